Context: an optimization exercise on an open-source flow, tuned for small area and a short achievable clock period. The choices shown serve that exercise and are no tape-out recipe.
RTL that was checked went through simulation tests only; none was proved equivalent to the original.
Order is by start time. A run may have started before the one above it ended, and the first run may already hold edits.
Some runs may be left out. An edit can pass the tests and still lose a function that they never use.
Only the layout flow was run in runs 18, 19 and 24; the RTL was not checked for function there.
The clock cells of runs 16 to 26 come from the design's own scripts or RTL, not from TritonCTS.
The flow treats the clock pin as an ideal source. Dropping or thinning the clock tree relies on that and would not hold on a real chip.

## design/flow/config.mk

```make
export PLATFORM = sky130hd
export DESIGN_NAME = c6288_top
export DESIGN_NICKNAME = c6288_top
export VERILOG_FILES = /design/flow/design.v
export SDC_FILE = /design/flow/constraint.sdc
export NUM_CORES = 4
export LEC_CHECK = 0
export CAP_MARGIN = 20
export CORE_MARGIN = 2
export CORE_UTILIZATION = 40
export SLEW_MARGIN = 20
```

## design/flow/constraint.sdc

```tcl
create_clock -name core_clock -period 15.0 [get_ports {clk}]
set_input_delay 3.0000 -clock core_clock [delete_from_list [all_inputs] [get_ports {clk}]]
set_output_delay 3.0000 -clock core_clock [all_outputs]
set_load 0.01 [all_outputs]
```

## design/flow/design.v

```verilog
module c6288(G1,G10,G11,G12,G13,G14,G15,G16,G17,G18,G19,G2,G20,G21,G22,G23,
  G24,G25,G26,G27,G28,G29,G3,G30,G31,G32,G4,G5,G6,G6257,G6258,G6259,G6260,
  G6261,G6262,G6263,G6264,G6265,G6266,G6267,G6268,G6269,G6270,G6271,G6272,
  G6273,G6274,G6275,G6276,G6277,G6278,G6279,G6280,G6281,G6282,G6283,G6284,
  G6285,G6286,G6287,G6288,G7,G8,G9);
input G1,G2,G3,G4,G5,G6,G7,G8,G9,G10,G11,G12,G13,G14,G15,G16,G17,G18,G19,G20,
  G21,G22,G23,G24,G25,G26,G27,G28,G29,G30,G31,G32;
output G6257,G6258,G6259,G6260,G6261,G6262,G6263,G6264,G6265,G6266,G6267,G6268,
  G6269,G6270,G6271,G6272,G6273,G6274,G6275,G6276,G6277,G6278,G6279,G6280,
  G6281,G6282,G6283,G6284,G6285,G6286,G6287,G6288;
  wire G545,G548,G551,G554,G557,G560,G563,G566,G569,G572,G575,G578,G581,G584,
    G587,G590,G593,G596,G599,G602,G605,G608,G611,G614,G617,G620,G623,G626,G629,
    G632,G635,G638,G641,G644,G647,G650,G653,G656,G659,G662,G665,G668,G671,G674,
    G677,G680,G683,G686,G689,G692,G695,G698,G701,G704,G707,G710,G713,G716,G719,
    G722,G725,G728,G731,G734,G737,G740,G743,G746,G749,G752,G755,G758,G761,G764,
    G767,G770,G773,G776,G779,G782,G785,G788,G791,G794,G797,G800,G803,G806,G809,
    G812,G815,G818,G821,G824,G827,G830,G833,G836,G839,G842,G845,G848,G851,G854,
    G857,G860,G863,G866,G869,G872,G875,G878,G881,G884,G887,G890,G893,G896,G899,
    G902,G905,G908,G911,G914,G917,G920,G923,G926,G929,G932,G935,G938,G941,G944,
    G947,G950,G953,G956,G959,G962,G965,G968,G971,G974,G977,G980,G983,G986,G989,
    G992,G995,G998,G1001,G1004,G1007,G1010,G1013,G1016,G1019,G1022,G1025,G1028,
    G1031,G1034,G1037,G1040,G1043,G1046,G1049,G1052,G1055,G1058,G1061,G1064,
    G1067,G1070,G1073,G1076,G1079,G1082,G1085,G1088,G1091,G1094,G1097,G1100,
    G1103,G1106,G1109,G1112,G1115,G1118,G1121,G1124,G1127,G1130,G1133,G1136,
    G1139,G1142,G1145,G1148,G1151,G1154,G1157,G1160,G1163,G1166,G1169,G1172,
    G1175,G1178,G1181,G1184,G1187,G1190,G1193,G1196,G1199,G1202,G1205,G1208,
    G1211,G1214,G1217,G1220,G1223,G1226,G1229,G1232,G1235,G1238,G1241,G1244,
    G1247,G1250,G1253,G1256,G1259,G1262,G1265,G1268,G1271,G1274,G1277,G1280,
    G1283,G1286,G1289,G1292,G1295,G1298,G1301,G1304,G1307,G1310,G1314,G1318,
    G1322,G1326,G1330,G1334,G1338,G1342,G1346,G1350,G1354,G1358,G1362,G1366,
    G1370,G1371,G1372,G1373,G1374,G1375,G1376,G1377,G1378,G1379,G1380,G1381,
    G1382,G1383,G1384,G1385,G1386,G1387,G1388,G1389,G1390,G1391,G1392,G1393,
    G1394,G1395,G1396,G1397,G1398,G1399,G1400,G1403,G1406,G1409,G1412,G1415,
    G1418,G1421,G1424,G1427,G1430,G1433,G1436,G1439,G1442,G1445,G1449,G1453,
    G1457,G1461,G1465,G1469,G1473,G1477,G1481,G1485,G1489,G1493,G1497,G1501,
    G1505,G1506,G1507,G1510,G1511,G1512,G1515,G1516,G1517,G1520,G1521,G1522,
    G1525,G1526,G1527,G1530,G1531,G1532,G1535,G1536,G1537,G1540,G1541,G1542,
    G1545,G1546,G1547,G1550,G1551,G1552,G1555,G1556,G1557,G1560,G1561,G1562,
    G1565,G1566,G1567,G1570,G1571,G1572,G1575,G1576,G1577,G1580,G1583,G1586,
    G1589,G1592,G1595,G1598,G1601,G1604,G1607,G1610,G1613,G1616,G1619,G1622,
    G1626,G1630,G1634,G1638,G1642,G1646,G1650,G1654,G1658,G1662,G1666,G1670,
    G1674,G1678,G1682,G1683,G1684,G1685,G1686,G1687,G1688,G1689,G1690,G1691,
    G1692,G1693,G1694,G1695,G1696,G1697,G1698,G1699,G1700,G1701,G1702,G1703,
    G1704,G1705,G1706,G1707,G1708,G1709,G1710,G1711,G1712,G1715,G1718,G1721,
    G1724,G1727,G1730,G1733,G1736,G1739,G1742,G1745,G1748,G1751,G1754,G1757,
    G1761,G1765,G1769,G1773,G1777,G1781,G1785,G1789,G1793,G1797,G1801,G1805,
    G1809,G1813,G1817,G1818,G1819,G1822,G1823,G1824,G1827,G1828,G1829,G1832,
    G1833,G1834,G1837,G1838,G1839,G1842,G1843,G1844,G1847,G1848,G1849,G1852,
    G1853,G1854,G1857,G1858,G1859,G1862,G1863,G1864,G1867,G1868,G1869,G1872,
    G1873,G1874,G1877,G1878,G1879,G1882,G1883,G1884,G1887,G1888,G1889,G1892,
    G1895,G1899,G1902,G1905,G1908,G1911,G1914,G1917,G1920,G1923,G1926,G1929,
    G1932,G1935,G1938,G1942,G1943,G1944,G1948,G1952,G1956,G1960,G1964,G1968,
    G1972,G1976,G1980,G1984,G1988,G1992,G1996,G1997,G1998,G2001,G2002,G2003,
    G2004,G2005,G2006,G2007,G2008,G2009,G2010,G2011,G2012,G2013,G2014,G2015,
    G2016,G2017,G2018,G2019,G2020,G2021,G2022,G2023,G2024,G2025,G2026,G2027,
    G2030,G2034,G2037,G2040,G2043,G2046,G2049,G2052,G2055,G2058,G2061,G2064,
    G2067,G2070,G2073,G2077,G2078,G2079,G2082,G2086,G2090,G2094,G2098,G2102,
    G2106,G2110,G2114,G2118,G2122,G2126,G2130,G2134,G2135,G2136,G2139,G2142,
    G2146,G2147,G2148,G2151,G2152,G2153,G2156,G2157,G2158,G2161,G2162,G2163,
    G2166,G2167,G2168,G2171,G2172,G2173,G2176,G2177,G2178,G2181,G2182,G2183,
    G2186,G2187,G2188,G2191,G2192,G2193,G2196,G2197,G2198,G2201,G2202,G2203,
    G2206,G2207,G2208,G2211,G2214,G2218,G2219,G2220,G2223,G2226,G2229,G2232,
    G2235,G2238,G2241,G2244,G2247,G2250,G2253,G2256,G2260,G2261,G2262,G2265,
    G2269,G2273,G2277,G2281,G2285,G2289,G2293,G2297,G2301,G2305,G2309,G2313,
    G2314,G2315,G2318,G2322,G2323,G2324,G2325,G2326,G2327,G2328,G2329,G2330,
    G2331,G2332,G2333,G2334,G2335,G2336,G2337,G2338,G2339,G2340,G2341,G2342,
    G2343,G2344,G2345,G2346,G2349,G2353,G2354,G2355,G2358,G2361,G2364,G2367,
    G2370,G2373,G2376,G2379,G2382,G2385,G2388,G2391,G2394,G2398,G2399,G2400,
    G2403,G2406,G2410,G2414,G2418,G2422,G2426,G2430,G2434,G2438,G2442,G2446,
    G2450,G2454,G2458,G2459,G2460,G2463,G2466,G2470,G2471,G2472,G2473,G2474,
    G2477,G2478,G2479,G2482,G2483,G2484,G2487,G2488,G2489,G2492,G2493,G2494,
    G2497,G2498,G2499,G2502,G2503,G2504,G2507,G2508,G2509,G2512,G2513,G2514,
    G2517,G2518,G2519,G2522,G2523,G2524,G2527,G2528,G2529,G2532,G2535,G2539,
    G2540,G2541,G2544,G2547,G2550,G2553,G2556,G2559,G2562,G2565,G2568,G2571,
    G2574,G2577,G2581,G2582,G2583,G2586,G2590,G2594,G2598,G2602,G2606,G2610,
    G2614,G2618,G2622,G2626,G2630,G2634,G2635,G2636,G2639,G2643,G2644,G2645,
    G2648,G2649,G2650,G2651,G2652,G2653,G2654,G2655,G2656,G2657,G2658,G2659,
    G2660,G2661,G2662,G2663,G2664,G2665,G2666,G2667,G2668,G2669,G2670,G2673,
    G2677,G2678,G2679,G2682,G2685,G2689,G2692,G2695,G2698,G2701,G2704,G2707,
    G2710,G2713,G2716,G2719,G2722,G2726,G2727,G2728,G2731,G2734,G2738,G2739,
    G2740,G2744,G2748,G2752,G2756,G2760,G2764,G2768,G2772,G2776,G2780,G2784,
    G2785,G2786,G2789,G2792,G2796,G2797,G2798,G2801,G2802,G2803,G2806,G2807,
    G2808,G2811,G2812,G2813,G2816,G2817,G2818,G2821,G2822,G2823,G2826,G2827,
    G2828,G2831,G2832,G2833,G2836,G2837,G2838,G2841,G2842,G2843,G2846,G2847,
    G2848,G2851,G2852,G2853,G2856,G2859,G2863,G2864,G2865,G2868,G2872,G2875,
    G2878,G2881,G2884,G2887,G2890,G2893,G2896,G2899,G2902,G2906,G2907,G2908,
    G2911,G2915,G2916,G2917,G2920,G2924,G2928,G2932,G2936,G2940,G2944,G2948,
    G2952,G2956,G2960,G2961,G2962,G2965,G2969,G2970,G2971,G2974,G2977,G2981,
    G2982,G2983,G2984,G2985,G2986,G2987,G2988,G2989,G2990,G2991,G2992,G2993,
    G2994,G2995,G2996,G2997,G2998,G2999,G3000,G3001,G3004,G3008,G3009,G3010,
    G3013,G3016,G3020,G3021,G3022,G3025,G3028,G3031,G3034,G3037,G3040,G3043,
    G3046,G3049,G3052,G3056,G3057,G3058,G3061,G3064,G3068,G3069,G3070,G3073,
    G3077,G3081,G3085,G3089,G3093,G3097,G3101,G3105,G3109,G3113,G3114,G3115,
    G3118,G3121,G3125,G3126,G3127,G3130,G3134,G3135,G3136,G3139,G3140,G3141,
    G3144,G3145,G3146,G3149,G3150,G3151,G3154,G3155,G3156,G3159,G3160,G3161,
    G3164,G3165,G3166,G3169,G3170,G3171,G3174,G3175,G3176,G3179,G3180,G3181,
    G3184,G3187,G3191,G3192,G3193,G3196,G3200,G3201,G3202,G3205,G3208,G3211,
    G3214,G3217,G3220,G3223,G3226,G3229,G3232,G3236,G3237,G3238,G3241,G3245,
    G3246,G3247,G3250,G3253,G3257,G3261,G3265,G3269,G3273,G3277,G3281,G3285,
    G3289,G3293,G3294,G3295,G3298,G3302,G3303,G3304,G3307,G3310,G3314,G3315,
    G3316,G3317,G3318,G3319,G3320,G3321,G3322,G3323,G3324,G3325,G3326,G3327,
    G3328,G3329,G3330,G3331,G3332,G3333,G3334,G3337,G3341,G3342,G3343,G3346,
    G3349,G3353,G3354,G3355,G3358,G3361,G3364,G3367,G3370,G3373,G3376,G3379,
    G3382,G3385,G3389,G3390,G3391,G3394,G3397,G3401,G3402,G3403,G3406,G3410,
    G3414,G3418,G3422,G3426,G3430,G3434,G3438,G3442,G3446,G3447,G3448,G3451,
    G3454,G3458,G3459,G3460,G3463,G3467,G3468,G3469,G3472,G3473,G3474,G3477,
    G3478,G3479,G3482,G3483,G3484,G3487,G3488,G3489,G3492,G3493,G3494,G3497,
    G3498,G3499,G3502,G3503,G3504,G3507,G3508,G3509,G3512,G3513,G3514,G3517,
    G3520,G3524,G3525,G3526,G3529,G3533,G3534,G3535,G3538,G3541,G3545,G3548,
    G3551,G3554,G3557,G3560,G3563,G3566,G3569,G3573,G3574,G3575,G3578,G3582,
    G3583,G3584,G3587,G3590,G3594,G3595,G3596,G3600,G3604,G3608,G3612,G3616,
    G3620,G3624,G3628,G3629,G3630,G3633,G3637,G3638,G3639,G3642,G3645,G3649,
    G3650,G3651,G3654,G3655,G3656,G3657,G3658,G3659,G3660,G3661,G3662,G3663,
    G3664,G3665,G3666,G3667,G3668,G3669,G3670,G3673,G3677,G3678,G3679,G3682,
    G3685,G3689,G3690,G3691,G3694,G3698,G3701,G3704,G3707,G3710,G3713,G3716,
    G3719,G3722,G3726,G3727,G3728,G3731,G3734,G3738,G3739,G3740,G3743,G3747,
    G3748,G3749,G3752,G3756,G3760,G3764,G3768,G3772,G3776,G3780,G3784,G3785,
    G3786,G3789,G3792,G3796,G3797,G3798,G3801,G3805,G3806,G3807,G3810,G3813,
    G3817,G3818,G3819,G3822,G3823,G3824,G3827,G3828,G3829,G3832,G3833,G3834,
    G3837,G3838,G3839,G3842,G3843,G3844,G3847,G3848,G3849,G3852,G3853,G3854,
    G3857,G3860,G3864,G3865,G3866,G3869,G3873,G3874,G3875,G3878,G3881,G3885,
    G3886,G3887,G3890,G3893,G3896,G3899,G3902,G3905,G3908,G3912,G3913,G3914,
    G3917,G3921,G3922,G3923,G3926,G3929,G3933,G3934,G3935,G3938,G3942,G3946,
    G3950,G3954,G3958,G3962,G3966,G3967,G3968,G3971,G3975,G3976,G3977,G3980,
    G3983,G3987,G3988,G3989,G3992,G3996,G3997,G3998,G3999,G4000,G4001,G4002,
    G4003,G4004,G4005,G4006,G4007,G4008,G4009,G4010,G4013,G4017,G4018,G4019,
    G4022,G4025,G4029,G4030,G4031,G4034,G4038,G4039,G4040,G4043,G4046,G4049,
    G4052,G4055,G4058,G4061,G4064,G4068,G4069,G4070,G4073,G4076,G4080,G4081,
    G4082,G4085,G4089,G4090,G4091,G4094,G4097,G4101,G4105,G4109,G4113,G4117,
    G4121,G4125,G4129,G4130,G4131,G4134,G4137,G4141,G4142,G4143,G4146,G4150,
    G4151,G4152,G4155,G4158,G4162,G4163,G4164,G4165,G4166,G4169,G4170,G4171,
    G4174,G4175,G4176,G4179,G4180,G4181,G4184,G4185,G4186,G4189,G4190,G4191,
    G4194,G4195,G4196,G4199,G4202,G4206,G4207,G4208,G4211,G4215,G4216,G4217,
    G4220,G4223,G4227,G4228,G4229,G4232,G4235,G4238,G4241,G4244,G4247,G4250,
    G4254,G4255,G4256,G4259,G4263,G4264,G4265,G4268,G4271,G4275,G4276,G4277,
    G4280,G4284,G4288,G4292,G4296,G4300,G4304,G4308,G4309,G4310,G4313,G4317,
    G4318,G4319,G4322,G4325,G4329,G4330,G4331,G4334,G4338,G4339,G4340,G4343,
    G4344,G4345,G4346,G4347,G4348,G4349,G4350,G4351,G4352,G4353,G4354,G4355,
    G4358,G4362,G4363,G4364,G4367,G4370,G4374,G4375,G4376,G4379,G4383,G4384,
    G4385,G4388,G4391,G4395,G4398,G4401,G4404,G4407,G4410,G4413,G4417,G4418,
    G4419,G4422,G4425,G4429,G4430,G4431,G4434,G4438,G4439,G4440,G4443,G4446,
    G4450,G4451,G4452,G4456,G4460,G4464,G4468,G4472,G4476,G4477,G4478,G4481,
    G4484,G4488,G4489,G4490,G4493,G4497,G4498,G4499,G4502,G4505,G4509,G4510,
    G4511,G4514,G4515,G4516,G4519,G4520,G4521,G4524,G4525,G4526,G4529,G4530,
    G4531,G4534,G4535,G4536,G4539,G4540,G4541,G4544,G4547,G4551,G4552,G4553,
    G4556,G4560,G4561,G4562,G4565,G4568,G4572,G4573,G4574,G4577,G4581,G4584,
    G4587,G4590,G4593,G4596,G4600,G4601,G4602,G4605,G4609,G4610,G4611,G4614,
    G4617,G4621,G4622,G4623,G4626,G4630,G4631,G4632,G4635,G4639,G4643,G4647,
    G4651,G4655,G4656,G4657,G4660,G4664,G4665,G4666,G4669,G4672,G4676,G4677,
    G4678,G4681,G4685,G4686,G4687,G4690,G4693,G4697,G4698,G4699,G4700,G4701,
    G4702,G4703,G4704,G4705,G4706,G4707,G4710,G4714,G4715,G4716,G4719,G4722,
    G4726,G4727,G4728,G4731,G4735,G4736,G4737,G4740,G4743,G4747,G4748,G4749,
    G4752,G4755,G4758,G4761,G4764,G4768,G4769,G4770,G4773,G4776,G4780,G4781,
    G4782,G4785,G4789,G4790,G4791,G4794,G4797,G4801,G4802,G4803,G4806,G4810,
    G4814,G4818,G4822,G4826,G4827,G4828,G4831,G4834,G4838,G4839,G4840,G4843,
    G4847,G4848,G4849,G4852,G4855,G4859,G4860,G4861,G4864,G4868,G4869,G4870,
    G4873,G4874,G4875,G4878,G4879,G4880,G4883,G4884,G4885,G4888,G4889,G4890,
    G4893,G4896,G4900,G4901,G4902,G4905,G4909,G4910,G4911,G4914,G4917,G4921,
    G4922,G4923,G4926,G4930,G4931,G4932,G4935,G4938,G4941,G4944,G4947,G4951,
    G4952,G4953,G4956,G4960,G4961,G4962,G4965,G4968,G4972,G4973,G4974,G4977,
    G4981,G4982,G4983,G4986,G4989,G4993,G4997,G5001,G5005,G5009,G5010,G5011,
    G5014,G5018,G5019,G5020,G5023,G5026,G5030,G5031,G5032,G5035,G5039,G5040,
    G5041,G5044,G5047,G5051,G5052,G5053,G5054,G5055,G5056,G5057,G5058,G5059,
    G5060,G5061,G5064,G5068,G5069,G5070,G5073,G5076,G5080,G5081,G5082,G5085,
    G5089,G5090,G5091,G5094,G5097,G5101,G5102,G5103,G5106,G5109,G5112,G5115,
    G5118,G5122,G5123,G5124,G5127,G5130,G5134,G5135,G5136,G5139,G5143,G5144,
    G5145,G5148,G5151,G5155,G5156,G5157,G5160,G5164,G5168,G5172,G5176,G5180,
    G5181,G5182,G5185,G5188,G5192,G5193,G5194,G5197,G5201,G5202,G5203,G5206,
    G5209,G5213,G5214,G5215,G5218,G5222,G5223,G5224,G5227,G5228,G5229,G5232,
    G5233,G5234,G5237,G5238,G5239,G5242,G5243,G5244,G5247,G5250,G5254,G5255,
    G5256,G5259,G5263,G5264,G5265,G5268,G5271,G5275,G5276,G5277,G5280,G5284,
    G5285,G5286,G5289,G5292,G5296,G5299,G5302,G5305,G5309,G5310,G5311,G5314,
    G5318,G5319,G5320,G5323,G5326,G5330,G5331,G5332,G5335,G5339,G5340,G5341,
    G5344,G5347,G5351,G5352,G5353,G5357,G5361,G5365,G5366,G5367,G5370,G5374,
    G5375,G5376,G5379,G5382,G5386,G5387,G5388,G5391,G5395,G5396,G5397,G5400,
    G5403,G5407,G5408,G5409,G5412,G5413,G5414,G5415,G5416,G5417,G5418,G5421,
    G5425,G5426,G5427,G5430,G5433,G5437,G5438,G5439,G5442,G5446,G5447,G5448,
    G5451,G5454,G5458,G5459,G5460,G5463,G5467,G5470,G5473,G5476,G5480,G5481,
    G5482,G5485,G5488,G5492,G5493,G5494,G5497,G5501,G5502,G5503,G5506,G5509,
    G5513,G5514,G5515,G5518,G5522,G5523,G5524,G5527,G5531,G5535,G5539,G5540,
    G5541,G5544,G5547,G5551,G5552,G5553,G5556,G5560,G5561,G5562,G5565,G5568,
    G5572,G5573,G5574,G5577,G5581,G5582,G5583,G5586,G5589,G5593,G5594,G5595,
    G5598,G5599,G5600,G5603,G5604,G5605,G5608,G5611,G5615,G5616,G5617,G5620,
    G5624,G5625,G5626,G5629,G5632,G5636,G5637,G5638,G5641,G5645,G5646,G5647,
    G5650,G5653,G5657,G5658,G5659,G5662,G5665,G5669,G5670,G5671,G5674,G5678,
    G5679,G5680,G5683,G5686,G5690,G5691,G5692,G5695,G5699,G5700,G5701,G5704,
    G5707,G5711,G5712,G5713,G5716,G5720,G5724,G5725,G5726,G5729,G5733,G5734,
    G5735,G5738,G5741,G5745,G5746,G5747,G5750,G5754,G5755,G5756,G5759,G5762,
    G5766,G5767,G5768,G5771,G5772,G5773,G5774,G5775,G5778,G5782,G5783,G5784,
    G5787,G5790,G5794,G5795,G5796,G5799,G5803,G5804,G5805,G5808,G5811,G5815,
    G5816,G5817,G5820,G5823,G5826,G5830,G5831,G5832,G5835,G5838,G5842,G5843,
    G5844,G5847,G5851,G5852,G5853,G5856,G5859,G5863,G5864,G5865,G5868,G5872,
    G5876,G5877,G5878,G5881,G5884,G5888,G5889,G5890,G5893,G5897,G5898,G5899,
    G5902,G5905,G5909,G5910,G5911,G5914,G5915,G5916,G5919,G5920,G5921,G5924,
    G5927,G5931,G5932,G5933,G5936,G5940,G5941,G5942,G5945,G5948,G5952,G5953,
    G5954,G5957,G5960,G5964,G5965,G5966,G5969,G5973,G5974,G5975,G5978,G5981,
    G5985,G5986,G5987,G5990,G5994,G5995,G5996,G5999,G6003,G6004,G6005,G6008,
    G6011,G6015,G6016,G6017,G6020,G6021,G6022,G6025,G6029,G6030,G6031,G6034,
    G6037,G6041,G6042,G6043,G6046,G6049,G6053,G6054,G6055,G6058,G6061,G6065,
    G6066,G6067,G6070,G6074,G6075,G6076,G6079,G6082,G6086,G6087,G6088,G6091,
    G6092,G6093,G6096,G6099,G6103,G6104,G6105,G6108,G6112,G6113,G6114,G6117,
    G6118,G6119,G6122,G6125,G6129,G6130,G6131,G6134,G6138,G6139,G6140,G6143,
    G6147,G6148,G6149,G6152,G6156,G6157,G6158,G6161,G6165,G6166,G6167,G6170,
    G6174,G6175,G6176,G6179,G6183,G6184,G6185,G6188,G6192,G6193,G6194,G6197,
    G6201,G6202,G6203,G6206,G6210,G6211,G6212,G6215,G6219,G6220,G6221,G6224,
    G6228,G6229,G6230,G6233,G6237,G6238,G6239,G6242,G6246,G6247,G6248,G6251,
    G6255,G6256;
  and AND2_0(G545,G1,G18);
  and AND2_1(G548,G1,G19);
  and AND2_2(G551,G1,G20);
  and AND2_3(G554,G1,G21);
  and AND2_4(G557,G1,G22);
  and AND2_5(G560,G1,G23);
  and AND2_6(G563,G1,G24);
  and AND2_7(G566,G1,G25);
  and AND2_8(G569,G1,G26);
  and AND2_9(G572,G1,G27);
  and AND2_10(G575,G1,G28);
  and AND2_11(G578,G1,G29);
  and AND2_12(G581,G1,G30);
  and AND2_13(G584,G1,G31);
  and AND2_14(G587,G1,G32);
  and AND2_15(G590,G2,G17);
  and AND2_16(G593,G2,G18);
  and AND2_17(G596,G2,G19);
  and AND2_18(G599,G2,G20);
  and AND2_19(G602,G2,G21);
  and AND2_20(G605,G2,G22);
  and AND2_21(G608,G2,G23);
  and AND2_22(G611,G2,G24);
  and AND2_23(G614,G2,G25);
  and AND2_24(G617,G2,G26);
  and AND2_25(G620,G2,G27);
  and AND2_26(G623,G2,G28);
  and AND2_27(G626,G2,G29);
  and AND2_28(G629,G2,G30);
  and AND2_29(G632,G2,G31);
  and AND2_30(G635,G2,G32);
  and AND2_31(G638,G3,G17);
  and AND2_32(G641,G3,G18);
  and AND2_33(G644,G3,G19);
  and AND2_34(G647,G3,G20);
  and AND2_35(G650,G3,G21);
  and AND2_36(G653,G3,G22);
  and AND2_37(G656,G3,G23);
  and AND2_38(G659,G3,G24);
  and AND2_39(G662,G3,G25);
  and AND2_40(G665,G3,G26);
  and AND2_41(G668,G3,G27);
  and AND2_42(G671,G3,G28);
  and AND2_43(G674,G3,G29);
  and AND2_44(G677,G3,G30);
  and AND2_45(G680,G3,G31);
  and AND2_46(G683,G3,G32);
  and AND2_47(G686,G4,G17);
  and AND2_48(G689,G4,G18);
  and AND2_49(G692,G4,G19);
  and AND2_50(G695,G4,G20);
  and AND2_51(G698,G4,G21);
  and AND2_52(G701,G4,G22);
  and AND2_53(G704,G4,G23);
  and AND2_54(G707,G4,G24);
  and AND2_55(G710,G4,G25);
  and AND2_56(G713,G4,G26);
  and AND2_57(G716,G4,G27);
  and AND2_58(G719,G4,G28);
  and AND2_59(G722,G4,G29);
  and AND2_60(G725,G4,G30);
  and AND2_61(G728,G4,G31);
  and AND2_62(G731,G4,G32);
  and AND2_63(G734,G5,G17);
  and AND2_64(G737,G5,G18);
  and AND2_65(G740,G5,G19);
  and AND2_66(G743,G5,G20);
  and AND2_67(G746,G5,G21);
  and AND2_68(G749,G5,G22);
  and AND2_69(G752,G5,G23);
  and AND2_70(G755,G5,G24);
  and AND2_71(G758,G5,G25);
  and AND2_72(G761,G5,G26);
  and AND2_73(G764,G5,G27);
  and AND2_74(G767,G5,G28);
  and AND2_75(G770,G5,G29);
  and AND2_76(G773,G5,G30);
  and AND2_77(G776,G5,G31);
  and AND2_78(G779,G5,G32);
  and AND2_79(G782,G6,G17);
  and AND2_80(G785,G6,G18);
  and AND2_81(G788,G6,G19);
  and AND2_82(G791,G6,G20);
  and AND2_83(G794,G6,G21);
  and AND2_84(G797,G6,G22);
  and AND2_85(G800,G6,G23);
  and AND2_86(G803,G6,G24);
  and AND2_87(G806,G6,G25);
  and AND2_88(G809,G6,G26);
  and AND2_89(G812,G6,G27);
  and AND2_90(G815,G6,G28);
  and AND2_91(G818,G6,G29);
  and AND2_92(G821,G6,G30);
  and AND2_93(G824,G6,G31);
  and AND2_94(G827,G6,G32);
  and AND2_95(G830,G7,G17);
  and AND2_96(G833,G7,G18);
  and AND2_97(G836,G7,G19);
  and AND2_98(G839,G7,G20);
  and AND2_99(G842,G7,G21);
  and AND2_100(G845,G7,G22);
  and AND2_101(G848,G7,G23);
  and AND2_102(G851,G7,G24);
  and AND2_103(G854,G7,G25);
  and AND2_104(G857,G7,G26);
  and AND2_105(G860,G7,G27);
  and AND2_106(G863,G7,G28);
  and AND2_107(G866,G7,G29);
  and AND2_108(G869,G7,G30);
  and AND2_109(G872,G7,G31);
  and AND2_110(G875,G7,G32);
  and AND2_111(G878,G8,G17);
  and AND2_112(G881,G8,G18);
  and AND2_113(G884,G8,G19);
  and AND2_114(G887,G8,G20);
  and AND2_115(G890,G8,G21);
  and AND2_116(G893,G8,G22);
  and AND2_117(G896,G8,G23);
  and AND2_118(G899,G8,G24);
  and AND2_119(G902,G8,G25);
  and AND2_120(G905,G8,G26);
  and AND2_121(G908,G8,G27);
  and AND2_122(G911,G8,G28);
  and AND2_123(G914,G8,G29);
  and AND2_124(G917,G8,G30);
  and AND2_125(G920,G8,G31);
  and AND2_126(G923,G8,G32);
  and AND2_127(G926,G9,G17);
  and AND2_128(G929,G9,G18);
  and AND2_129(G932,G9,G19);
  and AND2_130(G935,G9,G20);
  and AND2_131(G938,G9,G21);
  and AND2_132(G941,G9,G22);
  and AND2_133(G944,G9,G23);
  and AND2_134(G947,G9,G24);
  and AND2_135(G950,G9,G25);
  and AND2_136(G953,G9,G26);
  and AND2_137(G956,G9,G27);
  and AND2_138(G959,G9,G28);
  and AND2_139(G962,G9,G29);
  and AND2_140(G965,G9,G30);
  and AND2_141(G968,G9,G31);
  and AND2_142(G971,G9,G32);
  and AND2_143(G974,G10,G17);
  and AND2_144(G977,G10,G18);
  and AND2_145(G980,G10,G19);
  and AND2_146(G983,G10,G20);
  and AND2_147(G986,G10,G21);
  and AND2_148(G989,G10,G22);
  and AND2_149(G992,G10,G23);
  and AND2_150(G995,G10,G24);
  and AND2_151(G998,G10,G25);
  and AND2_152(G1001,G10,G26);
  and AND2_153(G1004,G10,G27);
  and AND2_154(G1007,G10,G28);
  and AND2_155(G1010,G10,G29);
  and AND2_156(G1013,G10,G30);
  and AND2_157(G1016,G10,G31);
  and AND2_158(G1019,G10,G32);
  and AND2_159(G1022,G11,G17);
  and AND2_160(G1025,G11,G18);
  and AND2_161(G1028,G11,G19);
  and AND2_162(G1031,G11,G20);
  and AND2_163(G1034,G11,G21);
  and AND2_164(G1037,G11,G22);
  and AND2_165(G1040,G11,G23);
  and AND2_166(G1043,G11,G24);
  and AND2_167(G1046,G11,G25);
  and AND2_168(G1049,G11,G26);
  and AND2_169(G1052,G11,G27);
  and AND2_170(G1055,G11,G28);
  and AND2_171(G1058,G11,G29);
  and AND2_172(G1061,G11,G30);
  and AND2_173(G1064,G11,G31);
  and AND2_174(G1067,G11,G32);
  and AND2_175(G1070,G12,G17);
  and AND2_176(G1073,G12,G18);
  and AND2_177(G1076,G12,G19);
  and AND2_178(G1079,G12,G20);
  and AND2_179(G1082,G12,G21);
  and AND2_180(G1085,G12,G22);
  and AND2_181(G1088,G12,G23);
  and AND2_182(G1091,G12,G24);
  and AND2_183(G1094,G12,G25);
  and AND2_184(G1097,G12,G26);
  and AND2_185(G1100,G12,G27);
  and AND2_186(G1103,G12,G28);
  and AND2_187(G1106,G12,G29);
  and AND2_188(G1109,G12,G30);
  and AND2_189(G1112,G12,G31);
  and AND2_190(G1115,G12,G32);
  and AND2_191(G1118,G13,G17);
  and AND2_192(G1121,G13,G18);
  and AND2_193(G1124,G13,G19);
  and AND2_194(G1127,G13,G20);
  and AND2_195(G1130,G13,G21);
  and AND2_196(G1133,G13,G22);
  and AND2_197(G1136,G13,G23);
  and AND2_198(G1139,G13,G24);
  and AND2_199(G1142,G13,G25);
  and AND2_200(G1145,G13,G26);
  and AND2_201(G1148,G13,G27);
  and AND2_202(G1151,G13,G28);
  and AND2_203(G1154,G13,G29);
  and AND2_204(G1157,G13,G30);
  and AND2_205(G1160,G13,G31);
  and AND2_206(G1163,G13,G32);
  and AND2_207(G1166,G14,G17);
  and AND2_208(G1169,G14,G18);
  and AND2_209(G1172,G14,G19);
  and AND2_210(G1175,G14,G20);
  and AND2_211(G1178,G14,G21);
  and AND2_212(G1181,G14,G22);
  and AND2_213(G1184,G14,G23);
  and AND2_214(G1187,G14,G24);
  and AND2_215(G1190,G14,G25);
  and AND2_216(G1193,G14,G26);
  and AND2_217(G1196,G14,G27);
  and AND2_218(G1199,G14,G28);
  and AND2_219(G1202,G14,G29);
  and AND2_220(G1205,G14,G30);
  and AND2_221(G1208,G14,G31);
  and AND2_222(G1211,G14,G32);
  and AND2_223(G1214,G15,G17);
  and AND2_224(G1217,G15,G18);
  and AND2_225(G1220,G15,G19);
  and AND2_226(G1223,G15,G20);
  and AND2_227(G1226,G15,G21);
  and AND2_228(G1229,G15,G22);
  and AND2_229(G1232,G15,G23);
  and AND2_230(G1235,G15,G24);
  and AND2_231(G1238,G15,G25);
  and AND2_232(G1241,G15,G26);
  and AND2_233(G1244,G15,G27);
  and AND2_234(G1247,G15,G28);
  and AND2_235(G1250,G15,G29);
  and AND2_236(G1253,G15,G30);
  and AND2_237(G1256,G15,G31);
  and AND2_238(G1259,G15,G32);
  and AND2_239(G1262,G16,G17);
  and AND2_240(G1265,G16,G18);
  and AND2_241(G1268,G16,G19);
  and AND2_242(G1271,G16,G20);
  and AND2_243(G1274,G16,G21);
  and AND2_244(G1277,G16,G22);
  and AND2_245(G1280,G16,G23);
  and AND2_246(G1283,G16,G24);
  and AND2_247(G1286,G16,G25);
  and AND2_248(G1289,G16,G26);
  and AND2_249(G1292,G16,G27);
  and AND2_250(G1295,G16,G28);
  and AND2_251(G1298,G16,G29);
  and AND2_252(G1301,G16,G30);
  and AND2_253(G1304,G16,G31);
  and AND2_254(G1307,G16,G32);
  not NOT_0(G1310,G590);
  not NOT_1(G1314,G638);
  not NOT_2(G1318,G686);
  not NOT_3(G1322,G734);
  not NOT_4(G1326,G782);
  not NOT_5(G1330,G830);
  not NOT_6(G1334,G878);
  not NOT_7(G1338,G926);
  not NOT_8(G1342,G974);
  not NOT_9(G1346,G1022);
  not NOT_10(G1350,G1070);
  not NOT_11(G1354,G1118);
  not NOT_12(G1358,G1166);
  not NOT_13(G1362,G1214);
  not NOT_14(G1366,G1262);
  nor NOR2_0(G1370,G590,G1310);
  not NOT_15(G1371,G1310);
  nor NOR2_1(G1372,G638,G1314);
  not NOT_16(G1373,G1314);
  nor NOR2_2(G1374,G686,G1318);
  not NOT_17(G1375,G1318);
  nor NOR2_3(G1376,G734,G1322);
  not NOT_18(G1377,G1322);
  nor NOR2_4(G1378,G782,G1326);
  not NOT_19(G1379,G1326);
  nor NOR2_5(G1380,G830,G1330);
  not NOT_20(G1381,G1330);
  nor NOR2_6(G1382,G878,G1334);
  not NOT_21(G1383,G1334);
  nor NOR2_7(G1384,G926,G1338);
  not NOT_22(G1385,G1338);
  nor NOR2_8(G1386,G974,G1342);
  not NOT_23(G1387,G1342);
  nor NOR2_9(G1388,G1022,G1346);
  not NOT_24(G1389,G1346);
  nor NOR2_10(G1390,G1070,G1350);
  not NOT_25(G1391,G1350);
  nor NOR2_11(G1392,G1118,G1354);
  not NOT_26(G1393,G1354);
  nor NOR2_12(G1394,G1166,G1358);
  not NOT_27(G1395,G1358);
  nor NOR2_13(G1396,G1214,G1362);
  not NOT_28(G1397,G1362);
  nor NOR2_14(G1398,G1262,G1366);
  not NOT_29(G1399,G1366);
  nor NOR2_15(G1400,G1370,G1371);
  nor NOR2_16(G1403,G1372,G1373);
  nor NOR2_17(G1406,G1374,G1375);
  nor NOR2_18(G1409,G1376,G1377);
  nor NOR2_19(G1412,G1378,G1379);
  nor NOR2_20(G1415,G1380,G1381);
  nor NOR2_21(G1418,G1382,G1383);
  nor NOR2_22(G1421,G1384,G1385);
  nor NOR2_23(G1424,G1386,G1387);
  nor NOR2_24(G1427,G1388,G1389);
  nor NOR2_25(G1430,G1390,G1391);
  nor NOR2_26(G1433,G1392,G1393);
  nor NOR2_27(G1436,G1394,G1395);
  nor NOR2_28(G1439,G1396,G1397);
  nor NOR2_29(G1442,G1398,G1399);
  nor NOR2_30(G1445,G1400,G545);
  nor NOR2_31(G1449,G1403,G593);
  nor NOR2_32(G1453,G1406,G641);
  nor NOR2_33(G1457,G1409,G689);
  nor NOR2_34(G1461,G1412,G737);
  nor NOR2_35(G1465,G1415,G785);
  nor NOR2_36(G1469,G1418,G833);
  nor NOR2_37(G1473,G1421,G881);
  nor NOR2_38(G1477,G1424,G929);
  nor NOR2_39(G1481,G1427,G977);
  nor NOR2_40(G1485,G1430,G1025);
  nor NOR2_41(G1489,G1433,G1073);
  nor NOR2_42(G1493,G1436,G1121);
  nor NOR2_43(G1497,G1439,G1169);
  nor NOR2_44(G1501,G1442,G1217);
  nor NOR2_45(G1505,G1400,G1445);
  nor NOR2_46(G1506,G1445,G545);
  nor NOR2_47(G1507,G1310,G1445);
  nor NOR2_48(G1510,G1403,G1449);
  nor NOR2_49(G1511,G1449,G593);
  nor NOR2_50(G1512,G1314,G1449);
  nor NOR2_51(G1515,G1406,G1453);
  nor NOR2_52(G1516,G1453,G641);
  nor NOR2_53(G1517,G1318,G1453);
  nor NOR2_54(G1520,G1409,G1457);
  nor NOR2_55(G1521,G1457,G689);
  nor NOR2_56(G1522,G1322,G1457);
  nor NOR2_57(G1525,G1412,G1461);
  nor NOR2_58(G1526,G1461,G737);
  nor NOR2_59(G1527,G1326,G1461);
  nor NOR2_60(G1530,G1415,G1465);
  nor NOR2_61(G1531,G1465,G785);
  nor NOR2_62(G1532,G1330,G1465);
  nor NOR2_63(G1535,G1418,G1469);
  nor NOR2_64(G1536,G1469,G833);
  nor NOR2_65(G1537,G1334,G1469);
  nor NOR2_66(G1540,G1421,G1473);
  nor NOR2_67(G1541,G1473,G881);
  nor NOR2_68(G1542,G1338,G1473);
  nor NOR2_69(G1545,G1424,G1477);
  nor NOR2_70(G1546,G1477,G929);
  nor NOR2_71(G1547,G1342,G1477);
  nor NOR2_72(G1550,G1427,G1481);
  nor NOR2_73(G1551,G1481,G977);
  nor NOR2_74(G1552,G1346,G1481);
  nor NOR2_75(G1555,G1430,G1485);
  nor NOR2_76(G1556,G1485,G1025);
  nor NOR2_77(G1557,G1350,G1485);
  nor NOR2_78(G1560,G1433,G1489);
  nor NOR2_79(G1561,G1489,G1073);
  nor NOR2_80(G1562,G1354,G1489);
  nor NOR2_81(G1565,G1436,G1493);
  nor NOR2_82(G1566,G1493,G1121);
  nor NOR2_83(G1567,G1358,G1493);
  nor NOR2_84(G1570,G1439,G1497);
  nor NOR2_85(G1571,G1497,G1169);
  nor NOR2_86(G1572,G1362,G1497);
  nor NOR2_87(G1575,G1442,G1501);
  nor NOR2_88(G1576,G1501,G1217);
  nor NOR2_89(G1577,G1366,G1501);
  nor NOR2_90(G1580,G1510,G1511);
  nor NOR2_91(G1583,G1515,G1516);
  nor NOR2_92(G1586,G1520,G1521);
  nor NOR2_93(G1589,G1525,G1526);
  nor NOR2_94(G1592,G1530,G1531);
  nor NOR2_95(G1595,G1535,G1536);
  nor NOR2_96(G1598,G1540,G1541);
  nor NOR2_97(G1601,G1545,G1546);
  nor NOR2_98(G1604,G1550,G1551);
  nor NOR2_99(G1607,G1555,G1556);
  nor NOR2_100(G1610,G1560,G1561);
  nor NOR2_101(G1613,G1565,G1566);
  nor NOR2_102(G1616,G1570,G1571);
  nor NOR2_103(G1619,G1575,G1576);
  nor NOR2_104(G1622,G1265,G1577);
  nor NOR2_105(G1626,G1580,G1507);
  nor NOR2_106(G1630,G1583,G1512);
  nor NOR2_107(G1634,G1586,G1517);
  nor NOR2_108(G1638,G1589,G1522);
  nor NOR2_109(G1642,G1592,G1527);
  nor NOR2_110(G1646,G1595,G1532);
  nor NOR2_111(G1650,G1598,G1537);
  nor NOR2_112(G1654,G1601,G1542);
  nor NOR2_113(G1658,G1604,G1547);
  nor NOR2_114(G1662,G1607,G1552);
  nor NOR2_115(G1666,G1610,G1557);
  nor NOR2_116(G1670,G1613,G1562);
  nor NOR2_117(G1674,G1616,G1567);
  nor NOR2_118(G1678,G1619,G1572);
  nor NOR2_119(G1682,G1265,G1622);
  nor NOR2_120(G1683,G1622,G1577);
  nor NOR2_121(G1684,G1580,G1626);
  nor NOR2_122(G1685,G1626,G1507);
  nor NOR2_123(G1686,G1583,G1630);
  nor NOR2_124(G1687,G1630,G1512);
  nor NOR2_125(G1688,G1586,G1634);
  nor NOR2_126(G1689,G1634,G1517);
  nor NOR2_127(G1690,G1589,G1638);
  nor NOR2_128(G1691,G1638,G1522);
  nor NOR2_129(G1692,G1592,G1642);
  nor NOR2_130(G1693,G1642,G1527);
  nor NOR2_131(G1694,G1595,G1646);
  nor NOR2_132(G1695,G1646,G1532);
  nor NOR2_133(G1696,G1598,G1650);
  nor NOR2_134(G1697,G1650,G1537);
  nor NOR2_135(G1698,G1601,G1654);
  nor NOR2_136(G1699,G1654,G1542);
  nor NOR2_137(G1700,G1604,G1658);
  nor NOR2_138(G1701,G1658,G1547);
  nor NOR2_139(G1702,G1607,G1662);
  nor NOR2_140(G1703,G1662,G1552);
  nor NOR2_141(G1704,G1610,G1666);
  nor NOR2_142(G1705,G1666,G1557);
  nor NOR2_143(G1706,G1613,G1670);
  nor NOR2_144(G1707,G1670,G1562);
  nor NOR2_145(G1708,G1616,G1674);
  nor NOR2_146(G1709,G1674,G1567);
  nor NOR2_147(G1710,G1619,G1678);
  nor NOR2_148(G1711,G1678,G1572);
  nor NOR2_149(G1712,G1682,G1683);
  nor NOR2_150(G1715,G1684,G1685);
  nor NOR2_151(G1718,G1686,G1687);
  nor NOR2_152(G1721,G1688,G1689);
  nor NOR2_153(G1724,G1690,G1691);
  nor NOR2_154(G1727,G1692,G1693);
  nor NOR2_155(G1730,G1694,G1695);
  nor NOR2_156(G1733,G1696,G1697);
  nor NOR2_157(G1736,G1698,G1699);
  nor NOR2_158(G1739,G1700,G1701);
  nor NOR2_159(G1742,G1702,G1703);
  nor NOR2_160(G1745,G1704,G1705);
  nor NOR2_161(G1748,G1706,G1707);
  nor NOR2_162(G1751,G1708,G1709);
  nor NOR2_163(G1754,G1710,G1711);
  nor NOR2_164(G1757,G1712,G1220);
  nor NOR2_165(G1761,G1715,G548);
  nor NOR2_166(G1765,G1718,G596);
  nor NOR2_167(G1769,G1721,G644);
  nor NOR2_168(G1773,G1724,G692);
  nor NOR2_169(G1777,G1727,G740);
  nor NOR2_170(G1781,G1730,G788);
  nor NOR2_171(G1785,G1733,G836);
  nor NOR2_172(G1789,G1736,G884);
  nor NOR2_173(G1793,G1739,G932);
  nor NOR2_174(G1797,G1742,G980);
  nor NOR2_175(G1801,G1745,G1028);
  nor NOR2_176(G1805,G1748,G1076);
  nor NOR2_177(G1809,G1751,G1124);
  nor NOR2_178(G1813,G1754,G1172);
  nor NOR2_179(G1817,G1712,G1757);
  nor NOR2_180(G1818,G1757,G1220);
  nor NOR2_181(G1819,G1622,G1757);
  nor NOR2_182(G1822,G1715,G1761);
  nor NOR2_183(G1823,G1761,G548);
  nor NOR2_184(G1824,G1626,G1761);
  nor NOR2_185(G1827,G1718,G1765);
  nor NOR2_186(G1828,G1765,G596);
  nor NOR2_187(G1829,G1630,G1765);
  nor NOR2_188(G1832,G1721,G1769);
  nor NOR2_189(G1833,G1769,G644);
  nor NOR2_190(G1834,G1634,G1769);
  nor NOR2_191(G1837,G1724,G1773);
  nor NOR2_192(G1838,G1773,G692);
  nor NOR2_193(G1839,G1638,G1773);
  nor NOR2_194(G1842,G1727,G1777);
  nor NOR2_195(G1843,G1777,G740);
  nor NOR2_196(G1844,G1642,G1777);
  nor NOR2_197(G1847,G1730,G1781);
  nor NOR2_198(G1848,G1781,G788);
  nor NOR2_199(G1849,G1646,G1781);
  nor NOR2_200(G1852,G1733,G1785);
  nor NOR2_201(G1853,G1785,G836);
  nor NOR2_202(G1854,G1650,G1785);
  nor NOR2_203(G1857,G1736,G1789);
  nor NOR2_204(G1858,G1789,G884);
  nor NOR2_205(G1859,G1654,G1789);
  nor NOR2_206(G1862,G1739,G1793);
  nor NOR2_207(G1863,G1793,G932);
  nor NOR2_208(G1864,G1658,G1793);
  nor NOR2_209(G1867,G1742,G1797);
  nor NOR2_210(G1868,G1797,G980);
  nor NOR2_211(G1869,G1662,G1797);
  nor NOR2_212(G1872,G1745,G1801);
  nor NOR2_213(G1873,G1801,G1028);
  nor NOR2_214(G1874,G1666,G1801);
  nor NOR2_215(G1877,G1748,G1805);
  nor NOR2_216(G1878,G1805,G1076);
  nor NOR2_217(G1879,G1670,G1805);
  nor NOR2_218(G1882,G1751,G1809);
  nor NOR2_219(G1883,G1809,G1124);
  nor NOR2_220(G1884,G1674,G1809);
  nor NOR2_221(G1887,G1754,G1813);
  nor NOR2_222(G1888,G1813,G1172);
  nor NOR2_223(G1889,G1678,G1813);
  nor NOR2_224(G1892,G1817,G1818);
  nor NOR2_225(G1895,G1268,G1819);
  nor NOR2_226(G1899,G1827,G1828);
  nor NOR2_227(G1902,G1832,G1833);
  nor NOR2_228(G1905,G1837,G1838);
  nor NOR2_229(G1908,G1842,G1843);
  nor NOR2_230(G1911,G1847,G1848);
  nor NOR2_231(G1914,G1852,G1853);
  nor NOR2_232(G1917,G1857,G1858);
  nor NOR2_233(G1920,G1862,G1863);
  nor NOR2_234(G1923,G1867,G1868);
  nor NOR2_235(G1926,G1872,G1873);
  nor NOR2_236(G1929,G1877,G1878);
  nor NOR2_237(G1932,G1882,G1883);
  nor NOR2_238(G1935,G1887,G1888);
  nor NOR2_239(G1938,G1892,G1889);
  nor NOR2_240(G1942,G1268,G1895);
  nor NOR2_241(G1943,G1895,G1819);
  nor NOR2_242(G1944,G1899,G1824);
  nor NOR2_243(G1948,G1902,G1829);
  nor NOR2_244(G1952,G1905,G1834);
  nor NOR2_245(G1956,G1908,G1839);
  nor NOR2_246(G1960,G1911,G1844);
  nor NOR2_247(G1964,G1914,G1849);
  nor NOR2_248(G1968,G1917,G1854);
  nor NOR2_249(G1972,G1920,G1859);
  nor NOR2_250(G1976,G1923,G1864);
  nor NOR2_251(G1980,G1926,G1869);
  nor NOR2_252(G1984,G1929,G1874);
  nor NOR2_253(G1988,G1932,G1879);
  nor NOR2_254(G1992,G1935,G1884);
  nor NOR2_255(G1996,G1892,G1938);
  nor NOR2_256(G1997,G1938,G1889);
  nor NOR2_257(G1998,G1942,G1943);
  nor NOR2_258(G2001,G1899,G1944);
  nor NOR2_259(G2002,G1944,G1824);
  nor NOR2_260(G2003,G1902,G1948);
  nor NOR2_261(G2004,G1948,G1829);
  nor NOR2_262(G2005,G1905,G1952);
  nor NOR2_263(G2006,G1952,G1834);
  nor NOR2_264(G2007,G1908,G1956);
  nor NOR2_265(G2008,G1956,G1839);
  nor NOR2_266(G2009,G1911,G1960);
  nor NOR2_267(G2010,G1960,G1844);
  nor NOR2_268(G2011,G1914,G1964);
  nor NOR2_269(G2012,G1964,G1849);
  nor NOR2_270(G2013,G1917,G1968);
  nor NOR2_271(G2014,G1968,G1854);
  nor NOR2_272(G2015,G1920,G1972);
  nor NOR2_273(G2016,G1972,G1859);
  nor NOR2_274(G2017,G1923,G1976);
  nor NOR2_275(G2018,G1976,G1864);
  nor NOR2_276(G2019,G1926,G1980);
  nor NOR2_277(G2020,G1980,G1869);
  nor NOR2_278(G2021,G1929,G1984);
  nor NOR2_279(G2022,G1984,G1874);
  nor NOR2_280(G2023,G1932,G1988);
  nor NOR2_281(G2024,G1988,G1879);
  nor NOR2_282(G2025,G1935,G1992);
  nor NOR2_283(G2026,G1992,G1884);
  nor NOR2_284(G2027,G1996,G1997);
  nor NOR2_285(G2030,G1998,G1223);
  nor NOR2_286(G2034,G2001,G2002);
  nor NOR2_287(G2037,G2003,G2004);
  nor NOR2_288(G2040,G2005,G2006);
  nor NOR2_289(G2043,G2007,G2008);
  nor NOR2_290(G2046,G2009,G2010);
  nor NOR2_291(G2049,G2011,G2012);
  nor NOR2_292(G2052,G2013,G2014);
  nor NOR2_293(G2055,G2015,G2016);
  nor NOR2_294(G2058,G2017,G2018);
  nor NOR2_295(G2061,G2019,G2020);
  nor NOR2_296(G2064,G2021,G2022);
  nor NOR2_297(G2067,G2023,G2024);
  nor NOR2_298(G2070,G2025,G2026);
  nor NOR2_299(G2073,G2027,G1175);
  nor NOR2_300(G2077,G1998,G2030);
  nor NOR2_301(G2078,G2030,G1223);
  nor NOR2_302(G2079,G1895,G2030);
  nor NOR2_303(G2082,G2034,G551);
  nor NOR2_304(G2086,G2037,G599);
  nor NOR2_305(G2090,G2040,G647);
  nor NOR2_306(G2094,G2043,G695);
  nor NOR2_307(G2098,G2046,G743);
  nor NOR2_308(G2102,G2049,G791);
  nor NOR2_309(G2106,G2052,G839);
  nor NOR2_310(G2110,G2055,G887);
  nor NOR2_311(G2114,G2058,G935);
  nor NOR2_312(G2118,G2061,G983);
  nor NOR2_313(G2122,G2064,G1031);
  nor NOR2_314(G2126,G2067,G1079);
  nor NOR2_315(G2130,G2070,G1127);
  nor NOR2_316(G2134,G2027,G2073);
  nor NOR2_317(G2135,G2073,G1175);
  nor NOR2_318(G2136,G1938,G2073);
  nor NOR2_319(G2139,G2077,G2078);
  nor NOR2_320(G2142,G1271,G2079);
  nor NOR2_321(G2146,G2034,G2082);
  nor NOR2_322(G2147,G2082,G551);
  nor NOR2_323(G2148,G1944,G2082);
  nor NOR2_324(G2151,G2037,G2086);
  nor NOR2_325(G2152,G2086,G599);
  nor NOR2_326(G2153,G1948,G2086);
  nor NOR2_327(G2156,G2040,G2090);
  nor NOR2_328(G2157,G2090,G647);
  nor NOR2_329(G2158,G1952,G2090);
  nor NOR2_330(G2161,G2043,G2094);
  nor NOR2_331(G2162,G2094,G695);
  nor NOR2_332(G2163,G1956,G2094);
  nor NOR2_333(G2166,G2046,G2098);
  nor NOR2_334(G2167,G2098,G743);
  nor NOR2_335(G2168,G1960,G2098);
  nor NOR2_336(G2171,G2049,G2102);
  nor NOR2_337(G2172,G2102,G791);
  nor NOR2_338(G2173,G1964,G2102);
  nor NOR2_339(G2176,G2052,G2106);
  nor NOR2_340(G2177,G2106,G839);
  nor NOR2_341(G2178,G1968,G2106);
  nor NOR2_342(G2181,G2055,G2110);
  nor NOR2_343(G2182,G2110,G887);
  nor NOR2_344(G2183,G1972,G2110);
  nor NOR2_345(G2186,G2058,G2114);
  nor NOR2_346(G2187,G2114,G935);
  nor NOR2_347(G2188,G1976,G2114);
  nor NOR2_348(G2191,G2061,G2118);
  nor NOR2_349(G2192,G2118,G983);
  nor NOR2_350(G2193,G1980,G2118);
  nor NOR2_351(G2196,G2064,G2122);
  nor NOR2_352(G2197,G2122,G1031);
  nor NOR2_353(G2198,G1984,G2122);
  nor NOR2_354(G2201,G2067,G2126);
  nor NOR2_355(G2202,G2126,G1079);
  nor NOR2_356(G2203,G1988,G2126);
  nor NOR2_357(G2206,G2070,G2130);
  nor NOR2_358(G2207,G2130,G1127);
  nor NOR2_359(G2208,G1992,G2130);
  nor NOR2_360(G2211,G2134,G2135);
  nor NOR2_361(G2214,G2139,G2136);
  nor NOR2_362(G2218,G1271,G2142);
  nor NOR2_363(G2219,G2142,G2079);
  nor NOR2_364(G2220,G2151,G2152);
  nor NOR2_365(G2223,G2156,G2157);
  nor NOR2_366(G2226,G2161,G2162);
  nor NOR2_367(G2229,G2166,G2167);
  nor NOR2_368(G2232,G2171,G2172);
  nor NOR2_369(G2235,G2176,G2177);
  nor NOR2_370(G2238,G2181,G2182);
  nor NOR2_371(G2241,G2186,G2187);
  nor NOR2_372(G2244,G2191,G2192);
  nor NOR2_373(G2247,G2196,G2197);
  nor NOR2_374(G2250,G2201,G2202);
  nor NOR2_375(G2253,G2206,G2207);
  nor NOR2_376(G2256,G2211,G2208);
  nor NOR2_377(G2260,G2139,G2214);
  nor NOR2_378(G2261,G2214,G2136);
  nor NOR2_379(G2262,G2218,G2219);
  nor NOR2_380(G2265,G2220,G2148);
  nor NOR2_381(G2269,G2223,G2153);
  nor NOR2_382(G2273,G2226,G2158);
  nor NOR2_383(G2277,G2229,G2163);
  nor NOR2_384(G2281,G2232,G2168);
  nor NOR2_385(G2285,G2235,G2173);
  nor NOR2_386(G2289,G2238,G2178);
  nor NOR2_387(G2293,G2241,G2183);
  nor NOR2_388(G2297,G2244,G2188);
  nor NOR2_389(G2301,G2247,G2193);
  nor NOR2_390(G2305,G2250,G2198);
  nor NOR2_391(G2309,G2253,G2203);
  nor NOR2_392(G2313,G2211,G2256);
  nor NOR2_393(G2314,G2256,G2208);
  nor NOR2_394(G2315,G2260,G2261);
  nor NOR2_395(G2318,G2262,G1226);
  nor NOR2_396(G2322,G2220,G2265);
  nor NOR2_397(G2323,G2265,G2148);
  nor NOR2_398(G2324,G2223,G2269);
  nor NOR2_399(G2325,G2269,G2153);
  nor NOR2_400(G2326,G2226,G2273);
  nor NOR2_401(G2327,G2273,G2158);
  nor NOR2_402(G2328,G2229,G2277);
  nor NOR2_403(G2329,G2277,G2163);
  nor NOR2_404(G2330,G2232,G2281);
  nor NOR2_405(G2331,G2281,G2168);
  nor NOR2_406(G2332,G2235,G2285);
  nor NOR2_407(G2333,G2285,G2173);
  nor NOR2_408(G2334,G2238,G2289);
  nor NOR2_409(G2335,G2289,G2178);
  nor NOR2_410(G2336,G2241,G2293);
  nor NOR2_411(G2337,G2293,G2183);
  nor NOR2_412(G2338,G2244,G2297);
  nor NOR2_413(G2339,G2297,G2188);
  nor NOR2_414(G2340,G2247,G2301);
  nor NOR2_415(G2341,G2301,G2193);
  nor NOR2_416(G2342,G2250,G2305);
  nor NOR2_417(G2343,G2305,G2198);
  nor NOR2_418(G2344,G2253,G2309);
  nor NOR2_419(G2345,G2309,G2203);
  nor NOR2_420(G2346,G2313,G2314);
  nor NOR2_421(G2349,G2315,G1178);
  nor NOR2_422(G2353,G2262,G2318);
  nor NOR2_423(G2354,G2318,G1226);
  nor NOR2_424(G2355,G2142,G2318);
  nor NOR2_425(G2358,G2322,G2323);
  nor NOR2_426(G2361,G2324,G2325);
  nor NOR2_427(G2364,G2326,G2327);
  nor NOR2_428(G2367,G2328,G2329);
  nor NOR2_429(G2370,G2330,G2331);
  nor NOR2_430(G2373,G2332,G2333);
  nor NOR2_431(G2376,G2334,G2335);
  nor NOR2_432(G2379,G2336,G2337);
  nor NOR2_433(G2382,G2338,G2339);
  nor NOR2_434(G2385,G2340,G2341);
  nor NOR2_435(G2388,G2342,G2343);
  nor NOR2_436(G2391,G2344,G2345);
  nor NOR2_437(G2394,G2346,G1130);
  nor NOR2_438(G2398,G2315,G2349);
  nor NOR2_439(G2399,G2349,G1178);
  nor NOR2_440(G2400,G2214,G2349);
  nor NOR2_441(G2403,G2353,G2354);
  nor NOR2_442(G2406,G1274,G2355);
  nor NOR2_443(G2410,G2358,G554);
  nor NOR2_444(G2414,G2361,G602);
  nor NOR2_445(G2418,G2364,G650);
  nor NOR2_446(G2422,G2367,G698);
  nor NOR2_447(G2426,G2370,G746);
  nor NOR2_448(G2430,G2373,G794);
  nor NOR2_449(G2434,G2376,G842);
  nor NOR2_450(G2438,G2379,G890);
  nor NOR2_451(G2442,G2382,G938);
  nor NOR2_452(G2446,G2385,G986);
  nor NOR2_453(G2450,G2388,G1034);
  nor NOR2_454(G2454,G2391,G1082);
  nor NOR2_455(G2458,G2346,G2394);
  nor NOR2_456(G2459,G2394,G1130);
  nor NOR2_457(G2460,G2256,G2394);
  nor NOR2_458(G2463,G2398,G2399);
  nor NOR2_459(G2466,G2403,G2400);
  nor NOR2_460(G2470,G1274,G2406);
  nor NOR2_461(G2471,G2406,G2355);
  nor NOR2_462(G2472,G2358,G2410);
  nor NOR2_463(G2473,G2410,G554);
  nor NOR2_464(G2474,G2265,G2410);
  nor NOR2_465(G2477,G2361,G2414);
  nor NOR2_466(G2478,G2414,G602);
  nor NOR2_467(G2479,G2269,G2414);
  nor NOR2_468(G2482,G2364,G2418);
  nor NOR2_469(G2483,G2418,G650);
  nor NOR2_470(G2484,G2273,G2418);
  nor NOR2_471(G2487,G2367,G2422);
  nor NOR2_472(G2488,G2422,G698);
  nor NOR2_473(G2489,G2277,G2422);
  nor NOR2_474(G2492,G2370,G2426);
  nor NOR2_475(G2493,G2426,G746);
  nor NOR2_476(G2494,G2281,G2426);
  nor NOR2_477(G2497,G2373,G2430);
  nor NOR2_478(G2498,G2430,G794);
  nor NOR2_479(G2499,G2285,G2430);
  nor NOR2_480(G2502,G2376,G2434);
  nor NOR2_481(G2503,G2434,G842);
  nor NOR2_482(G2504,G2289,G2434);
  nor NOR2_483(G2507,G2379,G2438);
  nor NOR2_484(G2508,G2438,G890);
  nor NOR2_485(G2509,G2293,G2438);
  nor NOR2_486(G2512,G2382,G2442);
  nor NOR2_487(G2513,G2442,G938);
  nor NOR2_488(G2514,G2297,G2442);
  nor NOR2_489(G2517,G2385,G2446);
  nor NOR2_490(G2518,G2446,G986);
  nor NOR2_491(G2519,G2301,G2446);
  nor NOR2_492(G2522,G2388,G2450);
  nor NOR2_493(G2523,G2450,G1034);
  nor NOR2_494(G2524,G2305,G2450);
  nor NOR2_495(G2527,G2391,G2454);
  nor NOR2_496(G2528,G2454,G1082);
  nor NOR2_497(G2529,G2309,G2454);
  nor NOR2_498(G2532,G2458,G2459);
  nor NOR2_499(G2535,G2463,G2460);
  nor NOR2_500(G2539,G2403,G2466);
  nor NOR2_501(G2540,G2466,G2400);
  nor NOR2_502(G2541,G2470,G2471);
  nor NOR2_503(G2544,G2477,G2478);
  nor NOR2_504(G2547,G2482,G2483);
  nor NOR2_505(G2550,G2487,G2488);
  nor NOR2_506(G2553,G2492,G2493);
  nor NOR2_507(G2556,G2497,G2498);
  nor NOR2_508(G2559,G2502,G2503);
  nor NOR2_509(G2562,G2507,G2508);
  nor NOR2_510(G2565,G2512,G2513);
  nor NOR2_511(G2568,G2517,G2518);
  nor NOR2_512(G2571,G2522,G2523);
  nor NOR2_513(G2574,G2527,G2528);
  nor NOR2_514(G2577,G2532,G2529);
  nor NOR2_515(G2581,G2463,G2535);
  nor NOR2_516(G2582,G2535,G2460);
  nor NOR2_517(G2583,G2539,G2540);
  nor NOR2_518(G2586,G2541,G1229);
  nor NOR2_519(G2590,G2544,G2474);
  nor NOR2_520(G2594,G2547,G2479);
  nor NOR2_521(G2598,G2550,G2484);
  nor NOR2_522(G2602,G2553,G2489);
  nor NOR2_523(G2606,G2556,G2494);
  nor NOR2_524(G2610,G2559,G2499);
  nor NOR2_525(G2614,G2562,G2504);
  nor NOR2_526(G2618,G2565,G2509);
  nor NOR2_527(G2622,G2568,G2514);
  nor NOR2_528(G2626,G2571,G2519);
  nor NOR2_529(G2630,G2574,G2524);
  nor NOR2_530(G2634,G2532,G2577);
  nor NOR2_531(G2635,G2577,G2529);
  nor NOR2_532(G2636,G2581,G2582);
  nor NOR2_533(G2639,G2583,G1181);
  nor NOR2_534(G2643,G2541,G2586);
  nor NOR2_535(G2644,G2586,G1229);
  nor NOR2_536(G2645,G2406,G2586);
  nor NOR2_537(G2648,G2544,G2590);
  nor NOR2_538(G2649,G2590,G2474);
  nor NOR2_539(G2650,G2547,G2594);
  nor NOR2_540(G2651,G2594,G2479);
  nor NOR2_541(G2652,G2550,G2598);
  nor NOR2_542(G2653,G2598,G2484);
  nor NOR2_543(G2654,G2553,G2602);
  nor NOR2_544(G2655,G2602,G2489);
  nor NOR2_545(G2656,G2556,G2606);
  nor NOR2_546(G2657,G2606,G2494);
  nor NOR2_547(G2658,G2559,G2610);
  nor NOR2_548(G2659,G2610,G2499);
  nor NOR2_549(G2660,G2562,G2614);
  nor NOR2_550(G2661,G2614,G2504);
  nor NOR2_551(G2662,G2565,G2618);
  nor NOR2_552(G2663,G2618,G2509);
  nor NOR2_553(G2664,G2568,G2622);
  nor NOR2_554(G2665,G2622,G2514);
  nor NOR2_555(G2666,G2571,G2626);
  nor NOR2_556(G2667,G2626,G2519);
  nor NOR2_557(G2668,G2574,G2630);
  nor NOR2_558(G2669,G2630,G2524);
  nor NOR2_559(G2670,G2634,G2635);
  nor NOR2_560(G2673,G2636,G1133);
  nor NOR2_561(G2677,G2583,G2639);
  nor NOR2_562(G2678,G2639,G1181);
  nor NOR2_563(G2679,G2466,G2639);
  nor NOR2_564(G2682,G2643,G2644);
  nor NOR2_565(G2685,G1277,G2645);
  nor NOR2_566(G2689,G2648,G2649);
  nor NOR2_567(G2692,G2650,G2651);
  nor NOR2_568(G2695,G2652,G2653);
  nor NOR2_569(G2698,G2654,G2655);
  nor NOR2_570(G2701,G2656,G2657);
  nor NOR2_571(G2704,G2658,G2659);
  nor NOR2_572(G2707,G2660,G2661);
  nor NOR2_573(G2710,G2662,G2663);
  nor NOR2_574(G2713,G2664,G2665);
  nor NOR2_575(G2716,G2666,G2667);
  nor NOR2_576(G2719,G2668,G2669);
  nor NOR2_577(G2722,G2670,G1085);
  nor NOR2_578(G2726,G2636,G2673);
  nor NOR2_579(G2727,G2673,G1133);
  nor NOR2_580(G2728,G2535,G2673);
  nor NOR2_581(G2731,G2677,G2678);
  nor NOR2_582(G2734,G2682,G2679);
  nor NOR2_583(G2738,G1277,G2685);
  nor NOR2_584(G2739,G2685,G2645);
  nor NOR2_585(G2740,G2689,G557);
  nor NOR2_586(G2744,G2692,G605);
  nor NOR2_587(G2748,G2695,G653);
  nor NOR2_588(G2752,G2698,G701);
  nor NOR2_589(G2756,G2701,G749);
  nor NOR2_590(G2760,G2704,G797);
  nor NOR2_591(G2764,G2707,G845);
  nor NOR2_592(G2768,G2710,G893);
  nor NOR2_593(G2772,G2713,G941);
  nor NOR2_594(G2776,G2716,G989);
  nor NOR2_595(G2780,G2719,G1037);
  nor NOR2_596(G2784,G2670,G2722);
  nor NOR2_597(G2785,G2722,G1085);
  nor NOR2_598(G2786,G2577,G2722);
  nor NOR2_599(G2789,G2726,G2727);
  nor NOR2_600(G2792,G2731,G2728);
  nor NOR2_601(G2796,G2682,G2734);
  nor NOR2_602(G2797,G2734,G2679);
  nor NOR2_603(G2798,G2738,G2739);
  nor NOR2_604(G2801,G2689,G2740);
  nor NOR2_605(G2802,G2740,G557);
  nor NOR2_606(G2803,G2590,G2740);
  nor NOR2_607(G2806,G2692,G2744);
  nor NOR2_608(G2807,G2744,G605);
  nor NOR2_609(G2808,G2594,G2744);
  nor NOR2_610(G2811,G2695,G2748);
  nor NOR2_611(G2812,G2748,G653);
  nor NOR2_612(G2813,G2598,G2748);
  nor NOR2_613(G2816,G2698,G2752);
  nor NOR2_614(G2817,G2752,G701);
  nor NOR2_615(G2818,G2602,G2752);
  nor NOR2_616(G2821,G2701,G2756);
  nor NOR2_617(G2822,G2756,G749);
  nor NOR2_618(G2823,G2606,G2756);
  nor NOR2_619(G2826,G2704,G2760);
  nor NOR2_620(G2827,G2760,G797);
  nor NOR2_621(G2828,G2610,G2760);
  nor NOR2_622(G2831,G2707,G2764);
  nor NOR2_623(G2832,G2764,G845);
  nor NOR2_624(G2833,G2614,G2764);
  nor NOR2_625(G2836,G2710,G2768);
  nor NOR2_626(G2837,G2768,G893);
  nor NOR2_627(G2838,G2618,G2768);
  nor NOR2_628(G2841,G2713,G2772);
  nor NOR2_629(G2842,G2772,G941);
  nor NOR2_630(G2843,G2622,G2772);
  nor NOR2_631(G2846,G2716,G2776);
  nor NOR2_632(G2847,G2776,G989);
  nor NOR2_633(G2848,G2626,G2776);
  nor NOR2_634(G2851,G2719,G2780);
  nor NOR2_635(G2852,G2780,G1037);
  nor NOR2_636(G2853,G2630,G2780);
  nor NOR2_637(G2856,G2784,G2785);
  nor NOR2_638(G2859,G2789,G2786);
  nor NOR2_639(G2863,G2731,G2792);
  nor NOR2_640(G2864,G2792,G2728);
  nor NOR2_641(G2865,G2796,G2797);
  nor NOR2_642(G2868,G2798,G1232);
  nor NOR2_643(G2872,G2806,G2807);
  nor NOR2_644(G2875,G2811,G2812);
  nor NOR2_645(G2878,G2816,G2817);
  nor NOR2_646(G2881,G2821,G2822);
  nor NOR2_647(G2884,G2826,G2827);
  nor NOR2_648(G2887,G2831,G2832);
  nor NOR2_649(G2890,G2836,G2837);
  nor NOR2_650(G2893,G2841,G2842);
  nor NOR2_651(G2896,G2846,G2847);
  nor NOR2_652(G2899,G2851,G2852);
  nor NOR2_653(G2902,G2856,G2853);
  nor NOR2_654(G2906,G2789,G2859);
  nor NOR2_655(G2907,G2859,G2786);
  nor NOR2_656(G2908,G2863,G2864);
  nor NOR2_657(G2911,G2865,G1184);
  nor NOR2_658(G2915,G2798,G2868);
  nor NOR2_659(G2916,G2868,G1232);
  nor NOR2_660(G2917,G2685,G2868);
  nor NOR2_661(G2920,G2872,G2803);
  nor NOR2_662(G2924,G2875,G2808);
  nor NOR2_663(G2928,G2878,G2813);
  nor NOR2_664(G2932,G2881,G2818);
  nor NOR2_665(G2936,G2884,G2823);
  nor NOR2_666(G2940,G2887,G2828);
  nor NOR2_667(G2944,G2890,G2833);
  nor NOR2_668(G2948,G2893,G2838);
  nor NOR2_669(G2952,G2896,G2843);
  nor NOR2_670(G2956,G2899,G2848);
  nor NOR2_671(G2960,G2856,G2902);
  nor NOR2_672(G2961,G2902,G2853);
  nor NOR2_673(G2962,G2906,G2907);
  nor NOR2_674(G2965,G2908,G1136);
  nor NOR2_675(G2969,G2865,G2911);
  nor NOR2_676(G2970,G2911,G1184);
  nor NOR2_677(G2971,G2734,G2911);
  nor NOR2_678(G2974,G2915,G2916);
  nor NOR2_679(G2977,G1280,G2917);
  nor NOR2_680(G2981,G2872,G2920);
  nor NOR2_681(G2982,G2920,G2803);
  nor NOR2_682(G2983,G2875,G2924);
  nor NOR2_683(G2984,G2924,G2808);
  nor NOR2_684(G2985,G2878,G2928);
  nor NOR2_685(G2986,G2928,G2813);
  nor NOR2_686(G2987,G2881,G2932);
  nor NOR2_687(G2988,G2932,G2818);
  nor NOR2_688(G2989,G2884,G2936);
  nor NOR2_689(G2990,G2936,G2823);
  nor NOR2_690(G2991,G2887,G2940);
  nor NOR2_691(G2992,G2940,G2828);
  nor NOR2_692(G2993,G2890,G2944);
  nor NOR2_693(G2994,G2944,G2833);
  nor NOR2_694(G2995,G2893,G2948);
  nor NOR2_695(G2996,G2948,G2838);
  nor NOR2_696(G2997,G2896,G2952);
  nor NOR2_697(G2998,G2952,G2843);
  nor NOR2_698(G2999,G2899,G2956);
  nor NOR2_699(G3000,G2956,G2848);
  nor NOR2_700(G3001,G2960,G2961);
  nor NOR2_701(G3004,G2962,G1088);
  nor NOR2_702(G3008,G2908,G2965);
  nor NOR2_703(G3009,G2965,G1136);
  nor NOR2_704(G3010,G2792,G2965);
  nor NOR2_705(G3013,G2969,G2970);
  nor NOR2_706(G3016,G2974,G2971);
  nor NOR2_707(G3020,G1280,G2977);
  nor NOR2_708(G3021,G2977,G2917);
  nor NOR2_709(G3022,G2981,G2982);
  nor NOR2_710(G3025,G2983,G2984);
  nor NOR2_711(G3028,G2985,G2986);
  nor NOR2_712(G3031,G2987,G2988);
  nor NOR2_713(G3034,G2989,G2990);
  nor NOR2_714(G3037,G2991,G2992);
  nor NOR2_715(G3040,G2993,G2994);
  nor NOR2_716(G3043,G2995,G2996);
  nor NOR2_717(G3046,G2997,G2998);
  nor NOR2_718(G3049,G2999,G3000);
  nor NOR2_719(G3052,G3001,G1040);
  nor NOR2_720(G3056,G2962,G3004);
  nor NOR2_721(G3057,G3004,G1088);
  nor NOR2_722(G3058,G2859,G3004);
  nor NOR2_723(G3061,G3008,G3009);
  nor NOR2_724(G3064,G3013,G3010);
  nor NOR2_725(G3068,G2974,G3016);
  nor NOR2_726(G3069,G3016,G2971);
  nor NOR2_727(G3070,G3020,G3021);
  nor NOR2_728(G3073,G3022,G560);
  nor NOR2_729(G3077,G3025,G608);
  nor NOR2_730(G3081,G3028,G656);
  nor NOR2_731(G3085,G3031,G704);
  nor NOR2_732(G3089,G3034,G752);
  nor NOR2_733(G3093,G3037,G800);
  nor NOR2_734(G3097,G3040,G848);
  nor NOR2_735(G3101,G3043,G896);
  nor NOR2_736(G3105,G3046,G944);
  nor NOR2_737(G3109,G3049,G992);
  nor NOR2_738(G3113,G3001,G3052);
  nor NOR2_739(G3114,G3052,G1040);
  nor NOR2_740(G3115,G2902,G3052);
  nor NOR2_741(G3118,G3056,G3057);
  nor NOR2_742(G3121,G3061,G3058);
  nor NOR2_743(G3125,G3013,G3064);
  nor NOR2_744(G3126,G3064,G3010);
  nor NOR2_745(G3127,G3068,G3069);
  nor NOR2_746(G3130,G3070,G1235);
  nor NOR2_747(G3134,G3022,G3073);
  nor NOR2_748(G3135,G3073,G560);
  nor NOR2_749(G3136,G2920,G3073);
  nor NOR2_750(G3139,G3025,G3077);
  nor NOR2_751(G3140,G3077,G608);
  nor NOR2_752(G3141,G2924,G3077);
  nor NOR2_753(G3144,G3028,G3081);
  nor NOR2_754(G3145,G3081,G656);
  nor NOR2_755(G3146,G2928,G3081);
  nor NOR2_756(G3149,G3031,G3085);
  nor NOR2_757(G3150,G3085,G704);
  nor NOR2_758(G3151,G2932,G3085);
  nor NOR2_759(G3154,G3034,G3089);
  nor NOR2_760(G3155,G3089,G752);
  nor NOR2_761(G3156,G2936,G3089);
  nor NOR2_762(G3159,G3037,G3093);
  nor NOR2_763(G3160,G3093,G800);
  nor NOR2_764(G3161,G2940,G3093);
  nor NOR2_765(G3164,G3040,G3097);
  nor NOR2_766(G3165,G3097,G848);
  nor NOR2_767(G3166,G2944,G3097);
  nor NOR2_768(G3169,G3043,G3101);
  nor NOR2_769(G3170,G3101,G896);
  nor NOR2_770(G3171,G2948,G3101);
  nor NOR2_771(G3174,G3046,G3105);
  nor NOR2_772(G3175,G3105,G944);
  nor NOR2_773(G3176,G2952,G3105);
  nor NOR2_774(G3179,G3049,G3109);
  nor NOR2_775(G3180,G3109,G992);
  nor NOR2_776(G3181,G2956,G3109);
  nor NOR2_777(G3184,G3113,G3114);
  nor NOR2_778(G3187,G3118,G3115);
  nor NOR2_779(G3191,G3061,G3121);
  nor NOR2_780(G3192,G3121,G3058);
  nor NOR2_781(G3193,G3125,G3126);
  nor NOR2_782(G3196,G3127,G1187);
  nor NOR2_783(G3200,G3070,G3130);
  nor NOR2_784(G3201,G3130,G1235);
  nor NOR2_785(G3202,G2977,G3130);
  nor NOR2_786(G3205,G3139,G3140);
  nor NOR2_787(G3208,G3144,G3145);
  nor NOR2_788(G3211,G3149,G3150);
  nor NOR2_789(G3214,G3154,G3155);
  nor NOR2_790(G3217,G3159,G3160);
  nor NOR2_791(G3220,G3164,G3165);
  nor NOR2_792(G3223,G3169,G3170);
  nor NOR2_793(G3226,G3174,G3175);
  nor NOR2_794(G3229,G3179,G3180);
  nor NOR2_795(G3232,G3184,G3181);
  nor NOR2_796(G3236,G3118,G3187);
  nor NOR2_797(G3237,G3187,G3115);
  nor NOR2_798(G3238,G3191,G3192);
  nor NOR2_799(G3241,G3193,G1139);
  nor NOR2_800(G3245,G3127,G3196);
  nor NOR2_801(G3246,G3196,G1187);
  nor NOR2_802(G3247,G3016,G3196);
  nor NOR2_803(G3250,G3200,G3201);
  nor NOR2_804(G3253,G1283,G3202);
  nor NOR2_805(G3257,G3205,G3136);
  nor NOR2_806(G3261,G3208,G3141);
  nor NOR2_807(G3265,G3211,G3146);
  nor NOR2_808(G3269,G3214,G3151);
  nor NOR2_809(G3273,G3217,G3156);
  nor NOR2_810(G3277,G3220,G3161);
  nor NOR2_811(G3281,G3223,G3166);
  nor NOR2_812(G3285,G3226,G3171);
  nor NOR2_813(G3289,G3229,G3176);
  nor NOR2_814(G3293,G3184,G3232);
  nor NOR2_815(G3294,G3232,G3181);
  nor NOR2_816(G3295,G3236,G3237);
  nor NOR2_817(G3298,G3238,G1091);
  nor NOR2_818(G3302,G3193,G3241);
  nor NOR2_819(G3303,G3241,G1139);
  nor NOR2_820(G3304,G3064,G3241);
  nor NOR2_821(G3307,G3245,G3246);
  nor NOR2_822(G3310,G3250,G3247);
  nor NOR2_823(G3314,G1283,G3253);
  nor NOR2_824(G3315,G3253,G3202);
  nor NOR2_825(G3316,G3205,G3257);
  nor NOR2_826(G3317,G3257,G3136);
  nor NOR2_827(G3318,G3208,G3261);
  nor NOR2_828(G3319,G3261,G3141);
  nor NOR2_829(G3320,G3211,G3265);
  nor NOR2_830(G3321,G3265,G3146);
  nor NOR2_831(G3322,G3214,G3269);
  nor NOR2_832(G3323,G3269,G3151);
  nor NOR2_833(G3324,G3217,G3273);
  nor NOR2_834(G3325,G3273,G3156);
  nor NOR2_835(G3326,G3220,G3277);
  nor NOR2_836(G3327,G3277,G3161);
  nor NOR2_837(G3328,G3223,G3281);
  nor NOR2_838(G3329,G3281,G3166);
  nor NOR2_839(G3330,G3226,G3285);
  nor NOR2_840(G3331,G3285,G3171);
  nor NOR2_841(G3332,G3229,G3289);
  nor NOR2_842(G3333,G3289,G3176);
  nor NOR2_843(G3334,G3293,G3294);
  nor NOR2_844(G3337,G3295,G1043);
  nor NOR2_845(G3341,G3238,G3298);
  nor NOR2_846(G3342,G3298,G1091);
  nor NOR2_847(G3343,G3121,G3298);
  nor NOR2_848(G3346,G3302,G3303);
  nor NOR2_849(G3349,G3307,G3304);
  nor NOR2_850(G3353,G3250,G3310);
  nor NOR2_851(G3354,G3310,G3247);
  nor NOR2_852(G3355,G3314,G3315);
  nor NOR2_853(G3358,G3316,G3317);
  nor NOR2_854(G3361,G3318,G3319);
  nor NOR2_855(G3364,G3320,G3321);
  nor NOR2_856(G3367,G3322,G3323);
  nor NOR2_857(G3370,G3324,G3325);
  nor NOR2_858(G3373,G3326,G3327);
  nor NOR2_859(G3376,G3328,G3329);
  nor NOR2_860(G3379,G3330,G3331);
  nor NOR2_861(G3382,G3332,G3333);
  nor NOR2_862(G3385,G3334,G995);
  nor NOR2_863(G3389,G3295,G3337);
  nor NOR2_864(G3390,G3337,G1043);
  nor NOR2_865(G3391,G3187,G3337);
  nor NOR2_866(G3394,G3341,G3342);
  nor NOR2_867(G3397,G3346,G3343);
  nor NOR2_868(G3401,G3307,G3349);
  nor NOR2_869(G3402,G3349,G3304);
  nor NOR2_870(G3403,G3353,G3354);
  nor NOR2_871(G3406,G3355,G1238);
  nor NOR2_872(G3410,G3358,G563);
  nor NOR2_873(G3414,G3361,G611);
  nor NOR2_874(G3418,G3364,G659);
  nor NOR2_875(G3422,G3367,G707);
  nor NOR2_876(G3426,G3370,G755);
  nor NOR2_877(G3430,G3373,G803);
  nor NOR2_878(G3434,G3376,G851);
  nor NOR2_879(G3438,G3379,G899);
  nor NOR2_880(G3442,G3382,G947);
  nor NOR2_881(G3446,G3334,G3385);
  nor NOR2_882(G3447,G3385,G995);
  nor NOR2_883(G3448,G3232,G3385);
  nor NOR2_884(G3451,G3389,G3390);
  nor NOR2_885(G3454,G3394,G3391);
  nor NOR2_886(G3458,G3346,G3397);
  nor NOR2_887(G3459,G3397,G3343);
  nor NOR2_888(G3460,G3401,G3402);
  nor NOR2_889(G3463,G3403,G1190);
  nor NOR2_890(G3467,G3355,G3406);
  nor NOR2_891(G3468,G3406,G1238);
  nor NOR2_892(G3469,G3253,G3406);
  nor NOR2_893(G3472,G3358,G3410);
  nor NOR2_894(G3473,G3410,G563);
  nor NOR2_895(G3474,G3257,G3410);
  nor NOR2_896(G3477,G3361,G3414);
  nor NOR2_897(G3478,G3414,G611);
  nor NOR2_898(G3479,G3261,G3414);
  nor NOR2_899(G3482,G3364,G3418);
  nor NOR2_900(G3483,G3418,G659);
  nor NOR2_901(G3484,G3265,G3418);
  nor NOR2_902(G3487,G3367,G3422);
  nor NOR2_903(G3488,G3422,G707);
  nor NOR2_904(G3489,G3269,G3422);
  nor NOR2_905(G3492,G3370,G3426);
  nor NOR2_906(G3493,G3426,G755);
  nor NOR2_907(G3494,G3273,G3426);
  nor NOR2_908(G3497,G3373,G3430);
  nor NOR2_909(G3498,G3430,G803);
  nor NOR2_910(G3499,G3277,G3430);
  nor NOR2_911(G3502,G3376,G3434);
  nor NOR2_912(G3503,G3434,G851);
  nor NOR2_913(G3504,G3281,G3434);
  nor NOR2_914(G3507,G3379,G3438);
  nor NOR2_915(G3508,G3438,G899);
  nor NOR2_916(G3509,G3285,G3438);
  nor NOR2_917(G3512,G3382,G3442);
  nor NOR2_918(G3513,G3442,G947);
  nor NOR2_919(G3514,G3289,G3442);
  nor NOR2_920(G3517,G3446,G3447);
  nor NOR2_921(G3520,G3451,G3448);
  nor NOR2_922(G3524,G3394,G3454);
  nor NOR2_923(G3525,G3454,G3391);
  nor NOR2_924(G3526,G3458,G3459);
  nor NOR2_925(G3529,G3460,G1142);
  nor NOR2_926(G3533,G3403,G3463);
  nor NOR2_927(G3534,G3463,G1190);
  nor NOR2_928(G3535,G3310,G3463);
  nor NOR2_929(G3538,G3467,G3468);
  nor NOR2_930(G3541,G1286,G3469);
  nor NOR2_931(G3545,G3477,G3478);
  nor NOR2_932(G3548,G3482,G3483);
  nor NOR2_933(G3551,G3487,G3488);
  nor NOR2_934(G3554,G3492,G3493);
  nor NOR2_935(G3557,G3497,G3498);
  nor NOR2_936(G3560,G3502,G3503);
  nor NOR2_937(G3563,G3507,G3508);
  nor NOR2_938(G3566,G3512,G3513);
  nor NOR2_939(G3569,G3517,G3514);
  nor NOR2_940(G3573,G3451,G3520);
  nor NOR2_941(G3574,G3520,G3448);
  nor NOR2_942(G3575,G3524,G3525);
  nor NOR2_943(G3578,G3526,G1094);
  nor NOR2_944(G3582,G3460,G3529);
  nor NOR2_945(G3583,G3529,G1142);
  nor NOR2_946(G3584,G3349,G3529);
  nor NOR2_947(G3587,G3533,G3534);
  nor NOR2_948(G3590,G3538,G3535);
  nor NOR2_949(G3594,G1286,G3541);
  nor NOR2_950(G3595,G3541,G3469);
  nor NOR2_951(G3596,G3545,G3474);
  nor NOR2_952(G3600,G3548,G3479);
  nor NOR2_953(G3604,G3551,G3484);
  nor NOR2_954(G3608,G3554,G3489);
  nor NOR2_955(G3612,G3557,G3494);
  nor NOR2_956(G3616,G3560,G3499);
  nor NOR2_957(G3620,G3563,G3504);
  nor NOR2_958(G3624,G3566,G3509);
  nor NOR2_959(G3628,G3517,G3569);
  nor NOR2_960(G3629,G3569,G3514);
  nor NOR2_961(G3630,G3573,G3574);
  nor NOR2_962(G3633,G3575,G1046);
  nor NOR2_963(G3637,G3526,G3578);
  nor NOR2_964(G3638,G3578,G1094);
  nor NOR2_965(G3639,G3397,G3578);
  nor NOR2_966(G3642,G3582,G3583);
  nor NOR2_967(G3645,G3587,G3584);
  nor NOR2_968(G3649,G3538,G3590);
  nor NOR2_969(G3650,G3590,G3535);
  nor NOR2_970(G3651,G3594,G3595);
  nor NOR2_971(G3654,G3545,G3596);
  nor NOR2_972(G3655,G3596,G3474);
  nor NOR2_973(G3656,G3548,G3600);
  nor NOR2_974(G3657,G3600,G3479);
  nor NOR2_975(G3658,G3551,G3604);
  nor NOR2_976(G3659,G3604,G3484);
  nor NOR2_977(G3660,G3554,G3608);
  nor NOR2_978(G3661,G3608,G3489);
  nor NOR2_979(G3662,G3557,G3612);
  nor NOR2_980(G3663,G3612,G3494);
  nor NOR2_981(G3664,G3560,G3616);
  nor NOR2_982(G3665,G3616,G3499);
  nor NOR2_983(G3666,G3563,G3620);
  nor NOR2_984(G3667,G3620,G3504);
  nor NOR2_985(G3668,G3566,G3624);
  nor NOR2_986(G3669,G3624,G3509);
  nor NOR2_987(G3670,G3628,G3629);
  nor NOR2_988(G3673,G3630,G998);
  nor NOR2_989(G3677,G3575,G3633);
  nor NOR2_990(G3678,G3633,G1046);
  nor NOR2_991(G3679,G3454,G3633);
  nor NOR2_992(G3682,G3637,G3638);
  nor NOR2_993(G3685,G3642,G3639);
  nor NOR2_994(G3689,G3587,G3645);
  nor NOR2_995(G3690,G3645,G3584);
  nor NOR2_996(G3691,G3649,G3650);
  nor NOR2_997(G3694,G3651,G1241);
  nor NOR2_998(G3698,G3654,G3655);
  nor NOR2_999(G3701,G3656,G3657);
  nor NOR2_1000(G3704,G3658,G3659);
  nor NOR2_1001(G3707,G3660,G3661);
  nor NOR2_1002(G3710,G3662,G3663);
  nor NOR2_1003(G3713,G3664,G3665);
  nor NOR2_1004(G3716,G3666,G3667);
  nor NOR2_1005(G3719,G3668,G3669);
  nor NOR2_1006(G3722,G3670,G950);
  nor NOR2_1007(G3726,G3630,G3673);
  nor NOR2_1008(G3727,G3673,G998);
  nor NOR2_1009(G3728,G3520,G3673);
  nor NOR2_1010(G3731,G3677,G3678);
  nor NOR2_1011(G3734,G3682,G3679);
  nor NOR2_1012(G3738,G3642,G3685);
  nor NOR2_1013(G3739,G3685,G3639);
  nor NOR2_1014(G3740,G3689,G3690);
  nor NOR2_1015(G3743,G3691,G1193);
  nor NOR2_1016(G3747,G3651,G3694);
  nor NOR2_1017(G3748,G3694,G1241);
  nor NOR2_1018(G3749,G3541,G3694);
  nor NOR2_1019(G3752,G3698,G566);
  nor NOR2_1020(G3756,G3701,G614);
  nor NOR2_1021(G3760,G3704,G662);
  nor NOR2_1022(G3764,G3707,G710);
  nor NOR2_1023(G3768,G3710,G758);
  nor NOR2_1024(G3772,G3713,G806);
  nor NOR2_1025(G3776,G3716,G854);
  nor NOR2_1026(G3780,G3719,G902);
  nor NOR2_1027(G3784,G3670,G3722);
  nor NOR2_1028(G3785,G3722,G950);
  nor NOR2_1029(G3786,G3569,G3722);
  nor NOR2_1030(G3789,G3726,G3727);
  nor NOR2_1031(G3792,G3731,G3728);
  nor NOR2_1032(G3796,G3682,G3734);
  nor NOR2_1033(G3797,G3734,G3679);
  nor NOR2_1034(G3798,G3738,G3739);
  nor NOR2_1035(G3801,G3740,G1145);
  nor NOR2_1036(G3805,G3691,G3743);
  nor NOR2_1037(G3806,G3743,G1193);
  nor NOR2_1038(G3807,G3590,G3743);
  nor NOR2_1039(G3810,G3747,G3748);
  nor NOR2_1040(G3813,G1289,G3749);
  nor NOR2_1041(G3817,G3698,G3752);
  nor NOR2_1042(G3818,G3752,G566);
  nor NOR2_1043(G3819,G3596,G3752);
  nor NOR2_1044(G3822,G3701,G3756);
  nor NOR2_1045(G3823,G3756,G614);
  nor NOR2_1046(G3824,G3600,G3756);
  nor NOR2_1047(G3827,G3704,G3760);
  nor NOR2_1048(G3828,G3760,G662);
  nor NOR2_1049(G3829,G3604,G3760);
  nor NOR2_1050(G3832,G3707,G3764);
  nor NOR2_1051(G3833,G3764,G710);
  nor NOR2_1052(G3834,G3608,G3764);
  nor NOR2_1053(G3837,G3710,G3768);
  nor NOR2_1054(G3838,G3768,G758);
  nor NOR2_1055(G3839,G3612,G3768);
  nor NOR2_1056(G3842,G3713,G3772);
  nor NOR2_1057(G3843,G3772,G806);
  nor NOR2_1058(G3844,G3616,G3772);
  nor NOR2_1059(G3847,G3716,G3776);
  nor NOR2_1060(G3848,G3776,G854);
  nor NOR2_1061(G3849,G3620,G3776);
  nor NOR2_1062(G3852,G3719,G3780);
  nor NOR2_1063(G3853,G3780,G902);
  nor NOR2_1064(G3854,G3624,G3780);
  nor NOR2_1065(G3857,G3784,G3785);
  nor NOR2_1066(G3860,G3789,G3786);
  nor NOR2_1067(G3864,G3731,G3792);
  nor NOR2_1068(G3865,G3792,G3728);
  nor NOR2_1069(G3866,G3796,G3797);
  nor NOR2_1070(G3869,G3798,G1097);
  nor NOR2_1071(G3873,G3740,G3801);
  nor NOR2_1072(G3874,G3801,G1145);
  nor NOR2_1073(G3875,G3645,G3801);
  nor NOR2_1074(G3878,G3805,G3806);
  nor NOR2_1075(G3881,G3810,G3807);
  nor NOR2_1076(G3885,G1289,G3813);
  nor NOR2_1077(G3886,G3813,G3749);
  nor NOR2_1078(G3887,G3822,G3823);
  nor NOR2_1079(G3890,G3827,G3828);
  nor NOR2_1080(G3893,G3832,G3833);
  nor NOR2_1081(G3896,G3837,G3838);
  nor NOR2_1082(G3899,G3842,G3843);
  nor NOR2_1083(G3902,G3847,G3848);
  nor NOR2_1084(G3905,G3852,G3853);
  nor NOR2_1085(G3908,G3857,G3854);
  nor NOR2_1086(G3912,G3789,G3860);
  nor NOR2_1087(G3913,G3860,G3786);
  nor NOR2_1088(G3914,G3864,G3865);
  nor NOR2_1089(G3917,G3866,G1049);
  nor NOR2_1090(G3921,G3798,G3869);
  nor NOR2_1091(G3922,G3869,G1097);
  nor NOR2_1092(G3923,G3685,G3869);
  nor NOR2_1093(G3926,G3873,G3874);
  nor NOR2_1094(G3929,G3878,G3875);
  nor NOR2_1095(G3933,G3810,G3881);
  nor NOR2_1096(G3934,G3881,G3807);
  nor NOR2_1097(G3935,G3885,G3886);
  nor NOR2_1098(G3938,G3887,G3819);
  nor NOR2_1099(G3942,G3890,G3824);
  nor NOR2_1100(G3946,G3893,G3829);
  nor NOR2_1101(G3950,G3896,G3834);
  nor NOR2_1102(G3954,G3899,G3839);
  nor NOR2_1103(G3958,G3902,G3844);
  nor NOR2_1104(G3962,G3905,G3849);
  nor NOR2_1105(G3966,G3857,G3908);
  nor NOR2_1106(G3967,G3908,G3854);
  nor NOR2_1107(G3968,G3912,G3913);
  nor NOR2_1108(G3971,G3914,G1001);
  nor NOR2_1109(G3975,G3866,G3917);
  nor NOR2_1110(G3976,G3917,G1049);
  nor NOR2_1111(G3977,G3734,G3917);
  nor NOR2_1112(G3980,G3921,G3922);
  nor NOR2_1113(G3983,G3926,G3923);
  nor NOR2_1114(G3987,G3878,G3929);
  nor NOR2_1115(G3988,G3929,G3875);
  nor NOR2_1116(G3989,G3933,G3934);
  nor NOR2_1117(G3992,G3935,G1244);
  nor NOR2_1118(G3996,G3887,G3938);
  nor NOR2_1119(G3997,G3938,G3819);
  nor NOR2_1120(G3998,G3890,G3942);
  nor NOR2_1121(G3999,G3942,G3824);
  nor NOR2_1122(G4000,G3893,G3946);
  nor NOR2_1123(G4001,G3946,G3829);
  nor NOR2_1124(G4002,G3896,G3950);
  nor NOR2_1125(G4003,G3950,G3834);
  nor NOR2_1126(G4004,G3899,G3954);
  nor NOR2_1127(G4005,G3954,G3839);
  nor NOR2_1128(G4006,G3902,G3958);
  nor NOR2_1129(G4007,G3958,G3844);
  nor NOR2_1130(G4008,G3905,G3962);
  nor NOR2_1131(G4009,G3962,G3849);
  nor NOR2_1132(G4010,G3966,G3967);
  nor NOR2_1133(G4013,G3968,G953);
  nor NOR2_1134(G4017,G3914,G3971);
  nor NOR2_1135(G4018,G3971,G1001);
  nor NOR2_1136(G4019,G3792,G3971);
  nor NOR2_1137(G4022,G3975,G3976);
  nor NOR2_1138(G4025,G3980,G3977);
  nor NOR2_1139(G4029,G3926,G3983);
  nor NOR2_1140(G4030,G3983,G3923);
  nor NOR2_1141(G4031,G3987,G3988);
  nor NOR2_1142(G4034,G3989,G1196);
  nor NOR2_1143(G4038,G3935,G3992);
  nor NOR2_1144(G4039,G3992,G1244);
  nor NOR2_1145(G4040,G3813,G3992);
  nor NOR2_1146(G4043,G3996,G3997);
  nor NOR2_1147(G4046,G3998,G3999);
  nor NOR2_1148(G4049,G4000,G4001);
  nor NOR2_1149(G4052,G4002,G4003);
  nor NOR2_1150(G4055,G4004,G4005);
  nor NOR2_1151(G4058,G4006,G4007);
  nor NOR2_1152(G4061,G4008,G4009);
  nor NOR2_1153(G4064,G4010,G905);
  nor NOR2_1154(G4068,G3968,G4013);
  nor NOR2_1155(G4069,G4013,G953);
  nor NOR2_1156(G4070,G3860,G4013);
  nor NOR2_1157(G4073,G4017,G4018);
  nor NOR2_1158(G4076,G4022,G4019);
  nor NOR2_1159(G4080,G3980,G4025);
  nor NOR2_1160(G4081,G4025,G3977);
  nor NOR2_1161(G4082,G4029,G4030);
  nor NOR2_1162(G4085,G4031,G1148);
  nor NOR2_1163(G4089,G3989,G4034);
  nor NOR2_1164(G4090,G4034,G1196);
  nor NOR2_1165(G4091,G3881,G4034);
  nor NOR2_1166(G4094,G4038,G4039);
  nor NOR2_1167(G4097,G1292,G4040);
  nor NOR2_1168(G4101,G4043,G569);
  nor NOR2_1169(G4105,G4046,G617);
  nor NOR2_1170(G4109,G4049,G665);
  nor NOR2_1171(G4113,G4052,G713);
  nor NOR2_1172(G4117,G4055,G761);
  nor NOR2_1173(G4121,G4058,G809);
  nor NOR2_1174(G4125,G4061,G857);
  nor NOR2_1175(G4129,G4010,G4064);
  nor NOR2_1176(G4130,G4064,G905);
  nor NOR2_1177(G4131,G3908,G4064);
  nor NOR2_1178(G4134,G4068,G4069);
  nor NOR2_1179(G4137,G4073,G4070);
  nor NOR2_1180(G4141,G4022,G4076);
  nor NOR2_1181(G4142,G4076,G4019);
  nor NOR2_1182(G4143,G4080,G4081);
  nor NOR2_1183(G4146,G4082,G1100);
  nor NOR2_1184(G4150,G4031,G4085);
  nor NOR2_1185(G4151,G4085,G1148);
  nor NOR2_1186(G4152,G3929,G4085);
  nor NOR2_1187(G4155,G4089,G4090);
  nor NOR2_1188(G4158,G4094,G4091);
  nor NOR2_1189(G4162,G1292,G4097);
  nor NOR2_1190(G4163,G4097,G4040);
  nor NOR2_1191(G4164,G4043,G4101);
  nor NOR2_1192(G4165,G4101,G569);
  nor NOR2_1193(G4166,G3938,G4101);
  nor NOR2_1194(G4169,G4046,G4105);
  nor NOR2_1195(G4170,G4105,G617);
  nor NOR2_1196(G4171,G3942,G4105);
  nor NOR2_1197(G4174,G4049,G4109);
  nor NOR2_1198(G4175,G4109,G665);
  nor NOR2_1199(G4176,G3946,G4109);
  nor NOR2_1200(G4179,G4052,G4113);
  nor NOR2_1201(G4180,G4113,G713);
  nor NOR2_1202(G4181,G3950,G4113);
  nor NOR2_1203(G4184,G4055,G4117);
  nor NOR2_1204(G4185,G4117,G761);
  nor NOR2_1205(G4186,G3954,G4117);
  nor NOR2_1206(G4189,G4058,G4121);
  nor NOR2_1207(G4190,G4121,G809);
  nor NOR2_1208(G4191,G3958,G4121);
  nor NOR2_1209(G4194,G4061,G4125);
  nor NOR2_1210(G4195,G4125,G857);
  nor NOR2_1211(G4196,G3962,G4125);
  nor NOR2_1212(G4199,G4129,G4130);
  nor NOR2_1213(G4202,G4134,G4131);
  nor NOR2_1214(G4206,G4073,G4137);
  nor NOR2_1215(G4207,G4137,G4070);
  nor NOR2_1216(G4208,G4141,G4142);
  nor NOR2_1217(G4211,G4143,G1052);
  nor NOR2_1218(G4215,G4082,G4146);
  nor NOR2_1219(G4216,G4146,G1100);
  nor NOR2_1220(G4217,G3983,G4146);
  nor NOR2_1221(G4220,G4150,G4151);
  nor NOR2_1222(G4223,G4155,G4152);
  nor NOR2_1223(G4227,G4094,G4158);
  nor NOR2_1224(G4228,G4158,G4091);
  nor NOR2_1225(G4229,G4162,G4163);
  nor NOR2_1226(G4232,G4169,G4170);
  nor NOR2_1227(G4235,G4174,G4175);
  nor NOR2_1228(G4238,G4179,G4180);
  nor NOR2_1229(G4241,G4184,G4185);
  nor NOR2_1230(G4244,G4189,G4190);
  nor NOR2_1231(G4247,G4194,G4195);
  nor NOR2_1232(G4250,G4199,G4196);
  nor NOR2_1233(G4254,G4134,G4202);
  nor NOR2_1234(G4255,G4202,G4131);
  nor NOR2_1235(G4256,G4206,G4207);
  nor NOR2_1236(G4259,G4208,G1004);
  nor NOR2_1237(G4263,G4143,G4211);
  nor NOR2_1238(G4264,G4211,G1052);
  nor NOR2_1239(G4265,G4025,G4211);
  nor NOR2_1240(G4268,G4215,G4216);
  nor NOR2_1241(G4271,G4220,G4217);
  nor NOR2_1242(G4275,G4155,G4223);
  nor NOR2_1243(G4276,G4223,G4152);
  nor NOR2_1244(G4277,G4227,G4228);
  nor NOR2_1245(G4280,G4229,G1247);
  nor NOR2_1246(G4284,G4232,G4166);
  nor NOR2_1247(G4288,G4235,G4171);
  nor NOR2_1248(G4292,G4238,G4176);
  nor NOR2_1249(G4296,G4241,G4181);
  nor NOR2_1250(G4300,G4244,G4186);
  nor NOR2_1251(G4304,G4247,G4191);
  nor NOR2_1252(G4308,G4199,G4250);
  nor NOR2_1253(G4309,G4250,G4196);
  nor NOR2_1254(G4310,G4254,G4255);
  nor NOR2_1255(G4313,G4256,G956);
  nor NOR2_1256(G4317,G4208,G4259);
  nor NOR2_1257(G4318,G4259,G1004);
  nor NOR2_1258(G4319,G4076,G4259);
  nor NOR2_1259(G4322,G4263,G4264);
  nor NOR2_1260(G4325,G4268,G4265);
  nor NOR2_1261(G4329,G4220,G4271);
  nor NOR2_1262(G4330,G4271,G4217);
  nor NOR2_1263(G4331,G4275,G4276);
  nor NOR2_1264(G4334,G4277,G1199);
  nor NOR2_1265(G4338,G4229,G4280);
  nor NOR2_1266(G4339,G4280,G1247);
  nor NOR2_1267(G4340,G4097,G4280);
  nor NOR2_1268(G4343,G4232,G4284);
  nor NOR2_1269(G4344,G4284,G4166);
  nor NOR2_1270(G4345,G4235,G4288);
  nor NOR2_1271(G4346,G4288,G4171);
  nor NOR2_1272(G4347,G4238,G4292);
  nor NOR2_1273(G4348,G4292,G4176);
  nor NOR2_1274(G4349,G4241,G4296);
  nor NOR2_1275(G4350,G4296,G4181);
  nor NOR2_1276(G4351,G4244,G4300);
  nor NOR2_1277(G4352,G4300,G4186);
  nor NOR2_1278(G4353,G4247,G4304);
  nor NOR2_1279(G4354,G4304,G4191);
  nor NOR2_1280(G4355,G4308,G4309);
  nor NOR2_1281(G4358,G4310,G908);
  nor NOR2_1282(G4362,G4256,G4313);
  nor NOR2_1283(G4363,G4313,G956);
  nor NOR2_1284(G4364,G4137,G4313);
  nor NOR2_1285(G4367,G4317,G4318);
  nor NOR2_1286(G4370,G4322,G4319);
  nor NOR2_1287(G4374,G4268,G4325);
  nor NOR2_1288(G4375,G4325,G4265);
  nor NOR2_1289(G4376,G4329,G4330);
  nor NOR2_1290(G4379,G4331,G1151);
  nor NOR2_1291(G4383,G4277,G4334);
  nor NOR2_1292(G4384,G4334,G1199);
  nor NOR2_1293(G4385,G4158,G4334);
  nor NOR2_1294(G4388,G4338,G4339);
  nor NOR2_1295(G4391,G1295,G4340);
  nor NOR2_1296(G4395,G4343,G4344);
  nor NOR2_1297(G4398,G4345,G4346);
  nor NOR2_1298(G4401,G4347,G4348);
  nor NOR2_1299(G4404,G4349,G4350);
  nor NOR2_1300(G4407,G4351,G4352);
  nor NOR2_1301(G4410,G4353,G4354);
  nor NOR2_1302(G4413,G4355,G860);
  nor NOR2_1303(G4417,G4310,G4358);
  nor NOR2_1304(G4418,G4358,G908);
  nor NOR2_1305(G4419,G4202,G4358);
  nor NOR2_1306(G4422,G4362,G4363);
  nor NOR2_1307(G4425,G4367,G4364);
  nor NOR2_1308(G4429,G4322,G4370);
  nor NOR2_1309(G4430,G4370,G4319);
  nor NOR2_1310(G4431,G4374,G4375);
  nor NOR2_1311(G4434,G4376,G1103);
  nor NOR2_1312(G4438,G4331,G4379);
  nor NOR2_1313(G4439,G4379,G1151);
  nor NOR2_1314(G4440,G4223,G4379);
  nor NOR2_1315(G4443,G4383,G4384);
  nor NOR2_1316(G4446,G4388,G4385);
  nor NOR2_1317(G4450,G1295,G4391);
  nor NOR2_1318(G4451,G4391,G4340);
  nor NOR2_1319(G4452,G4395,G572);
  nor NOR2_1320(G4456,G4398,G620);
  nor NOR2_1321(G4460,G4401,G668);
  nor NOR2_1322(G4464,G4404,G716);
  nor NOR2_1323(G4468,G4407,G764);
  nor NOR2_1324(G4472,G4410,G812);
  nor NOR2_1325(G4476,G4355,G4413);
  nor NOR2_1326(G4477,G4413,G860);
  nor NOR2_1327(G4478,G4250,G4413);
  nor NOR2_1328(G4481,G4417,G4418);
  nor NOR2_1329(G4484,G4422,G4419);
  nor NOR2_1330(G4488,G4367,G4425);
  nor NOR2_1331(G4489,G4425,G4364);
  nor NOR2_1332(G4490,G4429,G4430);
  nor NOR2_1333(G4493,G4431,G1055);
  nor NOR2_1334(G4497,G4376,G4434);
  nor NOR2_1335(G4498,G4434,G1103);
  nor NOR2_1336(G4499,G4271,G4434);
  nor NOR2_1337(G4502,G4438,G4439);
  nor NOR2_1338(G4505,G4443,G4440);
  nor NOR2_1339(G4509,G4388,G4446);
  nor NOR2_1340(G4510,G4446,G4385);
  nor NOR2_1341(G4511,G4450,G4451);
  nor NOR2_1342(G4514,G4395,G4452);
  nor NOR2_1343(G4515,G4452,G572);
  nor NOR2_1344(G4516,G4284,G4452);
  nor NOR2_1345(G4519,G4398,G4456);
  nor NOR2_1346(G4520,G4456,G620);
  nor NOR2_1347(G4521,G4288,G4456);
  nor NOR2_1348(G4524,G4401,G4460);
  nor NOR2_1349(G4525,G4460,G668);
  nor NOR2_1350(G4526,G4292,G4460);
  nor NOR2_1351(G4529,G4404,G4464);
  nor NOR2_1352(G4530,G4464,G716);
  nor NOR2_1353(G4531,G4296,G4464);
  nor NOR2_1354(G4534,G4407,G4468);
  nor NOR2_1355(G4535,G4468,G764);
  nor NOR2_1356(G4536,G4300,G4468);
  nor NOR2_1357(G4539,G4410,G4472);
  nor NOR2_1358(G4540,G4472,G812);
  nor NOR2_1359(G4541,G4304,G4472);
  nor NOR2_1360(G4544,G4476,G4477);
  nor NOR2_1361(G4547,G4481,G4478);
  nor NOR2_1362(G4551,G4422,G4484);
  nor NOR2_1363(G4552,G4484,G4419);
  nor NOR2_1364(G4553,G4488,G4489);
  nor NOR2_1365(G4556,G4490,G1007);
  nor NOR2_1366(G4560,G4431,G4493);
  nor NOR2_1367(G4561,G4493,G1055);
  nor NOR2_1368(G4562,G4325,G4493);
  nor NOR2_1369(G4565,G4497,G4498);
  nor NOR2_1370(G4568,G4502,G4499);
  nor NOR2_1371(G4572,G4443,G4505);
  nor NOR2_1372(G4573,G4505,G4440);
  nor NOR2_1373(G4574,G4509,G4510);
  nor NOR2_1374(G4577,G4511,G1250);
  nor NOR2_1375(G4581,G4519,G4520);
  nor NOR2_1376(G4584,G4524,G4525);
  nor NOR2_1377(G4587,G4529,G4530);
  nor NOR2_1378(G4590,G4534,G4535);
  nor NOR2_1379(G4593,G4539,G4540);
  nor NOR2_1380(G4596,G4544,G4541);
  nor NOR2_1381(G4600,G4481,G4547);
  nor NOR2_1382(G4601,G4547,G4478);
  nor NOR2_1383(G4602,G4551,G4552);
  nor NOR2_1384(G4605,G4553,G959);
  nor NOR2_1385(G4609,G4490,G4556);
  nor NOR2_1386(G4610,G4556,G1007);
  nor NOR2_1387(G4611,G4370,G4556);
  nor NOR2_1388(G4614,G4560,G4561);
  nor NOR2_1389(G4617,G4565,G4562);
  nor NOR2_1390(G4621,G4502,G4568);
  nor NOR2_1391(G4622,G4568,G4499);
  nor NOR2_1392(G4623,G4572,G4573);
  nor NOR2_1393(G4626,G4574,G1202);
  nor NOR2_1394(G4630,G4511,G4577);
  nor NOR2_1395(G4631,G4577,G1250);
  nor NOR2_1396(G4632,G4391,G4577);
  nor NOR2_1397(G4635,G4581,G4516);
  nor NOR2_1398(G4639,G4584,G4521);
  nor NOR2_1399(G4643,G4587,G4526);
  nor NOR2_1400(G4647,G4590,G4531);
  nor NOR2_1401(G4651,G4593,G4536);
  nor NOR2_1402(G4655,G4544,G4596);
  nor NOR2_1403(G4656,G4596,G4541);
  nor NOR2_1404(G4657,G4600,G4601);
  nor NOR2_1405(G4660,G4602,G911);
  nor NOR2_1406(G4664,G4553,G4605);
  nor NOR2_1407(G4665,G4605,G959);
  nor NOR2_1408(G4666,G4425,G4605);
  nor NOR2_1409(G4669,G4609,G4610);
  nor NOR2_1410(G4672,G4614,G4611);
  nor NOR2_1411(G4676,G4565,G4617);
  nor NOR2_1412(G4677,G4617,G4562);
  nor NOR2_1413(G4678,G4621,G4622);
  nor NOR2_1414(G4681,G4623,G1154);
  nor NOR2_1415(G4685,G4574,G4626);
  nor NOR2_1416(G4686,G4626,G1202);
  nor NOR2_1417(G4687,G4446,G4626);
  nor NOR2_1418(G4690,G4630,G4631);
  nor NOR2_1419(G4693,G1298,G4632);
  nor NOR2_1420(G4697,G4581,G4635);
  nor NOR2_1421(G4698,G4635,G4516);
  nor NOR2_1422(G4699,G4584,G4639);
  nor NOR2_1423(G4700,G4639,G4521);
  nor NOR2_1424(G4701,G4587,G4643);
  nor NOR2_1425(G4702,G4643,G4526);
  nor NOR2_1426(G4703,G4590,G4647);
  nor NOR2_1427(G4704,G4647,G4531);
  nor NOR2_1428(G4705,G4593,G4651);
  nor NOR2_1429(G4706,G4651,G4536);
  nor NOR2_1430(G4707,G4655,G4656);
  nor NOR2_1431(G4710,G4657,G863);
  nor NOR2_1432(G4714,G4602,G4660);
  nor NOR2_1433(G4715,G4660,G911);
  nor NOR2_1434(G4716,G4484,G4660);
  nor NOR2_1435(G4719,G4664,G4665);
  nor NOR2_1436(G4722,G4669,G4666);
  nor NOR2_1437(G4726,G4614,G4672);
  nor NOR2_1438(G4727,G4672,G4611);
  nor NOR2_1439(G4728,G4676,G4677);
  nor NOR2_1440(G4731,G4678,G1106);
  nor NOR2_1441(G4735,G4623,G4681);
  nor NOR2_1442(G4736,G4681,G1154);
  nor NOR2_1443(G4737,G4505,G4681);
  nor NOR2_1444(G4740,G4685,G4686);
  nor NOR2_1445(G4743,G4690,G4687);
  nor NOR2_1446(G4747,G1298,G4693);
  nor NOR2_1447(G4748,G4693,G4632);
  nor NOR2_1448(G4749,G4697,G4698);
  nor NOR2_1449(G4752,G4699,G4700);
  nor NOR2_1450(G4755,G4701,G4702);
  nor NOR2_1451(G4758,G4703,G4704);
  nor NOR2_1452(G4761,G4705,G4706);
  nor NOR2_1453(G4764,G4707,G815);
  nor NOR2_1454(G4768,G4657,G4710);
  nor NOR2_1455(G4769,G4710,G863);
  nor NOR2_1456(G4770,G4547,G4710);
  nor NOR2_1457(G4773,G4714,G4715);
  nor NOR2_1458(G4776,G4719,G4716);
  nor NOR2_1459(G4780,G4669,G4722);
  nor NOR2_1460(G4781,G4722,G4666);
  nor NOR2_1461(G4782,G4726,G4727);
  nor NOR2_1462(G4785,G4728,G1058);
  nor NOR2_1463(G4789,G4678,G4731);
  nor NOR2_1464(G4790,G4731,G1106);
  nor NOR2_1465(G4791,G4568,G4731);
  nor NOR2_1466(G4794,G4735,G4736);
  nor NOR2_1467(G4797,G4740,G4737);
  nor NOR2_1468(G4801,G4690,G4743);
  nor NOR2_1469(G4802,G4743,G4687);
  nor NOR2_1470(G4803,G4747,G4748);
  nor NOR2_1471(G4806,G4749,G575);
  nor NOR2_1472(G4810,G4752,G623);
  nor NOR2_1473(G4814,G4755,G671);
  nor NOR2_1474(G4818,G4758,G719);
  nor NOR2_1475(G4822,G4761,G767);
  nor NOR2_1476(G4826,G4707,G4764);
  nor NOR2_1477(G4827,G4764,G815);
  nor NOR2_1478(G4828,G4596,G4764);
  nor NOR2_1479(G4831,G4768,G4769);
  nor NOR2_1480(G4834,G4773,G4770);
  nor NOR2_1481(G4838,G4719,G4776);
  nor NOR2_1482(G4839,G4776,G4716);
  nor NOR2_1483(G4840,G4780,G4781);
  nor NOR2_1484(G4843,G4782,G1010);
  nor NOR2_1485(G4847,G4728,G4785);
  nor NOR2_1486(G4848,G4785,G1058);
  nor NOR2_1487(G4849,G4617,G4785);
  nor NOR2_1488(G4852,G4789,G4790);
  nor NOR2_1489(G4855,G4794,G4791);
  nor NOR2_1490(G4859,G4740,G4797);
  nor NOR2_1491(G4860,G4797,G4737);
  nor NOR2_1492(G4861,G4801,G4802);
  nor NOR2_1493(G4864,G4803,G1253);
  nor NOR2_1494(G4868,G4749,G4806);
  nor NOR2_1495(G4869,G4806,G575);
  nor NOR2_1496(G4870,G4635,G4806);
  nor NOR2_1497(G4873,G4752,G4810);
  nor NOR2_1498(G4874,G4810,G623);
  nor NOR2_1499(G4875,G4639,G4810);
  nor NOR2_1500(G4878,G4755,G4814);
  nor NOR2_1501(G4879,G4814,G671);
  nor NOR2_1502(G4880,G4643,G4814);
  nor NOR2_1503(G4883,G4758,G4818);
  nor NOR2_1504(G4884,G4818,G719);
  nor NOR2_1505(G4885,G4647,G4818);
  nor NOR2_1506(G4888,G4761,G4822);
  nor NOR2_1507(G4889,G4822,G767);
  nor NOR2_1508(G4890,G4651,G4822);
  nor NOR2_1509(G4893,G4826,G4827);
  nor NOR2_1510(G4896,G4831,G4828);
  nor NOR2_1511(G4900,G4773,G4834);
  nor NOR2_1512(G4901,G4834,G4770);
  nor NOR2_1513(G4902,G4838,G4839);
  nor NOR2_1514(G4905,G4840,G962);
  nor NOR2_1515(G4909,G4782,G4843);
  nor NOR2_1516(G4910,G4843,G1010);
  nor NOR2_1517(G4911,G4672,G4843);
  nor NOR2_1518(G4914,G4847,G4848);
  nor NOR2_1519(G4917,G4852,G4849);
  nor NOR2_1520(G4921,G4794,G4855);
  nor NOR2_1521(G4922,G4855,G4791);
  nor NOR2_1522(G4923,G4859,G4860);
  nor NOR2_1523(G4926,G4861,G1205);
  nor NOR2_1524(G4930,G4803,G4864);
  nor NOR2_1525(G4931,G4864,G1253);
  nor NOR2_1526(G4932,G4693,G4864);
  nor NOR2_1527(G4935,G4873,G4874);
  nor NOR2_1528(G4938,G4878,G4879);
  nor NOR2_1529(G4941,G4883,G4884);
  nor NOR2_1530(G4944,G4888,G4889);
  nor NOR2_1531(G4947,G4893,G4890);
  nor NOR2_1532(G4951,G4831,G4896);
  nor NOR2_1533(G4952,G4896,G4828);
  nor NOR2_1534(G4953,G4900,G4901);
  nor NOR2_1535(G4956,G4902,G914);
  nor NOR2_1536(G4960,G4840,G4905);
  nor NOR2_1537(G4961,G4905,G962);
  nor NOR2_1538(G4962,G4722,G4905);
  nor NOR2_1539(G4965,G4909,G4910);
  nor NOR2_1540(G4968,G4914,G4911);
  nor NOR2_1541(G4972,G4852,G4917);
  nor NOR2_1542(G4973,G4917,G4849);
  nor NOR2_1543(G4974,G4921,G4922);
  nor NOR2_1544(G4977,G4923,G1157);
  nor NOR2_1545(G4981,G4861,G4926);
  nor NOR2_1546(G4982,G4926,G1205);
  nor NOR2_1547(G4983,G4743,G4926);
  nor NOR2_1548(G4986,G4930,G4931);
  nor NOR2_1549(G4989,G1301,G4932);
  nor NOR2_1550(G4993,G4935,G4870);
  nor NOR2_1551(G4997,G4938,G4875);
  nor NOR2_1552(G5001,G4941,G4880);
  nor NOR2_1553(G5005,G4944,G4885);
  nor NOR2_1554(G5009,G4893,G4947);
  nor NOR2_1555(G5010,G4947,G4890);
  nor NOR2_1556(G5011,G4951,G4952);
  nor NOR2_1557(G5014,G4953,G866);
  nor NOR2_1558(G5018,G4902,G4956);
  nor NOR2_1559(G5019,G4956,G914);
  nor NOR2_1560(G5020,G4776,G4956);
  nor NOR2_1561(G5023,G4960,G4961);
  nor NOR2_1562(G5026,G4965,G4962);
  nor NOR2_1563(G5030,G4914,G4968);
  nor NOR2_1564(G5031,G4968,G4911);
  nor NOR2_1565(G5032,G4972,G4973);
  nor NOR2_1566(G5035,G4974,G1109);
  nor NOR2_1567(G5039,G4923,G4977);
  nor NOR2_1568(G5040,G4977,G1157);
  nor NOR2_1569(G5041,G4797,G4977);
  nor NOR2_1570(G5044,G4981,G4982);
  nor NOR2_1571(G5047,G4986,G4983);
  nor NOR2_1572(G5051,G1301,G4989);
  nor NOR2_1573(G5052,G4989,G4932);
  nor NOR2_1574(G5053,G4935,G4993);
  nor NOR2_1575(G5054,G4993,G4870);
  nor NOR2_1576(G5055,G4938,G4997);
  nor NOR2_1577(G5056,G4997,G4875);
  nor NOR2_1578(G5057,G4941,G5001);
  nor NOR2_1579(G5058,G5001,G4880);
  nor NOR2_1580(G5059,G4944,G5005);
  nor NOR2_1581(G5060,G5005,G4885);
  nor NOR2_1582(G5061,G5009,G5010);
  nor NOR2_1583(G5064,G5011,G818);
  nor NOR2_1584(G5068,G4953,G5014);
  nor NOR2_1585(G5069,G5014,G866);
  nor NOR2_1586(G5070,G4834,G5014);
  nor NOR2_1587(G5073,G5018,G5019);
  nor NOR2_1588(G5076,G5023,G5020);
  nor NOR2_1589(G5080,G4965,G5026);
  nor NOR2_1590(G5081,G5026,G4962);
  nor NOR2_1591(G5082,G5030,G5031);
  nor NOR2_1592(G5085,G5032,G1061);
  nor NOR2_1593(G5089,G4974,G5035);
  nor NOR2_1594(G5090,G5035,G1109);
  nor NOR2_1595(G5091,G4855,G5035);
  nor NOR2_1596(G5094,G5039,G5040);
  nor NOR2_1597(G5097,G5044,G5041);
  nor NOR2_1598(G5101,G4986,G5047);
  nor NOR2_1599(G5102,G5047,G4983);
  nor NOR2_1600(G5103,G5051,G5052);
  nor NOR2_1601(G5106,G5053,G5054);
  nor NOR2_1602(G5109,G5055,G5056);
  nor NOR2_1603(G5112,G5057,G5058);
  nor NOR2_1604(G5115,G5059,G5060);
  nor NOR2_1605(G5118,G5061,G770);
  nor NOR2_1606(G5122,G5011,G5064);
  nor NOR2_1607(G5123,G5064,G818);
  nor NOR2_1608(G5124,G4896,G5064);
  nor NOR2_1609(G5127,G5068,G5069);
  nor NOR2_1610(G5130,G5073,G5070);
  nor NOR2_1611(G5134,G5023,G5076);
  nor NOR2_1612(G5135,G5076,G5020);
  nor NOR2_1613(G5136,G5080,G5081);
  nor NOR2_1614(G5139,G5082,G1013);
  nor NOR2_1615(G5143,G5032,G5085);
  nor NOR2_1616(G5144,G5085,G1061);
  nor NOR2_1617(G5145,G4917,G5085);
  nor NOR2_1618(G5148,G5089,G5090);
  nor NOR2_1619(G5151,G5094,G5091);
  nor NOR2_1620(G5155,G5044,G5097);
  nor NOR2_1621(G5156,G5097,G5041);
  nor NOR2_1622(G5157,G5101,G5102);
  nor NOR2_1623(G5160,G5103,G1256);
  nor NOR2_1624(G5164,G5106,G578);
  nor NOR2_1625(G5168,G5109,G626);
  nor NOR2_1626(G5172,G5112,G674);
  nor NOR2_1627(G5176,G5115,G722);
  nor NOR2_1628(G5180,G5061,G5118);
  nor NOR2_1629(G5181,G5118,G770);
  nor NOR2_1630(G5182,G4947,G5118);
  nor NOR2_1631(G5185,G5122,G5123);
  nor NOR2_1632(G5188,G5127,G5124);
  nor NOR2_1633(G5192,G5073,G5130);
  nor NOR2_1634(G5193,G5130,G5070);
  nor NOR2_1635(G5194,G5134,G5135);
  nor NOR2_1636(G5197,G5136,G965);
  nor NOR2_1637(G5201,G5082,G5139);
  nor NOR2_1638(G5202,G5139,G1013);
  nor NOR2_1639(G5203,G4968,G5139);
  nor NOR2_1640(G5206,G5143,G5144);
  nor NOR2_1641(G5209,G5148,G5145);
  nor NOR2_1642(G5213,G5094,G5151);
  nor NOR2_1643(G5214,G5151,G5091);
  nor NOR2_1644(G5215,G5155,G5156);
  nor NOR2_1645(G5218,G5157,G1208);
  nor NOR2_1646(G5222,G5103,G5160);
  nor NOR2_1647(G5223,G5160,G1256);
  nor NOR2_1648(G5224,G4989,G5160);
  nor NOR2_1649(G5227,G5106,G5164);
  nor NOR2_1650(G5228,G5164,G578);
  nor NOR2_1651(G5229,G4993,G5164);
  nor NOR2_1652(G5232,G5109,G5168);
  nor NOR2_1653(G5233,G5168,G626);
  nor NOR2_1654(G5234,G4997,G5168);
  nor NOR2_1655(G5237,G5112,G5172);
  nor NOR2_1656(G5238,G5172,G674);
  nor NOR2_1657(G5239,G5001,G5172);
  nor NOR2_1658(G5242,G5115,G5176);
  nor NOR2_1659(G5243,G5176,G722);
  nor NOR2_1660(G5244,G5005,G5176);
  nor NOR2_1661(G5247,G5180,G5181);
  nor NOR2_1662(G5250,G5185,G5182);
  nor NOR2_1663(G5254,G5127,G5188);
  nor NOR2_1664(G5255,G5188,G5124);
  nor NOR2_1665(G5256,G5192,G5193);
  nor NOR2_1666(G5259,G5194,G917);
  nor NOR2_1667(G5263,G5136,G5197);
  nor NOR2_1668(G5264,G5197,G965);
  nor NOR2_1669(G5265,G5026,G5197);
  nor NOR2_1670(G5268,G5201,G5202);
  nor NOR2_1671(G5271,G5206,G5203);
  nor NOR2_1672(G5275,G5148,G5209);
  nor NOR2_1673(G5276,G5209,G5145);
  nor NOR2_1674(G5277,G5213,G5214);
  nor NOR2_1675(G5280,G5215,G1160);
  nor NOR2_1676(G5284,G5157,G5218);
  nor NOR2_1677(G5285,G5218,G1208);
  nor NOR2_1678(G5286,G5047,G5218);
  nor NOR2_1679(G5289,G5222,G5223);
  nor NOR2_1680(G5292,G1304,G5224);
  nor NOR2_1681(G5296,G5232,G5233);
  nor NOR2_1682(G5299,G5237,G5238);
  nor NOR2_1683(G5302,G5242,G5243);
  nor NOR2_1684(G5305,G5247,G5244);
  nor NOR2_1685(G5309,G5185,G5250);
  nor NOR2_1686(G5310,G5250,G5182);
  nor NOR2_1687(G5311,G5254,G5255);
  nor NOR2_1688(G5314,G5256,G869);
  nor NOR2_1689(G5318,G5194,G5259);
  nor NOR2_1690(G5319,G5259,G917);
  nor NOR2_1691(G5320,G5076,G5259);
  nor NOR2_1692(G5323,G5263,G5264);
  nor NOR2_1693(G5326,G5268,G5265);
  nor NOR2_1694(G5330,G5206,G5271);
  nor NOR2_1695(G5331,G5271,G5203);
  nor NOR2_1696(G5332,G5275,G5276);
  nor NOR2_1697(G5335,G5277,G1112);
  nor NOR2_1698(G5339,G5215,G5280);
  nor NOR2_1699(G5340,G5280,G1160);
  nor NOR2_1700(G5341,G5097,G5280);
  nor NOR2_1701(G5344,G5284,G5285);
  nor NOR2_1702(G5347,G5289,G5286);
  nor NOR2_1703(G5351,G1304,G5292);
  nor NOR2_1704(G5352,G5292,G5224);
  nor NOR2_1705(G5353,G5296,G5229);
  nor NOR2_1706(G5357,G5299,G5234);
  nor NOR2_1707(G5361,G5302,G5239);
  nor NOR2_1708(G5365,G5247,G5305);
  nor NOR2_1709(G5366,G5305,G5244);
  nor NOR2_1710(G5367,G5309,G5310);
  nor NOR2_1711(G5370,G5311,G821);
  nor NOR2_1712(G5374,G5256,G5314);
  nor NOR2_1713(G5375,G5314,G869);
  nor NOR2_1714(G5376,G5130,G5314);
  nor NOR2_1715(G5379,G5318,G5319);
  nor NOR2_1716(G5382,G5323,G5320);
  nor NOR2_1717(G5386,G5268,G5326);
  nor NOR2_1718(G5387,G5326,G5265);
  nor NOR2_1719(G5388,G5330,G5331);
  nor NOR2_1720(G5391,G5332,G1064);
  nor NOR2_1721(G5395,G5277,G5335);
  nor NOR2_1722(G5396,G5335,G1112);
  nor NOR2_1723(G5397,G5151,G5335);
  nor NOR2_1724(G5400,G5339,G5340);
  nor NOR2_1725(G5403,G5344,G5341);
  nor NOR2_1726(G5407,G5289,G5347);
  nor NOR2_1727(G5408,G5347,G5286);
  nor NOR2_1728(G5409,G5351,G5352);
  nor NOR2_1729(G5412,G5296,G5353);
  nor NOR2_1730(G5413,G5353,G5229);
  nor NOR2_1731(G5414,G5299,G5357);
  nor NOR2_1732(G5415,G5357,G5234);
  nor NOR2_1733(G5416,G5302,G5361);
  nor NOR2_1734(G5417,G5361,G5239);
  nor NOR2_1735(G5418,G5365,G5366);
  nor NOR2_1736(G5421,G5367,G773);
  nor NOR2_1737(G5425,G5311,G5370);
  nor NOR2_1738(G5426,G5370,G821);
  nor NOR2_1739(G5427,G5188,G5370);
  nor NOR2_1740(G5430,G5374,G5375);
  nor NOR2_1741(G5433,G5379,G5376);
  nor NOR2_1742(G5437,G5323,G5382);
  nor NOR2_1743(G5438,G5382,G5320);
  nor NOR2_1744(G5439,G5386,G5387);
  nor NOR2_1745(G5442,G5388,G1016);
  nor NOR2_1746(G5446,G5332,G5391);
  nor NOR2_1747(G5447,G5391,G1064);
  nor NOR2_1748(G5448,G5209,G5391);
  nor NOR2_1749(G5451,G5395,G5396);
  nor NOR2_1750(G5454,G5400,G5397);
  nor NOR2_1751(G5458,G5344,G5403);
  nor NOR2_1752(G5459,G5403,G5341);
  nor NOR2_1753(G5460,G5407,G5408);
  nor NOR2_1754(G5463,G5409,G1259);
  nor NOR2_1755(G5467,G5412,G5413);
  nor NOR2_1756(G5470,G5414,G5415);
  nor NOR2_1757(G5473,G5416,G5417);
  nor NOR2_1758(G5476,G5418,G725);
  nor NOR2_1759(G5480,G5367,G5421);
  nor NOR2_1760(G5481,G5421,G773);
  nor NOR2_1761(G5482,G5250,G5421);
  nor NOR2_1762(G5485,G5425,G5426);
  nor NOR2_1763(G5488,G5430,G5427);
  nor NOR2_1764(G5492,G5379,G5433);
  nor NOR2_1765(G5493,G5433,G5376);
  nor NOR2_1766(G5494,G5437,G5438);
  nor NOR2_1767(G5497,G5439,G968);
  nor NOR2_1768(G5501,G5388,G5442);
  nor NOR2_1769(G5502,G5442,G1016);
  nor NOR2_1770(G5503,G5271,G5442);
  nor NOR2_1771(G5506,G5446,G5447);
  nor NOR2_1772(G5509,G5451,G5448);
  nor NOR2_1773(G5513,G5400,G5454);
  nor NOR2_1774(G5514,G5454,G5397);
  nor NOR2_1775(G5515,G5458,G5459);
  nor NOR2_1776(G5518,G5460,G1211);
  nor NOR2_1777(G5522,G5409,G5463);
  nor NOR2_1778(G5523,G5463,G1259);
  nor NOR2_1779(G5524,G5292,G5463);
  nor NOR2_1780(G5527,G5467,G581);
  nor NOR2_1781(G5531,G5470,G629);
  nor NOR2_1782(G5535,G5473,G677);
  nor NOR2_1783(G5539,G5418,G5476);
  nor NOR2_1784(G5540,G5476,G725);
  nor NOR2_1785(G5541,G5305,G5476);
  nor NOR2_1786(G5544,G5480,G5481);
  nor NOR2_1787(G5547,G5485,G5482);
  nor NOR2_1788(G5551,G5430,G5488);
  nor NOR2_1789(G5552,G5488,G5427);
  nor NOR2_1790(G5553,G5492,G5493);
  nor NOR2_1791(G5556,G5494,G920);
  nor NOR2_1792(G5560,G5439,G5497);
  nor NOR2_1793(G5561,G5497,G968);
  nor NOR2_1794(G5562,G5326,G5497);
  nor NOR2_1795(G5565,G5501,G5502);
  nor NOR2_1796(G5568,G5506,G5503);
  nor NOR2_1797(G5572,G5451,G5509);
  nor NOR2_1798(G5573,G5509,G5448);
  nor NOR2_1799(G5574,G5513,G5514);
  nor NOR2_1800(G5577,G5515,G1163);
  nor NOR2_1801(G5581,G5460,G5518);
  nor NOR2_1802(G5582,G5518,G1211);
  nor NOR2_1803(G5583,G5347,G5518);
  nor NOR2_1804(G5586,G5522,G5523);
  nor NOR2_1805(G5589,G1307,G5524);
  nor NOR2_1806(G5593,G5467,G5527);
  nor NOR2_1807(G5594,G5527,G581);
  nor NOR2_1808(G5595,G5353,G5527);
  nor NOR2_1809(G5598,G5470,G5531);
  nor NOR2_1810(G5599,G5531,G629);
  nor NOR2_1811(G5600,G5357,G5531);
  nor NOR2_1812(G5603,G5473,G5535);
  nor NOR2_1813(G5604,G5535,G677);
  nor NOR2_1814(G5605,G5361,G5535);
  nor NOR2_1815(G5608,G5539,G5540);
  nor NOR2_1816(G5611,G5544,G5541);
  nor NOR2_1817(G5615,G5485,G5547);
  nor NOR2_1818(G5616,G5547,G5482);
  nor NOR2_1819(G5617,G5551,G5552);
  nor NOR2_1820(G5620,G5553,G872);
  nor NOR2_1821(G5624,G5494,G5556);
  nor NOR2_1822(G5625,G5556,G920);
  nor NOR2_1823(G5626,G5382,G5556);
  nor NOR2_1824(G5629,G5560,G5561);
  nor NOR2_1825(G5632,G5565,G5562);
  nor NOR2_1826(G5636,G5506,G5568);
  nor NOR2_1827(G5637,G5568,G5503);
  nor NOR2_1828(G5638,G5572,G5573);
  nor NOR2_1829(G5641,G5574,G1115);
  nor NOR2_1830(G5645,G5515,G5577);
  nor NOR2_1831(G5646,G5577,G1163);
  nor NOR2_1832(G5647,G5403,G5577);
  nor NOR2_1833(G5650,G5581,G5582);
  nor NOR2_1834(G5653,G5586,G5583);
  nor NOR2_1835(G5657,G1307,G5589);
  nor NOR2_1836(G5658,G5589,G5524);
  nor NOR2_1837(G5659,G5598,G5599);
  nor NOR2_1838(G5662,G5603,G5604);
  nor NOR2_1839(G5665,G5608,G5605);
  nor NOR2_1840(G5669,G5544,G5611);
  nor NOR2_1841(G5670,G5611,G5541);
  nor NOR2_1842(G5671,G5615,G5616);
  nor NOR2_1843(G5674,G5617,G824);
  nor NOR2_1844(G5678,G5553,G5620);
  nor NOR2_1845(G5679,G5620,G872);
  nor NOR2_1846(G5680,G5433,G5620);
  nor NOR2_1847(G5683,G5624,G5625);
  nor NOR2_1848(G5686,G5629,G5626);
  nor NOR2_1849(G5690,G5565,G5632);
  nor NOR2_1850(G5691,G5632,G5562);
  nor NOR2_1851(G5692,G5636,G5637);
  nor NOR2_1852(G5695,G5638,G1067);
  nor NOR2_1853(G5699,G5574,G5641);
  nor NOR2_1854(G5700,G5641,G1115);
  nor NOR2_1855(G5701,G5454,G5641);
  nor NOR2_1856(G5704,G5645,G5646);
  nor NOR2_1857(G5707,G5650,G5647);
  nor NOR2_1858(G5711,G5586,G5653);
  nor NOR2_1859(G5712,G5653,G5583);
  nor NOR2_1860(G5713,G5657,G5658);
  nor NOR2_1861(G5716,G5659,G5595);
  nor NOR2_1862(G5720,G5662,G5600);
  nor NOR2_1863(G5724,G5608,G5665);
  nor NOR2_1864(G5725,G5665,G5605);
  nor NOR2_1865(G5726,G5669,G5670);
  nor NOR2_1866(G5729,G5671,G776);
  nor NOR2_1867(G5733,G5617,G5674);
  nor NOR2_1868(G5734,G5674,G824);
  nor NOR2_1869(G5735,G5488,G5674);
  nor NOR2_1870(G5738,G5678,G5679);
  nor NOR2_1871(G5741,G5683,G5680);
  nor NOR2_1872(G5745,G5629,G5686);
  nor NOR2_1873(G5746,G5686,G5626);
  nor NOR2_1874(G5747,G5690,G5691);
  nor NOR2_1875(G5750,G5692,G1019);
  nor NOR2_1876(G5754,G5638,G5695);
  nor NOR2_1877(G5755,G5695,G1067);
  nor NOR2_1878(G5756,G5509,G5695);
  nor NOR2_1879(G5759,G5699,G5700);
  nor NOR2_1880(G5762,G5704,G5701);
  nor NOR2_1881(G5766,G5650,G5707);
  nor NOR2_1882(G5767,G5707,G5647);
  nor NOR2_1883(G5768,G5711,G5712);
  nor NOR2_1884(G5771,G5659,G5716);
  nor NOR2_1885(G5772,G5716,G5595);
  nor NOR2_1886(G5773,G5662,G5720);
  nor NOR2_1887(G5774,G5720,G5600);
  nor NOR2_1888(G5775,G5724,G5725);
  nor NOR2_1889(G5778,G5726,G728);
  nor NOR2_1890(G5782,G5671,G5729);
  nor NOR2_1891(G5783,G5729,G776);
  nor NOR2_1892(G5784,G5547,G5729);
  nor NOR2_1893(G5787,G5733,G5734);
  nor NOR2_1894(G5790,G5738,G5735);
  nor NOR2_1895(G5794,G5683,G5741);
  nor NOR2_1896(G5795,G5741,G5680);
  nor NOR2_1897(G5796,G5745,G5746);
  nor NOR2_1898(G5799,G5747,G971);
  nor NOR2_1899(G5803,G5692,G5750);
  nor NOR2_1900(G5804,G5750,G1019);
  nor NOR2_1901(G5805,G5568,G5750);
  nor NOR2_1902(G5808,G5754,G5755);
  nor NOR2_1903(G5811,G5759,G5756);
  nor NOR2_1904(G5815,G5704,G5762);
  nor NOR2_1905(G5816,G5762,G5701);
  nor NOR2_1906(G5817,G5766,G5767);
  nor NOR2_1907(G5820,G5771,G5772);
  nor NOR2_1908(G5823,G5773,G5774);
  nor NOR2_1909(G5826,G5775,G680);
  nor NOR2_1910(G5830,G5726,G5778);
  nor NOR2_1911(G5831,G5778,G728);
  nor NOR2_1912(G5832,G5611,G5778);
  nor NOR2_1913(G5835,G5782,G5783);
  nor NOR2_1914(G5838,G5787,G5784);
  nor NOR2_1915(G5842,G5738,G5790);
  nor NOR2_1916(G5843,G5790,G5735);
  nor NOR2_1917(G5844,G5794,G5795);
  nor NOR2_1918(G5847,G5796,G923);
  nor NOR2_1919(G5851,G5747,G5799);
  nor NOR2_1920(G5852,G5799,G971);
  nor NOR2_1921(G5853,G5632,G5799);
  nor NOR2_1922(G5856,G5803,G5804);
  nor NOR2_1923(G5859,G5808,G5805);
  nor NOR2_1924(G5863,G5759,G5811);
  nor NOR2_1925(G5864,G5811,G5756);
  nor NOR2_1926(G5865,G5815,G5816);
  nor NOR2_1927(G5868,G5820,G584);
  nor NOR2_1928(G5872,G5823,G632);
  nor NOR2_1929(G5876,G5775,G5826);
  nor NOR2_1930(G5877,G5826,G680);
  nor NOR2_1931(G5878,G5665,G5826);
  nor NOR2_1932(G5881,G5830,G5831);
  nor NOR2_1933(G5884,G5835,G5832);
  nor NOR2_1934(G5888,G5787,G5838);
  nor NOR2_1935(G5889,G5838,G5784);
  nor NOR2_1936(G5890,G5842,G5843);
  nor NOR2_1937(G5893,G5844,G875);
  nor NOR2_1938(G5897,G5796,G5847);
  nor NOR2_1939(G5898,G5847,G923);
  nor NOR2_1940(G5899,G5686,G5847);
  nor NOR2_1941(G5902,G5851,G5852);
  nor NOR2_1942(G5905,G5856,G5853);
  nor NOR2_1943(G5909,G5808,G5859);
  nor NOR2_1944(G5910,G5859,G5805);
  nor NOR2_1945(G5911,G5863,G5864);
  nor NOR2_1946(G5914,G5820,G5868);
  nor NOR2_1947(G5915,G5868,G584);
  nor NOR2_1948(G5916,G5716,G5868);
  nor NOR2_1949(G5919,G5823,G5872);
  nor NOR2_1950(G5920,G5872,G632);
  nor NOR2_1951(G5921,G5720,G5872);
  nor NOR2_1952(G5924,G5876,G5877);
  nor NOR2_1953(G5927,G5881,G5878);
  nor NOR2_1954(G5931,G5835,G5884);
  nor NOR2_1955(G5932,G5884,G5832);
  nor NOR2_1956(G5933,G5888,G5889);
  nor NOR2_1957(G5936,G5890,G827);
  nor NOR2_1958(G5940,G5844,G5893);
  nor NOR2_1959(G5941,G5893,G875);
  nor NOR2_1960(G5942,G5741,G5893);
  nor NOR2_1961(G5945,G5897,G5898);
  nor NOR2_1962(G5948,G5902,G5899);
  nor NOR2_1963(G5952,G5856,G5905);
  nor NOR2_1964(G5953,G5905,G5853);
  nor NOR2_1965(G5954,G5909,G5910);
  nor NOR2_1966(G5957,G5919,G5920);
  nor NOR2_1967(G5960,G5924,G5921);
  nor NOR2_1968(G5964,G5881,G5927);
  nor NOR2_1969(G5965,G5927,G5878);
  nor NOR2_1970(G5966,G5931,G5932);
  nor NOR2_1971(G5969,G5933,G779);
  nor NOR2_1972(G5973,G5890,G5936);
  nor NOR2_1973(G5974,G5936,G827);
  nor NOR2_1974(G5975,G5790,G5936);
  nor NOR2_1975(G5978,G5940,G5941);
  nor NOR2_1976(G5981,G5945,G5942);
  nor NOR2_1977(G5985,G5902,G5948);
  nor NOR2_1978(G5986,G5948,G5899);
  nor NOR2_1979(G5987,G5952,G5953);
  nor NOR2_1980(G5990,G5957,G5916);
  nor NOR2_1981(G5994,G5924,G5960);
  nor NOR2_1982(G5995,G5960,G5921);
  nor NOR2_1983(G5996,G5964,G5965);
  nor NOR2_1984(G5999,G5966,G731);
  nor NOR2_1985(G6003,G5933,G5969);
  nor NOR2_1986(G6004,G5969,G779);
  nor NOR2_1987(G6005,G5838,G5969);
  nor NOR2_1988(G6008,G5973,G5974);
  nor NOR2_1989(G6011,G5978,G5975);
  nor NOR2_1990(G6015,G5945,G5981);
  nor NOR2_1991(G6016,G5981,G5942);
  nor NOR2_1992(G6017,G5985,G5986);
  nor NOR2_1993(G6020,G5957,G5990);
  nor NOR2_1994(G6021,G5990,G5916);
  nor NOR2_1995(G6022,G5994,G5995);
  nor NOR2_1996(G6025,G5996,G683);
  nor NOR2_1997(G6029,G5966,G5999);
  nor NOR2_1998(G6030,G5999,G731);
  nor NOR2_1999(G6031,G5884,G5999);
  nor NOR2_2000(G6034,G6003,G6004);
  nor NOR2_2001(G6037,G6008,G6005);
  nor NOR2_2002(G6041,G5978,G6011);
  nor NOR2_2003(G6042,G6011,G5975);
  nor NOR2_2004(G6043,G6015,G6016);
  nor NOR2_2005(G6046,G6020,G6021);
  nor NOR2_2006(G6049,G6022,G635);
  nor NOR2_2007(G6053,G5996,G6025);
  nor NOR2_2008(G6054,G6025,G683);
  nor NOR2_2009(G6055,G5927,G6025);
  nor NOR2_2010(G6058,G6029,G6030);
  nor NOR2_2011(G6061,G6034,G6031);
  nor NOR2_2012(G6065,G6008,G6037);
  nor NOR2_2013(G6066,G6037,G6005);
  nor NOR2_2014(G6067,G6041,G6042);
  nor NOR2_2015(G6070,G6046,G587);
  nor NOR2_2016(G6074,G6022,G6049);
  nor NOR2_2017(G6075,G6049,G635);
  nor NOR2_2018(G6076,G5960,G6049);
  nor NOR2_2019(G6079,G6053,G6054);
  nor NOR2_2020(G6082,G6058,G6055);
  nor NOR2_2021(G6086,G6034,G6061);
  nor NOR2_2022(G6087,G6061,G6031);
  nor NOR2_2023(G6088,G6065,G6066);
  nor NOR2_2024(G6091,G6046,G6070);
  nor NOR2_2025(G6092,G6070,G587);
  nor NOR2_2026(G6093,G5990,G6070);
  nor NOR2_2027(G6096,G6074,G6075);
  nor NOR2_2028(G6099,G6079,G6076);
  nor NOR2_2029(G6103,G6058,G6082);
  nor NOR2_2030(G6104,G6082,G6055);
  nor NOR2_2031(G6105,G6086,G6087);
  nor NOR2_2032(G6108,G6096,G6093);
  nor NOR2_2033(G6112,G6079,G6099);
  nor NOR2_2034(G6113,G6099,G6076);
  nor NOR2_2035(G6114,G6103,G6104);
  nor NOR2_2036(G6117,G6096,G6108);
  nor NOR2_2037(G6118,G6108,G6093);
  nor NOR2_2038(G6119,G6112,G6113);
  nor NOR2_2039(G6122,G6117,G6118);
  not NOT_30(G6125,G6122);
  nor NOR2_2040(G6129,G6122,G6125);
  not NOT_31(G6130,G6125);
  nor NOR2_2041(G6131,G6108,G6125);
  nor NOR2_2042(G6134,G6119,G6131);
  nor NOR2_2043(G6138,G6119,G6134);
  nor NOR2_2044(G6139,G6134,G6131);
  nor NOR2_2045(G6140,G6099,G6134);
  nor NOR2_2046(G6143,G6114,G6140);
  nor NOR2_2047(G6147,G6114,G6143);
  nor NOR2_2048(G6148,G6143,G6140);
  nor NOR2_2049(G6149,G6082,G6143);
  nor NOR2_2050(G6152,G6105,G6149);
  nor NOR2_2051(G6156,G6105,G6152);
  nor NOR2_2052(G6157,G6152,G6149);
  nor NOR2_2053(G6158,G6061,G6152);
  nor NOR2_2054(G6161,G6088,G6158);
  nor NOR2_2055(G6165,G6088,G6161);
  nor NOR2_2056(G6166,G6161,G6158);
  nor NOR2_2057(G6167,G6037,G6161);
  nor NOR2_2058(G6170,G6067,G6167);
  nor NOR2_2059(G6174,G6067,G6170);
  nor NOR2_2060(G6175,G6170,G6167);
  nor NOR2_2061(G6176,G6011,G6170);
  nor NOR2_2062(G6179,G6043,G6176);
  nor NOR2_2063(G6183,G6043,G6179);
  nor NOR2_2064(G6184,G6179,G6176);
  nor NOR2_2065(G6185,G5981,G6179);
  nor NOR2_2066(G6188,G6017,G6185);
  nor NOR2_2067(G6192,G6017,G6188);
  nor NOR2_2068(G6193,G6188,G6185);
  nor NOR2_2069(G6194,G5948,G6188);
  nor NOR2_2070(G6197,G5987,G6194);
  nor NOR2_2071(G6201,G5987,G6197);
  nor NOR2_2072(G6202,G6197,G6194);
  nor NOR2_2073(G6203,G5905,G6197);
  nor NOR2_2074(G6206,G5954,G6203);
  nor NOR2_2075(G6210,G5954,G6206);
  nor NOR2_2076(G6211,G6206,G6203);
  nor NOR2_2077(G6212,G5859,G6206);
  nor NOR2_2078(G6215,G5911,G6212);
  nor NOR2_2079(G6219,G5911,G6215);
  nor NOR2_2080(G6220,G6215,G6212);
  nor NOR2_2081(G6221,G5811,G6215);
  nor NOR2_2082(G6224,G5865,G6221);
  nor NOR2_2083(G6228,G5865,G6224);
  nor NOR2_2084(G6229,G6224,G6221);
  nor NOR2_2085(G6230,G5762,G6224);
  nor NOR2_2086(G6233,G5817,G6230);
  nor NOR2_2087(G6237,G5817,G6233);
  nor NOR2_2088(G6238,G6233,G6230);
  nor NOR2_2089(G6239,G5707,G6233);
  nor NOR2_2090(G6242,G5768,G6239);
  nor NOR2_2091(G6246,G5768,G6242);
  nor NOR2_2092(G6247,G6242,G6239);
  nor NOR2_2093(G6248,G5653,G6242);
  nor NOR2_2094(G6251,G5713,G6248);
  nor NOR2_2095(G6255,G5713,G6251);
  nor NOR2_2096(G6256,G6251,G6248);
  and AND2_255(G6257,G1,G17);
  nor NOR2_2097(G6258,G1505,G1506);
  nor NOR2_2098(G6259,G1822,G1823);
  nor NOR2_2099(G6260,G2146,G2147);
  nor NOR2_2100(G6261,G2472,G2473);
  nor NOR2_2101(G6262,G2801,G2802);
  nor NOR2_2102(G6263,G3134,G3135);
  nor NOR2_2103(G6264,G3472,G3473);
  nor NOR2_2104(G6265,G3817,G3818);
  nor NOR2_2105(G6266,G4164,G4165);
  nor NOR2_2106(G6267,G4514,G4515);
  nor NOR2_2107(G6268,G4868,G4869);
  nor NOR2_2108(G6269,G5227,G5228);
  nor NOR2_2109(G6270,G5593,G5594);
  nor NOR2_2110(G6271,G5914,G5915);
  nor NOR2_2111(G6272,G6091,G6092);
  nor NOR2_2112(G6273,G6129,G6130);
  nor NOR2_2113(G6274,G6138,G6139);
  nor NOR2_2114(G6275,G6147,G6148);
  nor NOR2_2115(G6276,G6156,G6157);
  nor NOR2_2116(G6277,G6165,G6166);
  nor NOR2_2117(G6278,G6174,G6175);
  nor NOR2_2118(G6279,G6183,G6184);
  nor NOR2_2119(G6280,G6192,G6193);
  nor NOR2_2120(G6281,G6201,G6202);
  nor NOR2_2121(G6282,G6210,G6211);
  nor NOR2_2122(G6283,G6219,G6220);
  nor NOR2_2123(G6284,G6228,G6229);
  nor NOR2_2124(G6285,G6237,G6238);
  nor NOR2_2125(G6286,G6246,G6247);
  nor NOR2_2126(G6287,G5589,G6251);
  nor NOR2_2127(G6288,G6255,G6256);
endmodule
module c6288_top (
  input         clk,
  input  [15:0] a,
  input  [15:0] b,
  output [31:0] p
);
  reg  [15:0] a_q;
  reg  [15:0] b_q;
  reg  [31:0] p_q;
  wire [31:0] prod;
  always @(posedge clk) begin
    a_q <= a;
    b_q <= b;
    p_q <= prod;
  end
  assign p = p_q;
  c6288 u_mul (
    .G1 (a_q[0]),  .G2 (a_q[1]),  .G3 (a_q[2]),  .G4 (a_q[3]),
    .G5 (a_q[4]),  .G6 (a_q[5]),  .G7 (a_q[6]),  .G8 (a_q[7]),
    .G9 (a_q[8]),  .G10(a_q[9]),  .G11(a_q[10]), .G12(a_q[11]),
    .G13(a_q[12]), .G14(a_q[13]), .G15(a_q[14]), .G16(a_q[15]),
    .G17(b_q[0]),  .G18(b_q[1]),  .G19(b_q[2]),  .G20(b_q[3]),
    .G21(b_q[4]),  .G22(b_q[5]),  .G23(b_q[6]),  .G24(b_q[7]),
    .G25(b_q[8]),  .G26(b_q[9]),  .G27(b_q[10]), .G28(b_q[11]),
    .G29(b_q[12]), .G30(b_q[13]), .G31(b_q[14]), .G32(b_q[15]),
    .G6257(prod[0]),  .G6258(prod[1]),  .G6259(prod[2]),  .G6260(prod[3]),
    .G6261(prod[4]),  .G6262(prod[5]),  .G6263(prod[6]),  .G6264(prod[7]),
    .G6265(prod[8]),  .G6266(prod[9]),  .G6267(prod[10]), .G6268(prod[11]),
    .G6269(prod[12]), .G6270(prod[13]), .G6271(prod[14]), .G6272(prod[15]),
    .G6273(prod[16]), .G6274(prod[17]), .G6275(prod[18]), .G6276(prod[19]),
    .G6277(prod[20]), .G6278(prod[21]), .G6279(prod[22]), .G6280(prod[23]),
    .G6281(prod[24]), .G6282(prod[25]), .G6283(prod[26]), .G6284(prod[27]),
    .G6285(prod[28]), .G6286(prod[29]), .G6287(prod[31]), .G6288(prod[30])
  );
endmodule
```

## design/flow/run.sh

```bash
#!/bin/bash
# synth_recipe.tcl (not shown) runs the flow's synth.tcl, then flattens the netlist and writes it again
# the make line also repeats each setting of config.mk as NAME=value (left out here)
make -C /OpenROAD-flow-scripts/flow DESIGN_CONFIG=/design/flow/config.mk WORK_HOME=/design/flow/orfs CLKGATE_MAP_FILE= SYNTH_SCRIPT=/design/flow/synth_recipe.tcl finish
```

==> flow_metrics.py, run 1 <==
metrics = {
    "grt": {
        "grt_remaining_overflow": 0,
        "antenna_found_initial": 0,
        "grt_max_degree": 17,
        "grt_pass1_vias": 4940,
        "grt.total_usage_pct": 12.42,
        "grt_pass1_wl_mm": 21.34,
    },
    "route": {
        "met1Wirelength_mm": 4.548,
        "dr.pass1.iters": 4,
        "via_per_inst": 4.627,
        "wl_met3_um": 366,
        "top_layer_used": "met4",
        "drc_errors": 0,
        "route.antenna.remaining_nets": 0,
        "met2_length_mm": 6.623,
        "via_count": 4201,
        "wl_per_cell_um": 12.91,
        "drt_iter0_drc": 55,
        "wl_mm": 11.72,
    },
    "setup_path": {
        "path_max_fanout": 16,
        "worst-path-buf-inv": 0,
        "crit_path_max_incr_delay_ns": 0.59,
        "cp.arrival_ns": 14.27,
        "cp.required_ns": 15.22,
        "cp_top_family": "adder cells",
        "end_kind": "register",
        "crit_path_start_kind": "register",
        "critPathKind": "reg -> reg",
        "cpMaxStageDelayCell": "dfxtp_1",
        "cpMostUsedCell": "fa_1",
    },
    "place": {
        "place_congestion": 0.7531,
        "io_buffers": 64,
        "dp_hpwl_mm": 10.42,
    },
    "timing": {
        "report.final.slew_viol_count": 0,
        "finalSetupViolCount": 0,
        "skew_ns": 0.009526,
        "timing.slew.headroom_pct": 65.40,
        "rsz0062_at_grt": "false",
        "tns_ns": 0,
        "period_needed_ns": 14.05,
        "worstMarginPinSlew_ns": 0.5184,
        "finalHoldViolCount": 0,
        "period_share_pct": 93.68,
        "max_freq_ghz": 0.07116,
    },
    "cts": {
        "cts_resized": 0,
        "cts_made_buffers": 9,
        "cts_max_path_buffers": 2,
        "cts_tree": "yes",
        "clk_latency_ns": 0.35,
        "clock-sinks": 64,
        "ctsHtreeMaxLevel": 3,
        "clock-root-buffer": "clkbuf_16",
        "path_clk_slew_ns": 0.06,
        "post_cts_buffers": 0,
        "cts_hold_buf": 0,
    },
    "yosys": {
        "synth_area_um2": 7946,
        "ys_seq_area_share_pct": 16.12,
        "syn_area_per_cell_um2": 13.33,
        "ys_ff_latch": 64,
        "ys_warn_count": 1,
        "synth.distinct_cells": 9,
        "synthCells": 596,
    },
    "floorplan": {
        "ios": 65,
        "initial_core_util_pct": 40.83,
        "core_area_um2": 19460,
        "design.die.area_um2": 21010,
        "die_y_um": 144.9,
        "rows": 51,
        "die_x_um": 144.9,
    },
    "run": {
        "maxCapViolations": 0,
    },
    "cells_and_area": {
        "n_antenna_cell": 0,
        "post-route-util_pct": 45.74,
        "drive_gt1_share_pct": 3.577,
        "final_common_cell": "and2_1",
        "synthToLayoutAreaGrowth_pct": 12.03,
        "nets": 912,
        "final_cell_mix": "and2_1 (247), fa_1 (224), dfxtp_1 (64), clkdlybuf4s50_1 (64), ha_1 (16)",
    },
    "status": {
        "outcome": "timing/DRC/antenna clean",
    },
    "worst_hold_path": {
        "hold_path.class": "reg -> reg",
    },
}
## flip-flops by register name, indices dropped and copies added (netlist names)
signal	count
p_q	32
a_q	16
b_q	16
## per-layer routing
metal	vias to the layer above	track usage, %
li1	1861	-
met5	-	0
met1	2277	13.26
met2	50	23.95
met3	13	2.610
met4	0	4.455
## worst paths after layout
path                           to      startpoint  cells past startpoint  slack [ns]
setup / recovery  p_q[30]$_DFF_P_  b_q[0]$_DFF_P_                     31        0.95
hold / removal     p_q[0]$_DFF_P_  a_q[0]$_DFF_P_                      1        0.70
setup reg to reg  p_q[30]$_DFF_P_  b_q[0]$_DFF_P_                     31        0.95
hold reg to reg    p_q[0]$_DFF_P_  a_q[0]$_DFF_P_                      1        0.70
## Yosys cell counts, drive strengths merged
master | instances | area (um^2)
and2 | 255 | 1605
buf | 32 | 356.6
dfxtp | 64 | 1281
fa | 224 | 4484
ha | 16 | 200.2
inv | 4 | 15.01
nand2 | 1 | 3.750
## layout make-up
class / instances / area [um^2]
inverter: 4 / 15.01
clock buffer: 13 / 280.3
timing repair buffer: 64 / 640.6
clock inverter: 2 / 60.06
fill: 1799 / 10560
tap: 265 / 331.6
multi-input combinational: 496 / 6294
sequential: 64 / 1281
## kinds of logic (layout without fill, tap and decap cells)
logic type                 after synthesis  after routing  synth area share, %
and+or+nand+nor                        256            256                20.25
buffers and inverters                   36             83                4.676
adders and majority gates              240            240                58.95
DFF                                     64             64                16.12
## worst register-to-register path: cells and delay by family, from the launching register on
| kind | cells | cell delay, ns |
|---|---|---|
| flip-flops | 1 | 0.59 |
| adder cells (fa/ha/maj) | 30 | 13.16 |
| AND/OR/NAND/NOR | 1 | 0.20 |
## per-stage QoR
| step | hold slack (ns) | std cells | worst slack [ns] | area (um^2) |
|---|---|---|---|---|
| final | 0.6969 | 908 | 0.9481 | 8902 |
| after global routing | 0.7468 | 908 | 0.3939 | 8902 |
| after CTS | 0.7077 | 908 | 0.8112 | 8902 |
| after detailed placement | 0.6937 | 893 | 0.8166 | 8562 |
| after global placement | 0.6986 | 893 | 1.070 | 8562 |
| after floorplan | 0.5261 | 596 | 1.389 | 7946 |
Power of run 1 is not shown: default switching activity piles up to over one toggle a cycle in this logic, so the estimate is an artifact.
==> inputs of run 2 (changes only) <==
==> design/flow/design.v (replaced) <==
module c6288 (
  input  [15:0] a,
  input  [15:0] b,
  output [31:0] p
);
  wire pp1;
  wire pp2;
  wire pp3;
  wire pp4;
  wire pp5;
  wire pp6;
  wire pp7;
  wire pp8;
  wire pp9;
  wire pp10;
  wire pp11;
  wire pp12;
  wire pp13;
  wire pp14;
  wire pp15;
  wire pp16;
  wire pp17;
  wire pp18;
  wire pp19;
  wire pp20;
  wire pp21;
  wire pp22;
  wire pp23;
  wire pp24;
  wire pp25;
  wire pp26;
  wire pp27;
  wire pp28;
  wire pp29;
  wire pp30;
  wire pp31;
  wire pp32;
  wire pp33;
  wire pp34;
  wire pp35;
  wire pp36;
  wire pp37;
  wire pp38;
  wire pp39;
  wire pp40;
  wire pp41;
  wire pp42;
  wire pp43;
  wire pp44;
  wire pp45;
  wire pp46;
  wire pp47;
  wire pp48;
  wire pp49;
  wire pp50;
  wire pp51;
  wire pp52;
  wire pp53;
  wire pp54;
  wire pp55;
  wire pp56;
  wire pp57;
  wire pp58;
  wire pp59;
  wire pp60;
  wire pp61;
  wire pp62;
  wire pp63;
  wire pp64;
  wire pp65;
  wire pp66;
  wire pp67;
  wire pp68;
  wire pp69;
  wire pp70;
  wire pp71;
  wire pp72;
  wire pp73;
  wire pp74;
  wire pp75;
  wire pp76;
  wire pp77;
  wire pp78;
  wire pp79;
  wire pp80;
  wire pp81;
  wire pp82;
  wire pp83;
  wire pp84;
  wire pp85;
  wire pp86;
  wire pp87;
  wire pp88;
  wire pp89;
  wire pp90;
  wire pp91;
  wire pp92;
  wire pp93;
  wire pp94;
  wire pp95;
  wire pp96;
  wire pp97;
  wire pp98;
  wire pp99;
  wire pp100;
  wire pp101;
  wire pp102;
  wire pp103;
  wire pp104;
  wire pp105;
  wire pp106;
  wire pp107;
  wire pp108;
  wire pp109;
  wire pp110;
  wire pp111;
  wire pp112;
  wire pp113;
  wire pp114;
  wire pp115;
  wire pp116;
  wire pp117;
  wire pp118;
  wire pp119;
  wire pp120;
  wire pp121;
  wire pp122;
  wire pp123;
  wire pp124;
  wire pp125;
  wire pp126;
  wire pp127;
  wire pp128;
  wire pp129;
  wire pp130;
  wire pp131;
  wire pp132;
  wire pp133;
  wire pp134;
  wire pp135;
  wire pp136;
  wire pp137;
  wire pp138;
  wire pp139;
  wire pp140;
  wire pp141;
  wire pp142;
  wire pp143;
  wire pp144;
  wire pp145;
  wire pp146;
  wire pp147;
  wire pp148;
  wire pp149;
  wire pp150;
  wire pp151;
  wire pp152;
  wire pp153;
  wire pp154;
  wire pp155;
  wire pp156;
  wire pp157;
  wire pp158;
  wire pp159;
  wire pp160;
  wire pp161;
  wire pp162;
  wire pp163;
  wire pp164;
  wire pp165;
  wire pp166;
  wire pp167;
  wire pp168;
  wire pp169;
  wire pp170;
  wire pp171;
  wire pp172;
  wire pp173;
  wire pp174;
  wire pp175;
  wire pp176;
  wire pp177;
  wire pp178;
  wire pp179;
  wire pp180;
  wire pp181;
  wire pp182;
  wire pp183;
  wire pp184;
  wire pp185;
  wire pp186;
  wire pp187;
  wire pp188;
  wire pp189;
  wire pp190;
  wire pp191;
  wire pp192;
  wire pp193;
  wire pp194;
  wire pp195;
  wire pp196;
  wire pp197;
  wire pp198;
  wire pp199;
  wire pp200;
  wire pp201;
  wire pp202;
  wire pp203;
  wire pp204;
  wire pp205;
  wire pp206;
  wire pp207;
  wire pp208;
  wire pp209;
  wire pp210;
  wire pp211;
  wire pp212;
  wire pp213;
  wire pp214;
  wire pp215;
  wire pp216;
  wire pp217;
  wire pp218;
  wire pp219;
  wire pp220;
  wire pp221;
  wire pp222;
  wire pp223;
  wire pp224;
  wire pp225;
  wire pp226;
  wire pp227;
  wire pp228;
  wire pp229;
  wire pp230;
  wire pp231;
  wire pp232;
  wire pp233;
  wire pp234;
  wire pp235;
  wire pp236;
  wire pp237;
  wire pp238;
  wire pp239;
  wire pp240;
  wire pp241;
  wire pp242;
  wire pp243;
  wire pp244;
  wire pp245;
  wire pp246;
  wire pp247;
  wire pp248;
  wire pp249;
  wire pp250;
  wire pp251;
  wire pp252;
  wire pp253;
  wire pp254;
  wire pp255;
  wire pp256;
  wire s257;
  wire c258;
  wire s259;
  wire c260;
  wire s261;
  wire c262;
  wire s263;
  wire c264;
  wire s265;
  wire c266;
  wire s267;
  wire c268;
  wire s269;
  wire c270;
  wire s271;
  wire c272;
  wire s273;
  wire c274;
  wire s275;
  wire c276;
  wire s277;
  wire c278;
  wire s279;
  wire c280;
  wire s281;
  wire c282;
  wire s283;
  wire c284;
  wire s285;
  wire c286;
  wire s287;
  wire c288;
  wire s289;
  wire c290;
  wire s291;
  wire c292;
  wire s293;
  wire c294;
  wire s295;
  wire c296;
  wire s297;
  wire c298;
  wire s299;
  wire c300;
  wire s301;
  wire c302;
  wire s303;
  wire c304;
  wire s305;
  wire c306;
  wire s307;
  wire c308;
  wire s309;
  wire c310;
  wire s311;
  wire c312;
  wire s313;
  wire c314;
  wire s315;
  wire c316;
  wire s317;
  wire c318;
  wire s319;
  wire c320;
  wire s321;
  wire c322;
  wire s323;
  wire c324;
  wire s325;
  wire c326;
  wire s327;
  wire c328;
  wire s329;
  wire c330;
  wire s331;
  wire c332;
  wire s333;
  wire c334;
  wire s335;
  wire c336;
  wire s337;
  wire c338;
  wire s339;
  wire c340;
  wire s341;
  wire c342;
  wire s343;
  wire c344;
  wire s345;
  wire c346;
  wire s347;
  wire c348;
  wire s349;
  wire c350;
  wire s351;
  wire c352;
  wire s353;
  wire c354;
  wire s355;
  wire c356;
  wire s357;
  wire c358;
  wire s359;
  wire c360;
  wire s361;
  wire c362;
  wire s363;
  wire c364;
  wire s365;
  wire c366;
  wire s367;
  wire c368;
  wire s369;
  wire c370;
  wire s371;
  wire c372;
  wire s373;
  wire c374;
  wire s375;
  wire c376;
  wire s377;
  wire c378;
  wire s379;
  wire c380;
  wire s381;
  wire c382;
  wire s383;
  wire c384;
  wire s385;
  wire c386;
  wire s387;
  wire c388;
  wire s389;
  wire c390;
  wire s391;
  wire c392;
  wire s393;
  wire c394;
  wire s395;
  wire c396;
  wire s397;
  wire c398;
  wire s399;
  wire c400;
  wire s401;
  wire c402;
  wire s403;
  wire c404;
  wire s405;
  wire c406;
  wire s407;
  wire c408;
  wire s409;
  wire c410;
  wire s411;
  wire c412;
  wire s413;
  wire c414;
  wire s415;
  wire c416;
  wire s417;
  wire c418;
  wire s419;
  wire c420;
  wire s421;
  wire c422;
  wire s423;
  wire c424;
  wire s425;
  wire c426;
  wire s427;
  wire c428;
  wire s429;
  wire c430;
  wire s431;
  wire c432;
  wire s433;
  wire c434;
  wire s435;
  wire c436;
  wire s437;
  wire c438;
  wire s439;
  wire c440;
  wire s441;
  wire c442;
  wire s443;
  wire c444;
  wire s445;
  wire c446;
  wire s447;
  wire c448;
  wire s449;
  wire c450;
  wire s451;
  wire c452;
  wire s453;
  wire c454;
  wire s455;
  wire c456;
  wire s457;
  wire c458;
  wire s459;
  wire c460;
  wire s461;
  wire c462;
  wire s463;
  wire c464;
  wire s465;
  wire c466;
  wire s467;
  wire c468;
  wire s469;
  wire c470;
  wire s471;
  wire c472;
  wire s473;
  wire c474;
  wire s475;
  wire c476;
  wire s477;
  wire c478;
  wire s479;
  wire c480;
  wire s481;
  wire c482;
  wire s483;
  wire c484;
  wire s485;
  wire c486;
  wire s487;
  wire c488;
  wire s489;
  wire c490;
  wire s491;
  wire c492;
  wire s493;
  wire c494;
  wire s495;
  wire c496;
  wire s497;
  wire c498;
  wire s499;
  wire c500;
  wire s501;
  wire c502;
  wire s503;
  wire c504;
  wire s505;
  wire c506;
  wire s507;
  wire c508;
  wire s509;
  wire c510;
  wire s511;
  wire c512;
  wire s513;
  wire c514;
  wire s515;
  wire c516;
  wire s517;
  wire c518;
  wire s519;
  wire c520;
  wire s521;
  wire c522;
  wire s523;
  wire c524;
  wire s525;
  wire c526;
  wire s527;
  wire c528;
  wire s529;
  wire c530;
  wire s531;
  wire c532;
  wire s533;
  wire c534;
  wire s535;
  wire c536;
  wire s537;
  wire c538;
  wire s539;
  wire c540;
  wire s541;
  wire c542;
  wire s543;
  wire c544;
  wire s545;
  wire c546;
  wire s547;
  wire c548;
  wire s549;
  wire c550;
  wire s551;
  wire c552;
  wire s553;
  wire c554;
  wire s555;
  wire c556;
  wire s557;
  wire c558;
  wire s559;
  wire c560;
  wire s561;
  wire c562;
  wire s563;
  wire c564;
  wire s565;
  wire c566;
  wire s567;
  wire c568;
  wire s569;
  wire c570;
  wire s571;
  wire c572;
  wire s573;
  wire c574;
  wire s575;
  wire c576;
  wire s577;
  wire c578;
  wire s579;
  wire c580;
  wire s581;
  wire c582;
  wire s583;
  wire c584;
  wire s585;
  wire c586;
  wire s587;
  wire c588;
  wire s589;
  wire c590;
  wire s591;
  wire c592;
  wire s593;
  wire c594;
  wire s595;
  wire c596;
  wire s597;
  wire c598;
  wire s599;
  wire c600;
  wire s601;
  wire c602;
  wire s603;
  wire c604;
  wire s605;
  wire c606;
  wire s607;
  wire c608;
  wire s609;
  wire c610;
  wire s611;
  wire c612;
  wire s613;
  wire c614;
  wire s615;
  wire c616;
  wire s617;
  wire c618;
  wire s619;
  wire c620;
  wire s621;
  wire c622;
  wire s623;
  wire c624;
  wire s625;
  wire c626;
  wire s627;
  wire c628;
  wire s629;
  wire c630;
  wire s631;
  wire c632;
  wire s633;
  wire c634;
  wire s635;
  wire c636;
  wire s637;
  wire c638;
  wire s639;
  wire c640;
  wire s641;
  wire c642;
  wire s643;
  wire c644;
  wire s645;
  wire c646;
  wire s647;
  wire c648;
  wire s649;
  wire c650;
  wire s651;
  wire c652;
  wire s653;
  wire c654;
  wire s655;
  wire c656;
  wire s657;
  wire c658;
  wire s659;
  wire c660;
  wire s661;
  wire c662;
  wire s663;
  wire c664;
  wire s665;
  wire c666;
  wire s667;
  wire c668;
  wire s669;
  wire c670;
  wire s671;
  wire c672;
  wire s673;
  wire c674;
  wire s675;
  wire c676;
  assign pp1 = ~(a[0] & b[0]);
  assign pp2 = ~(a[1] & b[0]);
  assign pp3 = ~(a[2] & b[0]);
  assign pp4 = ~(a[3] & b[0]);
  assign pp5 = ~(a[4] & b[0]);
  assign pp6 = ~(a[5] & b[0]);
  assign pp7 = ~(a[6] & b[0]);
  assign pp8 = ~(a[7] & b[0]);
  assign pp9 = ~(a[8] & b[0]);
  assign pp10 = ~(a[9] & b[0]);
  assign pp11 = ~(a[10] & b[0]);
  assign pp12 = ~(a[11] & b[0]);
  assign pp13 = ~(a[12] & b[0]);
  assign pp14 = ~(a[13] & b[0]);
  assign pp15 = ~(a[14] & b[0]);
  assign pp16 = ~(a[15] & b[0]);
  assign pp17 = ~(a[0] & b[1]);
  assign pp18 = ~(a[1] & b[1]);
  assign pp19 = ~(a[2] & b[1]);
  assign pp20 = ~(a[3] & b[1]);
  assign pp21 = ~(a[4] & b[1]);
  assign pp22 = ~(a[5] & b[1]);
  assign pp23 = ~(a[6] & b[1]);
  assign pp24 = ~(a[7] & b[1]);
  assign pp25 = ~(a[8] & b[1]);
  assign pp26 = ~(a[9] & b[1]);
  assign pp27 = ~(a[10] & b[1]);
  assign pp28 = ~(a[11] & b[1]);
  assign pp29 = ~(a[12] & b[1]);
  assign pp30 = ~(a[13] & b[1]);
  assign pp31 = ~(a[14] & b[1]);
  assign pp32 = ~(a[15] & b[1]);
  assign pp33 = ~(a[0] & b[2]);
  assign pp34 = ~(a[1] & b[2]);
  assign pp35 = ~(a[2] & b[2]);
  assign pp36 = ~(a[3] & b[2]);
  assign pp37 = ~(a[4] & b[2]);
  assign pp38 = ~(a[5] & b[2]);
  assign pp39 = ~(a[6] & b[2]);
  assign pp40 = ~(a[7] & b[2]);
  assign pp41 = ~(a[8] & b[2]);
  assign pp42 = ~(a[9] & b[2]);
  assign pp43 = ~(a[10] & b[2]);
  assign pp44 = ~(a[11] & b[2]);
  assign pp45 = ~(a[12] & b[2]);
  assign pp46 = ~(a[13] & b[2]);
  assign pp47 = ~(a[14] & b[2]);
  assign pp48 = ~(a[15] & b[2]);
  assign pp49 = ~(a[0] & b[3]);
  assign pp50 = ~(a[1] & b[3]);
  assign pp51 = ~(a[2] & b[3]);
  assign pp52 = ~(a[3] & b[3]);
  assign pp53 = ~(a[4] & b[3]);
  assign pp54 = ~(a[5] & b[3]);
  assign pp55 = ~(a[6] & b[3]);
  assign pp56 = ~(a[7] & b[3]);
  assign pp57 = ~(a[8] & b[3]);
  assign pp58 = ~(a[9] & b[3]);
  assign pp59 = ~(a[10] & b[3]);
  assign pp60 = ~(a[11] & b[3]);
  assign pp61 = ~(a[12] & b[3]);
  assign pp62 = ~(a[13] & b[3]);
  assign pp63 = ~(a[14] & b[3]);
  assign pp64 = ~(a[15] & b[3]);
  assign pp65 = ~(a[0] & b[4]);
  assign pp66 = ~(a[1] & b[4]);
  assign pp67 = ~(a[2] & b[4]);
  assign pp68 = ~(a[3] & b[4]);
  assign pp69 = ~(a[4] & b[4]);
  assign pp70 = ~(a[5] & b[4]);
  assign pp71 = ~(a[6] & b[4]);
  assign pp72 = ~(a[7] & b[4]);
  assign pp73 = ~(a[8] & b[4]);
  assign pp74 = ~(a[9] & b[4]);
  assign pp75 = ~(a[10] & b[4]);
  assign pp76 = ~(a[11] & b[4]);
  assign pp77 = ~(a[12] & b[4]);
  assign pp78 = ~(a[13] & b[4]);
  assign pp79 = ~(a[14] & b[4]);
  assign pp80 = ~(a[15] & b[4]);
  assign pp81 = ~(a[0] & b[5]);
  assign pp82 = ~(a[1] & b[5]);
  assign pp83 = ~(a[2] & b[5]);
  assign pp84 = ~(a[3] & b[5]);
  assign pp85 = ~(a[4] & b[5]);
  assign pp86 = ~(a[5] & b[5]);
  assign pp87 = ~(a[6] & b[5]);
  assign pp88 = ~(a[7] & b[5]);
  assign pp89 = ~(a[8] & b[5]);
  assign pp90 = ~(a[9] & b[5]);
  assign pp91 = ~(a[10] & b[5]);
  assign pp92 = ~(a[11] & b[5]);
  assign pp93 = ~(a[12] & b[5]);
  assign pp94 = ~(a[13] & b[5]);
  assign pp95 = ~(a[14] & b[5]);
  assign pp96 = ~(a[15] & b[5]);
  assign pp97 = ~(a[0] & b[6]);
  assign pp98 = ~(a[1] & b[6]);
  assign pp99 = ~(a[2] & b[6]);
  assign pp100 = ~(a[3] & b[6]);
  assign pp101 = ~(a[4] & b[6]);
  assign pp102 = ~(a[5] & b[6]);
  assign pp103 = ~(a[6] & b[6]);
  assign pp104 = ~(a[7] & b[6]);
  assign pp105 = ~(a[8] & b[6]);
  assign pp106 = ~(a[9] & b[6]);
  assign pp107 = ~(a[10] & b[6]);
  assign pp108 = ~(a[11] & b[6]);
  assign pp109 = ~(a[12] & b[6]);
  assign pp110 = ~(a[13] & b[6]);
  assign pp111 = ~(a[14] & b[6]);
  assign pp112 = ~(a[15] & b[6]);
  assign pp113 = ~(a[0] & b[7]);
  assign pp114 = ~(a[1] & b[7]);
  assign pp115 = ~(a[2] & b[7]);
  assign pp116 = ~(a[3] & b[7]);
  assign pp117 = ~(a[4] & b[7]);
  assign pp118 = ~(a[5] & b[7]);
  assign pp119 = ~(a[6] & b[7]);
  assign pp120 = ~(a[7] & b[7]);
  assign pp121 = ~(a[8] & b[7]);
  assign pp122 = ~(a[9] & b[7]);
  assign pp123 = ~(a[10] & b[7]);
  assign pp124 = ~(a[11] & b[7]);
  assign pp125 = ~(a[12] & b[7]);
  assign pp126 = ~(a[13] & b[7]);
  assign pp127 = ~(a[14] & b[7]);
  assign pp128 = ~(a[15] & b[7]);
  assign pp129 = ~(a[0] & b[8]);
  assign pp130 = ~(a[1] & b[8]);
  assign pp131 = ~(a[2] & b[8]);
  assign pp132 = ~(a[3] & b[8]);
  assign pp133 = ~(a[4] & b[8]);
  assign pp134 = ~(a[5] & b[8]);
  assign pp135 = ~(a[6] & b[8]);
  assign pp136 = ~(a[7] & b[8]);
  assign pp137 = ~(a[8] & b[8]);
  assign pp138 = ~(a[9] & b[8]);
  assign pp139 = ~(a[10] & b[8]);
  assign pp140 = ~(a[11] & b[8]);
  assign pp141 = ~(a[12] & b[8]);
  assign pp142 = ~(a[13] & b[8]);
  assign pp143 = ~(a[14] & b[8]);
  assign pp144 = ~(a[15] & b[8]);
  assign pp145 = ~(a[0] & b[9]);
  assign pp146 = ~(a[1] & b[9]);
  assign pp147 = ~(a[2] & b[9]);
  assign pp148 = ~(a[3] & b[9]);
  assign pp149 = ~(a[4] & b[9]);
  assign pp150 = ~(a[5] & b[9]);
  assign pp151 = ~(a[6] & b[9]);
  assign pp152 = ~(a[7] & b[9]);
  assign pp153 = ~(a[8] & b[9]);
  assign pp154 = ~(a[9] & b[9]);
  assign pp155 = ~(a[10] & b[9]);
  assign pp156 = ~(a[11] & b[9]);
  assign pp157 = ~(a[12] & b[9]);
  assign pp158 = ~(a[13] & b[9]);
  assign pp159 = ~(a[14] & b[9]);
  assign pp160 = ~(a[15] & b[9]);
  assign pp161 = ~(a[0] & b[10]);
  assign pp162 = ~(a[1] & b[10]);
  assign pp163 = ~(a[2] & b[10]);
  assign pp164 = ~(a[3] & b[10]);
  assign pp165 = ~(a[4] & b[10]);
  assign pp166 = ~(a[5] & b[10]);
  assign pp167 = ~(a[6] & b[10]);
  assign pp168 = ~(a[7] & b[10]);
  assign pp169 = ~(a[8] & b[10]);
  assign pp170 = ~(a[9] & b[10]);
  assign pp171 = ~(a[10] & b[10]);
  assign pp172 = ~(a[11] & b[10]);
  assign pp173 = ~(a[12] & b[10]);
  assign pp174 = ~(a[13] & b[10]);
  assign pp175 = ~(a[14] & b[10]);
  assign pp176 = ~(a[15] & b[10]);
  assign pp177 = ~(a[0] & b[11]);
  assign pp178 = ~(a[1] & b[11]);
  assign pp179 = ~(a[2] & b[11]);
  assign pp180 = ~(a[3] & b[11]);
  assign pp181 = ~(a[4] & b[11]);
  assign pp182 = ~(a[5] & b[11]);
  assign pp183 = ~(a[6] & b[11]);
  assign pp184 = ~(a[7] & b[11]);
  assign pp185 = ~(a[8] & b[11]);
  assign pp186 = ~(a[9] & b[11]);
  assign pp187 = ~(a[10] & b[11]);
  assign pp188 = ~(a[11] & b[11]);
  assign pp189 = ~(a[12] & b[11]);
  assign pp190 = ~(a[13] & b[11]);
  assign pp191 = ~(a[14] & b[11]);
  assign pp192 = ~(a[15] & b[11]);
  assign pp193 = ~(a[0] & b[12]);
  assign pp194 = ~(a[1] & b[12]);
  assign pp195 = ~(a[2] & b[12]);
  assign pp196 = ~(a[3] & b[12]);
  assign pp197 = ~(a[4] & b[12]);
  assign pp198 = ~(a[5] & b[12]);
  assign pp199 = ~(a[6] & b[12]);
  assign pp200 = ~(a[7] & b[12]);
  assign pp201 = ~(a[8] & b[12]);
  assign pp202 = ~(a[9] & b[12]);
  assign pp203 = ~(a[10] & b[12]);
  assign pp204 = ~(a[11] & b[12]);
  assign pp205 = ~(a[12] & b[12]);
  assign pp206 = ~(a[13] & b[12]);
  assign pp207 = ~(a[14] & b[12]);
  assign pp208 = ~(a[15] & b[12]);
  assign pp209 = ~(a[0] & b[13]);
  assign pp210 = ~(a[1] & b[13]);
  assign pp211 = ~(a[2] & b[13]);
  assign pp212 = ~(a[3] & b[13]);
  assign pp213 = ~(a[4] & b[13]);
  assign pp214 = ~(a[5] & b[13]);
  assign pp215 = ~(a[6] & b[13]);
  assign pp216 = ~(a[7] & b[13]);
  assign pp217 = ~(a[8] & b[13]);
  assign pp218 = ~(a[9] & b[13]);
  assign pp219 = ~(a[10] & b[13]);
  assign pp220 = ~(a[11] & b[13]);
  assign pp221 = ~(a[12] & b[13]);
  assign pp222 = ~(a[13] & b[13]);
  assign pp223 = ~(a[14] & b[13]);
  assign pp224 = ~(a[15] & b[13]);
  assign pp225 = ~(a[0] & b[14]);
  assign pp226 = ~(a[1] & b[14]);
  assign pp227 = ~(a[2] & b[14]);
  assign pp228 = ~(a[3] & b[14]);
  assign pp229 = ~(a[4] & b[14]);
  assign pp230 = ~(a[5] & b[14]);
  assign pp231 = ~(a[6] & b[14]);
  assign pp232 = ~(a[7] & b[14]);
  assign pp233 = ~(a[8] & b[14]);
  assign pp234 = ~(a[9] & b[14]);
  assign pp235 = ~(a[10] & b[14]);
  assign pp236 = ~(a[11] & b[14]);
  assign pp237 = ~(a[12] & b[14]);
  assign pp238 = ~(a[13] & b[14]);
  assign pp239 = ~(a[14] & b[14]);
  assign pp240 = ~(a[15] & b[14]);
  assign pp241 = ~(a[0] & b[15]);
  assign pp242 = ~(a[1] & b[15]);
  assign pp243 = ~(a[2] & b[15]);
  assign pp244 = ~(a[3] & b[15]);
  assign pp245 = ~(a[4] & b[15]);
  assign pp246 = ~(a[5] & b[15]);
  assign pp247 = ~(a[6] & b[15]);
  assign pp248 = ~(a[7] & b[15]);
  assign pp249 = ~(a[8] & b[15]);
  assign pp250 = ~(a[9] & b[15]);
  assign pp251 = ~(a[10] & b[15]);
  assign pp252 = ~(a[11] & b[15]);
  assign pp253 = ~(a[12] & b[15]);
  assign pp254 = ~(a[13] & b[15]);
  assign pp255 = ~(a[14] & b[15]);
  assign pp256 = ~(a[15] & b[15]);
  assign s257 = ~(pp104 ^ pp119);
  assign c258 = pp104 | pp119;
  mul_fa us259 (.a(pp105), .b(pp120), .c(pp135), .s(s259), .co(c260));
  assign s261 = ~(pp15 ^ pp150);
  assign c262 = pp15 | pp150;
  mul_fa us263 (.a(pp106), .b(pp121), .c(pp136), .s(s263), .co(c264));
  mul_fa us265 (.a(pp151), .b(pp16), .c(pp166), .s(s265), .co(c266));
  assign s267 = ~(pp181 ^ pp196);
  assign c268 = pp181 | pp196;
  mul_fa us269 (.a(pp107), .b(pp122), .c(pp137), .s(s269), .co(c270));
  mul_fa us271 (.a(pp152), .b(pp167), .c(pp182), .s(s271), .co(c272));
  assign s273 = ~(pp197 ^ pp212);
  assign c274 = pp197 | pp212;
  mul_fa us275 (.a(pp108), .b(pp123), .c(pp138), .s(s275), .co(c276));
  mul_fa us277 (.a(pp153), .b(pp168), .c(pp183), .s(s277), .co(c278));
  mul_fa us279 (.a(pp109), .b(pp124), .c(pp139), .s(s279), .co(c280));
  assign s281 = ~(pp10 ^ pp100);
  assign c282 = pp10 | pp100;
  mul_fa us283 (.a(pp101), .b(pp11), .c(pp116), .s(s283), .co(c284));
  assign s285 = ~(pp131 ^ pp146);
  assign c286 = pp131 | pp146;
  mul_fa us287 (.a(pp102), .b(pp117), .c(pp12), .s(s287), .co(c288));
  mul_fa us289 (.a(pp132), .b(pp147), .c(pp162), .s(s289), .co(c290));
  assign s291 = ~(pp177 ^ pp27);
  assign c292 = pp177 | pp27;
  mul_fa us293 (.a(pp103), .b(pp118), .c(pp13), .s(s293), .co(c294));
  mul_fa us295 (.a(pp133), .b(pp148), .c(pp163), .s(s295), .co(c296));
  mul_fa us297 (.a(pp178), .b(pp193), .c(pp28), .s(s297), .co(c298));
  assign s299 = ~(pp43 ^ pp58);
  assign c300 = pp43 | pp58;
  mul_fa us301 (.a(pp134), .b(pp14), .c(pp149), .s(s301), .co(c302));
  mul_fa us303 (.a(pp164), .b(pp179), .c(pp194), .s(s303), .co(c304));
  mul_fa us305 (.a(pp209), .b(pp29), .c(pp44), .s(s305), .co(c306));
  mul_fa us307 (.a(pp59), .b(pp74), .c(pp89), .s(s307), .co(c308));
  mul_fa us309 (.a(pp165), .b(pp180), .c(pp195), .s(s309), .co(c310));
  mul_fa us311 (.a(pp210), .b(pp225), .c(pp30), .s(s311), .co(c312));
  mul_fa us313 (.a(pp45), .b(pp60), .c(pp75), .s(s313), .co(c314));
  mul_fa us315 (.a(pp90), .b(c258), .c(s261), .s(s315), .co(c316));
  mul_fa us317 (.a(pp211), .b(pp226), .c(pp241), .s(s317), .co(c318));
  mul_fa us319 (.a(pp31), .b(pp46), .c(pp61), .s(s319), .co(c320));
  mul_fa us321 (.a(pp76), .b(pp91), .c(c262), .s(s321), .co(c322));
  mul_fa us323 (.a(s267), .b(c260), .c(s263), .s(s323), .co(c324));
  mul_fa us325 (.a(pp227), .b(pp242), .c(pp32), .s(s325), .co(c326));
  mul_fa us327 (.a(pp47), .b(pp62), .c(pp77), .s(s327), .co(c328));
  mul_fa us329 (.a(pp92), .b(c268), .c(s273), .s(s329), .co(c330));
  mul_fa us331 (.a(c264), .b(c266), .c(s269), .s(s331), .co(c332));
  mul_fa us333 (.a(pp198), .b(pp213), .c(pp228), .s(s333), .co(c334));
  mul_fa us335 (.a(pp243), .b(pp48), .c(pp63), .s(s335), .co(c336));
  mul_fa us337 (.a(pp78), .b(pp93), .c(c274), .s(s337), .co(c338));
  mul_fa us339 (.a(c270), .b(c272), .c(s275), .s(s339), .co(c340));
  mul_fa us341 (.a(pp154), .b(pp169), .c(pp184), .s(s341), .co(c342));
  mul_fa us343 (.a(pp199), .b(pp214), .c(pp229), .s(s343), .co(c344));
  mul_fa us345 (.a(pp244), .b(pp64), .c(pp79), .s(s345), .co(c346));
  mul_fa us347 (.a(pp94), .b(c276), .c(c278), .s(s347), .co(c348));
  mul_fa us349 (.a(pp110), .b(pp125), .c(pp140), .s(s349), .co(c350));
  mul_fa us351 (.a(pp155), .b(pp170), .c(pp185), .s(s351), .co(c352));
  mul_fa us353 (.a(pp200), .b(pp215), .c(pp230), .s(s353), .co(c354));
  mul_fa us355 (.a(pp245), .b(pp80), .c(pp95), .s(s355), .co(c356));
  mul_fa us357 (.a(pp111), .b(pp126), .c(pp141), .s(s357), .co(c358));
  mul_fa us359 (.a(pp156), .b(pp171), .c(pp186), .s(s359), .co(c360));
  mul_fa us361 (.a(pp201), .b(pp216), .c(pp231), .s(s361), .co(c362));
  mul_fa us363 (.a(pp112), .b(pp127), .c(pp142), .s(s363), .co(c364));
  mul_fa us365 (.a(pp157), .b(pp172), .c(pp187), .s(s365), .co(c366));
  mul_fa us367 (.a(pp128), .b(pp143), .c(pp158), .s(s367), .co(c368));
  assign s369 = ~(pp22 ^ pp37);
  assign c370 = pp22 | pp37;
  mul_fa us371 (.a(pp113), .b(pp23), .c(pp38), .s(s371), .co(c372));
  assign s373 = ~(pp53 ^ pp68);
  assign c374 = pp53 | pp68;
  mul_fa us375 (.a(pp114), .b(pp129), .c(pp24), .s(s375), .co(c376));
  mul_fa us377 (.a(pp39), .b(pp54), .c(pp69), .s(s377), .co(c378));
  assign s379 = ~(pp84 ^ pp9);
  assign c380 = pp84 | pp9;
  mul_fa us381 (.a(pp115), .b(pp130), .c(pp145), .s(s381), .co(c382));
  mul_fa us383 (.a(pp25), .b(pp40), .c(pp55), .s(s383), .co(c384));
  mul_fa us385 (.a(pp70), .b(pp85), .c(s281), .s(s385), .co(c386));
  mul_fa us387 (.a(pp161), .b(pp26), .c(pp41), .s(s387), .co(c388));
  mul_fa us389 (.a(pp56), .b(pp71), .c(pp86), .s(s389), .co(c390));
  mul_fa us391 (.a(c282), .b(s285), .c(s283), .s(s391), .co(c392));
  mul_fa us393 (.a(pp42), .b(pp57), .c(pp72), .s(s393), .co(c394));
  mul_fa us395 (.a(pp87), .b(c286), .c(s291), .s(s395), .co(c396));
  mul_fa us397 (.a(c284), .b(s287), .c(s289), .s(s397), .co(c398));
  mul_fa us399 (.a(pp73), .b(pp88), .c(c292), .s(s399), .co(c400));
  mul_fa us401 (.a(s299), .b(c288), .c(c290), .s(s401), .co(c402));
  mul_fa us403 (.a(s293), .b(s295), .c(s297), .s(s403), .co(c404));
  mul_fa us405 (.a(c300), .b(s257), .c(c294), .s(s405), .co(c406));
  mul_fa us407 (.a(c296), .b(c298), .c(s301), .s(s407), .co(c408));
  mul_fa us409 (.a(s303), .b(s305), .c(s307), .s(s409), .co(c410));
  mul_fa us411 (.a(c302), .b(c304), .c(c306), .s(s411), .co(c412));
  mul_fa us413 (.a(c308), .b(s259), .c(s309), .s(s413), .co(c414));
  mul_fa us415 (.a(s311), .b(s313), .c(s315), .s(s415), .co(c416));
  mul_fa us417 (.a(c310), .b(c312), .c(c314), .s(s417), .co(c418));
  mul_fa us419 (.a(s265), .b(s317), .c(s319), .s(s419), .co(c420));
  mul_fa us421 (.a(c316), .b(s321), .c(s323), .s(s421), .co(c422));
  mul_fa us423 (.a(c318), .b(c320), .c(s271), .s(s423), .co(c424));
  mul_fa us425 (.a(s325), .b(s327), .c(c322), .s(s425), .co(c426));
  mul_fa us427 (.a(s329), .b(c324), .c(s331), .s(s427), .co(c428));
  mul_fa us429 (.a(c326), .b(c328), .c(s277), .s(s429), .co(c430));
  mul_fa us431 (.a(s333), .b(s335), .c(c330), .s(s431), .co(c432));
  mul_fa us433 (.a(s337), .b(c332), .c(s339), .s(s433), .co(c434));
  mul_fa us435 (.a(c334), .b(c336), .c(s279), .s(s435), .co(c436));
  mul_fa us437 (.a(s341), .b(s343), .c(s345), .s(s437), .co(c438));
  mul_fa us439 (.a(c338), .b(c340), .c(s347), .s(s439), .co(c440));
  mul_fa us441 (.a(c280), .b(c342), .c(c344), .s(s441), .co(c442));
  mul_fa us443 (.a(c346), .b(s349), .c(s351), .s(s443), .co(c444));
  mul_fa us445 (.a(s353), .b(s355), .c(c348), .s(s445), .co(c446));
  mul_fa us447 (.a(pp246), .b(pp96), .c(c350), .s(s447), .co(c448));
  mul_fa us449 (.a(c352), .b(c354), .c(c356), .s(s449), .co(c450));
  mul_fa us451 (.a(s357), .b(s359), .c(s361), .s(s451), .co(c452));
  mul_fa us453 (.a(pp202), .b(pp217), .c(pp232), .s(s453), .co(c454));
  mul_fa us455 (.a(pp247), .b(c358), .c(c360), .s(s455), .co(c456));
  mul_fa us457 (.a(c362), .b(s363), .c(s365), .s(s457), .co(c458));
  mul_fa us459 (.a(pp173), .b(pp188), .c(pp203), .s(s459), .co(c460));
  mul_fa us461 (.a(pp218), .b(pp233), .c(pp248), .s(s461), .co(c462));
  mul_fa us463 (.a(c364), .b(c366), .c(s367), .s(s463), .co(c464));
  mul_fa us465 (.a(pp144), .b(pp159), .c(pp174), .s(s465), .co(c466));
  mul_fa us467 (.a(pp189), .b(pp204), .c(pp219), .s(s467), .co(c468));
  mul_fa us469 (.a(pp234), .b(pp249), .c(c368), .s(s469), .co(c470));
  mul_fa us471 (.a(pp160), .b(pp175), .c(pp190), .s(s471), .co(c472));
  mul_fa us473 (.a(pp205), .b(pp220), .c(pp235), .s(s473), .co(c474));
  mul_fa us475 (.a(pp176), .b(pp191), .c(pp206), .s(s475), .co(c476));
  assign s477 = ~(pp20 ^ pp35);
  assign c478 = pp20 | pp35;
  mul_fa us479 (.a(pp21), .b(pp36), .c(pp51), .s(s479), .co(c480));
  assign s481 = ~(pp6 ^ pp66);
  assign c482 = pp6 | pp66;
  mul_fa us483 (.a(pp52), .b(pp67), .c(pp7), .s(s483), .co(c484));
  mul_fa us485 (.a(pp82), .b(pp97), .c(s369), .s(s485), .co(c486));
  mul_fa us487 (.a(pp8), .b(pp83), .c(pp98), .s(s487), .co(c488));
  mul_fa us489 (.a(c370), .b(s373), .c(s371), .s(s489), .co(c490));
  mul_fa us491 (.a(pp99), .b(c374), .c(s379), .s(s491), .co(c492));
  mul_fa us493 (.a(c372), .b(s375), .c(s377), .s(s493), .co(c494));
  mul_fa us495 (.a(c380), .b(c376), .c(c378), .s(s495), .co(c496));
  mul_fa us497 (.a(s381), .b(s383), .c(s385), .s(s497), .co(c498));
  mul_fa us499 (.a(c382), .b(c384), .c(s387), .s(s499), .co(c500));
  mul_fa us501 (.a(s389), .b(c386), .c(s391), .s(s501), .co(c502));
  mul_fa us503 (.a(c388), .b(c390), .c(s393), .s(s503), .co(c504));
  mul_fa us505 (.a(s395), .b(c392), .c(s397), .s(s505), .co(c506));
  mul_fa us507 (.a(c394), .b(c396), .c(s399), .s(s507), .co(c508));
  mul_fa us509 (.a(c398), .b(s401), .c(s403), .s(s509), .co(c510));
  mul_fa us511 (.a(c400), .b(c402), .c(c404), .s(s511), .co(c512));
  mul_fa us513 (.a(s405), .b(s407), .c(s409), .s(s513), .co(c514));
  mul_fa us515 (.a(c406), .b(c408), .c(c410), .s(s515), .co(c516));
  mul_fa us517 (.a(s411), .b(s413), .c(s415), .s(s517), .co(c518));
  mul_fa us519 (.a(c412), .b(c414), .c(s417), .s(s519), .co(c520));
  mul_fa us521 (.a(s419), .b(c416), .c(s421), .s(s521), .co(c522));
  mul_fa us523 (.a(c418), .b(c420), .c(s423), .s(s523), .co(c524));
  mul_fa us525 (.a(s425), .b(c422), .c(s427), .s(s525), .co(c526));
  mul_fa us527 (.a(c424), .b(s429), .c(c426), .s(s527), .co(c528));
  mul_fa us529 (.a(s431), .b(c428), .c(s433), .s(s529), .co(c530));
  mul_fa us531 (.a(c430), .b(s435), .c(s437), .s(s531), .co(c532));
  mul_fa us533 (.a(c432), .b(c434), .c(s439), .s(s533), .co(c534));
  mul_fa us535 (.a(c436), .b(c438), .c(s441), .s(s535), .co(c536));
  mul_fa us537 (.a(s443), .b(c440), .c(s445), .s(s537), .co(c538));
  mul_fa us539 (.a(c442), .b(c444), .c(s447), .s(s539), .co(c540));
  mul_fa us541 (.a(s449), .b(s451), .c(c446), .s(s541), .co(c542));
  mul_fa us543 (.a(s453), .b(c448), .c(c450), .s(s543), .co(c544));
  mul_fa us545 (.a(c452), .b(s455), .c(s457), .s(s545), .co(c546));
  mul_fa us547 (.a(c454), .b(s459), .c(s461), .s(s547), .co(c548));
  mul_fa us549 (.a(c456), .b(c458), .c(s463), .s(s549), .co(c550));
  mul_fa us551 (.a(c460), .b(c462), .c(s465), .s(s551), .co(c552));
  mul_fa us553 (.a(s467), .b(c464), .c(s469), .s(s553), .co(c554));
  mul_fa us555 (.a(pp250), .b(c466), .c(c468), .s(s555), .co(c556));
  mul_fa us557 (.a(s471), .b(s473), .c(c470), .s(s557), .co(c558));
  mul_fa us559 (.a(pp221), .b(pp236), .c(pp251), .s(s559), .co(c560));
  mul_fa us561 (.a(c472), .b(c474), .c(s475), .s(s561), .co(c562));
  mul_fa us563 (.a(pp192), .b(pp207), .c(pp222), .s(s563), .co(c564));
  mul_fa us565 (.a(pp237), .b(pp252), .c(c476), .s(s565), .co(c566));
  mul_fa us567 (.a(pp208), .b(pp223), .c(pp238), .s(s567), .co(c568));
  assign s569 = ~(pp19 ^ pp34);
  assign c570 = pp19 | pp34;
  mul_fa us571 (.a(pp5), .b(pp50), .c(pp65), .s(s571), .co(c572));
  mul_fa us573 (.a(pp81), .b(c478), .c(s481), .s(s573), .co(c574));
  mul_fa us575 (.a(c482), .b(c480), .c(s483), .s(s575), .co(c576));
  mul_fa us577 (.a(c484), .b(s487), .c(c486), .s(s577), .co(c578));
  mul_fa us579 (.a(c488), .b(s491), .c(c490), .s(s579), .co(c580));
  mul_fa us581 (.a(c492), .b(c494), .c(s495), .s(s581), .co(c582));
  mul_fa us583 (.a(c496), .b(s499), .c(c498), .s(s583), .co(c584));
  mul_fa us585 (.a(c500), .b(s503), .c(c502), .s(s585), .co(c586));
  mul_fa us587 (.a(c504), .b(s507), .c(c506), .s(s587), .co(c588));
  mul_fa us589 (.a(c508), .b(c510), .c(s511), .s(s589), .co(c590));
  mul_fa us591 (.a(c512), .b(c514), .c(s515), .s(s591), .co(c592));
  mul_fa us593 (.a(c516), .b(s519), .c(c518), .s(s593), .co(c594));
  mul_fa us595 (.a(c520), .b(s523), .c(c522), .s(s595), .co(c596));
  mul_fa us597 (.a(c524), .b(s527), .c(c526), .s(s597), .co(c598));
  mul_fa us599 (.a(c528), .b(s531), .c(c530), .s(s599), .co(c600));
  mul_fa us601 (.a(c532), .b(s535), .c(c534), .s(s601), .co(c602));
  mul_fa us603 (.a(c536), .b(s539), .c(c538), .s(s603), .co(c604));
  mul_fa us605 (.a(c540), .b(s543), .c(s545), .s(s605), .co(c606));
  mul_fa us607 (.a(s547), .b(c544), .c(c546), .s(s607), .co(c608));
  mul_fa us609 (.a(c548), .b(s551), .c(c550), .s(s609), .co(c610));
  mul_fa us611 (.a(c552), .b(s555), .c(c554), .s(s611), .co(c612));
  mul_fa us613 (.a(s559), .b(c556), .c(s561), .s(s613), .co(c614));
  mul_fa us615 (.a(c560), .b(s563), .c(c562), .s(s615), .co(c616));
  mul_fa us617 (.a(pp253), .b(c564), .c(s567), .s(s617), .co(c618));
  mul_fa us619 (.a(pp224), .b(pp239), .c(pp254), .s(s619), .co(c620));
  assign s621 = ~(pp18 ^ pp3);
  assign c622 = pp18 | pp3;
  mul_fa us623 (.a(pp4), .b(pp49), .c(s569), .s(s623), .co(c624));
  mul_fa us625 (.a(c570), .b(s477), .c(s571), .s(s625), .co(c626));
  mul_fa us627 (.a(c572), .b(s479), .c(s573), .s(s627), .co(c628));
  mul_fa us629 (.a(c574), .b(s485), .c(s575), .s(s629), .co(c630));
  mul_fa us631 (.a(c576), .b(s489), .c(s577), .s(s631), .co(c632));
  mul_fa us633 (.a(s493), .b(c578), .c(s579), .s(s633), .co(c634));
  mul_fa us635 (.a(s497), .b(c580), .c(s581), .s(s635), .co(c636));
  mul_fa us637 (.a(c582), .b(s501), .c(s583), .s(s637), .co(c638));
  mul_fa us639 (.a(s505), .b(c584), .c(s585), .s(s639), .co(c640));
  mul_fa us641 (.a(s509), .b(c586), .c(s587), .s(s641), .co(c642));
  mul_fa us643 (.a(s513), .b(c588), .c(s589), .s(s643), .co(c644));
  mul_fa us645 (.a(s517), .b(c590), .c(s591), .s(s645), .co(c646));
  mul_fa us647 (.a(c592), .b(s521), .c(s593), .s(s647), .co(c648));
  mul_fa us649 (.a(s525), .b(c594), .c(s595), .s(s649), .co(c650));
  mul_fa us651 (.a(s529), .b(c596), .c(s597), .s(s651), .co(c652));
  mul_fa us653 (.a(s533), .b(c598), .c(s599), .s(s653), .co(c654));
  mul_fa us655 (.a(s537), .b(c600), .c(s601), .s(s655), .co(c656));
  mul_fa us657 (.a(s541), .b(c602), .c(s603), .s(s657), .co(c658));
  mul_fa us659 (.a(c542), .b(s605), .c(c604), .s(s659), .co(c660));
  mul_fa us661 (.a(s549), .b(c606), .c(s607), .s(s661), .co(c662));
  mul_fa us663 (.a(s553), .b(c608), .c(s609), .s(s663), .co(c664));
  mul_fa us665 (.a(s557), .b(c610), .c(s611), .s(s665), .co(c666));
  mul_fa us667 (.a(c558), .b(s613), .c(c612), .s(s667), .co(c668));
  mul_fa us669 (.a(s565), .b(c614), .c(s615), .s(s669), .co(c670));
  mul_fa us671 (.a(c566), .b(s617), .c(c616), .s(s671), .co(c672));
  mul_fa us673 (.a(c568), .b(s619), .c(c618), .s(s673), .co(c674));
  mul_fa us675 (.a(pp240), .b(pp255), .c(c620), .s(s675), .co(c676));
  wire [31:0] x = {1'b1, pp256, s675, s673, c670, s669, c666, c664, c662, s661, c658, c656, c654, c652, c650, c648, c646, c644, c642, c640, c638, c636, c634, c632, c630, c628, c626, c624, c622, pp33, pp17, pp1};
  wire [31:0] y = {1'b1, c676, c674, c672, s671, c668, s667, s665, s663, c660, s659, s657, s655, s653, s651, s649, s647, s645, s643, s641, s639, s637, s635, s633, s631, s629, s627, s625, s623, s621, pp2, 1'b1};
  wire [31:0] g0 = x & y;
  wire [31:0] p0 = x ^ y;
  wire nc0 = g0[0] | p0[0];
  wire G0_1 = g0[1] | (p0[1] & nc0);
  wire P0_1 = p0[1] & p0[0];
  wire G0_3 = g0[3] | (p0[3] & g0[2]);
  wire P0_3 = p0[3] & p0[2];
  wire G0_5 = g0[5] | (p0[5] & g0[4]);
  wire P0_5 = p0[5] & p0[4];
  wire G0_7 = g0[7] | (p0[7] & g0[6]);
  wire P0_7 = p0[7] & p0[6];
  wire G0_9 = g0[9] | (p0[9] & g0[8]);
  wire P0_9 = p0[9] & p0[8];
  wire G0_11 = g0[11] | (p0[11] & g0[10]);
  wire P0_11 = p0[11] & p0[10];
  wire G0_13 = g0[13] | (p0[13] & g0[12]);
  wire P0_13 = p0[13] & p0[12];
  wire G0_15 = g0[15] | (p0[15] & g0[14]);
  wire P0_15 = p0[15] & p0[14];
  wire G0_17 = g0[17] | (p0[17] & g0[16]);
  wire P0_17 = p0[17] & p0[16];
  wire G0_19 = g0[19] | (p0[19] & g0[18]);
  wire P0_19 = p0[19] & p0[18];
  wire G0_21 = g0[21] | (p0[21] & g0[20]);
  wire P0_21 = p0[21] & p0[20];
  wire G0_23 = g0[23] | (p0[23] & g0[22]);
  wire P0_23 = p0[23] & p0[22];
  wire G0_25 = g0[25] | (p0[25] & g0[24]);
  wire P0_25 = p0[25] & p0[24];
  wire G0_27 = g0[27] | (p0[27] & g0[26]);
  wire P0_27 = p0[27] & p0[26];
  wire G0_29 = g0[29] | (p0[29] & g0[28]);
  wire P0_29 = p0[29] & p0[28];
  wire G0_31 = g0[31] | (p0[31] & g0[30]);
  wire P0_31 = p0[31] & p0[30];
  wire G1_2 = g0[2] | (p0[2] & G0_1);
  wire P1_2 = p0[2] & P0_1;
  wire G1_3 = G0_3 | (P0_3 & G0_1);
  wire P1_3 = P0_3 & P0_1;
  wire G1_6 = g0[6] | (p0[6] & G0_5);
  wire P1_6 = p0[6] & P0_5;
  wire G1_7 = G0_7 | (P0_7 & G0_5);
  wire P1_7 = P0_7 & P0_5;
  wire G1_10 = g0[10] | (p0[10] & G0_9);
  wire P1_10 = p0[10] & P0_9;
  wire G1_11 = G0_11 | (P0_11 & G0_9);
  wire P1_11 = P0_11 & P0_9;
  wire G1_14 = g0[14] | (p0[14] & G0_13);
  wire P1_14 = p0[14] & P0_13;
  wire G1_15 = G0_15 | (P0_15 & G0_13);
  wire P1_15 = P0_15 & P0_13;
  wire G1_18 = g0[18] | (p0[18] & G0_17);
  wire P1_18 = p0[18] & P0_17;
  wire G1_19 = G0_19 | (P0_19 & G0_17);
  wire P1_19 = P0_19 & P0_17;
  wire G1_22 = g0[22] | (p0[22] & G0_21);
  wire P1_22 = p0[22] & P0_21;
  wire G1_23 = G0_23 | (P0_23 & G0_21);
  wire P1_23 = P0_23 & P0_21;
  wire G1_26 = g0[26] | (p0[26] & G0_25);
  wire P1_26 = p0[26] & P0_25;
  wire G1_27 = G0_27 | (P0_27 & G0_25);
  wire P1_27 = P0_27 & P0_25;
  wire G1_30 = g0[30] | (p0[30] & G0_29);
  wire P1_30 = p0[30] & P0_29;
  wire G1_31 = G0_31 | (P0_31 & G0_29);
  wire P1_31 = P0_31 & P0_29;
  wire G2_4 = g0[4] | (p0[4] & G1_3);
  wire P2_4 = p0[4] & P1_3;
  wire G2_5 = G0_5 | (P0_5 & G1_3);
  wire P2_5 = P0_5 & P1_3;
  wire G2_6 = G1_6 | (P1_6 & G1_3);
  wire P2_6 = P1_6 & P1_3;
  wire G2_7 = G1_7 | (P1_7 & G1_3);
  wire P2_7 = P1_7 & P1_3;
  wire G2_12 = g0[12] | (p0[12] & G1_11);
  wire P2_12 = p0[12] & P1_11;
  wire G2_13 = G0_13 | (P0_13 & G1_11);
  wire P2_13 = P0_13 & P1_11;
  wire G2_14 = G1_14 | (P1_14 & G1_11);
  wire P2_14 = P1_14 & P1_11;
  wire G2_15 = G1_15 | (P1_15 & G1_11);
  wire P2_15 = P1_15 & P1_11;
  wire G2_20 = g0[20] | (p0[20] & G1_19);
  wire P2_20 = p0[20] & P1_19;
  wire G2_21 = G0_21 | (P0_21 & G1_19);
  wire P2_21 = P0_21 & P1_19;
  wire G2_22 = G1_22 | (P1_22 & G1_19);
  wire P2_22 = P1_22 & P1_19;
  wire G2_23 = G1_23 | (P1_23 & G1_19);
  wire P2_23 = P1_23 & P1_19;
  wire G2_28 = g0[28] | (p0[28] & G1_27);
  wire P2_28 = p0[28] & P1_27;
  wire G2_29 = G0_29 | (P0_29 & G1_27);
  wire P2_29 = P0_29 & P1_27;
  wire G2_30 = G1_30 | (P1_30 & G1_27);
  wire P2_30 = P1_30 & P1_27;
  wire G2_31 = G1_31 | (P1_31 & G1_27);
  wire P2_31 = P1_31 & P1_27;
  wire G3_8 = g0[8] | (p0[8] & G2_7);
  wire P3_8 = p0[8] & P2_7;
  wire G3_9 = G0_9 | (P0_9 & G2_7);
  wire P3_9 = P0_9 & P2_7;
  wire G3_10 = G1_10 | (P1_10 & G2_7);
  wire P3_10 = P1_10 & P2_7;
  wire G3_11 = G1_11 | (P1_11 & G2_7);
  wire P3_11 = P1_11 & P2_7;
  wire G3_12 = G2_12 | (P2_12 & G2_7);
  wire P3_12 = P2_12 & P2_7;
  wire G3_13 = G2_13 | (P2_13 & G2_7);
  wire P3_13 = P2_13 & P2_7;
  wire G3_14 = G2_14 | (P2_14 & G2_7);
  wire P3_14 = P2_14 & P2_7;
  wire G3_15 = G2_15 | (P2_15 & G2_7);
  wire P3_15 = P2_15 & P2_7;
  wire G3_24 = g0[24] | (p0[24] & G2_23);
  wire P3_24 = p0[24] & P2_23;
  wire G3_25 = G0_25 | (P0_25 & G2_23);
  wire P3_25 = P0_25 & P2_23;
  wire G3_26 = G1_26 | (P1_26 & G2_23);
  wire P3_26 = P1_26 & P2_23;
  wire G3_27 = G1_27 | (P1_27 & G2_23);
  wire P3_27 = P1_27 & P2_23;
  wire G3_28 = G2_28 | (P2_28 & G2_23);
  wire P3_28 = P2_28 & P2_23;
  wire G3_29 = G2_29 | (P2_29 & G2_23);
  wire P3_29 = P2_29 & P2_23;
  wire G3_30 = G2_30 | (P2_30 & G2_23);
  wire P3_30 = P2_30 & P2_23;
  wire G3_31 = G2_31 | (P2_31 & G2_23);
  wire P3_31 = P2_31 & P2_23;
  wire G4_16 = g0[16] | (p0[16] & G3_15);
  wire P4_16 = p0[16] & P3_15;
  wire G4_17 = G0_17 | (P0_17 & G3_15);
  wire P4_17 = P0_17 & P3_15;
  wire G4_18 = G1_18 | (P1_18 & G3_15);
  wire P4_18 = P1_18 & P3_15;
  wire G4_19 = G1_19 | (P1_19 & G3_15);
  wire P4_19 = P1_19 & P3_15;
  wire G4_20 = G2_20 | (P2_20 & G3_15);
  wire P4_20 = P2_20 & P3_15;
  wire G4_21 = G2_21 | (P2_21 & G3_15);
  wire P4_21 = P2_21 & P3_15;
  wire G4_22 = G2_22 | (P2_22 & G3_15);
  wire P4_22 = P2_22 & P3_15;
  wire G4_23 = G2_23 | (P2_23 & G3_15);
  wire P4_23 = P2_23 & P3_15;
  wire G4_24 = G3_24 | (P3_24 & G3_15);
  wire P4_24 = P3_24 & P3_15;
  wire G4_25 = G3_25 | (P3_25 & G3_15);
  wire P4_25 = P3_25 & P3_15;
  wire G4_26 = G3_26 | (P3_26 & G3_15);
  wire P4_26 = P3_26 & P3_15;
  wire G4_27 = G3_27 | (P3_27 & G3_15);
  wire P4_27 = P3_27 & P3_15;
  wire G4_28 = G3_28 | (P3_28 & G3_15);
  wire P4_28 = P3_28 & P3_15;
  wire G4_29 = G3_29 | (P3_29 & G3_15);
  wire P4_29 = P3_29 & P3_15;
  wire G4_30 = G3_30 | (P3_30 & G3_15);
  wire P4_30 = P3_30 & P3_15;
  wire G4_31 = G3_31 | (P3_31 & G3_15);
  wire P4_31 = P3_31 & P3_15;
  assign p[0] = p0[0];
  assign p[1] = ~(p0[1] ^ nc0);
  assign p[2] = ~(p0[2] ^ G0_1);
  assign p[3] = ~(p0[3] ^ G1_2);
  assign p[4] = ~(p0[4] ^ G1_3);
  assign p[5] = ~(p0[5] ^ G2_4);
  assign p[6] = ~(p0[6] ^ G2_5);
  assign p[7] = ~(p0[7] ^ G2_6);
  assign p[8] = ~(p0[8] ^ G2_7);
  assign p[9] = ~(p0[9] ^ G3_8);
  assign p[10] = ~(p0[10] ^ G3_9);
  assign p[11] = ~(p0[11] ^ G3_10);
  assign p[12] = ~(p0[12] ^ G3_11);
  assign p[13] = ~(p0[13] ^ G3_12);
  assign p[14] = ~(p0[14] ^ G3_13);
  assign p[15] = ~(p0[15] ^ G3_14);
  assign p[16] = ~(p0[16] ^ G3_15);
  assign p[17] = ~(p0[17] ^ G4_16);
  assign p[18] = ~(p0[18] ^ G4_17);
  assign p[19] = ~(p0[19] ^ G4_18);
  assign p[20] = ~(p0[20] ^ G4_19);
  assign p[21] = ~(p0[21] ^ G4_20);
  assign p[22] = ~(p0[22] ^ G4_21);
  assign p[23] = ~(p0[23] ^ G4_22);
  assign p[24] = ~(p0[24] ^ G4_23);
  assign p[25] = ~(p0[25] ^ G4_24);
  assign p[26] = ~(p0[26] ^ G4_25);
  assign p[27] = ~(p0[27] ^ G4_26);
  assign p[28] = ~(p0[28] ^ G4_27);
  assign p[29] = ~(p0[29] ^ G4_28);
  assign p[30] = ~(p0[30] ^ G4_29);
  assign p[31] = ~(p0[31] ^ G4_30);
endmodule
module mul_fa (input a, input b, input c, output s, output co);
  assign s  = a ^ b ^ c;
  assign co = (a & b) | (a & c) | (b & c);
endmodule
module mul_ha (input a, input b, output s, output co);
  assign s  = a ^ b;
  assign co = a & b;
endmodule
module c6288_top (
  input         clk,
  input  [15:0] a,
  input  [15:0] b,
  output [31:0] p
);
  reg  [15:0] a_q;
  reg  [15:0] b_q;
  reg  [31:0] p_q;
  wire [31:0] prod;
  always @(posedge clk) begin
    a_q <= a;
    b_q <= b;
    p_q <= prod;
  end
  assign p = p_q;
  c6288 u_mul (.a(a_q), .b(b_q), .p(prod));
endmodule
--- a/design/flow/config.mk
+++ b/design/flow/config.mk
@@ -9,3 +9,5 @@
 export CORE_MARGIN = 2
 export CORE_UTILIZATION = 40
 export SLEW_MARGIN = 20
+export SYNTH_HIERARCHICAL = 1
+export SYNTH_MINIMUM_KEEP_SIZE = 0
==> run 2 against run 1 <==
  * Global-route usage grew 6.7 points
  * Sequential share of layout area decreased by 0.48 points
  * Synthesized cell count up 31%
  * Non-clock buffer count grew 1
  * Die area rose by 1.7%
  * Clock skew about the same
  * Worst hold slack improved by 0.11 ns
==> flow_metrics.py, run 2 <==
metrics = {
    "setup_path": {
        "cp.arrival_ns": 5.89,
        "end_kind": "register",
        "cp.required_ns": 15.24,
        "crit_path_start_kind": "register",
        "path_max_fanout": 16,
        "critPathKind": "reg -> reg",
    },
    "grt": {
        "grt_pass1_wl_mm": 31.63,
        "grt_max_degree": 17,
        "grt.total_usage_pct": 19.12,
        "antenna_found_initial": 0,
        "grt_pass1_vias": 5904,
        "grt_remaining_overflow": 0,
    },
    "cells_and_area": {
        "nets": 1092,
        "regMostFlops": "p_q",
        "drive_gt1_share_pct": 4.390,
        "multi_input_area_um2": 6485,
        "n_antenna_cell": 0,
        "largest_reg_flops": 32,
        "synthToLayoutAreaGrowth_pct": 13.96,
        "final_common_cell": "nand2_1",
        "seq_area_um2": 1281,
        "nFillCells": 1891,
        "final_cell_mix": "nand2_1 (234), fa_1 (199), dfxtp_1 (64), clkdlybuf4s50_1 (64), ha_1 (45)",
        "reg_top3": "p_q (32), a_q (16), b_q (16)",
    },
    "timing": {
        "worstMarginPinSlew_ns": 0.8230,
        "period_share_pct": 37.69,
        "finalSetupViolCount": 0,
        "max_freq_ghz": 0.1769,
        "report.final.slew_viol_count": 0,
        "timing.slew.headroom_pct": 45.06,
        "tns_ns": 0,
        "finalHoldViolCount": 0,
        "skew_ns": 0.009596,
        "rsz0062_at_grt": "false",
        "period_needed_ns": 5.653,
    },
    "cts": {
        "cts_resized": 0,
        "cts_tree": "yes",
        "post_cts_buffers": 0,
        "cts_made_buffers": 9,
        "clock-root-buffer": "clkbuf_16",
        "ctsHtreeMaxLevel": 3,
        "path_clk_slew_ns": 0.06,
        "clk_latency_ns": 0.35,
        "cts_hold_buf": 0,
        "clock-sinks": 64,
        "cts_max_path_buffers": 2,
    },
    "yosys": {
        "dominantRegCellSynth": "dfxtp_1",
        "synth_top_area_cell": "fa_1",
        "synth.area.top_cells": "fa_1 (49%), dfxtp_1 (16%), nand2_1 (11%)",
        "synthCells": 779,
        "synth_top_area_share_pct": 49.30,
        "synth_area_um2": 8082,
        "async_flop_share_pct": 0,
        "ys_warn_count": 7,
        "synthTopCellsByCount": "nand2_1 (234), fa_1 (199), dfxtp_1 (64)",
        "syn_area_per_cell_um2": 10.37,
        "ys_seq_area_share_pct": 15.85,
        "ys_ff_latch": 64,
        "synth_most_common_cell": "nand2_1",
        "synth.distinct_cells": 45,
        "synth_edf_count": 0,
    },
    "status": {
        "outcome": "timing/DRC/antenna clean",
    },
    "route": {
        "drc_errors": 0,
        "wl_per_cell_um": 18.18,
        "dr.pass1.iters": 5,
        "via_count": 5587,
        "via_per_inst": 5.149,
        "wl_mm": 19.72,
        "route.antenna.remaining_nets": 0,
        "drt_iter0_drc": 274,
    },
    "worst_hold_path": {
        "hold_path.class": "reg -> reg",
    },
    "floorplan": {
        "design.die.area_um2": 21360,
        "ios": 65,
        "die_x_um": 146.1,
        "die_y_um": 146.1,
        "rows": 51,
        "initial_core_util_pct": 41.12,
        "core_area_um2": 19650,
    },
    "place": {
        "io_buffers": 64,
        "dp_hpwl_mm": 14.96,
        "place_congestion": 0.8230,
    },
    "run": {
        "maxCapViolations": 0,
    },
}
-- run 2: changes by cell type after synthesis, sizes merged, moves of 29 or more --
cell / before / now
clkbuf: 0 / 39
ha: 16 / 45
buf: 32 / 1
and2: 255 / 33
inv: 4 / 42
nand2: 1 / 234
-- run 2: worst max-delay path, cell delays in order, from the launching register on --
cell and delay [ns]:
dfxtp_1 0.78, nand2_1 0.17, fa_1 0.48, fa_1 0.55, fa_1 0.44, fa_1 0.43, fa_1 0.51, fa_1 0.41
ha_1 0.40, nand3_1 0.11, nor2_1 0.27, nand4_1 0.15, a21oi_2 0.29, o21ai_2 0.16, o21a_1 0.20, o21ba_1 0.18
-- run 2: modules after synthesis, one instance, submodules excluded --
module	flip-flops and latches	times used
c6288	0	1
c6288_top	64	1
mul_fa	0	195
-- run 2: metal layers --
layer  GRT usage (%)  vias to the layer above  share of wire [%]
met4           6.505                        0                2.1
met2           31.01                      181                 49
met5               0                        -                  0
met3           3.344                       22                5.3
li1                -                     2496                  -
met1           26.15                     2888                 43
-- run 2: cell type report --
class                           count  share of cell area [%]
Sequential cell                    64                   13.91
Inverter                           42                   1.712
Clock inverter                      6                  0.7336
Tap cell                          265                   3.600
Timing Repair Buffer               65                   7.037
Multi-Input combinational cell    633                   70.41
Clock buffer                       10                   2.595
-- run 2: metrics by stage --
stage               setup WS (ns)  cell area (um^2)  cells  hold WS, ns  utilization [%]
global route                9.119              9210   1085       0.8224            46.86
finish                      9.347              9210   1085       0.8036            46.86
floorplan                   9.840              8082    779       0.5007                -
CTS                         9.380              9210   1085       0.8020            46.86
detailed placement          9.414              8904   1069       0.7988            45.30
global placement            9.505              8904   1069       0.7767            45.30
-- run 2: path summary, 6_finish.rpt --
path,start,endpoint,slack (ns),cells after the start
max,a_q[11]$_DFF_P_,p_q[31]$_DFF_P_,9.35,15
min,b_q[0]$_DFF_P_,p_q[0]$_DFF_P_,0.80,1
max reg2reg,a_q[11]$_DFF_P_,p_q[31]$_DFF_P_,9.35,15
min reg2reg,b_q[0]$_DFF_P_,p_q[0]$_DFF_P_,0.80,1
-- run 2: cells by family (layout without fill, tap and decap cells) --
| group | count (synthesis) | after routing | synth area share (%) |
|---|---|---|---|
| compound gates | 59 | 59 | 5.280 |
| xor+xnor | 19 | 19 | 2.059 |
| fa+ha+maj | 244 | 244 | 56.26 |
| buf+inv | 82 | 123 | 3.902 |
| flops | 64 | 64 | 15.85 |
| mux | 2 | 2 | 0.2477 |
| simple gates | 309 | 309 | 16.40 |
Power of run 2 is not shown: the default activity estimate is doubtful for this run.
==> inputs of run 3 (changes only) <==
==> design/flow/flow/run.sh (new file) <==
#!/bin/bash
# Layout flow: the standard flow (standard synthesis unchanged), with
# small port buffers and timing repair aimed at a tighter setup target than
# the clock period needs. The clock period and constraints are unchanged.
set -uo pipefail
source flow/params.sh
bash standard.sh \
  SETUP_SLACK_MARGIN=$SETUP_MARGIN \
  MATCH_CELL_FOOTPRINT=0 \
  "BUFFER_PORTS_ARGS=-buffer_cell $PORT_BUF" \
  $EXTRA finish > standard.log 2>&1
st=$?
cp orfs/logs/sky130hd/c6288_top/base/*.log . 2>/dev/null
exit $st
==> design/flow/flow/params.sh (new file) <==
SETUP_MARGIN=0
PORT_BUF=sky130_fd_sc_hd__buf_1
EXTRA=""
==> design/flow/standard.sh (new file) <==
#!/bin/bash
# synth_recipe.tcl (not shown) runs the flow's synth.tcl, then flattens the netlist and writes it again
# the make line also repeats each setting of config.mk as NAME=value (left out here)
make -C /OpenROAD-flow-scripts/flow DESIGN_CONFIG=/design/flow/config.mk WORK_HOME=/design/flow/orfs CLKGATE_MAP_FILE= SYNTH_SCRIPT=/design/flow/synth_recipe.tcl "${@:-finish}"
removed: design/flow/run.sh
==> run 3 against run 2 <==
  * Routed wire length rose by 0.75%
  * Die area did not move
  * Core utilization fell by 1.9 points
  * Still clean on timing, DRC and antenna
  * Sequential share of layout area rose by 0.60 points
  * Clock skew fell by 0.0029 ns
==> flow_metrics.py, run 3 <==
metrics = {
    "cells_and_area": {
        "multi_input_area_um2": 6485,
        "stdcell_area_um2": 8831,
        "final_cell_mix": "nand2_1 (234), fa_1 (199), dfxtp_1 (64), buf_1 (64), ha_1 (45)",
        "seq_area_um2": 1281,
        "regMostFlops": "p_q",
        "reg_top3": "p_q (32), a_q (16), b_q (16)",
        "final_common_cell": "nand2_1",
        "nets": 1093,
        "synthToLayoutAreaGrowth_pct": 9.274,
        "n_antenna_cell": 0,
        "drive_gt1_share_pct": 4.390,
        "nFillCells": 1900,
        "largest_reg_flops": 32,
    },
    "yosys": {
        "syn_area_per_cell_um2": 10.37,
        "synth_area_um2": 8082,
        "synth_edf_count": 0,
        "dominantRegCellSynth": "dfxtp_1",
        "ys_warn_count": 7,
        "async_flop_share_pct": 0,
        "synthTopCellsByCount": "nand2_1 (234), fa_1 (199), dfxtp_1 (64)",
        "synthCells": 779,
        "ys_ff_latch": 64,
        "yosys.area_share.adder_pct": 56.26,
        "synth-simple-area-share_pct": 16.40,
        "synth_xor_area_share_pct": 2.059,
        "synth_most_common_cell": "nand2_1",
        "synth.area.mux_share_pct": 0.2477,
        "synth_top_family_by_area": "adder cells",
        "synth-compound-area-share_pct": 5.279,
        "synth_top_area_cell": "fa_1",
        "synth.area.top_cells": "fa_1 (49%), dfxtp_1 (16%), nand2_1 (11%)",
        "synth.distinct_cells": 45,
        "ys_seq_area_share_pct": 15.85,
        "synth_top_area_share_pct": 49.30,
    },
    "worst_hold_path": {
        "hold_path.class": "reg -> reg",
        "hold_depth": 2,
        "hold_end": "p_q[0]$_DFF_P_",
        "worstHoldStart": "a_q[0]$_DFF_P_",
    },
    "grt": {
        "antenna_found_initial": 0,
        "grt_remaining_overflow": 0,
        "met2_usage_pct": 32.50,
        "met3_usage_pct": 3.313,
        "grt.total_usage_pct": 19.68,
        "top_usage_layer": "met2",
        "grt_max_degree": 17,
        "grt_pass1_vias": 6076,
        "grt_pass1_wl_mm": 32.59,
        "grtUsageMet1_pct": 26.93,
    },
    "floorplan": {
        "core_area_um2": 19650,
        "die_x_um": 146.1,
        "die_y_um": 146.1,
        "initial_core_util_pct": 41.12,
        "rows": 51,
        "design.die.area_um2": 21360,
        "ios": 65,
    },
    "route": {
        "wl_mm": 19.87,
        "drc_errors": 0,
        "via_count": 5613,
        "wl_per_cell_um": 18.32,
        "via_per_inst": 5.173,
        "route.antenna.remaining_nets": 0,
        "dr.pass1.iters": 6,
        "drt_iter0_drc": 316,
    },
    "cts": {
        "cts_hold_buf": 0,
        "clock-sinks": 64,
        "cts_resized": 0,
        "ctsHtreeMaxLevel": 3,
        "cts_max_path_buffers": 2,
        "clk_latency_ns": 0.34,
        "cts_made_buffers": 9,
        "post_cts_buffers": 0,
        "cts_tree": "yes",
        "clock-root-buffer": "clkbuf_16",
        "path_clk_slew_ns": 0.06,
    },
    "setup_path": {
        "critPathKind": "reg -> reg",
        "cpMaxStageDelayCell": "dfxtp_1",
        "cp_top_family": "adder cells",
        "crit_chain": "nand2_1 -> fa_1 -> fa_1 -> fa_1 -> fa_1 -> fa_1 -> fa_1 -> ha_1 -> a211oi_2 -> nor2_2 -> nor4_4 -> o311ai_4 -> o21ai_2 -> o21a_1 -> o21ba_1",
        "cp.required_ns": 15.23,
        "end_kind": "register",
        "worst-path-stages": 15,
        "cp.arrival_ns": 5.87,
        "ff2ff_path_depth": 15,
        "r2r_start": "b_q[6]$_DFF_P_",
        "cpMostUsedCell": "fa_1",
        "r2r_slack_ns": 9.36,
        "r2r-end": "p_q[31]$_DFF_P_",
        "path_max_fanout": 16,
        "crit_path_start_kind": "register",
        "crit_path_max_incr_delay_ns": 0.76,
        "worst-path-buf-inv": 0,
    },
    "timing": {
        "finalSetupViolCount": 0,
        "report.final.slew_viol_count": 0,
        "rsz0062_at_grt": "false",
        "worstMarginPinSlew_ns": 0.8347,
        "finalHoldViolCount": 0,
        "timing.slew.headroom_pct": 44.27,
        "whs_ns": 0.7134,
        "period_needed_ns": 5.643,
        "tns_ns": 0,
        "period_share_pct": 37.62,
        "skew_ns": 0.006697,
        "max_freq_ghz": 0.1772,
    },
    "run": {
        "maxCapViolations": 0,
    },
    "place": {
        "dp_hpwl_mm": 15.24,
        "place_congestion": 0.8509,
        "placed_area_um2": 8511,
        "io_buffers": 64,
    },
    "status": {
        "outcome": "timing/DRC/antenna clean",
    },
}
run 3: cell count changes in the layout (fill, tap and decap cells not counted), sizes merged:
| cell | before | now |
|---|---|---|
| clkdlybuf4s50 | 64 | 0 |
| bufinv | 1 | 2 |
| buf | 1 | 66 |
| clkinvlp | 2 | 1 |
| inv | 43 | 42 |
run 3: metal layers:
metal / share of wire, % / wire length, um
met5: 0 / 0
met4: 2.0 / 391
met3: 4.9 / 981
met2: 49 / 9761
met1: 44 / 8737
run 3: through the flow:
step                setup slack, ns  utilization, %  instances
floorplan                     9.840               -        779
global placement              9.504           43.30       1070
detailed placement            9.404           43.30       1070
CTS                           9.378           44.93       1085
global route                  9.098           44.93       1085
finish                        9.357           44.93       1085
run 3: cells by family (layout without fill, tap and decap cells):
logic type      Yosys count  in the layout
simple gates            309            309
fa+ha+maj               244            244
buf+inv                  82            123
flops                    64             64
compound gates           59             59
xor+xnor                 19             19
mux                       2              2
run 3: worst max-delay path by stage:
| stage | start | slack [ns] | to |
|---|---|---|---|
| global route | a_q[10]$_DFF_P_ | 9.10 | p_q[28]$_DFF_P_ |
| CTS | b_q[6]$_DFF_P_ | 9.38 | p_q[31]$_DFF_P_ |
| finish | b_q[6]$_DFF_P_ | 9.36 | p_q[31]$_DFF_P_ |
| detailed placement | b_q[6]$_DFF_P_ | 9.40 | p_q[31]$_DFF_P_ |
| floorplan | a_q[15]$_DFF_P_ | 9.84 | p_q[27]$_DFF_P_ |
| global placement | b_q[6]$_DFF_P_ | 9.50 | p_q[31]$_DFF_P_ |
run 3: cell type report:
cell class / instances / area share (%)
Clock inverter: 5 / 0.9209
Clock buffer: 10 / 2.706
Timing Repair Buffer: 66 / 2.890
Inverter: 42 / 1.785
Tap cell: 265 / 3.755
Multi-Input combinational cell: 633 / 73.43
Sequential cell: 64 / 14.51
run 3: worst register-to-register path, cell delays in order, from the launching register on:
cell      delay [ns]
dfxtp_1         0.76
nand2_1         0.19
fa_1            0.59
fa_1            0.45
fa_1            0.47
fa_1            0.41
fa_1            0.51
fa_1            0.41
ha_1            0.43
a211oi_2        0.11
nor2_2          0.24
nor4_4          0.08
o311ai_4        0.34
o21ai_2         0.15
o21a_1          0.21
o21ba_1         0.19
run 3: per-module statistics from Yosys (local to each module, per instance):
module     flops+latches  cell area [um^2]  cells  times used
c6288                  0              2897    520           1
mul_fa                 0             20.02      1         195
c6288_top             64              1281     64           1
Power of run 3 is not shown: the default activity estimate is doubtful for this run.
==> inputs of run 4 (changes only) <==
==> design/flow/flow/params.sh (replaced) <==
SETUP_MARGIN=10.5
PORT_BUF=sky130_fd_sc_hd__buf_1
EXTRA=""
==> run 4 against run 3 <==
  * Still clean
  * Core utilization is 3.9 points higher
  * Count of clock-buffer cells in the layout did not move
  * Non-clock buffer count rose by 43
  * Clock skew grew 0.0087 ns
  * Maximum frequency increased by 13%
  * Sequential cell count is the same
  * Register-to-register slack improved by 0.66 ns
  * Synthesized area did not move
  * Critical path type unchanged
  * Critical endpoint is now p_q[28]$_DFF_P_
==> flow_metrics.py, run 4 <==
metrics = {
    "yosys": {
        "synth_edf_count": 0,
        "synth-simple-area-share_pct": 16.40,
        "syn_area_per_cell_um2": 10.37,
        "synth.area.top_cells": "fa_1 (49%), dfxtp_1 (16%), nand2_1 (11%)",
        "yosys.area_share.adder_pct": 56.26,
        "synth_most_common_cell": "nand2_1",
        "async_flop_share_pct": 0,
        "ys_warn_count": 7,
        "synth.distinct_cells": 45,
        "synth.area.mux_share_pct": 0.2477,
        "ys_ff_latch": 64,
        "dominantRegCellSynth": "dfxtp_1",
        "synth_top_area_share_pct": 49.30,
        "synthTopCellsByCount": "nand2_1 (234), fa_1 (199), dfxtp_1 (64)",
        "synth_top_area_cell": "fa_1",
        "synthCells": 779,
        "synth-compound-area-share_pct": 5.279,
        "ys_seq_area_share_pct": 15.85,
        "synth_xor_area_share_pct": 2.059,
        "synth_area_um2": 8082,
        "synth_top_family_by_area": "adder cells",
    },
    "timing": {
        "finalHoldViolCount": 0,
        "period_needed_ns": 4.982,
        "tns_ns": 0,
        "report.final.slew_viol_count": 0,
        "timing.slew.headroom_pct": 72.03,
        "max_freq_ghz": 0.2007,
        "rsz0062_at_grt": "true",
        "finalSetupViolCount": 0,
        "period_share_pct": 33.22,
        "worstMarginPinSlew_ns": 0.4195,
        "skew_ns": 0.01544,
    },
    "route": {
        "wl_mm": 21.48,
        "via_per_inst": 5.215,
        "wl_per_cell_um": 19.04,
        "drt_iter0_drc": 386,
        "dr.pass1.iters": 5,
        "via_count": 5883,
        "drc_errors": 0,
        "route.antenna.remaining_nets": 0,
    },
    "status": {
        "outcome": "timing/DRC/antenna clean",
    },
    "worst_hold_path": {
        "worstHoldStart": "b_q[0]$_DFF_P_",
        "hold_path.class": "reg -> reg",
        "hold_depth": 1,
        "hold_end": "p_q[0]$_DFF_P_",
    },
    "floorplan": {
        "die_y_um": 146.1,
        "ios": 65,
        "design.die.area_um2": 21360,
        "rows": 51,
        "die_x_um": 146.1,
        "core_area_um2": 19650,
        "initial_core_util_pct": 41.12,
    },
    "cells_and_area": {
        "regMostFlops": "p_q",
        "nets": 1136,
        "final_common_cell": "nand2_1",
        "instances_no_fill": 1128,
        "synthToLayoutAreaGrowth_pct": 18.81,
        "largest_reg_flops": 32,
        "n_antenna_cell": 0,
        "final_cell_mix": "nand2_1 (231), fa_1 (183), buf_1 (64)",
        "reg_top3": "p_q (32), a_q (16), b_q (16)",
        "drive_gt1_share_pct": 17.73,
        "stdcell_area_um2": 9602,
    },
    "cts": {
        "cts_tree": "yes",
        "cts_max_path_buffers": 2,
        "clock-root-buffer": "clkbuf_16",
        "path_clk_slew_ns": 0.05,
        "clk_latency_ns": 0.35,
        "clock-sinks": 64,
        "ctsHtreeMaxLevel": 3,
        "cts_made_buffers": 9,
    },
    "place": {
        "io_buffers": 64,
        "dp.cells": 1069,
        "placed_area_um2": 8559,
        "place_congestion": 0.8322,
        "dp_hpwl_mm": 15.29,
    },
    "setup_path": {
        "critPathKind": "reg -> reg",
        "crit_path_start_kind": "register",
        "ff2ff_path_depth": 16,
        "path_max_fanout": 6,
        "crit_start": "b_q[6]$_DFF_P_",
        "cp.required_ns": 15.23,
        "cp.arrival_ns": 5.21,
        "r2r_slack_ns": 10.02,
        "r2r_start": "b_q[6]$_DFF_P_",
        "end_kind": "register",
        "r2r-end": "p_q[28]$_DFF_P_",
    },
    "grt": {
        "grt_max_degree": 17,
        "grt_pass1_wl_mm": 34.20,
        "grt_pass1_vias": 6360,
        "grt.total_usage_pct": 20.77,
        "grt_remaining_overflow": 0,
        "antenna_found_initial": 0,
    },
    "run": {
        "maxCapViolations": 0,
    },
}
-- run 4: repair_timing --
action                                  4_1_cts  5_1_grt
hold buffers                                  0        0
buffers inserted                             36        8
pin swaps                                    16        4
resized for setup                            71       25
endpoints found under the setup margin       19       19
-- run 4: logic make-up after synthesis --
logic type                 Yosys count
and+or+nand+nor                    309
adders and majority gates          244
DFF                                 64
muxes                                2
AOI/OAI and AO/OA                   59
buffers and inverters               82
xor gates and xnor gates            19
-- run 4: worst max-delay path by stage --
| stage | end | slack [ns] | cells after the start |
|---|---|---|---|
| after global placement | p_q[31]$_DFF_P_ | 9.55 | 15 |
| after detailed placement | p_q[31]$_DFF_P_ | 9.50 | 15 |
| after floorplan | p_q[27]$_DFF_P_ | 10.14 | 17 |
| after global routing | p_q[28]$_DFF_P_ | 9.89 | 16 |
| after CTS | p_q[31]$_DFF_P_ | 10.08 | 16 |
| final | p_q[28]$_DFF_P_ | 10.02 | 16 |
-- run 4: layout make-up --
| class | count | area, um^2 |
|---|---|---|
| Fill cell | 1902 | 10050 |
| Multi-Input combinational cell | 633 | 6782 |
| Sequential cell | 64 | 1370 |
| Timing Repair Buffer | 109 | 618.1 |
| Tap cell | 265 | 331.6 |
| Clock buffer | 10 | 239.0 |
| Inverter | 42 | 157.7 |
| Clock inverter | 5 | 103.9 |
-- run 4: modules after synthesis (local to each module, per instance) --
module     copies in the design  cells inside  flops+latches
c6288                         1           520              0
c6288_top                     1            64             64
mul_fa                      195             1              0
-- run 4: through the flow --
step	setup WS (ns)	utilization [%]	hold slack, ns
CTS	10.08	48.06	0.6228
floorplan	10.14	-	0.5037
global placement	9.550	43.55	0.7988
detailed placement	9.499	43.55	0.8013
global route	9.888	48.85	0.6516
finish	10.02	48.85	0.6211
-- run 4: routing by layer --
layer	part of all wire (%)	vias up	global-route usage (%)	routed length, um
li1	-	2585	-	-
met1	41	3014	27.53	8768
met2	49	224	33.37	10460
met3	6.7	60	4.469	1429
met4	3.8	0	8.495	818
met5	0	-	0	0
-- run 4: critical path: stages (launching register included) --
cell and delay, ns:
dfxtp_4 0.43, nand2_2 0.08, fa_2 0.48, fa_1 0.57, fa_2 0.45, fa_2 0.35
fa_2 0.55, fa_2 0.46, ha_4 0.20, a211oi_4 0.27, nor2_4 0.07, nor4_4 0.22
o311ai_4 0.16, o21ai_4 0.24, buf_4 0.14, a21bo_2 0.12, o31ai_2 0.05
Power of run 4 is not shown: the default activity estimate is doubtful for this run.
--- run 5: outline of the changes from run 4 ---
design/flow/design.v: 1386 -> 1393 lines; modules unchanged: 3
  c6288: edited, 1360 -> 1345 lines, shown in part
  mul_fx: new, 6 lines
  mul_x2: new, 3 lines
  mul_maj: new, 3 lines
  mul_han: new, 4 lines
  mul_xn2: new, 3 lines
  mul_or2: new, 3 lines
==> module c6288 as of run 5, first 125 of 1345 lines <==
module c6288 (
  input  [15:0] a,
  input  [15:0] b,
  output [31:0] p
);
  wire pp0_0;
  wire pp0_1;
  wire pp0_2;
  wire pp0_3;
  wire pp0_4;
  wire pp0_5;
  wire pp0_6;
  wire pp0_7;
  wire pp0_8;
  wire pp0_9;
  wire pp0_10;
  wire pp0_11;
  wire pp0_12;
  wire pp0_13;
  wire pp0_14;
  wire pp0_15;
  wire pp1_0;
  wire pp1_1;
  wire pp1_2;
  wire pp1_3;
  wire pp1_4;
  wire pp1_5;
  wire pp1_6;
  wire pp1_7;
  wire pp1_8;
  wire pp1_9;
  wire pp1_10;
  wire pp1_11;
  wire pp1_12;
  wire pp1_13;
  wire pp1_14;
  wire pp1_15;
  wire pp2_0;
  wire pp2_1;
  wire pp2_2;
  wire pp2_3;
  wire pp2_4;
  wire pp2_5;
  wire pp2_6;
  wire pp2_7;
  wire pp2_8;
  wire pp2_9;
  wire pp2_10;
  wire pp2_11;
  wire pp2_12;
  wire pp2_13;
  wire pp2_14;
  wire pp2_15;
  wire pp3_0;
  wire pp3_1;
  wire pp3_2;
  wire pp3_3;
  wire pp3_4;
  wire pp3_5;
  wire pp3_6;
  wire pp3_7;
  wire pp3_8;
  wire pp3_9;
  wire pp3_10;
  wire pp3_11;
  wire pp3_12;
  wire pp3_13;
  wire pp3_14;
  wire pp3_15;
  wire pp4_0;
  wire pp4_1;
  wire pp4_2;
  wire pp4_3;
  wire pp4_4;
  wire pp4_5;
  wire pp4_6;
  wire pp4_7;
  wire pp4_8;
  wire pp4_9;
  wire pp4_10;
  wire pp4_11;
  wire pp4_12;
  wire pp4_13;
  wire pp4_14;
  wire pp4_15;
  wire pp5_0;
  wire pp5_1;
  wire pp5_2;
  wire pp5_3;
  wire pp5_4;
  wire pp5_5;
  wire pp5_6;
  wire pp5_7;
  wire pp5_8;
  wire pp5_9;
  wire pp5_10;
  wire pp5_11;
  wire pp5_12;
  wire pp5_13;
  wire pp5_14;
  wire pp5_15;
  wire pp6_0;
  wire pp6_1;
  wire pp6_2;
  wire pp6_3;
  wire pp6_4;
  wire pp6_5;
  wire pp6_6;
  wire pp6_7;
  wire pp6_8;
  wire pp6_9;
  wire pp6_10;
  wire pp6_11;
  wire pp6_12;
  wire pp6_13;
  wire pp6_14;
  wire pp6_15;
  wire pp7_0;
  wire pp7_1;
  wire pp7_2;
  wire pp7_3;
  wire pp7_4;
  wire pp7_5;
  wire pp7_6;
  wire pp7_7;
==> module mul_fx as of run 5 <==
module mul_fx (input a, input b, input c, output s, output co);
  wire t;
  mul_x2  u_x1 (.a(a), .b(b), .y(t));
  mul_x2  u_x2 (.a(t), .b(c), .y(s));
  mul_maj u_mj (.a(a), .b(b), .c(c), .y(co));
endmodule
==> module mul_x2 as of run 5 <==
module mul_x2 (input a, input b, output y);
  assign y = a ^ b;
endmodule
==> module mul_maj as of run 5 <==
module mul_maj (input a, input b, input c, output y);
  assign y = (a & b) | (a & c) | (b & c);
endmodule
==> module mul_han as of run 5 <==
module mul_han (input a, input b, output s, output co);
  mul_xn2 u_x (.a(a), .b(b), .y(s));
  mul_or2 u_o (.a(a), .b(b), .y(co));
endmodule
==> module mul_xn2 as of run 5 <==
module mul_xn2 (input a, input b, output y);
  assign y = ~(a ^ b);
endmodule
==> module mul_or2 as of run 5 <==
module mul_or2 (input a, input b, output y);
  assign y = a | b;
endmodule
==> design/flow/flow/params.sh (replaced) <==
SETUP_MARGIN=10.6
PORT_BUF=sky130_fd_sc_hd__buf_1
EXTRA=""
==> run 5 against run 4 <==
  * Still clean on timing, DRC and antenna
  * Synthesized area down 0.51%
  * Global-route usage up 0.27 points
  * Count of clock-buffer cells in the layout down 1
  * Clock skew down 0.0071 ns
  * Critical endpoint is now p_q[29]$_DFF_P_
  * Largest cell class unchanged
  * Highest routed layer unchanged
==> flow_metrics.py, run 5 <==
metrics = {
    "status": {
        "outcome": "timing/DRC/antenna clean",
    },
    "yosys": {
        "synth_top_area_cell": "fa_1",
        "synth_xor_area_share_pct": 3.813,
        "synth_area_um2": 8040,
        "ys_ff_latch": 64,
        "synth-simple-area-share_pct": 17.20,
        "synth.area.mux_share_pct": 0.2490,
        "async_flop_share_pct": 0,
        "synth_most_common_cell": "nand2_1",
        "synthTopCellsByCount": "nand2_1 (266), fa_1 (195), dfxtp_1 (64)",
        "ys_warn_count": 7,
        "yosys.area_share.adder_pct": 54.00,
        "ys_seq_area_share_pct": 15.94,
        "synth_edf_count": 0,
        "dominantRegCellSynth": "dfxtp_1",
        "syn_area_per_cell_um2": 10.16,
        "synth.area.top_cells": "fa_1 (49%), dfxtp_1 (16%), nand2_1 (12%)",
        "synth-compound-area-share_pct": 5.213,
        "synth_top_area_share_pct": 48.55,
        "synthCells": 791,
        "synth_top_family_by_area": "adder cells",
        "synth.distinct_cells": 57,
    },
    "timing": {
        "worstMarginPinSlew_ns": 0.5112,
        "period_share_pct": 32.20,
        "finalSetupViolCount": 0,
        "period_needed_ns": 4.830,
        "timing.slew.headroom_pct": 65.92,
        "rsz0062_at_grt": "true",
        "report.final.slew_viol_count": 0,
        "tns_ns": 0,
        "finalHoldViolCount": 0,
        "skew_ns": 0.008297,
        "max_freq_ghz": 0.2071,
    },
    "floorplan": {
        "die_y_um": 145.8,
        "design.die.area_um2": 21250,
        "ios": 65,
        "core_area_um2": 19590,
        "initial_core_util_pct": 41.04,
        "rows": 51,
        "die_x_um": 145.8,
    },
    "cts": {
        "clock-root-buffer": "clkbuf_16",
        "cts_max_path_buffers": 2,
        "clk_latency_ns": 0.35,
        "path_clk_slew_ns": 0.06,
        "ctsHtreeMaxLevel": 3,
        "cts_made_buffers": 9,
        "cts_tree": "yes",
        "cts_hold_buf": 0,
        "clock-sinks": 64,
    },
    "grt": {
        "antenna_found_initial": 0,
        "grt_pass1_vias": 6373,
        "grt_remaining_overflow": 0,
        "grt_max_degree": 17,
        "grt_pass1_wl_mm": 34.28,
        "grt.total_usage_pct": 21.04,
    },
    "setup_path": {
        "critPathKind": "reg -> reg",
        "crit_path_start_kind": "register",
        "ff2ff_path_depth": 14,
        "path_max_fanout": 6,
        "end_kind": "register",
        "cp.required_ns": 15.24,
        "cp.arrival_ns": 5.07,
    },
    "cells_and_area": {
        "largest_reg_flops": 32,
        "n_antenna_cell": 0,
        "synthToLayoutAreaGrowth_pct": 19.93,
        "final_common_cell": "nand2_1",
        "drive_gt1_share_pct": 22.13,
        "nets": 1130,
        "regMostFlops": "p_q",
        "reg_top3": "p_q (32), a_q (16), b_q (16)",
        "nFillCells": 1846,
        "final_cell_mix": "nand2_1 (260), fa_1 (181), buf_1 (64)",
    },
    "place": {
        "dp_hpwl_mm": 15.42,
        "place_congestion": 0.8408,
        "io_buffers": 64,
    },
    "route": {
        "wl_per_cell_um": 19.31,
        "via_count": 5983,
        "via_per_inst": 5.262,
        "dr.pass1.iters": 5,
        "drc_errors": 0,
        "wl_mm": 21.95,
        "drt_iter0_drc": 427,
        "route.antenna.remaining_nets": 0,
    },
    "worst_hold_path": {
        "hold_depth": 1,
        "hold_path.class": "reg -> reg",
    },
    "run": {
        "maxCapViolations": 0,
    },
}
## run 5: cell count changes in the layout (fill, tap and decap cells not counted), moves of 5 or more
| cell | delta |
|---|---|
| nand3_1 | -5 |
| dfxtp_4 | +12 |
| or2_1 | +15 |
| buf_4 | +17 |
| dfxtp_2 | -11 |
| xnor2_1 | +11 |
| nand2_1 | +29 |
| and2_1 | -32 |
| ha_1 | -11 |
| inv_1 | -33 |
| xor2_1 | +5 |
## run 5: final timing paths
kind	start	to	slack (ns)
setup / recovery	b_q[10]$_DFF_P_	p_q[29]$_DFF_P_	10.17
hold / removal	a_q[0]$_DFF_P_	p_q[0]$_DFF_P_	0.62
setup reg to reg	b_q[10]$_DFF_P_	p_q[29]$_DFF_P_	10.17
hold reg to reg	a_q[0]$_DFF_P_	p_q[0]$_DFF_P_	0.62
## run 5: logic make-up (layout without fill, tap and decap cells)
kind of cell               count (synthesis)  count (layout)
AOI/OAI and AO/OA                         57              57
and+or+nand+nor                          330             330
xor gates and xnor gates                  35              35
muxes                                      2               2
buffers and inverters                     73             154
DFF                                       64              64
adders and majority gates                230             230
## run 5: modules after synthesis (local to each module, per instance), excerpt
module	flops+latches	area [um^2]
c6288	0	2255
c6288_top	64	1281
mul_fa	0	20.02
mul_ha	0	12.51
mul_or2	0	6.256
mul_xn2	0	8.758
## run 5: metrics by stage
stage,std cells,utilization [%],hold WS [ns],setup WS [ns],area (um^2)
2_1_floorplan,791,-,0.5928,10.13,8323
3_3_place_gp,1055,43.11,0.6401,9.622,8446
3_5_place_dp,1055,43.11,0.6381,9.532,8446
4_1_cts,1122,48.23,0.6213,10.16,9448
5_1_grt,1137,49.22,0.6366,9.995,9643
6_report,1137,49.22,0.6234,10.17,9643
## run 5: area by class of cell
type                       count  area, um^2  area share [%]
timing repair buffer         130       793.3           8.226
multi-input combinational    654        6789           70.40
clock inverter                 7       72.57          0.7526
tap                          265       331.6           3.438
inverter                       8       30.03          0.3114
clock buffer                   9       225.2           2.336
sequential                    64        1401           14.53
## run 5: metal layers
layer  GRT usage, %  share of wire, %  vias to the layer above
li1               -                 -                     2617
met1          26.93                40                     3120
met2          36.18                51                      216
met3          3.386               5.9                       30
met4          7.598               2.5                        0
met5              0                 0                        -
## run 5: repair_timing
action | CTS | global route
resized for setup | 99 | 15
pin swaps | 27 | 15
buffers inserted | 51 | 15
endpoints found under the setup margin | 22 | 20
## run 5: critical path: stages, from the launching register on
cell and delay [ns]:
dfxtp_4 0.41, nand2_2 0.07, fa_1 0.45, fa_2 0.40
fa_1 0.54, fa_1 0.46, fa_1 0.51, fa_1 0.45
ha_4 0.32, o21ai_2 0.05, o211a_1 0.23, or3b_4 0.39
o211ai_4 0.15, mux2i_1 0.21, nand2_1 0.06
Power of run 5 is not shown: the default activity estimate is doubtful for this run.
==> inputs of run 6 (changes only) <==
==> design/flow/flow/params.sh (replaced) <==
SETUP_MARGIN=0
PORT_BUF=sky130_fd_sc_hd__buf_1
EXTRA=""
==> run 6 against run 5 <==
  * Still clean on timing, DRC and antenna
  * Sequential cell count unchanged
  * Die area unchanged
  * Critical path depth unchanged
  * Maximum frequency is 15% lower
  * Worst setup slack worse by 0.87 ns
  * First-iteration DRC count decreased by 28%
  * Sequential share of layout area grew 0.26 points
  * Synthesized area is the same
  * Worst hold slack better by 0.17 ns
  * Routed wire length decreased by 9.9%
  * Clock skew down 0.0030 ns
  * Highest routed layer unchanged
==> flow_metrics.py, run 6 <==
metrics = {
    "setup_path": {
        "r2r_slack_ns": 9.30,
        "crit_path_start_kind": "register",
        "r2r-end": "p_q[28]$_DFF_P_",
        "cp.required_ns": 15.26,
        "ff2ff_path_depth": 14,
        "critPathKind": "reg -> reg",
        "end_kind": "register",
        "path_max_fanout": 16,
        "cp.arrival_ns": 5.96,
        "r2r_start": "b_q[13]$_DFF_P_",
    },
    "timing": {
        "rsz0062_at_grt": "false",
        "period_needed_ns": 5.704,
        "report.final.slew_viol_count": 0,
        "finalSetupViolCount": 0,
        "period_share_pct": 38.03,
        "tns_ns": 0,
        "worstMarginPinSlew_ns": 0.8752,
        "finalHoldViolCount": 0,
        "setup_ws_ns": 9.296,
        "timing.slew.headroom_pct": 41.57,
        "skew_ns": 0.005255,
        "max_freq_ghz": 0.1753,
    },
    "yosys": {
        "synth_edf_count": 0,
        "synth.area.top_cells": "fa_1 (49%), dfxtp_1 (16%), nand2_1 (12%)",
        "ys_ff_latch": 64,
        "synth.distinct_cells": 57,
        "dominantRegCellSynth": "dfxtp_1",
        "synth_most_common_cell": "nand2_1",
        "synth_top_area_share_pct": 48.55,
        "synth_area_um2": 8040,
        "synth_top_area_cell": "fa_1",
        "synthCells": 791,
        "synthTopCellsByCount": "nand2_1 (266), fa_1 (195), dfxtp_1 (64)",
        "ys_seq_area_share_pct": 15.94,
        "async_flop_share_pct": 0,
        "ys_warn_count": 7,
        "syn_area_per_cell_um2": 10.16,
    },
    "floorplan": {
        "die_y_um": 145.8,
        "initial_core_util_pct": 41.04,
        "core_area_um2": 19590,
        "rows": 51,
        "ios": 65,
        "design.die.area_um2": 21250,
        "die_x_um": 145.8,
    },
    "cts": {
        "clock-root-buffer": "clkbuf_16",
        "post_cts_buffers": 0,
        "cts_made_buffers": 9,
        "cts_resized": 0,
        "ctsHtreeMaxLevel": 3,
        "cts_max_path_buffers": 2,
        "clk_latency_ns": 0.34,
        "cts_tree": "yes",
        "path_clk_slew_ns": 0.06,
        "cts_hold_buf": 0,
        "clock-sinks": 64,
    },
    "route": {
        "drt_iter0_drc": 307,
        "route.antenna.remaining_nets": 0,
        "drc_errors": 0,
        "dr.pass1.iters": 4,
        "wl_per_cell_um": 18.47,
        "via_count": 5612,
        "via_per_inst": 5.240,
        "wl_mm": 19.78,
    },
    "place": {
        "pre_cts_ws_ns": 9.346,
        "place_congestion": 0.8486,
        "dp_hpwl_mm": 15.20,
        "io_buffers": 64,
        "dp.cells": 1055,
    },
    "grt": {
        "grtUsageMet1_pct": 25.10,
        "met3_usage_pct": 3.542,
        "grt_remaining_overflow": 0,
        "grt_pass1_vias": 6070,
        "grt_max_degree": 17,
        "top_usage_layer": "met2",
        "met2_usage_pct": 32.33,
        "grt_pass1_wl_mm": 31.97,
        "grt.total_usage_pct": 19.43,
        "antenna_found_initial": 0,
    },
    "run": {
        "maxCapViolations": 0,
    },
    "worst_hold_path": {
        "hold_end": "p_q[0]$_DFF_P_",
        "hold_path.class": "reg -> reg",
        "hold_depth": 1,
        "worstHoldStart": "b_q[0]$_DFF_P_",
    },
    "cells_and_area": {
        "final_cell_mix": "nand2_1 (266), fa_1 (195), dfxtp_1 (64), buf_1 (64), ha_1 (35)",
        "final_common_cell": "nand2_1",
        "largest_reg_flops": 32,
        "post-route-util_pct": 44.20,
        "reg_top3": "p_q (32), a_q (16), b_q (16)",
        "nFillCells": 1901,
        "regMostFlops": "p_q",
        "instances_no_fill": 1071,
        "synthToLayoutAreaGrowth_pct": 7.703,
        "n_antenna_cell": 0,
        "drive_gt1_share_pct": 4.963,
        "nets": 1064,
    },
    "status": {
        "outcome": "timing/DRC/antenna clean",
    },
}
## run 6: modules after synthesis (local to each module, per instance), a selection
module     cells inside  copies in the design
c6288               472                     1
c6288_top            64                     1
mul_fa                1                   195
mul_ha                1                    30
mul_or2               1                    15
mul_xn2               1                    15
## run 6: how the worst max path moves through the flow
stage | start | end | slack (ns) | cells past startpoint
2_1_floorplan | b_q[10]$_DFF_P_ | p_q[28]$_DFF_P_ | 9.81 | 16
3_3_place_gp | b_q[13]$_DFF_P_ | p_q[29]$_DFF_P_ | 9.42 | 14
3_5_place_dp | b_q[10]$_DFF_P_ | p_q[28]$_DFF_P_ | 9.35 | 14
4_1_cts | a_q[6]$_DFF_P_ | p_q[28]$_DFF_P_ | 9.32 | 14
5_1_grt | b_q[10]$_DFF_P_ | p_q[29]$_DFF_P_ | 9.02 | 14
6_report | b_q[13]$_DFF_P_ | p_q[28]$_DFF_P_ | 9.30 | 14
## run 6: metal layers
layer / wire [um] / up-vias
met5: 0 / -
met3: 1150 / 43
met2: 9848 / 209
li1: - / 2486
met1: 8097 / 2874
met4: 683 / 0
## run 6: kinds of logic (layout without fill, tap and decap cells)
| logic type | count (synthesis) | in the layout | synth area share (%) |
|---|---|---|---|
| AOI/OAI and AO/OA | 57 | 57 | 5.213 |
| xor gates and xnor gates | 35 | 35 | 3.813 |
| adders and majority gates | 230 | 230 | 54.00 |
| buffers and inverters | 73 | 88 | 3.595 |
| DFF | 64 | 64 | 15.94 |
| muxes | 2 | 2 | 0.2490 |
| and+or+nand+nor | 330 | 330 | 17.20 |
## run 6: per-stage QoR
stage                     hold slack, ns  area [um^2]
after floorplan                   0.6290         8040
after global placement            0.7831         8353
after detailed placement          0.7891         8353
after CTS                         0.8048         8660
after global routing              0.8450         8660
final                             0.7969         8660
## run 6: layout make-up
type / count / area, um^2 / area share (%)
Sequential cell: 64 / 1281 / 14.80
Tap cell: 265 / 331.6 / 3.829
Multi-Input combinational cell: 654 / 6470 / 74.71
Inverter: 8 / 30.03 / 0.3468
Timing Repair Buffer: 64 / 240.2 / 2.774
Clock inverter: 6 / 67.56 / 0.7802
Clock buffer: 10 / 239.0 / 2.760
## run 6: worst max-delay path: stages, from the launching register on
cell       delay, ns
dfxtp_1         0.77
nand2_1         0.18
fa_1            0.49
fa_1            0.49
fa_1            0.41
fa_1            0.57
fa_1            0.45
fa_1            0.47
ha_1            0.37
and3_2          0.23
and4_2          0.27
o2111ai_1       0.32
o211ai_4        0.27
nor3_2          0.09
a311oi_2        0.22
Power of run 6 is not shown: the default activity estimate is doubtful for this run.
==> inputs of run 7 (changes only) <==
==> design/flow/flow/run.sh (replaced) <==
#!/bin/bash
set -uo pipefail
source flow/params.sh
export RES=orfs/results/sky130hd/c6288_top/base
ARGS=(MATCH_CELL_FOOTPRINT=0 "BUFFER_PORTS_ARGS=-buffer_cell $PORT_BUF" SETUP_SLACK_MARGIN=$SETUP_MARGIN $EXTRA)
bash standard.sh "${ARGS[@]}" floorplan > std_floorplan.log 2>&1 || exit 1
if [ -n "$IN_FF" ]; then
  IN_FF=$IN_FF openroad -no_init -exit flow/upsize.tcl > upsize.log 2>&1 || exit 1
fi
bash standard.sh "${ARGS[@]}" cts > std_cts.log 2>&1 || exit 1
if [ -n "$SKEW_CELLS" ]; then
  SKEW_CELLS="$SKEW_CELLS" openroad -no_init -exit flow/skew.tcl > skew.log 2>&1 || exit 1
fi
bash standard.sh "${ARGS[@]}" finish > std_finish.log 2>&1
st=$?
cp orfs/logs/sky130hd/c6288_top/base/*.log . 2>/dev/null
exit $st
==> design/flow/flow/params.sh (replaced) <==
SETUP_MARGIN=0
PORT_BUF=sky130_fd_sc_hd__buf_1
IN_FF=sky130_fd_sc_hd__dfxtp_4
SKEW_CELLS="sky130_fd_sc_hd__clkdlybuf4s50_1 sky130_fd_sc_hd__clkbuf_4"
EXTRA=""
==> design/flow/flow/skew.tcl (new file) <==
read_db $::env(RES)/4_cts.odb
set block [ord::get_db_block]
set db [ord::get_db]
array set groups {}
foreach inst [$block getInsts] {
  if {[string match {p_q*} [$inst getName]]} {
    set it [$inst findITerm CLK]
    lappend groups([[$it getNet] getName]) $it
  }
}
set k 0
foreach netname [lsort [array names groups]] {
  set src [$block findNet $netname]
  set sx 0; set sy 0; set c 0
  foreach it $groups($netname) {
    set bb [[$it getInst] getBBox]
    incr sx [$bb xMin]; incr sy [$bb yMin]; incr c
  }
  set x [expr {$sx / $c}]; set y [expr {$sy / $c}]
  foreach cell $::env(SKEW_CELLS) {
    set buf [odb::dbInst_create $block [$db findMaster $cell] "skew_buf_$k"]
    set dst [odb::dbNet_create $block "skew_clk_$k"]
    $dst setSigType CLOCK
    [$buf findITerm A] connect $src
    [$buf findITerm X] connect $dst
    $buf setLocation $x $y
    $buf setPlacementStatus PLACED
    set src $dst
    incr k
  }
  foreach it $groups($netname) {
    $it disconnect
    $it connect $src
  }
  puts "leaf $netname: $c product registers behind $::env(SKEW_CELLS)"
}
global_connect
detailed_placement
check_placement
write_db $::env(RES)/4_cts.odb
==> design/flow/flow/upsize.tcl (new file) <==
# Give the operand registers a stronger flip-flop of the same type.
read_db $::env(RES)/2_floorplan.odb
set block [ord::get_db_block]
set m [[ord::get_db] findMaster $::env(IN_FF)]
set n 0
foreach inst [$block getInsts] {
  set name [$inst getName]
  if {[string match {a_q*} $name] || [string match {b_q*} $name]} {
    $inst swapMaster $m
    incr n
  }
}
puts "upsized $n registers to $::env(IN_FF)"
write_db $::env(RES)/2_floorplan.odb
==> run 7 against run 6 <==
  * Synthesized area unchanged
  * Synthesized cell count unchanged
  * Routed wire length up 1.9%
  * Sequential cell count unchanged
  * Worst setup slack better by 1.1 ns
  * Critical endpoint is now p_q[26]$_DFF_P_
  * Largest cell class unchanged
  * Highest routed layer unchanged
==> flow_metrics.py, run 7 <==
metrics = {
    "cts": {
        "ctsHtreeMaxLevel": 3,
        "cts_hold_buf": 0,
        "cts_tree": "yes",
        "path_clk_slew_ns": 0.06,
        "cts_resized": 0,
        "post_cts_buffers": 0,
        "clk_latency_ns": 0.97,
        "clock-sinks": 64,
        "cts_max_path_buffers": 2,
        "cts_made_buffers": 9,
        "clock-root-buffer": "clkbuf_16",
    },
    "route": {
        "drc_errors": 0,
        "wl_mm": 20.15,
        "via_per_inst": 5.263,
        "route.antenna.remaining_nets": 0,
        "via_count": 5700,
        "drt_iter0_drc": 295,
        "dr.pass1.iters": 5,
        "wl_per_cell_um": 18.61,
    },
    "setup_path": {
        "cpMaxStageDelayCell": "fa_1",
        "crit_path_max_incr_delay_ns": 0.57,
        "cpMostUsedCell": "fa_1",
        "ff2ff_path_depth": 14,
        "critPathKind": "reg -> reg",
        "path_max_fanout": 16,
        "end_kind": "register",
        "cp.arrival_ns": 5.50,
        "crit_chain": "nand2_1 -> fa_1 -> fa_1 -> fa_1 -> fa_1 -> fa_1 -> fa_1 -> ha_1 -> and3_2 -> and4_2 -> o2111ai_1 -> o2111a_1 -> o21bai_2 -> xnor2_1",
        "cp.required_ns": 15.87,
        "crit_path_start_kind": "register",
    },
    "grt": {
        "grt_remaining_overflow": 0,
        "antenna_found_initial": 0,
        "grt_pass1_vias": 6121,
        "grt_pass1_wl_mm": 32.72,
        "grt_max_degree": 17,
        "grt.total_usage_pct": 20.07,
    },
    "cells_and_area": {
        "final_cell_mix": "nand2_1 (266), fa_1 (195), buf_1 (64)",
        "nFillCells": 1879,
        "instances_no_fill": 1083,
        "largest_reg_flops": 32,
        "regMostFlops": "p_q",
        "final_common_cell": "nand2_1",
        "nets": 1076,
        "reg_top3": "p_q (32), a_q (16), b_q (16)",
        "synthToLayoutAreaGrowth_pct": 10.40,
        "multi_input_area_um2": 6470,
        "seq_area_um2": 1401,
        "drive_gt1_share_pct": 9.535,
        "n_antenna_cell": 0,
    },
    "floorplan": {
        "rows": 51,
        "ios": 65,
        "die_y_um": 145.8,
        "design.die.area_um2": 21250,
        "core_area_um2": 19590,
        "initial_core_util_pct": 41.04,
        "die_x_um": 145.8,
    },
    "run": {
        "maxCapViolations": 0,
    },
    "yosys": {
        "synth_edf_count": 0,
        "synthCells": 791,
        "synth_most_common_cell": "nand2_1",
        "dominantRegCellSynth": "dfxtp_1",
        "synth_area_um2": 8040,
        "synth.area.top_cells": "fa_1 (49%), dfxtp_1 (16%), nand2_1 (12%)",
        "ys_warn_count": 7,
        "ys_ff_latch": 64,
        "ys_seq_area_share_pct": 15.94,
        "syn_area_per_cell_um2": 10.16,
        "synth.distinct_cells": 57,
        "synthTopCellsByCount": "nand2_1 (266), fa_1 (195), dfxtp_1 (64)",
        "synth_top_area_cell": "fa_1",
        "async_flop_share_pct": 0,
        "synth_top_area_share_pct": 48.55,
    },
    "timing": {
        "finalHoldViolCount": 0,
        "timing.slew.headroom_pct": 59.52,
        "period_share_pct": 30.85,
        "rsz0062_at_grt": "false",
        "tns_ns": 0,
        "worstMarginPinSlew_ns": 0.6066,
        "finalSetupViolCount": 0,
        "max_freq_ghz": 0.2161,
        "period_needed_ns": 4.628,
        "whs_ns": 0.005859,
        "skew_ns": 0.6409,
        "report.final.slew_viol_count": 0,
    },
    "worst_hold_path": {
        "hold_path.class": "reg -> reg",
        "hold_depth": 1,
    },
    "place": {
        "place_congestion": 0.8383,
        "dp.cells": 1055,
        "io_buffers": 64,
        "dp_hpwl_mm": 15.39,
    },
    "status": {
        "outcome": "timing/DRC/antenna clean",
    },
}
## run 7: cell families after synthesis
group	Yosys count	synth area share [%]
adder cells (fa/ha/maj)	230	54.00
multiplexers	2	0.2490
AND/OR/NAND/NOR	330	17.20
AO/OA/AOI/OAI	57	5.213
buffers and inverters	73	3.595
XOR/XNOR	35	3.813
flip-flops	64	15.94
## run 7: through the flow
step | area (um^2) | utilization [%] | setup WS (ns)
after CTS | 8771 | 44.77 | 9.754
after floorplan | 8040 | - | 9.811
final | 8876 | 45.31 | 10.37
after global placement | 8473 | 43.25 | 9.799
after global routing | 8876 | 45.31 | 10.14
after detailed placement | 8473 | 43.25 | 9.765
## run 7: layer usage
layer	vias to the layer above	share of wire [%]	wire (um)	track usage, %
li1	2512	-	-	-
met1	2974	41	8272	25.76
met2	176	50	10160	33.33
met3	38	4.9	983	3.730
met4	0	3.7	738	8.725
met5	-	0	0	0
## run 7: layout make-up
cell class	instances	share of cell area, %
sequential	64	15.79
tap	265	3.736
clock buffer	9	2.537
inverter	8	0.3383
clock inverter	7	0.8176
buffer	12	1.184
timing repair buffer	64	2.707
multi-input combinational	654	72.89
## run 7: path summary, 6_finish.rpt
path / end / startpoint / slack (ns)
max: p_q[26]$_DFF_P_ / b_q[10]$_DFF_P_ / 10.37
min: p_q[0]$_DFF_P_ / b_q[0]$_DFF_P_ / 0.006
max reg2reg: p_q[26]$_DFF_P_ / b_q[10]$_DFF_P_ / 10.37
min reg2reg: p_q[0]$_DFF_P_ / b_q[0]$_DFF_P_ / 0.006
## run 7: worst max-delay path, delay by kind of cell, from the launching register on
kind | cells | cell delay, ns
compound gates | 3 | 0.75
xor+xnor | 1 | 0.13
fa+ha+maj | 7 | 3.19
simple gates | 3 | 0.61
flops | 1 | 0.46
## run 7: per-module statistics from Yosys, one instance, submodules excluded, a selection
| module | times used | cells | flip-flops and latches |
|---|---|---|---|
| mul_ha | 30 | 1 | 0 |
| mul_fa | 195 | 1 | 0 |
| mul_or2 | 15 | 1 | 0 |
| c6288 | 1 | 472 | 0 |
| c6288_top | 1 | 64 | 64 |
| mul_xn2 | 15 | 1 | 0 |
Power of run 7 is not shown: the default activity estimate is doubtful for this run.
==> inputs of run 8 (changes only) <==
--- a/design/flow/config.mk
+++ b/design/flow/config.mk
@@ -8,6 +8,7 @@
 export CAP_MARGIN = 20
 export CORE_MARGIN = 2
 export CORE_UTILIZATION = 40
+export CTS_BUF_LIST = sky130_fd_sc_hd__clkbuf_4 sky130_fd_sc_hd__clkbuf_8
 export SLEW_MARGIN = 20
 export SYNTH_HIERARCHICAL = 1
 export SYNTH_MINIMUM_KEEP_SIZE = 0
==> run 8 against run 7 <==
  * Still clean on timing, DRC and antenna
  * Sequential share of layout area increased by 0.15 points
  * Critical endpoint is now p_q[28]$_DFF_P_
  * Worst setup slack gained 0.015 ns
  * Critical path depth stayed put
  * Worst hold slack improved by 0.036 ns
  * Cell count grew 0.18%
==> flow_metrics.py, run 8 <==
metrics = {
    "cells_and_area": {
        "seq_area_um2": 1401,
        "reg_top3": "p_q (32), a_q (16), b_q (16)",
        "final_common_cell": "nand2_1",
        "synthToLayoutAreaGrowth_pct": 9.384,
        "final_cell_mix": "nand2_1 (266), fa_1 (195), buf_1 (64)",
        "multi_input_area_um2": 6470,
        "n_antenna_cell": 0,
        "regMostFlops": "p_q",
        "nFillCells": 1886,
        "largest_reg_flops": 32,
        "drive_gt1_share_pct": 9.512,
        "stdcell_area_um2": 8795,
        "nets": 1078,
    },
    "yosys": {
        "ys_warn_count": 7,
        "synth_edf_count": 0,
        "ys_ff_latch": 64,
        "async_flop_share_pct": 0,
        "synth.distinct_cells": 57,
        "synth.area.top_cells": "fa_1 (49%), dfxtp_1 (16%), nand2_1 (12%)",
        "synthTopCellsByCount": "nand2_1 (266), fa_1 (195), dfxtp_1 (64)",
        "synth_most_common_cell": "nand2_1",
        "dominantRegCellSynth": "dfxtp_1",
        "synth_top_area_cell": "fa_1",
        "synth_area_um2": 8040,
        "syn_area_per_cell_um2": 10.16,
        "synthCells": 791,
        "synth_top_area_share_pct": 48.55,
        "ys_seq_area_share_pct": 15.94,
    },
    "timing": {
        "report.final.slew_viol_count": 0,
        "finalSetupViolCount": 0,
        "worstMarginPinSlew_ns": 0.6067,
        "skew_ns": 0.6489,
        "tns_ns": 0,
        "max_freq_ghz": 0.2168,
        "period_share_pct": 30.75,
        "rsz0062_at_grt": "false",
        "finalHoldViolCount": 0,
        "timing.slew.headroom_pct": 59.51,
        "period_needed_ns": 4.613,
    },
    "route": {
        "wl_per_cell_um": 18.45,
        "wl_mm": 20.02,
        "via_count": 5649,
        "route.antenna.remaining_nets": 0,
        "dr.pass1.iters": 5,
        "drc_errors": 0,
        "via_per_inst": 5.206,
        "drt_iter0_drc": 296,
    },
    "setup_path": {
        "critPathKind": "reg -> reg",
        "r2r_slack_ns": 10.39,
        "r2r-end": "p_q[28]$_DFF_P_",
        "worst-path-buf-inv": 0,
        "ff2ff_path_depth": 14,
        "end_kind": "register",
        "crit_chain": "nand2_1 -> fa_1 -> fa_1 -> fa_1 -> fa_1 -> fa_1 -> fa_1 -> ha_1 -> and3_2 -> and4_2 -> o2111ai_1 -> o211ai_4 -> nor3_2 -> a311oi_2",
        "crit_path_start_kind": "register",
        "path_max_fanout": 16,
        "cp.required_ns": 15.91,
        "cpMaxStageDelayCell": "fa_1",
        "cpMostUsedCell": "fa_1",
        "r2r_start": "a_q[4]$_DFF_P_",
        "crit_path_max_incr_delay_ns": 0.56,
        "cp_top_family": "adder cells",
        "cp.arrival_ns": 5.52,
    },
    "worst_hold_path": {
        "worstHoldStart": "a_q[0]$_DFF_P_",
        "hold_path.class": "reg -> reg",
        "hold_depth": 2,
        "hold_end": "p_q[1]$_DFF_P_",
    },
    "cts": {
        "clock-root-buffer": "clkbuf_8",
        "post_cts_buffers": 0,
        "clock-sinks": 64,
        "cts_made_buffers": 9,
        "cts_max_path_buffers": 2,
        "clk_latency_ns": 0.99,
        "cts_tree": "yes",
        "cts_resized": 0,
        "ctsHtreeMaxLevel": 3,
        "path_clk_slew_ns": 0.09,
        "cts_hold_buf": 0,
    },
    "place": {
        "io_buffers": 64,
        "dp_hpwl_mm": 15.39,
        "placed_area_um2": 8473,
        "place_congestion": 0.8383,
    },
    "run": {
        "maxCapViolations": 0,
    },
    "grt": {
        "antenna_found_initial": 0,
        "grt_remaining_overflow": 0,
        "grt_max_degree": 17,
        "grt_pass1_wl_mm": 32.71,
        "grt.total_usage_pct": 20.02,
        "grt_pass1_vias": 6106,
    },
    "floorplan": {
        "core_area_um2": 19590,
        "initial_core_util_pct": 41.04,
        "design.die.area_um2": 21250,
        "ios": 65,
        "rows": 51,
        "die_x_um": 145.8,
        "die_y_um": 145.8,
    },
    "status": {
        "outcome": "timing/DRC/antenna clean",
    },
}
-- run 8: cell types whose count changed in the layout (fill, tap and decap cells not counted), sizes merged --
cell / delta
dlygate4sd3: +2
-- run 8: how the worst max path moves through the flow --
stage,startpoint,end,slack [ns],cells after the start
2_1_floorplan,b_q[10]$_DFF_P_,p_q[28]$_DFF_P_,9.81,16
5_1_grt,a_q[4]$_DFF_P_,p_q[26]$_DFF_P_,10.14,14
3_5_place_dp,a_q[4]$_DFF_P_,p_q[29]$_DFF_P_,9.77,14
4_1_cts,a_q[4]$_DFF_P_,p_q[28]$_DFF_P_,9.75,14
6_report,a_q[4]$_DFF_P_,p_q[28]$_DFF_P_,10.39,14
3_3_place_gp,a_q[4]$_DFF_P_,p_q[29]$_DFF_P_,9.80,14
-- run 8: cell families (layout without fill, tap and decap cells) --
| kind of cell | after synthesis | after routing | synth area share (%) |
|---|---|---|---|
| AOI/OAI and AO/OA | 57 | 57 | 5.213 |
| buffers and inverters | 73 | 102 | 3.595 |
| DFF | 64 | 64 | 15.94 |
| xor gates and xnor gates | 35 | 35 | 3.813 |
| muxes | 2 | 2 | 0.2490 |
| adders and majority gates | 230 | 230 | 54.00 |
| and+or+nand+nor | 330 | 330 | 17.20 |
-- run 8: stage by stage --
stage               worst slack [ns]  hold slack, ns  std cells  utilization, %
floorplan                      9.811          0.6290        791               -
global placement               9.799          0.6000       1055           43.25
detailed placement             9.765          0.6116       1055           43.25
CTS                            9.754          0.6202       1071           44.26
global route                   10.14         0.02963       1085           44.89
finish                         10.39         0.04229       1085           44.89
-- run 8: cell type report --
class,instances,share of cell area (%)
Multi-Input combinational cell,654,73.57
Buffer,12,1.195
Inverter,8,0.3414
Clock inverter,7,0.8252
Timing Repair Buffer,66,2.959
Tap cell,265,3.770
Sequential cell,64,15.93
Clock buffer,9,1.408
-- run 8: worst reg2reg max path, stage by stage, from the launching register on --
cell and delay (ns):
dfxtp_4 0.46, nand2_1 0.12, fa_1 0.46, fa_1 0.48, fa_1 0.40, fa_1 0.56
fa_1 0.44, fa_1 0.47, ha_1 0.37, and3_2 0.23, and4_2 0.27, o2111ai_1 0.31
o211ai_4 0.26, nor3_2 0.09, a311oi_2 0.23
-- run 8: Yosys stat by module, one instance, submodules excluded, excerpt --
module	flip-flops and latches	cells	times used	area (um^2)
mul_xn2	0	1	15	8.758
mul_or2	0	1	15	6.256
mul_fa	0	1	195	20.02
c6288	0	472	1	2255
mul_ha	0	1	30	12.51
c6288_top	64	64	1	1281
-- run 8: layer usage --
| layer | GRT usage (%) | up-vias | routed length, um |
|---|---|---|---|
| met3 | 3.417 | 40 | 1123 |
| met1 | 25.96 | 2902 | 8030 |
| met4 | 8.676 | 0 | 687 |
| li1 | - | 2515 | - |
| met5 | 0 | - | 0 |
| met2 | 33.18 | 192 | 10180 |
Power of run 8 is not shown: the default activity estimate is doubtful for this run.
==> inputs of run 9 (changes only) <==
--- a/design/flow/design.v
+++ b/design/flow/design.v
@@ -1311,37 +1311,37 @@
   wire G4_30 = G3_30 | (P3_30 & G3_15);
   wire G4_31 = G3_31 | (P3_31 & G3_15);
   assign p[0] = pg[0];
-  assign p[1] = ~(pg[1] ^ nc0);
-  assign p[2] = ~(pg[2] ^ rg1);
-  assign p[3] = ~(pg[3] ^ rg2);
-  assign p[4] = ~(pg[4] ^ rg3);
-  assign p[5] = ~(pg[5] ^ G2_4);
-  assign p[6] = ~(pg[6] ^ G2_5);
-  assign p[7] = ~(pg[7] ^ G2_6);
-  assign p[8] = ~(pg[8] ^ G2_7);
-  assign p[9] = ~(pg[9] ^ G3_8);
-  assign p[10] = ~(pg[10] ^ G3_9);
-  assign p[11] = ~(pg[11] ^ G3_10);
-  assign p[12] = ~(pg[12] ^ G3_11);
-  assign p[13] = ~(pg[13] ^ G3_12);
-  assign p[14] = ~(pg[14] ^ G3_13);
-  assign p[15] = ~(pg[15] ^ G3_14);
-  assign p[16] = ~(pg[16] ^ G3_15);
-  assign p[17] = ~(pg[17] ^ G4_16);
-  assign p[18] = ~(pg[18] ^ G4_17);
-  assign p[19] = ~(pg[19] ^ G4_18);
-  assign p[20] = ~(pg[20] ^ G4_19);
-  assign p[21] = ~(pg[21] ^ G4_20);
-  assign p[22] = ~(pg[22] ^ G4_21);
-  assign p[23] = ~(pg[23] ^ G4_22);
-  assign p[24] = ~(pg[24] ^ G4_23);
-  assign p[25] = ~(pg[25] ^ G4_24);
-  assign p[26] = ~(pg[26] ^ G4_25);
-  assign p[27] = ~(pg[27] ^ G4_26);
-  assign p[28] = ~(pg[28] ^ G4_27);
-  assign p[29] = ~(pg[29] ^ G4_28);
-  assign p[30] = ~(pg[30] ^ G4_29);
-  assign p[31] = ~(pg[31] ^ G4_30);
+  mul_xn2 u_sum1 (.a(pg[1]), .b(nc0), .y(p[1]));
+  mul_xn2 u_sum2 (.a(pg[2]), .b(rg1), .y(p[2]));
+  mul_xn2 u_sum3 (.a(pg[3]), .b(rg2), .y(p[3]));
+  mul_xn2 u_sum4 (.a(pg[4]), .b(rg3), .y(p[4]));
+  mul_xn2 u_sum5 (.a(pg[5]), .b(G2_4), .y(p[5]));
+  mul_xn2 u_sum6 (.a(pg[6]), .b(G2_5), .y(p[6]));
+  mul_xn2 u_sum7 (.a(pg[7]), .b(G2_6), .y(p[7]));
+  mul_xn2 u_sum8 (.a(pg[8]), .b(G2_7), .y(p[8]));
+  mul_xn2 u_sum9 (.a(pg[9]), .b(G3_8), .y(p[9]));
+  mul_xn2 u_sum10 (.a(pg[10]), .b(G3_9), .y(p[10]));
+  mul_xn2 u_sum11 (.a(pg[11]), .b(G3_10), .y(p[11]));
+  mul_xn2 u_sum12 (.a(pg[12]), .b(G3_11), .y(p[12]));
+  mul_xn2 u_sum13 (.a(pg[13]), .b(G3_12), .y(p[13]));
+  mul_xn2 u_sum14 (.a(pg[14]), .b(G3_13), .y(p[14]));
+  mul_xn2 u_sum15 (.a(pg[15]), .b(G3_14), .y(p[15]));
+  mul_xn2 u_sum16 (.a(pg[16]), .b(G3_15), .y(p[16]));
+  mul_xn2 u_sum17 (.a(pg[17]), .b(G4_16), .y(p[17]));
+  mul_xn2 u_sum18 (.a(pg[18]), .b(G4_17), .y(p[18]));
+  mul_xn2 u_sum19 (.a(pg[19]), .b(G4_18), .y(p[19]));
+  mul_xn2 u_sum20 (.a(pg[20]), .b(G4_19), .y(p[20]));
+  mul_xn2 u_sum21 (.a(pg[21]), .b(G4_20), .y(p[21]));
+  mul_xn2 u_sum22 (.a(pg[22]), .b(G4_21), .y(p[22]));
+  mul_xn2 u_sum23 (.a(pg[23]), .b(G4_22), .y(p[23]));
+  mul_xn2 u_sum24 (.a(pg[24]), .b(G4_23), .y(p[24]));
+  mul_xn2 u_sum25 (.a(pg[25]), .b(G4_24), .y(p[25]));
+  mul_xn2 u_sum26 (.a(pg[26]), .b(G4_25), .y(p[26]));
+  mul_xn2 u_sum27 (.a(pg[27]), .b(G4_26), .y(p[27]));
+  mul_xn2 u_sum28 (.a(pg[28]), .b(G4_27), .y(p[28]));
+  mul_xn2 u_sum29 (.a(pg[29]), .b(G4_28), .y(p[29]));
+  mul_xn2 u_sum30 (.a(pg[30]), .b(G4_29), .y(p[30]));
+  mul_xn2 u_sum31 (.a(pg[31]), .b(G4_30), .y(p[31]));
 endmodule
 module mul_fa (input a, input b, input c, output s, output co);
   assign s  = a ^ b ^ c;
==> run 9 against run 8 <==
  * First-iteration DRC count decreased by 3.4%
  * Synthesized area is 2.0% lower
  * Largest cell class unchanged
  * Clock skew is 0.0037 ns lower
  * Critical endpoint is now p_q[31]$_DFF_P_
==> flow_metrics.py, run 9 <==
metrics = {
    "cts": {
        "clock-sinks": 64,
        "ctsHtreeMaxLevel": 3,
        "post_cts_buffers": 0,
        "cts_hold_buf": 0,
        "cts_resized": 0,
        "cts_tree": "yes",
        "cts_max_path_buffers": 2,
        "cts_made_buffers": 9,
        "clock-root-buffer": "clkbuf_8",
        "clk_latency_ns": 0.99,
        "path_clk_slew_ns": 0.08,
    },
    "floorplan": {
        "initial_core_util_pct": 40.63,
        "design.die.area_um2": 20840,
        "rows": 51,
        "die_y_um": 144.4,
        "core_area_um2": 19400,
        "die_x_um": 144.4,
        "ios": 65,
    },
    "cells_and_area": {
        "final_common_cell": "nand2_1",
        "reg_top3": "p_q (32), a_q (16), b_q (16)",
        "final_cell_mix": "nand2_1 (267), fa_1 (195), buf_1 (64)",
        "drive_gt1_share_pct": 7.950,
        "n_antenna_cell": 0,
        "multi_input_area_um2": 6345,
        "nets": 1058,
        "post-route-util_pct": 44.70,
        "nFillCells": 1907,
        "stdcell_area_um2": 8672,
        "regMostFlops": "p_q",
        "seq_area_um2": 1401,
        "synthToLayoutAreaGrowth_pct": 10.03,
        "largest_reg_flops": 32,
    },
    "timing": {
        "finalHoldViolCount": 0,
        "finalSetupViolCount": 0,
        "period_share_pct": 30.28,
        "worstMarginPinSlew_ns": 0.9309,
        "period_needed_ns": 4.543,
        "max_freq_ghz": 0.2201,
        "rsz0062_at_grt": "false",
        "tns_ns": 0,
        "skew_ns": 0.6453,
        "timing.slew.headroom_pct": 37.29,
        "report.final.slew_viol_count": 0,
        "setup_ws_ns": 10.46,
    },
    "worst_hold_path": {
        "hold_path.class": "reg -> reg",
        "worstHoldStart": "b_q[0]$_DFF_P_",
        "hold_depth": 1,
        "hold_end": "p_q[0]$_DFF_P_",
    },
    "setup_path": {
        "r2r-end": "p_q[31]$_DFF_P_",
        "crit_path_start_kind": "register",
        "critPathKind": "reg -> reg",
        "r2r_start": "b_q[10]$_DFF_P_",
        "cp.required_ns": 15.85,
        "r2r_slack_ns": 10.46,
        "cpMostUsedCell": "fa_1",
        "end_kind": "register",
        "crit_path_max_incr_delay_ns": 0.57,
        "cpMaxStageDelayCell": "fa_1",
        "ff2ff_path_depth": 14,
        "path_max_fanout": 16,
        "crit_chain": "nand2_1 -> fa_1 -> fa_1 -> fa_1 -> fa_1 -> fa_1 -> fa_1 -> ha_1 -> a21oi_1 -> o21ai_1 -> o211a_1 -> o31ai_1 -> a311oi_1 -> xnor2_1",
        "cp.arrival_ns": 5.39,
    },
    "grt": {
        "grt_remaining_overflow": 0,
        "antenna_found_initial": 0,
        "grt.total_usage_pct": 20.04,
        "grt_pass1_wl_mm": 31.16,
        "grt_max_degree": 17,
        "grt_pass1_vias": 5906,
    },
    "place": {
        "dp_hpwl_mm": 14.67,
        "io_buffers": 64,
        "place_congestion": 0.8406,
        "pre_cts_ws_ns": 9.922,
        "placed_area_um2": 8333,
    },
    "route": {
        "via_per_inst": 5.101,
        "wl_per_cell_um": 18.15,
        "dr.pass1.iters": 5,
        "route.antenna.remaining_nets": 0,
        "drc_errors": 0,
        "via_count": 5458,
        "drt_iter0_drc": 286,
        "wl_mm": 19.43,
    },
    "yosys": {
        "ys_warn_count": 7,
        "synthTopCellsByCount": "nand2_1 (267), fa_1 (195), dfxtp_1 (64)",
        "async_flop_share_pct": 0,
        "synth.area.top_cells": "fa_1 (50%), dfxtp_1 (16%), nand2_1 (13%)",
        "synth.distinct_cells": 38,
        "syn_area_per_cell_um2": 10.18,
        "ys_seq_area_share_pct": 16.26,
        "ys_ff_latch": 64,
        "synth_top_area_share_pct": 49.53,
        "synth_most_common_cell": "nand2_1",
        "synth_top_area_cell": "fa_1",
        "synthCells": 774,
        "synth_edf_count": 0,
        "dominantRegCellSynth": "dfxtp_1",
        "synth_area_um2": 7881,
    },
    "status": {
        "outcome": "timing/DRC/antenna clean",
    },
    "run": {
        "maxCapViolations": 0,
    },
}
run 9: cell types whose count changed after synthesis, moves of 4 or more:
cell,change
clkbuf_1,+9
xor2_1,-10
ha_1,-5
and3_1,+4
inv_1,-4
buf_1,-9
a21o_1,+9
xnor2_1,+21
a211oi_1,-4
run 9: worst max-delay path by stage:
stage / end / slack, ns / from
6_report: p_q[31]$_DFF_P_ / 10.46 / b_q[10]$_DFF_P_
5_1_grt: p_q[31]$_DFF_P_ / 10.21 / a_q[6]$_DFF_P_
4_1_cts: p_q[31]$_DFF_P_ / 9.89 / b_q[10]$_DFF_P_
3_5_place_dp: p_q[31]$_DFF_P_ / 9.92 / a_q[15]$_DFF_P_
3_3_place_gp: p_q[31]$_DFF_P_ / 9.99 / a_q[15]$_DFF_P_
2_1_floorplan: p_q[31]$_DFF_P_ / 9.92 / b_q[10]$_DFF_P_
run 9: worst max-delay path: cells and delay by family (launching register included):
family,cells,cell delay (ns)
adders and majority gates,7,3.14
xor gates and xnor gates,1,0.11
AOI/OAI and AO/OA,5,1.18
and+or+nand+nor,1,0.12
DFF,1,0.47
run 9: routing by layer:
metal	vias to the layer above	part of all wire [%]	track usage, %
li1	2440	-	-
met1	2809	41	26.02
met2	179	49	32.63
met3	30	6.8	5.232
met4	0	2.3	7.052
met5	-	0	0
run 9: through the flow:
step	std cells	hold WS (ns)
2_1_floorplan	774	0.6290
3_3_place_gp	1040	0.6094
3_5_place_dp	1040	0.6179
4_1_cts	1056	0.6288
5_1_grt	1070	0.01970
6_report	1070	0.01672
run 9: cell type report:
| type | count | share of cell area [%] |
|---|---|---|
| Timing Repair Buffer | 64 | 2.770 |
| Inverter | 4 | 0.1731 |
| Tap cell | 265 | 3.823 |
| Sequential cell | 64 | 16.16 |
| Buffer | 14 | 1.414 |
| Clock inverter | 6 | 0.9811 |
| Clock buffer | 10 | 1.515 |
| Multi-Input combinational cell | 643 | 73.16 |
run 9: cell families (layout without fill, tap and decap cells):
kind of cell	after synthesis	after routing	share of synthesized area, %
compound gates	55	55	4.921
xor+xnor	46	46	5.112
fa+ha+maj	225	225	54.29
buf+inv	67	98	3.239
flops	64	64	16.26
other cells	2	2	0.09529
simple gates	315	315	16.08
run 9: Yosys stat by module, one instance, submodules excluded, excerpt:
module,cell area (um^2),flops+latches,copies in the design
c6288,1824,0,1
c6288_top,1281,64,1
mul_fa,20.02,0,195
mul_ha,12.51,0,30
mul_xn2,8.758,0,46
mul_or2,6.256,0,15
Power of run 9 is not shown: the default activity estimate is doubtful for this run.
==> inputs of run 10 (changes only) <==
==> design/flow/flow/params.sh (replaced) <==
SETUP_MARGIN=0
PORT_BUF=sky130_fd_sc_hd__buf_1
IN_FF=sky130_fd_sc_hd__dfxtp_4
SKEW_CELLS="sky130_fd_sc_hd__clkdlybuf4s50_1 sky130_fd_sc_hd__clkdlybuf4s15_1 sky130_fd_sc_hd__clkbuf_4"
EXTRA=""
--- a/design/flow/config.mk
+++ b/design/flow/config.mk
@@ -8,7 +8,7 @@
 export CAP_MARGIN = 20
 export CORE_MARGIN = 2
 export CORE_UTILIZATION = 40
-export CTS_BUF_LIST = sky130_fd_sc_hd__clkbuf_4 sky130_fd_sc_hd__clkbuf_8
+export CTS_BUF_LIST = sky130_fd_sc_hd__clkbuf_4
 export SLEW_MARGIN = 20
 export SYNTH_HIERARCHICAL = 1
 export SYNTH_MINIMUM_KEEP_SIZE = 0
==> run 10 against run 9 <==
  * Core utilization is 0.29 points higher
  * Die area is the same
  * Sequential cell count stayed put
  * Synthesized cell count unchanged
  * Non-clock buffer count grew 11
  * Clock skew grew 0.20 ns
  * Synthesized area unchanged
  * Worst setup slack got worse by 0.20 ns
  * Routed wire length is 0.80% higher
  * First-iteration DRC count rose by 13%
  * Highest routed layer unchanged
==> flow_metrics.py, run 10 <==
metrics = {
    "setup_path": {
        "cp.required_ns": 12.00,
        "crit_chain": "buf_1",
        "r2r-end": "p_q[31]$_DFF_P_",
        "critPathKind": "reg -> out",
        "r2r_start": "a_q[15]$_DFF_P_",
        "crit_path_max_incr_delay_ns": 0.33,
        "crit_path_start_kind": "register",
        "ff2ff_path_depth": 14,
        "cpMaxStageDelayCell": "dfxtp_1",
        "cp_top_family": "flip-flops",
        "path_max_fanout": 1,
        "worst-path-buf-inv": 1,
        "cp.arrival_ns": 1.74,
        "r2r_slack_ns": 10.61,
        "end_kind": "output pin",
    },
    "yosys": {
        "async_flop_share_pct": 0,
        "ys_warn_count": 7,
        "ys_ff_latch": 64,
        "synth.area.top_cells": "fa_1 (50%), dfxtp_1 (16%), nand2_1 (13%)",
        "synth-compound-area-share_pct": 4.921,
        "yosys.area_share.adder_pct": 54.29,
        "synth_most_common_cell": "nand2_1",
        "synth.distinct_cells": 38,
        "dominantRegCellSynth": "dfxtp_1",
        "syn_area_per_cell_um2": 10.18,
        "synth_area_um2": 7881,
        "ys_seq_area_share_pct": 16.26,
        "synthTopCellsByCount": "nand2_1 (267), fa_1 (195), dfxtp_1 (64)",
        "synth_xor_area_share_pct": 5.112,
        "synth_top_family_by_area": "adder cells",
        "synth_edf_count": 0,
        "synthCells": 774,
        "synth-simple-area-share_pct": 16.08,
        "synth_top_area_cell": "fa_1",
        "synth.area.mux_share_pct": 0,
        "synth_top_area_share_pct": 49.53,
    },
    "cells_and_area": {
        "largest_reg_flops": 32,
        "nets": 1069,
        "drive_gt1_share_pct": 7.843,
        "nFillCells": 1903,
        "multi_input_area_um2": 6345,
        "synthToLayoutAreaGrowth_pct": 10.75,
        "seq_area_um2": 1401,
        "reg_top3": "p_q (32), a_q (16), b_q (16)",
        "final_common_cell": "nand2_1",
        "final_cell_mix": "nand2_1 (267), fa_1 (195), buf_1 (64)",
        "regMostFlops": "p_q",
        "instances_no_fill": 1082,
        "stdcell_area_um2": 8728,
    },
    "worst_hold_path": {
        "worstHoldStart": "b_q[2]$_DFF_P_",
        "hold_path.class": "reg -> reg",
        "hold_depth": 3,
        "hold_end": "p_q[2]$_DFF_P_",
    },
    "cts": {
        "path_clk_slew_ns": 0.08,
        "post_cts_buffers": 0,
        "clock-sinks": 64,
        "clock-root-buffer": "clkbuf_4",
        "ctsHtreeMaxLevel": 3,
        "cts_made_buffers": 9,
        "clk_latency_ns": 1.25,
        "cts_tree": "yes",
        "cts_resized": 0,
        "cts_max_path_buffers": 2,
    },
    "grt": {
        "grt.total_usage_pct": 20.09,
        "grt_pass1_wl_mm": 31.31,
        "grt_max_degree": 17,
        "grt_remaining_overflow": 0,
        "antenna_found_initial": 1,
        "grt_pass1_vias": 5980,
    },
    "place": {
        "io_buffers": 64,
        "dp_hpwl_mm": 14.67,
        "placed_area_um2": 8333,
        "place_congestion": 0.8406,
        "dp.cells": 1040,
    },
    "timing": {
        "period_needed_ns": 4.739,
        "timing.slew.headroom_pct": 37.11,
        "report.final.slew_viol_count": 0,
        "period_share_pct": 31.60,
        "rsz0062_at_grt": "false",
        "whs_ns": 0.03124,
        "max_freq_ghz": 0.2110,
        "skew_ns": 0.8411,
        "finalSetupViolCount": 0,
        "worstMarginPinSlew_ns": 0.9335,
        "tns_ns": 0,
        "finalHoldViolCount": 0,
    },
    "route": {
        "drt_iter0_drc": 324,
        "via_count": 5514,
        "drc_errors": 0,
        "dr.pass1.iters": 5,
        "via_per_inst": 5.096,
        "wl_mm": 19.58,
        "route.antenna.remaining_nets": 0,
        "wl_per_cell_um": 18.10,
    },
    "floorplan": {
        "core_area_um2": 19400,
        "ios": 65,
        "design.die.area_um2": 20840,
        "die_x_um": 144.4,
        "initial_core_util_pct": 40.63,
        "die_y_um": 144.4,
        "rows": 51,
    },
    "status": {
        "outcome": "timing/DRC/antenna clean",
    },
    "run": {
        "maxCapViolations": 0,
    },
}
## run 10: cells by family (layout without fill, tap and decap cells)
| family | after synthesis | count (layout) |
|---|---|---|
| AO/OA/AOI/OAI | 55 | 55 |
| XOR/XNOR | 46 | 46 |
| adder cells (fa/ha/maj) | 225 | 225 |
| buffers and inverters | 67 | 109 |
| flip-flops | 64 | 64 |
| other | 2 | 3 |
| AND/OR/NAND/NOR | 315 | 315 |
## run 10: worst max path at each step
stage / from / endpoint / slack (ns) / cells past startpoint
6_report: p_q[29]$_DFF_P_ / p[29] / 10.26 / 1
5_1_grt: p_q[31]$_DFF_P_ / p[31] / 10.16 / 1
4_1_cts: a_q[15]$_DFF_P_ / p_q[31]$_DFF_P_ / 9.90 / 14
3_5_place_dp: a_q[15]$_DFF_P_ / p_q[31]$_DFF_P_ / 9.92 / 14
3_3_place_gp: a_q[15]$_DFF_P_ / p_q[31]$_DFF_P_ / 9.99 / 14
2_1_floorplan: b_q[10]$_DFF_P_ / p_q[31]$_DFF_P_ / 9.92 / 16
## run 10: timing repair
item | 4_1_cts | 5_1_grt
hold buffers | 0 | 4
endpoints found under the hold margin | 0 | 2
setup endpoints to repair | 0 | 0
## run 10: metal layers
layer / share of wire (%) / routed length, um / global-route usage [%]
met2: 50 / 9724 / 32.50
met5: 0 / 0 / 0
met1: 41 / 8016 / 26.34
met3: 7.1 / 1385 / 5.066
met4: 2.3 / 455 / 7.205
## run 10: layout make-up
cell class / count / area share (%)
multi-input combinational: 643 / 72.69
buffer: 21 / 2.208
clock buffer: 10 / 0.8601
tap: 265 / 3.799
antenna: 1 / 0.02867
sequential: 64 / 16.06
clock inverter: 6 / 0.9748
timing repair buffer: 68 / 3.211
inverter: 4 / 0.1720
## run 10: metrics by stage
stage | util (%) | worst slack (ns)
floorplan | - | 9.920
global placement | 42.96 | 9.993
detailed placement | 42.96 | 9.922
CTS | 43.78 | 9.901
global route | 44.99 | 10.16
finish | 44.99 | 10.26
## run 10: modules after synthesis (local to each module, per instance), a selection
| module | cell area (um^2) | flip-flops and latches |
|---|---|---|
| c6288_top | 1281 | 64 |
| mul_xn2 | 8.758 | 0 |
| c6288 | 1824 | 0 |
| mul_ha | 12.51 | 0 |
| mul_fa | 20.02 | 0 |
| mul_or2 | 6.256 | 0 |
Power of run 10 is not shown: the default activity estimate is doubtful for this run.
==> inputs of run 11 (changes only) <==
--- a/design/flow/flow/run.sh
+++ b/design/flow/flow/run.sh
@@ -3,6 +3,7 @@
 source flow/params.sh
 export RES=orfs/results/sky130hd/c6288_top/base
 ARGS=(MATCH_CELL_FOOTPRINT=0 "BUFFER_PORTS_ARGS=-buffer_cell $PORT_BUF" SETUP_SLACK_MARGIN=$SETUP_MARGIN $EXTRA)
+if [ -n "${CTS_OPTS:-}" ]; then ARGS+=("CTS_ARGS=$CTS_OPTS"); fi
 bash standard.sh "${ARGS[@]}" floorplan > std_floorplan.log 2>&1 || exit 1
 if [ -n "$IN_FF" ]; then
   IN_FF=$IN_FF openroad -no_init -exit flow/upsize.tcl > upsize.log 2>&1 || exit 1
==> design/flow/flow/params.sh (replaced) <==
SETUP_MARGIN=0
PORT_BUF=sky130_fd_sc_hd__buf_1
IN_FF=sky130_fd_sc_hd__dfxtp_4
SKEW_CELLS="sky130_fd_sc_hd__clkdlybuf4s50_1 sky130_fd_sc_hd__clkbuf_4"
EXTRA=""
CTS_OPTS="-sink_clustering_enable -repair_clock_nets -dont_use_dummy_load -buf_list {sky130_fd_sc_hd__clkbuf_4 sky130_fd_sc_hd__clkbuf_8}"
--- a/design/flow/config.mk
+++ b/design/flow/config.mk
@@ -8,7 +8,7 @@
 export CAP_MARGIN = 20
 export CORE_MARGIN = 2
 export CORE_UTILIZATION = 40
-export CTS_BUF_LIST = sky130_fd_sc_hd__clkbuf_4
+export CTS_BUF_LIST = sky130_fd_sc_hd__clkbuf_4 sky130_fd_sc_hd__clkbuf_8
 export SLEW_MARGIN = 20
 export SYNTH_HIERARCHICAL = 1
 export SYNTH_MINIMUM_KEEP_SIZE = 0
==> run 11 against run 10 <==
  * Synthesized area unchanged
  * Count of clock-buffer cells in the layout decreased by 1
  * Clock skew decreased by 0.19 ns
  * Largest cell class unchanged
  * Highest routed layer unchanged
==> flow_metrics.py, run 11 <==
metrics = {
    "yosys": {
        "synth_top_area_cell": "fa_1",
        "ys_seq_area_share_pct": 16.26,
        "synth_most_common_cell": "nand2_1",
        "synth_top_family_by_area": "adder cells",
        "synth-compound-area-share_pct": 4.921,
        "synth.area.top_cells": "fa_1 (50%), dfxtp_1 (16%), nand2_1 (13%)",
        "synthCells": 774,
        "synth_area_um2": 7881,
        "synth-simple-area-share_pct": 16.08,
        "synth_top_area_share_pct": 49.53,
        "ys_warn_count": 7,
        "async_flop_share_pct": 0,
        "synthTopCellsByCount": "nand2_1 (267), fa_1 (195), dfxtp_1 (64)",
        "synth_xor_area_share_pct": 5.112,
        "dominantRegCellSynth": "dfxtp_1",
        "syn_area_per_cell_um2": 10.18,
        "yosys.area_share.adder_pct": 54.29,
        "ys_ff_latch": 64,
        "synth.distinct_cells": 38,
        "synth.area.mux_share_pct": 0,
        "synth_edf_count": 0,
    },
    "grt": {
        "grt_max_degree": 17,
        "grt_remaining_overflow": 0,
        "grt.total_usage_pct": 20.02,
        "grt_pass1_vias": 5834,
        "grt_pass1_wl_mm": 31.02,
        "antenna_found_initial": 0,
    },
    "setup_path": {
        "cp.required_ns": 15.84,
        "cp.arrival_ns": 5.43,
        "critPathKind": "reg -> reg",
        "crit_path_start_kind": "register",
        "path_max_fanout": 16,
        "end_kind": "register",
    },
    "worst_hold_path": {
        "hold_path.class": "reg -> reg",
    },
    "timing": {
        "timing.slew.headroom_pct": 33.89,
        "finalHoldViolCount": 0,
        "finalSetupViolCount": 0,
        "period_share_pct": 30.64,
        "report.final.slew_viol_count": 0,
        "period_needed_ns": 4.597,
        "skew_ns": 0.6535,
        "rsz0062_at_grt": "false",
        "max_freq_ghz": 0.2175,
        "tns_ns": 0,
        "worstMarginPinSlew_ns": 0.9812,
    },
    "status": {
        "outcome": "timing/DRC/antenna clean",
    },
    "cts": {
        "post_cts_buffers": 0,
        "cts_made_buffers": 9,
        "ctsHtreeMaxLevel": 3,
        "clk_latency_ns": 0.98,
        "cts_tree": "yes",
        "clock-root-buffer": "clkbuf_8",
        "path_clk_slew_ns": 0.08,
        "clock-sinks": 64,
        "cts_resized": 0,
        "cts_max_path_buffers": 2,
        "cts_hold_buf": 0,
    },
    "floorplan": {
        "design.die.area_um2": 20840,
        "die_x_um": 144.4,
        "die_y_um": 144.4,
        "rows": 51,
        "initial_core_util_pct": 40.63,
        "core_area_um2": 19400,
        "ios": 65,
    },
    "cells_and_area": {
        "reg_top3": "p_q (32), a_q (16), b_q (16)",
        "nFillCells": 1915,
        "final_cell_mix": "nand2_1 (267), fa_1 (195), buf_1 (64)",
        "regMostFlops": "p_q",
        "synthToLayoutAreaGrowth_pct": 8.859,
        "drive_gt1_share_pct": 7.268,
        "nets": 1058,
        "final_common_cell": "nand2_1",
        "largest_reg_flops": 32,
        "n_antenna_cell": 0,
        "post-route-util_pct": 44.23,
    },
    "route": {
        "drt_iter0_drc": 336,
        "via_count": 5448,
        "via_per_inst": 5.125,
        "drc_errors": 0,
        "wl_mm": 19.45,
        "dr.pass1.iters": 5,
        "route.antenna.remaining_nets": 0,
        "wl_per_cell_um": 18.29,
    },
    "place": {
        "place_congestion": 0.8406,
        "dp_hpwl_mm": 14.67,
        "io_buffers": 64,
    },
    "run": {
        "maxCapViolations": 0,
    },
}
[run 11: cell count changes in the layout (fill, tap and decap cells not counted), sizes merged, moves of 2 or more]
cell,before,now
clkinv,3,0
clkdlybuf4s15,7,0
bufinv,2,0
dlygate4sd3,4,0
[run 11: stage by stage]
stage | hold WS [ns] | instance area [um^2] | instances | worst slack, ns
2_1_floorplan | 0.6290 | 7881 | 774 | 9.920
3_3_place_gp | 0.6094 | 8333 | 1040 | 9.993
3_5_place_dp | 0.6179 | 8333 | 1040 | 9.922
4_1_cts | 0.6339 | 8457 | 1049 | 9.886
5_1_grt | 0.02832 | 8579 | 1063 | 10.19
6_report | 0.02336 | 8579 | 1063 | 10.40
[run 11: path summary, 6_finish.rpt]
check / start / endpoint / slack [ns] / depth (start not counted)
setup / recovery: b_q[10]$_DFF_P_ / p_q[31]$_DFF_P_ / 10.40 / 14
hold / removal: b_q[0]$_DFF_P_ / p_q[0]$_DFF_P_ / 0.02 / 1
setup reg to reg: b_q[10]$_DFF_P_ / p_q[31]$_DFF_P_ / 10.40 / 14
hold reg to reg: b_q[0]$_DFF_P_ / p_q[0]$_DFF_P_ / 0.02 / 1
[run 11: worst max-delay path, stage by stage, from the launching register on]
cell and delay [ns]:
dfxtp_4 0.47, nand2_1 0.12, fa_1 0.58, fa_1 0.44
fa_1 0.46, fa_1 0.41, fa_1 0.51, fa_1 0.41
ha_1 0.34, a21oi_1 0.13, o21ai_1 0.40, o211a_1 0.22
o31ai_1 0.11, a311oi_1 0.36, xnor2_1 0.11
[run 11: final cells by class]
cell class	count	area (um^2)	area share (%)
Timing Repair Buffer	64	240.2	2.800
Clock buffer	9	123.9	1.444
Tap cell	265	331.6	3.865
Multi-Input combinational cell	643	6345	73.95
Inverter	4	15.01	0.1750
Buffer	14	122.6	1.429
Sequential cell	64	1401	16.33
[run 11: cell families after synthesis]
group | Yosys count
and+or+nand+nor | 315
AOI/OAI and AO/OA | 55
adders and majority gates | 225
xor gates and xnor gates | 46
DFF | 64
other | 2
buffers and inverters | 67
[run 11: metal layers]
metal	up-vias	routed length, um	GRT usage [%]
met5	-	0	0
met4	0	439	7.001
met3	25	1378	5.199
met2	187	9658	32.53
met1	2801	7969	26.09
li1	2435	-	-
[run 11: Yosys stat by module (local to each module, per instance), excerpt]
module     cell area, um^2  flops+latches
mul_fa               20.02              0
c6288_top             1281             64
mul_or2              6.256              0
mul_ha               12.51              0
mul_xn2              8.758              0
c6288                 1824              0
Power of run 11 is not shown: the default activity estimate is doubtful for this run.
==> inputs of run 12 (changes only) <==
==> design/flow/flow/params.sh (replaced) <==
SETUP_MARGIN=0
PORT_BUF=sky130_fd_sc_hd__buf_1
IN_FF=sky130_fd_sc_hd__dfxtp_2
SKEW_CELLS="sky130_fd_sc_hd__clkdlybuf4s50_1 sky130_fd_sc_hd__clkbuf_4"
EXTRA=""
CTS_OPTS="-sink_clustering_enable -repair_clock_nets -dont_use_dummy_load -buf_list {sky130_fd_sc_hd__clkbuf_4 sky130_fd_sc_hd__clkbuf_8}"
==> run 12 against run 11 <==
  * Still clean
  * Synthesized cell count stayed put
  * Sequential cell count is the same
  * Non-clock buffer count stayed put
  * Maximum frequency decreased by 0.61%
  * Core utilization down 0.41 points
  * Via count is 1.0% higher
  * Critical path type unchanged
==> flow_metrics.py, run 12 <==
metrics = {
    "yosys": {
        "synth_top_area_cell": "fa_1",
        "ys_ff_latch": 64,
        "async_flop_share_pct": 0,
        "synth_area_um2": 7881,
        "synth_edf_count": 0,
        "synth_most_common_cell": "nand2_1",
        "dominantRegCellSynth": "dfxtp_1",
        "synth.distinct_cells": 38,
        "ys_warn_count": 7,
        "synthTopCellsByCount": "nand2_1 (267), fa_1 (195), dfxtp_1 (64)",
        "ys_seq_area_share_pct": 16.26,
        "syn_area_per_cell_um2": 10.18,
        "synth.area.top_cells": "fa_1 (50%), dfxtp_1 (16%), nand2_1 (13%)",
        "synthCells": 774,
        "synth_top_area_share_pct": 49.53,
    },
    "cells_and_area": {
        "instances_no_fill": 1063,
        "stdcell_area_um2": 8499,
        "synthToLayoutAreaGrowth_pct": 7.842,
        "regMostFlops": "p_q",
        "drive_gt1_share_pct": 7.268,
        "final_common_cell": "nand2_1",
        "n_antenna_cell": 0,
        "final_cell_mix": "nand2_1 (267), fa_1 (195), buf_1 (64)",
        "largest_reg_flops": 32,
        "post-route-util_pct": 43.81,
        "reg_top3": "p_q (32), a_q (16), b_q (16)",
        "nets": 1058,
    },
    "grt": {
        "grt_max_degree": 17,
        "grt_pass1_vias": 5777,
        "grtUsageMet1_pct": 27.52,
        "grt.total_usage_pct": 19.95,
        "grt_pass1_wl_mm": 30.97,
        "met2_usage_pct": 32.20,
        "antenna_found_initial": 0,
        "met3_usage_pct": 4.338,
        "top_usage_layer": "met2",
        "grt_remaining_overflow": 0,
    },
    "setup_path": {
        "ff2ff_path_depth": 14,
        "worst-path-stages": 14,
        "critPathKind": "reg -> reg",
        "cp.arrival_ns": 5.50,
        "crit_path_start_kind": "register",
        "cpMostUsedCell": "fa_1",
        "path_max_fanout": 16,
        "end_kind": "register",
        "cp_top_family": "adder cells",
        "r2r_start": "b_q[10]$_DFF_P_",
        "worst-path-buf-inv": 0,
        "cp.required_ns": 15.88,
        "r2r-end": "p_q[31]$_DFF_P_",
        "cpMaxStageDelayCell": "fa_1",
        "r2r_slack_ns": 10.38,
        "crit_path_max_incr_delay_ns": 0.57,
        "crit_chain": "nand2_1 -> fa_1 -> fa_1 -> fa_1 -> fa_1 -> fa_1 -> fa_1 -> ha_1 -> a21oi_1 -> o21ai_1 -> o211a_1 -> o31ai_1 -> a311oi_1 -> xnor2_1",
    },
    "timing": {
        "worstMarginPinSlew_ns": 0.5879,
        "period_needed_ns": 4.625,
        "period_share_pct": 30.83,
        "report.final.slew_viol_count": 0,
        "max_freq_ghz": 0.2162,
        "skew_ns": 0.6578,
        "timing.slew.headroom_pct": 60.40,
        "finalSetupViolCount": 0,
        "finalHoldViolCount": 0,
        "tns_ns": 0,
        "rsz0062_at_grt": "false",
    },
    "route": {
        "dr.pass1.iters": 5,
        "via_count": 5503,
        "wl_mm": 19.48,
        "drt_iter0_drc": 274,
        "drc_errors": 0,
        "route.antenna.remaining_nets": 0,
        "wl_per_cell_um": 18.33,
        "via_per_inst": 5.177,
    },
    "cts": {
        "cts_hold_buf": 0,
        "ctsHtreeMaxLevel": 3,
        "cts_max_path_buffers": 2,
        "cts_tree": "yes",
        "clock-root-buffer": "clkbuf_8",
        "clk_latency_ns": 0.98,
        "path_clk_slew_ns": 0.09,
        "clock-sinks": 64,
        "post_cts_buffers": 0,
        "cts_made_buffers": 9,
        "cts_resized": 0,
    },
    "place": {
        "place_congestion": 0.8283,
        "dp.cells": 1040,
        "dp_hpwl_mm": 14.69,
        "placed_area_um2": 8253,
        "io_buffers": 64,
    },
    "worst_hold_path": {
        "worstHoldStart": "b_q[0]$_DFF_P_",
        "hold_end": "p_q[0]$_DFF_P_",
        "hold_depth": 1,
        "hold_path.class": "reg -> reg",
    },
    "floorplan": {
        "die_x_um": 144.4,
        "design.die.area_um2": 20840,
        "initial_core_util_pct": 40.63,
        "die_y_um": 144.4,
        "rows": 51,
        "ios": 65,
        "core_area_um2": 19400,
    },
    "run": {
        "maxCapViolations": 0,
    },
    "status": {
        "outcome": "timing/DRC/antenna clean",
    },
}
-- run 12: cell counts after synthesis --
Identical to the previous run, type by type.
-- run 12: worst reg2reg max path, cell delays in order (launching register included) --
cell and delay, ns:
dfxtp_2 0.54, nand2_1 0.14, fa_1 0.57, fa_1 0.44
fa_1 0.46, fa_1 0.41, fa_1 0.51, fa_1 0.41
ha_1 0.34, a21oi_1 0.13, o21ai_1 0.39, o211a_1 0.22
o31ai_1 0.11, a311oi_1 0.36, xnor2_1 0.11
-- run 12: final cells by class --
type                            instances  area, um^2
Buffer                                 14       122.6
Fill cell                            1944       10900
Inverter                                4       15.01
Sequential cell                        64        1321
Clock buffer                            9       123.9
Timing Repair Buffer                   64       240.2
Multi-Input combinational cell        643        6345
Tap cell                              265       331.6
-- run 12: cells by family after synthesis --
family | share of synthesized area (%)
other cells | 0.09529
fa+ha+maj | 54.29
buf+inv | 3.239
compound gates | 4.921
simple gates | 16.08
flops | 16.26
xor+xnor | 5.112
-- run 12: how the worst max path moves through the flow --
stage                     from               to  slack, ns
6_report       b_q[10]$_DFF_P_  p_q[31]$_DFF_P_      10.38
5_1_grt        b_q[10]$_DFF_P_  p_q[31]$_DFF_P_      10.22
4_1_cts        b_q[10]$_DFF_P_  p_q[31]$_DFF_P_       9.77
3_5_place_dp    b_q[0]$_DFF_P_  p_q[31]$_DFF_P_       9.77
3_3_place_gp   a_q[15]$_DFF_P_  p_q[31]$_DFF_P_       9.88
2_1_floorplan  b_q[10]$_DFF_P_  p_q[31]$_DFF_P_       9.92
-- run 12: modules after synthesis (local to each module, per instance), excerpt --
| module | times used | area, um^2 |
|---|---|---|
| mul_ha | 30 | 12.51 |
| c6288_top | 1 | 1281 |
| mul_or2 | 15 | 6.256 |
| mul_fa | 195 | 20.02 |
| mul_xn2 | 46 | 8.758 |
| c6288 | 1 | 1824 |
-- run 12: layer usage --
metal,vias to the layer above,routed length (um),share of wire [%]
met2,181,9529,49
li1,2433,-,-
met3,26,1212,6.2
met4,0,366,1.9
met5,-,0,0
met1,2863,8376,43
-- run 12: per-stage QoR --
step	hold WS [ns]	worst slack (ns)
global placement	0.6394	9.877
detailed placement	0.6490	9.774
CTS	0.6551	9.768
finish	0.05820	10.38
global route	0.06116	10.22
floorplan	0.6290	9.920
Power of run 12 is not shown: the default activity estimate is doubtful for this run.
==> inputs of run 13 (changes only) <==
==> design/flow/flow/params.sh (replaced) <==
SETUP_MARGIN=11.0
PORT_BUF=sky130_fd_sc_hd__buf_1
IN_FF=sky130_fd_sc_hd__dfxtp_2
SKEW_CELLS="sky130_fd_sc_hd__clkdlybuf4s50_1 sky130_fd_sc_hd__clkbuf_4"
EXTRA="SKIP_CTS_REPAIR_TIMING=1 REMOVE_ABC_BUFFERS=1 SETUP_MOVE_SEQUENCE=sizeup,swap"
CTS_OPTS="-sink_clustering_enable -repair_clock_nets -dont_use_dummy_load -buf_list {sky130_fd_sc_hd__clkbuf_4 sky130_fd_sc_hd__clkbuf_8}"
==> run 13 against run 12 <==
  * Clock skew is 0.0011 ns higher
  * Highest routed layer unchanged
  * Via count is 0.31% higher
  * First-iteration DRC count is 11% higher
  * Count of clock-buffer cells in the layout is the same
  * Largest cell class unchanged
  * Non-clock buffer count shrank 1
  * Cell count barely moved
  * Sequential share of layout area increased by 0.26 points
==> flow_metrics.py, run 13 <==
metrics = {
    "status": {
        "outcome": "timing/DRC/antenna clean",
    },
    "floorplan": {
        "design.die.area_um2": 20840,
        "die_y_um": 144.4,
        "core_area_um2": 19400,
        "rows": 51,
        "die_x_um": 144.4,
        "ios": 65,
        "initial_core_util_pct": 40.63,
    },
    "cts": {
        "ctsHtreeMaxLevel": 3,
        "clock-root-buffer": "clkbuf_8",
        "clock-sinks": 64,
        "cts_made_buffers": 9,
        "clk_latency_ns": 0.99,
        "cts_tree": "yes",
        "cts_max_path_buffers": 2,
        "path_clk_slew_ns": 0.11,
    },
    "timing": {
        "skew_ns": 0.6588,
        "finalSetupViolCount": 0,
        "finalHoldViolCount": 0,
        "worstMarginPinSlew_ns": 0.5725,
        "period_needed_ns": 4.444,
        "tns_ns": 0,
        "timing.slew.headroom_pct": 61.43,
        "period_share_pct": 29.63,
        "max_freq_ghz": 0.2250,
        "whs_ns": 0.008973,
        "report.final.slew_viol_count": 0,
        "rsz0062_at_grt": "true",
    },
    "yosys": {
        "synth.distinct_cells": 38,
        "synth_top_area_share_pct": 49.53,
        "dominantRegCellSynth": "dfxtp_1",
        "synth_top_area_cell": "fa_1",
        "synth.area.top_cells": "fa_1 (50%), dfxtp_1 (16%), nand2_1 (13%)",
        "synthCells": 774,
        "synth_edf_count": 0,
        "synthTopCellsByCount": "nand2_1 (267), fa_1 (195), dfxtp_1 (64)",
        "async_flop_share_pct": 0,
        "synth_area_um2": 7881,
        "ys_seq_area_share_pct": 16.26,
        "synth_most_common_cell": "nand2_1",
        "syn_area_per_cell_um2": 10.18,
        "ys_ff_latch": 64,
        "ys_warn_count": 7,
    },
    "route": {
        "drc_errors": 0,
        "dr.pass1.iters": 5,
        "wl_per_cell_um": 18.34,
        "drt_iter0_drc": 304,
        "via_count": 5520,
        "via_per_inst": 5.198,
        "route.antenna.remaining_nets": 0,
        "wl_mm": 19.48,
    },
    "grt": {
        "met2_usage_pct": 31.40,
        "top_usage_layer": "met2",
        "met3_usage_pct": 4.040,
        "antenna_found_initial": 0,
        "grt_max_degree": 17,
        "grt_pass1_vias": 5821,
        "grtUsageMet1_pct": 27.11,
        "grt_remaining_overflow": 0,
        "grt_pass1_wl_mm": 30.85,
        "grt.total_usage_pct": 19.81,
    },
    "cells_and_area": {
        "nets": 1057,
        "nFillCells": 1869,
        "final_common_cell": "nand2_1",
        "multi_input_area_um2": 6601,
        "seq_area_um2": 1415,
        "n_antenna_cell": 0,
        "final_cell_mix": "nand2_1 (253), fa_1 (184), xnor2_1 (44)",
        "drive_gt1_share_pct": 18.07,
        "stdcell_area_um2": 8951,
        "regMostFlops": "p_q",
        "largest_reg_flops": 32,
        "synthToLayoutAreaGrowth_pct": 13.57,
        "reg_top3": "p_q (32), a_q (16), b_q (16)",
    },
    "setup_path": {
        "critPathKind": "reg -> out",
        "crit_path_max_incr_delay_ns": 0.33,
        "cpMaxStageDelayCell": "dfxtp_1",
        "cp_top_family": "flip-flops",
        "cp.arrival_ns": 1.44,
        "end_kind": "output pin",
        "cp.required_ns": 12.00,
        "crit_chain": "buf_2",
        "worst-path-buf-inv": 1,
        "crit_path_start_kind": "register",
        "path_max_fanout": 1,
    },
    "place": {
        "io_buffers": 64,
        "placed_area_um2": 8253,
        "place_congestion": 0.8640,
        "dp_hpwl_mm": 14.40,
    },
    "worst_hold_path": {
        "hold_path.class": "reg -> reg",
    },
    "run": {
        "maxCapViolations": 0,
    },
}
-- run 13: cell counts after synthesis --
Identical to the previous run, type by type.
-- run 13: final cells by class --
type | count | share of cell area (%)
inverter | 4 | 0.1677
multi-input combinational | 643 | 73.75
tap | 265 | 3.704
clock buffer | 9 | 1.384
sequential | 64 | 15.81
buffer | 12 | 1.174
timing repair buffer | 65 | 4.012
-- run 13: cells by family (layout without fill, tap and decap cells) --
family / count (synthesis) / after routing / share of synthesized area [%]
AOI/OAI and AO/OA: 55 / 55 / 4.921
xor gates and xnor gates: 46 / 46 / 5.112
adders and majority gates: 225 / 225 / 54.29
buffers and inverters: 67 / 90 / 3.239
DFF: 64 / 64 / 16.26
other: 2 / 2 / 0.09529
and+or+nand+nor: 315 / 315 / 16.08
-- run 13: stage by stage --
stage	instances	setup WS [ns]	utilization (%)
2_1_floorplan	711	10.14	-
3_5_place_dp	1040	9.836	42.54
3_3_place_gp	1040	9.911	42.54
6_report	1062	10.56	46.14
5_1_grt	1062	10.49	46.14
4_1_cts	1049	9.824	43.18
-- run 13: final timing paths --
kind | start | end | slack (ns) | cells past startpoint
worst max-delay path | p_q[25]$_DFF_P_ | p[25] | 10.56 | 1
worst min register to register | a_q[0]$_DFF_P_ | p_q[0]$_DFF_P_ | 0.009 | 1
worst max register to register | b_q[13]$_DFF_P_ | p_q[31]$_DFF_P_ | 10.73 | 14
worst min-delay path | a_q[0]$_DFF_P_ | p_q[0]$_DFF_P_ | 0.009 | 1
-- run 13: modules after synthesis (local to each module, per instance), excerpt --
module / flip-flops and latches / cell area (um^2) / cells / times used
c6288: 0 / 1824 / 424 / 1
c6288_top: 64 / 1281 / 64 / 1
mul_fa: 0 / 20.02 / 1 / 195
mul_ha: 0 / 12.51 / 1 / 30
mul_or2: 0 / 6.256 / 1 / 15
mul_xn2: 0 / 8.758 / 1 / 46
-- run 13: per-layer routing --
metal / wire (um) / vias up / part of all wire [%]
met5: 0 / - / 0
met4: 601 / 0 / 3.1
met3: 1252 / 40 / 6.4
met2: 9594 / 199 / 49
met1: 8029 / 2853 / 41
li1: - / 2428 / -
Power of run 13 is not shown: the default activity estimate is doubtful for this run.
==> inputs of run 14 (changes only) <==
--- a/design/flow/flow/params.sh
+++ b/design/flow/flow/params.sh
@@ -1,4 +1,4 @@
-SETUP_MARGIN=11.0
+SETUP_MARGIN=10.7
 PORT_BUF=sky130_fd_sc_hd__buf_1
 IN_FF=sky130_fd_sc_hd__dfxtp_2
 SKEW_CELLS="sky130_fd_sc_hd__clkdlybuf4s50_1 sky130_fd_sc_hd__clkbuf_4"
==> run 14 against run 13 <==
  * Critical path depth stayed put
  * Worst setup slack better by 0.0058 ns
  * Synthesized area unchanged
  * Sequential share of layout area rose by 0.19 points
  * Synthesized cell count did not move
  * Global-route usage unchanged
  * Worst hold slack got worse by 0.0051 ns
  * Largest cell class unchanged
==> flow_metrics.py, run 14 <==
metrics = {
    "timing": {
        "finalHoldViolCount": 0,
        "rsz0062_at_grt": "true",
        "worstMarginPinSlew_ns": 0.6073,
        "skew_ns": 0.6556,
        "timing.slew.headroom_pct": 59.09,
        "tns_ns": 0,
        "finalSetupViolCount": 0,
        "period_share_pct": 29.59,
        "max_freq_ghz": 0.2253,
        "period_needed_ns": 4.438,
        "report.final.slew_viol_count": 0,
        "whs_ns": 0.003853,
    },
    "yosys": {
        "synth_area_um2": 7881,
        "ys_warn_count": 7,
        "syn_area_per_cell_um2": 10.18,
        "ys_seq_area_share_pct": 16.26,
        "synth_edf_count": 0,
        "synth.area.top_cells": "fa_1 (50%), dfxtp_1 (16%), nand2_1 (13%)",
        "synth_top_area_cell": "fa_1",
        "synth_most_common_cell": "nand2_1",
        "synth.distinct_cells": 38,
        "ys_ff_latch": 64,
        "async_flop_share_pct": 0,
        "synthCells": 774,
        "dominantRegCellSynth": "dfxtp_1",
        "synthTopCellsByCount": "nand2_1 (267), fa_1 (195), dfxtp_1 (64)",
        "synth_top_area_share_pct": 49.53,
    },
    "worst_hold_path": {
        "hold_depth": 1,
        "hold_end": "p_q[0]$_DFF_P_",
        "hold_path.class": "reg -> reg",
        "worstHoldStart": "a_q[0]$_DFF_P_",
    },
    "setup_path": {
        "cp_top_family": "flip-flops",
        "crit_chain": "buf_2",
        "path_max_fanout": 1,
        "end_kind": "output pin",
        "r2r_start": "a_q[7]$_DFF_P_",
        "r2r-end": "p_q[31]$_DFF_P_",
        "r2r_slack_ns": 10.73,
        "ff2ff_path_depth": 14,
        "crit_path_start_kind": "register",
        "crit_path_max_incr_delay_ns": 0.33,
        "worst-path-buf-inv": 1,
        "cpMaxStageDelayCell": "dfxtp_1",
        "critPathKind": "reg -> out",
        "cp.arrival_ns": 1.44,
        "cp.required_ns": 12.00,
    },
    "floorplan": {
        "ios": 65,
        "design.die.area_um2": 20840,
        "die_y_um": 144.4,
        "initial_core_util_pct": 40.63,
        "rows": 51,
        "core_area_um2": 19400,
        "die_x_um": 144.4,
    },
    "route": {
        "route.antenna.remaining_nets": 0,
        "dr.pass1.iters": 5,
        "wl_mm": 19.29,
        "via_count": 5501,
        "wl_per_cell_um": 18.16,
        "drt_iter0_drc": 301,
        "via_per_inst": 5.180,
        "drc_errors": 0,
    },
    "cells_and_area": {
        "final_common_cell": "nand2_1",
        "regMostFlops": "p_q",
        "final_cell_mix": "nand2_1 (264), fa_1 (191), xnor2_1 (46)",
        "nets": 1057,
        "drive_gt1_share_pct": 15.18,
        "reg_top3": "p_q (32), a_q (16), b_q (16)",
        "nFillCells": 1878,
        "synthToLayoutAreaGrowth_pct": 12.21,
        "largest_reg_flops": 32,
        "n_antenna_cell": 0,
    },
    "place": {
        "place_congestion": 0.8640,
        "io_buffers": 64,
        "dp_hpwl_mm": 14.40,
    },
    "cts": {
        "cts_made_buffers": 9,
        "clock-sinks": 64,
        "clock-root-buffer": "clkbuf_8",
        "clk_latency_ns": 0.99,
        "ctsHtreeMaxLevel": 3,
        "cts_max_path_buffers": 2,
        "cts_tree": "yes",
        "path_clk_slew_ns": 0.11,
    },
    "grt": {
        "grt_remaining_overflow": 0,
        "grt_max_degree": 17,
        "antenna_found_initial": 0,
        "grt_pass1_vias": 5821,
        "grt.total_usage_pct": 19.81,
        "grt_pass1_wl_mm": 30.85,
    },
    "status": {
        "outcome": "timing/DRC/antenna clean",
    },
    "run": {
        "maxCapViolations": 0,
    },
}
-- run 14: cell counts after synthesis --
No cell type changed its count.
-- run 14: per-layer routing --
| layer | routed length (um) | GRT usage (%) |
|---|---|---|
| met1 | 7837 | 27.11 |
| met2 | 9486 | 31.40 |
| met3 | 1442 | 4.040 |
| met4 | 522 | 7.256 |
| met5 | 0 | 0 |
-- run 14: cells by family (layout without fill, tap and decap cells) --
logic type	count (synthesis)	in the layout	synth area share, %
adders and majority gates	225	225	54.29
AOI/OAI and AO/OA	55	55	4.921
xor gates and xnor gates	46	46	5.112
buffers and inverters	67	90	3.239
DFF	64	64	16.26
and+or+nand+nor	315	315	16.08
other	2	2	0.09529
-- run 14: cell type report --
class	instances	area (um^2)	area share [%]
Multi-Input combinational cell	643	6494	73.43
Sequential cell	64	1415	16.00
Timing Repair Buffer	65	359.1	4.061
Tap cell	265	331.6	3.749
Clock buffer	9	123.9	1.401
Buffer	12	105.1	1.188
Inverter	4	15.01	0.1698
-- run 14: worst reg2reg max path, cell delays in order (launching register included) --
cell and delay, ns:
dfxtp_4 0.49, nand2_2 0.10, fa_1 0.44, fa_1 0.51, fa_1 0.43, fa_1 0.56
fa_1 0.43, fa_1 0.50, ha_4 0.32, nand2_2 0.09, o21ai_4 0.22, o211a_1 0.18
o31ai_1 0.09, a311oi_1 0.33, xnor2_1 0.10
-- run 14: worst max path at each step --
stage / start / to / slack [ns] / cells after the start
2_1_floorplan: b_q[10]$_DFF_P_ / p_q[31]$_DFF_P_ / 10.14 / 14
3_3_place_gp: a_q[15]$_DFF_P_ / p_q[31]$_DFF_P_ / 9.91 / 14
3_5_place_dp: a_q[15]$_DFF_P_ / p_q[31]$_DFF_P_ / 9.84 / 14
4_1_cts: a_q[6]$_DFF_P_ / p_q[31]$_DFF_P_ / 9.82 / 14
5_1_grt: p_q[25]$_DFF_P_ / p[25] / 10.49 / 1
6_report: p_q[25]$_DFF_P_ / p[25] / 10.56 / 1
-- run 14: stage by stage --
| step | instances | utilization, % | setup WS [ns] | cell area [um^2] |
|---|---|---|---|---|
| final | 1062 | 45.59 | 10.56 | 8843 |
| after global routing | 1062 | 45.59 | 10.49 | 8843 |
| after CTS | 1049 | 43.18 | 9.824 | 8377 |
| after detailed placement | 1040 | 42.54 | 9.836 | 8253 |
| after global placement | 1040 | 42.54 | 9.911 | 8253 |
| after floorplan | 711 | - | 10.14 | 7641 |
-- run 14: modules after synthesis, one instance, submodules excluded, a selection --
module / cell area (um^2) / flip-flops and latches / cells inside / copies in the design
c6288: 1824 / 0 / 424 / 1
c6288_top: 1281 / 64 / 64 / 1
mul_fa: 20.02 / 0 / 1 / 195
mul_ha: 12.51 / 0 / 1 / 30
mul_xn2: 8.758 / 0 / 1 / 46
mul_or2: 6.256 / 0 / 1 / 15
Power of run 14 is not shown: the default activity estimate is doubtful for this run.
==> inputs of run 15 (changes only) <==
--- a/design/flow/config.mk
+++ b/design/flow/config.mk
@@ -7,8 +7,7 @@
 export LEC_CHECK = 0
 export CAP_MARGIN = 20
 export CORE_MARGIN = 2
-export CORE_UTILIZATION = 40
-export CTS_BUF_LIST = sky130_fd_sc_hd__clkbuf_4 sky130_fd_sc_hd__clkbuf_8
+export CORE_UTILIZATION = 65
 export SLEW_MARGIN = 20
 export SYNTH_HIERARCHICAL = 1
 export SYNTH_MINIMUM_KEEP_SIZE = 0
==> run 15 against run 14 <==
  * Die area decreased by 38%
  * Synthesized area unchanged
  * Maximum frequency decreased by 0.35%
  * Core utilization increased by 27 points
  * Count of clock-buffer cells in the layout unchanged
  * Synthesized cell count unchanged
  * Critical path depth unchanged
  * Critical path type unchanged
  * Global-route usage increased by 12 points
  * Worst hold slack improved by 0.20 ns
  * First-iteration DRC count decreased by 5.3%
  * Non-clock buffer count increased by 1
  * Clock skew increased by 0.010 ns
  * Critical endpoint is now p[0]
==> flow_metrics.py, run 15 <==
metrics = {
    "route": {
        "drc_errors": 0,
        "via_count": 5670,
        "route.antenna.remaining_nets": 0,
        "via_per_inst": 6.000,
        "drt_iter0_drc": 285,
        "wl_per_cell_um": 20.64,
        "dr.pass1.iters": 5,
        "wl_mm": 19.50,
    },
    "cells_and_area": {
        "largest_reg_flops": 32,
        "multi_input_area_um2": 6494,
        "reg_top3": "p_q (32), a_q (16), b_q (16)",
        "drive_gt1_share_pct": 15.16,
        "nets": 1058,
        "final_cell_mix": "nand2_1 (265), fa_1 (189), xnor2_1 (45)",
        "n_antenna_cell": 0,
        "regMostFlops": "p_q",
        "nFillCells": 898,
        "seq_area_um2": 1411,
        "final_common_cell": "nand2_1",
        "synthToLayoutAreaGrowth_pct": 10.33,
    },
    "cts": {
        "clock-sinks": 64,
        "cts_tree": "yes",
        "clk_latency_ns": 1.01,
        "clock-root-buffer": "clkbuf_8",
        "ctsHtreeMaxLevel": 3,
        "cts_made_buffers": 9,
        "path_clk_slew_ns": 0.08,
        "cts_max_path_buffers": 2,
    },
    "floorplan": {
        "rows": 40,
        "die_y_um": 114.1,
        "ios": 65,
        "core_area_um2": 11910,
        "initial_core_util_pct": 66.17,
        "design.die.area_um2": 13020,
        "die_x_um": 114.1,
    },
    "place": {
        "io_buffers": 64,
        "dp_hpwl_mm": 14.90,
        "place_congestion": 0.9026,
    },
    "worst_hold_path": {
        "hold_path.class": "reg -> reg",
        "hold_depth": 3,
    },
    "yosys": {
        "synth_edf_count": 0,
        "synthTopCellsByCount": "nand2_1 (267), fa_1 (195), dfxtp_1 (64)",
        "ys_warn_count": 7,
        "ys_ff_latch": 64,
        "synth_area_um2": 7881,
        "synth_top_area_share_pct": 49.53,
        "async_flop_share_pct": 0,
        "syn_area_per_cell_um2": 10.18,
        "synth.distinct_cells": 38,
        "synth_most_common_cell": "nand2_1",
        "synth_top_area_cell": "fa_1",
        "ys_seq_area_share_pct": 16.26,
        "synthCells": 774,
        "dominantRegCellSynth": "dfxtp_1",
        "synth.area.top_cells": "fa_1 (50%), dfxtp_1 (16%), nand2_1 (13%)",
    },
    "grt": {
        "antenna_found_initial": 0,
        "grt_pass1_wl_mm": 31.09,
        "grt_remaining_overflow": 0,
        "grt_pass1_vias": 6109,
        "grt.total_usage_pct": 32.21,
        "grt_max_degree": 17,
    },
    "timing": {
        "worstMarginPinSlew_ns": 0.6509,
        "period_share_pct": 29.69,
        "rsz0062_at_grt": "true",
        "finalSetupViolCount": 0,
        "tns_ns": 0,
        "timing.slew.headroom_pct": 56.15,
        "finalHoldViolCount": 0,
        "report.final.slew_viol_count": 0,
        "whs_ns": 0.2036,
        "period_needed_ns": 4.454,
        "skew_ns": 0.6658,
        "max_freq_ghz": 0.2245,
    },
    "run": {
        "maxCapViolations": 0,
    },
    "setup_path": {
        "cpMaxStageDelayCell": "dfxtp_2",
        "path_max_fanout": 1,
        "cp.arrival_ns": 1.45,
        "end_kind": "output pin",
        "worst-path-buf-inv": 1,
        "critPathKind": "reg -> out",
        "crit_path_start_kind": "register",
        "crit_path_max_incr_delay_ns": 0.33,
        "ff2ff_path_depth": 14,
        "crit_chain": "buf_6",
        "worst-path-stages": 1,
        "cp_top_family": "flip-flops",
        "r2r_slack_ns": 10.75,
        "cp.required_ns": 12.00,
    },
    "status": {
        "outcome": "timing/DRC/antenna clean",
    },
}
-- run 15: cells by family (layout without fill, tap and decap cells) --
family / Yosys count / after routing / share of synthesized area [%]
other: 2 / 2 / 0.09529
buffers and inverters: 67 / 91 / 3.239
XOR/XNOR: 46 / 46 / 5.112
adder cells (fa/ha/maj): 225 / 225 / 54.29
AO/OA/AOI/OAI: 55 / 55 / 4.921
AND/OR/NAND/NOR: 315 / 315 / 16.08
flip-flops: 64 / 64 / 16.26
-- run 15: metrics by stage --
stage	setup WS, ns	std cells	utilization (%)	instance area, um^2
5_1_grt	10.51	945	73.00	8696
3_3_place_gp	9.963	922	68.05	8105
4_1_cts	9.820	931	69.09	8229
6_report	10.55	945	73.00	8696
3_5_place_dp	9.846	922	68.05	8105
2_1_floorplan	10.14	711	-	7641
-- run 15: layout make-up --
type	instances	share of cell area (%)
Buffer	12	1.209
Clock buffer	9	1.424
Inverter	4	0.1727
Multi-Input combinational cell	643	74.68
Sequential cell	64	16.23
Tap cell	147	2.115
Timing Repair Buffer	66	4.173
-- run 15: worst paths after layout --
check / startpoint / to
worst min register to register: a_q[0]$_DFF_P_ / p_q[2]$_DFF_P_
worst max register to register: b_q[14]$_DFF_P_ / p_q[31]$_DFF_P_
worst max-delay path: p_q[0]$_DFF_P_ / p[0]
worst min-delay path: a_q[0]$_DFF_P_ / p_q[2]$_DFF_P_
-- run 15: routing by layer --
| metal | routed length, um | up-vias | GRT usage (%) |
|---|---|---|---|
| met4 | 963 | 0 | 18.70 |
| met1 | 7185 | 2908 | 40.34 |
| li1 | - | 2431 | - |
| met2 | 10180 | 269 | 53.57 |
| met5 | 0 | - | 0 |
| met3 | 1174 | 62 | 5.188 |
-- run 15: tightest hold or removal path: cells and delay by family, from the launching register on --
| kind | cells | cell delay [ns] |
|---|---|---|
| and+or+nand+nor | 1 | 0.08 |
| xor gates and xnor gates | 1 | 0.09 |
| DFF | 1 | 0.40 |
| adders and majority gates | 1 | 0.21 |
-- run 15: Yosys stat by module, one instance, submodules excluded, a selection --
module     times used  cells
mul_ha             30      1
c6288               1    424
mul_or2            15      1
mul_xn2            46      1
mul_fa            195      1
c6288_top           1     64
Power of run 15 is not shown: the default activity estimate is doubtful for this run.
==> inputs of run 16 (changes only) <==
--- a/design/flow/flow/run.sh
+++ b/design/flow/flow/run.sh
@@ -10,7 +10,7 @@
 fi
 bash standard.sh "${ARGS[@]}" cts > std_cts.log 2>&1 || exit 1
 if [ -n "$SKEW_CELLS" ]; then
-  SKEW_CELLS="$SKEW_CELLS" openroad -no_init -exit flow/skew.tcl > skew.log 2>&1 || exit 1
+  SKEW_CELLS="$SKEW_CELLS" ROOT_CELL="${ROOT_CELL:-}" P_GROUP="${P_GROUP:-8}" IN_ROOTS="${IN_ROOTS:-2}" openroad -no_init -exit flow/${SKEW_TCL:-skew.tcl} > skew.log 2>&1 || exit 1
 fi
 bash standard.sh "${ARGS[@]}" finish > std_finish.log 2>&1
 st=$?
==> design/flow/flow/params.sh (replaced) <==
SETUP_MARGIN=10.7
PORT_BUF=sky130_fd_sc_hd__buf_1
IN_FF=sky130_fd_sc_hd__dfxtp_2
SKEW_CELLS="sky130_fd_sc_hd__clkdlybuf4s50_1 sky130_fd_sc_hd__clkbuf_8"
EXTRA="SKIP_CTS_REPAIR_TIMING=1 REMOVE_ABC_BUFFERS=1 SETUP_MOVE_SEQUENCE=sizeup,swap"
CTS_OPTS="-sink_clustering_enable -repair_clock_nets -dont_use_dummy_load -buf_list {sky130_fd_sc_hd__clkbuf_4 sky130_fd_sc_hd__clkbuf_8}"
SKEW_TCL="skew2.tcl"
ROOT_CELL="sky130_fd_sc_hd__clkbuf_16"
P_GROUP="8"
IN_ROOTS="2"
==> design/flow/flow/skew2.tcl (new file) <==
read_db $::env(RES)/4_cts.odb
set block [ord::get_db_block]
set db [ord::get_db]
set portnet [$block findNet clk]
set root ""
foreach it [$portnet getITerms] { set root [$it getInst] }
$root swapMaster [$db findMaster $::env(ROOT_CELL)]
set rootnet [[$root findITerm X] getNet]
puts "root [$root getName] -> [$rootnet getName]"
set leaves {}
set pflops {}
set inflops {}
foreach inst [$block getInsts] {
  set name [$inst getName]
  if {[string match {a_q*} $name] || [string match {b_q*} $name] || [string match {p_q*} $name]} {
    set it [$inst findITerm CLK]
    set drv [[$it getNet] getFirstOutput]
    if {$drv ne "NULL" && $drv ne ""} {
      set d [$drv getInst]
      if {$d ne $root} { lappend leaves $d }
    }
    $it disconnect
    if {[string match {p_q*} $name]} {
      lappend pflops $inst
    } else {
      lappend inflops $inst
    }
  }
}
# operand registers: split by position among IN_ROOTS new root buffers
set pts {}
foreach inst $inflops {
  set bb [$inst getBBox]
  lappend pts [list $inst [$bb xMin] [$bb yMin]]
}
set pts [lsort -integer -index 2 $pts]
set nr $::env(IN_ROOTS)
set per [expr {([llength $pts] + $nr - 1) / $nr}]
for {set r 0} {$r < $nr} {incr r} {
  set grp [lrange $pts [expr {$r * $per}] [expr {$r * $per + $per - 1}]]
  set sx 0; set sy 0
  foreach p $grp { incr sx [lindex $p 1]; incr sy [lindex $p 2] }
  set n [llength $grp]
  set buf [odb::dbInst_create $block [$db findMaster $::env(ROOT_CELL)] "clk_in_root_$r"]
  set dst [odb::dbNet_create $block "clk_in_$r"]
  $dst setSigType CLOCK
  [$buf findITerm A] connect $portnet
  [$buf findITerm X] connect $dst
  $buf setLocation [expr {$sx / $n}] [expr {$sy / $n}]
  $buf setPlacementStatus PLACED
  foreach p $grp { [[lindex $p 0] findITerm CLK] connect $dst }
  puts "operand root $r: $n registers"
}
set pts {}
foreach inst $pflops {
  set bb [$inst getBBox]
  lappend pts [list $inst [$bb xMin] [$bb yMin]]
}
set pts [lsort -integer -index 2 $pts]
set gsize $::env(P_GROUP)
set k 0
set g 0
for {set i 0} {$i < [llength $pts]} {incr i $gsize} {
  set grp [lsort -integer -index 1 [lrange $pts $i [expr {$i + $gsize - 1}]]]
  set sx 0; set sy 0
  foreach p $grp { incr sx [lindex $p 1]; incr sy [lindex $p 2] }
  set n [llength $grp]
  set x [expr {$sx / $n}]; set y [expr {$sy / $n}]
  set src $rootnet
  foreach cell $::env(SKEW_CELLS) {
    set buf [odb::dbInst_create $block [$db findMaster $cell] "skew_buf_$k"]
    set dst [odb::dbNet_create $block "skew_clk_$k"]
    $dst setSigType CLOCK
    [$buf findITerm A] connect $src
    [$buf findITerm X] connect $dst
    $buf setLocation $x $y
    $buf setPlacementStatus PLACED
    set src $dst
    incr k
  }
  foreach p $grp { [[lindex $p 0] findITerm CLK] connect $src }
  puts "group $g: $n product registers behind $::env(SKEW_CELLS)"
  incr g
}
# remove the CTS leaf buffers that now drive nothing
foreach d [lsort -unique $leaves] {
  set out [[$d findITerm X] getNet]
  set loads 0
  if {$out ne "NULL"} {
    foreach it [$out getITerms] { if {[$it isInputSignal]} { incr loads } }
  }
  if {$loads == 0} {
    puts "removing [$d getName]"
    odb::dbInst_destroy $d
    if {$out ne "NULL"} { odb::dbNet_destroy $out }
  }
}
global_connect
detailed_placement
check_placement
write_db $::env(RES)/4_cts.odb
==> run 16 against run 15 <==
  * Count of clock-buffer cells in the layout is 8 lower
  * Synthesized cell count stayed put
  * Via count is 0.32% lower
  * Core utilization is 1.4 points lower
  * Worst hold slack worse by 0.019 ns
==> flow_metrics.py, run 16 <==
metrics = {
    "status": {
        "outcome": "timing/DRC/antenna clean",
    },
    "yosys": {
        "synthCells": 774,
        "synth_edf_count": 0,
        "synth_area_um2": 7881,
        "ys_ff_latch": 64,
        "synth_most_common_cell": "nand2_1",
        "synth_top_area_cell": "fa_1",
        "async_flop_share_pct": 0,
        "synth.area.top_cells": "fa_1 (50%), dfxtp_1 (16%), nand2_1 (13%)",
        "ys_warn_count": 7,
        "synthTopCellsByCount": "nand2_1 (267), fa_1 (195), dfxtp_1 (64)",
        "dominantRegCellSynth": "dfxtp_1",
        "synth_top_area_share_pct": 49.53,
        "syn_area_per_cell_um2": 10.18,
        "ys_seq_area_share_pct": 16.26,
        "synth.distinct_cells": 38,
    },
    "setup_path": {
        "cpMaxStageDelayCell": "dfxtp_1",
        "r2r-end": "p_q[31]$_DFF_P_",
        "critPathKind": "reg -> out",
        "cp_top_family": "flip-flops",
        "path_max_fanout": 1,
        "crit_path_start_kind": "register",
        "r2r_start": "a_q[15]$_DFF_P_",
        "crit_chain": "buf_1",
        "end_kind": "output pin",
        "worst-path-buf-inv": 1,
        "r2r_slack_ns": 10.83,
        "cp.arrival_ns": 1.27,
        "ff2ff_path_depth": 14,
        "cp.required_ns": 12.00,
        "crit_path_max_incr_delay_ns": 0.33,
    },
    "floorplan": {
        "core_area_um2": 11910,
        "ios": 65,
        "initial_core_util_pct": 66.17,
        "rows": 40,
        "design.die.area_um2": 13020,
        "die_x_um": 114.1,
        "die_y_um": 114.1,
    },
    "cells_and_area": {
        "regMostFlops": "p_q",
        "drive_gt1_share_pct": 10.03,
        "instances_no_fill": 935,
        "n_antenna_cell": 0,
        "stdcell_area_um2": 8532,
        "final_cell_mix": "nand2_1 (262), fa_1 (190), buf_1 (56)",
        "synthToLayoutAreaGrowth_pct": 8.255,
        "final_common_cell": "nand2_1",
        "nets": 1048,
        "reg_top3": "p_q (32), a_q (16), b_q (16)",
        "largest_reg_flops": 32,
    },
    "timing": {
        "max_freq_ghz": 0.2341,
        "finalHoldViolCount": 0,
        "rsz0062_at_grt": "true",
        "finalSetupViolCount": 0,
        "tns_ns": 0,
        "skew_ns": 0.6625,
        "report.final.slew_viol_count": 0,
        "period_needed_ns": 4.271,
        "setup_ws_ns": 10.73,
        "timing.slew.headroom_pct": 55.82,
        "period_share_pct": 28.48,
        "worstMarginPinSlew_ns": 0.6558,
    },
    "route": {
        "via_per_inst": 6.045,
        "dr.pass1.iters": 5,
        "route.antenna.remaining_nets": 0,
        "drt_iter0_drc": 406,
        "wl_per_cell_um": 20.93,
        "drc_errors": 0,
        "via_count": 5652,
        "wl_mm": 19.57,
    },
    "run": {
        "maxCapViolations": 0,
    },
    "place": {
        "place_congestion": 0.9026,
        "dp.cells": 922,
        "io_buffers": 64,
        "pre_cts_ws_ns": 9.846,
        "dp_hpwl_mm": 14.90,
        "placed_area_um2": 8105,
    },
    "grt": {
        "grt.total_usage_pct": 32.04,
        "antenna_found_initial": 0,
        "grt_max_degree": 17,
        "grt_pass1_vias": 6045,
        "grt_pass1_wl_mm": 31.13,
        "grt_remaining_overflow": 0,
    },
    "worst_hold_path": {
        "hold_depth": 3,
        "hold_path.class": "reg -> reg",
        "hold_end": "p_q[1]$_DFF_P_",
        "worstHoldStart": "a_q[0]$_DFF_P_",
    },
    "cts": {
        "clk_latency_ns": 0.80,
        "path_clk_slew_ns": 0.09,
        "clock-sinks": 64,
    },
}
## run 16: cell types whose count changed in the layout (fill, tap and decap cells not counted), sizes merged
cell           change
clkdlybuf4s50      -2
buf                -8
## run 16: through the flow
stage | hold WS [ns] | utilization [%]
2_1_floorplan | 0.6267 | -
3_3_place_gp | 0.6173 | 68.05
3_5_place_dp | 0.6285 | 68.05
4_1_cts | 0.6495 | 69.09
5_1_grt | 0.1934 | 71.63
6_report | 0.1847 | 71.63
## run 16: worst max-delay path by stage
stage | slack (ns) | start | cells past startpoint | end
global route | 10.65 | a_q[7]$_DFF_P_ | 14 | p_q[23]$_DFF_P_
CTS | 9.82 | b_q[0]$_DFF_P_ | 14 | p_q[31]$_DFF_P_
detailed placement | 9.85 | a_q[15]$_DFF_P_ | 14 | p_q[31]$_DFF_P_
floorplan | 10.14 | b_q[10]$_DFF_P_ | 14 | p_q[31]$_DFF_P_
finish | 10.73 | p_q[25]$_DFF_P_ | 1 | p[25]
global placement | 9.96 | a_q[15]$_DFF_P_ | 14 | p_q[31]$_DFF_P_
## run 16: layer usage
layer / part of all wire [%] / GRT usage (%) / wire length, um / vias up
met5: 0 / 0 / 0 / -
met4: 3.9 / 14.47 / 770 / 0
met3: 6.2 / 5.506 / 1207 / 54
met2: 52 / 54.72 / 10260 / 259
met1: 37 / 40.45 / 7327 / 2928
li1: - / - / - / 2411
## run 16: cells by family (layout without fill, tap and decap cells)
logic type | Yosys count | after routing | synth area share [%]
AO/OA/AOI/OAI | 55 | 55 | 4.921
buffers and inverters | 67 | 81 | 3.239
XOR/XNOR | 46 | 46 | 5.112
flip-flops | 64 | 64 | 16.26
other | 2 | 2 | 0.09529
AND/OR/NAND/NOR | 315 | 315 | 16.08
adder cells (fa/ha/maj) | 225 | 225 | 54.29
## run 16: modules after synthesis (local to each module, per instance), excerpt
| module | cells | flops+latches |
|---|---|---|
| c6288 | 424 | 0 |
| mul_or2 | 1 | 0 |
| mul_ha | 1 | 0 |
| mul_fa | 1 | 0 |
| mul_xn2 | 1 | 0 |
| c6288_top | 64 | 64 |
## run 16: layout make-up
| class | instances | area, um^2 |
|---|---|---|
| Multi-Input combinational cell | 643 | 6494 |
| Fill cell | 930 | 3379 |
| Sequential cell | 64 | 1399 |
| Timing Repair Buffer | 66 | 270.3 |
| Tap cell | 147 | 183.9 |
| Buffer | 10 | 145.1 |
| Clock buffer | 1 | 25.02 |
| Inverter | 4 | 15.01 |
Power of run 16 is not shown: the default activity estimate is doubtful for this run.
==> inputs of run 17 (changes only) <==
--- a/design/flow/flow/params.sh
+++ b/design/flow/flow/params.sh
@@ -7,4 +7,4 @@
 SKEW_TCL="skew2.tcl"
 ROOT_CELL="sky130_fd_sc_hd__clkbuf_16"
 P_GROUP="8"
-IN_ROOTS="2"
+IN_ROOTS="3"
==> run 17 against run 16 <==
  * Still clean
  * Final area shrank 0.12%
  * Sequential share of layout area about the same
  * Register-to-register slack about the same
  * Clock skew grew 0.0095 ns
  * Worst setup slack better by 0.0044 ns
  * Via count down 0.65%
  * Critical endpoint unchanged
  * Largest cell class unchanged
==> flow_metrics.py, run 17 <==
metrics = {
    "status": {
        "outcome": "timing/DRC/antenna clean",
    },
    "setup_path": {
        "cp.required_ns": 12.00,
        "worst-path-buf-inv": 1,
        "r2r-end": "p_q[31]$_DFF_P_",
        "r2r_slack_ns": 10.84,
        "critPathKind": "reg -> out",
        "crit_path_max_incr_delay_ns": 0.32,
        "cp.arrival_ns": 1.27,
        "cpMaxStageDelayCell": "dfxtp_1",
        "cp_top_family": "flip-flops",
        "crit_path_start_kind": "register",
        "path_max_fanout": 1,
        "end_kind": "output pin",
        "ff2ff_path_depth": 14,
        "r2r_start": "a_q[4]$_DFF_P_",
        "crit_chain": "buf_1",
    },
    "timing": {
        "max_freq_ghz": 0.2344,
        "finalSetupViolCount": 0,
        "worstMarginPinSlew_ns": 0.6491,
        "tns_ns": 0,
        "period_share_pct": 28.45,
        "skew_ns": 0.6720,
        "report.final.slew_viol_count": 0,
        "timing.slew.headroom_pct": 56.27,
        "rsz0062_at_grt": "true",
        "period_needed_ns": 4.267,
        "finalHoldViolCount": 0,
    },
    "cells_and_area": {
        "final_cell_mix": "nand2_1 (264), fa_1 (192), buf_1 (54)",
        "nets": 1048,
        "drive_gt1_share_pct": 9.645,
        "stdcell_area_um2": 8522,
        "synthToLayoutAreaGrowth_pct": 8.128,
        "largest_reg_flops": 32,
        "n_antenna_cell": 0,
        "regMostFlops": "p_q",
        "reg_top3": "p_q (32), a_q (16), b_q (16)",
        "final_common_cell": "nand2_1",
    },
    "route": {
        "wl_mm": 19.38,
        "drc_errors": 0,
        "route.antenna.remaining_nets": 0,
        "dr.pass1.iters": 6,
        "met2_length_mm": 10.08,
        "via_per_inst": 6.005,
        "wl_per_cell_um": 20.72,
        "via_count": 5615,
        "wl_met3_mm": 1.312,
        "drt_iter0_drc": 389,
        "top_layer_used": "met4",
        "met1Wirelength_mm": 7.101,
    },
    "grt": {
        "grt_pass1_vias": 6098,
        "grt_max_degree": 17,
        "grt_pass1_wl_mm": 31.26,
        "antenna_found_initial": 0,
        "grt.total_usage_pct": 32.21,
        "grt_remaining_overflow": 0,
    },
    "worst_hold_path": {
        "hold_path.class": "reg -> reg",
        "hold_depth": 3,
        "hold_end": "p_q[1]$_DFF_P_",
        "worstHoldStart": "a_q[0]$_DFF_P_",
    },
    "yosys": {
        "ys_ff_latch": 64,
        "async_flop_share_pct": 0,
        "synth_most_common_cell": "nand2_1",
        "synth_edf_count": 0,
        "ys_warn_count": 7,
        "synth.area.top_cells": "fa_1 (50%), dfxtp_1 (16%), nand2_1 (13%)",
        "syn_area_per_cell_um2": 10.18,
        "dominantRegCellSynth": "dfxtp_1",
        "synth_top_area_share_pct": 49.53,
        "synth_top_area_cell": "fa_1",
        "synthCells": 774,
        "synthTopCellsByCount": "nand2_1 (267), fa_1 (195), dfxtp_1 (64)",
        "synth_area_um2": 7881,
        "ys_seq_area_share_pct": 16.26,
        "synth.distinct_cells": 38,
    },
    "floorplan": {
        "initial_core_util_pct": 66.17,
        "rows": 40,
        "design.die.area_um2": 13020,
        "die_y_um": 114.1,
        "core_area_um2": 11910,
        "ios": 65,
        "die_x_um": 114.1,
    },
    "place": {
        "io_buffers": 64,
        "dp_hpwl_mm": 14.90,
        "place_congestion": 0.9026,
        "placed_area_um2": 8105,
    },
    "cts": {
        "clock-sinks": 64,
        "clk_latency_ns": 0.79,
        "path_clk_slew_ns": 0.09,
    },
    "run": {
        "maxCapViolations": 0,
    },
}
## run 17: cell counts after synthesis
Identical to the previous run, type by type.
## run 17: per-layer routing
| metal | GRT usage, % | vias to the layer above |
|---|---|---|
| met5 | 0 | - |
| met4 | 16.26 | 0 |
| met3 | 5.558 | 61 |
| met2 | 53.57 | 260 |
| met1 | 41.21 | 2887 |
| li1 | - | 2407 |
## run 17: final cells by class
cell class              count  area, um^2
repair buffers             65       262.8
well taps                 147       183.9
clock buffers               1       25.02
plain buffers              11       170.2
multi-input cells         643        6464
fillers                   932        3390
inverters                   4       15.01
flip-flops and latches     64        1401
## run 17: logic make-up after synthesis
| logic type | Yosys count | share of synthesized area (%) |
|---|---|---|
| adders and majority gates | 225 | 54.29 |
| buffers and inverters | 67 | 3.239 |
| xor gates and xnor gates | 46 | 5.112 |
| DFF | 64 | 16.26 |
| AOI/OAI and AO/OA | 55 | 4.921 |
| other | 2 | 0.09529 |
| and+or+nand+nor | 315 | 16.08 |
## run 17: worst max path at each step
stage | end | startpoint | cells past startpoint | slack [ns]
finish | p[25] | p_q[25]$_DFF_P_ | 1 | 10.73
global route | p_q[23]$_DFF_P_ | b_q[13]$_DFF_P_ | 14 | 10.66
CTS | p_q[31]$_DFF_P_ | b_q[0]$_DFF_P_ | 14 | 9.82
detailed placement | p_q[31]$_DFF_P_ | a_q[15]$_DFF_P_ | 14 | 9.85
global placement | p_q[31]$_DFF_P_ | a_q[15]$_DFF_P_ | 14 | 9.96
floorplan | p_q[31]$_DFF_P_ | b_q[10]$_DFF_P_ | 14 | 10.14
## run 17: stage by stage
step / util [%] / setup WS (ns) / hold WS, ns / std cells
2_1_floorplan: - / 10.14 / 0.6267 / 711
3_3_place_gp: 68.05 / 9.963 / 0.6173 / 922
3_5_place_dp: 68.05 / 9.846 / 0.6285 / 922
4_1_cts: 69.09 / 9.820 / 0.6495 / 931
5_1_grt: 71.54 / 10.66 / 0.1704 / 935
6_report: 71.54 / 10.73 / 0.1693 / 935
## run 17: modules after synthesis (local to each module, per instance), excerpt
module     area (um^2)  copies in the design  cells  flops+latches
mul_fa           20.02                   195      1              0
c6288_top         1281                     1     64             64
c6288             1824                     1    424              0
mul_ha           12.51                    30      1              0
mul_or2          6.256                    15      1              0
mul_xn2          8.758                    46      1              0
Power of run 17 is not shown: the default activity estimate is doubtful for this run.
==> inputs of run 18 (changes only) <==
--- a/design/flow/design.v
+++ b/design/flow/design.v
@@ -1182,8 +1182,7 @@
   mul_ha u_cpa30 (.a(xn[30]), .b(yn[30]), .s(pg[30]), .co(kl[30]));
   assign pg[31] = 1'b0;
   assign kl[31] = 1'b1;
-  wire nc0 = kl[0] | pg[0];
-  wire rg1 = kl[1] | (pg[1] & nc0);
+  wire rg1 = kl[1] | (pg[1] & 1'b1);
   wire rg2 = kl[2] | (pg[2] & rg1);
   wire rg3 = kl[3] | (pg[3] & rg2);
   wire G0_5 = kl[5] | (pg[5] & kl[4]);
@@ -1310,38 +1309,346 @@
   wire G4_29 = G3_29 | (P3_29 & G3_15);
   wire G4_30 = G3_30 | (P3_30 & G3_15);
   wire G4_31 = G3_31 | (P3_31 & G3_15);
+  wire q1;
+  mul_nor2 u_q1 (.a(kl[1]), .b(pg[1]), .y(q1));
+  wire q2;
+  mul_inv u_q2 (.a(q1), .y(q2));
+  wire q3;
+  mul_aoi21 u_q3 (.a1(pg[2]), .a2(q2), .b1(kl[2]), .y(q3));
+  wire q4;
+  mul_inv u_q4 (.a(q3), .y(q4));
+  wire q5;
+  mul_aoi21 u_q5 (.a1(pg[3]), .a2(q4), .b1(kl[3]), .y(q5));
+  wire q6;
+  mul_aoi21 u_q6 (.a1(pg[5]), .a2(kl[4]), .b1(kl[5]), .y(q6));
+  wire q7;
+  mul_nand2 u_q7 (.a(pg[5]), .b(pg[4]), .y(q7));
+  wire q8;
+  mul_aoi21 u_q8 (.a1(pg[7]), .a2(kl[6]), .b1(kl[7]), .y(q8));
+  wire q9;
+  mul_nand2 u_q9 (.a(pg[7]), .b(pg[6]), .y(q9));
+  wire q10;
+  mul_aoi21 u_q10 (.a1(pg[9]), .a2(kl[8]), .b1(kl[9]), .y(q10));
+  wire q11;
+  mul_nand2 u_q11 (.a(pg[9]), .b(pg[8]), .y(q11));
+  wire q12;
+  mul_aoi21 u_q12 (.a1(pg[11]), .a2(kl[10]), .b1(kl[11]), .y(q12));
+  wire q13;
+  mul_nand2 u_q13 (.a(pg[11]), .b(pg[10]), .y(q13));
+  wire q14;
+  mul_aoi21 u_q14 (.a1(pg[13]), .a2(kl[12]), .b1(kl[13]), .y(q14));
+  wire q15;
+  mul_nand2 u_q15 (.a(pg[13]), .b(pg[12]), .y(q15));
+  wire q16;
+  mul_aoi21 u_q16 (.a1(pg[15]), .a2(kl[14]), .b1(kl[15]), .y(q16));
+  wire q17;
+  mul_nand2 u_q17 (.a(pg[15]), .b(pg[14]), .y(q17));
+  wire q18;
+  mul_aoi21 u_q18 (.a1(pg[17]), .a2(kl[16]), .b1(kl[17]), .y(q18));
+  wire q19;
+  mul_nand2 u_q19 (.a(pg[17]), .b(pg[16]), .y(q19));
+  wire q20;
+  mul_aoi21 u_q20 (.a1(pg[19]), .a2(kl[18]), .b1(kl[19]), .y(q20));
+  wire q21;
+  mul_nand2 u_q21 (.a(pg[19]), .b(pg[18]), .y(q21));
+  wire q22;
+  mul_aoi21 u_q22 (.a1(pg[21]), .a2(kl[20]), .b1(kl[21]), .y(q22));
+  wire q23;
+  mul_nand2 u_q23 (.a(pg[21]), .b(pg[20]), .y(q23));
+  wire q24;
+  mul_aoi21 u_q24 (.a1(pg[23]), .a2(kl[22]), .b1(kl[23]), .y(q24));
+  wire q25;
+  mul_nand2 u_q25 (.a(pg[23]), .b(pg[22]), .y(q25));
+  wire q26;
+  mul_aoi21 u_q26 (.a1(pg[25]), .a2(kl[24]), .b1(kl[25]), .y(q26));
+  wire q27;
+  mul_nand2 u_q27 (.a(pg[25]), .b(pg[24]), .y(q27));
+  wire q28;
+  mul_aoi21 u_q28 (.a1(pg[27]), .a2(kl[26]), .b1(kl[27]), .y(q28));
+  wire q29;
+  mul_nand2 u_q29 (.a(pg[27]), .b(pg[26]), .y(q29));
+  wire q30;
+  mul_aoi21 u_q30 (.a1(pg[29]), .a2(kl[28]), .b1(kl[29]), .y(q30));
+  wire q31;
+  mul_nand2 u_q31 (.a(pg[29]), .b(pg[28]), .y(q31));
+  wire q32;
+  mul_aoi21 u_q32 (.a1(pg[31]), .a2(kl[30]), .b1(kl[31]), .y(q32));
+  wire q33;
+  mul_nand2 u_q33 (.a(pg[31]), .b(pg[30]), .y(q33));
+  wire q34;
+  mul_inv u_q34 (.a(q6), .y(q34));
+  wire q35;
+  mul_aoi21 u_q35 (.a1(pg[6]), .a2(q34), .b1(kl[6]), .y(q35));
+  wire q36;
+  mul_inv u_q36 (.a(q7), .y(q36));
+  wire q37;
+  mul_nand2 u_q37 (.a(pg[6]), .b(q36), .y(q37));
+  wire q38;
+  mul_oai21 u_q38 (.a1(q9), .a2(q6), .b1(q8), .y(q38));
+  wire q39;
+  mul_nor2 u_q39 (.a(q9), .b(q7), .y(q39));
+  wire q40;
+  mul_inv u_q40 (.a(q10), .y(q40));
+  wire q41;
+  mul_aoi21 u_q41 (.a1(pg[10]), .a2(q40), .b1(kl[10]), .y(q41));
+  wire q42;
+  mul_inv u_q42 (.a(q11), .y(q42));
+  wire q43;
+  mul_nand2 u_q43 (.a(pg[10]), .b(q42), .y(q43));
+  wire q44;
+  mul_oai21 u_q44 (.a1(q13), .a2(q10), .b1(q12), .y(q44));
+  wire q45;
+  mul_nor2 u_q45 (.a(q13), .b(q11), .y(q45));
+  wire q46;
+  mul_inv u_q46 (.a(q14), .y(q46));
+  wire q47;
+  mul_aoi21 u_q47 (.a1(pg[14]), .a2(q46), .b1(kl[14]), .y(q47));
+  wire q48;
+  mul_inv u_q48 (.a(q15), .y(q48));
+  wire q49;
+  mul_nand2 u_q49 (.a(pg[14]), .b(q48), .y(q49));
+  wire q50;
+  mul_oai21 u_q50 (.a1(q17), .a2(q14), .b1(q16), .y(q50));
+  wire q51;
+  mul_nor2 u_q51 (.a(q17), .b(q15), .y(q51));
+  wire q52;
+  mul_inv u_q52 (.a(q18), .y(q52));
+  wire q53;
+  mul_aoi21 u_q53 (.a1(pg[18]), .a2(q52), .b1(kl[18]), .y(q53));
+  wire q54;
+  mul_inv u_q54 (.a(q19), .y(q54));
+  wire q55;
+  mul_nand2 u_q55 (.a(pg[18]), .b(q54), .y(q55));
+  wire q56;
+  mul_oai21 u_q56 (.a1(q21), .a2(q18), .b1(q20), .y(q56));
+  wire q57;
+  mul_nor2 u_q57 (.a(q21), .b(q19), .y(q57));
+  wire q58;
+  mul_inv u_q58 (.a(q22), .y(q58));
+  wire q59;
+  mul_aoi21 u_q59 (.a1(pg[22]), .a2(q58), .b1(kl[22]), .y(q59));
+  wire q60;
+  mul_inv u_q60 (.a(q23), .y(q60));
+  wire q61;
+  mul_nand2 u_q61 (.a(pg[22]), .b(q60), .y(q61));
+  wire q62;
+  mul_oai21 u_q62 (.a1(q25), .a2(q22), .b1(q24), .y(q62));
+  wire q63;
+  mul_nor2 u_q63 (.a(q25), .b(q23), .y(q63));
+  wire q64;
+  mul_inv u_q64 (.a(q26), .y(q64));
+  wire q65;
+  mul_aoi21 u_q65 (.a1(pg[26]), .a2(q64), .b1(kl[26]), .y(q65));
+  wire q66;
+  mul_inv u_q66 (.a(q27), .y(q66));
+  wire q67;
+  mul_nand2 u_q67 (.a(pg[26]), .b(q66), .y(q67));
+  wire q68;
+  mul_oai21 u_q68 (.a1(q29), .a2(q26), .b1(q28), .y(q68));
+  wire q69;
+  mul_nor2 u_q69 (.a(q29), .b(q27), .y(q69));
+  wire q70;
+  mul_inv u_q70 (.a(q30), .y(q70));
+  wire q71;
+  mul_aoi21 u_q71 (.a1(pg[30]), .a2(q70), .b1(kl[30]), .y(q71));
+  wire q72;
+  mul_inv u_q72 (.a(q31), .y(q72));
+  wire q73;
+  mul_nand2 u_q73 (.a(pg[30]), .b(q72), .y(q73));
+  wire q74;
+  mul_oai21 u_q74 (.a1(q33), .a2(q30), .b1(q32), .y(q74));
+  wire q75;
+  mul_nor2 u_q75 (.a(q33), .b(q31), .y(q75));
+  wire q76;
+  mul_inv u_q76 (.a(q5), .y(q76));
+  wire q77;
+  mul_aoi21 u_q77 (.a1(pg[4]), .a2(q76), .b1(kl[4]), .y(q77));
+  wire q78;
+  mul_oai21 u_q78 (.a1(q7), .a2(q5), .b1(q6), .y(q78));
+  wire q79;
+  mul_oai21 u_q79 (.a1(q37), .a2(q5), .b1(q35), .y(q79));
+  wire q80;
+  mul_aoi21 u_q80 (.a1(q39), .a2(q76), .b1(q38), .y(q80));
+  wire q81;
+  mul_aoi21 u_q81 (.a1(pg[12]), .a2(q44), .b1(kl[12]), .y(q81));
+  wire q82;
+  mul_nand2 u_q82 (.a(pg[12]), .b(q45), .y(q82));
+  wire q83;
+  mul_inv u_q83 (.a(q44), .y(q83));
+  wire q84;
+  mul_oai21 u_q84 (.a1(q15), .a2(q83), .b1(q14), .y(q84));
+  wire q85;
+  mul_inv u_q85 (.a(q45), .y(q85));
+  wire q86;
+  mul_nor2 u_q86 (.a(q15), .b(q85), .y(q86));
+  wire q87;
+  mul_oai21 u_q87 (.a1(q49), .a2(q83), .b1(q47), .y(q87));
+  wire q88;
+  mul_nor2 u_q88 (.a(q49), .b(q85), .y(q88));
+  wire q89;
+  mul_aoi21 u_q89 (.a1(q51), .a2(q44), .b1(q50), .y(q89));
+  wire q90;
+  mul_nand2 u_q90 (.a(q51), .b(q45), .y(q90));
+  wire q91;
+  mul_aoi21 u_q91 (.a1(pg[20]), .a2(q56), .b1(kl[20]), .y(q91));
+  wire q92;
+  mul_nand2 u_q92 (.a(pg[20]), .b(q57), .y(q92));
+  wire q93;
+  mul_inv u_q93 (.a(q56), .y(q93));
+  wire q94;
+  mul_oai21 u_q94 (.a1(q23), .a2(q93), .b1(q22), .y(q94));
+  wire q95;
+  mul_inv u_q95 (.a(q57), .y(q95));
+  wire q96;
+  mul_nor2 u_q96 (.a(q23), .b(q95), .y(q96));
+  wire q97;
+  mul_oai21 u_q97 (.a1(q61), .a2(q93), .b1(q59), .y(q97));
+  wire q98;
+  mul_nor2 u_q98 (.a(q61), .b(q95), .y(q98));
+  wire q99;
+  mul_aoi21 u_q99 (.a1(q63), .a2(q56), .b1(q62), .y(q99));
+  wire q100;
+  mul_nand2 u_q100 (.a(q63), .b(q57), .y(q100));
+  wire q101;
+  mul_aoi21 u_q101 (.a1(pg[28]), .a2(q68), .b1(kl[28]), .y(q101));
+  wire q102;
+  mul_nand2 u_q102 (.a(pg[28]), .b(q69), .y(q102));
+  wire q103;
+  mul_inv u_q103 (.a(q68), .y(q103));
+  wire q104;
+  mul_oai21 u_q104 (.a1(q31), .a2(q103), .b1(q30), .y(q104));
+  wire q105;
+  mul_inv u_q105 (.a(q69), .y(q105));
+  wire q106;
+  mul_nor2 u_q106 (.a(q31), .b(q105), .y(q106));
+  wire q107;
+  mul_oai21 u_q107 (.a1(q73), .a2(q103), .b1(q71), .y(q107));
+  wire q108;
+  mul_nor2 u_q108 (.a(q73), .b(q105), .y(q108));
+  wire q109;
+  mul_aoi21 u_q109 (.a1(q75), .a2(q68), .b1(q74), .y(q109));
+  wire q110;
+  mul_nand2 u_q110 (.a(q75), .b(q69), .y(q110));
+  wire q111;
+  mul_inv u_q111 (.a(q80), .y(q111));
+  wire q112;
+  mul_aoi21 u_q112 (.a1(pg[8]), .a2(q111), .b1(kl[8]), .y(q112));
+  wire q113;
+  mul_oai21 u_q113 (.a1(q11), .a2(q80), .b1(q10), .y(q113));
+  wire q114;
+  mul_oai21 u_q114 (.a1(q43), .a2(q80), .b1(q41), .y(q114));
+  wire q115;
+  mul_aoi21 u_q115 (.a1(q45), .a2(q111), .b1(q44), .y(q115));
+  wire q116;
+  mul_oai21 u_q116 (.a1(q82), .a2(q80), .b1(q81), .y(q116));
+  wire q117;
+  mul_aoi21 u_q117 (.a1(q86), .a2(q111), .b1(q84), .y(q117));
+  wire q118;
+  mul_aoi21 u_q118 (.a1(q88), .a2(q111), .b1(q87), .y(q118));
+  wire q119;
+  mul_oai21 u_q119 (.a1(q90), .a2(q80), .b1(q89), .y(q119));
+  wire q120;
+  mul_inv u_q120 (.a(q99), .y(q120));
+  wire q121;
+  mul_aoi21 u_q121 (.a1(pg[24]), .a2(q120), .b1(kl[24]), .y(q121));
+  wire q122;
+  mul_inv u_q122 (.a(q100), .y(q122));
+  wire q123;
+  mul_nand2 u_q123 (.a(pg[24]), .b(q122), .y(q123));
+  wire q124;
+  mul_oai21 u_q124 (.a1(q27), .a2(q99), .b1(q26), .y(q124));
+  wire q125;
+  mul_nor2 u_q125 (.a(q27), .b(q100), .y(q125));
+  wire q126;
+  mul_oai21 u_q126 (.a1(q67), .a2(q99), .b1(q65), .y(q126));
+  wire q127;
+  mul_nor2 u_q127 (.a(q67), .b(q100), .y(q127));
+  wire q128;
+  mul_aoi21 u_q128 (.a1(q69), .a2(q120), .b1(q68), .y(q128));
+  wire q129;
+  mul_nand2 u_q129 (.a(q69), .b(q122), .y(q129));
+  wire q130;
+  mul_oai21 u_q130 (.a1(q102), .a2(q99), .b1(q101), .y(q130));
+  wire q131;
+  mul_nor2 u_q131 (.a(q102), .b(q100), .y(q131));
+  wire q132;
+  mul_aoi21 u_q132 (.a1(q106), .a2(q120), .b1(q104), .y(q132));
+  wire q133;
+  mul_nand2 u_q133 (.a(q106), .b(q122), .y(q133));
+  wire q134;
+  mul_aoi21 u_q134 (.a1(q108), .a2(q120), .b1(q107), .y(q134));
+  wire q135;
+  mul_nand2 u_q135 (.a(q108), .b(q122), .y(q135));
+  wire q136;
+  mul_oai21 u_q136 (.a1(q110), .a2(q99), .b1(q109), .y(q136));
+  wire q137;
+  mul_nor2 u_q137 (.a(q110), .b(q100), .y(q137));
+  wire q138;
+  mul_aoi21 u_q138 (.a1(pg[16]), .a2(q119), .b1(kl[16]), .y(q138));
+  wire q139;
+  mul_inv u_q139 (.a(q119), .y(q139));
+  wire q140;
+  mul_oai21 u_q140 (.a1(q19), .a2(q139), .b1(q18), .y(q140));
+  wire q141;
+  mul_oai21 u_q141 (.a1(q55), .a2(q139), .b1(q53), .y(q141));
+  wire q142;
+  mul_aoi21 u_q142 (.a1(q57), .a2(q119), .b1(q56), .y(q142));
+  wire q143;
+  mul_oai21 u_q143 (.a1(q92), .a2(q139), .b1(q91), .y(q143));
+  wire q144;
+  mul_aoi21 u_q144 (.a1(q96), .a2(q119), .b1(q94), .y(q144));
+  wire q145;
+  mul_aoi21 u_q145 (.a1(q98), .a2(q119), .b1(q97), .y(q145));
+  wire q146;
+  mul_oai21 u_q146 (.a1(q100), .a2(q139), .b1(q99), .y(q146));
+  wire q147;
+  mul_oai21 u_q147 (.a1(q123), .a2(q139), .b1(q121), .y(q147));
+  wire q148;
+  mul_aoi21 u_q148 (.a1(q125), .a2(q119), .b1(q124), .y(q148));
+  wire q149;
+  mul_aoi21 u_q149 (.a1(q127), .a2(q119), .b1(q126), .y(q149));
+  wire q150;
+  mul_oai21 u_q150 (.a1(q129), .a2(q139), .b1(q128), .y(q150));
+  wire q151;
+  mul_aoi21 u_q151 (.a1(q131), .a2(q119), .b1(q130), .y(q151));
+  wire q152;
+  mul_oai21 u_q152 (.a1(q133), .a2(q139), .b1(q132), .y(q152));
+  wire q153;
+  mul_oai21 u_q153 (.a1(q135), .a2(q139), .b1(q134), .y(q153));
+  wire q154;
+  mul_aoi21 u_q154 (.a1(q137), .a2(q119), .b1(q136), .y(q154));
   assign p[0] = pg[0];
-  mul_xn2 u_sum1 (.a(pg[1]), .b(nc0), .y(p[1]));
-  mul_xn2 u_sum2 (.a(pg[2]), .b(rg1), .y(p[2]));
-  mul_xn2 u_sum3 (.a(pg[3]), .b(rg2), .y(p[3]));
-  mul_xn2 u_sum4 (.a(pg[4]), .b(rg3), .y(p[4]));
-  mul_xn2 u_sum5 (.a(pg[5]), .b(G2_4), .y(p[5]));
-  mul_xn2 u_sum6 (.a(pg[6]), .b(G2_5), .y(p[6]));
-  mul_xn2 u_sum7 (.a(pg[7]), .b(G2_6), .y(p[7]));
-  mul_xn2 u_sum8 (.a(pg[8]), .b(G2_7), .y(p[8]));
-  mul_xn2 u_sum9 (.a(pg[9]), .b(G3_8), .y(p[9]));
-  mul_xn2 u_sum10 (.a(pg[10]), .b(G3_9), .y(p[10]));
-  mul_xn2 u_sum11 (.a(pg[11]), .b(G3_10), .y(p[11]));
-  mul_xn2 u_sum12 (.a(pg[12]), .b(G3_11), .y(p[12]));
-  mul_xn2 u_sum13 (.a(pg[13]), .b(G3_12), .y(p[13]));
-  mul_xn2 u_sum14 (.a(pg[14]), .b(G3_13), .y(p[14]));
-  mul_xn2 u_sum15 (.a(pg[15]), .b(G3_14), .y(p[15]));
-  mul_xn2 u_sum16 (.a(pg[16]), .b(G3_15), .y(p[16]));
-  mul_xn2 u_sum17 (.a(pg[17]), .b(G4_16), .y(p[17]));
-  mul_xn2 u_sum18 (.a(pg[18]), .b(G4_17), .y(p[18]));
-  mul_xn2 u_sum19 (.a(pg[19]), .b(G4_18), .y(p[19]));
-  mul_xn2 u_sum20 (.a(pg[20]), .b(G4_19), .y(p[20]));
-  mul_xn2 u_sum21 (.a(pg[21]), .b(G4_20), .y(p[21]));
-  mul_xn2 u_sum22 (.a(pg[22]), .b(G4_21), .y(p[22]));
-  mul_xn2 u_sum23 (.a(pg[23]), .b(G4_22), .y(p[23]));
-  mul_xn2 u_sum24 (.a(pg[24]), .b(G4_23), .y(p[24]));
-  mul_xn2 u_sum25 (.a(pg[25]), .b(G4_24), .y(p[25]));
-  mul_xn2 u_sum26 (.a(pg[26]), .b(G4_25), .y(p[26]));
-  mul_xn2 u_sum27 (.a(pg[27]), .b(G4_26), .y(p[27]));
-  mul_xn2 u_sum28 (.a(pg[28]), .b(G4_27), .y(p[28]));
-  mul_xn2 u_sum29 (.a(pg[29]), .b(G4_28), .y(p[29]));
-  mul_xn2 u_sum30 (.a(pg[30]), .b(G4_29), .y(p[30]));
-  mul_xn2 u_sum31 (.a(pg[31]), .b(G4_30), .y(p[31]));
+  assign p[1] = pg[1];
+  mul_x2 u_sum2 (.a(pg[2]), .b(q1), .y(p[2]));
+  mul_x2 u_sum3 (.a(pg[3]), .b(q3), .y(p[3]));
+  mul_x2 u_sum4 (.a(pg[4]), .b(q5), .y(p[4]));
+  mul_x2 u_sum5 (.a(pg[5]), .b(q77), .y(p[5]));
+  mul_xn2 u_sum6 (.a(pg[6]), .b(q78), .y(p[6]));
+  mul_xn2 u_sum7 (.a(pg[7]), .b(q79), .y(p[7]));
+  mul_x2 u_sum8 (.a(pg[8]), .b(q80), .y(p[8]));
+  mul_x2 u_sum9 (.a(pg[9]), .b(q112), .y(p[9]));
+  mul_xn2 u_sum10 (.a(pg[10]), .b(q113), .y(p[10]));
+  mul_xn2 u_sum11 (.a(pg[11]), .b(q114), .y(p[11]));
+  mul_x2 u_sum12 (.a(pg[12]), .b(q115), .y(p[12]));
+  mul_xn2 u_sum13 (.a(pg[13]), .b(q116), .y(p[13]));
+  mul_x2 u_sum14 (.a(pg[14]), .b(q117), .y(p[14]));
+  mul_x2 u_sum15 (.a(pg[15]), .b(q118), .y(p[15]));
+  mul_xn2 u_sum16 (.a(pg[16]), .b(q119), .y(p[16]));
+  mul_x2 u_sum17 (.a(pg[17]), .b(q138), .y(p[17]));
+  mul_xn2 u_sum18 (.a(pg[18]), .b(q140), .y(p[18]));
+  mul_xn2 u_sum19 (.a(pg[19]), .b(q141), .y(p[19]));
+  mul_x2 u_sum20 (.a(pg[20]), .b(q142), .y(p[20]));
+  mul_xn2 u_sum21 (.a(pg[21]), .b(q143), .y(p[21]));
+  mul_x2 u_sum22 (.a(pg[22]), .b(q144), .y(p[22]));
+  mul_x2 u_sum23 (.a(pg[23]), .b(q145), .y(p[23]));
+  mul_xn2 u_sum24 (.a(pg[24]), .b(q146), .y(p[24]));
+  mul_xn2 u_sum25 (.a(pg[25]), .b(q147), .y(p[25]));
+  mul_x2 u_sum26 (.a(pg[26]), .b(q148), .y(p[26]));
+  mul_x2 u_sum27 (.a(pg[27]), .b(q149), .y(p[27]));
+  mul_xn2 u_sum28 (.a(pg[28]), .b(q150), .y(p[28]));
+  mul_x2 u_sum29 (.a(pg[29]), .b(q151), .y(p[29]));
+  mul_xn2 u_sum30 (.a(pg[30]), .b(q152), .y(p[30]));
+  mul_inv u_sum31 (.a(q153), .y(p[31]));
 endmodule
 module mul_fa (input a, input b, input c, output s, output co);
   assign s  = a ^ b ^ c;
@@ -1366,6 +1673,21 @@
 module mul_xn2 (input a, input b, output y);
   assign y = ~(a ^ b);
 endmodule
+module mul_inv (input a, output y);
+  assign y = ~a;
+endmodule
+module mul_nand2 (input a, input b, output y);
+  assign y = ~(a & b);
+endmodule
+module mul_nor2 (input a, input b, output y);
+  assign y = ~(a | b);
+endmodule
+module mul_aoi21 (input a1, input a2, input b1, output y);
+  assign y = ~((a1 & a2) | b1);
+endmodule
+module mul_oai21 (input a1, input a2, input b1, output y);
+  assign y = ~((a1 | a2) & b1);
+endmodule
 module mul_or2 (input a, input b, output y);
   assign y = a | b;
 endmodule
==> run 18 against run 17 <==
  * Worst setup slack better by 0.0067 ns
  * Sequential cell count is the same
  * Sequential share of layout area fell by 0.38 points
  * Maximum frequency rose by 0.16%
  * Count of clock-buffer cells in the layout unchanged
  * The layout now fails its checks (hold timing)
  * Cell count grew 7.1%
  * Final area grew 2.4%
  * Synthesized area is 6.5% higher
  * Largest cell class unchanged
==> flow_metrics.py, run 18 <==
metrics = {
    "yosys": {
        "synth_edf_count": 0,
        "dominantRegCellSynth": "dfxtp_1",
        "synth_xor_area_share_pct": 4.592,
        "synth.area.mux_share_pct": 0,
        "synthTopCellsByCount": "nand2_1 (283), fa_1 (195), dfxtp_1 (64)",
        "syn_area_per_cell_um2": 10.31,
        "synth.distinct_cells": 16,
        "synth_area_um2": 8392,
        "ys_ff_latch": 64,
        "ys_seq_area_share_pct": 15.27,
        "synth-simple-area-share_pct": 14.66,
        "synth_top_area_cell": "fa_1",
        "async_flop_share_pct": 0,
        "synth.area.top_cells": "fa_1 (47%), dfxtp_1 (15%), nand2_1 (13%)",
        "synth_top_area_share_pct": 46.52,
        "synth_most_common_cell": "nand2_1",
        "synth-compound-area-share_pct": 6.322,
        "yosys.area_share.adder_pct": 50.99,
        "synth_top_family_by_area": "adder cells",
        "ys_warn_count": 7,
        "synthCells": 814,
    },
    "worst_hold_path": {
        "hold_depth": 2,
        "hold_path.class": "reg -> reg",
    },
    "cells_and_area": {
        "nets": 1089,
        "final_common_cell": "nand2_1",
        "final_cell_mix": "nand2_1 (281), fa_1 (195), buf_1 (60)",
        "regMostFlops": "p_q",
        "drive_gt1_share_pct": 12.91,
        "largest_reg_flops": 32,
        "synthToLayoutAreaGrowth_pct": 3.981,
        "n_antenna_cell": 0,
        "reg_top3": "p_q (32), a_q (16), b_q (16)",
    },
    "grt": {
        "grt_pass1_wl_mm": 31.52,
        "grt_max_degree": 17,
        "grt_pass1_vias": 6563,
        "antenna_found_initial": 0,
        "grt.total_usage_pct": 29.35,
        "grt_remaining_overflow": 0,
    },
    "route": {
        "via_count": 5732,
        "via_per_inst": 5.726,
        "wl_mm": 19.45,
        "drc_errors": 0,
        "route.antenna.remaining_nets": 0,
        "drt_iter0_drc": 223,
        "wl_per_cell_um": 19.43,
        "dr.pass1.iters": 5,
    },
    "status": {
        "so.violations": "hold timing",
        "outcome": "complete, but fails checks",
    },
    "timing": {
        "finalSetupViolCount": 0,
        "worstMarginPinSlew_ns": 0.4229,
        "period_needed_ns": 4.260,
        "period_share_pct": 28.40,
        "max_freq_ghz": 0.2347,
        "timing.slew.headroom_pct": 71.81,
        "skew_ns": 0.6765,
        "finalHoldViolCount": 1,
        "rsz0062_at_grt": "false",
        "whs_ns": -0.02247,
        "report.final.slew_viol_count": 0,
        "tns_ns": 0,
    },
    "floorplan": {
        "die_y_um": 117.6,
        "die_x_um": 117.6,
        "initial_core_util_pct": 66.50,
        "core_area_um2": 12620,
        "rows": 41,
        "ios": 65,
        "design.die.area_um2": 13840,
    },
    "setup_path": {
        "crit_path_max_incr_delay_ns": 0.34,
        "path_max_fanout": 1,
        "cp_top_family": "flip-flops",
        "end_kind": "output pin",
        "worst-path-stages": 1,
        "critPathKind": "reg -> out",
        "worst-path-buf-inv": 1,
        "cp.required_ns": 12.00,
        "cp.arrival_ns": 1.26,
        "cpMaxStageDelayCell": "dfxtp_2",
        "ff2ff_path_depth": 15,
        "crit_path_start_kind": "register",
        "crit_chain": "buf_2",
    },
    "cts": {
        "clk_latency_ns": 0.80,
        "clock-sinks": 64,
        "path_clk_slew_ns": 0.09,
    },
    "place": {
        "io_buffers": 64,
        "place_congestion": 0.8873,
        "dp_hpwl_mm": 14.68,
    },
    "run": {
        "maxCapViolations": 0,
    },
}
## run 18: worst paths after layout
check                                     start              end  slack [ns]
worst max-delay path            p_q[23]$_DFF_P_            p[23]       10.74
worst min-delay path             a_q[0]$_DFF_P_   p_q[1]$_DFF_P_       -0.02
worst max register to register  b_q[10]$_DFF_P_  p_q[28]$_DFF_P_       10.83
worst min register to register   a_q[0]$_DFF_P_   p_q[1]$_DFF_P_       -0.02
## run 18: cells by family after synthesis
group / after synthesis
AO/OA/AOI/OAI: 73
adder cells (fa/ha/maj): 225
flip-flops: 64
XOR/XNOR: 44
AND/OR/NAND/NOR: 316
buffers and inverters: 92
## run 18: final cells by class
type                       count  area (um^2)
sequential                    64         1401
tap                          172        215.2
fill                        1039         3894
clock buffer                   1        25.02
inverter                      28        108.9
multi-input combinational    658         6523
timing repair buffer          67        282.8
buffer                        11        170.2
## run 18: per-layer routing
layer	vias to the layer above	track usage (%)	routed length [um]
met5	-	0	0
met1	2959	34.28	7235
met4	0	14.91	813
met2	223	52.29	10230
met3	55	4.748	1175
li1	2495	-	-
## run 18: stage by stage
stage          util, %  cell area [um^2]  hold WS (ns)  std cells  setup WS (ns)
5_1_grt          69.15              8726       0.02148       1001          10.68
6_report         69.15              8726      -0.02247       1001          10.74
3_3_place_gp     65.88              8314        0.6610        987          9.950
2_1_floorplan        -              7811        0.6498        750          10.00
3_5_place_dp     65.88              8314        0.6710        987          9.821
4_1_cts          66.87              8438        0.6857        996          9.807
## run 18: per-module statistics from Yosys, one instance, submodules excluded, a selection
module     times used  cell area, um^2  cells  flip-flops and latches
mul_oai21          29            5.005      1                       0
mul_xn2            28            8.758      1                       0
mul_x2             16            8.758      1                       0
mul_nor2           16            3.754      1                       0
mul_aoi21          44            8.758      1                       0
mul_nand2          29            3.754      1                       0
c6288_top           1             1281     64                      64
mul_or2            15            6.256      1                       0
mul_inv            28            3.754      1                       0
mul_fa            195            20.02      1                       0
Power of run 18 is not shown: the default activity estimate is doubtful for this run.
==> inputs of run 19 (changes only) <==
--- a/design/flow/design.v
+++ b/design/flow/design.v
@@ -1309,346 +1309,38 @@
   wire G4_29 = G3_29 | (P3_29 & G3_15);
   wire G4_30 = G3_30 | (P3_30 & G3_15);
   wire G4_31 = G3_31 | (P3_31 & G3_15);
-  wire q1;
-  mul_nor2 u_q1 (.a(kl[1]), .b(pg[1]), .y(q1));
-  wire q2;
-  mul_inv u_q2 (.a(q1), .y(q2));
-  wire q3;
-  mul_aoi21 u_q3 (.a1(pg[2]), .a2(q2), .b1(kl[2]), .y(q3));
-  wire q4;
-  mul_inv u_q4 (.a(q3), .y(q4));
-  wire q5;
-  mul_aoi21 u_q5 (.a1(pg[3]), .a2(q4), .b1(kl[3]), .y(q5));
-  wire q6;
-  mul_aoi21 u_q6 (.a1(pg[5]), .a2(kl[4]), .b1(kl[5]), .y(q6));
-  wire q7;
-  mul_nand2 u_q7 (.a(pg[5]), .b(pg[4]), .y(q7));
-  wire q8;
-  mul_aoi21 u_q8 (.a1(pg[7]), .a2(kl[6]), .b1(kl[7]), .y(q8));
-  wire q9;
-  mul_nand2 u_q9 (.a(pg[7]), .b(pg[6]), .y(q9));
-  wire q10;
-  mul_aoi21 u_q10 (.a1(pg[9]), .a2(kl[8]), .b1(kl[9]), .y(q10));
-  wire q11;
-  mul_nand2 u_q11 (.a(pg[9]), .b(pg[8]), .y(q11));
-  wire q12;
-  mul_aoi21 u_q12 (.a1(pg[11]), .a2(kl[10]), .b1(kl[11]), .y(q12));
-  wire q13;
-  mul_nand2 u_q13 (.a(pg[11]), .b(pg[10]), .y(q13));
-  wire q14;
-  mul_aoi21 u_q14 (.a1(pg[13]), .a2(kl[12]), .b1(kl[13]), .y(q14));
-  wire q15;
-  mul_nand2 u_q15 (.a(pg[13]), .b(pg[12]), .y(q15));
-  wire q16;
-  mul_aoi21 u_q16 (.a1(pg[15]), .a2(kl[14]), .b1(kl[15]), .y(q16));
-  wire q17;
-  mul_nand2 u_q17 (.a(pg[15]), .b(pg[14]), .y(q17));
-  wire q18;
-  mul_aoi21 u_q18 (.a1(pg[17]), .a2(kl[16]), .b1(kl[17]), .y(q18));
-  wire q19;
-  mul_nand2 u_q19 (.a(pg[17]), .b(pg[16]), .y(q19));
-  wire q20;
-  mul_aoi21 u_q20 (.a1(pg[19]), .a2(kl[18]), .b1(kl[19]), .y(q20));
-  wire q21;
-  mul_nand2 u_q21 (.a(pg[19]), .b(pg[18]), .y(q21));
-  wire q22;
-  mul_aoi21 u_q22 (.a1(pg[21]), .a2(kl[20]), .b1(kl[21]), .y(q22));
-  wire q23;
-  mul_nand2 u_q23 (.a(pg[21]), .b(pg[20]), .y(q23));
-  wire q24;
-  mul_aoi21 u_q24 (.a1(pg[23]), .a2(kl[22]), .b1(kl[23]), .y(q24));
-  wire q25;
-  mul_nand2 u_q25 (.a(pg[23]), .b(pg[22]), .y(q25));
-  wire q26;
-  mul_aoi21 u_q26 (.a1(pg[25]), .a2(kl[24]), .b1(kl[25]), .y(q26));
-  wire q27;
-  mul_nand2 u_q27 (.a(pg[25]), .b(pg[24]), .y(q27));
-  wire q28;
-  mul_aoi21 u_q28 (.a1(pg[27]), .a2(kl[26]), .b1(kl[27]), .y(q28));
-  wire q29;
-  mul_nand2 u_q29 (.a(pg[27]), .b(pg[26]), .y(q29));
-  wire q30;
-  mul_aoi21 u_q30 (.a1(pg[29]), .a2(kl[28]), .b1(kl[29]), .y(q30));
-  wire q31;
-  mul_nand2 u_q31 (.a(pg[29]), .b(pg[28]), .y(q31));
-  wire q32;
-  mul_aoi21 u_q32 (.a1(pg[31]), .a2(kl[30]), .b1(kl[31]), .y(q32));
-  wire q33;
-  mul_nand2 u_q33 (.a(pg[31]), .b(pg[30]), .y(q33));
-  wire q34;
-  mul_inv u_q34 (.a(q6), .y(q34));
-  wire q35;
-  mul_aoi21 u_q35 (.a1(pg[6]), .a2(q34), .b1(kl[6]), .y(q35));
-  wire q36;
-  mul_inv u_q36 (.a(q7), .y(q36));
-  wire q37;
-  mul_nand2 u_q37 (.a(pg[6]), .b(q36), .y(q37));
-  wire q38;
-  mul_oai21 u_q38 (.a1(q9), .a2(q6), .b1(q8), .y(q38));
-  wire q39;
-  mul_nor2 u_q39 (.a(q9), .b(q7), .y(q39));
-  wire q40;
-  mul_inv u_q40 (.a(q10), .y(q40));
-  wire q41;
-  mul_aoi21 u_q41 (.a1(pg[10]), .a2(q40), .b1(kl[10]), .y(q41));
-  wire q42;
-  mul_inv u_q42 (.a(q11), .y(q42));
-  wire q43;
-  mul_nand2 u_q43 (.a(pg[10]), .b(q42), .y(q43));
-  wire q44;
-  mul_oai21 u_q44 (.a1(q13), .a2(q10), .b1(q12), .y(q44));
-  wire q45;
-  mul_nor2 u_q45 (.a(q13), .b(q11), .y(q45));
-  wire q46;
-  mul_inv u_q46 (.a(q14), .y(q46));
-  wire q47;
-  mul_aoi21 u_q47 (.a1(pg[14]), .a2(q46), .b1(kl[14]), .y(q47));
-  wire q48;
-  mul_inv u_q48 (.a(q15), .y(q48));
-  wire q49;
-  mul_nand2 u_q49 (.a(pg[14]), .b(q48), .y(q49));
-  wire q50;
-  mul_oai21 u_q50 (.a1(q17), .a2(q14), .b1(q16), .y(q50));
-  wire q51;
-  mul_nor2 u_q51 (.a(q17), .b(q15), .y(q51));
-  wire q52;
-  mul_inv u_q52 (.a(q18), .y(q52));
-  wire q53;
-  mul_aoi21 u_q53 (.a1(pg[18]), .a2(q52), .b1(kl[18]), .y(q53));
-  wire q54;
-  mul_inv u_q54 (.a(q19), .y(q54));
-  wire q55;
-  mul_nand2 u_q55 (.a(pg[18]), .b(q54), .y(q55));
-  wire q56;
-  mul_oai21 u_q56 (.a1(q21), .a2(q18), .b1(q20), .y(q56));
-  wire q57;
-  mul_nor2 u_q57 (.a(q21), .b(q19), .y(q57));
-  wire q58;
-  mul_inv u_q58 (.a(q22), .y(q58));
-  wire q59;
-  mul_aoi21 u_q59 (.a1(pg[22]), .a2(q58), .b1(kl[22]), .y(q59));
-  wire q60;
-  mul_inv u_q60 (.a(q23), .y(q60));
-  wire q61;
-  mul_nand2 u_q61 (.a(pg[22]), .b(q60), .y(q61));
-  wire q62;
-  mul_oai21 u_q62 (.a1(q25), .a2(q22), .b1(q24), .y(q62));
-  wire q63;
-  mul_nor2 u_q63 (.a(q25), .b(q23), .y(q63));
-  wire q64;
-  mul_inv u_q64 (.a(q26), .y(q64));
-  wire q65;
-  mul_aoi21 u_q65 (.a1(pg[26]), .a2(q64), .b1(kl[26]), .y(q65));
-  wire q66;
-  mul_inv u_q66 (.a(q27), .y(q66));
-  wire q67;
-  mul_nand2 u_q67 (.a(pg[26]), .b(q66), .y(q67));
-  wire q68;
-  mul_oai21 u_q68 (.a1(q29), .a2(q26), .b1(q28), .y(q68));
-  wire q69;
-  mul_nor2 u_q69 (.a(q29), .b(q27), .y(q69));
-  wire q70;
-  mul_inv u_q70 (.a(q30), .y(q70));
-  wire q71;
-  mul_aoi21 u_q71 (.a1(pg[30]), .a2(q70), .b1(kl[30]), .y(q71));
-  wire q72;
-  mul_inv u_q72 (.a(q31), .y(q72));
-  wire q73;
-  mul_nand2 u_q73 (.a(pg[30]), .b(q72), .y(q73));
-  wire q74;
-  mul_oai21 u_q74 (.a1(q33), .a2(q30), .b1(q32), .y(q74));
-  wire q75;
-  mul_nor2 u_q75 (.a(q33), .b(q31), .y(q75));
-  wire q76;
-  mul_inv u_q76 (.a(q5), .y(q76));
-  wire q77;
-  mul_aoi21 u_q77 (.a1(pg[4]), .a2(q76), .b1(kl[4]), .y(q77));
-  wire q78;
-  mul_oai21 u_q78 (.a1(q7), .a2(q5), .b1(q6), .y(q78));
-  wire q79;
-  mul_oai21 u_q79 (.a1(q37), .a2(q5), .b1(q35), .y(q79));
-  wire q80;
-  mul_aoi21 u_q80 (.a1(q39), .a2(q76), .b1(q38), .y(q80));
-  wire q81;
-  mul_aoi21 u_q81 (.a1(pg[12]), .a2(q44), .b1(kl[12]), .y(q81));
-  wire q82;
-  mul_nand2 u_q82 (.a(pg[12]), .b(q45), .y(q82));
-  wire q83;
-  mul_inv u_q83 (.a(q44), .y(q83));
-  wire q84;
-  mul_oai21 u_q84 (.a1(q15), .a2(q83), .b1(q14), .y(q84));
-  wire q85;
-  mul_inv u_q85 (.a(q45), .y(q85));
-  wire q86;
-  mul_nor2 u_q86 (.a(q15), .b(q85), .y(q86));
-  wire q87;
-  mul_oai21 u_q87 (.a1(q49), .a2(q83), .b1(q47), .y(q87));
-  wire q88;
-  mul_nor2 u_q88 (.a(q49), .b(q85), .y(q88));
-  wire q89;
-  mul_aoi21 u_q89 (.a1(q51), .a2(q44), .b1(q50), .y(q89));
-  wire q90;
-  mul_nand2 u_q90 (.a(q51), .b(q45), .y(q90));
-  wire q91;
-  mul_aoi21 u_q91 (.a1(pg[20]), .a2(q56), .b1(kl[20]), .y(q91));
-  wire q92;
-  mul_nand2 u_q92 (.a(pg[20]), .b(q57), .y(q92));
-  wire q93;
-  mul_inv u_q93 (.a(q56), .y(q93));
-  wire q94;
-  mul_oai21 u_q94 (.a1(q23), .a2(q93), .b1(q22), .y(q94));
-  wire q95;
-  mul_inv u_q95 (.a(q57), .y(q95));
-  wire q96;
-  mul_nor2 u_q96 (.a(q23), .b(q95), .y(q96));
-  wire q97;
-  mul_oai21 u_q97 (.a1(q61), .a2(q93), .b1(q59), .y(q97));
-  wire q98;
-  mul_nor2 u_q98 (.a(q61), .b(q95), .y(q98));
-  wire q99;
-  mul_aoi21 u_q99 (.a1(q63), .a2(q56), .b1(q62), .y(q99));
-  wire q100;
-  mul_nand2 u_q100 (.a(q63), .b(q57), .y(q100));
-  wire q101;
-  mul_aoi21 u_q101 (.a1(pg[28]), .a2(q68), .b1(kl[28]), .y(q101));
-  wire q102;
-  mul_nand2 u_q102 (.a(pg[28]), .b(q69), .y(q102));
-  wire q103;
-  mul_inv u_q103 (.a(q68), .y(q103));
-  wire q104;
-  mul_oai21 u_q104 (.a1(q31), .a2(q103), .b1(q30), .y(q104));
-  wire q105;
-  mul_inv u_q105 (.a(q69), .y(q105));
-  wire q106;
-  mul_nor2 u_q106 (.a(q31), .b(q105), .y(q106));
-  wire q107;
-  mul_oai21 u_q107 (.a1(q73), .a2(q103), .b1(q71), .y(q107));
-  wire q108;
-  mul_nor2 u_q108 (.a(q73), .b(q105), .y(q108));
-  wire q109;
-  mul_aoi21 u_q109 (.a1(q75), .a2(q68), .b1(q74), .y(q109));
-  wire q110;
-  mul_nand2 u_q110 (.a(q75), .b(q69), .y(q110));
-  wire q111;
-  mul_inv u_q111 (.a(q80), .y(q111));
-  wire q112;
-  mul_aoi21 u_q112 (.a1(pg[8]), .a2(q111), .b1(kl[8]), .y(q112));
-  wire q113;
-  mul_oai21 u_q113 (.a1(q11), .a2(q80), .b1(q10), .y(q113));
-  wire q114;
-  mul_oai21 u_q114 (.a1(q43), .a2(q80), .b1(q41), .y(q114));
-  wire q115;
-  mul_aoi21 u_q115 (.a1(q45), .a2(q111), .b1(q44), .y(q115));
-  wire q116;
-  mul_oai21 u_q116 (.a1(q82), .a2(q80), .b1(q81), .y(q116));
-  wire q117;
-  mul_aoi21 u_q117 (.a1(q86), .a2(q111), .b1(q84), .y(q117));
-  wire q118;
-  mul_aoi21 u_q118 (.a1(q88), .a2(q111), .b1(q87), .y(q118));
-  wire q119;
-  mul_oai21 u_q119 (.a1(q90), .a2(q80), .b1(q89), .y(q119));
-  wire q120;
-  mul_inv u_q120 (.a(q99), .y(q120));
-  wire q121;
-  mul_aoi21 u_q121 (.a1(pg[24]), .a2(q120), .b1(kl[24]), .y(q121));
-  wire q122;
-  mul_inv u_q122 (.a(q100), .y(q122));
-  wire q123;
-  mul_nand2 u_q123 (.a(pg[24]), .b(q122), .y(q123));
-  wire q124;
-  mul_oai21 u_q124 (.a1(q27), .a2(q99), .b1(q26), .y(q124));
-  wire q125;
-  mul_nor2 u_q125 (.a(q27), .b(q100), .y(q125));
-  wire q126;
-  mul_oai21 u_q126 (.a1(q67), .a2(q99), .b1(q65), .y(q126));
-  wire q127;
-  mul_nor2 u_q127 (.a(q67), .b(q100), .y(q127));
-  wire q128;
-  mul_aoi21 u_q128 (.a1(q69), .a2(q120), .b1(q68), .y(q128));
-  wire q129;
-  mul_nand2 u_q129 (.a(q69), .b(q122), .y(q129));
-  wire q130;
-  mul_oai21 u_q130 (.a1(q102), .a2(q99), .b1(q101), .y(q130));
-  wire q131;
-  mul_nor2 u_q131 (.a(q102), .b(q100), .y(q131));
-  wire q132;
-  mul_aoi21 u_q132 (.a1(q106), .a2(q120), .b1(q104), .y(q132));
-  wire q133;
-  mul_nand2 u_q133 (.a(q106), .b(q122), .y(q133));
-  wire q134;
-  mul_aoi21 u_q134 (.a1(q108), .a2(q120), .b1(q107), .y(q134));
-  wire q135;
-  mul_nand2 u_q135 (.a(q108), .b(q122), .y(q135));
-  wire q136;
-  mul_oai21 u_q136 (.a1(q110), .a2(q99), .b1(q109), .y(q136));
-  wire q137;
-  mul_nor2 u_q137 (.a(q110), .b(q100), .y(q137));
-  wire q138;
-  mul_aoi21 u_q138 (.a1(pg[16]), .a2(q119), .b1(kl[16]), .y(q138));
-  wire q139;
-  mul_inv u_q139 (.a(q119), .y(q139));
-  wire q140;
-  mul_oai21 u_q140 (.a1(q19), .a2(q139), .b1(q18), .y(q140));
-  wire q141;
-  mul_oai21 u_q141 (.a1(q55), .a2(q139), .b1(q53), .y(q141));
-  wire q142;
-  mul_aoi21 u_q142 (.a1(q57), .a2(q119), .b1(q56), .y(q142));
-  wire q143;
-  mul_oai21 u_q143 (.a1(q92), .a2(q139), .b1(q91), .y(q143));
-  wire q144;
-  mul_aoi21 u_q144 (.a1(q96), .a2(q119), .b1(q94), .y(q144));
-  wire q145;
-  mul_aoi21 u_q145 (.a1(q98), .a2(q119), .b1(q97), .y(q145));
-  wire q146;
-  mul_oai21 u_q146 (.a1(q100), .a2(q139), .b1(q99), .y(q146));
-  wire q147;
-  mul_oai21 u_q147 (.a1(q123), .a2(q139), .b1(q121), .y(q147));
-  wire q148;
-  mul_aoi21 u_q148 (.a1(q125), .a2(q119), .b1(q124), .y(q148));
-  wire q149;
-  mul_aoi21 u_q149 (.a1(q127), .a2(q119), .b1(q126), .y(q149));
-  wire q150;
-  mul_oai21 u_q150 (.a1(q129), .a2(q139), .b1(q128), .y(q150));
-  wire q151;
-  mul_aoi21 u_q151 (.a1(q131), .a2(q119), .b1(q130), .y(q151));
-  wire q152;
-  mul_oai21 u_q152 (.a1(q133), .a2(q139), .b1(q132), .y(q152));
-  wire q153;
-  mul_oai21 u_q153 (.a1(q135), .a2(q139), .b1(q134), .y(q153));
-  wire q154;
-  mul_aoi21 u_q154 (.a1(q137), .a2(q119), .b1(q136), .y(q154));
   assign p[0] = pg[0];
   assign p[1] = pg[1];
-  mul_x2 u_sum2 (.a(pg[2]), .b(q1), .y(p[2]));
-  mul_x2 u_sum3 (.a(pg[3]), .b(q3), .y(p[3]));
-  mul_x2 u_sum4 (.a(pg[4]), .b(q5), .y(p[4]));
-  mul_x2 u_sum5 (.a(pg[5]), .b(q77), .y(p[5]));
-  mul_xn2 u_sum6 (.a(pg[6]), .b(q78), .y(p[6]));
-  mul_xn2 u_sum7 (.a(pg[7]), .b(q79), .y(p[7]));
-  mul_x2 u_sum8 (.a(pg[8]), .b(q80), .y(p[8]));
-  mul_x2 u_sum9 (.a(pg[9]), .b(q112), .y(p[9]));
-  mul_xn2 u_sum10 (.a(pg[10]), .b(q113), .y(p[10]));
-  mul_xn2 u_sum11 (.a(pg[11]), .b(q114), .y(p[11]));
-  mul_x2 u_sum12 (.a(pg[12]), .b(q115), .y(p[12]));
-  mul_xn2 u_sum13 (.a(pg[13]), .b(q116), .y(p[13]));
-  mul_x2 u_sum14 (.a(pg[14]), .b(q117), .y(p[14]));
-  mul_x2 u_sum15 (.a(pg[15]), .b(q118), .y(p[15]));
-  mul_xn2 u_sum16 (.a(pg[16]), .b(q119), .y(p[16]));
-  mul_x2 u_sum17 (.a(pg[17]), .b(q138), .y(p[17]));
-  mul_xn2 u_sum18 (.a(pg[18]), .b(q140), .y(p[18]));
-  mul_xn2 u_sum19 (.a(pg[19]), .b(q141), .y(p[19]));
-  mul_x2 u_sum20 (.a(pg[20]), .b(q142), .y(p[20]));
-  mul_xn2 u_sum21 (.a(pg[21]), .b(q143), .y(p[21]));
-  mul_x2 u_sum22 (.a(pg[22]), .b(q144), .y(p[22]));
-  mul_x2 u_sum23 (.a(pg[23]), .b(q145), .y(p[23]));
-  mul_xn2 u_sum24 (.a(pg[24]), .b(q146), .y(p[24]));
-  mul_xn2 u_sum25 (.a(pg[25]), .b(q147), .y(p[25]));
-  mul_x2 u_sum26 (.a(pg[26]), .b(q148), .y(p[26]));
-  mul_x2 u_sum27 (.a(pg[27]), .b(q149), .y(p[27]));
-  mul_xn2 u_sum28 (.a(pg[28]), .b(q150), .y(p[28]));
-  mul_x2 u_sum29 (.a(pg[29]), .b(q151), .y(p[29]));
-  mul_xn2 u_sum30 (.a(pg[30]), .b(q152), .y(p[30]));
-  mul_inv u_sum31 (.a(q153), .y(p[31]));
+  mul_xn2 u_sum2 (.a(pg[2]), .b(rg1), .y(p[2]));
+  mul_xn2 u_sum3 (.a(pg[3]), .b(rg2), .y(p[3]));
+  mul_xn2 u_sum4 (.a(pg[4]), .b(rg3), .y(p[4]));
+  mul_xn2 u_sum5 (.a(pg[5]), .b(G2_4), .y(p[5]));
+  mul_xn2 u_sum6 (.a(pg[6]), .b(G2_5), .y(p[6]));
+  mul_xn2 u_sum7 (.a(pg[7]), .b(G2_6), .y(p[7]));
+  mul_xn2 u_sum8 (.a(pg[8]), .b(G2_7), .y(p[8]));
+  mul_xn2 u_sum9 (.a(pg[9]), .b(G3_8), .y(p[9]));
+  mul_xn2 u_sum10 (.a(pg[10]), .b(G3_9), .y(p[10]));
+  mul_xn2 u_sum11 (.a(pg[11]), .b(G3_10), .y(p[11]));
+  mul_xn2 u_sum12 (.a(pg[12]), .b(G3_11), .y(p[12]));
+  mul_xn2 u_sum13 (.a(pg[13]), .b(G3_12), .y(p[13]));
+  mul_xn2 u_sum14 (.a(pg[14]), .b(G3_13), .y(p[14]));
+  mul_xn2 u_sum15 (.a(pg[15]), .b(G3_14), .y(p[15]));
+  mul_xn2 u_sum16 (.a(pg[16]), .b(G3_15), .y(p[16]));
+  mul_xn2 u_sum17 (.a(pg[17]), .b(G4_16), .y(p[17]));
+  mul_xn2 u_sum18 (.a(pg[18]), .b(G4_17), .y(p[18]));
+  mul_xn2 u_sum19 (.a(pg[19]), .b(G4_18), .y(p[19]));
+  mul_xn2 u_sum20 (.a(pg[20]), .b(G4_19), .y(p[20]));
+  mul_xn2 u_sum21 (.a(pg[21]), .b(G4_20), .y(p[21]));
+  mul_xn2 u_sum22 (.a(pg[22]), .b(G4_21), .y(p[22]));
+  mul_xn2 u_sum23 (.a(pg[23]), .b(G4_22), .y(p[23]));
+  mul_xn2 u_sum24 (.a(pg[24]), .b(G4_23), .y(p[24]));
+  mul_xn2 u_sum25 (.a(pg[25]), .b(G4_24), .y(p[25]));
+  mul_xn2 u_sum26 (.a(pg[26]), .b(G4_25), .y(p[26]));
+  mul_xn2 u_sum27 (.a(pg[27]), .b(G4_26), .y(p[27]));
+  mul_xn2 u_sum28 (.a(pg[28]), .b(G4_27), .y(p[28]));
+  mul_xn2 u_sum29 (.a(pg[29]), .b(G4_28), .y(p[29]));
+  mul_xn2 u_sum30 (.a(pg[30]), .b(G4_29), .y(p[30]));
+  assign p[31] = ~G4_30;
 endmodule
 module mul_fa (input a, input b, input c, output s, output co);
   assign s  = a ^ b ^ c;
==> run 19 against run 18 <==
  * Critical path type is now reg -> reg
  * Maximum frequency decreased by 7.0%
  * Register-to-register slack got worse by 0.41 ns
  * The run now finishes clean
  * Worst hold slack improved by 0.066 ns
  * Synthesized cell count decreased by 8.1%
  * Routed wire length decreased by 1.1%
  * Worst setup slack got worse by 0.32 ns
  * Critical endpoint is now p_q[30]$_DFF_P_
  * Core utilization increased by 5.0 points
  * Sequential cell count unchanged
==> flow_metrics.py, run 19 <==
metrics = {
    "setup_path": {
        "cp.arrival_ns": 5.25,
        "cp_top_family": "adder cells",
        "cp.required_ns": 15.67,
        "critPathKind": "reg -> reg",
        "crit_path_start_kind": "register",
        "worst-path-buf-inv": 0,
        "end_kind": "register",
        "crit_chain": "nand2_2 -> fa_2 -> fa_1 -> fa_2 -> fa_1 -> fa_2 -> fa_2 -> ha_4 -> a21oi_2 -> o21ai_4 -> a221oi_4 -> nand2_1 -> o21ba_4 -> a31o_4 -> a21o_1 -> xnor2_1",
        "crit_path_max_incr_delay_ns": 0.56,
        "cpMaxStageDelayCell": "fa_2",
        "r2r_slack_ns": 10.42,
        "cpMostUsedCell": "fa_2",
        "path_max_fanout": 16,
    },
    "grt": {
        "antenna_found_initial": 0,
        "grt_remaining_overflow": 0,
        "grt_max_degree": 17,
        "grt_pass1_vias": 6085,
        "grt_pass1_wl_mm": 31.05,
        "grt.total_usage_pct": 32.60,
    },
    "yosys": {
        "syn_area_per_cell_um2": 10.39,
        "yosys.area_share.adder_pct": 55.05,
        "synth_top_area_share_pct": 50.22,
        "synth.area.mux_share_pct": 0,
        "dominantRegCellSynth": "dfxtp_1",
        "synth_xor_area_share_pct": 4.957,
        "synth_top_family_by_area": "adder cells",
        "synth.distinct_cells": 35,
        "ys_warn_count": 7,
        "synth-simple-area-share_pct": 15.45,
        "synth_most_common_cell": "nand2_1",
        "synth_top_area_cell": "fa_1",
        "synth-compound-area-share_pct": 4.684,
        "synthTopCellsByCount": "nand2_1 (263), fa_1 (195), dfxtp_1 (64)",
        "synth_area_um2": 7774,
        "synthCells": 748,
        "async_flop_share_pct": 0,
        "ys_seq_area_share_pct": 16.48,
        "synth.area.top_cells": "fa_1 (50%), dfxtp_1 (16%), nand2_1 (13%)",
        "ys_ff_latch": 64,
        "synth_edf_count": 0,
    },
    "place": {
        "dp_hpwl_mm": 14.02,
        "io_buffers": 64,
        "place_congestion": 0.8767,
    },
    "route": {
        "via_count": 5480,
        "via_per_inst": 6.055,
        "wl_per_cell_um": 21.27,
        "route.antenna.remaining_nets": 0,
        "drc_errors": 0,
        "wl_mm": 19.25,
        "drt_iter0_drc": 433,
        "dr.pass1.iters": 5,
    },
    "status": {
        "outcome": "timing/DRC/antenna clean",
    },
    "timing": {
        "finalSetupViolCount": 0,
        "timing.slew.headroom_pct": 45.76,
        "period_share_pct": 30.53,
        "tns_ns": 0,
        "max_freq_ghz": 0.2184,
        "period_needed_ns": 4.579,
        "rsz0062_at_grt": "true",
        "worstMarginPinSlew_ns": 0.8051,
        "skew_ns": 0.6926,
        "finalHoldViolCount": 0,
        "report.final.slew_viol_count": 0,
    },
    "cts": {
        "path_clk_slew_ns": 0.08,
        "clock-sinks": 64,
        "clk_latency_ns": 0.82,
    },
    "cells_and_area": {
        "nets": 1022,
        "synthToLayoutAreaGrowth_pct": 10.30,
        "drive_gt1_share_pct": 15.22,
        "regMostFlops": "p_q",
        "n_antenna_cell": 0,
        "reg_top3": "p_q (32), a_q (16), b_q (16)",
        "final_cell_mix": "nand2_1 (249), fa_1 (179), buf_1 (52)",
        "largest_reg_flops": 32,
        "final_common_cell": "nand2_1",
    },
    "worst_hold_path": {
        "hold_path.class": "reg -> reg",
    },
    "floorplan": {
        "rows": 39,
        "ios": 65,
        "initial_core_util_pct": 67.22,
        "die_y_um": 113.4,
        "design.die.area_um2": 12850,
        "die_x_um": 113.4,
        "core_area_um2": 11560,
    },
    "run": {
        "maxCapViolations": 0,
    },
}
## run 19: changes by cell type after synthesis, sizes merged, moves of 4 or more
cell / previous run / this run
o21ai: 29 / 7
or2: 15 / 19
a21oi: 44 / 14
xor2: 16 / 0
nor2: 16 / 2
xnor2: 28 / 44
nand2: 284 / 263
a21o: 0 / 17
buf: 64 / 2
clkbuf: 0 / 62
inv: 28 / 4
## run 19: modules after synthesis, one instance, submodules excluded, a selection
module,cell area [um^2],cells inside,copies in the design,flip-flops and latches
mul_xn2,8.758,1,44,0
c6288_top,1281,64,1,64
mul_fa,20.02,1,195,0
c6288,1734,400,1,0
mul_or2,6.256,1,15,0
mul_ha,12.51,1,30,0
## run 19: final cells by class
| type | count | area, um^2 |
|---|---|---|
| multi-input combinational | 616 | 6506 |
| fill | 817 | 2990 |
| sequential | 64 | 1404 |
| timing repair buffer | 66 | 275.3 |
| tap | 143 | 178.9 |
| buffer | 11 | 170.2 |
| clock buffer | 1 | 25.02 |
| inverter | 4 | 15.01 |
## run 19: cell families after synthesis
group	Yosys count
adders and majority gates	225
AOI/OAI and AO/OA	49
buffers and inverters	68
xor gates and xnor gates	44
and+or+nand+nor	298
DFF	64
## run 19: routing by layer
metal	vias to the layer above	global-route usage (%)	part of all wire [%]
met1	2854	42.59	39
met3	56	5.731	6.4
li1	2318	-	-
met2	252	53.25	51
met4	0	16.26	3.3
met5	-	0	0
## run 19: path summary, 6_finish.rpt
path | from | endpoint | depth (start not counted)
worst max-delay path | b_q[13]$_DFF_P_ | p_q[30]$_DFF_P_ | 16
worst min-delay path | b_q[1]$_DFF_P_ | p_q[1]$_DFF_P_ | 2
worst max register to register | b_q[13]$_DFF_P_ | p_q[30]$_DFF_P_ | 16
worst min register to register | b_q[1]$_DFF_P_ | p_q[1]$_DFF_P_ | 2
## run 19: metrics by stage
stage	std cells	setup slack (ns)	util (%)	area (um^2)	hold WS, ns
after CTS	900	9.307	70.12	8109	0.6567
after global placement	891	9.420	69.05	7985	0.6413
after floorplan	684	9.770	-	7526	0.6267
final	905	10.42	74.14	8574	0.04316
after detailed placement	891	9.333	69.05	7985	0.6454
after global routing	905	10.28	74.14	8574	0.05110
## run 19: worst min-delay path, stage by stage, from the launching register on
cell	delay [ns]
dfxtp_4	0.41
nand2_1	0.09
ha_1	0.15
Power of run 19 is not shown: the default activity estimate is doubtful for this run.
==> inputs of run 20 (changes only) <==
--- a/design/flow/design.v
+++ b/design/flow/design.v
@@ -1182,7 +1182,8 @@
   mul_ha u_cpa30 (.a(xn[30]), .b(yn[30]), .s(pg[30]), .co(kl[30]));
   assign pg[31] = 1'b0;
   assign kl[31] = 1'b1;
-  wire rg1 = kl[1] | (pg[1] & 1'b1);
+  wire nc0 = kl[0] | pg[0];
+  wire rg1 = kl[1] | (pg[1] & nc0);
   wire rg2 = kl[2] | (pg[2] & rg1);
   wire rg3 = kl[3] | (pg[3] & rg2);
   wire G0_5 = kl[5] | (pg[5] & kl[4]);
@@ -1310,7 +1311,7 @@
   wire G4_30 = G3_30 | (P3_30 & G3_15);
   wire G4_31 = G3_31 | (P3_31 & G3_15);
   assign p[0] = pg[0];
-  assign p[1] = pg[1];
+  mul_xn2 u_sum1 (.a(pg[1]), .b(nc0), .y(p[1]));
   mul_xn2 u_sum2 (.a(pg[2]), .b(rg1), .y(p[2]));
   mul_xn2 u_sum3 (.a(pg[3]), .b(rg2), .y(p[3]));
   mul_xn2 u_sum4 (.a(pg[4]), .b(rg3), .y(p[4]));
@@ -1340,7 +1341,7 @@
   mul_xn2 u_sum28 (.a(pg[28]), .b(G4_27), .y(p[28]));
   mul_xn2 u_sum29 (.a(pg[29]), .b(G4_28), .y(p[29]));
   mul_xn2 u_sum30 (.a(pg[30]), .b(G4_29), .y(p[30]));
-  assign p[31] = ~G4_30;
+  mul_xn2 u_sum31 (.a(pg[31]), .b(G4_30), .y(p[31]));
 endmodule
 module mul_fa (input a, input b, input c, output s, output co);
   assign s  = a ^ b ^ c;
@@ -1365,21 +1366,6 @@
 module mul_xn2 (input a, input b, output y);
   assign y = ~(a ^ b);
 endmodule
-module mul_inv (input a, output y);
-  assign y = ~a;
-endmodule
-module mul_nand2 (input a, input b, output y);
-  assign y = ~(a & b);
-endmodule
-module mul_nor2 (input a, input b, output y);
-  assign y = ~(a | b);
-endmodule
-module mul_aoi21 (input a1, input a2, input b1, output y);
-  assign y = ~((a1 & a2) | b1);
-endmodule
-module mul_oai21 (input a1, input a2, input b1, output y);
-  assign y = ~((a1 | a2) & b1);
-endmodule
 module mul_or2 (input a, input b, output y);
   assign y = a | b;
 endmodule
--- a/design/flow/flow/params.sh
+++ b/design/flow/flow/params.sh
@@ -1,4 +1,4 @@
-SETUP_MARGIN=10.7
+SETUP_MARGIN=10.9
 PORT_BUF=sky130_fd_sc_hd__buf_1
 IN_FF=sky130_fd_sc_hd__dfxtp_2
 SKEW_CELLS="sky130_fd_sc_hd__clkdlybuf4s50_1 sky130_fd_sc_hd__clkbuf_8"
==> run 20 against run 19 <==
  * Still clean
  * Critical endpoint is now p[26]
  * Register-to-register slack gained 0.44 ns
  * Maximum frequency grew 7.8%
  * Via count grew 2.6%
  * Core utilization shrank 0.62 points
==> flow_metrics.py, run 20 <==
metrics = {
    "cells_and_area": {
        "regMostFlops": "p_q",
        "stdcell_area_um2": 8757,
        "nets": 1049,
        "instances_no_fill": 936,
        "largest_reg_flops": 32,
        "final_cell_mix": "nand2_1 (250), fa_1 (181), xnor2_1 (44)",
        "reg_top3": "p_q (32), a_q (16), b_q (16)",
        "synthToLayoutAreaGrowth_pct": 11.11,
        "final_common_cell": "nand2_1",
        "drive_gt1_share_pct": 17.87,
        "n_antenna_cell": 0,
    },
    "timing": {
        "finalHoldViolCount": 0,
        "report.final.slew_viol_count": 0,
        "tns_ns": 0,
        "timing.slew.headroom_pct": 55.24,
        "whs_ns": 0.1634,
        "rsz0062_at_grt": "true",
        "period_share_pct": 28.31,
        "skew_ns": 0.6794,
        "worstMarginPinSlew_ns": 0.6643,
        "max_freq_ghz": 0.2355,
        "period_needed_ns": 4.247,
        "finalSetupViolCount": 0,
    },
    "worst_hold_path": {
        "hold_end": "p_q[2]$_DFF_P_",
        "hold_path.class": "reg -> reg",
        "hold_depth": 3,
        "worstHoldStart": "a_q[0]$_DFF_P_",
    },
    "route": {
        "via_per_inst": 6.009,
        "wl_per_cell_um": 21.12,
        "via_count": 5624,
        "route.antenna.remaining_nets": 0,
        "wl_mm": 19.77,
        "drc_errors": 0,
        "dr.pass1.iters": 7,
        "drt_iter0_drc": 337,
    },
    "setup_path": {
        "ff2ff_path_depth": 14,
        "crit_path_max_incr_delay_ns": 0.32,
        "cpMaxStageDelayCell": "dfxtp_1",
        "end_kind": "output pin",
        "critPathKind": "reg -> out",
        "worst-path-buf-inv": 1,
        "cp.arrival_ns": 1.25,
        "cp_top_family": "flip-flops",
        "r2r_start": "b_q[10]$_DFF_P_",
        "crit_chain": "buf_2",
        "r2r-end": "p_q[31]$_DFF_P_",
        "crit_path_start_kind": "register",
        "path_max_fanout": 1,
        "r2r_slack_ns": 10.86,
        "cp.required_ns": 12.00,
    },
    "yosys": {
        "synth_xor_area_share_pct": 5.112,
        "ys_seq_area_share_pct": 16.26,
        "dominantRegCellSynth": "dfxtp_1",
        "synthCells": 774,
        "yosys.area_share.adder_pct": 54.29,
        "syn_area_per_cell_um2": 10.18,
        "synth_most_common_cell": "nand2_1",
        "synth_top_family_by_area": "adder cells",
        "synth.distinct_cells": 38,
        "synth_edf_count": 0,
        "synthTopCellsByCount": "nand2_1 (267), fa_1 (195), dfxtp_1 (64)",
        "synth.area.mux_share_pct": 0,
        "ys_warn_count": 7,
        "synth.area.top_cells": "fa_1 (50%), dfxtp_1 (16%), nand2_1 (13%)",
        "synth_area_um2": 7881,
        "synth-compound-area-share_pct": 4.921,
        "synth_top_area_share_pct": 49.53,
        "synth_top_area_cell": "fa_1",
        "async_flop_share_pct": 0,
        "synth-simple-area-share_pct": 16.08,
        "ys_ff_latch": 64,
    },
    "place": {
        "dp_hpwl_mm": 14.90,
        "dp.cells": 922,
        "placed_area_um2": 8105,
        "place_congestion": 0.9026,
        "io_buffers": 64,
    },
    "grt": {
        "grt_pass1_wl_mm": 31.26,
        "grt_max_degree": 17,
        "grt.total_usage_pct": 32.21,
        "grt_remaining_overflow": 0,
        "grt_pass1_vias": 6098,
        "antenna_found_initial": 0,
    },
    "floorplan": {
        "initial_core_util_pct": 66.17,
        "core_area_um2": 11910,
        "die_x_um": 114.1,
        "rows": 40,
        "die_y_um": 114.1,
        "design.die.area_um2": 13020,
        "ios": 65,
    },
    "cts": {
        "path_clk_slew_ns": 0.09,
        "clk_latency_ns": 0.80,
        "clock-sinks": 64,
    },
    "status": {
        "outcome": "timing/DRC/antenna clean",
    },
    "run": {
        "maxCapViolations": 0,
    },
}
-- run 20: changes by cell type after synthesis, sizes merged, moves of 3 or more --
cell	previous run	this run
o211ai	1	6
nor2	2	12
a21o	17	14
nor3	0	5
nand2	263	267
o21a	0	3
and3	0	4
a21oi	14	17
-- run 20: per-module statistics from Yosys, one instance, submodules excluded, excerpt --
module / flip-flops and latches / copies in the design / cells
mul_or2: 0 / 15 / 1
mul_xn2: 0 / 46 / 1
c6288: 0 / 1 / 424
mul_fa: 0 / 195 / 1
c6288_top: 64 / 1 / 64
mul_ha: 0 / 30 / 1
-- run 20: worst max-delay path by stage --
stage | to | cells past startpoint | startpoint
after CTS | p_q[31]$_DFF_P_ | 14 | b_q[0]$_DFF_P_
after floorplan | p_q[31]$_DFF_P_ | 14 | b_q[10]$_DFF_P_
after global routing | p_q[26]$_DFF_P_ | 14 | b_q[10]$_DFF_P_
after detailed placement | p_q[31]$_DFF_P_ | 14 | a_q[15]$_DFF_P_
after global placement | p_q[31]$_DFF_P_ | 14 | a_q[15]$_DFF_P_
final | p[26] | 1 | p_q[26]$_DFF_P_
-- run 20: kinds of logic after synthesis --
family          after synthesis
xor+xnor                     46
compound gates               55
fa+ha+maj                   225
buf+inv                      67
flops                        64
simple gates                315
other cells                   2
-- run 20: final cells by class --
class                           count  area (um^2)
Multi-Input combinational cell    643         6594
Fill cell                         889         3154
Timing Repair Buffer               66        356.6
Sequential cell                    64         1413
Clock buffer                        1        25.02
Tap cell                          147        183.9
Buffer                             11        170.2
Inverter                            4        15.01
-- run 20: layer usage --
metal / up-vias / GRT usage (%) / wire, um
li1: 2411 / - / -
met1: 2902 / 41.21 / 7308
met2: 249 / 53.57 / 10430
met3: 62 / 5.558 / 1205
met4: 0 / 16.26 / 832
met5: - / 0 / 0
-- run 20: per-stage QoR --
step                util (%)  setup slack, ns
floorplan                  -            10.14
global placement       68.05            9.963
detailed placement     68.05            9.846
CTS                    69.09            9.820
global route           73.52            10.69
finish                 73.52            10.75
-- run 20: tightest hold or removal path: cells and delay by family, from the launching register on --
kind | cells | cell delay [ns]
flip-flops | 1 | 0.40
adder cells (fa/ha/maj) | 1 | 0.20
AND/OR/NAND/NOR | 1 | 0.08
XOR/XNOR | 1 | 0.09
Power of run 20 is not shown: the default activity estimate is doubtful for this run.
==> inputs of run 21 (changes only) <==
==> design/flow/flow/params.sh (replaced) <==
SETUP_MARGIN=11.0
PORT_BUF=sky130_fd_sc_hd__buf_1
IN_FF=sky130_fd_sc_hd__dfxtp_2
SKEW_CELLS="sky130_fd_sc_hd__clkdlybuf4s25_1 sky130_fd_sc_hd__clkbuf_8"
EXTRA="SKIP_CTS_REPAIR_TIMING=1 REMOVE_ABC_BUFFERS=1 SETUP_MOVE_SEQUENCE=sizeup,swap"
CTS_OPTS="-sink_clustering_enable -repair_clock_nets -dont_use_dummy_load -buf_list {sky130_fd_sc_hd__clkbuf_4 sky130_fd_sc_hd__clkbuf_8}"
SKEW_TCL="skew2.tcl"
ROOT_CELL="sky130_fd_sc_hd__clkbuf_16"
P_GROUP="8"
IN_ROOTS="3"
==> run 21 against run 20 <==
  * Non-clock buffer count is 2 lower
  * Synthesized area stayed put
  * Register-to-register slack worse by 0.22 ns
  * First-iteration DRC count is 9.2% lower
  * Sequential share of layout area is 0.097 points higher
  * Worst setup slack worse by 0.11 ns
  * Sequential cell count stayed put
  * Final area is 0.60% lower
  * Synthesized cell count stayed put
  * Critical path depth is 13 higher
  * Clock skew is 0.23 ns lower
  * Critical path type is now reg -> reg
  * Highest routed layer unchanged
==> flow_metrics.py, run 21 <==
metrics = {
    "status": {
        "outcome": "timing/DRC/antenna clean",
    },
    "floorplan": {
        "die_x_um": 114.1,
        "die_y_um": 114.1,
        "design.die.area_um2": 13020,
        "rows": 40,
        "initial_core_util_pct": 66.17,
        "ios": 65,
        "core_area_um2": 11910,
    },
    "grt": {
        "grt_remaining_overflow": 0,
        "grt_max_degree": 17,
        "antenna_found_initial": 0,
        "grt_pass1_vias": 6098,
        "grt_pass1_wl_mm": 31.26,
        "grt.total_usage_pct": 32.21,
    },
    "timing": {
        "finalSetupViolCount": 0,
        "worstMarginPinSlew_ns": 0.6643,
        "period_share_pct": 29.06,
        "finalHoldViolCount": 0,
        "timing.slew.headroom_pct": 55.24,
        "period_needed_ns": 4.359,
        "rsz0062_at_grt": "true",
        "report.final.slew_viol_count": 0,
        "max_freq_ghz": 0.2294,
        "skew_ns": 0.4505,
        "tns_ns": 0,
    },
    "cells_and_area": {
        "final_cell_mix": "nand2_1 (259), fa_1 (183), xnor2_1 (44)",
        "nets": 1047,
        "regMostFlops": "p_q",
        "largest_reg_flops": 32,
        "final_common_cell": "nand2_1",
        "reg_top3": "p_q (32), a_q (16), b_q (16)",
        "n_antenna_cell": 0,
        "synthToLayoutAreaGrowth_pct": 10.45,
        "drive_gt1_share_pct": 16.52,
        "instances_no_fill": 934,
    },
    "route": {
        "wl_mm": 19.67,
        "via_per_inst": 6.046,
        "route.antenna.remaining_nets": 0,
        "drt_iter0_drc": 306,
        "dr.pass1.iters": 5,
        "via_count": 5647,
        "wl_per_cell_um": 21.06,
        "drc_errors": 0,
    },
    "setup_path": {
        "crit_path_start_kind": "register",
        "end_kind": "register",
        "path_max_fanout": 16,
        "critPathKind": "reg -> reg",
        "cp.required_ns": 15.44,
        "cp.arrival_ns": 4.80,
    },
    "place": {
        "io_buffers": 64,
        "place_congestion": 0.9026,
        "dp.cells": 922,
        "dp_hpwl_mm": 14.90,
    },
    "yosys": {
        "synth_area_um2": 7881,
        "synth_top_area_cell": "fa_1",
        "ys_seq_area_share_pct": 16.26,
        "ys_warn_count": 7,
        "async_flop_share_pct": 0,
        "synthTopCellsByCount": "nand2_1 (267), fa_1 (195), dfxtp_1 (64)",
        "synth_most_common_cell": "nand2_1",
        "ys_ff_latch": 64,
        "synth.area.top_cells": "fa_1 (50%), dfxtp_1 (16%), nand2_1 (13%)",
        "syn_area_per_cell_um2": 10.18,
        "synth.distinct_cells": 38,
        "synth_edf_count": 0,
        "synthCells": 774,
        "synth_top_area_share_pct": 49.53,
        "dominantRegCellSynth": "dfxtp_1",
    },
    "run": {
        "maxCapViolations": 0,
    },
    "worst_hold_path": {
        "hold_path.class": "reg -> reg",
    },
    "cts": {
        "clk_latency_ns": 0.57,
        "path_clk_slew_ns": 0.07,
        "clock-sinks": 64,
    },
}
[run 21: metrics by stage]
stage                     hold WS (ns)  worst slack (ns)  util [%]  area, um^2
after global placement          0.6173             9.963     68.05        8105
after floorplan                 0.6267             10.14         -        7641
after global routing            0.1620             10.48     73.08        8705
final                           0.1724             10.64     73.08        8705
after detailed placement        0.6285             9.846     68.05        8105
after CTS                       0.6495             9.820     69.09        8229
[run 21: path summary, 6_finish.rpt]
check	startpoint	to	slack [ns]	cells past startpoint
max reg2reg	b_q[10]$_DFF_P_	p_q[31]$_DFF_P_	10.64	14
min reg2reg	a_q[0]$_DFF_P_	p_q[0]$_DFF_P_	0.17	1
min	a_q[0]$_DFF_P_	p_q[0]$_DFF_P_	0.17	1
max	b_q[10]$_DFF_P_	p_q[31]$_DFF_P_	10.64	14
[run 21: cell type report]
cell class | instances | area (um^2)
flip-flops and latches | 64 | 1413
repair buffers | 64 | 336.6
multi-input cells | 643 | 6561
fillers | 899 | 3207
well taps | 147 | 183.9
clock buffers | 1 | 25.02
plain buffers | 11 | 170.2
inverters | 4 | 15.01
[run 21: Yosys stat by module (local to each module, per instance), excerpt]
module | copies in the design | cell area [um^2] | cells
c6288 | 1 | 1824 | 424
c6288_top | 1 | 1281 | 64
mul_fa | 195 | 20.02 | 1
mul_ha | 30 | 12.51 | 1
mul_or2 | 15 | 6.256 | 1
mul_xn2 | 46 | 8.758 | 1
[run 21: cell families after synthesis]
kind of cell             synth area share (%)
buffers and inverters                   3.239
other                                 0.09529
XOR/XNOR                                5.112
flip-flops                              16.26
AND/OR/NAND/NOR                         16.08
adder cells (fa/ha/maj)                 54.29
AO/OA/AOI/OAI                           4.921
[run 21: metal layers]
layer / up-vias / track usage [%] / part of all wire, %
met5: - / 0 / 0
met4: 0 / 16.26 / 4.9
met3: 70 / 5.558 / 6.2
met2: 246 / 53.57 / 52
met1: 2922 / 41.21 / 37
li1: 2409 / - / -
[run 21: critical path: stages, from the launching register on]
cell and delay, ns:
dfxtp_4 0.48, nand2_2 0.09, fa_1 0.43, fa_1 0.51, fa_1 0.43, fa_1 0.48, fa_1 0.54, fa_1 0.46
ha_4 0.32, nand2_2 0.09, o21ai_4 0.22, o211a_1 0.18, o31ai_2 0.09, a311oi_2 0.24, xnor2_1 0.10
Power of run 21 is not shown: the default activity estimate is doubtful for this run.
==> inputs of run 22 (changes only) <==
==> design/flow/flow/params.sh (replaced) <==
SETUP_MARGIN=10.5
PORT_BUF=sky130_fd_sc_hd__buf_1
IN_FF=sky130_fd_sc_hd__dfxtp_2
SKEW_CELLS="sky130_fd_sc_hd__clkdlybuf4s50_1 sky130_fd_sc_hd__clkbuf_8"
EXTRA="SKIP_CTS_REPAIR_TIMING=1 REMOVE_ABC_BUFFERS=1 SETUP_MOVE_SEQUENCE=sizeup,swap"
CTS_OPTS="-sink_clustering_enable -repair_clock_nets -dont_use_dummy_load -buf_list {sky130_fd_sc_hd__clkbuf_4 sky130_fd_sc_hd__clkbuf_8}"
SKEW_TCL="skew2.tcl"
ROOT_CELL="sky130_fd_sc_hd__clkbuf_16"
P_GROUP="8"
IN_ROOTS="3"
==> run 22 against run 21 <==
  * Count of clock-buffer cells in the layout stayed put
  * Critical path depth is 1 lower
  * Die area stayed put
  * Core utilization is 2.8 points lower
  * First-iteration DRC count is 5.2% higher
  * Synthesized area stayed put
  * Global-route usage stayed put
  * Via count is 0.92% lower
  * Still clean
==> flow_metrics.py, run 22 <==
metrics = {
    "cells_and_area": {
        "instances_no_fill": 936,
        "drive_gt1_share_pct": 6.844,
        "nets": 1049,
        "post-route-util_pct": 70.33,
        "final_cell_mix": "nand2_1 (267), fa_1 (195), buf_1 (64)",
        "final_common_cell": "nand2_1",
        "largest_reg_flops": 32,
        "regMostFlops": "p_q",
        "n_antenna_cell": 0,
        "synthToLayoutAreaGrowth_pct": 6.287,
        "reg_top3": "p_q (32), a_q (16), b_q (16)",
    },
    "setup_path": {
        "crit_end": "p_q[19]$_DFF_P_",
        "cp.required_ns": 15.66,
        "worst-path-stages": 13,
        "critPathKind": "reg -> reg",
        "crit_path_max_incr_delay_ns": 0.60,
        "worst-path-buf-inv": 0,
        "crit_chain": "nand2_1 -> fa_1 -> fa_1 -> fa_1 -> fa_1 -> fa_1 -> ha_1 -> a211o_1 -> o211ai_2 -> o211ai_4 -> or2_4 -> a311o_1 -> xnor2_1",
        "path_max_fanout": 16,
        "r2r_slack_ns": 10.66,
        "end_kind": "register",
        "cpMostUsedCell": "fa_1",
        "cp.arrival_ns": 5.00,
        "crit_start": "a_q[12]$_DFF_P_",
        "r2r-end": "p_q[19]$_DFF_P_",
        "r2r_start": "a_q[12]$_DFF_P_",
        "cp_top_family": "adder cells",
        "cpMaxStageDelayCell": "dfxtp_2",
        "crit_path_start_kind": "register",
        "ff2ff_path_depth": 13,
    },
    "grt": {
        "grt_pass1_wl_mm": 31.26,
        "grt_pass1_vias": 6098,
        "grt_remaining_overflow": 0,
        "grt_max_degree": 17,
        "antenna_found_initial": 0,
        "grt.total_usage_pct": 32.21,
    },
    "timing": {
        "period_needed_ns": 4.342,
        "skew_ns": 0.6826,
        "finalHoldViolCount": 0,
        "whs_ns": 0.1865,
        "worstMarginPinSlew_ns": 0.6342,
        "report.final.slew_viol_count": 0,
        "rsz0062_at_grt": "true",
        "timing.slew.headroom_pct": 57.27,
        "max_freq_ghz": 0.2303,
        "finalSetupViolCount": 0,
        "tns_ns": 0,
        "period_share_pct": 28.94,
    },
    "yosys": {
        "synthCells": 774,
        "async_flop_share_pct": 0,
        "synth_most_common_cell": "nand2_1",
        "ys_ff_latch": 64,
        "dominantRegCellSynth": "dfxtp_1",
        "synth.area.top_cells": "fa_1 (50%), dfxtp_1 (16%), nand2_1 (13%)",
        "syn_area_per_cell_um2": 10.18,
        "ys_warn_count": 7,
        "synth_area_um2": 7881,
        "ys_seq_area_share_pct": 16.26,
        "synth.distinct_cells": 38,
        "synth_top_area_cell": "fa_1",
        "synth_edf_count": 0,
        "synthTopCellsByCount": "nand2_1 (267), fa_1 (195), dfxtp_1 (64)",
        "synth_top_area_share_pct": 49.53,
    },
    "place": {
        "io_buffers": 64,
        "dp.cells": 922,
        "place_congestion": 0.9026,
        "dp_hpwl_mm": 14.90,
    },
    "run": {
        "maxCapViolations": 0,
    },
    "worst_hold_path": {
        "hold_path.class": "reg -> reg",
    },
    "cts": {
        "path_clk_slew_ns": 0.08,
        "clock-sinks": 64,
        "clk_latency_ns": 0.80,
    },
    "route": {
        "via_per_inst": 5.978,
        "dr.pass1.iters": 5,
        "via_count": 5595,
        "route.antenna.remaining_nets": 0,
        "wl_per_cell_um": 20.48,
        "drc_errors": 0,
        "drt_iter0_drc": 322,
        "wl_mm": 19.17,
    },
    "floorplan": {
        "rows": 40,
        "die_x_um": 114.1,
        "core_area_um2": 11910,
        "ios": 65,
        "die_y_um": 114.1,
        "initial_core_util_pct": 66.17,
        "design.die.area_um2": 13020,
    },
    "status": {
        "outcome": "timing/DRC/antenna clean",
    },
}
==> run 22: kinds of logic (layout without fill, tap and decap cells) <==
family | after synthesis | count (layout) | synth area share [%]
compound gates | 55 | 55 | 4.921
xor+xnor | 46 | 46 | 5.112
fa+ha+maj | 225 | 225 | 54.29
buf+inv | 67 | 82 | 3.239
flops | 64 | 64 | 16.26
other cells | 2 | 2 | 0.09529
simple gates | 315 | 315 | 16.08
==> run 22: worst min-delay path, cell delays in order (launching register included) <==
cell     delay (ns)
dfxtp_4        0.41
nand2_1        0.08
ha_1           0.20
xnor2_1        0.13
==> run 22: routing by layer <==
metal / GRT usage, % / vias up / wire length [um] / part of all wire (%)
li1: - / 2409 / - / -
met1: 41.21 / 2859 / 7063 / 37
met2: 53.57 / 269 / 9889 / 52
met3: 5.558 / 58 / 1325 / 6.9
met4: 16.26 / 0 / 892 / 4.7
met5: 0 / - / 0 / 0
==> run 22: per-stage QoR <==
step	cell area, um^2	setup slack, ns
floorplan	7641	10.14
global placement	8105	9.963
detailed placement	8105	9.846
CTS	8229	9.820
global route	8377	10.48
finish	8377	10.66
==> run 22: worst min path at each step <==
stage	startpoint	end	cells past startpoint
after CTS	b_q[0]$_DFF_P_	p_q[0]$_DFF_P_	1
after floorplan	b_q[0]$_DFF_P_	p_q[0]$_DFF_P_	1
final	b_q[0]$_DFF_P_	p_q[1]$_DFF_P_	3
after global placement	b_q[0]$_DFF_P_	p_q[0]$_DFF_P_	1
after detailed placement	b_q[0]$_DFF_P_	p_q[0]$_DFF_P_	1
after global routing	a_q[0]$_DFF_P_	p_q[2]$_DFF_P_	3
==> run 22: per-module statistics from Yosys, one instance, submodules excluded, a selection <==
module / cell area [um^2] / times used / cells / flops+latches
c6288_top: 1281 / 1 / 64 / 64
c6288: 1824 / 1 / 424 / 0
mul_xn2: 8.758 / 46 / 1 / 0
mul_or2: 6.256 / 15 / 1 / 0
mul_ha: 12.51 / 30 / 1 / 0
mul_fa: 20.02 / 195 / 1 / 0
==> run 22: layout make-up <==
class | instances | area (um^2)
multi-input combinational | 643 | 6364
fill | 943 | 3535
sequential | 64 | 1359
timing repair buffer | 66 | 260.3
tap | 147 | 183.9
buffer | 11 | 170.2
clock buffer | 1 | 25.02
inverter | 4 | 15.01
Power of run 22 is not shown: the default activity estimate is doubtful for this run.
==> inputs of run 23 (changes only) <==
--- a/design/flow/flow/params.sh
+++ b/design/flow/flow/params.sh
@@ -1,4 +1,4 @@
-SETUP_MARGIN=10.5
+SETUP_MARGIN=10.6
 PORT_BUF=sky130_fd_sc_hd__buf_1
 IN_FF=sky130_fd_sc_hd__dfxtp_2
 SKEW_CELLS="sky130_fd_sc_hd__clkdlybuf4s50_1 sky130_fd_sc_hd__clkbuf_8"
==> run 23 against run 22 <==
  * Maximum frequency up 0.96%
  * Core utilization grew 0.53 points
  * Non-clock buffer count did not move
  * Routed wire length rose by 1.3%
  * Critical path depth shrank 12
  * First-iteration DRC count up 35%
  * Sequential cell count stayed put
  * Final area increased by 0.75%
  * Synthesized cell count unchanged
  * Critical endpoint is now p[22]
  * Register-to-register slack improved by 0.12 ns
  * Largest cell class unchanged
==> flow_metrics.py, run 23 <==
metrics = {
    "yosys": {
        "dominantRegCellSynth": "dfxtp_1",
        "synth.area.top_cells": "fa_1 (50%), dfxtp_1 (16%), nand2_1 (13%)",
        "synth_top_area_share_pct": 49.53,
        "synth_edf_count": 0,
        "synth_area_um2": 7881,
        "ys_warn_count": 7,
        "async_flop_share_pct": 0,
        "ys_seq_area_share_pct": 16.26,
        "synth.distinct_cells": 38,
        "synth_most_common_cell": "nand2_1",
        "synthCells": 774,
        "synthTopCellsByCount": "nand2_1 (267), fa_1 (195), dfxtp_1 (64)",
        "synth_top_area_cell": "fa_1",
        "syn_area_per_cell_um2": 10.18,
        "ys_ff_latch": 64,
    },
    "setup_path": {
        "crit_path_start_kind": "register",
        "crit_chain": "buf_1",
        "path_max_fanout": 1,
        "r2r_start": "a_q[15]$_DFF_P_",
        "crit_path_max_incr_delay_ns": 0.34,
        "worst-path-buf-inv": 1,
        "critPathKind": "reg -> out",
        "end_kind": "output pin",
        "cpMaxStageDelayCell": "dfxtp_1",
        "cp_top_family": "flip-flops",
        "crit_start": "p_q[22]$_DFF_P_",
        "cp.required_ns": 12.00,
        "cp.arrival_ns": 1.30,
    },
    "cells_and_area": {
        "synthToLayoutAreaGrowth_pct": 7.080,
        "n_antenna_cell": 0,
        "largest_reg_flops": 32,
        "multi_input_area_um2": 6394,
        "regMostFlops": "p_q",
        "post-route-util_pct": 70.85,
        "final_common_cell": "nand2_1",
        "final_cell_mix": "nand2_1 (267), fa_1 (195), buf_1 (64)",
        "seq_area_um2": 1391,
        "reg_top3": "p_q (32), a_q (16), b_q (16)",
        "nFillCells": 938,
        "nets": 1049,
        "drive_gt1_share_pct": 7.098,
    },
    "floorplan": {
        "die_x_um": 114.1,
        "initial_core_util_pct": 66.17,
        "ios": 65,
        "die_y_um": 114.1,
        "core_area_um2": 11910,
        "design.die.area_um2": 13020,
        "rows": 40,
    },
    "grt": {
        "grt_max_degree": 17,
        "grt_pass1_vias": 6098,
        "grt_remaining_overflow": 0,
        "antenna_found_initial": 0,
        "grt_pass1_wl_mm": 31.26,
        "grt.total_usage_pct": 32.21,
    },
    "cts": {
        "clock-sinks": 64,
        "clk_latency_ns": 0.81,
        "path_clk_slew_ns": 0.09,
    },
    "timing": {
        "rsz0062_at_grt": "true",
        "worstMarginPinSlew_ns": 0.6410,
        "finalHoldViolCount": 0,
        "period_share_pct": 28.67,
        "max_freq_ghz": 0.2325,
        "period_needed_ns": 4.300,
        "finalSetupViolCount": 0,
        "report.final.slew_viol_count": 0,
        "timing.slew.headroom_pct": 56.81,
        "skew_ns": 0.6822,
        "tns_ns": 0,
    },
    "place": {
        "io_buffers": 64,
        "place_congestion": 0.9026,
        "dp_hpwl_mm": 14.90,
    },
    "route": {
        "drt_iter0_drc": 435,
        "wl_per_cell_um": 20.75,
        "drc_errors": 0,
        "route.antenna.remaining_nets": 0,
        "wl_mm": 19.42,
        "dr.pass1.iters": 5,
        "via_count": 5644,
        "via_per_inst": 6.030,
    },
    "worst_hold_path": {
        "hold_path.class": "reg -> reg",
        "worstHoldStart": "a_q[0]$_DFF_P_",
    },
    "status": {
        "outcome": "timing/DRC/antenna clean",
    },
    "run": {
        "maxCapViolations": 0,
    },
}
-- run 23: cell counts after synthesis --
Identical to the previous run, type by type.
-- run 23: per-layer routing --
layer / GRT usage, % / wire, um / part of all wire (%)
met1: 41.21 / 7260 / 37
met2: 53.57 / 10090 / 52
met5: 0 / 0 / 0
met3: 5.558 / 1226 / 6.3
met4: 16.26 / 849 / 4.4
-- run 23: area by class of cell --
| cell class | instances | area share (%) |
|---|---|---|
| Multi-Input combinational cell | 643 | 75.76 |
| Inverter | 4 | 0.1779 |
| Clock buffer | 1 | 0.2965 |
| Tap cell | 147 | 2.179 |
| Buffer | 11 | 2.016 |
| Sequential cell | 64 | 16.49 |
| Timing Repair Buffer | 66 | 3.084 |
-- run 23: logic make-up after synthesis --
kind of cell,synth area share [%]
buffers and inverters,3.239
and+or+nand+nor,16.08
DFF,16.26
adders and majority gates,54.29
other,0.09529
xor gates and xnor gates,5.112
AOI/OAI and AO/OA,4.921
-- run 23: Yosys stat by module (local to each module, per instance), a selection --
| module | cells inside | times used | flops+latches | area (um^2) |
|---|---|---|---|---|
| mul_or2 | 1 | 15 | 0 | 6.256 |
| mul_fa | 1 | 195 | 0 | 20.02 |
| mul_xn2 | 1 | 46 | 0 | 8.758 |
| c6288 | 424 | 1 | 0 | 1824 |
| mul_ha | 1 | 30 | 0 | 12.51 |
| c6288_top | 64 | 1 | 64 | 1281 |
-- run 23: path summary, 6_finish.rpt --
path         depth (start not counted)              end  slack, ns
max reg2reg                         14  p_q[30]$_DFF_P_      10.78
min                                  3   p_q[1]$_DFF_P_       0.17
min reg2reg                          3   p_q[1]$_DFF_P_       0.17
max                                  1            p[22]      10.70
-- run 23: metrics by stage --
step	hold slack [ns]	instance area [um^2]	std cells	setup slack (ns)
2_1_floorplan	0.6267	7641	711	10.14
3_3_place_gp	0.6173	8105	922	9.963
3_5_place_dp	0.6285	8105	922	9.846
4_1_cts	0.6495	8229	931	9.820
5_1_grt	0.1705	8439	936	10.56
6_report	0.1713	8439	936	10.70
Power of run 23 is not shown: the default activity estimate is doubtful for this run.
==> inputs of run 24 (changes only) <==
--- a/design/flow/design.v
+++ b/design/flow/design.v
@@ -936,16 +936,16 @@
   assign pp15_14 = ~(a[14] & b[15]);
   assign pp15_15 = ~(a[15] & b[15]);
   mul_han u_ha0 (.a(pp0_13), .b(pp10_3), .s(hs0), .co(hc0));
-  mul_fa u_fa1 (.a(pp0_14), .b(pp10_4), .c(pp11_3), .s(s1), .co(c1));
+  mul_fx u_fa1 (.a(pp0_14), .b(pp10_4), .c(pp11_3), .s(s1), .co(c1));
   mul_han u_ha2 (.a(pp12_2), .b(pp13_1), .s(hs2), .co(hc2));
-  mul_fa u_fa3 (.a(pp0_15), .b(pp10_5), .c(pp11_4), .s(s3), .co(c3));
+  mul_fx u_fa3 (.a(pp0_15), .b(pp10_5), .c(pp11_4), .s(s3), .co(c3));
   mul_fa u_fa4 (.a(pp12_3), .b(pp13_2), .c(pp14_1), .s(s4), .co(c4));
   mul_han u_ha5 (.a(pp15_0), .b(pp1_14), .s(hs5), .co(hc5));
-  mul_fa u_fa6 (.a(pp10_6), .b(pp11_5), .c(pp12_4), .s(s6), .co(c6));
+  mul_fx u_fa6 (.a(pp10_6), .b(pp11_5), .c(pp12_4), .s(s6), .co(c6));
   mul_fa u_fa7 (.a(pp13_3), .b(pp14_2), .c(pp15_1), .s(s7), .co(c7));
   mul_han u_ha8 (.a(pp1_15), .b(pp2_14), .s(hs8), .co(hc8));
   mul_fa u_fa9 (.a(pp10_7), .b(pp11_6), .c(pp12_5), .s(s9), .co(c9));
-  mul_fa u_fa10 (.a(pp13_4), .b(pp14_3), .c(pp15_2), .s(s10), .co(c10));
+  mul_fx u_fa10 (.a(pp13_4), .b(pp14_3), .c(pp15_2), .s(s10), .co(c10));
   mul_fa u_fa11 (.a(pp10_8), .b(pp11_7), .c(pp12_6), .s(s11), .co(c11));
   mul_han u_ha12 (.a(pp0_9), .b(pp1_8), .s(hs12), .co(hc12));
   mul_fa u_fa13 (.a(pp0_10), .b(pp10_0), .c(pp1_9), .s(s13), .co(c13));
@@ -968,19 +968,19 @@
   mul_fa u_fa30 (.a(pp2_13), .b(pp3_12), .c(pp4_11), .s(s30), .co(c30));
   mul_fa u_fa31 (.a(pp5_10), .b(pp6_9), .c(pp7_8), .s(s31), .co(c31));
   mul_fa u_fa32 (.a(pp8_7), .b(pp9_6), .c(hc2), .s(s32), .co(c32));
-  mul_fa u_fa33 (.a(hs5), .b(c1), .c(s3), .s(s33), .co(c33));
+  mul_fx u_fa33 (.a(hs5), .b(c1), .c(s3), .s(s33), .co(c33));
   mul_fa u_fa34 (.a(pp3_13), .b(pp4_12), .c(pp5_11), .s(s34), .co(c34));
   mul_fa u_fa35 (.a(pp6_10), .b(pp7_9), .c(pp8_8), .s(s35), .co(c35));
   mul_fa u_fa36 (.a(pp9_7), .b(hc5), .c(hs8), .s(s36), .co(c36));
-  mul_fa u_fa37 (.a(c3), .b(c4), .c(s6), .s(s37), .co(c37));
+  mul_fx u_fa37 (.a(c3), .b(c4), .c(s6), .s(s37), .co(c37));
   mul_fa u_fa38 (.a(pp2_15), .b(pp3_14), .c(pp4_13), .s(s38), .co(c38));
   mul_fa u_fa39 (.a(pp5_12), .b(pp6_11), .c(pp7_10), .s(s39), .co(c39));
   mul_fa u_fa40 (.a(pp8_9), .b(pp9_8), .c(hc8), .s(s40), .co(c40));
-  mul_fa u_fa41 (.a(c6), .b(c7), .c(s10), .s(s41), .co(c41));
+  mul_fx u_fa41 (.a(c6), .b(c7), .c(s10), .s(s41), .co(c41));
   mul_fa u_fa42 (.a(pp13_5), .b(pp14_4), .c(pp15_3), .s(s42), .co(c42));
   mul_fa u_fa43 (.a(pp3_15), .b(pp4_14), .c(pp5_13), .s(s43), .co(c43));
   mul_fa u_fa44 (.a(pp6_12), .b(pp7_11), .c(pp8_10), .s(s44), .co(c44));
-  mul_fa u_fa45 (.a(pp9_9), .b(c10), .c(c9), .s(s45), .co(c45));
+  mul_fx u_fa45 (.a(pp9_9), .b(c10), .c(c9), .s(s45), .co(c45));
   mul_fa u_fa46 (.a(pp10_9), .b(pp11_8), .c(pp12_7), .s(s46), .co(c46));
   mul_fa u_fa47 (.a(pp13_6), .b(pp14_5), .c(pp15_4), .s(s47), .co(c47));
   mul_fa u_fa48 (.a(pp4_15), .b(pp5_14), .c(pp6_13), .s(s48), .co(c48));
@@ -1017,19 +1017,19 @@
   mul_fa u_fa79 (.a(s27), .b(s28), .c(s29), .s(s79), .co(c79));
   mul_fa u_fa80 (.a(c26), .b(c27), .c(c28), .s(s80), .co(c80));
   mul_fa u_fa81 (.a(s30), .b(s31), .c(s4), .s(s81), .co(c81));
-  mul_fa u_fa82 (.a(c29), .b(s32), .c(s33), .s(s82), .co(c82));
+  mul_fx u_fa82 (.a(c29), .b(s32), .c(s33), .s(s82), .co(c82));
   mul_fa u_fa83 (.a(c30), .b(c31), .c(s34), .s(s83), .co(c83));
   mul_fa u_fa84 (.a(s35), .b(s7), .c(c32), .s(s84), .co(c84));
-  mul_fa u_fa85 (.a(s36), .b(c33), .c(s37), .s(s85), .co(c85));
+  mul_fx u_fa85 (.a(s36), .b(c33), .c(s37), .s(s85), .co(c85));
   mul_fa u_fa86 (.a(c34), .b(c35), .c(s38), .s(s86), .co(c86));
   mul_fa u_fa87 (.a(s39), .b(s9), .c(c36), .s(s87), .co(c87));
   mul_fa u_fa88 (.a(s40), .b(c37), .c(s41), .s(s88), .co(c88));
   mul_fa u_fa89 (.a(c38), .b(c39), .c(s11), .s(s89), .co(c89));
   mul_fa u_fa90 (.a(s42), .b(s43), .c(s44), .s(s90), .co(c90));
-  mul_fa u_fa91 (.a(c40), .b(c41), .c(s45), .s(s91), .co(c91));
+  mul_fx u_fa91 (.a(c40), .b(c41), .c(s45), .s(s91), .co(c91));
   mul_fa u_fa92 (.a(c11), .b(c42), .c(c43), .s(s92), .co(c92));
   mul_fa u_fa93 (.a(c44), .b(s46), .c(s47), .s(s93), .co(c93));
-  mul_fa u_fa94 (.a(s48), .b(s49), .c(c45), .s(s94), .co(c94));
+  mul_fx u_fa94 (.a(s48), .b(s49), .c(c45), .s(s94), .co(c94));
   mul_fa u_fa95 (.a(pp8_12), .b(pp9_11), .c(c46), .s(s95), .co(c95));
   mul_fa u_fa96 (.a(c47), .b(c48), .c(c49), .s(s96), .co(c96));
   mul_fa u_fa97 (.a(s50), .b(s51), .c(s52), .s(s97), .co(c97));
@@ -1067,15 +1067,15 @@
   mul_fa u_fa129 (.a(c74), .b(c75), .c(c76), .s(s129), .co(c129));
   mul_fa u_fa130 (.a(s77), .b(s78), .c(s79), .s(s130), .co(c130));
   mul_fa u_fa131 (.a(c77), .b(c78), .c(s80), .s(s131), .co(c131));
-  mul_fa u_fa132 (.a(s81), .b(c79), .c(s82), .s(s132), .co(c132));
+  mul_fx u_fa132 (.a(s81), .b(c79), .c(s82), .s(s132), .co(c132));
   mul_fa u_fa133 (.a(c80), .b(c81), .c(s83), .s(s133), .co(c133));
-  mul_fa u_fa134 (.a(s84), .b(c82), .c(s85), .s(s134), .co(c134));
+  mul_fx u_fa134 (.a(s84), .b(c82), .c(s85), .s(s134), .co(c134));
   mul_fa u_fa135 (.a(c83), .b(s86), .c(c84), .s(s135), .co(c135));
   mul_fa u_fa136 (.a(s87), .b(c85), .c(s88), .s(s136), .co(c136));
   mul_fa u_fa137 (.a(c86), .b(s89), .c(s90), .s(s137), .co(c137));
-  mul_fa u_fa138 (.a(c87), .b(c88), .c(s91), .s(s138), .co(c138));
+  mul_fx u_fa138 (.a(c87), .b(c88), .c(s91), .s(s138), .co(c138));
   mul_fa u_fa139 (.a(c89), .b(c90), .c(s92), .s(s139), .co(c139));
-  mul_fa u_fa140 (.a(s93), .b(c91), .c(s94), .s(s140), .co(c140));
+  mul_fx u_fa140 (.a(s93), .b(c91), .c(s94), .s(s140), .co(c140));
   mul_fa u_fa141 (.a(c92), .b(c93), .c(s95), .s(s141), .co(c141));
   mul_fa u_fa142 (.a(s96), .b(s97), .c(c94), .s(s142), .co(c142));
   mul_fa u_fa143 (.a(s98), .b(c95), .c(c96), .s(s143), .co(c143));
@@ -1104,10 +1104,10 @@
   mul_fa u_fa166 (.a(c125), .b(c126), .c(s127), .s(s166), .co(c166));
   mul_fa u_fa167 (.a(c127), .b(c128), .c(s129), .s(s167), .co(c167));
   mul_fa u_fa168 (.a(c129), .b(s131), .c(c130), .s(s168), .co(c168));
-  mul_fa u_fa169 (.a(c131), .b(s133), .c(c132), .s(s169), .co(c169));
-  mul_fa u_fa170 (.a(c133), .b(s135), .c(c134), .s(s170), .co(c170));
-  mul_fa u_fa171 (.a(c135), .b(s137), .c(s138), .s(s171), .co(c171));
-  mul_fa u_fa172 (.a(c137), .b(s139), .c(s140), .s(s172), .co(c172));
+  mul_fx u_fa169 (.a(c131), .b(s133), .c(c132), .s(s169), .co(c169));
+  mul_fx u_fa170 (.a(c133), .b(s135), .c(c134), .s(s170), .co(c170));
+  mul_fx u_fa171 (.a(c135), .b(s137), .c(s138), .s(s171), .co(c171));
+  mul_fx u_fa172 (.a(c137), .b(s139), .c(s140), .s(s172), .co(c172));
   mul_fa u_fa173 (.a(c139), .b(s141), .c(s142), .s(s173), .co(c173));
   mul_fa u_fa174 (.a(c141), .b(s143), .c(s144), .s(s174), .co(c174));
   mul_fa u_fa175 (.a(s145), .b(c143), .c(c144), .s(s175), .co(c175));
@@ -1131,10 +1131,10 @@
   mul_fa u_fa193 (.a(s128), .b(c165), .c(s166), .s(s193), .co(c193));
   mul_fa u_fa194 (.a(s130), .b(c166), .c(s167), .s(s194), .co(c194));
   mul_fa u_fa195 (.a(c167), .b(s132), .c(s168), .s(s195), .co(c195));
-  mul_fa u_fa196 (.a(s134), .b(c168), .c(s169), .s(s196), .co(c196));
-  mul_fa u_fa197 (.a(s136), .b(c169), .c(s170), .s(s197), .co(c197));
-  mul_fa u_fa198 (.a(c136), .b(c170), .c(s171), .s(s198), .co(c198));
-  mul_fa u_fa199 (.a(c138), .b(s172), .c(c171), .s(s199), .co(c199));
+  mul_fx u_fa196 (.a(s134), .b(c168), .c(s169), .s(s196), .co(c196));
+  mul_fx u_fa197 (.a(s136), .b(c169), .c(s170), .s(s197), .co(c197));
+  mul_fx u_fa198 (.a(c136), .b(c170), .c(s171), .s(s198), .co(c198));
+  mul_fx u_fa199 (.a(c138), .b(s172), .c(c171), .s(s199), .co(c199));
   mul_fa u_fa200 (.a(c140), .b(s173), .c(c172), .s(s200), .co(c200));
   mul_fa u_fa201 (.a(c142), .b(s174), .c(c173), .s(s201), .co(c201));
   mul_fa u_fa202 (.a(s146), .b(s175), .c(c174), .s(s202), .co(c202));
==> run 24 against run 23 <==
  * Still clean
  * Maximum frequency increased by 1.1%
  * Critical path depth stayed put
  * Worst setup slack gained 0.045 ns
  * Core utilization up 0.81 points
  * Sequential cell count unchanged
  * Global-route usage is 0.083 points lower
  * Sequential share of layout area shrank 0.48 points
  * Routed wire length grew 0.56%
  * Worst hold slack got worse by 0.0082 ns
  * Final area up 2.4%
  * Die area is 2.6% higher
==> flow_metrics.py, run 24 <==
metrics = {
    "yosys": {
        "synth_most_common_cell": "nand2_1",
        "synth_top_family_by_area": "adder cells",
        "synth.area.mux_share_pct": 0,
        "ys_warn_count": 7,
        "async_flop_share_pct": 0,
        "synth_top_area_cell": "fa_1",
        "ys_ff_latch": 64,
        "synth.distinct_cells": 40,
        "synthTopCellsByCount": "nand2_1 (267), fa_1 (171), dfxtp_1 (64)",
        "synth_edf_count": 0,
        "synth_xor_area_share_pct": 10.17,
        "synth-simple-area-share_pct": 15.66,
        "synth-compound-area-share_pct": 4.794,
        "synth_area_um2": 8092,
        "synth_top_area_share_pct": 42.31,
        "syn_area_per_cell_um2": 9.844,
        "synth.area.top_cells": "fa_1 (42%), dfxtp_1 (16%), nand2_1 (12%)",
        "synthCells": 822,
        "yosys.area_share.adder_pct": 50.29,
        "ys_seq_area_share_pct": 15.83,
        "dominantRegCellSynth": "dfxtp_1",
    },
    "setup_path": {
        "worst-path-buf-inv": 1,
        "cp_top_family": "flip-flops",
        "crit_path_max_incr_delay_ns": 0.32,
        "critPathKind": "reg -> out",
        "cp.arrival_ns": 1.25,
        "cpMaxStageDelayCell": "dfxtp_1",
        "crit_path_start_kind": "register",
        "cp.required_ns": 12.00,
        "crit_chain": "buf_1",
        "path_max_fanout": 1,
        "end_kind": "output pin",
    },
    "route": {
        "drt_iter0_drc": 401,
        "via_per_inst": 5.782,
        "route.antenna.remaining_nets": 0,
        "drc_errors": 0,
        "dr.pass1.iters": 5,
        "via_count": 5811,
        "wl_per_cell_um": 19.44,
        "wl_mm": 19.53,
    },
    "grt": {
        "grt_max_degree": 17,
        "grt.total_usage_pct": 32.13,
        "grt_pass1_vias": 6292,
        "grt_pass1_wl_mm": 32.06,
        "antenna_found_initial": 0,
        "grt_remaining_overflow": 0,
    },
    "timing": {
        "tns_ns": 0,
        "report.final.slew_viol_count": 0,
        "timing.slew.headroom_pct": 45.02,
        "rsz0062_at_grt": "false",
        "period_share_pct": 28.37,
        "finalSetupViolCount": 0,
        "worstMarginPinSlew_ns": 0.8161,
        "setup_ws_ns": 10.75,
        "period_needed_ns": 4.255,
        "finalHoldViolCount": 0,
        "max_freq_ghz": 0.2350,
        "skew_ns": 0.6639,
    },
    "cells_and_area": {
        "largest_reg_flops": 32,
        "synthToLayoutAreaGrowth_pct": 6.819,
        "drive_gt1_share_pct": 9.319,
        "final_cell_mix": "nand2_1 (267), fa_1 (171), buf_1 (64)",
        "reg_top3": "p_q (32), a_q (16), b_q (16)",
        "stdcell_area_um2": 8643,
        "final_common_cell": "nand2_1",
        "nets": 1073,
        "regMostFlops": "p_q",
        "n_antenna_cell": 0,
    },
    "cts": {
        "clock-sinks": 64,
        "clk_latency_ns": 0.78,
        "path_clk_slew_ns": 0.07,
    },
    "place": {
        "dp_hpwl_mm": 14.75,
        "pre_cts_ws_ns": 10.00,
        "place_congestion": 0.8985,
        "io_buffers": 64,
        "placed_area_um2": 8342,
    },
    "floorplan": {
        "core_area_um2": 12060,
        "die_x_um": 115.6,
        "design.die.area_um2": 13360,
        "rows": 40,
        "die_y_um": 115.6,
        "initial_core_util_pct": 67.09,
        "ios": 65,
    },
    "status": {
        "outcome": "timing/DRC/antenna clean",
    },
    "worst_hold_path": {
        "hold_path.class": "reg -> reg",
    },
    "run": {
        "maxCapViolations": 0,
    },
}
## run 24: cell types whose count changed after synthesis
cell    delta
xor2_1    +48
maj3_2    +24
fa_1      -24
## run 24: per-stage QoR
| stage | hold WS [ns] | std cells | util, % |
|---|---|---|---|
| 5_1_grt | 0.1773 | 1005 | 71.66 |
| 3_3_place_gp | 0.6402 | 991 | 69.16 |
| 3_5_place_dp | 0.6404 | 991 | 69.16 |
| 6_report | 0.1631 | 1005 | 71.66 |
| 4_1_cts | 0.6515 | 1000 | 70.19 |
| 2_1_floorplan | 0.6267 | 759 | - |
## run 24: final timing paths
kind / slack [ns] / end / from / depth (start not counted)
setup / recovery: 10.75 / p[20] / p_q[20]$_DFF_P_ / 1
hold / removal: 0.16 / p_q[30]$_DFF_P_ / a_q[15]$_DFF_P_ / 3
setup reg to reg: 10.78 / p_q[31]$_DFF_P_ / b_q[6]$_DFF_P_ / 13
hold reg to reg: 0.16 / p_q[30]$_DFF_P_ / a_q[15]$_DFF_P_ / 3
## run 24: per-module statistics from Yosys, one instance, submodules excluded, a selection
module / cells / cell area (um^2)
mul_xn2: 1 / 8.758
mul_maj: 1 / 11.26
c6288: 424 / 1824
mul_fa: 1 / 20.02
mul_or2: 1 / 6.256
c6288_top: 64 / 1281
mul_ha: 1 / 12.51
mul_x2: 1 / 8.758
## run 24: area by class of cell
class,count,area (um^2)
Buffer,11,170.2
Clock buffer,1,25.02
Fill cell,916,3418
Inverter,4,15.01
Multi-Input combinational cell,691,6579
Sequential cell,64,1384
Tap cell,168,210.2
Timing Repair Buffer,66,260.3
## run 24: tightest hold or removal path, stage by stage (launching register included)
cell,delay [ns]
dfxtp_2,0.42
nand2_1,0.12
ha_1,0.17
xnor2_1,0.07
## run 24: cells by family after synthesis
logic type / count (synthesis)
simple gates: 315
fa+ha+maj: 225
xor+xnor: 94
buf+inv: 67
flops: 64
compound gates: 55
other cells: 2
## run 24: routing by layer
layer  share of wire, %  GRT usage (%)  routed length (um)  up-vias
li1                   -              -                   -     2584
met1                 43          45.29                8310     2926
met2                 47          49.90                9154      261
met3                7.7          6.224                1507       40
met4                2.9          12.45                 561        0
met5                  0              0                   0        -
Power of run 24 is not shown: the default activity estimate is doubtful for this run.
==> inputs of run 25 (changes only) <==
==> design/flow/design.v: back to that of run 9 <==
--- a/design/flow/config.mk
+++ b/design/flow/config.mk
@@ -7,7 +7,7 @@
 export LEC_CHECK = 0
 export CAP_MARGIN = 20
 export CORE_MARGIN = 2
-export CORE_UTILIZATION = 65
+export CORE_UTILIZATION = 80
 export SLEW_MARGIN = 20
 export SYNTH_HIERARCHICAL = 1
 export SYNTH_MINIMUM_KEEP_SIZE = 0
==> run 25 against run 24 <==
  * Critical endpoint is now p[22]
  * Non-clock buffer count down 1
  * Worst setup slack worse by 0.089 ns
  * First-iteration DRC count up 35%
  * Maximum frequency down 2.1%
  * Critical path depth unchanged
==> flow_metrics.py, run 25 <==
metrics = {
    "cells_and_area": {
        "multi_input_area_um2": 6419,
        "synthToLayoutAreaGrowth_pct": 6.795,
        "nFillCells": 465,
        "instances_no_fill": 921,
        "seq_area_um2": 1371,
        "n_antenna_cell": 0,
        "nets": 1048,
        "largest_reg_flops": 32,
        "final_common_cell": "nand2_1",
        "regMostFlops": "p_q",
        "final_cell_mix": "nand2_1 (266), fa_1 (194), buf_1 (64)",
        "reg_top3": "p_q (32), a_q (16), b_q (16)",
        "drive_gt1_share_pct": 7.614,
    },
    "cts": {
        "clock-sinks": 64,
        "path_clk_slew_ns": 0.10,
        "clk_latency_ns": 0.83,
    },
    "route": {
        "drt_iter0_drc": 541,
        "wl_mm": 20.51,
        "via_per_inst": 6.489,
        "dr.pass1.iters": 5,
        "via_count": 5976,
        "route.antenna.remaining_nets": 0,
        "wl_per_cell_um": 22.27,
        "drc_errors": 0,
    },
    "timing": {
        "finalSetupViolCount": 0,
        "tns_ns": 0,
        "finalHoldViolCount": 0,
        "skew_ns": 0.7103,
        "worstMarginPinSlew_ns": 0.6594,
        "rsz0062_at_grt": "true",
        "period_share_pct": 28.96,
        "period_needed_ns": 4.344,
        "report.final.slew_viol_count": 0,
        "timing.slew.headroom_pct": 55.58,
        "max_freq_ghz": 0.2302,
    },
    "floorplan": {
        "die_x_um": 103.3,
        "rows": 36,
        "ios": 65,
        "initial_core_util_pct": 81.38,
        "die_y_um": 103.3,
        "design.die.area_um2": 10660,
        "core_area_um2": 9684,
    },
    "yosys": {
        "synth_edf_count": 0,
        "synth_area_um2": 7881,
        "synth_most_common_cell": "nand2_1",
        "ys_seq_area_share_pct": 16.26,
        "synth.distinct_cells": 38,
        "synth_top_area_share_pct": 49.53,
        "synth_top_area_cell": "fa_1",
        "ys_ff_latch": 64,
        "synthCells": 774,
        "synth.area.top_cells": "fa_1 (50%), dfxtp_1 (16%), nand2_1 (13%)",
        "ys_warn_count": 7,
        "syn_area_per_cell_um2": 10.18,
        "dominantRegCellSynth": "dfxtp_1",
        "synthTopCellsByCount": "nand2_1 (267), fa_1 (195), dfxtp_1 (64)",
        "async_flop_share_pct": 0,
    },
    "setup_path": {
        "cp.arrival_ns": 1.34,
        "path_max_fanout": 1,
        "end_kind": "output pin",
        "worst-path-buf-inv": 1,
        "crit_path_max_incr_delay_ns": 0.34,
        "cp_top_family": "flip-flops",
        "crit_chain": "buf_1",
        "crit_path_start_kind": "register",
        "cp.required_ns": 12.00,
        "cpMaxStageDelayCell": "dfxtp_1",
        "critPathKind": "reg -> out",
    },
    "status": {
        "outcome": "timing/DRC/antenna clean",
    },
    "grt": {
        "grt.total_usage_pct": 38.69,
        "antenna_found_initial": 0,
        "grt_pass1_vias": 6134,
        "grt_max_degree": 17,
        "grt_pass1_wl_mm": 29.95,
        "top_usage_layer": "met2",
        "met3_usage_pct": 7.796,
        "grt_remaining_overflow": 0,
        "met2_usage_pct": 64.14,
        "grtUsageMet1_pct": 47.46,
    },
    "place": {
        "place_congestion": 0.9709,
        "io_buffers": 64,
        "dp.cells": 908,
        "dp_hpwl_mm": 14.46,
    },
    "worst_hold_path": {
        "hold_path.class": "reg -> reg",
    },
    "run": {
        "maxCapViolations": 0,
    },
}
## run 25: through the flow
step / instance area (um^2) / setup slack, ns / utilization (%) / hold WS (ns)
detailed placement: 8088 / 9.863 / 83.51 / 0.6208
floorplan: 7641 / 10.14 / - / 0.6267
global placement: 8088 / 9.969 / 83.51 / 0.6153
CTS: 8212 / 9.853 / 84.79 / 0.6265
finish: 8417 / 10.66 / 86.91 / 0.1789
global route: 8417 / 10.57 / 86.91 / 0.1766
## run 25: worst paths after layout
path / from / end / slack, ns / depth (start not counted)
worst min register to register: a_q[15]$_DFF_P_ / p_q[30]$_DFF_P_ / 0.18 / 3
worst min-delay path: a_q[15]$_DFF_P_ / p_q[30]$_DFF_P_ / 0.18 / 3
worst max-delay path: p_q[22]$_DFF_P_ / p[22] / 10.66 / 1
worst max register to register: b_q[3]$_DFF_P_ / p_q[19]$_DFF_P_ / 10.71 / 13
## run 25: logic make-up after synthesis
group,share of synthesized area (%)
other,0.09529
xor gates and xnor gates,5.112
adders and majority gates,54.29
AOI/OAI and AO/OA,4.921
and+or+nand+nor,16.08
DFF,16.26
buffers and inverters,3.239
## run 25: area by class of cell
cell class | instances | area share [%]
buffer | 11 | 2.022
clock buffer | 1 | 0.2973
inverter | 4 | 0.1784
multi-input combinational | 643 | 76.26
sequential | 64 | 16.29
tap | 133 | 1.977
timing repair buffer | 65 | 2.973
## run 25: routing by layer
layer	vias to the layer above	share of wire [%]
met3	134	9.1
met1	2927	33
met4	0	6.9
met2	503	51
li1	2412	-
met5	-	0
## run 25: Yosys stat by module, one instance, submodules excluded, a selection
module,flip-flops and latches,copies in the design
c6288,0,1
mul_fa,0,195
c6288_top,64,1
mul_ha,0,30
mul_or2,0,15
mul_xn2,0,46
Power of run 25 is not shown: the default activity estimate is doubtful for this run.
==> inputs of run 26 (changes only) <==
--- a/design/flow/config.mk
+++ b/design/flow/config.mk
@@ -7,7 +7,8 @@
 export LEC_CHECK = 0
 export CAP_MARGIN = 20
 export CORE_MARGIN = 2
-export CORE_UTILIZATION = 80
+export CORE_UTILIZATION = 65
+export PLACE_DENSITY = 0.8
 export SLEW_MARGIN = 20
 export SYNTH_HIERARCHICAL = 1
 export SYNTH_MINIMUM_KEEP_SIZE = 0
==> run 26 against run 25 <==
  * Still clean on timing, DRC and antenna
  * Worst setup slack worse by 0.011 ns
  * Final area up 0.64%
  * Cell count up 1.6%
  * Global-route usage down 5.6 points
  * Highest routed layer unchanged
==> flow_metrics.py, run 26 <==
metrics = {
    "route": {
        "via_per_inst": 6.092,
        "drt_iter0_drc": 683,
        "wl_per_cell_um": 21.07,
        "route.antenna.remaining_nets": 0,
        "wl_mm": 19.72,
        "via_count": 5702,
        "drc_errors": 0,
        "dr.pass1.iters": 5,
    },
    "floorplan": {
        "core_area_um2": 11910,
        "initial_core_util_pct": 66.17,
        "die_x_um": 114.1,
        "ios": 65,
        "design.die.area_um2": 13020,
        "rows": 40,
        "die_y_um": 114.1,
    },
    "setup_path": {
        "cp.arrival_ns": 5.03,
        "cp.required_ns": 15.67,
        "cpMostUsedCell": "fa_1",
        "r2r-end": "p_q[31]$_DFF_P_",
        "cp_top_family": "adder cells",
        "crit_chain": "nand2_1 -> fa_1 -> fa_1 -> fa_1 -> fa_1 -> fa_1 -> fa_1 -> ha_1 -> nand2_1 -> o21ai_4 -> o211a_1 -> o31ai_2 -> a311oi_2 -> xnor2_1",
        "r2r_slack_ns": 10.64,
        "ff2ff_path_depth": 14,
        "critPathKind": "reg -> reg",
        "r2r_start": "a_q[7]$_DFF_P_",
        "path_max_fanout": 16,
        "worst-path-buf-inv": 0,
        "crit_path_max_incr_delay_ns": 0.54,
        "cpMaxStageDelayCell": "fa_1",
        "end_kind": "register",
        "crit_path_start_kind": "register",
    },
    "run": {
        "maxCapViolations": 0,
    },
    "yosys": {
        "ys_ff_latch": 64,
        "synth.distinct_cells": 38,
        "ys_warn_count": 7,
        "async_flop_share_pct": 0,
        "synth_top_area_cell": "fa_1",
        "syn_area_per_cell_um2": 10.18,
        "synth_edf_count": 0,
        "synth.area.top_cells": "fa_1 (50%), dfxtp_1 (16%), nand2_1 (13%)",
        "ys_seq_area_share_pct": 16.26,
        "synthTopCellsByCount": "nand2_1 (267), fa_1 (195), dfxtp_1 (64)",
        "dominantRegCellSynth": "dfxtp_1",
        "synthCells": 774,
        "synth_area_um2": 7881,
        "synth_most_common_cell": "nand2_1",
        "synth_top_area_share_pct": 49.53,
    },
    "grt": {
        "grt_pass1_vias": 6320,
        "grt_pass1_wl_mm": 32.40,
        "grt.total_usage_pct": 33.10,
        "antenna_found_initial": 0,
        "grt_max_degree": 17,
        "grt_remaining_overflow": 0,
    },
    "cells_and_area": {
        "reg_top3": "p_q (32), a_q (16), b_q (16)",
        "final_common_cell": "nand2_1",
        "synthToLayoutAreaGrowth_pct": 7.477,
        "multi_input_area_um2": 6415,
        "largest_reg_flops": 32,
        "nets": 1049,
        "regMostFlops": "p_q",
        "n_antenna_cell": 0,
        "drive_gt1_share_pct": 7.478,
        "final_cell_mix": "nand2_1 (267), fa_1 (195), buf_1 (64)",
        "nFillCells": 849,
        "seq_area_um2": 1401,
    },
    "timing": {
        "period_needed_ns": 4.356,
        "worstMarginPinSlew_ns": 0.6405,
        "rsz0062_at_grt": "true",
        "tns_ns": 0,
        "report.final.slew_viol_count": 0,
        "period_share_pct": 29.04,
        "max_freq_ghz": 0.2296,
        "skew_ns": 0.6674,
        "finalHoldViolCount": 0,
        "finalSetupViolCount": 0,
        "timing.slew.headroom_pct": 56.85,
    },
    "cts": {
        "clock-sinks": 64,
        "path_clk_slew_ns": 0.07,
        "clk_latency_ns": 0.79,
    },
    "worst_hold_path": {
        "hold_depth": 3,
        "hold_path.class": "reg -> reg",
        "worstHoldStart": "a_q[15]$_DFF_P_",
        "hold_end": "p_q[30]$_DFF_P_",
    },
    "status": {
        "outcome": "timing/DRC/antenna clean",
    },
    "place": {
        "place_congestion": 0.8780,
        "io_buffers": 64,
        "dp_hpwl_mm": 14.81,
    },
}
-- run 26: cell counts after synthesis --
No cell type changed its count.
-- run 26: cells by family (layout without fill, tap and decap cells) --
kind of cell,count (synthesis),after routing,share of synthesized area (%)
compound gates,55,55,4.921
xor+xnor,46,46,5.112
fa+ha+maj,225,225,54.29
buf+inv,67,82,3.239
flops,64,64,16.26
other cells,2,2,0.09529
simple gates,315,315,16.08
-- run 26: Yosys stat by module (local to each module, per instance), excerpt --
module	copies in the design	flops+latches	area, um^2	cells
c6288_top	1	64	1281	64
mul_fa	195	0	20.02	1
mul_ha	30	0	12.51	1
c6288	1	0	1824	424
mul_xn2	46	0	8.758	1
mul_or2	15	0	6.256	1
-- run 26: layer usage --
metal | global-route usage, % | share of wire (%) | vias to the layer above
li1 | - | - | 2413
met5 | 0 | 0 | -
met2 | 50.56 | 48 | 351
met3 | 6.141 | 9.2 | 56
met1 | 47.49 | 40 | 2882
met4 | 13.82 | 3.4 | 0
-- run 26: worst max path at each step --
stage / start / end / slack, ns / cells after the start
6_report: a_q[7]$_DFF_P_ / p_q[31]$_DFF_P_ / 10.64 / 14
5_1_grt: b_q[10]$_DFF_P_ / p_q[31]$_DFF_P_ / 10.49 / 14
4_1_cts: a_q[7]$_DFF_P_ / p_q[31]$_DFF_P_ / 9.86 / 14
3_5_place_dp: a_q[4]$_DFF_P_ / p_q[31]$_DFF_P_ / 9.86 / 14
3_3_place_gp: b_q[10]$_DFF_P_ / p_q[31]$_DFF_P_ / 9.97 / 14
2_1_floorplan: b_q[10]$_DFF_P_ / p_q[31]$_DFF_P_ / 10.14 / 14
-- run 26: final cells by class --
type	count	share of cell area, %
Multi-Input combinational cell	643	75.73
Clock buffer	1	0.2954
Sequential cell	64	16.54
Tap cell	147	2.171
Buffer	11	2.009
Inverter	4	0.1773
Timing Repair Buffer	66	3.072
-- run 26: tightest hold or removal path: cells and delay by family (launching register included) --
kind,cells,cell delay [ns]
XOR/XNOR,1,0.07
adder cells (fa/ha/maj),1,0.17
flip-flops,1,0.41
AND/OR/NAND/NOR,1,0.10
-- run 26: through the flow --
| stage | hold WS [ns] | setup WS (ns) | area [um^2] | instances | util [%] |
|---|---|---|---|---|---|
| after CTS | 0.6310 | 9.857 | 8229 | 931 | 69.09 |
| after global routing | 0.1923 | 10.49 | 8471 | 936 | 71.11 |
| after detailed placement | 0.6503 | 9.861 | 8105 | 922 | 68.05 |
| final | 0.1529 | 10.64 | 8471 | 936 | 71.11 |
| after floorplan | 0.6267 | 10.14 | 7641 | 711 | - |
| after global placement | 0.6377 | 9.969 | 8105 | 922 | 68.05 |
Power of run 26 is not shown: the default activity estimate is doubtful for this run.

==> separate check: timing with driven ports <==
The results above use ideal ports. As a check the final layouts listed here were re-extracted and re-timed, cells and wires unchanged. Step 1 (the two cells are an assumption about what drives the block):
set clk [get_ports {clk}]
set_driving_cell -lib_cell sky130_fd_sc_hd__clkbuf_16 $clk
set_driving_cell -lib_cell sky130_fd_sc_hd__buf_2 [delete_from_list [all_inputs] $clk]
Step 2, shift: input delay + t, output delay - t, t = (earliest + latest rising clock arrival at the registers) / 2. This alone moves slack from input paths to output paths. Three values: no drivers, after step 1, after step 2; two values: the first two.
| run | shift t [ns] | slack for setup (ns) | worst hold slack (ns) | worst setup path at the end | clock arrival spread, ns | worst data-port slew with drivers (ns) |
|---|---|---|---|---|---|---|
| run 1 | 0.386 | 0.948 / 0.948 / 0.948 | 0.697 / 0.697 / 0.697 | register to register | 0.010 / 0.009 | 0.03 |
| run 2 | 0.389 | 9.347 / 9.347 / 9.347 | 0.804 / 0.804 / 0.804 | register to register | 0.010 / 0.010 | 0.06 |
| run 3 | 0.382 | 9.357 / 9.357 / 9.357 | 0.713 / 0.713 / 0.713 | register to register | 0.007 / 0.007 | 0.04 |
| run 4 | 0.391 | 10.018 / 10.018 / 10.018 | 0.621 / 0.621 / 0.621 | register to register | 0.015 / 0.015 | 0.06 |
| run 5 | 0.391 | 10.170 / 10.170 / 10.170 | 0.623 / 0.623 / 0.623 | register to register | 0.008 / 0.008 | 0.05 |
| run 6 | 0.383 | 9.296 / 9.296 / 9.296 | 0.797 / 0.797 / 0.797 | register to register | 0.007 / 0.006 | 0.05 |
| run 7 | 0.694 | 10.372 / 10.372 / 10.372 | 0.006 / 0.006 / 0.006 | register to register | 0.641 / 0.641 | 0.05 |
| run 8 | 0.710 | 10.388 / 10.388 / 10.388 | 0.042 / 0.042 / 0.042 | register to register | 0.649 / 0.649 | 0.05 |
| run 9 | 0.702 | 10.457 / 10.457 / 10.457 | 0.017 / 0.017 / 0.017 | register to register | 0.645 / 0.646 | 0.04 |
| run 10 | 0.868 | 10.261 / 10.222 / 10.614 | 0.031 / 0.031 / 0.031 | register to register | 0.841 / 0.841 | 0.04 |
| run 11 | 0.696 | 10.403 / 10.403 / 10.403 | 0.023 / 0.023 / 0.023 | register to register | 0.654 / 0.653 | 0.04 |
| run 12 | 0.694 | 10.375 / 10.375 / 10.375 | 0.058 / 0.058 / 0.058 | register to register | 0.658 / 0.658 | 0.04 |
| run 13 | 0.702 | 10.556 / 10.520 / 10.734 | 0.009 / 0.009 / 0.009 | register to register | 0.659 / 0.659 | 0.04 |
| run 14 | 0.699 | 10.562 / 10.525 / 10.734 | 0.004 / 0.004 / 0.004 | register to register | 0.655 / 0.656 | 0.04 |
| run 15 | 0.714 | 10.546 / 10.507 / 10.752 | 0.204 / 0.204 / 0.204 | register to register | 0.675 / 0.674 | 0.04 |
| run 16 | 0.529 | 10.729 / 10.666 / 10.828 | 0.185 / 0.185 / 0.185 | register to register | 0.662 / 0.662 | 0.04 |
| run 17 | 0.530 | 10.733 / 10.661 / 10.837 | 0.169 / 0.169 / 0.169 | register to register | 0.672 / 0.672 | 0.04 |
| run 18 | 0.529 | 10.740 / 10.669 / 10.831 | -0.022 / -0.022 / -0.022 | register to register | 0.676 / 0.677 | 0.04 |
| run 19 | 0.554 | 10.420 / 10.420 / 10.420 | 0.043 / 0.043 / 0.043 | register to register | 0.693 / 0.692 | 0.04 |
| run 20 | 0.533 | 10.753 / 10.681 / 10.863 | 0.163 / 0.164 / 0.164 | register to register | 0.680 / 0.679 | 0.04 |
| run 21 | 0.419 | 10.641 / 10.641 / 10.641 | 0.172 / 0.173 / 0.173 | register to register | 0.451 / 0.450 | 0.04 |
| run 22 | 0.533 | 10.658 / 10.632 / 10.658 | 0.186 / 0.186 / 0.186 | register to register | 0.682 / 0.683 | 0.04 |
| run 23 | 0.534 | 10.699 / 10.630 / 10.776 | 0.171 / 0.172 / 0.172 | register to register | 0.683 / 0.682 | 0.04 |
| run 24 | 0.528 | 10.745 / 10.668 / 10.784 | 0.163 / 0.163 / 0.163 | register to register | 0.664 / 0.664 | 0.04 |
| run 25 | 0.550 | 10.656 / 10.584 / 10.711 | 0.179 / 0.179 / 0.179 | register to register | 0.710 / 0.711 | 0.04 |
| run 26 | 0.526 | 10.644 / 10.644 / 10.644 | 0.153 / 0.153 / 0.153 | register to register | 0.668 / 0.667 | 0.04 |
Clock arrivals are far apart in 20 of these runs, so t is only a midpoint there and step 2 fits no single register.
